Source: an optimization exercise on an open RTL-to-GDS flow (aim: a short achievable clock period and few clock cycles). Production flows keep margins and buffers that such runs may drop. RTL that was checked went through simulation tests only; none was proved equivalent to the original. The runs stand in the order in which they began. Some may have run side by side, so a run need not build on the results above it, and the first need not be the original design. The series may have gaps, and a smaller design here may also do less where the tests do not look. Only the layout flow was run in runs 2, 4 to 12 and 14 to 19; the RTL was not checked for function there. Power figures rest on the tool's default switching activity, not on a simulated workload.

==> flow/design.v <==
package definesPkg;
   parameter IF_ID_WIDTH = 1 + 16 * 2;
   parameter ID_EX_WIDTH = (16 * 6) + (2 * 3) + (2 * 1) + 16 + 16;
   parameter EX_WB_WIDTH = (16 * 5);
	parameter BTB_num_rows = 1 << 5;
endpackage
module ALU(
	clk,
	reset,
   ALUop,
   ALUop1,
   ALUop2,
   o_N,
   o_Z,
	N,
	Z,
	update_flags,
   ALUout
);
	input clk, reset;
   input [2:0] ALUop;
   input [15:0] ALUop1;
   input [15:0] ALUop2;
   output logic o_N;
   output logic o_Z;
	output logic N;
	output logic Z;
	input update_flags;
   output logic [15:0] ALUout;
   assign o_Z = ~|{ALUout};
   assign o_N = ALUout[15];
	always_ff @(posedge clk or posedge reset) begin
		if(reset) begin
			N <= '0;
			Z <= '0;
		end else begin
			if(update_flags) begin
				N <= o_N;
				Z <= o_Z;
			end
		end
	end
   always_comb begin
      case(ALUop)
         'b000: ALUout = ALUop1 + ALUop2;
         'b001: ALUout = ALUop1 - ALUop2;
         'b010: ALUout = ALUop1 + (ALUop2 << 1);                
         'b011: ALUout = ALUop1;                                
         'b100: ALUout = (ALUop2 << 8) | {8'b0, ALUop1[7:0]};  
         default: ALUout = '0;
      endcase
   end
endmodule
import definesPkg::*;
module BTB
(
	clk,
	reset,
	i_wr,
	w_PC,
	r_PC,
	i_valid,  
	i_BT,
	o_valid,
	o_BT,
	BTBtable
);
	input clk;
	input reset;
	input i_wr, i_valid;
	input [15:0] i_BT;
	input [15:0] r_PC;
	input [15:0] w_PC;
	wire [4:0] rindex = r_PC[5:1];
	wire [4:0] windex = w_PC[5:1];
	output logic o_valid;
	output logic [15:0] o_BT;
	output logic [BTB_num_rows - 1:0][17:0] BTBtable;
	always_comb begin
		o_BT = BTBtable[rindex][15:0];
		o_valid = BTBtable[rindex][16];
	end
	always_ff @(posedge clk or posedge reset) begin
		if(reset) begin
			BTBtable <= '0;
		end else begin
			if(i_wr) begin
				BTBtable[windex] <= {1'b1, i_valid, i_BT};
			end
		end
	end
endmodule
module RF
(
   clk, 
   reset,
   reg1,
   reg2,
   regw,
   dataw,
   data2,
   data1,
   RFWrite,
	regs
);
   input clk;
   input reset;
   output logic [7:0][15:0] regs;
   input [2:0] reg1;  
   input [2:0] reg2;  
   input [2:0] regw;  
   input RFWrite;
   input [15:0] dataw;
   output [15:0] data1;
   output [15:0] data2;
   assign data1 = regs[reg1];
   assign data2 = regs[reg2];
   always_ff @(posedge clk) begin
      if(reset) begin
         regs <= {16'hBADD, 16'hCAFE, 16'hBADD, 16'hCAFE, 16'hBADD, 16'hCAFE, 16'hBADD, 16'hCAFE};
      end else begin
         if(RFWrite) begin
            regs[regw] <= dataw;
         end
      end
   end
endmodule
import definesPkg::*;
module datapath_fetch
(
   clk,
   reset,
   BT,
   i_pc_rddata,
   IF_ID,
   PC,
	taken,
	f_valid,
	o_valid,
	o_BT
);
   input clk;
   input reset;
   input [15:0] BT;
	input taken;
   input [15:0] i_pc_rddata;
	output logic f_valid;
	assign f_valid = 1'b1;
	input o_valid;
	input [15:0] o_BT;
   output logic [15:0] PC;
   output logic [IF_ID_WIDTH-1:0] IF_ID;
	logic [15:0] PC_input;
	always_comb begin
		if(taken == 1'b1) begin
			PC_input = BT;
		end else begin
			if(o_valid) begin
				PC_input = o_BT;  
			end else begin
				PC_input = PC + 16'd2;
			end
		end
	end
   always_ff @(posedge clk or posedge reset) begin
      if(reset) begin
         PC <= '0;
         IF_ID <= '0;
      end else begin
         PC <= PC_input;
         IF_ID[32] <= o_valid;
         IF_ID[31:16] <= PC_input;
         IF_ID[15:0] <= PC;
      end
   end
endmodule
import definesPkg::*;
module datapath_RF_Read
(
   clk,
   reset,
	i_pc_rddata,
   Rx,
   Ry,
   data1,
   data2,
   IF_ID,
   ID_EX,
	dataw,
	regw,
	taken,
	f_valid,
	d_valid,
	RFWrite
);
	input clk;
	input reset;
	input taken;
	input f_valid;
	output d_valid;
	input [15:0] i_pc_rddata;
	input          [IF_ID_WIDTH-1:0] IF_ID;
	output logic   [ID_EX_WIDTH-1:0] ID_EX;   
	wire [15:0] PC = IF_ID[31:16];
	wire [15:0] instr = i_pc_rddata[15:0];
	output logic [2:0] Rx;
	output logic [2:0] Ry;
	logic Rx_valid, Ry_valid;
	input [15:0] data1;  
	input [15:0] data2;  
	logic [15:0] s_ext_imm8;
	logic [15:0] s_ext_imm11;
	logic d_valid;
	always_ff @(posedge clk or posedge reset) begin
		if(reset) begin
			d_valid <= '0;
		end else begin
			d_valid <= (taken) ? '0 : f_valid;
		end
	end
	wire [4:0] opcode = instr[4:0];
	input [15:0] dataw;
	input [2:0] regw;
	input RFWrite;
	logic [15:0] operand1;
	logic [15:0] operand2;
   always_comb begin
      Ry = instr[10:8];		
      Rx = instr[7:5];
		casex(opcode) 
			5'bx00xx, 5'b0010x, 5'b10110, 5'b0100x, 5'b01010, 5'b01100: Rx_valid = '1;
			default: Rx_valid = '0;
		endcase
		casex(opcode) 
			5'b000xx, 5'b0010x: Ry_valid = '1;
			default: Ry_valid = '0;
		endcase
   end
	always_comb begin
		operand1 = data1;
		operand2 = data2;
		if((regw == Rx) & RFWrite) begin
			operand1 = dataw;
		end
		if((regw == Ry) & RFWrite) begin
			operand2 = dataw;
		end
	end
   always_comb begin
      s_ext_imm8 = {{8{instr[15]}}, instr[15:8]};
   end
   always_comb begin
      s_ext_imm11 = {{5{instr[15]}}, instr[15:5]};
   end
   always_ff @(posedge clk or posedge reset) begin
      if(reset) begin
         ID_EX <= '0;   
      end else begin
         ID_EX <= {IF_ID[32], IF_ID[15:0], Rx_valid, Ry_valid, Rx, Ry, s_ext_imm8, s_ext_imm11, operand1, operand2, PC, instr};  
      end
   end
endmodule
import definesPkg::*;
module datapath_execute
(
   clk,
   reset,
   ID_EX,
   EX_WB,
	ALUop,
	ALUop1,
	ALUop2,
	ALUout,
	Z,
	N,
	update_flags,
   o_ldst_addr,
   o_ldst_rd,
   o_ldst_wr,
   o_ldst_wrdata,
	dataw,
	regw,
	BT,
	taken,
	d_valid,
	ex_valid,
	i_wr,
	i_valid,
	already_valid,
	w_PC,
	BTBtable,
	RFWrite
);
   input clk;
   input reset;   
   input d_valid;
	input already_valid;  
	output logic i_wr;
	output logic i_valid;
	output logic [15:0] w_PC;
	output logic [15:0] BT;
	output logic taken;
	input [BTB_num_rows - 1:0][17:0] BTBtable;
   input [ID_EX_WIDTH-1:0] ID_EX;
   output logic [EX_WB_WIDTH-1:0] EX_WB;
   wire [15:0] PC;
   wire [15:0] instr;
   wire [15:0] data1;  
   wire [15:0] data2;  
   wire [15:0] s_ext_imm8;
   wire [15:0] s_ext_imm11;
	output logic ex_valid;
	wire [2:0] Rx;
	wire [2:0] Ry;
	wire Rx_valid, Ry_valid;
	wire [15:0] instr_PC;
	wire predicted;  
   assign {predicted, instr_PC, Rx_valid, Ry_valid, Rx, Ry, s_ext_imm8, s_ext_imm11, data1, data2, PC, instr} = ID_EX;
	always_ff @(posedge clk or posedge reset) begin
		if(reset) begin
			ex_valid <= '0;
		end else begin
			ex_valid <= (taken) ? '0 : d_valid;
		end
	end
   output logic [2:0] ALUop;	
   output logic [15:0] ALUop1;
   output logic [15:0] ALUop2;
	input [15:0] ALUout;
	input Z, N;
	output logic update_flags;
	output logic [15:0] o_ldst_addr;
   output logic o_ldst_rd;
   output logic o_ldst_wr;
   output logic [15:0] o_ldst_wrdata;
	wire [4:0] opcode = instr[4:0];
	input [15:0] dataw;
	input [2:0] regw;
	input RFWrite;
	logic [15:0] operand1;
	logic [15:0] operand2;
	always_comb begin
		operand1 = data1;
		operand2 = data2;
		if((regw == Rx) & Rx_valid & RFWrite) begin
			operand1 = dataw;
		end
		if((regw == Ry) & Ry_valid & RFWrite) begin
			operand2 = dataw;
		end
	end
	wire [15:0] next_PC = instr_PC + 16'd2;
	wire is_jcall = (opcode[4:3] == 2'b11) & (opcode[1:0] == 2'b00);
	logic cond;
	always_comb begin
		casex(opcode)
			5'bx1x00: cond = '1;
			5'bx1001: cond = Z;
			5'bx1010: cond = N;
			default: cond = '0;
		endcase
	end
	always_comb begin
		BT = cond ? ALUout : next_PC;
		taken = ex_valid & (BT != PC);
	end
	always_comb begin
		i_wr = taken & (cond | predicted);
		i_valid = cond;
		w_PC = instr_PC;
	end
	always_comb begin
		update_flags = '0;
		ALUop1 = '0;
		ALUop2 = '0;
		casex(opcode)
			5'b00000: begin
				ALUop1 = '0;
				ALUop2 = operand2;
			end
			5'b00001: begin
				ALUop1 = operand1;
				ALUop2 = operand2;
				update_flags = '1;
			end
			5'b0001x: begin
				ALUop1 = operand1;
				ALUop2 = operand2;
				update_flags = '1;
			end
			5'b10000: begin
				ALUop1 = '0;
				ALUop2 = s_ext_imm8;
			end
			5'b10001: begin
				ALUop1 = operand1;
				ALUop2 = s_ext_imm8;
				update_flags = '1;
			end
			5'b1001x: begin
				ALUop1 = operand1;
				ALUop2 = s_ext_imm8;
				update_flags = '1;
			end
			5'b10110: begin
				ALUop1 = operand1;
				ALUop2 = {8'b0, instr[15:8]};  
			end
			5'b11100, 5'b11000, 5'b11001, 5'b11010: begin
				ALUop1 = next_PC;
				ALUop2 = s_ext_imm11;
			end
			5'b01100, 5'b01000, 5'b01001, 5'b01010: begin
				ALUop1 = operand1;
				ALUop2 = '0;
			end
			default: begin
				ALUop1 = '0;
				ALUop2 = '0;
			end
		endcase
		update_flags = update_flags & ex_valid;
	end
   always_comb begin
      casex(opcode) 
         5'bx000x: ALUop = 3'b000; 
         5'bx001x: ALUop = 3'b001;
			5'b10110: ALUop = 3'b100;
			5'b1100x, 5'b11010, 5'b11100: ALUop = 3'b010;
			5'b0100x, 5'b01010, 5'b01100: ALUop = 3'b011;
         default: ALUop = '0;
      endcase
   end
	always_comb begin
		if(ex_valid) begin
			case(opcode)
				5'b00100: begin
					o_ldst_addr = operand2;
					o_ldst_rd = 1'b1;
					o_ldst_wr = 1'b0;
					o_ldst_wrdata = '0;
				end
				5'b00101: begin
					o_ldst_addr = operand2;
					o_ldst_rd = 1'b0;
					o_ldst_wr = 1'b1;
					o_ldst_wrdata = operand1;
				end
				default: begin
					o_ldst_addr = '0;
					o_ldst_wrdata = '0;
					o_ldst_wr = '0;
					o_ldst_rd = '0;
				end
			endcase
		end else begin
			o_ldst_addr = '0;
			o_ldst_wrdata = '0;
			o_ldst_wr = '0;
			o_ldst_rd = '0;
		end
	end
	always_ff @(posedge clk or posedge reset) begin
		if(reset) begin
			EX_WB <= '0;
		end else begin
			EX_WB <= {instr_PC + 16'd2, data1, data2, ALUout, instr};
		end
	end
endmodule
import definesPkg::*;
module datapath_writeback
(
   clk,
   reset,
   EX_WB,
	i_ldst_rddata,
	RFWrite,
	dataw,
	regw,
	ex_valid,
	wb_valid
);
   input clk;
   input reset;
	input ex_valid;
   input [EX_WB_WIDTH-1:0] EX_WB;
   input [15:0] i_ldst_rddata;
	wire [15:0] instr;
	wire [15:0] ALUout;
   wire [15:0] data1;  
   wire [15:0] data2;  
	output logic wb_valid;
	output logic RFWrite;
	output logic [15:0] dataw;
	output logic [2:0] regw;
	logic[15:0] PC;
	assign {PC, data1, data2, ALUout, instr} = EX_WB;
	wire [4:0] opcode = instr[4:0];
	always_ff @(posedge clk or posedge reset) begin
		if(reset) begin
			wb_valid <= '0;
		end else begin
			wb_valid <= ex_valid;
		end
	end
	always_comb begin
		RFWrite = 1'b0;
		dataw = '0;
		regw = '0;
		if(wb_valid) begin
			casex(opcode)
				5'b0000x, 5'b00010, 5'b1000x, 5'b10010, 5'b10110: begin
					RFWrite = 1'b1;
					dataw = ALUout;
					regw = instr[7:5];
				end
				5'b11100, 5'b01100: begin
					RFWrite = 1'b1;
					dataw = PC;
					regw = 3'd7;
				end
				5'b00100: begin
					RFWrite = 1'b1;
					dataw = i_ldst_rddata;  
					regw = instr[7:5];  
				end
				default: begin
					RFWrite = 1'b0;
					dataw = '0;
					regw = '0;
				end
			endcase
		end else begin
			RFWrite = 1'b0;
			dataw = '0;
			regw = '0;
		end
	end
endmodule
import definesPkg::*;
module cpu
(
   input clk,
   input reset,
   output [15:0] o_pc_addr,
   output o_pc_rd,
   input [15:0] i_pc_rddata,
   output [15:0] o_ldst_addr,
   output o_ldst_rd,
   output o_ldst_wr,
   input [15:0] i_ldst_rddata,
   output [15:0] o_ldst_wrdata,
   output [127:0] o_tb_regs
);
	wire [15:0] BT;
   wire [15:0] PC;	
	wire i_wr;
	wire [15:0] r_PC = PC;
	wire [15:0] w_PC;
	wire i_valid;  
	wire [15:0] i_BT = BT;
	wire o_valid;
	wire already_valid = 1'b0;
	wire [15:0] o_BT;
	wire [BTB_num_rows - 1:0][17:0] BTBtable;
	BTB btb0(.*);
   wire [IF_ID_WIDTH-1:0] IF_ID;
	wire taken;
   datapath_fetch f0(.*);
   assign o_pc_rd = '1;
   assign o_pc_addr = PC;
	wire f_valid;
   wire [15:0] data1;
   wire [15:0] data2;
   wire [15:0] dataw;
   wire [2:0] reg1; 
   wire [2:0] reg2; 
   wire [2:0] regw; 
	wire [7:0][15:0] regs;
   wire RFWrite;
   RF rf0(.*);
   assign o_tb_regs = regs;
	wire d_valid;
   wire [ID_EX_WIDTH-1:0] ID_EX;
   wire [2:0] Rx;
   wire [2:0] Ry;
   assign reg1 = Rx;
   assign reg2 = Ry;
   datapath_RF_Read r0(.*);
	wire ex_valid;
   wire [EX_WB_WIDTH-1:0] EX_WB;
   datapath_execute ex0(.*);
   wire [2:0] ALUop;
   wire [15:0] ALUop1;
   wire [15:0] ALUop2;
   wire o_N;
   wire o_Z;
	wire N, Z, update_flags;
   wire [15:0] ALUout;  
   ALU a0(.*);
   wire wb_valid;
   datapath_writeback wb0(.*);
endmodule
==> flow/run.sh <==
#!/bin/bash
# synth_recipe.tcl (not shown) runs the flow's synth.tcl, then flattens the netlist and writes it again
# the make line also repeats each setting of config.mk as NAME=value (left out here)
make -C /OpenROAD-flow-scripts/flow DESIGN_CONFIG=/design/flow/config.mk WORK_HOME=/design/flow/orfs CLKGATE_MAP_FILE= SYNTH_SCRIPT=/design/flow/synth_recipe.tcl finish
==> flow/config.mk <==
export PLATFORM = sky130hd
export DESIGN_NAME = cpu
export DESIGN_NICKNAME = cpu
export VERILOG_FILES = /design/flow/design.v
export SDC_FILE = /design/flow/constraint.sdc
export NUM_CORES = 4
export LEC_CHECK = 0
export CAP_MARGIN = 20
export CORE_MARGIN = 2
export CORE_UTILIZATION = 40
export SLEW_MARGIN = 20
==> flow/constraint.sdc <==
create_clock -name core_clock -period 10.0 [get_ports {clk}]
set_input_delay 2.0000 -clock core_clock [delete_from_list [all_inputs] [get_ports {clk}]]
set_output_delay 2.0000 -clock core_clock [all_outputs]
set_load 0.01 [all_outputs]
==> results.py, run 1 <==
metrics = {
    "global_route": {
        "met2_usage": 0.724,
        "grt_max_degree": 150,
        "use_met3": 0.201,
        "antenna_found_initial": 44,
        "grt_pass1_wl_um": 439000,
        "grtUsageMet1": 0.606,
        "grt.busiest_layer": "met2",
        "gr-total-overflow": 0,
        "grt_pass1_vias": 48100,
        "grt_usage": 0.512,
    },
    "logic_synthesis": {
        "synthesis.nets": 4981,
        "synth.distinct_cells": 114,
        "syn_area_um2": 49100,
        "ys.flop_type": "dfrtp_1",
        "synth_area_per_cell_um2": 10.0,
        "synth-edff-count": 0,
        "async_flop_share": 0.843,
        "yosysWarnings": 7,
        "ys_seq_area_frac": 0.403,
        "synth_seq_cells": 817,
        "syn-instance-count": 4895,
    },
    "route": {
        "wire_per_inst_um": 47.5,
        "drt_first_pass_iters": 8,
        "viasPerCell": 7.48,
        "num_vias": 51700,
        "totalWireLength_um": 328000,
        "ant_nets": 0,
        "drcViolationCount": 0,
        "drtIter0Drc": 8979,
    },
    "clock_network": {
        "clock_sinks": 817,
        "clk_pin_slew_ps": 60,
        "cts_tree": "yes",
        "cts_root_buf": "clkbuf_16",
        "clockBufferDepth": 3,
        "insertion_delay_ps": 760,
        "cts-resized-gates": 0,
        "numCtsBuffers": 97,
        "postCtsHoldBufs": 0,
        "postCtsSetupBuffers": 0,
        "htreeDepth": 3,
    },
    "timing": {
        "clock_skew_ps": 55.3,
        "fmax_ghz": 0.110,
        "period_minus_slack_ps": 9070,
        "hold_viol": 0,
        "maxSlewHeadroom": 0.0923,
        "setup_violations": 0,
        "final.setup.tns_ps": 0,
        "rsz0062_at_grt": "no",
        "slew_viol_final": 0,
        "max_slew.worst_pin.slew_ps": 1360,
        "min_period_over_period": 0.907,
        "setup_slack_ps": 929,
    },
    "worst_setup_path": {
        "critPathKind": "in2reg",
        "startpoint_type": "primary input",
        "cp-end-kind": "register",
        "crit_arrival_ps": 9730,
        "required_ps": 10660,
        "crit_fanout": 8,
    },
    "final_layout": {
        "final_cell_mix": "dfrtp_1 (684), o21ai_0 (458), nand2_1 (380)",
        "drive_above_1_share": 0.187,
        "fillerInstances": 11500,
        "finalNetCount": 5251,
        "mostFrequentLayoutCell": "dfrtp_1",
        "area.growth.synth_to_final_pct": 19.2,
    },
    "die": {
        "dieHeight_um": 354,
        "core_area_um2": 122000,
        "ioPinCount": 213,
        "rows": 128,
        "start_util": 0.403,
        "die_w_um": 354,
        "dieArea_um2": 126000,
    },
    "placed_design": {
        "pre_cts_slack_ps": 542,
        "port_buffers": 211,
        "globalplace.congestion": 1.09,
        "hpwl_um": 242000,
    },
    "worst_hold_path": {
        "worstHoldPathType": "reg2reg",
    },
    "job": {
        "max_cap_viol_count": 0,
    },
    "run_status": {
        "status": "finished clean",
    },
}
-- through the flow --
step                      area (µm²)  cells   util  hold slack (ps)
final                          58500   6902  0.480              355
after global routing           58500   6877  0.480              364
after CTS                      58500   6872  0.480              359
after detailed placement       55000   6691  0.452              343
after global placement         55000   6690  0.451              345
after floorplan                49200   4895      -              331
-- worst paths after layout --
kind                                   startpoint                             end  slack [ps]  cells after the start
hold / removal             f0.IF_ID[32]$_DFF_PP0_         r0.ID_EX[120]$_DFF_PP0_         350                      0
hold reg to reg            f0.IF_ID[32]$_DFF_PP0_         r0.ID_EX[120]$_DFF_PP0_         350                      0
setup reg to reg           ex0.EX_WB[3]$_DFF_PP0_  btb0.BTBtable[121]$_DFFE_PP0P_        1100                     25
setup / recovery                 i_ldst_rddata[2]  btb0.BTBtable[229]$_DFFE_PP0P_         930                     21
max in group asynchronous                   reset  btb0.BTBtable[139]$_DFFE_PP0P_        6330                      4
min in group asynchronous                   reset          r0.ID_EX[32]$_DFF_PP0_        1560                      2
-- worst max-delay path: stages --
cell	delay, ps
clkdlybuf4s50_1	450
or3b_2	440
a21boi_1	310
o221a_2	370
nand4_2	280
a311oi_1	780
nor2_1	130
ha_1	350
or3_1	420
a221o_1	270
a2111oi_0	550
a311oi_1	250
a2111o_1	500
nand3_1	300
o21bai_1	240
a31oi_1	420
a211o_1	320
a32oi_1	130
buf_4	270
nor2_1	640
a22o_1	260
-- registers in the layout, summed over array words and instances, names as in the netlist --
name	cells
ex0.ex_valid	1
r0.d_valid	1
rf0.regs	128
f0.PC	15
a0.N	1
a0.Z	1
r0.ID_EX	67
wb0.wb_valid	1
btb0.BTBtable	544
f0.IF_ID	18
ex0.EX_WB	40
-- routing by layer --
layer  vias up  wire, µm
li1      19600         -
met1     25900    113000
met2      4732    133000
met3      1348     44800
met4        33     36500
met5         -       251
-- synthesized netlist by cell type, drive strengths merged (11+ instances only) --
library cell	n	area share
nand3	190	0.020
or3	51	0.0065
mux2i	133	0.027
a32o	22	0.0045
buf	156	0.017
o21ai	484	0.049
a21oi	215	0.022
a21o	24	0.0037
o21a	17	0.0026
a31oi	27	0.0034
nor2	382	0.029
and3	36	0.0046
o221ai	38	0.0074
o41ai	28	0.0050
ha	49	0.012
nor3	80	0.0084
xnor2	50	0.0089
inv	67	0.0051
dfxtp	128	0.052
o211ai	27	0.0042
a22oi	71	0.011
a211oi	26	0.0045
o2bb2ai	106	0.019
xor2	37	0.0066
nand2	394	0.031
nor4	21	0.0031
and2	30	0.0038
a32oi	18	0.0032
o31ai	214	0.033
clkbuf	253	0.019
mux2	37	0.0086
o22ai	65	0.0083
o32ai	20	0.0036
a22o	142	0.025
a221o	60	0.012
dfrtp	689	0.35
nand4	31	0.0041
nand2b	22	0.0028
a221oi	11	0.0022
mux4	265	0.12
-- area by class of cell --
type,count,area [µm²],share of cell area
timing repair buffer,580,5320,0.0908
multi-input combinational,3599,27600,0.472
antenna,30,75.1,0.00128
sequential,817,19800,0.338
inverter,70,267,0.00455
clock buffer,147,2930,0.0500
tap,1625,2030,0.0347
clock inverter,34,485,0.00829
-- kinds of logic after synthesis --
| logic type | share of synthesized area |
|---|---|
| compound gates | 0.247 |
| xor+xnor | 0.0155 |
| fa+ha+maj | 0.0139 |
| buf+inv | 0.0412 |
| flops | 0.403 |
| mux | 0.157 |
| other cells | 0.0000763 |
| simple gates | 0.122 |
Testbench counts, summed over its fixed seeds: cycles 96,456.
Power of run 1 is not shown: the default activity estimate is doubtful for this run.
==> run 2, diff against run 1 <==
==> flow/design.v (replaced) <==
package definesPkg;
   parameter BTB_BITS = 5;
endpackage
import definesPkg::*;
module cpu
(
   input clk,
   input reset,
   output [15:0] o_pc_addr,
   output o_pc_rd,
   input [15:0] i_pc_rddata,
   output [15:0] o_ldst_addr,
   output o_ldst_rd,
   output o_ldst_wr,
   input [15:0] i_ldst_rddata,
   output [15:0] o_ldst_wrdata,
   output [127:0] o_tb_regs
);
   localparam NB = 1 << BTB_BITS;
   localparam TW = 15 - BTB_BITS;    
   logic [15:0] pc;
   logic [15:0] rf [0:7];
   logic        N, Z;
   logic        d_valid;
   logic [15:0] d_pc;
   logic        d_hold;
   logic [15:0] d_ir;
   logic        x_valid;
   logic [15:0] x_in1, x_in2;
   logic        x_sub, x_setf, x_wr, x_ld;
   logic [2:0]  x_rd;
   logic        x_br, x_breg, x_call, x_ret;
   logic [1:0]  x_cond;           
   logic [15:0] x_tgt, x_jreg, x_pc, x_pc2, x_pred;
   logic [15:0] m_addr, m_wdata;
   logic        m_rd, m_wr;
   logic        w_ld;
   logic [2:0]  w_rd;
   logic [NB-1:0] bt_v, bt_ret, bt_call;
   logic [TW-1:0] bt_tag [0:NB-1];
   logic [15:0]   bt_tgt [0:NB-1];
   logic [15:0]   rar;
   assign o_pc_addr = pc;
   assign o_pc_rd = 1'b1;
   assign o_ldst_addr = m_addr;
   assign o_ldst_wrdata = m_wdata;
   assign o_ldst_rd = m_rd;
   assign o_ldst_wr = m_wr;
   assign o_tb_regs = {rf[7], rf[6], rf[5], rf[4], rf[3], rf[2], rf[1], rf[0]};
   wire [15:0] sum = x_in1 + (x_in2 ^ {16{x_sub}}) + {15'b0, x_sub};
   logic taken;
   always_comb begin
      case (x_cond)
         2'd0: taken = x_br;
         2'd1: taken = x_br & Z;
         2'd2: taken = x_br & N;
         default: taken = 1'b0;
      endcase
   end
   wire [15:0] actual = taken ? (x_breg ? x_jreg : x_tgt) : x_pc2;
   wire        mp = x_valid & (actual != x_pred);
   wire [BTB_BITS-1:0] ridx = pc[BTB_BITS:1];
   wire        hit = bt_v[ridx] & (bt_tag[ridx] == pc[15:BTB_BITS+1]);
   wire [15:0] pc2 = pc + 16'd2;
   wire [15:0] pred_next = hit ? (bt_ret[ridx] ? rar : bt_tgt[ridx]) : pc2;
   wire [15:0] instr = d_hold ? d_ir : i_pc_rddata;
   wire [4:0]  op = instr[4:0];
   wire [2:0]  rx = instr[7:5];
   wire [2:0]  ry = instr[10:8];
   wire [15:0] s8 = {{8{instr[15]}}, instr[15:8]};
   wire [15:0] off = {{4{instr[15]}}, instr[15:5], 1'b0};
   wire [15:0] d_pc2 = d_pc + 16'd2;
   logic use_x, use_y;
   always_comb begin
      case (op)
         5'b00001, 5'b00010, 5'b00011, 5'b00101,
         5'b10001, 5'b10010, 5'b10011, 5'b10110,
         5'b01000, 5'b01001, 5'b01010, 5'b01100: use_x = 1'b1;
         default: use_x = 1'b0;
      endcase
      case (op)
         5'b00000, 5'b00001, 5'b00010, 5'b00011, 5'b00100, 5'b00101: use_y = 1'b1;
         default: use_y = 1'b0;
      endcase
   end
   logic [15:0] va, vb;
   always_comb begin
      if (x_valid & x_wr & (x_rd == rx)) va = sum;
      else if (w_ld & (w_rd == rx)) va = i_ldst_rddata;
      else va = rf[rx];
      if (x_valid & x_wr & (x_rd == ry)) vb = sum;
      else if (w_ld & (w_rd == ry)) vb = i_ldst_rddata;
      else vb = rf[ry];
   end
   wire stall = d_valid & x_valid & x_ld &
                ((use_x & (x_rd == rx)) | (use_y & (x_rd == ry)));
   wire go = d_valid & ~stall & ~mp;
   logic [15:0] n_in1, n_in2;
   logic n_sub, n_setf, n_wr, n_ld, n_st, n_br, n_breg, n_call, n_ret;
   logic [1:0] n_cond;
   logic [2:0] n_rd;
   always_comb begin
      n_in1 = 16'd0; n_in2 = 16'd0;
      n_sub = 1'b0; n_setf = 1'b0; n_wr = 1'b0; n_ld = 1'b0; n_st = 1'b0;
      n_br = 1'b0; n_breg = 1'b0; n_call = 1'b0; n_ret = 1'b0; n_cond = 2'd3;
      n_rd = rx;
      case (op)
         5'b00000: begin n_in2 = vb; n_wr = 1'b1; end                                   
         5'b00001: begin n_in1 = va; n_in2 = vb; n_wr = 1'b1; n_setf = 1'b1; end       
         5'b00010: begin n_in1 = va; n_in2 = vb; n_wr = 1'b1; n_setf = 1'b1; n_sub = 1'b1; end  
         5'b00011: begin n_in1 = va; n_in2 = vb; n_setf = 1'b1; n_sub = 1'b1; end      
         5'b00100: begin n_ld = 1'b1; end                                               
         5'b00101: begin n_st = 1'b1; end                                               
         5'b10000: begin n_in2 = s8; n_wr = 1'b1; end                                   
         5'b10001: begin n_in1 = va; n_in2 = s8; n_wr = 1'b1; n_setf = 1'b1; end       
         5'b10010: begin n_in1 = va; n_in2 = s8; n_wr = 1'b1; n_setf = 1'b1; n_sub = 1'b1; end  
         5'b10011: begin n_in1 = va; n_in2 = s8; n_setf = 1'b1; n_sub = 1'b1; end      
         5'b10110: begin n_in1 = {8'd0, va[7:0]}; n_in2 = {instr[15:8], 8'd0}; n_wr = 1'b1; end  
         5'b01000: begin n_br = 1'b1; n_breg = 1'b1; n_cond = 2'd0; n_ret = (rx == 3'd7); end  
         5'b01001: begin n_br = 1'b1; n_breg = 1'b1; n_cond = 2'd1; n_ret = (rx == 3'd7); end  
         5'b01010: begin n_br = 1'b1; n_breg = 1'b1; n_cond = 2'd2; n_ret = (rx == 3'd7); end  
         5'b01100: begin n_br = 1'b1; n_breg = 1'b1; n_cond = 2'd0; n_call = 1'b1;             
                         n_in1 = d_pc2; n_wr = 1'b1; n_rd = 3'd7; end
         5'b11000: begin n_br = 1'b1; n_cond = 2'd0; end                                
         5'b11001: begin n_br = 1'b1; n_cond = 2'd1; end                                
         5'b11010: begin n_br = 1'b1; n_cond = 2'd2; end                                
         5'b11100: begin n_br = 1'b1; n_cond = 2'd0; n_call = 1'b1;                      
                         n_in1 = d_pc2; n_wr = 1'b1; n_rd = 3'd7; end
         default: ;
      endcase
   end
   always_ff @(posedge clk or posedge reset) begin
      if (reset) begin
         pc <= 16'd0;
         d_valid <= 1'b0;
         d_hold <= 1'b0;
         x_valid <= 1'b0;
         m_rd <= 1'b0;
         m_wr <= 1'b0;
         w_ld <= 1'b0;
         N <= 1'b0;
         Z <= 1'b0;
         bt_v <= '0;
         rar <= 16'd0;
      end else begin
         if (mp) pc <= actual;
         else if (!stall) pc <= pred_next;
         if (mp & x_call) rar <= x_pc2;
         else if (!mp & hit & bt_call[ridx]) rar <= pc2;
         if (mp) begin
            d_valid <= 1'b0;
            d_hold <= 1'b0;
         end else if (stall) begin
            d_hold <= 1'b1;
         end else begin
            d_valid <= 1'b1;
            d_hold <= 1'b0;
         end
         x_valid <= go;
         m_rd <= go & n_ld;
         m_wr <= go & n_st;
         w_ld <= x_valid & x_ld;
         if (x_valid & x_setf) begin
            N <= sum[15];
            Z <= (sum == 16'd0);
         end
         if (x_valid & mp) begin
            if (taken) bt_v[x_pc[BTB_BITS:1]] <= 1'b1;
            else bt_v[x_pc[BTB_BITS:1]] <= 1'b0;
         end
      end
   end
   always_ff @(posedge clk) begin
      if (!mp & !stall) d_pc <= pc;
      if (stall) d_ir <= instr;
      x_in1 <= n_in1;
      x_in2 <= n_in2;
      x_sub <= n_sub;
      x_setf <= n_setf;
      x_wr <= n_wr;
      x_ld <= n_ld;
      x_rd <= n_rd;
      x_br <= n_br;
      x_breg <= n_breg;
      x_call <= n_call;
      x_ret <= n_ret;
      x_cond <= n_cond;
      x_tgt <= d_pc2 + off;
      x_jreg <= va;
      x_pc <= d_pc;
      x_pc2 <= d_pc2;
      x_pred <= pc;
      m_addr <= vb;
      m_wdata <= va;
      w_rd <= x_rd;
      if (x_valid & mp & taken) begin
         bt_tag[x_pc[BTB_BITS:1]] <= x_pc[15:BTB_BITS+1];
         bt_tgt[x_pc[BTB_BITS:1]] <= actual;
         bt_ret[x_pc[BTB_BITS:1]] <= x_ret;
         bt_call[x_pc[BTB_BITS:1]] <= x_call;
      end
   end
   always_ff @(posedge clk) begin
      if (reset) begin
         rf[0] <= 16'hCAFE; rf[1] <= 16'hBADD; rf[2] <= 16'hCAFE; rf[3] <= 16'hBADD;
         rf[4] <= 16'hCAFE; rf[5] <= 16'hBADD; rf[6] <= 16'hCAFE; rf[7] <= 16'hBADD;
      end else begin
         if (w_ld) rf[w_rd] <= i_ldst_rddata;
         if (x_valid & x_wr) rf[x_rd] <= sum;
      end
   end
endmodule
==> run 2 against run 1 <==
Synthesized area is 12% higher. Utilization is 1.4 points lower. Critical path type is now reg2reg. Final cell count is 14% lower. Register-to-register slack better by 2900 ps. Via count is 31% lower. Highest routed layer unchanged. Global-route usage is 27 points lower. Wire length is 47% lower. Die area is 12% higher. Largest cell class is now sequential cells.
==> results.py, run 2 <==
metrics = {
    "run_status": {
        "status": "finished clean",
    },
    "route": {
        "totalWireLength_um": 173000,
        "viasPerCell": 6.01,
        "drt_first_pass_iters": 8,
        "drtIter0Drc": 4510,
        "ant_nets": 0,
        "drcViolationCount": 0,
        "wire_per_inst_um": 29.3,
        "num_vias": 35600,
    },
    "worst_setup_path": {
        "cp_top_family": "simple AND/OR/NAND/NOR gates",
        "cp_cell_sequence": "inv_1 > ha_1 > mux2_2 > a21o_1 > nand2_2 > buf_4 > a21oi_1 > o221a_2 > a41oi_4 > buf_4 > nand2_1 > inv_2 > buf_4 > nand2_1 > nor2_4",
        "path_buf_inv": 5,
        "startpoint_type": "register",
        "cpMostUsedCell": "buf_4",
        "slowest_stage": "nor2_4",
        "rr_worst_depth": 15,
        "critPathKind": "reg2reg",
        "max_stage_delay_ps": 870,
        "r2r-start": "x_cond[0]$_DFF_P_",
        "crit_arrival_ps": 6430,
        "crit_fanout": 65,
        "timing.rr.end": "bt_tag[14][3]$_DFFE_PP_",
        "required_ps": 10390,
        "rrSetupSlack_ps": 3960,
        "crit_cells": 15,
        "cp-end-kind": "register",
    },
    "global_route": {
        "grt_pass1_wl_um": 248000,
        "grt_pass1_vias": 34200,
        "grt_max_degree": 99,
        "antenna_found_initial": 4,
        "gr-total-overflow": 0,
        "grt_usage": 0.243,
    },
    "die": {
        "core_area_um2": 137000,
        "dieHeight_um": 376,
        "start_util": 0.403,
        "ioPinCount": 213,
        "dieArea_um2": 141000,
        "rows": 136,
        "die_w_um": 376,
    },
    "final_layout": {
        "largest_reg_flops": 512,
        "fillerInstances": 11900,
        "drive_above_1_share": 0.169,
        "mostFrequentLayoutCell": "edfxtp_1",
        "area.growth.synth_to_final_pct": 16.0,
        "final_cell_mix": "edfxtp_1 (1056), nand2_1 (473), mux4_2 (256)",
        "finalNetCount": 4100,
    },
    "power_and_ir_drop": {
        "p_comb_frac": 0.297,
        "intPower_mw": 11.3,
        "seq_power_share": 0.417,
        "switchingPower_mw": 5.85,
        "p_clk_frac": 0.286,
        "switching_share": 0.342,
        "powerDensity_nw_per_um2": 268,
        "leakage_nw": 21.7,
        "ir_worst_vdd_v": 0.000259,
    },
    "clock_network": {
        "htreeDepth": 4,
        "clockBufferDepth": 3,
        "insertion_delay_ps": 780,
        "cts-resized-gates": 0,
        "clock_sinks": 1270,
        "postCtsHoldBufs": 0,
        "cts_tree": "yes",
        "clk_pin_slew_ps": 60,
        "numCtsBuffers": 134,
        "postCtsSetupBuffers": 0,
        "cts_root_buf": "clkbuf_16",
    },
    "placed_design": {
        "hpwl_um": 117000,
        "globalplace.congestion": 0.987,
        "port_buffers": 211,
        "pre_cts_slack_ps": 3960,
    },
    "timing": {
        "slew_viol_final": 0,
        "hold_viol": 0,
        "holdWs_ps": 434,
        "setup_slack_ps": 3960,
        "final.setup.tns_ps": 0,
        "clock_skew_ps": 32.8,
        "setup_violations": 0,
        "max_slew.worst_pin.slew_ps": 1210,
        "min_period_over_period": 0.604,
        "rsz0062_at_grt": "no",
        "fmax_ghz": 0.166,
        "maxSlewHeadroom": 0.193,
        "period_minus_slack_ps": 6040,
    },
    "logic_synthesis": {
        "synth_top_area_share": 0.574,
        "ys.flop_type": "edfxtp_1",
        "synthesis.nets": 3902,
        "synth_area_leaders": "edfxtp_1 (57%), mux4_2 (10%), dfxtp_1 (5.1%), dfrtp_1 (3.3%), nand2_1 (3.2%)",
        "ys_top_cells_by_count": "edfxtp_1 (1056), nand2_1 (474), mux4_2 (256)",
        "synth_most_common_cell": "edfxtp_1",
        "syn-instance-count": 3829,
        "synth_area_per_cell_um2": 14.4,
        "async_flop_share": 0.0567,
        "ys_seq_area_frac": 0.659,
        "yosysWarnings": 1,
        "synth_seq_cells": 1270,
        "synth-edff-count": 1056,
        "synth_top_cell_by_area": "edfxtp_1",
        "synth.distinct_cells": 78,
        "syn_area_um2": 55200,
    },
    "worst_hold_path": {
        "min_to": "x_pc[2]$_DFF_P_",
        "whs_path_depth": 0,
        "min_from": "d_pc[2]$_DFFE_PP_",
        "worstHoldPathType": "reg2reg",
    },
    "job": {
        "max_cap_viol_count": 0,
    },
}
-- run 2: changes by cell type in the layout (fill, tap and decap cells not counted), moves of 52 or more --
cell and delta:
buf_4 -234, a22o_1 -117, a21oi_1 -76, o21ai_0 -281
nand2_1 +93, o2bb2ai_1 -105, edfxtp_1 +1056, a22oi_1 -64
a221o_1 -58, nor2_1 -256, mux2i_1 -52, o31ai_1 -189
nor3_1 +71, dfrtp_1 -617
-- run 2: cell families (layout without fill, tap and decap cells) --
family,Yosys count,in the layout,share of synthesized area
and+or+nand+nor,1083,1083,0.0893
AOI/OAI and AO/OA,613,613,0.0694
buffers and inverters,319,622,0.0242
DFF,1270,1270,0.659
other,1,2,0.0000679
xor gates and xnor gates,100,100,0.0159
adders and majority gates,39,39,0.00911
muxes,404,404,0.133
-- run 2: area by class of cell --
cell class | instances | area (µm²) | share of cell area
repair buffers | 312 | 2910 | 0.0454
multi-input cells | 2240 | 17900 | 0.280
flip-flops and latches | 1270 | 36400 | 0.568
inverters | 69 | 264 | 0.00412
diodes | 1 | 2.50 | 0.0000391
well taps | 1794 | 2240 | 0.0351
clock buffers | 168 | 3560 | 0.0555
clock inverters | 73 | 739 | 0.0116
-- run 2: worst register-to-register path: stages, from the launching register on --
cell,delay [ps]
dfxtp_1,320
inv_1,80
ha_1,150
mux2_2,350
a21o_1,240
nand2_2,70
buf_4,520
a21oi_1,270
o221a_2,320
a41oi_4,200
buf_4,400
nand2_1,380
inv_2,140
buf_4,670
nand2_1,680
nor2_4,880
-- run 2: layer usage --
| layer | vias up | wire, µm | global-route usage |
|---|---|---|---|
| li1 | 15200 | - | - |
| met1 | 18300 | 70200 | 0.328 |
| met2 | 1738 | 83700 | 0.399 |
| met3 | 332 | 13300 | 0.0406 |
| met4 | 4 | 6240 | 0.0846 |
| met5 | - | 27 | 0 |
-- run 2: through the flow --
step	utilization	std cells	instance area [µm²]	power, mW
after floorplan	-	3829	55200	10.2
after global placement	0.435	5684	59700	12.3
after detailed placement	0.435	5685	59700	12.3
after CTS	0.467	5926	64000	17.2
after global routing	0.467	5926	64000	17.8
final	0.467	5927	64000	17.1
-- run 2: power by group through the flow --
stage                     clock (mW)  sequential (mW)  combinational (mW)
after global placement             0             7.24                5.04
after detailed placement           0             7.24                5.08
after floorplan                    0             6.92                3.33
after global routing            5.17             7.18                5.40
after CTS                       4.96             7.14                5.10
final                           4.89             7.14                5.09
-- run 2: how the worst max path moves through the flow --
stage,startpoint,endpoint,slack [ps]
global route,x_cond[0]$_DFF_P_,bt_tag[15][3]$_DFFE_PP_,3580
global placement,x_cond[0]$_DFF_P_,bt_tag[13][2]$_DFFE_PP_,4000
CTS,x_cond[0]$_DFF_P_,bt_tag[15][3]$_DFFE_PP_,3950
finish,x_cond[0]$_DFF_P_,bt_tag[14][3]$_DFFE_PP_,3960
floorplan,reset,rf[0][0]$_DFFE_PP_,3760
detailed placement,x_cond[0]$_DFF_P_,bt_tag[15][2]$_DFFE_PP_,3960
==> run 3, diff against run 2 <==
--- a/flow/design.v
+++ b/flow/design.v
@@ -33,4 +33,5 @@
    logic [1:0]  x_cond;           
    logic [15:0] x_tgt, x_jreg, x_pc, x_pc2, x_pred;
+   logic        x_eqf;            
    logic [15:0] m_addr, m_wdata;
    logic        m_rd, m_wr;
@@ -41,4 +42,8 @@
    logic [15:0]   bt_tgt [0:NB-1];
    logic [15:0]   rar;
+   logic          u_we, u_set, u_ret, u_call;
+   logic [BTB_BITS-1:0] u_idx;
+   logic [TW-1:0] u_tag;
+   logic [15:0]   u_tgt;
    assign o_pc_addr = pc;
    assign o_pc_rd = 1'b1;
@@ -59,5 +64,7 @@
    end
    wire [15:0] actual = taken ? (x_breg ? x_jreg : x_tgt) : x_pc2;
-   wire        mp = x_valid & (actual != x_pred);
+   wire        eq_t = (x_tgt == x_pred);
+   wire        eq_r = (x_jreg == x_pred);
+   wire        mp = x_valid & (taken ? ~(x_breg ? eq_r : eq_t) : ~x_eqf);
    wire [BTB_BITS-1:0] ridx = pc[BTB_BITS:1];
    wire        hit = bt_v[ridx] & (bt_tag[ridx] == pc[15:BTB_BITS+1]);
@@ -142,4 +149,5 @@
          Z <= 1'b0;
          bt_v <= '0;
+         u_we <= 1'b0;
          rar <= 16'd0;
       end else begin
@@ -165,8 +173,6 @@
             Z <= (sum == 16'd0);
          end
-         if (x_valid & mp) begin
-            if (taken) bt_v[x_pc[BTB_BITS:1]] <= 1'b1;
-            else bt_v[x_pc[BTB_BITS:1]] <= 1'b0;
-         end
+         u_we <= mp;
+         if (u_we) bt_v[u_idx] <= u_set;
       end
    end
@@ -194,9 +200,16 @@
       m_wdata <= va;
       w_rd <= x_rd;
-      if (x_valid & mp & taken) begin
-         bt_tag[x_pc[BTB_BITS:1]] <= x_pc[15:BTB_BITS+1];
-         bt_tgt[x_pc[BTB_BITS:1]] <= actual;
-         bt_ret[x_pc[BTB_BITS:1]] <= x_ret;
-         bt_call[x_pc[BTB_BITS:1]] <= x_call;
+      x_eqf <= (d_pc2 == pc);
+      u_set <= taken;
+      u_idx <= x_pc[BTB_BITS:1];
+      u_tag <= x_pc[15:BTB_BITS+1];
+      u_tgt <= actual;
+      u_ret <= x_ret;
+      u_call <= x_call;
+      if (u_we & u_set) begin
+         bt_tag[u_idx] <= u_tag;
+         bt_tgt[u_idx] <= u_tgt;
+         bt_ret[u_idx] <= u_ret;
+         bt_call[u_idx] <= u_call;
       end
    end
==> flow/flow/run.sh (new file) <==
#!/bin/bash
# Standard ORFS layout, with repair_timing aiming for a larger setup margin.
set -euo pipefail
bash standard.sh SETUP_SLACK_MARGIN=6.8 finish > standard_flow.log 2>&1
==> flow/standard.sh (new file) <==
#!/bin/bash
# synth_recipe.tcl (not shown) runs the flow's synth.tcl, then flattens the netlist and writes it again
# the make line also repeats each setting of config.mk as NAME=value (left out here)
make -C /OpenROAD-flow-scripts/flow DESIGN_CONFIG=/design/flow/config.mk WORK_HOME=/design/flow/orfs CLKGATE_MAP_FILE= SYNTH_SCRIPT=/design/flow/synth_recipe.tcl "${@:-finish}"
--- a/flow/config.mk
+++ b/flow/config.mk
@@ -6,6 +6,8 @@
 export NUM_CORES = 4
 export LEC_CHECK = 0
+export ABC_CLOCK_PERIOD_IN_PS = 3000
 export CAP_MARGIN = 20
 export CORE_MARGIN = 2
 export CORE_UTILIZATION = 40
+export SETUP_SLACK_MARGIN = 5
 export SLEW_MARGIN = 20
removed: flow/run.sh
==> run 3 against run 2 <==
Fmax rose by 63%. Sequential power rose by 5.0%. Die area rose by 1.4%. Clock skew rose by 24 ps. Cell area rose by 15%. Utilization rose by 6.1 points. Largest cell class unchanged. Final cell count rose by 9.7%. Critical path type is now reg2out. Worst setup slack improved by 2300 ps.
==> results.py, run 3 <==
metrics = {
    "run_status": {
        "status": "finished clean",
    },
    "die": {
        "ioPinCount": 213,
        "die_w_um": 378,
        "rows": 137,
        "start_util": 0.402,
        "dieArea_um2": 143000,
        "dieHeight_um": 378,
        "core_area_um2": 139000,
    },
    "worst_setup_path": {
        "cp_cell_sequence": "buf_12 > buf_16 > buf_6",
        "max_stage_delay_ps": 540,
        "startpoint_type": "register",
        "slowest_stage": "dfrtp_4",
        "required_ps": 8000,
        "cp-end-kind": "output pin",
        "crit_arrival_ps": 1720,
        "cp_top_family": "flip-flops",
        "crit_fanout": 4,
        "rrSetupSlack_ps": 6390,
        "critPathKind": "reg2out",
        "path_buf_inv": 3,
    },
    "logic_synthesis": {
        "synth_top_area_share": 0.567,
        "ys_seq_area_frac": 0.662,
        "ys_top_cells_by_count": "edfxtp_1 (1056), nand2_1 (414), mux4_2 (245)",
        "synth_area_per_cell_um2": 14.7,
        "yosysWarnings": 1,
        "synth_seq_cells": 1306,
        "synth-edff-count": 1056,
        "synthesis.nets": 3888,
        "syn_area_um2": 56000,
        "synth_top_cell_by_area": "edfxtp_1",
        "ys.flop_type": "edfxtp_1",
        "syn-instance-count": 3813,
        "async_flop_share": 0.0559,
        "synth.distinct_cells": 85,
        "synth_area_leaders": "edfxtp_1 (57%), mux4_2 (9.9%), dfxtp_1 (6.3%), dfrtp_1 (3.3%), nand2_1 (2.8%)",
        "synth_most_common_cell": "edfxtp_1",
    },
    "clock_network": {
        "cts_tree": "yes",
        "clock_sinks": 1306,
        "clockBufferDepth": 3,
        "insertion_delay_ps": 790,
        "cts_root_buf": "clkbuf_16",
        "htreeDepth": 4,
        "numCtsBuffers": 139,
        "clk_pin_slew_ps": 60,
    },
    "global_route": {
        "antenna_found_initial": 5,
        "grt_pass1_vias": 37400,
        "grt_usage": 0.265,
        "grt_pass1_wl_um": 271000,
        "gr-total-overflow": 0,
        "grt_max_degree": 66,
    },
    "timing": {
        "clock_skew_ps": 57.1,
        "setup_violations": 0,
        "final.setup.tns_ps": 0,
        "min_period_over_period": 0.372,
        "period_minus_slack_ps": 3720,
        "slew_viol_final": 0,
        "fmax_ghz": 0.269,
        "hold_viol": 0,
        "max_slew.worst_pin.slew_ps": 1110,
        "setup_slack_ps": 6280,
        "maxSlewHeadroom": 0.259,
        "rsz0062_at_grt": "yes",
    },
    "final_layout": {
        "drive_above_1_share": 0.389,
        "final_cell_mix": "edfxtp_1 (1056), buf_4 (393), nand2_1 (373)",
        "finalNetCount": 4585,
        "multiInputGateArea_um2": 20400,
        "area.growth.synth_to_final_pct": 31.2,
        "finalNonFillerCells": 6503,
        "seqCellArea_um2": 37200,
        "mostFrequentLayoutCell": "edfxtp_1",
        "fillerInstances": 11200,
        "largest_reg_flops": 512,
    },
    "placed_design": {
        "pre_cts_slack_ps": 4130,
        "globalplace.congestion": 0.954,
        "placedCellCount": 5739,
        "hpwl_um": 106000,
        "port_buffers": 211,
    },
    "power_and_ir_drop": {
        "ir_worst_vdd_v": 0.000222,
        "powerDensity_nw_per_um2": 258,
        "leakage_nw": 25.8,
        "power_mw": 18.9,
    },
    "route": {
        "viasPerCell": 6.05,
        "drtIter0Drc": 5865,
        "drt_first_pass_iters": 9,
        "drcViolationCount": 0,
        "ant_nets": 0,
        "totalWireLength_um": 196000,
        "wire_per_inst_um": 30.2,
        "num_vias": 39300,
    },
    "job": {
        "max_cap_viol_count": 0,
    },
    "worst_hold_path": {
        "worstHoldPathType": "reg2reg",
    },
}
run 3: logic make-up (layout without fill, tap and decap cells):
logic type | count (synthesis) | after routing | share of synthesized area
xor gates and xnor gates | 131 | 131 | 0.0205
AOI/OAI and AO/OA | 572 | 572 | 0.0673
buffers and inverters | 347 | 1153 | 0.0272
DFF | 1306 | 1306 | 0.662
adders and majority gates | 41 | 41 | 0.00943
muxes | 411 | 411 | 0.131
and+or+nand+nor | 1004 | 1008 | 0.0815
other | 1 | 5 | 0.0000670
run 3: cell type report:
type                    instances  share of cell area
flip-flops and latches       1306               0.507
well taps                    1876              0.0320
inverters                      92             0.00644
diodes                          4            0.000136
repair inverters                2            0.000341
clock buffers                 201              0.0536
repair buffers                805               0.116
multi-input cells            2164               0.278
clock inverters                53             0.00692
run 3: final timing paths:
kind | from | endpoint | cells past startpoint
max in group asynchronous | reset | pc[2]$_DFFE_PP0N_ | 3
max reg2reg | pc[1]$_DFFE_PP0N_ | pc[6]$_DFFE_PP0N_ | 15
min reg2reg | x_pc[8]$_DFF_P_ | u_tag[2]$_DFF_P_ | 0
min | x_pc[8]$_DFF_P_ | u_tag[2]$_DFF_P_ | 0
min in group asynchronous | reset | d_hold$_DFF_PP0_ | 2
max | pc[1]$_DFFE_PP0N_ | o_pc_addr[1] | 3
run 3: metal layers:
metal  vias to the layer above  track usage  routed length (µm)
met3                       666       0.0615               20400
met4                         8        0.131               12100
met1                     19900        0.342               73100
met5                         -            0                  46
met2                      2631        0.421               90900
li1                      16200            -                   -
run 3: stage by stage:
step	utilization	hold slack, ps	cell area, µm²
global placement	0.437	313	60800
CTS	0.510	322	71000
detailed placement	0.437	312	60800
finish	0.528	321	73500
global route	0.528	331	73400
floorplan	-	310	56800
run 3: worst reg2reg max path: stages (launching register included):
cell and delay, ps:
dfrtp_4 490, buf_6 120, buf_12 140, buf_16 160, mux4_2 520, a22o_1 250, a211o_1 320, a21oi_2 210
o22ai_4 110, nor4_4 240, buf_6 200, buf_6 130, and2_4 200, buf_4 150, o311ai_4 100, a21o_1 170
run 3: where the power goes:
group / internal [mW] / switching, mW / total (mW)
combinational: 2.96 / 3.40 / 6.37
clock: 2.88 / 2.18 / 5.06
sequential: 6.74 / 0.752 / 7.50
total: 12.6 / 6.34 / 18.9
run 3: repair_timing:
action,in CTS,in global routing
endpoints found under the setup margin,1408,524
resized for setup,1384,249
pin swaps,126,112
setup buffers,336,121
gates cloned,39,10
hold buffers,0,0
Testbench counts for the RTL of run 3, summed over its fixed seeds: cycles 85,049.
==> run 4, diff against run 3 <==
--- a/flow/design.v
+++ b/flow/design.v
@@ -26,4 +26,5 @@
    logic        d_hold;
    logic [15:0] d_ir;
+   logic        d_pt;             
    logic        x_valid;
    logic [15:0] x_in1, x_in2;
@@ -34,4 +35,5 @@
    logic [15:0] x_tgt, x_jreg, x_pc, x_pc2, x_pred;
    logic        x_eqf;            
+   logic        x_dres;           
    logic [15:0] m_addr, m_wdata;
    logic        m_rd, m_wr;
@@ -66,5 +68,5 @@
    wire        eq_t = (x_tgt == x_pred);
    wire        eq_r = (x_jreg == x_pred);
-   wire        mp = x_valid & (taken ? ~(x_breg ? eq_r : eq_t) : ~x_eqf);
+   wire        mp = x_valid & ~x_dres & (taken ? ~(x_breg ? eq_r : eq_t) : ~x_eqf);
    wire [BTB_BITS-1:0] ridx = pc[BTB_BITS:1];
    wire        hit = bt_v[ridx] & (bt_tag[ridx] == pc[15:BTB_BITS+1]);
@@ -103,4 +105,12 @@
                 ((use_x & (x_rd == rx)) | (use_y & (x_rd == ry)));
    wire go = d_valid & ~stall & ~mp;
+   wire fz = (x_valid & x_setf) ? (sum == 16'd0) : Z;
+   wire fn = (x_valid & x_setf) ? sum[15] : N;
+   wire is_jc = (op == 5'b11000) | (op == 5'b11100);
+   wire is_cz = (op == 5'b11001);
+   wire is_cn = (op == 5'b11010);
+   wire dtaken = is_jc | (is_cz & fz) | (is_cn & fn);
+   wire dmis = go & (is_jc | is_cz | is_cn) & (dtaken != d_pt);
+   wire [15:0] tgt = d_pc2 + off;
    logic [15:0] n_in1, n_in2;
    logic n_sub, n_setf, n_wr, n_ld, n_st, n_br, n_breg, n_call, n_ret;
@@ -153,8 +163,10 @@
       end else begin
          if (mp) pc <= actual;
+         else if (dmis) pc <= dtaken ? tgt : d_pc2;
          else if (!stall) pc <= pred_next;
          if (mp & x_call) rar <= x_pc2;
+         else if (dmis & is_jc & op[2]) rar <= d_pc2;
          else if (!mp & hit & bt_call[ridx]) rar <= pc2;
-         if (mp) begin
+         if (mp | dmis) begin
             d_valid <= 1'b0;
             d_hold <= 1'b0;
@@ -173,10 +185,14 @@
             Z <= (sum == 16'd0);
          end
-         u_we <= mp;
+         u_we <= mp | (x_valid & x_dres);
          if (u_we) bt_v[u_idx] <= u_set;
       end
    end
    always_ff @(posedge clk) begin
-      if (!mp & !stall) d_pc <= pc;
+      if (!mp & !stall) begin
+         d_pc <= pc;
+         d_pt <= hit;
+      end
+      x_dres <= dmis;
       if (stall) d_ir <= instr;
       x_in1 <= n_in1;
@@ -192,5 +208,5 @@
       x_ret <= n_ret;
       x_cond <= n_cond;
-      x_tgt <= d_pc2 + off;
+      x_tgt <= tgt;
       x_jreg <= va;
       x_pc <= d_pc;
==> flow/flow/run.sh (replaced) <==
#!/bin/bash
# Standard ORFS layout, with repair_timing aiming for a larger setup margin.
set -euo pipefail
bash standard.sh SETUP_SLACK_MARGIN=7.0 finish > standard_flow.log 2>&1
==> run 4 against run 3 <==
Still clean. Clock-buffer cell count fell by 8. Synthesized area grew 0.94%. Die area up 0.93%. Critical endpoint is now pc[13]$_DFFE_PP0P_. Largest cell class unchanged.
==> results.py, run 4 <==
metrics = {
    "timing": {
        "period_minus_slack_ps": 4510,
        "holdWs_ps": 310,
        "setup_violations": 0,
        "min_period_over_period": 0.451,
        "clock_skew_ps": 45.0,
        "maxSlewHeadroom": 0.237,
        "slew_viol_final": 0,
        "final.setup.tns_ps": 0,
        "hold_viol": 0,
        "rsz0062_at_grt": "yes",
        "fmax_ghz": 0.222,
        "max_slew.worst_pin.slew_ps": 1140,
    },
    "route": {
        "drt_first_pass_iters": 8,
        "totalWireLength_um": 193000,
        "drtIter0Drc": 5109,
        "drcViolationCount": 0,
        "wire_per_inst_um": 29.3,
        "num_vias": 39300,
        "ant_nets": 0,
        "viasPerCell": 5.97,
    },
    "final_layout": {
        "antenna_cells": 0,
        "mostFrequentLayoutCell": "edfxtp_1",
        "fillerInstances": 11300,
        "finalNetCount": 4666,
        "final_cell_mix": "edfxtp_1 (1057), nand2_1 (424), buf_4 (349)",
        "drive_above_1_share": 0.387,
        "seqCellArea_um2": 37300,
        "area.growth.synth_to_final_pct": 31.1,
        "largest_reg_flops": 512,
        "multiInputGateArea_um2": 21300,
        "final_util": 0.530,
    },
    "placed_design": {
        "port_buffers": 211,
        "globalplace.congestion": 0.895,
        "hpwl_um": 108000,
    },
    "worst_setup_path": {
        "startpoint_type": "primary input",
        "cp_top_family": "compound AO/OA/AOI/OAI gates",
        "critPathKind": "in2reg",
        "cp_cell_sequence": "buf_6 > mux2i_4 > buf_12 > clkinv_16 > ha_4 > fa_2 > a211oi_4 > o21ai_2 > a31oi_2 > nor2b_1 > o21a_1 > or4_4 > buf_4 > buf_6 > nand2_4 > xnor2_2 > o21ai_1 > mux2i_1 > a21o_1",
        "cp-end-kind": "register",
        "path_buf_inv": 5,
        "rrSetupSlack_ps": 5590,
        "required_ps": 10670,
        "timing.rr.end": "rar[11]$_DFFE_PP0P_",
        "rr_worst_depth": 17,
        "crit_fanout": 2,
        "r2r-start": "x_sub$_DFF_P_",
        "cpMostUsedCell": "buf_6",
        "max_stage_delay_ps": 430,
        "slowest_stage": "or4_4",
        "crit_arrival_ps": 5180,
    },
    "worst_hold_path": {
        "worstHoldPathType": "reg2reg",
        "min_to": "u_idx[3]$_DFF_P_",
        "whs_path_depth": 0,
        "min_from": "x_pc[4]$_DFF_P_",
    },
    "logic_synthesis": {
        "synth_top_cell_by_area": "edfxtp_1",
        "synth_area_per_cell_um2": 14.3,
        "synth_area_leaders": "edfxtp_1 (56%), mux4_2 (9.9%), dfxtp_1 (6.3%), dfrtp_1 (3.2%), nand2_1 (3.0%)",
        "synth_seq_cells": 1308,
        "async_flop_share": 0.0558,
        "synth_most_common_cell": "edfxtp_1",
        "ys_seq_area_frac": 0.657,
        "synth.distinct_cells": 76,
        "ys.flop_type": "edfxtp_1",
        "syn-instance-count": 3944,
        "synth-edff-count": 1057,
        "yosysWarnings": 1,
        "syn_area_um2": 56500,
        "synth_top_area_share": 0.562,
        "synthesis.nets": 4017,
        "ys_top_cells_by_count": "edfxtp_1 (1057), nand2_1 (450), mux4_2 (249)",
    },
    "die": {
        "start_util": 0.404,
        "core_area_um2": 140000,
        "dieHeight_um": 380,
        "dieArea_um2": 144000,
        "ioPinCount": 213,
        "rows": 137,
        "die_w_um": 380,
    },
    "global_route": {
        "grt_pass1_vias": 38200,
        "grt_pass1_wl_um": 273000,
        "grt_usage": 0.258,
        "antenna_found_initial": 0,
        "gr-total-overflow": 0,
        "grt_max_degree": 75,
    },
    "clock_network": {
        "clockBufferDepth": 3,
        "clock_sinks": 1308,
        "cts_root_buf": "clkbuf_16",
        "clk_pin_slew_ps": 60,
        "insertion_delay_ps": 800,
        "cts_tree": "yes",
        "numCtsBuffers": 140,
        "htreeDepth": 4,
    },
    "job": {
        "max_cap_viol_count": 0,
    },
    "power_and_ir_drop": {
        "powerDensity_nw_per_um2": 257,
        "ir_worst_vdd_v": 0.000175,
        "power_mw": 19.0,
        "leakage_nw": 26.4,
    },
    "run_status": {
        "status": "finished clean",
    },
}
-- run 4: cell types whose count changed in the layout (fill, tap and decap cells not counted), sizes merged, moves of 9 or more --
cell    change
nand3       +9
o221ai     -13
mux2       -14
mux2i      +26
nand2      +33
a21o       +10
buf        -41
clkbuf     -11
o21ai      +40
-- run 4: logic make-up after synthesis --
kind of cell             count (synthesis)  synth area share
AND/OR/NAND/NOR                       1088            0.0884
flip-flops                            1308             0.657
adder cells (fa/ha/maj)                 40           0.00908
buffers and inverters                  343            0.0248
AO/OA/AOI/OAI                          603            0.0675
multiplexers                           423             0.131
XOR/XNOR                               138            0.0217
other                                    1         0.0000664
-- run 4: worst max path at each step --
stage | depth (start not counted) | startpoint | slack (ps) | end
after global placement | 17 | i_pc_rddata[5] | 3050 | pc[15]$_DFFE_PP0P_
after CTS | 17 | i_pc_rddata[5] | 5510 | pc[15]$_DFFE_PP0P_
final | 19 | i_pc_rddata[5] | 5490 | pc[13]$_DFFE_PP0P_
after global routing | 17 | i_pc_rddata[5] | 5390 | pc[15]$_DFFE_PP0P_
after detailed placement | 17 | i_pc_rddata[5] | 3080 | pc[15]$_DFFE_PP0P_
after floorplan | 16 | i_pc_rddata[5] | 4780 | pc[15]$_DFFE_PP0P_
-- run 4: where the power goes --
group	internal (mW)	switching [mW]
clock network	2.96	2.25
logic	2.77	3.47
registers	6.80	0.810
-- run 4: metrics by stage --
step	cells	area [µm²]	setup slack [ps]
global placement	5854	61600	3050
floorplan	3944	58000	4780
detailed placement	5861	61800	3080
CTS	6480	72200	5510
global route	6582	74100	5390
finish	6582	74100	5490
-- run 4: area by class of cell --
type / instances / share of cell area
flip-flops and latches: 1308 / 0.503
multi-input cells: 2297 / 0.287
repair buffers: 760 / 0.110
clock buffers: 193 / 0.0527
well taps: 1876 / 0.0317
clock inverters: 62 / 0.00949
inverters: 82 / 0.00574
repair inverters: 4 / 0.000675
-- run 4: timing repair --
action	4_1_cts	5_1_grt
endpoints found under the setup margin	1440	500
resized for setup	1388	196
gates cloned	43	8
buffers inserted	321	94
pin swaps	131	90
hold buffers	0	0
-- run 4: per-layer routing --
layer  wire length (µm)  GRT usage
met3              18300     0.0602
met2              89800      0.411
met4              10200      0.108
met1              74400      0.339
met5                  0          0
==> run 5, diff against run 4 <==
--- a/flow/design.v
+++ b/flow/design.v
@@ -19,4 +19,5 @@
    localparam NB = 1 << BTB_BITS;
    localparam TW = 15 - BTB_BITS;    
+   localparam PT = 4;                
    logic [15:0] pc;
    logic [15:0] rf [0:7];
@@ -26,5 +27,5 @@
    logic        d_hold;
    logic [15:0] d_ir;
-   logic        d_pt;             
+   logic        d_ptok;           
    logic        x_valid;
    logic [15:0] x_in1, x_in2;
@@ -33,7 +34,9 @@
    logic        x_br, x_breg, x_call, x_ret;
    logic [1:0]  x_cond;           
-   logic [15:0] x_tgt, x_jreg, x_pc, x_pc2, x_pred;
+   wire  [15:0] x_tgt;
+   logic [15:0] x_jreg, x_pc, x_pc2, x_pred;
    logic        x_eqf;            
-   logic        x_dres;           
+   logic        x_ptok;           
+   logic [15:0] x_off;
    logic [15:0] m_addr, m_wdata;
    logic        m_rd, m_wr;
@@ -66,9 +69,10 @@
    end
    wire [15:0] actual = taken ? (x_breg ? x_jreg : x_tgt) : x_pc2;
-   wire        eq_t = (x_tgt == x_pred);
    wire        eq_r = (x_jreg == x_pred);
-   wire        mp = x_valid & ~x_dres & (taken ? ~(x_breg ? eq_r : eq_t) : ~x_eqf);
+   wire        mp = x_valid & (taken ? ~(x_breg ? eq_r : x_ptok) : ~x_eqf);
+   assign      x_tgt = x_pc2 + x_off;
    wire [BTB_BITS-1:0] ridx = pc[BTB_BITS:1];
-   wire        hit = bt_v[ridx] & (bt_tag[ridx] == pc[15:BTB_BITS+1]);
+   wire        hit = bt_v[ridx] & (bt_tag[ridx][PT-1:0] == pc[BTB_BITS+PT:BTB_BITS+1]);
+   wire        hitf = bt_v[ridx] & (bt_tag[ridx] == pc[15:BTB_BITS+1]);
    wire [15:0] pc2 = pc + 16'd2;
    wire [15:0] pred_next = hit ? (bt_ret[ridx] ? rar : bt_tgt[ridx]) : pc2;
@@ -105,12 +109,4 @@
                 ((use_x & (x_rd == rx)) | (use_y & (x_rd == ry)));
    wire go = d_valid & ~stall & ~mp;
-   wire fz = (x_valid & x_setf) ? (sum == 16'd0) : Z;
-   wire fn = (x_valid & x_setf) ? sum[15] : N;
-   wire is_jc = (op == 5'b11000) | (op == 5'b11100);
-   wire is_cz = (op == 5'b11001);
-   wire is_cn = (op == 5'b11010);
-   wire dtaken = is_jc | (is_cz & fz) | (is_cn & fn);
-   wire dmis = go & (is_jc | is_cz | is_cn) & (dtaken != d_pt);
-   wire [15:0] tgt = d_pc2 + off;
    logic [15:0] n_in1, n_in2;
    logic n_sub, n_setf, n_wr, n_ld, n_st, n_br, n_breg, n_call, n_ret;
@@ -149,9 +145,7 @@
    always_ff @(posedge clk or posedge reset) begin
       if (reset) begin
-         pc <= 16'd0;
          d_valid <= 1'b0;
          d_hold <= 1'b0;
          x_valid <= 1'b0;
-         m_rd <= 1'b0;
          m_wr <= 1'b0;
          w_ld <= 1'b0;
@@ -162,11 +156,7 @@
          rar <= 16'd0;
       end else begin
-         if (mp) pc <= actual;
-         else if (dmis) pc <= dtaken ? tgt : d_pc2;
-         else if (!stall) pc <= pred_next;
          if (mp & x_call) rar <= x_pc2;
-         else if (dmis & is_jc & op[2]) rar <= d_pc2;
          else if (!mp & hit & bt_call[ridx]) rar <= pc2;
-         if (mp | dmis) begin
+         if (mp) begin
             d_valid <= 1'b0;
             d_hold <= 1'b0;
@@ -178,5 +168,4 @@
          end
          x_valid <= go;
-         m_rd <= go & n_ld;
          m_wr <= go & n_st;
          w_ld <= x_valid & x_ld;
@@ -185,6 +174,16 @@
             Z <= (sum == 16'd0);
          end
-         u_we <= mp | (x_valid & x_dres);
+         u_we <= mp;
          if (u_we) bt_v[u_idx] <= u_set;
+      end
+   end
+   always_ff @(posedge clk) begin
+      if (reset) begin
+         pc <= 16'd0;
+         m_rd <= 1'b0;
+      end else begin
+         if (mp) pc <= actual;
+         else if (!stall) pc <= pred_next;
+         m_rd <= go & n_ld;
       end
    end
@@ -192,7 +191,8 @@
       if (!mp & !stall) begin
          d_pc <= pc;
-         d_pt <= hit;
-      end
-      x_dres <= dmis;
+         d_ptok <= hitf & ~bt_ret[ridx];
+      end
+      x_ptok <= d_ptok;
+      x_off <= off;
       if (stall) d_ir <= instr;
       x_in1 <= n_in1;
@@ -208,5 +208,4 @@
       x_ret <= n_ret;
       x_cond <= n_cond;
-      x_tgt <= tgt;
       x_jreg <= va;
       x_pc <= d_pc;
==> run 5 against run 4 <==
Still clean on timing, DRC and antenna. Final cell count increased by 0.32%. Wire length increased by 11%. Synthesized area decreased by 0.52%. Clock skew increased by 6.0 ps. Die area decreased by 0.52%. Power decreased by 7.6%. First-iteration DRC count increased by 24%. Utilization increased by 0.78 points. Sequential cell count increased by 1. Worst setup slack improved by 770 ps.
==> results.py, run 5 <==
metrics = {
    "run_status": {
        "status": "finished clean",
    },
    "clock_network": {
        "numCtsBuffers": 141,
        "htreeDepth": 4,
        "insertion_delay_ps": 810,
        "cts_root_buf": "clkbuf_16",
        "clock_sinks": 1309,
        "postCtsHoldBufs": 0,
        "clockBufferDepth": 3,
        "cts_tree": "yes",
        "clk_pin_slew_ps": 60,
    },
    "worst_setup_path": {
        "rrSetupSlack_ps": 6630,
        "crit_cells": 1,
        "rr_worst_depth": 14,
        "required_ps": 8000,
        "max_stage_delay_ps": 700,
        "critPathKind": "reg2out",
        "cp_top_family": "flip-flops",
        "slowest_stage": "edfxtp_1",
        "path_buf_inv": 1,
        "startpoint_type": "register",
        "crit_fanout": 2,
        "crit_arrival_ps": 1740,
        "cp_cell_sequence": "buf_2",
        "cp-end-kind": "output pin",
    },
    "timing": {
        "min_period_over_period": 0.374,
        "slew_viol_final": 0,
        "period_minus_slack_ps": 3740,
        "clock_skew_ps": 51.0,
        "setup_violations": 0,
        "final.setup.tns_ps": 0,
        "maxSlewHeadroom": 0.232,
        "fmax_ghz": 0.268,
        "rsz0062_at_grt": "yes",
        "hold_viol": 0,
        "max_slew.worst_pin.slew_ps": 1150,
        "setup_slack_ps": 6260,
    },
    "route": {
        "drcViolationCount": 0,
        "drt_first_pass_iters": 17,
        "totalWireLength_um": 213000,
        "viasPerCell": 6.23,
        "drtIter0Drc": 6312,
        "num_vias": 41100,
        "ant_nets": 0,
        "wire_per_inst_um": 32.3,
    },
    "logic_synthesis": {
        "synth_top_area_share": 0.565,
        "syn-instance-count": 3932,
        "synthesis.nets": 4008,
        "synth_top_cell_by_area": "edfxtp_1",
        "yosysWarnings": 1,
        "synth.distinct_cells": 81,
        "ys_seq_area_frac": 0.659,
        "synth_area_per_cell_um2": 14.3,
        "async_flop_share": 0.0428,
        "ys.flop_type": "edfxtp_1",
        "synth_most_common_cell": "edfxtp_1",
        "synth_area_leaders": "edfxtp_1 (56%), mux4_2 (8.8%), dfxtp_1 (7.0%), nand2_1 (2.9%), dfrtp_1 (2.5%)",
        "synth-edff-count": 1057,
        "synth_seq_cells": 1309,
        "ys_top_cells_by_count": "edfxtp_1 (1057), nand2_1 (439), mux4_2 (220)",
        "syn_area_um2": 56200,
    },
    "global_route": {
        "antenna_found_initial": 21,
        "grt_usage": 0.287,
        "grt_max_degree": 73,
        "grt_pass1_vias": 38700,
        "grt_pass1_wl_um": 290000,
        "gr-total-overflow": 0,
    },
    "die": {
        "die_w_um": 379,
        "ioPinCount": 213,
        "core_area_um2": 140000,
        "rows": 137,
        "dieArea_um2": 144000,
        "start_util": 0.403,
        "dieHeight_um": 379,
    },
    "worst_hold_path": {
        "whs_path_depth": 0,
        "worstHoldPathType": "reg2reg",
    },
    "final_layout": {
        "area.growth.synth_to_final_pct": 33.4,
        "mostFrequentLayoutCell": "edfxtp_1",
        "finalNetCount": 4681,
        "final_cell_mix": "edfxtp_1 (1057), nand2_1 (388), buf_4 (343)",
        "largest_reg_flops": 512,
        "drive_above_1_share": 0.407,
    },
    "placed_design": {
        "port_buffers": 211,
        "globalplace.congestion": 0.892,
        "pre_cts_slack_ps": 4290,
        "hpwl_um": 109000,
    },
    "power_and_ir_drop": {
        "powerDensity_nw_per_um2": 235,
        "leakage_nw": 26.2,
        "ir_worst_vdd_v": 0.000216,
    },
    "job": {
        "max_cap_viol_count": 0,
    },
}
run 5: cell types whose count changed after synthesis, moves of 17 or more:
cell / before / now
buf_4: 8 / 28
clkbuf_1: 181 / 148
dfrtp_1: 73 / 56
dfxtp_1: 178 / 196
mux2_2: 57 / 78
mux4_2: 249 / 220
o21ai_0: 176 / 153
run 5: kinds of logic after synthesis:
group,count (synthesis),synth area share
compound gates,613,0.0697
xor+xnor,131,0.0204
fa+ha+maj,42,0.00962
buf+inv,332,0.0260
flops,1309,0.659
mux,420,0.126
other cells,1,0.0000667
simple gates,1084,0.0890
run 5: per-layer routing:
metal  part of all wire  track usage
met5             0.0017            0
met4              0.065        0.148
met2               0.44        0.430
met3               0.12       0.0927
met1               0.37        0.372
run 5: power by group:
group	switching, mW	total (mW)	leakage [nW]	internal, mW
logic	2.77	4.81	12.0	2.04
clock network	2.27	5.32	2.29	3.05
registers	0.748	7.46	11.9	6.72
total	5.79	17.6	26.2	11.8
run 5: per-stage QoR:
| step | area (µm²) | hold slack, ps | cells | utilization | total power, mW |
|---|---|---|---|---|---|
| floorplan | 58100 | 310 | 3932 | - | 9.71 |
| global placement | 61600 | 312 | 5849 | 0.442 | 11.2 |
| detailed placement | 61700 | 312 | 5849 | 0.442 | 11.2 |
| CTS | 72300 | 328 | 6456 | 0.518 | 17.3 |
| global route | 75000 | 340 | 6597 | 0.537 | 18.1 |
| finish | 75000 | 329 | 6603 | 0.537 | 17.6 |
run 5: final timing paths:
| kind | startpoint | to |
|---|---|---|
| setup reg to reg | register | d_ptok$_DFFE_PP_ |
| min in group asynchronous | reset | u_we$_DFF_PP0_ |
| setup / recovery | rf[4][5]$_DFFE_PP_ | o_tb_regs[69] |
| hold / removal | x_pc[14]$_DFF_P_ | u_tag[8]$_DFF_P_ |
| max in group asynchronous | reset | d_valid$_DFFE_PP0N_ |
| hold reg to reg | x_pc[14]$_DFF_P_ | u_tag[8]$_DFF_P_ |
run 5: area by class of cell:
type                       count  area, µm²
antenna                        9       22.5
clock buffer                 193       3940
clock inverter                63        768
fill                       11000      64500
inverter                      72        408
multi-input combinational   2299      21700
sequential                  1309      37200
tap                         1876       2350
timing repair buffer         775       8530
timing repair inverter         7       90.1
run 5: what timing repair did:
| item | CTS | global route |
|---|---|---|
| setup buffers | 295 | 130 |
| pin swaps | 130 | 124 |
| setup endpoints to repair | 1037 | 896 |
| gates resized for setup | 1423 | 288 |
| cloned | 56 | 8 |
==> run 6, diff against run 5 <==
--- a/flow/design.v
+++ b/flow/design.v
@@ -25,9 +25,9 @@
    logic        d_valid;
    logic [15:0] d_pc;
-   logic        d_hold;
-   logic [15:0] d_ir;
    logic        d_ptok;           
    logic        x_valid;
-   logic [15:0] x_in1, x_in2;
+   logic [15:0] x_a, x_b;           
+   logic [10:0] x_hi;               
+   logic [1:0]  x_sel1, x_sel2;
    logic        x_sub, x_setf, x_wr, x_ld;
    logic [2:0]  x_rd;
@@ -38,5 +38,4 @@
    logic        x_eqf;            
    logic        x_ptok;           
-   logic [15:0] x_off;
    logic [15:0] m_addr, m_wdata;
    logic        m_rd, m_wr;
@@ -57,6 +56,22 @@
    assign o_ldst_rd = m_rd;
    assign o_ldst_wr = m_wr;
-   assign o_tb_regs = {rf[7], rf[6], rf[5], rf[4], rf[3], rf[2], rf[1], rf[0]};
-   wire [15:0] sum = x_in1 + (x_in2 ^ {16{x_sub}}) + {15'b0, x_sub};
+   logic [127:0] tb_regs;
+   assign o_tb_regs = tb_regs;
+   logic [15:0] in1, in2;
+   always_comb begin
+      case (x_sel1)
+         2'd0: in1 = x_a;
+         2'd1: in1 = {8'd0, x_a[7:0]};
+         2'd2: in1 = x_pc2;
+         default: in1 = 16'd0;
+      endcase
+      case (x_sel2)
+         2'd0: in2 = x_b;
+         2'd1: in2 = {{8{x_hi[10]}}, x_hi[10:3]};
+         2'd2: in2 = {x_hi[10:3], 8'd0};
+         default: in2 = 16'd0;
+      endcase
+   end
+   wire [15:0] sum = in1 + (in2 ^ {16{x_sub}}) + {15'b0, x_sub};
    logic taken;
    always_comb begin
@@ -71,5 +86,5 @@
    wire        eq_r = (x_jreg == x_pred);
    wire        mp = x_valid & (taken ? ~(x_breg ? eq_r : x_ptok) : ~x_eqf);
-   assign      x_tgt = x_pc2 + x_off;
+   assign      x_tgt = x_pc2 + {{4{x_hi[10]}}, x_hi, 1'b0};
    wire [BTB_BITS-1:0] ridx = pc[BTB_BITS:1];
    wire        hit = bt_v[ridx] & (bt_tag[ridx][PT-1:0] == pc[BTB_BITS+PT:BTB_BITS+1]);
@@ -77,10 +92,8 @@
    wire [15:0] pc2 = pc + 16'd2;
    wire [15:0] pred_next = hit ? (bt_ret[ridx] ? rar : bt_tgt[ridx]) : pc2;
-   wire [15:0] instr = d_hold ? d_ir : i_pc_rddata;
+   wire [15:0] instr = i_pc_rddata;
    wire [4:0]  op = instr[4:0];
    wire [2:0]  rx = instr[7:5];
    wire [2:0]  ry = instr[10:8];
-   wire [15:0] s8 = {{8{instr[15]}}, instr[15:8]};
-   wire [15:0] off = {{4{instr[15]}}, instr[15:5], 1'b0};
    wire [15:0] d_pc2 = d_pc + 16'd2;
    logic use_x, use_y;
@@ -109,35 +122,35 @@
                 ((use_x & (x_rd == rx)) | (use_y & (x_rd == ry)));
    wire go = d_valid & ~stall & ~mp;
-   logic [15:0] n_in1, n_in2;
+   logic [1:0] n_sel1, n_sel2;
    logic n_sub, n_setf, n_wr, n_ld, n_st, n_br, n_breg, n_call, n_ret;
    logic [1:0] n_cond;
    logic [2:0] n_rd;
    always_comb begin
-      n_in1 = 16'd0; n_in2 = 16'd0;
+      n_sel1 = 2'd3; n_sel2 = 2'd3;
       n_sub = 1'b0; n_setf = 1'b0; n_wr = 1'b0; n_ld = 1'b0; n_st = 1'b0;
       n_br = 1'b0; n_breg = 1'b0; n_call = 1'b0; n_ret = 1'b0; n_cond = 2'd3;
       n_rd = rx;
       case (op)
-         5'b00000: begin n_in2 = vb; n_wr = 1'b1; end                                   
-         5'b00001: begin n_in1 = va; n_in2 = vb; n_wr = 1'b1; n_setf = 1'b1; end       
-         5'b00010: begin n_in1 = va; n_in2 = vb; n_wr = 1'b1; n_setf = 1'b1; n_sub = 1'b1; end  
-         5'b00011: begin n_in1 = va; n_in2 = vb; n_setf = 1'b1; n_sub = 1'b1; end      
+         5'b00000: begin n_sel2 = 2'd0; n_wr = 1'b1; end                                   
+         5'b00001: begin n_sel1 = 2'd0; n_sel2 = 2'd0; n_wr = 1'b1; n_setf = 1'b1; end       
+         5'b00010: begin n_sel1 = 2'd0; n_sel2 = 2'd0; n_wr = 1'b1; n_setf = 1'b1; n_sub = 1'b1; end  
+         5'b00011: begin n_sel1 = 2'd0; n_sel2 = 2'd0; n_setf = 1'b1; n_sub = 1'b1; end      
          5'b00100: begin n_ld = 1'b1; end                                               
          5'b00101: begin n_st = 1'b1; end                                               
-         5'b10000: begin n_in2 = s8; n_wr = 1'b1; end                                   
-         5'b10001: begin n_in1 = va; n_in2 = s8; n_wr = 1'b1; n_setf = 1'b1; end       
-         5'b10010: begin n_in1 = va; n_in2 = s8; n_wr = 1'b1; n_setf = 1'b1; n_sub = 1'b1; end  
-         5'b10011: begin n_in1 = va; n_in2 = s8; n_setf = 1'b1; n_sub = 1'b1; end      
-         5'b10110: begin n_in1 = {8'd0, va[7:0]}; n_in2 = {instr[15:8], 8'd0}; n_wr = 1'b1; end  
+         5'b10000: begin n_sel2 = 2'd1; n_wr = 1'b1; end                                   
+         5'b10001: begin n_sel1 = 2'd0; n_sel2 = 2'd1; n_wr = 1'b1; n_setf = 1'b1; end       
+         5'b10010: begin n_sel1 = 2'd0; n_sel2 = 2'd1; n_wr = 1'b1; n_setf = 1'b1; n_sub = 1'b1; end  
+         5'b10011: begin n_sel1 = 2'd0; n_sel2 = 2'd1; n_setf = 1'b1; n_sub = 1'b1; end      
+         5'b10110: begin n_sel1 = 2'd1; n_sel2 = 2'd2; n_wr = 1'b1; end  
          5'b01000: begin n_br = 1'b1; n_breg = 1'b1; n_cond = 2'd0; n_ret = (rx == 3'd7); end  
          5'b01001: begin n_br = 1'b1; n_breg = 1'b1; n_cond = 2'd1; n_ret = (rx == 3'd7); end  
          5'b01010: begin n_br = 1'b1; n_breg = 1'b1; n_cond = 2'd2; n_ret = (rx == 3'd7); end  
          5'b01100: begin n_br = 1'b1; n_breg = 1'b1; n_cond = 2'd0; n_call = 1'b1;             
-                         n_in1 = d_pc2; n_wr = 1'b1; n_rd = 3'd7; end
+                         n_sel1 = 2'd2; n_wr = 1'b1; n_rd = 3'd7; end
          5'b11000: begin n_br = 1'b1; n_cond = 2'd0; end                                
          5'b11001: begin n_br = 1'b1; n_cond = 2'd1; end                                
          5'b11010: begin n_br = 1'b1; n_cond = 2'd2; end                                
          5'b11100: begin n_br = 1'b1; n_cond = 2'd0; n_call = 1'b1;                      
-                         n_in1 = d_pc2; n_wr = 1'b1; n_rd = 3'd7; end
+                         n_sel1 = 2'd2; n_wr = 1'b1; n_rd = 3'd7; end
          default: ;
       endcase
@@ -146,5 +159,4 @@
       if (reset) begin
          d_valid <= 1'b0;
-         d_hold <= 1'b0;
          x_valid <= 1'b0;
          m_wr <= 1'b0;
@@ -158,13 +170,5 @@
          if (mp & x_call) rar <= x_pc2;
          else if (!mp & hit & bt_call[ridx]) rar <= pc2;
-         if (mp) begin
-            d_valid <= 1'b0;
-            d_hold <= 1'b0;
-         end else if (stall) begin
-            d_hold <= 1'b1;
-         end else begin
-            d_valid <= 1'b1;
-            d_hold <= 1'b0;
-         end
+         d_valid <= ~mp & ~stall;
          x_valid <= go;
          m_wr <= go & n_st;
@@ -184,5 +188,6 @@
       end else begin
          if (mp) pc <= actual;
-         else if (!stall) pc <= pred_next;
+         else if (stall) pc <= d_pc;
+         else pc <= pred_next;
          m_rd <= go & n_ld;
       end
@@ -194,8 +199,9 @@
       end
       x_ptok <= d_ptok;
-      x_off <= off;
-      if (stall) d_ir <= instr;
-      x_in1 <= n_in1;
-      x_in2 <= n_in2;
+      x_a <= va;
+      x_b <= vb;
+      x_hi <= instr[15:5];
+      x_sel1 <= n_sel1;
+      x_sel2 <= n_sel2;
       x_sub <= n_sub;
       x_setf <= n_setf;
@@ -229,4 +235,6 @@
       end
    end
+   always_ff @(posedge clk)
+      tb_regs <= {rf[7], rf[6], rf[5], rf[4], rf[3], rf[2], rf[1], rf[0]};
    always_ff @(posedge clk) begin
       if (reset) begin
==> run 6 against run 5 <==
Highest routed layer unchanged. Utilization down 3.8 points. Still clean. Worst setup slack better by 140 ps. Critical endpoint is now o_pc_addr[1]. Largest power group unchanged. Synthesized area up 0.83%. Fmax up 3.9%. Final cell count down 9.5%. Clock skew up 5.8 ps.
==> results.py, run 6 <==
metrics = {
    "run_status": {
        "status": "finished clean",
    },
    "logic_synthesis": {
        "syn_area_um2": 56700,
        "synth_area_per_cell_um2": 16.1,
        "async_flop_share": 0.0397,
        "synth_seq_cells": 1387,
        "yosysWarnings": 1,
        "ys.flop_type": "edfxtp_1",
        "synth_top_cell_by_area": "edfxtp_1",
        "synth_compound_area_frac": 0.0516,
        "synth_top_family_by_area": "multiplexers",
        "synth_area_leaders": "edfxtp_1 (55%), mux4_2 (12%), dfxtp_1 (10%), mux2i_1 (2.8%), dfrtp_1 (2.4%)",
        "synth.distinct_cells": 73,
        "ys_top_cells_by_count": "edfxtp_1 (1041), mux4_2 (312), dfxtp_1 (291)",
        "synth-simple-area-share": 0.0561,
        "synthesis.nets": 3594,
        "synth-edff-count": 1041,
        "ys_seq_area_frac": 0.679,
        "syn-instance-count": 3521,
        "synth_xor_area_frac": 0.0190,
        "muxShareOfSynthArea": 0.164,
        "synth_adder_area_share": 0.00888,
        "synth_most_common_cell": "edfxtp_1",
        "synth_top_area_share": 0.552,
    },
    "worst_setup_path": {
        "cp-startpoint": "pc[1]$_SDFF_PP0_",
        "startpoint_type": "register",
        "r2r-start": "x_sel2[0]$_DFF_P_",
        "cp-end-kind": "output pin",
        "critPathKind": "reg2out",
        "timing.rr.end": "Z$_DFFE_PP0P_",
        "rrSetupSlack_ps": 6450,
        "crit_end": "o_pc_addr[1]",
        "required_ps": 8000,
        "crit_fanout": 4,
        "rr_worst_depth": 16,
        "crit_arrival_ps": 1590,
    },
    "timing": {
        "period_minus_slack_ps": 3590,
        "rsz0062_at_grt": "yes",
        "max_slew.worst_pin.slew_ps": 1180,
        "holdWs_ps": 322,
        "min_period_over_period": 0.359,
        "setup_slack_ps": 6410,
        "slew_viol_final": 0,
        "setup_violations": 0,
        "clock_skew_ps": 56.7,
        "final.setup.tns_ps": 0,
        "hold_viol": 0,
        "maxSlewHeadroom": 0.203,
        "fmax_ghz": 0.278,
    },
    "clock_network": {
        "clock_sinks": 1387,
        "clk_pin_slew_ps": 60,
        "cts_tree": "yes",
        "clockBufferDepth": 3,
        "postCtsHoldBufs": 0,
        "cts_root_buf": "clkbuf_16",
        "htreeDepth": 4,
        "numCtsBuffers": 145,
        "insertion_delay_ps": 810,
    },
    "route": {
        "ant_nets": 0,
        "wire_per_inst_um": 30.3,
        "drcViolationCount": 0,
        "viasPerCell": 5.89,
        "totalWireLength_um": 181000,
        "drtIter0Drc": 4303,
        "drt_first_pass_iters": 6,
        "num_vias": 35200,
    },
    "global_route": {
        "grt_pass1_vias": 34500,
        "grt_usage": 0.244,
        "grt_max_degree": 62,
        "grt_pass1_wl_um": 254000,
        "gr-total-overflow": 0,
        "antenna_found_initial": 10,
    },
    "final_layout": {
        "finalNonFillerCells": 5976,
        "design_area_um2": 70400,
        "drive_above_1_share": 0.370,
        "mostFrequentLayoutCell": "edfxtp_1",
        "largest_reg_flops": 512,
        "area.growth.synth_to_final_pct": 24.3,
        "final_util": 0.499,
        "final_cell_mix": "edfxtp_1 (1041), mux4_2 (312), buf_4 (189)",
        "finalNetCount": 4039,
    },
    "die": {
        "start_util": 0.402,
        "core_area_um2": 141000,
        "die_w_um": 380,
        "dieArea_um2": 145000,
        "ioPinCount": 213,
        "rows": 138,
        "dieHeight_um": 380,
    },
    "placed_design": {
        "port_buffers": 211,
        "placedCellCount": 5467,
        "hpwl_um": 103000,
        "globalplace.congestion": 0.873,
        "dpl_cell_area_um2": 61400,
        "pre_cts_slack_ps": 4420,
    },
    "worst_hold_path": {
        "worstHoldPathType": "reg2reg",
    },
    "power_and_ir_drop": {
        "leakage_nw": 24.0,
        "powerDensity_nw_per_um2": 255,
        "power_mw": 17.9,
        "ir_worst_vdd_v": 0.000205,
    },
    "job": {
        "max_cap_viol_count": 0,
    },
}
-- run 6: changes by cell type after synthesis, moves of 28 or more --
cell / previous run / this run
a21oi_1: 155 / 127
a311oi_1: 34 / 2
a31oi_1: 44 / 12
and3_1: 52 / 15
dfxtp_1: 196 / 291
inv_1: 65 / 30
mux2i_1: 120 / 156
mux4_2: 220 / 312
nand2_1: 439 / 174
nand3_1: 168 / 102
nor2_1: 164 / 133
o21ai_0: 153 / 228
-- run 6: layout make-up --
class                           count  area, µm²
Multi-Input combinational cell   1877      18800
Clock inverter                     62        597
Sequential cell                  1387      38800
Timing Repair Buffer              521       5670
Inverter                           32        138
Antenna cell                        1       2.50
Clock buffer                      204       4070
Fill cell                       11700      70600
Tap cell                         1890       2360
Timing Repair inverter              2       17.5
-- run 6: worst min path at each step --
stage | from | endpoint | depth (start not counted)
detailed placement | x_pc[4]$_DFF_P_ | u_idx[3]$_DFF_P_ | 0
global route | x_pc[2]$_DFF_P_ | u_idx[1]$_DFF_P_ | 0
finish | x_pc[2]$_DFF_P_ | u_idx[1]$_DFF_P_ | 0
floorplan | x_pc[1]$_DFF_P_ | u_idx[0]$_DFF_P_ | 0
global placement | x_pc[4]$_DFF_P_ | u_idx[3]$_DFF_P_ | 0
CTS | x_pc[2]$_DFF_P_ | u_idx[1]$_DFF_P_ | 0
-- run 6: power by group --
part           switching (mW)  internal, mW  total, mW
Combinational            2.69          2.11       4.80
Clock                    2.33          3.00       5.33
Sequential              0.781          7.02       7.80
Total                    5.80          12.1       17.9
-- run 6: metal layers --
layer | vias to the layer above | GRT usage | part of all wire
met5 | - | 0 | 0.00029
met4 | 10 | 0.0988 | 0.040
met3 | 393 | 0.0510 | 0.091
met2 | 1905 | 0.379 | 0.47
met1 | 18200 | 0.336 | 0.40
li1 | 14700 | - | -
-- run 6: timing repair --
item	CTS	global route
endpoints found under the setup margin	601	510
pin swaps	64	52
buffers inserted	143	65
cloned	26	8
resized for setup	1278	216
hold endpoints to repair	0	0
-- run 6: cell families (layout without fill, tap and decap cells) --
logic type / count (synthesis) / after routing
adder cells (fa/ha/maj): 39 / 39
multiplexers: 531 / 531
buffers and inverters: 268 / 821
XOR/XNOR: 123 / 123
AND/OR/NAND/NOR: 664 / 675
other: 1 / 2
flip-flops: 1387 / 1387
AO/OA/AOI/OAI: 508 / 508
-- run 6: critical path, cell delays in order (launching register included) --
cell and delay [ps]:
dfxtp_4 360, buf_16 150, buf_16 140, buf_6 110
==> run 7, diff against run 6 <==
--- a/flow/config.mk
+++ b/flow/config.mk
@@ -9,5 +9,5 @@
 export CAP_MARGIN = 20
 export CORE_MARGIN = 2
-export CORE_UTILIZATION = 40
+export CORE_UTILIZATION = 55
 export SETUP_SLACK_MARGIN = 5
 export SLEW_MARGIN = 20
==> run 7 against run 6 <==
Still clean. Synthesized area unchanged. Via count rose by 2.1%. Sequential share of layout area up 0.21 points. Die area shrank 27%. Utilization increased by 19 points. Register-to-register slack hardly changed. First-iteration DRC count up 11%. Final cell count down 9.4%. Combinational power grew 3%. Critical path depth did not move. Synthesized cell count unchanged.
==> results.py, run 7 <==
metrics = {
    "worst_setup_path": {
        "r2r-start": "pc[1]$_SDFF_PP0_",
        "crit_fanout": 3,
        "crit_arrival_ps": 1550,
        "timing.rr.end": "rar[12]$_DFFE_PP0P_",
        "cp-end-kind": "output pin",
        "path_buf_inv": 3,
        "critPathKind": "reg2out",
        "cp_top_family": "flip-flops",
        "cp_cell_sequence": "buf_12 > buf_12 > buf_6",
        "rrSetupSlack_ps": 6460,
        "slowest_stage": "dfxtp_4",
        "startpoint_type": "register",
        "rr_worst_depth": 12,
        "required_ps": 8000,
        "cpMostUsedCell": "buf_12",
        "max_stage_delay_ps": 390,
    },
    "timing": {
        "min_period_over_period": 0.355,
        "period_minus_slack_ps": 3550,
        "hold_viol": 0,
        "maxSlewHeadroom": 0.191,
        "setup_violations": 0,
        "setup_slack_ps": 6450,
        "final.setup.tns_ps": 0,
        "clock_skew_ps": 24.8,
        "slew_viol_final": 0,
        "rsz0062_at_grt": "yes",
        "max_slew.worst_pin.slew_ps": 1200,
        "holdWs_ps": 327,
        "fmax_ghz": 0.282,
    },
    "run_status": {
        "status": "finished clean",
    },
    "global_route": {
        "grt_pass1_wl_um": 258000,
        "gr-total-overflow": 0,
        "grt_usage": 0.343,
        "grt_pass1_vias": 35300,
        "antenna_found_initial": 4,
        "grt_max_degree": 70,
    },
    "clock_network": {
        "htreeDepth": 4,
        "postCtsHoldBufs": 0,
        "clockBufferDepth": 3,
        "clk_pin_slew_ps": 70,
        "clock_sinks": 1387,
        "cts_root_buf": "clkbuf_16",
        "numCtsBuffers": 144,
        "cts_tree": "yes",
        "insertion_delay_ps": 780,
    },
    "placed_design": {
        "hpwl_um": 102000,
        "port_buffers": 211,
        "globalplace.congestion": 0.936,
        "pre_cts_slack_ps": 4440,
    },
    "die": {
        "core_area_um2": 102000,
        "start_util": 0.555,
        "dieArea_um2": 106000,
        "dieHeight_um": 325,
        "ioPinCount": 213,
        "rows": 117,
        "die_w_um": 325,
    },
    "logic_synthesis": {
        "synth_area_per_cell_um2": 16.1,
        "synth-simple-area-share": 0.0561,
        "yosysWarnings": 1,
        "synth.distinct_cells": 73,
        "synthesis.nets": 3594,
        "syn_area_um2": 56700,
        "syn-instance-count": 3521,
        "synth_adder_area_share": 0.00888,
        "async_flop_share": 0.0397,
        "synth_xor_area_frac": 0.0190,
        "synth_top_cell_by_area": "edfxtp_1",
        "synth_top_area_share": 0.552,
        "synth_compound_area_frac": 0.0516,
        "synth_most_common_cell": "edfxtp_1",
        "ys_top_cells_by_count": "edfxtp_1 (1041), mux4_2 (312), dfxtp_1 (291)",
        "synth_top_family_by_area": "multiplexers",
        "muxShareOfSynthArea": 0.164,
        "synth_area_leaders": "edfxtp_1 (55%), mux4_2 (12%), dfxtp_1 (10%), mux2i_1 (2.8%), dfrtp_1 (2.4%)",
        "ys.flop_type": "edfxtp_1",
        "ys_seq_area_frac": 0.679,
        "synth-edff-count": 1041,
        "synth_seq_cells": 1387,
    },
    "power_and_ir_drop": {
        "p_clk_frac": 0.301,
        "switchingPower_mw": 5.82,
        "powerDensity_nw_per_um2": 260,
        "intPower_mw": 12.4,
        "leakage_nw": 24.0,
        "p_comb_frac": 0.270,
        "ir_worst_vdd_v": 0.000204,
        "seq_power_share": 0.429,
        "power_mw": 18.3,
        "switching_share": 0.319,
    },
    "worst_hold_path": {
        "whs_path_depth": 0,
        "worstHoldPathType": "reg2reg",
        "min_to": "u_idx[4]$_DFF_P_",
        "min_from": "x_pc[5]$_DFF_P_",
    },
    "final_layout": {
        "final_util": 0.687,
        "fillerInstances": 6750,
        "area.growth.synth_to_final_pct": 23.7,
        "drive_above_1_share": 0.368,
        "final_cell_mix": "edfxtp_1 (1041), mux4_2 (312), o21ai_0 (183)",
        "largest_reg_flops": 512,
        "mostFrequentLayoutCell": "edfxtp_1",
        "finalNetCount": 4004,
    },
    "route": {
        "drtIter0Drc": 4758,
        "drt_first_pass_iters": 8,
        "drcViolationCount": 0,
        "ant_nets": 0,
        "viasPerCell": 6.64,
        "totalWireLength_um": 181000,
        "wire_per_inst_um": 33.4,
        "num_vias": 35900,
    },
    "job": {
        "max_cap_viol_count": 0,
    },
}
## run 7: cell counts after synthesis
No cell type changed its count.
## run 7: worst reg2reg max path, cell delays in order, from the launching register on
cell,delay [ps]
dfxtp_4,420
buf_12,130
buf_12,150
buf_16,150
mux4_2,500
nor2b_4,140
a211oi_2,180
nor4_2,100
xor2_1,150
or4_4,640
or3_4,540
mux2i_2,230
o21ai_1,80
## run 7: power groups by stage
stage	combinational (mW)	sequential, mW	clock [mW]
3_3_place_gp	3.47	7.99	0
5_1_grt	5.14	7.87	5.79
2_1_floorplan	2.60	7.51	0
6_report	4.94	7.83	5.50
4_1_cts	4.76	7.79	5.54
3_5_place_dp	3.49	8.04	0
## run 7: cells by family after synthesis
| logic type | Yosys count |
|---|---|
| AOI/OAI and AO/OA | 508 |
| xor gates and xnor gates | 123 |
| adders and majority gates | 39 |
| buffers and inverters | 268 |
| DFF | 1387 |
| muxes | 531 |
| other | 1 |
| and+or+nand+nor | 664 |
## run 7: worst max path at each step
stage                                 start  slack (ps)                to  cells after the start
final                      pc[1]$_SDFF_PP0_        6450      o_pc_addr[1]                      3
after CTS                  pc[5]$_SDFF_PP0_        6530      o_pc_addr[5]                      2
after global routing      x_sel2[0]$_DFF_P_        6360     Z$_DFFE_PP0P_                     15
after floorplan              i_pc_rddata[8]        6220  pc[9]$_SDFF_PP0_                     11
after global placement      i_pc_rddata[10]        4530  pc[3]$_SDFF_PP0_                     11
after detailed placement    i_pc_rddata[10]        4440  pc[5]$_SDFF_PP0_                     11
## run 7: layout make-up
cell class,count,area [µm²],share of cell area
repair buffers,484,5620,0.0801
multi-input cells,1880,19000,0.271
clock inverters,80,856,0.0122
well taps,1368,1710,0.0244
clock buffers,181,4010,0.0572
diodes,1,2.50,0.0000357
repair inverters,2,17.5,0.000250
inverters,32,141,0.00202
flip-flops and latches,1387,38700,0.552
## run 7: what timing repair did
item | CTS | global route
gates cloned | 41 | 4
gates resized for setup | 1344 | 127
pin swaps | 77 | 35
setup endpoints to repair | 1388 | 506
buffers inserted | 142 | 24
## run 7: metrics by stage
stage,cells,cell area (µm²)
after detailed placement,4942,60700
after global routing,5415,70100
after global placement,4942,60700
after floorplan,3521,57700
after CTS,5386,69300
final,5415,70100
## run 7: routing by layer
layer,track usage,part of all wire,vias up
met3,0.0707,0.10,492
met1,0.476,0.39,18500
met5,0,0.00022,-
li1,-,-,14600
met2,0.533,0.46,2316
met4,0.144,0.048,6
==> run 8, diff against run 7 <==
--- a/flow/design.v
+++ b/flow/design.v
@@ -2,4 +2,31 @@
    parameter BTB_BITS = 5;
 endpackage
+module add16
+(
+   input  [15:0] a,
+   input  [15:0] b,
+   input         cin,
+   output [15:0] s
+);
+   wire [15:0] g0 = a & b;
+   wire [15:0] p0 = a ^ b;
+   logic [15:0] g [0:4];
+   logic [15:0] p [0:4];
+   always_comb begin
+      g[0] = g0;
+      p[0] = p0;
+      g[0][0] = g0[0] | (p0[0] & cin);
+      p[0][0] = 1'b0;
+      for (int k = 0; k < 4; k++) begin
+         g[k+1] = g[k];
+         p[k+1] = p[k];
+         for (int i = (1 << k); i < 16; i++) begin
+            g[k+1][i] = g[k][i] | (p[k][i] & g[k][i-(1<<k)]);
+            p[k+1][i] = p[k][i] & p[k][i-(1<<k)];
+         end
+      end
+   end
+   assign s = p0 ^ {g[4][14:0], cin};
+endmodule
 import definesPkg::*;
 module cpu
@@ -21,21 +48,27 @@
    localparam PT = 4;                
    logic [15:0] pc;
+   logic [15:0] pcb;              
    logic [15:0] rf [0:7];
    logic        N, Z;
    logic        d_valid;
    logic [15:0] d_pc;
-   logic        d_ptok;           
+   logic        d_bok;            
+   logic [TW-1:0] d_btag;         
+   logic        d_fall;           
    logic        x_valid;
-   logic [15:0] x_a, x_b;           
-   logic [10:0] x_hi;               
-   logic [1:0]  x_sel1, x_sel2;
+   logic [15:0] x_a, x_b;         
+   logic [10:0] x_hi;             
+   logic        x_ah, x_al;       
+   logic        x_lk;             
+   logic        x_bm;             
+   logic [15:0] x_imm;            
    logic        x_sub, x_setf, x_wr, x_ld;
    logic [2:0]  x_rd;
    logic        x_br, x_breg, x_call, x_ret;
    logic [1:0]  x_cond;           
-   wire  [15:0] x_tgt;
    logic [15:0] x_jreg, x_pc, x_pc2, x_pred;
    logic        x_eqf;            
    logic        x_ptok;           
+   logic        x_z0, x_o1;       
    logic [15:0] m_addr, m_wdata;
    logic        m_rd, m_wr;
@@ -58,20 +91,8 @@
    logic [127:0] tb_regs;
    assign o_tb_regs = tb_regs;
-   logic [15:0] in1, in2;
-   always_comb begin
-      case (x_sel1)
-         2'd0: in1 = x_a;
-         2'd1: in1 = {8'd0, x_a[7:0]};
-         2'd2: in1 = x_pc2;
-         default: in1 = 16'd0;
-      endcase
-      case (x_sel2)
-         2'd0: in2 = x_b;
-         2'd1: in2 = {{8{x_hi[10]}}, x_hi[10:3]};
-         2'd2: in2 = {x_hi[10:3], 8'd0};
-         default: in2 = 16'd0;
-      endcase
-   end
-   wire [15:0] sum = in1 + (in2 ^ {16{x_sub}}) + {15'b0, x_sub};
+   wire [15:0] in1 = (x_a & {{8{x_ah}}, {8{x_al}}}) | (x_pc2 & {16{x_lk}});
+   wire [15:0] in2 = ((x_b ^ {16{x_sub}}) & {16{x_bm}}) | x_imm;
+   wire [15:0] sum;
+   add16 alu (.a(in1), .b(in2), .cin(x_sub), .s(sum));
    logic taken;
    always_comb begin
@@ -83,12 +104,15 @@
       endcase
    end
+   wire [15:0] x_tgt;
+   add16 tgt_add (.a(x_pc2), .b({{4{x_hi[10]}}, x_hi, 1'b0}), .cin(1'b0), .s(x_tgt));
    wire [15:0] actual = taken ? (x_breg ? x_jreg : x_tgt) : x_pc2;
    wire        eq_r = (x_jreg == x_pred);
-   wire        mp = x_valid & (taken ? ~(x_breg ? eq_r : x_ptok) : ~x_eqf);
-   assign      x_tgt = x_pc2 + {{4{x_hi[10]}}, x_hi, 1'b0};
-   wire [BTB_BITS-1:0] ridx = pc[BTB_BITS:1];
-   wire        hit = bt_v[ridx] & (bt_tag[ridx][PT-1:0] == pc[BTB_BITS+PT:BTB_BITS+1]);
-   wire        hitf = bt_v[ridx] & (bt_tag[ridx] == pc[15:BTB_BITS+1]);
-   wire [15:0] pc2 = pc + 16'd2;
+   wire        skip = x_valid & taken & ~x_breg & x_o1 & x_eqf & d_valid & d_fall;
+   wire        mp = x_valid & ~skip &
+                    (taken ? ~(x_breg ? eq_r : (x_ptok | (x_z0 & x_eqf))) : ~x_eqf);
+   wire [BTB_BITS-1:0] ridx = pcb[BTB_BITS:1];
+   wire        hit = bt_v[ridx] & (bt_tag[ridx][PT-1:0] == pcb[BTB_BITS+PT:BTB_BITS+1]);
+   wire [15:0] pc2;
+   add16 pc_inc (.a(pc), .b(16'd2), .cin(1'b0), .s(pc2));
    wire [15:0] pred_next = hit ? (bt_ret[ridx] ? rar : bt_tgt[ridx]) : pc2;
    wire [15:0] instr = i_pc_rddata;
@@ -96,5 +120,6 @@
    wire [2:0]  rx = instr[7:5];
    wire [2:0]  ry = instr[10:8];
-   wire [15:0] d_pc2 = d_pc + 16'd2;
+   wire [15:0] d_pc2;
+   add16 dpc_inc (.a(d_pc), .b(16'd2), .cin(1'b0), .s(d_pc2));
    logic use_x, use_y;
    always_comb begin
@@ -119,38 +144,40 @@
       else vb = rf[ry];
    end
-   wire stall = d_valid & x_valid & x_ld &
+   wire stall = d_valid & x_valid & x_ld & ~skip &
                 ((use_x & (x_rd == rx)) | (use_y & (x_rd == ry)));
-   wire go = d_valid & ~stall & ~mp;
-   logic [1:0] n_sel1, n_sel2;
+   wire go = d_valid & ~stall & ~mp & ~skip;
+   wire [15:0] s8 = {{8{instr[15]}}, instr[15:8]};
+   logic n_ah, n_al, n_lk, n_bm;
+   logic [15:0] n_imm;
    logic n_sub, n_setf, n_wr, n_ld, n_st, n_br, n_breg, n_call, n_ret;
    logic [1:0] n_cond;
    logic [2:0] n_rd;
    always_comb begin
-      n_sel1 = 2'd3; n_sel2 = 2'd3;
+      n_ah = 1'b0; n_al = 1'b0; n_lk = 1'b0; n_bm = 1'b0; n_imm = 16'd0;
       n_sub = 1'b0; n_setf = 1'b0; n_wr = 1'b0; n_ld = 1'b0; n_st = 1'b0;
       n_br = 1'b0; n_breg = 1'b0; n_call = 1'b0; n_ret = 1'b0; n_cond = 2'd3;
       n_rd = rx;
       case (op)
-         5'b00000: begin n_sel2 = 2'd0; n_wr = 1'b1; end                                   
-         5'b00001: begin n_sel1 = 2'd0; n_sel2 = 2'd0; n_wr = 1'b1; n_setf = 1'b1; end       
-         5'b00010: begin n_sel1 = 2'd0; n_sel2 = 2'd0; n_wr = 1'b1; n_setf = 1'b1; n_sub = 1'b1; end  
-         5'b00011: begin n_sel1 = 2'd0; n_sel2 = 2'd0; n_setf = 1'b1; n_sub = 1'b1; end      
-         5'b00100: begin n_ld = 1'b1; end                                               
-         5'b00101: begin n_st = 1'b1; end                                               
-         5'b10000: begin n_sel2 = 2'd1; n_wr = 1'b1; end                                   
-         5'b10001: begin n_sel1 = 2'd0; n_sel2 = 2'd1; n_wr = 1'b1; n_setf = 1'b1; end       
-         5'b10010: begin n_sel1 = 2'd0; n_sel2 = 2'd1; n_wr = 1'b1; n_setf = 1'b1; n_sub = 1'b1; end  
-         5'b10011: begin n_sel1 = 2'd0; n_sel2 = 2'd1; n_setf = 1'b1; n_sub = 1'b1; end      
-         5'b10110: begin n_sel1 = 2'd1; n_sel2 = 2'd2; n_wr = 1'b1; end  
+         5'b00000: begin n_bm = 1'b1; n_wr = 1'b1; end                                  
+         5'b00001: begin n_ah = 1'b1; n_al = 1'b1; n_bm = 1'b1; n_wr = 1'b1; n_setf = 1'b1; end  
+         5'b00010: begin n_ah = 1'b1; n_al = 1'b1; n_bm = 1'b1; n_wr = 1'b1; n_setf = 1'b1; n_sub = 1'b1; end  
+         5'b00011: begin n_ah = 1'b1; n_al = 1'b1; n_bm = 1'b1; n_setf = 1'b1; n_sub = 1'b1; end  
+         5'b00100: begin n_ld = 1'b1; end                                              
+         5'b00101: begin n_st = 1'b1; end                                              
+         5'b10000: begin n_imm = s8; n_wr = 1'b1; end                                  
+         5'b10001: begin n_ah = 1'b1; n_al = 1'b1; n_imm = s8; n_wr = 1'b1; n_setf = 1'b1; end  
+         5'b10010: begin n_ah = 1'b1; n_al = 1'b1; n_imm = ~s8; n_wr = 1'b1; n_setf = 1'b1; n_sub = 1'b1; end  
+         5'b10011: begin n_ah = 1'b1; n_al = 1'b1; n_imm = ~s8; n_setf = 1'b1; n_sub = 1'b1; end  
+         5'b10110: begin n_al = 1'b1; n_imm = {instr[15:8], 8'd0}; n_wr = 1'b1; end    
          5'b01000: begin n_br = 1'b1; n_breg = 1'b1; n_cond = 2'd0; n_ret = (rx == 3'd7); end  
          5'b01001: begin n_br = 1'b1; n_breg = 1'b1; n_cond = 2'd1; n_ret = (rx == 3'd7); end  
          5'b01010: begin n_br = 1'b1; n_breg = 1'b1; n_cond = 2'd2; n_ret = (rx == 3'd7); end  
          5'b01100: begin n_br = 1'b1; n_breg = 1'b1; n_cond = 2'd0; n_call = 1'b1;             
-                         n_sel1 = 2'd2; n_wr = 1'b1; n_rd = 3'd7; end
-         5'b11000: begin n_br = 1'b1; n_cond = 2'd0; end                                
-         5'b11001: begin n_br = 1'b1; n_cond = 2'd1; end                                
-         5'b11010: begin n_br = 1'b1; n_cond = 2'd2; end                                
-         5'b11100: begin n_br = 1'b1; n_cond = 2'd0; n_call = 1'b1;                      
-                         n_sel1 = 2'd2; n_wr = 1'b1; n_rd = 3'd7; end
+                         n_lk = 1'b1; n_wr = 1'b1; n_rd = 3'd7; end
+         5'b11000: begin n_br = 1'b1; n_cond = 2'd0; end                               
+         5'b11001: begin n_br = 1'b1; n_cond = 2'd1; end                               
+         5'b11010: begin n_br = 1'b1; n_cond = 2'd2; end                               
+         5'b11100: begin n_br = 1'b1; n_cond = 2'd0; n_call = 1'b1;                     
+                         n_lk = 1'b1; n_wr = 1'b1; n_rd = 3'd7; end
          default: ;
       endcase
@@ -178,8 +205,9 @@
             Z <= (sum == 16'd0);
          end
-         u_we <= mp;
+         u_we <= mp | skip;
          if (u_we) bt_v[u_idx] <= u_set;
       end
    end
+   wire [15:0] pc_next = mp ? actual : (stall ? d_pc : pred_next);
    always_ff @(posedge clk) begin
       if (reset) begin
@@ -187,21 +215,29 @@
          m_rd <= 1'b0;
       end else begin
-         if (mp) pc <= actual;
-         else if (stall) pc <= d_pc;
-         else pc <= pred_next;
+         pc <= pc_next;
          m_rd <= go & n_ld;
       end
    end
+   always_ff @(posedge clk or posedge reset)
+      if (reset) pcb <= 16'd0;
+      else pcb <= pc_next;
    always_ff @(posedge clk) begin
       if (!mp & !stall) begin
          d_pc <= pc;
-         d_ptok <= hitf & ~bt_ret[ridx];
-      end
-      x_ptok <= d_ptok;
+         d_bok <= hit & ~bt_ret[ridx];
+         d_btag <= bt_tag[ridx];
+         d_fall <= ~hit;
+      end
+      x_ptok <= d_bok & (d_btag == d_pc[15:BTB_BITS+1]);
+      x_z0 <= (instr[15:5] == 11'd0);
+      x_o1 <= (instr[15:5] == 11'd1);
       x_a <= va;
       x_b <= vb;
       x_hi <= instr[15:5];
-      x_sel1 <= n_sel1;
-      x_sel2 <= n_sel2;
+      x_ah <= n_ah;
+      x_al <= n_al;
+      x_lk <= n_lk;
+      x_bm <= n_bm;
+      x_imm <= n_imm;
       x_sub <= n_sub;
       x_setf <= n_setf;
--- a/flow/config.mk
+++ b/flow/config.mk
@@ -9,5 +9,5 @@
 export CAP_MARGIN = 20
 export CORE_MARGIN = 2
-export CORE_UTILIZATION = 55
+export CORE_UTILIZATION = 40
 export SETUP_SLACK_MARGIN = 5
 export SLEW_MARGIN = 20
==> run 8 against run 7 <==
Wire length rose by 0.36%. Still clean on timing, DRC and antenna. Via count up 0.51%. Largest power group unchanged. Largest cell class unchanged. Synthesized cell count up 3.9%. Non-clock buffer count increased by 29. Global-route usage shrank 10 points. Critical path type is now reg2reg.
==> results.py, run 8 <==
metrics = {
    "logic_synthesis": {
        "synth_most_common_cell": "edfxtp_1",
        "synth_seq_cells": 1423,
        "syn-instance-count": 3658,
        "synth_area_leaders": "edfxtp_1 (55%), mux4_2 (11%), dfxtp_1 (11%), mux2i_1 (2.9%), dfrtp_1 (2.8%)",
        "synth.distinct_cells": 76,
        "async_flop_share": 0.0450,
        "syn_area_um2": 57800,
        "ys_seq_area_frac": 0.681,
        "synth_top_area_share": 0.547,
        "ys.flop_type": "edfxtp_1",
        "synth-edff-count": 1052,
        "yosysWarnings": 4,
        "synthesis.nets": 3733,
        "synth_top_cell_by_area": "edfxtp_1",
        "synth_area_per_cell_um2": 15.8,
        "ys_top_cells_by_count": "edfxtp_1 (1052), dfxtp_1 (307), mux4_2 (286)",
    },
    "die": {
        "rows": 139,
        "dieHeight_um": 384,
        "dieArea_um2": 148000,
        "start_util": 0.403,
        "core_area_um2": 143000,
        "die_w_um": 384,
        "ioPinCount": 213,
    },
    "clock_network": {
        "insertion_delay_ps": 810,
        "cts_root_buf": "clkbuf_16",
        "clk_pin_slew_ps": 60,
        "cts_tree": "yes",
        "clockBufferDepth": 3,
        "postCtsHoldBufs": 0,
        "clock_sinks": 1423,
        "numCtsBuffers": 148,
        "htreeDepth": 4,
    },
    "global_route": {
        "antenna_found_initial": 8,
        "grt_max_degree": 67,
        "grt_usage": 0.241,
        "grt_pass1_vias": 34700,
        "gr-total-overflow": 0,
        "grt_pass1_wl_um": 255000,
    },
    "route": {
        "drcViolationCount": 0,
        "num_vias": 36100,
        "drt_first_pass_iters": 6,
        "wire_per_inst_um": 29.7,
        "drtIter0Drc": 4449,
        "ant_nets": 0,
        "viasPerCell": 5.91,
        "totalWireLength_um": 182000,
    },
    "final_layout": {
        "finalNetCount": 4159,
        "largest_reg_flops": 512,
        "drive_above_1_share": 0.366,
        "fillerInstances": 11800,
        "mostFrequentLayoutCell": "edfxtp_1",
        "area.growth.synth_to_final_pct": 24.6,
        "final_cell_mix": "edfxtp_1 (1052), mux4_2 (289), o21ai_0 (192)",
    },
    "worst_setup_path": {
        "cp_cell_sequence": "buf_12 > buf_16 > mux4_2 > mux2_4 > o22ai_4 > nor3_2 > or3b_4 > or4_4 > mux2_4 > mux2_4 > mux2_4 > and2_4",
        "timing.rr.end": "pc[9]$_SDFF_PP0_",
        "cpMostUsedCell": "mux2_4",
        "r2r-start": "pcb[1]$_DFF_PP0_",
        "rrSetupSlack_ps": 6060,
        "slowest_stage": "or4_4",
        "startpoint_type": "register",
        "required_ps": 10700,
        "crit_arrival_ps": 4640,
        "path_buf_inv": 2,
        "max_stage_delay_ps": 570,
        "cp-end-kind": "register",
        "rr_worst_depth": 12,
        "critPathKind": "reg2reg",
        "crit_fanout": 6,
        "cp_top_family": "multiplexers",
    },
    "placed_design": {
        "globalplace.congestion": 0.859,
        "hpwl_um": 102000,
        "port_buffers": 211,
    },
    "power_and_ir_drop": {
        "ir_worst_vdd_v": 0.000187,
        "powerDensity_nw_per_um2": 260,
        "leakage_nw": 24.7,
    },
    "timing": {
        "min_period_over_period": 0.394,
        "period_minus_slack_ps": 3940,
        "slew_viol_final": 0,
        "clock_skew_ps": 49.8,
        "hold_viol": 0,
        "fmax_ghz": 0.254,
        "max_slew.worst_pin.slew_ps": 1100,
        "final.setup.tns_ps": 0,
        "setup_violations": 0,
        "holdWs_ps": 300,
        "rsz0062_at_grt": "yes",
        "maxSlewHeadroom": 0.258,
    },
    "run_status": {
        "status": "finished clean",
    },
    "job": {
        "max_cap_viol_count": 0,
    },
    "worst_hold_path": {
        "min_to": "u_idx[0]$_DFF_P_",
        "worstHoldPathType": "reg2reg",
        "min_from": "x_pc[1]$_DFF_P_",
        "whs_path_depth": 0,
    },
}
==> run 8: power breakdown <==
group	switching (mW)	internal [mW]	total, mW
clock	2.36	3.15	5.51
sequential	0.820	7.23	8.05
combinational	2.87	2.31	5.18
total	6.05	12.7	18.7
==> run 8: cell families after synthesis <==
| family | synth area share |
|---|---|
| compound gates | 0.0596 |
| simple gates | 0.0563 |
| mux | 0.153 |
| flops | 0.681 |
| other cells | 0.0000649 |
| fa+ha+maj | 0.00927 |
| buf+inv | 0.0207 |
| xor+xnor | 0.0199 |
==> run 8: how the worst max path moves through the flow <==
stage,cells after the start,startpoint,slack [ps],endpoint
after detailed placement,11,i_pc_rddata[2],3630,pc[2]$_SDFF_PP0_
after global routing,12,pcb[1]$_DFF_PP0_,6000,pc[9]$_SDFF_PP0_
after CTS,12,pcb[1]$_DFF_PP0_,6070,pc[9]$_SDFF_PP0_
final,12,pcb[1]$_DFF_PP0_,6060,pc[9]$_SDFF_PP0_
after global placement,12,i_pc_rddata[2],3710,pc[7]$_SDFF_PP0_
after floorplan,10,i_pc_rddata[3],5880,pc[2]$_SDFF_PP0_
==> run 8: metrics by stage <==
stage / cell area [µm²] / std cells / power, mW / util / setup WS, ps
final: 72000 / 6112 / 18.7 / 0.502 / 6060
after global routing: 72000 / 6110 / 19.4 / 0.502 / 6000
after CTS: 70600 / 6054 / 18.5 / 0.492 / 6070
after detailed placement: 62900 / 5611 / 12.3 / 0.439 / 3630
after global placement: 62900 / 5611 / 12.3 / 0.439 / 3710
after floorplan: 59500 / 3658 / 10.9 / - / 5880
==> run 8: worst register-to-register path, cell delays in order (launching register included) <==
cell and delay (ps):
dfrtp_4 480, buf_12 160, buf_16 160, mux4_2 440, mux2_4 300, o22ai_4 260
nor3_2 70, or3b_4 380, or4_4 570, mux2_4 320, mux2_4 260, mux2_4 280
and2_4 150
==> run 8: layout make-up <==
cell class              count  area [µm²]  area share
inverters                  41         178     0.00247
clock inverters            60         598     0.00831
well taps                1903        2380      0.0331
flip-flops and latches   1423       39600       0.550
clock buffers             209        4260      0.0591
diodes                      6        15.0    0.000209
repair buffers            513        5590      0.0776
repair inverters            2        15.0    0.000209
multi-input cells        1955       19300       0.269
==> run 8: layer usage <==
layer,part of all wire,global-route usage
met4,0.034,0.0820
met1,0.41,0.338
met2,0.47,0.382
met5,0.00015,0
met3,0.084,0.0377
==> run 8: timing repair <==
action,in CTS,in global routing
resized for setup,1228,200
cloned,23,10
setup buffers,151,41
pin swaps,58,59
hold endpoints to repair,0,0
setup endpoints to repair,902,635
==> run 9, diff against run 8 <==
--- a/flow/design.v
+++ b/flow/design.v
@@ -49,4 +49,5 @@
    logic [15:0] pc;
    logic [15:0] pcb;              
+   logic [15:0] pco;              
    logic [15:0] rf [0:7];
    logic        N, Z;
@@ -56,4 +57,6 @@
    logic [TW-1:0] d_btag;         
    logic        d_fall;           
+   logic        d_hold;           
+   logic [15:0] d_ir;
    logic        x_valid;
    logic [15:0] x_a, x_b;         
@@ -83,5 +86,5 @@
    logic [TW-1:0] u_tag;
    logic [15:0]   u_tgt;
-   assign o_pc_addr = pc;
+   assign o_pc_addr = pco;
    assign o_pc_rd = 1'b1;
    assign o_ldst_addr = m_addr;
@@ -116,5 +119,5 @@
    add16 pc_inc (.a(pc), .b(16'd2), .cin(1'b0), .s(pc2));
    wire [15:0] pred_next = hit ? (bt_ret[ridx] ? rar : bt_tgt[ridx]) : pc2;
-   wire [15:0] instr = i_pc_rddata;
+   wire [15:0] instr = d_hold ? d_ir : i_pc_rddata;
    wire [4:0]  op = instr[4:0];
    wire [2:0]  rx = instr[7:5];
@@ -186,4 +189,5 @@
       if (reset) begin
          d_valid <= 1'b0;
+         d_hold <= 1'b0;
          x_valid <= 1'b0;
          m_wr <= 1'b0;
@@ -197,5 +201,13 @@
          if (mp & x_call) rar <= x_pc2;
          else if (!mp & hit & bt_call[ridx]) rar <= pc2;
-         d_valid <= ~mp & ~stall;
+         if (mp | skip) begin
+            d_valid <= ~mp;
+            d_hold <= 1'b0;
+         end else if (stall) begin
+            d_hold <= 1'b1;
+         end else begin
+            d_valid <= 1'b1;
+            d_hold <= 1'b0;
+         end
          x_valid <= go;
          m_wr <= go & n_st;
@@ -209,5 +221,5 @@
       end
    end
-   wire [15:0] pc_next = mp ? actual : (stall ? d_pc : pred_next);
+   wire [15:0] pc_next = mp ? actual : (stall ? pc : pred_next);
    always_ff @(posedge clk) begin
       if (reset) begin
@@ -220,7 +232,13 @@
    end
    always_ff @(posedge clk or posedge reset)
-      if (reset) pcb <= 16'd0;
-      else pcb <= pc_next;
+      if (reset) begin
+         pcb <= 16'hFFFE;
+         pco <= 16'd0;
+      end else begin
+         pcb <= pc_next;
+         pco <= pc_next;
+      end
    always_ff @(posedge clk) begin
+      if (stall) d_ir <= instr;
       if (!mp & !stall) begin
          d_pc <= pc;
--- a/flow/config.mk
+++ b/flow/config.mk
@@ -6,5 +6,5 @@
 export NUM_CORES = 4
 export LEC_CHECK = 0
-export ABC_CLOCK_PERIOD_IN_PS = 3000
+export ABC_CLOCK_PERIOD_IN_PS = 1000
 export CAP_MARGIN = 20
 export CORE_MARGIN = 2
==> run 9 against run 8 <==
Still clean on timing, DRC and antenna. Wire length is 8.3% higher. Sequential power grew 3.9%. Synthesized area increased by 2.5%. Worst setup slack better by 270 ps. Clock skew grew 28 ps. Critical path type is now in2reg. Highest routed layer is now met4.
==> results.py, run 9 <==
metrics = {
    "logic_synthesis": {
        "synth-edff-count": 1068,
        "synth_top_cell_by_area": "edfxtp_1",
        "syn-instance-count": 3789,
        "ys.flop_type": "edfxtp_1",
        "syn_area_um2": 59200,
        "yosysWarnings": 4,
        "synthesis.nets": 3863,
        "synth_top_area_share": 0.541,
        "synth_most_common_cell": "edfxtp_1",
        "synth_area_leaders": "edfxtp_1 (54%), mux4_2 (11%), dfxtp_1 (10%), dfrtp_1 (3.0%), mux2i_1 (1.8%)",
        "async_flop_share": 0.0556,
        "synth_seq_cells": 1456,
        "synth_area_per_cell_um2": 15.6,
        "ys_seq_area_frac": 0.680,
        "ys_top_cells_by_count": "edfxtp_1 (1068), dfxtp_1 (307), mux4_2 (289)",
        "synth.distinct_cells": 89,
    },
    "timing": {
        "rsz0062_at_grt": "yes",
        "slew_viol_final": 0,
        "setup_slack_ps": 6330,
        "final.setup.tns_ps": 0,
        "maxSlewHeadroom": 0.159,
        "clock_skew_ps": 77.7,
        "setup_violations": 0,
        "hold_viol": 0,
        "fmax_ghz": 0.272,
        "max_slew.worst_pin.slew_ps": 1260,
        "period_minus_slack_ps": 3670,
        "min_period_over_period": 0.367,
    },
    "clock_network": {
        "clock_sinks": 1456,
        "cts_root_buf": "clkbuf_16",
        "cts_tree": "yes",
        "postCtsHoldBufs": 0,
        "clockBufferDepth": 3,
        "htreeDepth": 4,
        "numCtsBuffers": 154,
        "insertion_delay_ps": 810,
        "clk_pin_slew_ps": 60,
    },
    "route": {
        "viasPerCell": 6.03,
        "drcViolationCount": 0,
        "drt_first_pass_iters": 6,
        "num_vias": 38400,
        "wire_per_inst_um": 30.9,
        "totalWireLength_um": 197000,
        "drtIter0Drc": 4875,
        "ant_nets": 0,
    },
    "final_layout": {
        "drive_above_1_share": 0.395,
        "mostFrequentLayoutCell": "edfxtp_1",
        "largest_reg_flops": 512,
        "final_cell_mix": "edfxtp_1 (1068), mux4_2 (289), buf_4 (197)",
        "area.growth.synth_to_final_pct": 27.7,
        "fillerInstances": 11900,
        "finalNetCount": 4369,
        "design_area_um2": 75700,
    },
    "power_and_ir_drop": {
        "ir_worst_vdd_v": 0.000150,
        "leakage_nw": 26.3,
        "powerDensity_nw_per_um2": 264,
    },
    "worst_setup_path": {
        "crit_fanout": 6,
        "startpoint_type": "primary input",
        "slowest_stage": "or4b_4",
        "rrSetupSlack_ps": 6350,
        "max_stage_delay_ps": 610,
        "path_buf_inv": 5,
        "critPathKind": "in2reg",
        "cp_cell_sequence": "buf_6 > mux2i_4 > a21oi_2 > a221oi_2 > a21oi_2 > or4b_4 > buf_12 > nand2_8 > clkinvlp_4 > buf_6 > buf_16",
        "cp-end-kind": "register",
        "crit_arrival_ps": 4220,
        "required_ps": 10550,
        "rr_worst_depth": 11,
        "r2r-start": "pcb[2]$_DFF_PP1_",
        "timing.rr.end": "pc[5]$_SDFF_PP0_",
        "cp_top_family": "buffers and inverters",
        "crit_cells": 11,
    },
    "placed_design": {
        "globalplace.congestion": 0.910,
        "port_buffers": 211,
        "dpl_cell_area_um2": 64400,
        "hpwl_um": 109000,
        "pre_cts_slack_ps": 4070,
    },
    "die": {
        "core_area_um2": 147000,
        "dieHeight_um": 389,
        "start_util": 0.402,
        "rows": 141,
        "die_w_um": 389,
        "ioPinCount": 213,
        "dieArea_um2": 151000,
    },
    "global_route": {
        "gr-total-overflow": 0,
        "grt_pass1_vias": 36900,
        "antenna_found_initial": 8,
        "grt_usage": 0.254,
        "grt_max_degree": 72,
        "grt_pass1_wl_um": 275000,
    },
    "job": {
        "max_cap_viol_count": 0,
    },
    "worst_hold_path": {
        "min_to": "u_idx[0]$_DFF_P_",
        "whs_path_depth": 0,
        "min_from": "x_pc[1]$_DFF_P_",
        "worstHoldPathType": "reg2reg",
    },
    "run_status": {
        "status": "finished clean",
    },
}
[run 9: cell types whose count changed after synthesis, sizes merged, moves of 11 or more]
cell	delta
a32o	+11
edfxtp	+16
mux2i	-57
nand2	+41
o21ai	-74
inv	+21
mux2	+17
xor2	+20
xnor2	-15
nand4	+22
o211ai	+40
nand3	+34
[run 9: cell families after synthesis]
kind of cell | after synthesis | share of synthesized area
buffers and inverters | 313 | 0.0233
xor gates and xnor gates | 136 | 0.0201
other | 1 | 0.0000633
muxes | 466 | 0.142
AOI/OAI and AO/OA | 573 | 0.0613
DFF | 1456 | 0.680
adders and majority gates | 40 | 0.00883
and+or+nand+nor | 804 | 0.0651
[run 9: routing by layer]
| layer | share of wire | vias up | global-route usage |
|---|---|---|---|
| met5 | 0 | - | 0 |
| met4 | 0.048 | 0 | 0.106 |
| met3 | 0.098 | 465 | 0.0494 |
| met2 | 0.46 | 2224 | 0.395 |
| met1 | 0.39 | 19800 | 0.350 |
| li1 | - | 15900 | - |
[run 9: cell type report]
type	instances	area, µm²	area share
Inverter	66	317	0.00418
Tap cell	1930	2410	0.0319
Antenna cell	5	12.5	0.000165
Multi-Input combinational cell	2030	20300	0.269
Clock buffer	224	4490	0.0593
Sequential cell	1456	40500	0.535
Clock inverter	65	797	0.0105
Timing Repair Buffer	580	6720	0.0888
Timing Repair inverter	7	72.6	0.000959
[run 9: through the flow]
step | hold WS, ps | utilization | std cells | power [mW]
6_report | 291 | 0.514 | 6363 | 20.0
5_1_grt | 313 | 0.514 | 6363 | 20.7
4_1_cts | 280 | 0.503 | 6297 | 19.7
3_5_place_dp | 312 | 0.437 | 5763 | 12.9
3_3_place_gp | 312 | 0.437 | 5763 | 12.9
2_1_floorplan | 310 | - | 3789 | 11.3
[run 9: worst max path at each step]
stage / start / end / slack (ps)
after global placement: i_pc_rddata[9] / pco[3]$_DFF_PP0_ / 4040
after global routing: pcb[2]$_DFF_PP1_ / rar[4]$_DFFE_PP0P_ / 6260
final: i_pc_rddata[4] / d_pc[1]$_DFFE_PP_ / 6330
after detailed placement: i_pc_rddata[6] / pco[3]$_DFF_PP0_ / 4070
after floorplan: i_pc_rddata[2] / pc[10]$_SDFF_PP0_ / 5690
after CTS: pcb[2]$_DFF_PP1_ / rar[4]$_DFFE_PP0P_ / 6330
[run 9: worst reg2reg max path: cells and delay by family, from the launching register on]
family | cells | cell delay, ps
and+or+nand+nor | 3 | 400
DFF | 1 | 680
AOI/OAI and AO/OA | 2 | 540
buffers and inverters | 3 | 910
muxes | 3 | 1040
[run 9: repair_timing]
| item | 4_1_cts | 5_1_grt |
|---|---|---|
| hold endpoints to repair | 0 | 0 |
| setup buffers | 198 | 55 |
| gates cloned | 47 | 6 |
| gates resized for setup | 1392 | 260 |
| pin swaps | 105 | 96 |
| endpoints found under the setup margin | 908 | 635 |
[run 9: where the power goes]
| part | leakage (nW) | total, mW | internal [mW] | switching (mW) |
|---|---|---|---|---|
| clock network | 2.57 | 5.88 | 3.39 | 2.48 |
| logic | 10.6 | 5.76 | 2.54 | 3.22 |
| registers | 13.1 | 8.36 | 7.43 | 0.935 |
| total | 26.3 | 20.0 | 13.4 | 6.63 |
==> run 10, diff against run 9 <==
--- a/flow/design.v
+++ b/flow/design.v
@@ -1,4 +1,4 @@
 package definesPkg;
-   parameter BTB_BITS = 5;
+   parameter BTB_BITS = 4;
 endpackage
 module add16
==> run 10 against run 9 <==
Non-clock buffer count fell by 45. Die area fell by 30%. Power fell by 34%. Combinational power fell by 37%. Register-to-register slack improved by 110 ps. Wire length fell by 27%. Critical path depth rose by 1. Clock skew fell by 58 ps. Utilization rose by 1.6 points. Largest cell class unchanged.
==> results.py, run 10 <==
metrics = {
    "clock_network": {
        "clock_sinks": 1008,
        "cts_root_buf": "clkbuf_16",
        "numCtsBuffers": 103,
        "insertion_delay_ps": 700,
        "cts_tree": "yes",
        "postCtsHoldBufs": 0,
        "htreeDepth": 3,
        "clockBufferDepth": 3,
        "clk_pin_slew_ps": 60,
    },
    "route": {
        "totalWireLength_um": 143000,
        "wire_per_inst_um": 29.5,
        "drtIter0Drc": 3878,
        "ant_nets": 0,
        "drt_first_pass_iters": 7,
        "drcViolationCount": 0,
        "num_vias": 29100,
        "viasPerCell": 6.00,
    },
    "timing": {
        "hold_viol": 0,
        "maxSlewHeadroom": 0.247,
        "final.setup.tns_ps": 0,
        "slew_viol_final": 0,
        "max_slew.worst_pin.slew_ps": 1130,
        "clock_skew_ps": 19.5,
        "rsz0062_at_grt": "yes",
        "fmax_ghz": 0.267,
        "setup_violations": 0,
        "period_minus_slack_ps": 3740,
        "min_period_over_period": 0.374,
    },
    "worst_setup_path": {
        "cp-end-kind": "register",
        "crit_arrival_ps": 4330,
        "startpoint_type": "primary input",
        "rr_worst_depth": 9,
        "required_ps": 10590,
        "timing.rr.end": "pco[15]$_DFF_PP0_",
        "crit_fanout": 5,
        "critPathKind": "in2reg",
        "rrSetupSlack_ps": 6460,
        "r2r-start": "pcb[1]$_DFF_PP1_",
    },
    "die": {
        "start_util": 0.405,
        "rows": 117,
        "dieArea_um2": 106000,
        "dieHeight_um": 325,
        "ioPinCount": 213,
        "core_area_um2": 102000,
        "die_w_um": 325,
    },
    "final_layout": {
        "largest_reg_flops": 256,
        "final_util": 0.529,
        "seqCellArea_um2": 27100,
        "finalNetCount": 3471,
        "mostFrequentLayoutCell": "edfxtp_1",
        "drive_above_1_share": 0.387,
        "final_cell_mix": "edfxtp_1 (637), buf_6 (201), nand2_1 (191)",
        "fillerInstances": 8322,
        "multiInputGateArea_um2": 15400,
        "area.growth.synth_to_final_pct": 30.8,
        "design_area_um2": 54000,
    },
    "logic_synthesis": {
        "yosysWarnings": 4,
        "ys_top_cells_by_count": "edfxtp_1 (637), dfxtp_1 (307), nand2_1 (235)",
        "async_flop_share": 0.0635,
        "syn-instance-count": 2937,
        "synth_top_cell_by_area": "edfxtp_1",
        "synthesis.nets": 3012,
        "synth_most_common_cell": "edfxtp_1",
        "synth_area_per_cell_um2": 14.1,
        "synth_area_leaders": "edfxtp_1 (46%), dfxtp_1 (15%), mux4_2 (9.3%), dfrtp_1 (3.4%), o21ai_0 (2.2%)",
        "ys_seq_area_frac": 0.651,
        "synth_top_area_share": 0.463,
        "syn_area_um2": 41300,
        "synth_seq_cells": 1008,
        "synth.distinct_cells": 85,
        "ys.flop_type": "edfxtp_1",
        "synth-edff-count": 637,
    },
    "placed_design": {
        "hpwl_um": 84900,
        "port_buffers": 211,
        "dpl_cell_area_um2": 45300,
        "globalplace.congestion": 0.939,
    },
    "power_and_ir_drop": {
        "powerDensity_nw_per_um2": 245,
        "power_mw": 13.2,
        "p_clk_frac": 0.294,
        "p_comb_frac": 0.273,
        "switchingPower_mw": 4.34,
        "ir_worst_vdd_v": 0.000157,
        "switching_share": 0.328,
        "intPower_mw": 8.90,
        "seq_power_share": 0.433,
        "leakage_nw": 19.5,
    },
    "global_route": {
        "gr-total-overflow": 0,
        "antenna_found_initial": 5,
        "grt_usage": 0.263,
        "grt_pass1_wl_um": 202000,
        "grt_pass1_vias": 28100,
        "grt_max_degree": 66,
    },
    "worst_hold_path": {
        "min_to": "u_idx[1]$_DFF_P_",
        "worstHoldPathType": "reg2reg",
        "whs_path_depth": 0,
        "min_from": "x_pc[2]$_DFF_P_",
    },
    "job": {
        "max_cap_viol_count": 0,
    },
    "run_status": {
        "status": "finished clean",
    },
}
run 10: cell count changes after synthesis, sizes merged, moves of 16 or more:
cell,change
mux2i,-44
mux4,-108
dfrtp,-16
mux2,-47
nand4,-19
edfxtp,-431
nor2,-32
buf,-40
run 10: per-stage QoR:
stage	setup WS (ps)	hold WS, ps	std cells
final	6260	329	4854
after global routing	6220	330	4854
after CTS	6340	327	4793
after detailed placement	4060	312	4374
after global placement	4080	316	4372
after floorplan	5770	310	2937
run 10: final cells by class:
cell class,count,share of cell area
inverter,54,0.00514
sequential,1008,0.503
clock inverter,42,0.00790
tap,1368,0.0317
clock buffer,152,0.0558
antenna,1,0.0000463
timing repair inverter,4,0.00104
timing repair buffer,535,0.110
multi-input combinational,1690,0.285
run 10: timing repair:
item / 4_1_cts / 5_1_grt
pin swaps: 102 / 71
gates cloned: 40 / 3
resized for setup: 1399 / 249
setup endpoints to repair: 594 / 549
setup buffers: 185 / 57
run 10: power groups by stage:
stage | clock network (mW) | registers [mW] | logic, mW
6_report | 3.89 | 5.73 | 3.62
5_1_grt | 4.11 | 5.78 | 3.81
4_1_cts | 3.92 | 5.72 | 3.38
3_5_place_dp | 0 | 5.84 | 2.77
3_3_place_gp | 0 | 5.82 | 2.75
2_1_floorplan | 0 | 5.47 | 2.00
run 10: how the worst max path moves through the flow:
stage,startpoint,end,depth (start not counted)
3_5_place_dp,i_pc_rddata[5],pc[6]$_SDFF_PP0_,13
3_3_place_gp,i_pc_rddata[5],pc[6]$_SDFF_PP0_,13
4_1_cts,i_pc_rddata[9],pc[1]$_SDFF_PP0_,11
6_report,i_pc_rddata[4],pc[15]$_SDFF_PP0_,12
5_1_grt,i_pc_rddata[3],pc[15]$_SDFF_PP0_,13
2_1_floorplan,i_pc_rddata[5],pc[10]$_SDFF_PP0_,13
run 10: cell families (layout without fill, tap and decap cells):
kind of cell    count (synthesis)  after routing  synth area share
compound gates                534            535            0.0805
xor+xnor                      129            129            0.0276
fa+ha+maj                      41             41            0.0130
buf+inv                       250            787            0.0253
flops                        1008           1008             0.651
mux                           267            267             0.122
other cells                     1              2         0.0000908
simple gates                  707            717            0.0806
run 10: worst max-delay path, cell delays in order:
cell and delay [ps]:
buf_6 90, mux2_4 290, o211ai_1 210, o2111ai_1 140, a211o_1 250, a221o_2 410, buf_12 170, buf_8 120
buf_8 120, o211ai_1 190, a211oi_1 80, a31o_2 240
run 10: per-layer routing:
layer  vias to the layer above  GRT usage  share of wire
li1                      12100          -              -
met1                     14800      0.361           0.39
met2                      1888      0.400           0.45
met3                       309     0.0788           0.12
met4                         0     0.0834          0.035
met5                         -          0              0
==> run 11, diff against run 10 <==
--- a/flow/design.v
+++ b/flow/design.v
@@ -1,4 +1,4 @@
 package definesPkg;
-   parameter BTB_BITS = 4;
+   parameter BTB_BITS = 5;
 endpackage
 module add16
@@ -48,5 +48,5 @@
    localparam PT = 4;                
    logic [15:0] pc;
-   logic [15:0] pcb;              
+   logic [NB-1:0] oh;             
    logic [15:0] pco;              
    logic [15:0] rf [0:7];
@@ -114,9 +114,27 @@
    wire        mp = x_valid & ~skip &
                     (taken ? ~(x_breg ? eq_r : (x_ptok | (x_z0 & x_eqf))) : ~x_eqf);
-   wire [BTB_BITS-1:0] ridx = pcb[BTB_BITS:1];
-   wire        hit = bt_v[ridx] & (bt_tag[ridx][PT-1:0] == pcb[BTB_BITS+PT:BTB_BITS+1]);
+   logic [15:0]   s_tgt;
+   logic [TW-1:0] s_tag;
+   logic          s_v, s_ret, s_call;
+   always_comb begin
+      s_tgt = '0; s_tag = '0; s_v = 1'b0; s_ret = 1'b0; s_call = 1'b0;
+      for (int i = 0; i < NB; i++) begin
+         s_tgt = s_tgt | (bt_tgt[i] & {16{oh[i]}});
+         s_tag = s_tag | (bt_tag[i] & {TW{oh[i]}});
+         s_v = s_v | (bt_v[i] & oh[i]);
+         s_ret = s_ret | (bt_ret[i] & oh[i]);
+         s_call = s_call | (bt_call[i] & oh[i]);
+      end
+   end
+   wire        hit = s_v & (s_tag[PT-1:0] == pc[BTB_BITS+PT:BTB_BITS+1]);
    wire [15:0] pc2;
    add16 pc_inc (.a(pc), .b(16'd2), .cin(1'b0), .s(pc2));
-   wire [15:0] pred_next = hit ? (bt_ret[ridx] ? rar : bt_tgt[ridx]) : pc2;
+   wire [15:0] pred_next = hit ? (s_ret ? rar : s_tgt) : pc2;
+   function automatic [NB-1:0] onehot(input [BTB_BITS-1:0] i);
+      onehot = '0;
+      onehot[i] = 1'b1;
+   endfunction
+   wire [NB-1:0] oh_pred = hit ? (s_ret ? onehot(rar[BTB_BITS:1]) : onehot(s_tgt[BTB_BITS:1]))
+                               : {oh[NB-2:0], oh[NB-1]};
    wire [15:0] instr = d_hold ? d_ir : i_pc_rddata;
    wire [4:0]  op = instr[4:0];
@@ -200,5 +218,5 @@
       end else begin
          if (mp & x_call) rar <= x_pc2;
-         else if (!mp & hit & bt_call[ridx]) rar <= pc2;
+         else if (!mp & hit & s_call) rar <= pc2;
          if (mp | skip) begin
             d_valid <= ~mp;
@@ -232,17 +250,17 @@
    end
    always_ff @(posedge clk or posedge reset)
-      if (reset) begin
-         pcb <= 16'hFFFE;
-         pco <= 16'd0;
-      end else begin
-         pcb <= pc_next;
-         pco <= pc_next;
-      end
+      if (reset) pco <= 16'd0;
+      else pco <= pc_next;
+   always_ff @(posedge clk) begin
+      if (reset) oh <= onehot('0);
+      else if (mp) oh <= onehot(actual[BTB_BITS:1]);
+      else if (!stall) oh <= oh_pred;
+   end
    always_ff @(posedge clk) begin
       if (stall) d_ir <= instr;
       if (!mp & !stall) begin
          d_pc <= pc;
-         d_bok <= hit & ~bt_ret[ridx];
-         d_btag <= bt_tag[ridx];
+         d_bok <= hit & ~s_ret;
+         d_btag <= s_tag;
          d_fall <= ~hit;
       end
==> run 11 against run 10 <==
Fmax rose by 5.9%. Combinational power rose by 22%. Worst hold slack got worse by 3.8 ps. Critical path type is now reg2out. Sequential cell count rose by 471. Critical path depth fell by 11. Final cell count rose by 45%. Power rose by 43%. Die area rose by 41%.
==> results.py, run 11 <==
metrics = {
    "worst_setup_path": {
        "required_ps": 8000,
        "crit_fanout": 1,
        "max_stage_delay_ps": 520,
        "slowest_stage": "dfrtp_2",
        "crit_arrival_ps": 1530,
        "critPathKind": "reg2out",
        "cp_top_family": "flip-flops",
        "cp_cell_sequence": "buf_6",
        "path_buf_inv": 1,
        "startpoint_type": "register",
        "cp-end-kind": "output pin",
    },
    "logic_synthesis": {
        "yosysWarnings": 4,
        "synth.distinct_cells": 92,
        "ys_seq_area_frac": 0.694,
        "async_flop_share": 0.0487,
        "synth-edff-count": 1068,
        "synth_most_common_cell": "edfxtp_1",
        "synth_area_per_cell_um2": 13.2,
        "synth_top_area_share": 0.548,
        "synth_seq_cells": 1479,
        "synth_area_leaders": "edfxtp_1 (55%), dfxtp_1 (12%), a22oi_1 (4.5%), nand2_1 (3.1%), dfrtp_1 (3.1%)",
        "syn-instance-count": 4438,
        "synth_top_cell_by_area": "edfxtp_1",
        "synthesis.nets": 4517,
        "ys_top_cells_by_count": "edfxtp_1 (1068), nand2_1 (481), a22oi_1 (353)",
        "ys.flop_type": "edfxtp_1",
        "syn_area_um2": 58600,
    },
    "power_and_ir_drop": {
        "leakage_nw": 26.6,
        "p_clk_frac": 0.318,
        "switching_share": 0.333,
        "p_comb_frac": 0.234,
        "switchingPower_mw": 6.30,
        "seq_power_share": 0.448,
        "power_mw": 18.9,
        "powerDensity_nw_per_um2": 249,
        "ir_worst_vdd_v": 0.000176,
        "intPower_mw": 12.6,
    },
    "timing": {
        "period_minus_slack_ps": 3530,
        "fmax_ghz": 0.283,
        "rsz0062_at_grt": "yes",
        "clock_skew_ps": 95.8,
        "setup_violations": 0,
        "max_slew.worst_pin.slew_ps": 1140,
        "maxSlewHeadroom": 0.237,
        "min_period_over_period": 0.353,
        "slew_viol_final": 0,
        "hold_viol": 0,
        "setup_slack_ps": 6470,
        "final.setup.tns_ps": 0,
    },
    "route": {
        "totalWireLength_um": 245000,
        "drcViolationCount": 0,
        "wire_per_inst_um": 34.9,
        "drtIter0Drc": 7734,
        "drt_first_pass_iters": 9,
        "viasPerCell": 6.49,
        "ant_nets": 0,
        "num_vias": 45500,
    },
    "die": {
        "dieArea_um2": 150000,
        "core_area_um2": 146000,
        "start_util": 0.402,
        "die_w_um": 387,
        "dieHeight_um": 387,
        "ioPinCount": 213,
        "rows": 140,
    },
    "clock_network": {
        "clock_sinks": 1479,
        "cts_tree": "yes",
        "insertion_delay_ps": 840,
        "clockBufferDepth": 3,
        "htreeDepth": 4,
        "numCtsBuffers": 156,
        "clk_pin_slew_ps": 60,
        "cts_root_buf": "clkbuf_16",
    },
    "global_route": {
        "grt_pass1_vias": 42000,
        "antenna_found_initial": 12,
        "grt_max_degree": 71,
        "gr-total-overflow": 0,
        "grt_pass1_wl_um": 332000,
        "grt_usage": 0.314,
    },
    "final_layout": {
        "area.growth.synth_to_final_pct": 29.5,
        "finalNetCount": 5037,
        "drive_above_1_share": 0.296,
        "largest_reg_flops": 512,
        "fillerInstances": 12000,
        "final_util": 0.521,
        "final_cell_mix": "edfxtp_1 (1068), nand2_1 (439), a22oi_1 (334)",
        "mostFrequentLayoutCell": "edfxtp_1",
    },
    "job": {
        "max_cap_viol_count": 0,
    },
    "placed_design": {
        "hpwl_um": 134000,
        "port_buffers": 211,
        "globalplace.congestion": 0.942,
        "pre_cts_slack_ps": 4080,
    },
    "run_status": {
        "status": "finished clean",
    },
    "worst_hold_path": {
        "worstHoldPathType": "reg2reg",
    },
}
-- run 11: cell types whose count changed after synthesis, moves of 31 or more --
cell / delta
a221oi_1: +49
a22o_1: +71
a22oi_1: +335
a311oi_1: +31
a31oi_1: +46
buf_1: +40
clkbuf_1: +69
dfxtp_1: +32
edfxtp_1: +431
mux4_2: -171
nand2_1: +246
nand3_1: +58
nand4_1: +95
nor2_1: +31
-- run 11: power groups by stage --
stage          Clock (mW)  Combinational (mW)  Sequential, mW
3_5_place_dp            0                3.11            8.52
3_3_place_gp            0                3.09            8.51
4_1_cts              6.03                3.96            8.40
5_1_grt              6.28                4.58            8.50
2_1_floorplan           0                1.95            8.02
6_report             6.02                4.43            8.47
-- run 11: area by class of cell --
type | instances | area [µm²] | share of cell area
repair inverters | 5 | 81.3 | 0.00107
repair buffers | 653 | 7360 | 0.0970
clock buffers | 217 | 4510 | 0.0594
well taps | 1917 | 2400 | 0.0316
diodes | 7 | 17.5 | 0.000231
flip-flops and latches | 1479 | 41000 | 0.540
multi-input cells | 2600 | 19300 | 0.254
inverters | 63 | 338 | 0.00446
clock inverters | 74 | 893 | 0.0118
-- run 11: final timing paths --
check	startpoint	to	slack [ps]	cells after the start
worst max-delay path	pco[1]$_DFF_PP0_	o_pc_addr[1]	6470	1
worst min-delay path	x_pc[5]$_DFF_P_	u_idx[4]$_DFF_P_	320	0
worst max register to register	x_sub$_DFF_P_	Z$_DFFE_PP0P_	6520	14
worst min register to register	x_pc[5]$_DFF_P_	u_idx[4]$_DFF_P_	320	0
max in group asynchronous	reset	bt_v[25]$_DFFE_PP0P_	8230	3
min in group asynchronous	reset	pco[3]$_DFF_PP0_	1420	3
-- run 11: logic make-up after synthesis --
family	synth area share
flops	0.694
simple gates	0.101
compound gates	0.129
buf+inv	0.0249
xor+xnor	0.0215
mux	0.0188
fa+ha+maj	0.0100
other cells	0.0000640
-- run 11: repair_timing --
| item | CTS | global route |
|---|---|---|
| resized for setup | 1449 | 280 |
| buffers inserted | 228 | 59 |
| cloned | 34 | 16 |
| hold buffers | 0 | 0 |
| pin swaps | 146 | 99 |
| setup endpoints to repair | 1043 | 621 |
-- run 11: per-stage QoR --
stage | cells | hold WS (ps) | instance area [µm²]
6_report | 7015 | 325 | 75800
5_1_grt | 7008 | 327 | 75800
4_1_cts | 6932 | 324 | 73800
3_5_place_dp | 6379 | 312 | 63600
3_3_place_gp | 6379 | 316 | 63600
2_1_floorplan | 4438 | 310 | 59600
-- run 11: layer usage --
metal | GRT usage | vias to the layer above | share of wire
met5 | 0 | - | 0.00028
met4 | 0.171 | 10 | 0.068
met3 | 0.0806 | 844 | 0.13
met2 | 0.479 | 3686 | 0.44
met1 | 0.409 | 22800 | 0.36
li1 | - | 18200 | -
==> run 12, diff against run 11 <==
--- a/flow/design.v
+++ b/flow/design.v
@@ -57,6 +57,4 @@
    logic [TW-1:0] d_btag;         
    logic        d_fall;           
-   logic        d_hold;           
-   logic [15:0] d_ir;
    logic        x_valid;
    logic [15:0] x_a, x_b;         
@@ -137,5 +135,5 @@
    wire [NB-1:0] oh_pred = hit ? (s_ret ? onehot(rar[BTB_BITS:1]) : onehot(s_tgt[BTB_BITS:1]))
                                : {oh[NB-2:0], oh[NB-1]};
-   wire [15:0] instr = d_hold ? d_ir : i_pc_rddata;
+   wire [15:0] instr = i_pc_rddata;
    wire [4:0]  op = instr[4:0];
    wire [2:0]  rx = instr[7:5];
@@ -207,5 +205,4 @@
       if (reset) begin
          d_valid <= 1'b0;
-         d_hold <= 1'b0;
          x_valid <= 1'b0;
          m_wr <= 1'b0;
@@ -219,13 +216,5 @@
          if (mp & x_call) rar <= x_pc2;
          else if (!mp & hit & s_call) rar <= pc2;
-         if (mp | skip) begin
-            d_valid <= ~mp;
-            d_hold <= 1'b0;
-         end else if (stall) begin
-            d_hold <= 1'b1;
-         end else begin
-            d_valid <= 1'b1;
-            d_hold <= 1'b0;
-         end
+         d_valid <= ~mp & ~stall;
          x_valid <= go;
          m_wr <= go & n_st;
@@ -239,5 +228,5 @@
       end
    end
-   wire [15:0] pc_next = mp ? actual : (stall ? pc : pred_next);
+   wire [15:0] pc_next = mp ? actual : (stall ? d_pc : pred_next);
    always_ff @(posedge clk) begin
       if (reset) begin
@@ -255,14 +244,12 @@
       if (reset) oh <= onehot('0);
       else if (mp) oh <= onehot(actual[BTB_BITS:1]);
-      else if (!stall) oh <= oh_pred;
+      else if (stall) oh <= onehot(d_pc[BTB_BITS:1]);
+      else oh <= oh_pred;
    end
    always_ff @(posedge clk) begin
-      if (stall) d_ir <= instr;
-      if (!mp & !stall) begin
-         d_pc <= pc;
-         d_bok <= hit & ~s_ret;
-         d_btag <= s_tag;
-         d_fall <= ~hit;
-      end
+      d_pc <= pc;
+      d_bok <= hit & ~s_ret;
+      d_btag <= s_tag;
+      d_fall <= ~hit;
       x_ptok <= d_bok & (d_btag == d_pc[15:BTB_BITS+1]);
       x_z0 <= (instr[15:5] == 11'd0);
==> run 12 against run 11 <==
Clock power down 5.8%. Worst hold slack worse by 36 ps. Clock skew fell by 40 ps. Critical path type is now in2reg. Largest power group unchanged. Highest routed layer unchanged.
==> results.py, run 12 <==
metrics = {
    "die": {
        "rows": 138,
        "die_w_um": 382,
        "dieHeight_um": 382,
        "dieArea_um2": 146000,
        "ioPinCount": 213,
        "start_util": 0.404,
        "core_area_um2": 142000,
    },
    "global_route": {
        "gr-total-overflow": 0,
        "antenna_found_initial": 8,
        "grt_pass1_wl_um": 304000,
        "grt_max_degree": 75,
        "grt_usage": 0.294,
        "grt_pass1_vias": 38700,
    },
    "timing": {
        "slew_viol_final": 0,
        "clock_skew_ps": 55.4,
        "setup_violations": 0,
        "min_period_over_period": 0.384,
        "final.setup.tns_ps": 0,
        "fmax_ghz": 0.260,
        "period_minus_slack_ps": 3840,
        "hold_viol": 0,
        "rsz0062_at_grt": "yes",
        "max_slew.worst_pin.slew_ps": 1220,
        "maxSlewHeadroom": 0.176,
    },
    "power_and_ir_drop": {
        "leakage_nw": 24.3,
        "powerDensity_nw_per_um2": 217,
        "ir_worst_vdd_v": 0.000213,
    },
    "logic_synthesis": {
        "ys_seq_area_frac": 0.691,
        "synth_seq_cells": 1446,
        "async_flop_share": 0.0491,
        "yosysWarnings": 4,
        "synth_area_leaders": "edfxtp_1 (54%), dfxtp_1 (12%), a22oi_1 (4.5%), dfrtp_1 (3.1%), mux4_2 (2.5%)",
        "synth_most_common_cell": "edfxtp_1",
        "ys_top_cells_by_count": "edfxtp_1 (1024), dfxtp_1 (351), a22oi_1 (340)",
        "syn_area_um2": 57300,
        "syn-instance-count": 4073,
        "synthesis.nets": 4156,
        "ys.flop_type": "edfxtp_1",
        "synth-edff-count": 1024,
        "synth_area_per_cell_um2": 14.1,
        "synth_top_cell_by_area": "edfxtp_1",
        "synth_top_area_share": 0.537,
        "synth.distinct_cells": 93,
    },
    "worst_setup_path": {
        "r2r-start": "oh[28]$_SDFF_PP0_",
        "rr_worst_depth": 10,
        "max_stage_delay_ps": 520,
        "cp_cell_sequence": "buf_12 > buf_12 > xnor2_4 > nand3_4 > or4b_1 > o31a_1 > nor3_4 > buf_12 > nand2b_4 > inv_12 > buf_12 > a221o_1 > and2_1",
        "slowest_stage": "or4b_1",
        "cpMostUsedCell": "buf_12",
        "cp-end-kind": "register",
        "startpoint_type": "primary input",
        "timing.rr.end": "oh[3]$_SDFF_PP0_",
        "crit_arrival_ps": 4520,
        "crit_fanout": 10,
        "required_ps": 10680,
        "critPathKind": "in2reg",
        "rrSetupSlack_ps": 6360,
    },
    "final_layout": {
        "mostFrequentLayoutCell": "edfxtp_1",
        "drive_above_1_share": 0.297,
        "area.growth.synth_to_final_pct": 25.7,
        "final_cell_mix": "edfxtp_1 (1024), a22oi_1 (333), buf_6 (200)",
        "finalNetCount": 4549,
        "largest_reg_flops": 512,
        "finalNonFillerCells": 6485,
        "final_util": 0.508,
    },
    "job": {
        "max_cap_viol_count": 0,
    },
    "route": {
        "drtIter0Drc": 7359,
        "drt_first_pass_iters": 6,
        "drcViolationCount": 0,
        "wire_per_inst_um": 34.0,
        "ant_nets": 0,
        "num_vias": 41600,
        "totalWireLength_um": 220000,
        "viasPerCell": 6.42,
    },
    "clock_network": {
        "htreeDepth": 4,
        "clockBufferDepth": 3,
        "clk_pin_slew_ps": 60,
        "cts_tree": "yes",
        "cts_root_buf": "clkbuf_16",
        "insertion_delay_ps": 810,
        "postCtsHoldBufs": 0,
        "numCtsBuffers": 148,
        "clock_sinks": 1446,
    },
    "placed_design": {
        "globalplace.congestion": 0.912,
        "port_buffers": 211,
        "placedCellCount": 5991,
        "hpwl_um": 121000,
    },
    "worst_hold_path": {
        "min_from": "x_pc[4]$_DFF_P_",
        "whs_path_depth": 0,
        "min_to": "u_idx[3]$_DFF_P_",
        "worstHoldPathType": "reg2reg",
    },
    "run_status": {
        "status": "finished clean",
    },
}
## run 12: kinds of logic (layout without fill, tap and decap cells)
| family | after synthesis | after routing | synth area share |
|---|---|---|---|
| compound gates | 1051 | 1051 | 0.126 |
| xor+xnor | 147 | 147 | 0.0229 |
| fa+ha+maj | 49 | 49 | 0.0111 |
| buf+inv | 339 | 850 | 0.0230 |
| flops | 1446 | 1446 | 0.691 |
| mux | 207 | 207 | 0.0512 |
| other cells | 1 | 4 | 0.0000655 |
| simple gates | 833 | 841 | 0.0748 |
## run 12: through the flow
| step | cell area [µm²] | setup slack (ps) | total power, mW | hold WS (ps) |
|---|---|---|---|---|
| 6_report | 72000 | 6160 | 15.6 | 289 |
| 5_1_grt | 72000 | 6100 | 16.0 | 293 |
| 4_1_cts | 70800 | 6190 | 15.4 | 290 |
| 3_5_place_dp | 62500 | 3780 | 9.41 | 312 |
| 3_3_place_gp | 62400 | 3840 | 9.40 | 310 |
| 2_1_floorplan | 58600 | 5800 | 8.43 | 310 |
## run 12: timing repair
action / in CTS / in global routing
pin swaps: 94 / 54
resized for setup: 1338 / 188
cloned: 23 / 3
endpoints found under the setup margin: 1391 / 926
setup buffers: 158 / 31
## run 12: worst max path at each step
stage	slack, ps	start	endpoint
2_1_floorplan	5800	i_pc_rddata[9]	oh[0]$_SDFF_PP1_
3_3_place_gp	3840	i_pc_rddata[10]	oh[13]$_SDFF_PP0_
3_5_place_dp	3780	i_pc_rddata[1]	oh[13]$_SDFF_PP0_
4_1_cts	6190	i_pc_rddata[10]	oh[0]$_SDFF_PP1_
5_1_grt	6100	i_pc_rddata[10]	oh[13]$_SDFF_PP0_
6_report	6160	i_pc_rddata[10]	pc[13]$_SDFF_PP0_
## run 12: layout make-up
type | instances | area [µm²]
tap | 1890 | 2360
antenna | 3 | 7.51
fill | 11800 | 69800
clock buffer | 233 | 4410
timing repair buffer | 525 | 5880
clock inverter | 43 | 578
timing repair inverter | 3 | 28.8
sequential | 1446 | 39900
multi-input combinational | 2296 | 18600
inverter | 46 | 214
## run 12: worst max-delay path: cells and delay by family
kind                   cells  cell delay [ps]
buffers and inverters      5              550
AND/OR/NAND/NOR            5             1270
AO/OA/AOI/OAI              2              520
XOR/XNOR                   1              150
## run 12: per-layer routing
metal,routed length [µm],vias to the layer above,share of wire,global-route usage
met5,12,-,0.000054,0
met4,9660,2,0.044,0.113
met3,26700,507,0.12,0.0661
met2,98800,3045,0.45,0.449
met1,85200,21300,0.39,0.408
li1,-,16700,-,-
## run 12: power by group
group	total, mW	internal (mW)	switching, mW
clock network	5.67	3.23	2.45
logic	2.99	1.08	1.91
registers	6.98	6.63	0.348
total	15.6	10.9	4.71
==> run 13, diff against run 12 <==
==> flow/design.v (replaced) <==
package definesPkg;
   parameter BTB_BITS = 5;
endpackage
import definesPkg::*;
module cpu
(
   input clk,
   input reset,
   output [15:0] o_pc_addr,
   output o_pc_rd,
   input [15:0] i_pc_rddata,
   output [15:0] o_ldst_addr,
   output o_ldst_rd,
   output o_ldst_wr,
   input [15:0] i_ldst_rddata,
   output [15:0] o_ldst_wrdata,
   output [127:0] o_tb_regs
);
   localparam NB = 1 << BTB_BITS;
   localparam TW = 15 - BTB_BITS;    
   localparam PT = 4;                
   logic [15:0] pc;
   logic [15:0] rf [0:7];
   logic        N, Z;
   logic        d_valid;
   logic [15:0] d_pc;
   logic        d_bok;            
   logic [TW-1:0] d_btag;         
   logic        d_fall;           
   logic        x_valid;
   logic [15:0] x_a, x_b;           
   logic [10:0] x_hi;               
   logic [1:0]  x_sel1, x_sel2;
   logic        x_sub, x_setf, x_wr, x_ld;
   logic [2:0]  x_rd;
   logic        x_br, x_breg, x_call, x_ret;
   logic [1:0]  x_cond;           
   wire  [15:0] x_tgt;
   logic [15:0] x_jreg, x_pc, x_pc2, x_pred;
   logic        x_eqf;            
   logic        x_ptok;           
   logic        x_z0, x_o1;       
   logic [15:0] m_addr, m_wdata;
   logic        m_rd, m_wr;
   logic        w_ld;
   logic [2:0]  w_rd;
   logic [NB-1:0] bt_v, bt_ret, bt_call;
   logic [TW-1:0] bt_tag [0:NB-1];
   logic [15:0]   bt_tgt [0:NB-1];
   logic [15:0]   rar;
   logic          u_we, u_set, u_ret, u_call;
   logic [BTB_BITS-1:0] u_idx;
   logic [TW-1:0] u_tag;
   logic [15:0]   u_tgt;
   assign o_pc_addr = pc;
   assign o_pc_rd = 1'b1;
   assign o_ldst_addr = m_addr;
   assign o_ldst_wrdata = m_wdata;
   assign o_ldst_rd = m_rd;
   assign o_ldst_wr = m_wr;
   logic [127:0] tb_regs;
   assign o_tb_regs = tb_regs;
   logic [15:0] in1, in2;
   always_comb begin
      case (x_sel1)
         2'd0: in1 = x_a;
         2'd1: in1 = {8'd0, x_a[7:0]};
         2'd2: in1 = x_pc2;
         default: in1 = 16'd0;
      endcase
      case (x_sel2)
         2'd0: in2 = x_b;
         2'd1: in2 = {{8{x_hi[10]}}, x_hi[10:3]};
         2'd2: in2 = {x_hi[10:3], 8'd0};
         default: in2 = 16'd0;
      endcase
   end
   wire [15:0] sum = in1 + (in2 ^ {16{x_sub}}) + {15'b0, x_sub};
   logic taken;
   always_comb begin
      case (x_cond)
         2'd0: taken = x_br;
         2'd1: taken = x_br & Z;
         2'd2: taken = x_br & N;
         default: taken = 1'b0;
      endcase
   end
   wire [15:0] actual = taken ? (x_breg ? x_jreg : x_tgt) : x_pc2;
   wire        eq_r = (x_jreg == x_pred);
   wire        skip = x_valid & taken & ~x_breg & x_o1 & x_eqf & d_valid & d_fall;
   wire        mp = x_valid & ~skip &
                    (taken ? ~(x_breg ? eq_r : (x_ptok | (x_z0 & x_eqf))) : ~x_eqf);
   assign      x_tgt = x_pc2 + {{4{x_hi[10]}}, x_hi, 1'b0};
   wire [BTB_BITS-1:0] ridx = pc[BTB_BITS:1];
   wire        hit = bt_v[ridx] & (bt_tag[ridx][PT-1:0] == pc[BTB_BITS+PT:BTB_BITS+1]);
   wire [15:0] pc2 = pc + 16'd2;
   wire [15:0] pred_next = hit ? (bt_ret[ridx] ? rar : bt_tgt[ridx]) : pc2;
   wire [15:0] instr = i_pc_rddata;
   wire [4:0]  op = instr[4:0];
   wire [2:0]  rx = instr[7:5];
   wire [2:0]  ry = instr[10:8];
   wire [15:0] d_pc2 = d_pc + 16'd2;
   logic use_x, use_y;
   always_comb begin
      case (op)
         5'b00001, 5'b00010, 5'b00011, 5'b00101,
         5'b10001, 5'b10010, 5'b10011, 5'b10110,
         5'b01000, 5'b01001, 5'b01010, 5'b01100: use_x = 1'b1;
         default: use_x = 1'b0;
      endcase
      case (op)
         5'b00000, 5'b00001, 5'b00010, 5'b00011, 5'b00100, 5'b00101: use_y = 1'b1;
         default: use_y = 1'b0;
      endcase
   end
   logic [15:0] va, vb;
   always_comb begin
      if (x_valid & x_wr & (x_rd == rx)) va = sum;
      else if (w_ld & (w_rd == rx)) va = i_ldst_rddata;
      else va = rf[rx];
      if (x_valid & x_wr & (x_rd == ry)) vb = sum;
      else if (w_ld & (w_rd == ry)) vb = i_ldst_rddata;
      else vb = rf[ry];
   end
   wire stall = d_valid & x_valid & x_ld & ~skip &
                ((use_x & (x_rd == rx)) | (use_y & (x_rd == ry)));
   wire go = d_valid & ~stall & ~mp & ~skip;
   logic [1:0] n_sel1, n_sel2;
   logic n_sub, n_setf, n_wr, n_ld, n_st, n_br, n_breg, n_call, n_ret;
   logic [1:0] n_cond;
   logic [2:0] n_rd;
   always_comb begin
      n_sel1 = 2'd3; n_sel2 = 2'd3;
      n_sub = 1'b0; n_setf = 1'b0; n_wr = 1'b0; n_ld = 1'b0; n_st = 1'b0;
      n_br = 1'b0; n_breg = 1'b0; n_call = 1'b0; n_ret = 1'b0; n_cond = 2'd3;
      n_rd = rx;
      case (op)
         5'b00000: begin n_sel2 = 2'd0; n_wr = 1'b1; end                                   
         5'b00001: begin n_sel1 = 2'd0; n_sel2 = 2'd0; n_wr = 1'b1; n_setf = 1'b1; end       
         5'b00010: begin n_sel1 = 2'd0; n_sel2 = 2'd0; n_wr = 1'b1; n_setf = 1'b1; n_sub = 1'b1; end  
         5'b00011: begin n_sel1 = 2'd0; n_sel2 = 2'd0; n_setf = 1'b1; n_sub = 1'b1; end      
         5'b00100: begin n_ld = 1'b1; end                                               
         5'b00101: begin n_st = 1'b1; end                                               
         5'b10000: begin n_sel2 = 2'd1; n_wr = 1'b1; end                                   
         5'b10001: begin n_sel1 = 2'd0; n_sel2 = 2'd1; n_wr = 1'b1; n_setf = 1'b1; end       
         5'b10010: begin n_sel1 = 2'd0; n_sel2 = 2'd1; n_wr = 1'b1; n_setf = 1'b1; n_sub = 1'b1; end  
         5'b10011: begin n_sel1 = 2'd0; n_sel2 = 2'd1; n_setf = 1'b1; n_sub = 1'b1; end      
         5'b10110: begin n_sel1 = 2'd1; n_sel2 = 2'd2; n_wr = 1'b1; end  
         5'b01000: begin n_br = 1'b1; n_breg = 1'b1; n_cond = 2'd0; n_ret = (rx == 3'd7); end  
         5'b01001: begin n_br = 1'b1; n_breg = 1'b1; n_cond = 2'd1; n_ret = (rx == 3'd7); end  
         5'b01010: begin n_br = 1'b1; n_breg = 1'b1; n_cond = 2'd2; n_ret = (rx == 3'd7); end  
         5'b01100: begin n_br = 1'b1; n_breg = 1'b1; n_cond = 2'd0; n_call = 1'b1;             
                         n_sel1 = 2'd2; n_wr = 1'b1; n_rd = 3'd7; end
         5'b11000: begin n_br = 1'b1; n_cond = 2'd0; end                                
         5'b11001: begin n_br = 1'b1; n_cond = 2'd1; end                                
         5'b11010: begin n_br = 1'b1; n_cond = 2'd2; end                                
         5'b11100: begin n_br = 1'b1; n_cond = 2'd0; n_call = 1'b1;                      
                         n_sel1 = 2'd2; n_wr = 1'b1; n_rd = 3'd7; end
         default: ;
      endcase
   end
   always_ff @(posedge clk or posedge reset) begin
      if (reset) begin
         d_valid <= 1'b0;
         x_valid <= 1'b0;
         m_wr <= 1'b0;
         w_ld <= 1'b0;
         N <= 1'b0;
         Z <= 1'b0;
         bt_v <= '0;
         u_we <= 1'b0;
         rar <= 16'd0;
      end else begin
         if (mp & x_call) rar <= x_pc2;
         else if (!mp & hit & bt_call[ridx]) rar <= pc2;
         d_valid <= ~mp & ~stall;
         x_valid <= go;
         m_wr <= go & n_st;
         w_ld <= x_valid & x_ld;
         if (x_valid & x_setf) begin
            N <= sum[15];
            Z <= (sum == 16'd0);
         end
         u_we <= mp | skip;
         if (u_we) bt_v[u_idx] <= u_set;
      end
   end
   always_ff @(posedge clk) begin
      if (reset) begin
         pc <= 16'd0;
         m_rd <= 1'b0;
      end else begin
         if (mp) pc <= actual;
         else if (stall) pc <= d_pc;
         else pc <= pred_next;
         m_rd <= go & n_ld;
      end
   end
   always_ff @(posedge clk) begin
      if (!mp & !stall) begin
         d_pc <= pc;
         d_bok <= hit & ~bt_ret[ridx];
         d_btag <= bt_tag[ridx];
         d_fall <= ~hit;
      end
      x_ptok <= d_bok & (d_btag == d_pc[15:BTB_BITS+1]);
      x_z0 <= (instr[15:5] == 11'd0);
      x_o1 <= (instr[15:5] == 11'd1);
      x_a <= va;
      x_b <= vb;
      x_hi <= instr[15:5];
      x_sel1 <= n_sel1;
      x_sel2 <= n_sel2;
      x_sub <= n_sub;
      x_setf <= n_setf;
      x_wr <= n_wr;
      x_ld <= n_ld;
      x_rd <= n_rd;
      x_br <= n_br;
      x_breg <= n_breg;
      x_call <= n_call;
      x_ret <= n_ret;
      x_cond <= n_cond;
      x_jreg <= va;
      x_pc <= d_pc;
      x_pc2 <= d_pc2;
      x_pred <= pc;
      m_addr <= vb;
      m_wdata <= va;
      w_rd <= x_rd;
      x_eqf <= (d_pc2 == pc);
      u_set <= taken;
      u_idx <= x_pc[BTB_BITS:1];
      u_tag <= x_pc[15:BTB_BITS+1];
      u_tgt <= actual;
      u_ret <= x_ret;
      u_call <= x_call;
      if (u_we & u_set) begin
         bt_tag[u_idx] <= u_tag;
         bt_tgt[u_idx] <= u_tgt;
         bt_ret[u_idx] <= u_ret;
         bt_call[u_idx] <= u_call;
      end
   end
   always_ff @(posedge clk)
      tb_regs <= {rf[7], rf[6], rf[5], rf[4], rf[3], rf[2], rf[1], rf[0]};
   always_ff @(posedge clk) begin
      if (reset) begin
         rf[0] <= 16'hCAFE; rf[1] <= 16'hBADD; rf[2] <= 16'hCAFE; rf[3] <= 16'hBADD;
         rf[4] <= 16'hCAFE; rf[5] <= 16'hBADD; rf[6] <= 16'hCAFE; rf[7] <= 16'hBADD;
      end else begin
         if (w_ld) rf[w_rd] <= i_ldst_rddata;
         if (x_valid & x_wr) rf[x_rd] <= sum;
      end
   end
endmodule
==> run 13 against run 12 <==
Still clean on timing, DRC and antenna. Die area is 0.12% lower. Sequential share of layout area decreased by 2.0 points. Sequential power is 13% higher. Non-clock buffer count increased by 96. Sequential cell count down 46. Utilization up 0.87 points. Combinational power grew 54%. Fmax grew 10%. Via count decreased by 12%. Largest power group unchanged.
==> results.py, run 13 <==
metrics = {
    "run_status": {
        "status": "finished clean",
    },
    "final_layout": {
        "largest_reg_flops": 512,
        "finalNetCount": 4251,
        "drive_above_1_share": 0.397,
        "final_util": 0.516,
        "area.growth.synth_to_final_pct": 28.0,
        "mostFrequentLayoutCell": "edfxtp_1",
        "seqCellArea_um2": 39100,
        "finalNonFillerCells": 6192,
        "final_cell_mix": "edfxtp_1 (1052), mux4_2 (274), buf_4 (244)",
        "fillerInstances": 11400,
        "multiInputGateArea_um2": 19500,
    },
    "route": {
        "ant_nets": 0,
        "num_vias": 36800,
        "drt_first_pass_iters": 6,
        "viasPerCell": 5.94,
        "drcViolationCount": 0,
        "wire_per_inst_um": 30.9,
        "totalWireLength_um": 191000,
        "drtIter0Drc": 4534,
    },
    "logic_synthesis": {
        "synth_top_family_by_area": "multiplexers",
        "synth_top_cell_by_area": "edfxtp_1",
        "ys_seq_area_frac": 0.679,
        "synth-edff-count": 1052,
        "ys.flop_type": "edfxtp_1",
        "syn-instance-count": 3636,
        "synth_adder_area_share": 0.00879,
        "synth_area_leaders": "edfxtp_1 (55%), mux4_2 (11%), dfxtp_1 (10%), mux2i_1 (3.1%), dfrtp_1 (2.4%)",
        "synth-simple-area-share": 0.0586,
        "synth_seq_cells": 1400,
        "muxShareOfSynthArea": 0.153,
        "synth_xor_area_frac": 0.0193,
        "synthesis.nets": 3709,
        "synth_compound_area_frac": 0.0585,
        "synth_top_area_share": 0.552,
        "async_flop_share": 0.0393,
        "syn_area_um2": 57200,
        "ys_top_cells_by_count": "edfxtp_1 (1052), dfxtp_1 (293), mux4_2 (274)",
        "synth_most_common_cell": "edfxtp_1",
        "synth_area_per_cell_um2": 15.7,
        "yosysWarnings": 1,
        "synth.distinct_cells": 76,
    },
    "clock_network": {
        "clock_sinks": 1400,
        "insertion_delay_ps": 820,
        "cts_root_buf": "clkbuf_16",
        "numCtsBuffers": 146,
        "clockBufferDepth": 3,
        "cts_tree": "yes",
        "postCtsHoldBufs": 0,
        "htreeDepth": 4,
        "clk_pin_slew_ps": 60,
    },
    "worst_setup_path": {
        "crit_arrival_ps": 4130,
        "max_stage_delay_ps": 500,
        "startpoint_type": "register",
        "cp-end-kind": "register",
        "slowest_stage": "mux4_2",
        "cp_cell_sequence": "buf_12 > buf_16 > buf_12 > mux4_2 > mux2_4 > o22ai_4 > a221oi_4 > xor2_1 > and4b_4 > nand3b_4 > buf_16 > mux2i_1 > o21ai_1",
        "crit_fanout": 7,
        "crit_cells": 13,
        "rr_worst_depth": 13,
        "path_buf_inv": 4,
        "critPathKind": "reg2reg",
        "r2r-start": "pc[1]$_SDFF_PP0_",
        "required_ps": 10650,
        "cp-startpoint": "pc[1]$_SDFF_PP0_",
        "cp_top_family": "multiplexers",
    },
    "global_route": {
        "grt_usage": 0.255,
        "grt_pass1_wl_um": 265000,
        "antenna_found_initial": 14,
        "gr-total-overflow": 0,
        "grt_pass1_vias": 35300,
        "grt_max_degree": 54,
    },
    "power_and_ir_drop": {
        "ir_worst_vdd_v": 0.000165,
        "power_mw": 18.0,
        "powerDensity_nw_per_um2": 246,
        "leakage_nw": 25.2,
    },
    "die": {
        "core_area_um2": 142000,
        "dieHeight_um": 382,
        "die_w_um": 382,
        "start_util": 0.404,
        "ioPinCount": 213,
        "rows": 138,
        "dieArea_um2": 146000,
    },
    "placed_design": {
        "globalplace.congestion": 0.881,
        "placedCellCount": 5582,
        "port_buffers": 211,
        "hpwl_um": 105000,
    },
    "worst_hold_path": {
        "whs_path_depth": 0,
        "worstHoldPathType": "reg2reg",
        "min_from": "x_pc[4]$_DFF_P_",
    },
    "timing": {
        "rsz0062_at_grt": "yes",
        "max_slew.worst_pin.slew_ps": 1110,
        "clock_skew_ps": 58.8,
        "setup_violations": 0,
        "maxSlewHeadroom": 0.258,
        "slew_viol_final": 0,
        "fmax_ghz": 0.287,
        "hold_viol": 0,
        "final.setup.tns_ps": 0,
        "min_period_over_period": 0.348,
        "period_minus_slack_ps": 3480,
    },
    "job": {
        "max_cap_viol_count": 0,
    },
}
-- run 13: cell types whose count changed in the layout (fill, tap and decap cells not counted), sizes merged, moves of 67 or more --
cell / change
a221oi: -72
a22o: -79
a22oi: -301
buf: +85
mux2i: +79
mux4: +210
nand4: -67
-- run 13: area by class of cell --
class	count	area share
inverter	43	0.00258
antenna	2	0.0000684
timing repair buffer	621	0.0964
timing repair inverter	2	0.000239
multi-input combinational	1964	0.267
tap	1890	0.0323
clock buffer	210	0.0564
sequential	1400	0.534
clock inverter	60	0.0106
-- run 13: kinds of logic after synthesis --
logic type               after synthesis
AO/OA/AOI/OAI                        548
XOR/XNOR                             126
adder cells (fa/ha/maj)               39
buffers and inverters                281
flip-flops                          1400
multiplexers                         523
other                                  1
AND/OR/NAND/NOR                      718
-- run 13: layer usage --
| metal | track usage | vias up | share of wire |
|---|---|---|---|
| met2 | 0.411 | 2049 | 0.47 |
| met5 | 0 | - | 0.00062 |
| met1 | 0.335 | 18900 | 0.39 |
| li1 | - | 15300 | - |
| met4 | 0.0916 | 18 | 0.044 |
| met3 | 0.0614 | 467 | 0.095 |
-- run 13: final timing paths --
check,to,slack (ps)
max,rar[8]$_DFFE_PP0P_,6520
min in group asynchronous,bt_v[22]$_DFFE_PP0P_,1790
max in group asynchronous,rar[11]$_DFFE_PP0P_,7870
min reg2reg,u_idx[3]$_DFF_P_,320
min,u_idx[3]$_DFF_P_,320
max reg2reg,rar[8]$_DFFE_PP0P_,6520
-- run 13: report_power, final --
group,internal [mW],total [mW],switching [mW]
sequential,7.11,7.91,0.800
clock,3.15,5.52,2.36
combinational,2.05,4.59,2.55
total,12.3,18.0,5.71
-- run 13: per-stage QoR --
step           worst slack [ps]  area (µm²)  hold WS, ps
2_1_floorplan              6290       58600          310
4_1_cts                    6510       71300          323
3_3_place_gp               4640       62100          312
6_report                   6520       73200          322
3_5_place_dp               4550       62100          312
5_1_grt                    6460       73200          331
-- run 13: what timing repair did --
item / CTS / global route
setup buffers: 213 / 77
pin swaps: 108 / 82
setup endpoints to repair: 893 / 454
resized for setup: 1342 / 255
cloned: 39 / 9
Testbench counts for the RTL of run 13, summed over its fixed seeds: cycles 85,432.
==> run 14, diff against run 13 <==
==> flow/design.v (replaced) <==
package definesPkg;
   parameter BTB_BITS = 5;
endpackage
module add16
(
   input  [15:0] a,
   input  [15:0] b,
   input         cin,
   output [15:0] s
);
   wire [15:0] g0 = a & b;
   wire [15:0] p0 = a ^ b;
   logic [15:0] g [0:4];
   logic [15:0] p [0:4];
   always_comb begin
      g[0] = g0;
      p[0] = p0;
      g[0][0] = g0[0] | (p0[0] & cin);
      p[0][0] = 1'b0;
      for (int k = 0; k < 4; k++) begin
         g[k+1] = g[k];
         p[k+1] = p[k];
         for (int i = (1 << k); i < 16; i++) begin
            g[k+1][i] = g[k][i] | (p[k][i] & g[k][i-(1<<k)]);
            p[k+1][i] = p[k][i] & p[k][i-(1<<k)];
         end
      end
   end
   assign s = p0 ^ {g[4][14:0], cin};
endmodule
import definesPkg::*;
module cpu
(
   input clk,
   input reset,
   output [15:0] o_pc_addr,
   output o_pc_rd,
   input [15:0] i_pc_rddata,
   output [15:0] o_ldst_addr,
   output o_ldst_rd,
   output o_ldst_wr,
   input [15:0] i_ldst_rddata,
   output [15:0] o_ldst_wrdata,
   output [127:0] o_tb_regs
);
   localparam NB = 1 << BTB_BITS;
   localparam TW = 15 - BTB_BITS;    
   localparam PT = 4;                
   logic [15:0] pc;
   logic [NB-1:0] oh;             
   logic [15:0] pco;              
   logic [15:0] rf [0:7];
   logic        N, Z;
   logic        d_valid;
   logic [15:0] d_pc;
   logic        d_bok;            
   logic [TW-1:0] d_btag;         
   logic        d_fall;           
   logic        d_hold;           
   logic [15:0] d_ir;
   logic        x_valid;
   logic [15:0] x_a, x_b;         
   logic [10:0] x_hi;             
   logic        x_ah, x_al;       
   logic        x_lk;             
   logic        x_bm;             
   logic [15:0] x_imm;            
   logic        x_sub, x_setf, x_wr, x_ld;
   logic [7:0]  x_ldoh;           
   logic [2:0]  x_rd;
   logic        x_br, x_breg, x_call, x_ret;
   logic [1:0]  x_cond;           
   logic [15:0] x_jreg, x_pc, x_pc2, x_pred;
   logic        x_eqf;            
   logic        x_ptok;           
   logic        x_z0, x_o1;       
   logic [15:0] m_addr, m_wdata;
   logic        m_rd, m_wr;
   logic        w_ld;
   logic [2:0]  w_rd;
   logic [NB-1:0] bt_v, bt_ret, bt_call;
   logic [TW-1:0] bt_tag [0:NB-1];
   logic [15:0]   bt_tgt [0:NB-1];
   logic [15:0]   rar;
   logic          u_we, u_set, u_ret, u_call;
   logic [BTB_BITS-1:0] u_idx;
   logic [TW-1:0] u_tag;
   logic [15:0]   u_tgt;
   assign o_pc_addr = pco;
   assign o_pc_rd = 1'b1;
   assign o_ldst_addr = m_addr;
   assign o_ldst_wrdata = m_wdata;
   assign o_ldst_rd = m_rd;
   assign o_ldst_wr = m_wr;
   logic [127:0] tb_regs;
   assign o_tb_regs = tb_regs;
   wire [15:0] in1 = (x_a & {{8{x_ah}}, {8{x_al}}}) | (x_pc2 & {16{x_lk}});
   wire [15:0] in2 = ((x_b ^ {16{x_sub}}) & {16{x_bm}}) | x_imm;
   wire [15:0] sum;
   add16 alu (.a(in1), .b(in2), .cin(x_sub), .s(sum));
   logic taken;
   always_comb begin
      case (x_cond)
         2'd0: taken = x_br;
         2'd1: taken = x_br & Z;
         2'd2: taken = x_br & N;
         default: taken = 1'b0;
      endcase
   end
   wire [15:0] x_tgt;
   add16 tgt_add (.a(x_pc2), .b({{4{x_hi[10]}}, x_hi, 1'b0}), .cin(1'b0), .s(x_tgt));
   wire [15:0] actual = taken ? (x_breg ? x_jreg : x_tgt) : x_pc2;
   wire        eq_r = (x_jreg == x_pred);
   wire        skip = x_valid & taken & ~x_breg & x_o1 & x_eqf & d_valid & d_fall;
   wire        mp = x_valid & ~skip &
                    (taken ? ~(x_breg ? eq_r : (x_ptok | (x_z0 & x_eqf))) : ~x_eqf);
   logic [15:0]   s_tgt;
   logic [TW-1:0] s_tag;
   logic          s_v, s_ret, s_call;
   always_comb begin
      s_tgt = '0; s_tag = '0; s_v = 1'b0; s_ret = 1'b0; s_call = 1'b0;
      for (int i = 0; i < NB; i++) begin
         s_tgt = s_tgt | (bt_tgt[i] & {16{oh[i]}});
         s_tag = s_tag | (bt_tag[i] & {TW{oh[i]}});
         s_v = s_v | (bt_v[i] & oh[i]);
         s_ret = s_ret | (bt_ret[i] & oh[i]);
         s_call = s_call | (bt_call[i] & oh[i]);
      end
   end
   wire        hit = s_v & (s_tag[PT-1:0] == pc[BTB_BITS+PT:BTB_BITS+1]);
   wire [15:0] pc2;
   add16 pc_inc (.a(pc), .b(16'd2), .cin(1'b0), .s(pc2));
   wire [15:0] pred_next = hit ? (s_ret ? rar : s_tgt) : pc2;
   function automatic [NB-1:0] onehot(input [BTB_BITS-1:0] i);
      onehot = '0;
      onehot[i] = 1'b1;
   endfunction
   wire [NB-1:0] oh_pred = hit ? (s_ret ? onehot(rar[BTB_BITS:1]) : onehot(s_tgt[BTB_BITS:1]))
                               : {oh[NB-2:0], oh[NB-1]};
   wire [15:0] instr = d_hold ? d_ir : i_pc_rddata;
   wire [4:0]  op = instr[4:0];
   wire [2:0]  rx = instr[7:5];
   wire [2:0]  ry = instr[10:8];
   wire [15:0] d_pc2;
   add16 dpc_inc (.a(d_pc), .b(16'd2), .cin(1'b0), .s(d_pc2));
   logic use_x, use_y;
   always_comb begin
      case (op)
         5'b00001, 5'b00010, 5'b00011, 5'b00101,
         5'b10001, 5'b10010, 5'b10011, 5'b10110,
         5'b01000, 5'b01001, 5'b01010, 5'b01100: use_x = 1'b1;
         default: use_x = 1'b0;
      endcase
      case (op)
         5'b00000, 5'b00001, 5'b00010, 5'b00011, 5'b00100, 5'b00101: use_y = 1'b1;
         default: use_y = 1'b0;
      endcase
   end
   logic [15:0] va, vb;
   always_comb begin
      if (x_valid & x_wr & (x_rd == rx)) va = sum;
      else if (w_ld & (w_rd == rx)) va = i_ldst_rddata;
      else va = rf[rx];
      if (x_valid & x_wr & (x_rd == ry)) vb = sum;
      else if (w_ld & (w_rd == ry)) vb = i_ldst_rddata;
      else vb = rf[ry];
   end
   wire stall = d_valid & ~skip & ((use_x & x_ldoh[rx]) | (use_y & x_ldoh[ry]));
   wire go = d_valid & ~stall & ~mp & ~skip;
   wire [15:0] s8 = {{8{instr[15]}}, instr[15:8]};
   logic n_ah, n_al, n_lk, n_bm;
   logic [15:0] n_imm;
   logic n_sub, n_setf, n_wr, n_ld, n_st, n_br, n_breg, n_call, n_ret;
   logic [1:0] n_cond;
   logic [2:0] n_rd;
   always_comb begin
      n_ah = 1'b0; n_al = 1'b0; n_lk = 1'b0; n_bm = 1'b0; n_imm = 16'd0;
      n_sub = 1'b0; n_setf = 1'b0; n_wr = 1'b0; n_ld = 1'b0; n_st = 1'b0;
      n_br = 1'b0; n_breg = 1'b0; n_call = 1'b0; n_ret = 1'b0; n_cond = 2'd3;
      n_rd = rx;
      case (op)
         5'b00000: begin n_bm = 1'b1; n_wr = 1'b1; end                                  
         5'b00001: begin n_ah = 1'b1; n_al = 1'b1; n_bm = 1'b1; n_wr = 1'b1; n_setf = 1'b1; end  
         5'b00010: begin n_ah = 1'b1; n_al = 1'b1; n_bm = 1'b1; n_wr = 1'b1; n_setf = 1'b1; n_sub = 1'b1; end  
         5'b00011: begin n_ah = 1'b1; n_al = 1'b1; n_bm = 1'b1; n_setf = 1'b1; n_sub = 1'b1; end  
         5'b00100: begin n_ld = 1'b1; end                                              
         5'b00101: begin n_st = 1'b1; end                                              
         5'b10000: begin n_imm = s8; n_wr = 1'b1; end                                  
         5'b10001: begin n_ah = 1'b1; n_al = 1'b1; n_imm = s8; n_wr = 1'b1; n_setf = 1'b1; end  
         5'b10010: begin n_ah = 1'b1; n_al = 1'b1; n_imm = ~s8; n_wr = 1'b1; n_setf = 1'b1; n_sub = 1'b1; end  
         5'b10011: begin n_ah = 1'b1; n_al = 1'b1; n_imm = ~s8; n_setf = 1'b1; n_sub = 1'b1; end  
         5'b10110: begin n_al = 1'b1; n_imm = {instr[15:8], 8'd0}; n_wr = 1'b1; end    
         5'b01000: begin n_br = 1'b1; n_breg = 1'b1; n_cond = 2'd0; n_ret = (rx == 3'd7); end  
         5'b01001: begin n_br = 1'b1; n_breg = 1'b1; n_cond = 2'd1; n_ret = (rx == 3'd7); end  
         5'b01010: begin n_br = 1'b1; n_breg = 1'b1; n_cond = 2'd2; n_ret = (rx == 3'd7); end  
         5'b01100: begin n_br = 1'b1; n_breg = 1'b1; n_cond = 2'd0; n_call = 1'b1;             
                         n_lk = 1'b1; n_wr = 1'b1; n_rd = 3'd7; end
         5'b11000: begin n_br = 1'b1; n_cond = 2'd0; end                               
         5'b11001: begin n_br = 1'b1; n_cond = 2'd1; end                               
         5'b11010: begin n_br = 1'b1; n_cond = 2'd2; end                               
         5'b11100: begin n_br = 1'b1; n_cond = 2'd0; n_call = 1'b1;                     
                         n_lk = 1'b1; n_wr = 1'b1; n_rd = 3'd7; end
         default: ;
      endcase
   end
   always_ff @(posedge clk or posedge reset) begin
      if (reset) begin
         d_valid <= 1'b0;
         d_hold <= 1'b0;
         x_valid <= 1'b0;
         m_wr <= 1'b0;
         w_ld <= 1'b0;
         N <= 1'b0;
         Z <= 1'b0;
         bt_v <= '0;
         u_we <= 1'b0;
         rar <= 16'd0;
      end else begin
         if (mp & x_call) rar <= x_pc2;
         else if (!mp & hit & s_call) rar <= pc2;
         if (mp | skip) begin
            d_valid <= ~mp;
            d_hold <= 1'b0;
         end else if (stall) begin
            d_hold <= 1'b1;
         end else begin
            d_valid <= 1'b1;
            d_hold <= 1'b0;
         end
         x_valid <= go;
         m_wr <= go & n_st;
         w_ld <= x_valid & x_ld;
         if (x_valid & x_setf) begin
            N <= sum[15];
            Z <= (sum == 16'd0);
         end
         u_we <= mp | skip;
         if (u_we) bt_v[u_idx] <= u_set;
      end
   end
   wire [15:0] pc_next = mp ? actual : (stall ? pc : pred_next);
   always_ff @(posedge clk) begin
      if (reset) begin
         pc <= 16'd0;
         m_rd <= 1'b0;
      end else begin
         pc <= pc_next;
         m_rd <= go & n_ld;
      end
   end
   always_ff @(posedge clk or posedge reset)
      if (reset) pco <= 16'd0;
      else pco <= pc_next;
   always_ff @(posedge clk) begin
      if (reset) oh <= onehot('0);
      else if (mp) oh <= onehot(actual[BTB_BITS:1]);
      else if (!stall) oh <= oh_pred;
   end
   always_ff @(posedge clk) begin
      if (!d_hold) d_ir <= i_pc_rddata;
      if (!stall) begin
         d_pc <= pc;
         d_bok <= hit & ~s_ret;
         d_btag <= s_tag;
         d_fall <= ~hit;
      end
      x_ptok <= d_bok & (d_btag == d_pc[15:BTB_BITS+1]);
      x_z0 <= (instr[15:5] == 11'd0);
      x_o1 <= (instr[15:5] == 11'd1);
      x_a <= va;
      x_b <= vb;
      x_hi <= instr[15:5];
      x_ah <= n_ah;
      x_al <= n_al;
      x_lk <= n_lk;
      x_bm <= n_bm;
      x_imm <= n_imm;
      x_sub <= n_sub;
      x_setf <= n_setf;
      x_wr <= n_wr;
      x_ld <= n_ld;
      x_ldoh <= (go & n_ld) ? (8'd1 << rx) : 8'd0;
      x_rd <= n_rd;
      x_br <= n_br;
      x_breg <= n_breg;
      x_call <= n_call;
      x_ret <= n_ret;
      x_cond <= n_cond;
      x_jreg <= va;
      x_pc <= d_pc;
      x_pc2 <= d_pc2;
      x_pred <= pc;
      m_addr <= vb;
      m_wdata <= va;
      w_rd <= x_rd;
      x_eqf <= (d_pc2 == pc);
      u_set <= taken;
      u_idx <= x_pc[BTB_BITS:1];
      u_tag <= x_pc[15:BTB_BITS+1];
      u_tgt <= actual;
      u_ret <= x_ret;
      u_call <= x_call;
      if (u_we & u_set) begin
         bt_tag[u_idx] <= u_tag;
         bt_tgt[u_idx] <= u_tgt;
         bt_ret[u_idx] <= u_ret;
         bt_call[u_idx] <= u_call;
      end
   end
   always_ff @(posedge clk)
      tb_regs <= {rf[7], rf[6], rf[5], rf[4], rf[3], rf[2], rf[1], rf[0]};
   always_ff @(posedge clk) begin
      if (reset) begin
         rf[0] <= 16'hCAFE; rf[1] <= 16'hBADD; rf[2] <= 16'hCAFE; rf[3] <= 16'hBADD;
         rf[4] <= 16'hCAFE; rf[5] <= 16'hBADD; rf[6] <= 16'hCAFE; rf[7] <= 16'hBADD;
      end else begin
         if (w_ld) rf[w_rd] <= i_ldst_rddata;
         if (x_valid & x_wr) rf[x_rd] <= sum;
      end
   end
endmodule
--- a/flow/config.mk
+++ b/flow/config.mk
@@ -10,4 +10,6 @@
 export CORE_MARGIN = 2
 export CORE_UTILIZATION = 40
+export CTS_CLUSTER_DIAMETER = 100
+export CTS_CLUSTER_SIZE = 24
 export SETUP_SLACK_MARGIN = 5
 export SLEW_MARGIN = 20
==> run 14 against run 13 <==
Still clean. Wire length increased by 29%. Critical path depth increased by 1. Sequential power increased by 8.0%. First-iteration DRC count increased by 64%. Global-route usage increased by 6.1 points. Sequential cell count increased by 76. Sequential share of layout area increased by 1.7 points. Clock skew increased by 7.3 ps. Worst setup slack got worse by 260 ps. Synthesized area increased by 2.9%. Utilization decreased by 1.0 points. Largest cell class unchanged.
==> results.py, run 14 <==
metrics = {
    "clock_network": {
        "clockBufferDepth": 3,
        "cts_tree": "yes",
        "numCtsBuffers": 73,
        "cts_root_buf": "clkbuf_16",
        "clock_sinks": 1476,
        "insertion_delay_ps": 750,
        "clk_pin_slew_ps": 100,
        "htreeDepth": 3,
    },
    "final_layout": {
        "mostFrequentLayoutCell": "edfxtp_1",
        "design_area_um2": 73900,
        "largest_reg_flops": 512,
        "finalNonFillerCells": 6929,
        "area.growth.synth_to_final_pct": 25.6,
        "final_util": 0.507,
        "finalNetCount": 5029,
        "fillerInstances": 12200,
        "final_cell_mix": "edfxtp_1 (1052), nand2_1 (389), a22oi_1 (342)",
        "drive_above_1_share": 0.304,
    },
    "logic_synthesis": {
        "synth_most_common_cell": "edfxtp_1",
        "syn_area_um2": 58800,
        "synth-simple-area-share": 0.105,
        "ys.flop_type": "edfxtp_1",
        "syn-instance-count": 4507,
        "synth_top_family_by_area": "compound AO/OA/AOI/OAI gates",
        "synth-edff-count": 1052,
        "synth.distinct_cells": 88,
        "synth_top_area_share": 0.537,
        "ys_top_cells_by_count": "edfxtp_1 (1052), nand2_1 (439), dfxtp_1 (352)",
        "synthesis.nets": 4586,
        "synth_area_leaders": "edfxtp_1 (54%), dfxtp_1 (12%), a22oi_1 (4.5%), dfrtp_1 (3.1%), nand2_1 (2.8%)",
        "ys_seq_area_frac": 0.687,
        "synth_area_per_cell_um2": 13.1,
        "synth_xor_area_frac": 0.0205,
        "async_flop_share": 0.0488,
        "muxShareOfSynthArea": 0.0235,
        "yosysWarnings": 4,
        "synth_seq_cells": 1476,
        "synth_top_cell_by_area": "edfxtp_1",
        "synth_adder_area_share": 0.00995,
        "synth_compound_area_frac": 0.129,
    },
    "timing": {
        "maxSlewHeadroom": 0.114,
        "slew_viol_final": 0,
        "setup_violations": 0,
        "final.setup.tns_ps": 0,
        "fmax_ghz": 0.267,
        "rsz0062_at_grt": "yes",
        "min_period_over_period": 0.374,
        "clock_skew_ps": 66.1,
        "period_minus_slack_ps": 3740,
        "hold_viol": 0,
        "max_slew.worst_pin.slew_ps": 1330,
    },
    "die": {
        "ioPinCount": 213,
        "dieArea_um2": 150000,
        "dieHeight_um": 388,
        "die_w_um": 388,
        "start_util": 0.403,
        "rows": 140,
        "core_area_um2": 146000,
    },
    "global_route": {
        "grt_pass1_vias": 42000,
        "antenna_found_initial": 9,
        "grt_usage": 0.316,
        "grt_max_degree": 67,
        "grt_pass1_wl_um": 335000,
        "gr-total-overflow": 0,
    },
    "job": {
        "max_cap_viol_count": 0,
    },
    "placed_design": {
        "placedCellCount": 6443,
        "port_buffers": 211,
        "dpl_cell_area_um2": 64200,
        "globalplace.congestion": 0.957,
        "hpwl_um": 139000,
    },
    "power_and_ir_drop": {
        "ir_worst_vdd_v": 0.000196,
        "powerDensity_nw_per_um2": 266,
        "leakage_nw": 25.6,
        "power_mw": 19.7,
    },
    "worst_setup_path": {
        "critPathKind": "in2reg",
        "crit_arrival_ps": 4370,
        "slowest_stage": "o32ai_2",
        "rrSetupSlack_ps": 6360,
        "max_stage_delay_ps": 330,
        "crit_fanout": 10,
        "cp_cell_sequence": "buf_8 > mux2i_4 > buf_12 > buf_8 > nor3_4 > a21oi_2 > a32oi_2 > o32ai_2 > and2_4 > buf_12 > inv_16 > or3_1 > o221a_4 > and2_1",
        "startpoint_type": "primary input",
        "cp-end-kind": "register",
        "required_ps": 10620,
    },
    "route": {
        "drcViolationCount": 0,
        "totalWireLength_um": 247000,
        "drtIter0Drc": 7444,
        "wire_per_inst_um": 35.6,
        "viasPerCell": 6.55,
        "ant_nets": 0,
        "drt_first_pass_iters": 9,
        "num_vias": 45400,
    },
    "run_status": {
        "status": "finished clean",
    },
    "worst_hold_path": {
        "worstHoldPathType": "reg2reg",
    },
}
==> run 14: cell types whose count changed in the layout (fill, tap and decap cells not counted), sizes merged, moves of 85 or more <==
| cell | previous run | this run |
|---|---|---|
| mux2i | 178 | 73 |
| nand2 | 234 | 440 |
| clkbuf | 219 | 128 |
| a22oi | 39 | 351 |
| nand4 | 35 | 130 |
| nand3 | 107 | 192 |
| mux4 | 274 | 0 |
==> run 14: cell type report <==
class | instances | area, µm² | share of cell area
diodes | 3 | 7.51 | 0.000102
inverters | 56 | 342 | 0.00462
repair buffers | 662 | 7490 | 0.101
well taps | 1917 | 2400 | 0.0325
repair inverters | 12 | 156 | 0.00212
clock buffers | 121 | 2020 | 0.0273
clock inverters | 13 | 203 | 0.00274
multi-input cells | 2669 | 20500 | 0.278
flip-flops and latches | 1476 | 40800 | 0.552
==> run 14: metrics by stage <==
stage,hold WS (ps),worst slack (ps)
2_1_floorplan,310,6080
3_3_place_gp,313,3620
3_5_place_dp,312,3580
4_1_cts,332,6410
5_1_grt,345,6250
6_report,333,6260
==> run 14: worst paths after layout <==
path	from	endpoint	cells past startpoint
max in group asynchronous	reset	bt_v[12]$_DFFE_PP0P_	3
min reg2reg	x_ret$_SDFF_PN0_	u_ret$_DFF_P_	0
min in group asynchronous	reset	d_hold$_DFF_PP0_	3
min	x_ret$_SDFF_PN0_	u_ret$_DFF_P_	0
max	i_pc_rddata[8]	pc[9]$_SDFF_PP0_	14
max reg2reg	oh[4]$_SDFFE_PP0P_	oh[7]$_SDFFE_PP0P_	12
==> run 14: critical path: cells and delay by family <==
family | cells | cell delay [ps]
buffers and inverters | 5 | 560
muxes | 1 | 180
and+or+nand+nor | 4 | 830
AOI/OAI and AO/OA | 4 | 790
==> run 14: kinds of logic after synthesis <==
kind of cell / after synthesis
AO/OA/AOI/OAI: 1077
buffers and inverters: 371
adder cells (fa/ha/maj): 45
XOR/XNOR: 138
other: 1
flip-flops: 1476
AND/OR/NAND/NOR: 1268
multiplexers: 131
==> run 14: power breakdown <==
group          switching (mW)  total [mW]  internal [mW]
sequential               1.09        8.54           7.46
clock                    2.05        3.48           1.44
combinational            4.80        7.66           2.87
total                    7.93        19.7           11.8
==> run 14: repair_timing <==
item	in CTS	in global routing
hold buffers	0	0
buffers inserted	221	63
setup endpoints to repair	1073	620
resized for setup	1539	321
pin swaps	149	81
gates cloned	53	11
==> run 14: per-layer routing <==
metal  GRT usage  vias up  share of wire
met5           0        -        0.00017
met4       0.146        6          0.059
met3      0.0911      797           0.14
met2       0.476     3589           0.44
met1       0.421    22800           0.36
li1            -    18200              -
==> run 15, diff against run 14 <==
--- a/flow/config.mk
+++ b/flow/config.mk
@@ -10,6 +10,4 @@
 export CORE_MARGIN = 2
 export CORE_UTILIZATION = 40
-export CTS_CLUSTER_DIAMETER = 100
-export CTS_CLUSTER_SIZE = 24
 export SETUP_SLACK_MARGIN = 5
 export SLEW_MARGIN = 20
==> run 15 against run 14 <==
Critical path depth is 1 higher. Die area unchanged. Wire length is 0.19% higher. Clock-buffer cell count up 100. Power grew 13%. Sequential power about the same. Cell area increased by 3.7%. Non-clock buffer count down 17. First-iteration DRC count up 1.8%. Final cell count rose by 1.9%.
==> results.py, run 15 <==
metrics = {
    "run_status": {
        "status": "finished clean",
    },
    "timing": {
        "maxSlewHeadroom": 0.185,
        "fmax_ghz": 0.275,
        "final.setup.tns_ps": 0,
        "max_slew.worst_pin.slew_ps": 1210,
        "rsz0062_at_grt": "yes",
        "clock_skew_ps": 75.5,
        "setup_violations": 0,
        "hold_viol": 0,
        "min_period_over_period": 0.364,
        "holdWs_ps": 306,
        "period_minus_slack_ps": 3640,
        "slew_viol_final": 0,
        "setup_slack_ps": 6360,
    },
    "logic_synthesis": {
        "synth_area_per_cell_um2": 13.1,
        "synth-edff-count": 1052,
        "ys.flop_type": "edfxtp_1",
        "synth.distinct_cells": 88,
        "synth_top_cell_by_area": "edfxtp_1",
        "syn_area_um2": 58800,
        "synthesis.nets": 4586,
        "async_flop_share": 0.0488,
        "syn-instance-count": 4507,
        "synth_most_common_cell": "edfxtp_1",
        "synth_area_leaders": "edfxtp_1 (54%), dfxtp_1 (12%), a22oi_1 (4.5%), dfrtp_1 (3.1%), nand2_1 (2.8%)",
        "yosysWarnings": 4,
        "synth_top_area_share": 0.537,
        "synth_seq_cells": 1476,
        "ys_seq_area_frac": 0.687,
        "ys_top_cells_by_count": "edfxtp_1 (1052), nand2_1 (439), dfxtp_1 (352)",
    },
    "route": {
        "num_vias": 45900,
        "drcViolationCount": 0,
        "totalWireLength_um": 247000,
        "drtIter0Drc": 7578,
        "ant_nets": 0,
        "drt_first_pass_iters": 7,
        "viasPerCell": 6.50,
        "wire_per_inst_um": 35.0,
    },
    "clock_network": {
        "clk_pin_slew_ps": 60,
        "insertion_delay_ps": 810,
        "clockBufferDepth": 3,
        "cts_tree": "yes",
        "htreeDepth": 4,
        "postCtsHoldBufs": 0,
        "cts_root_buf": "clkbuf_16",
        "numCtsBuffers": 154,
        "clock_sinks": 1476,
    },
    "final_layout": {
        "mostFrequentLayoutCell": "edfxtp_1",
        "finalNonFillerCells": 7063,
        "drive_above_1_share": 0.316,
        "fillerInstances": 11900,
        "area.growth.synth_to_final_pct": 30.2,
        "finalNetCount": 5090,
        "final_cell_mix": "edfxtp_1 (1052), nand2_1 (409), a22oi_1 (343)",
        "final_util": 0.525,
        "largest_reg_flops": 512,
    },
    "placed_design": {
        "pre_cts_slack_ps": 3580,
        "hpwl_um": 139000,
        "globalplace.congestion": 0.957,
        "port_buffers": 211,
        "placedCellCount": 6443,
    },
    "worst_setup_path": {
        "crit_arrival_ps": 4310,
        "slowest_stage": "a32oi_2",
        "cp-end-kind": "register",
        "crit_fanout": 8,
        "max_stage_delay_ps": 280,
        "required_ps": 10670,
        "critPathKind": "in2reg",
        "startpoint_type": "primary input",
        "cpMostUsedCell": "buf_12",
        "cp_cell_sequence": "buf_8 > mux2i_4 > buf_12 > clkinvlp_4 > buf_12 > nor2_4 > a21oi_2 > a32oi_2 > o32ai_2 > and2_4 > nand2_4 > buf_12 > clkinv_8 > a221oi_2 > a211oi_1",
    },
    "global_route": {
        "grt_pass1_vias": 42700,
        "grt_max_degree": 68,
        "grt_usage": 0.316,
        "grt_pass1_wl_um": 336000,
        "antenna_found_initial": 11,
        "gr-total-overflow": 0,
    },
    "die": {
        "dieArea_um2": 150000,
        "start_util": 0.403,
        "dieHeight_um": 388,
        "rows": 140,
        "die_w_um": 388,
        "core_area_um2": 146000,
        "ioPinCount": 213,
    },
    "power_and_ir_drop": {
        "leakage_nw": 27.0,
        "ir_worst_vdd_v": 0.000174,
        "powerDensity_nw_per_um2": 291,
    },
    "worst_hold_path": {
        "worstHoldPathType": "reg2reg",
    },
    "job": {
        "max_cap_viol_count": 0,
    },
}
==> run 15: cells by family (layout without fill, tap and decap cells) <==
logic type	count (synthesis)	count (layout)	synth area share
buffers and inverters	371	998	0.0251
AND/OR/NAND/NOR	1268	1276	0.105
flip-flops	1476	1476	0.687
other	1	5	0.0000637
AO/OA/AOI/OAI	1077	1077	0.129
adder cells (fa/ha/maj)	45	45	0.00995
multiplexers	131	131	0.0235
XOR/XNOR	138	138	0.0205
==> run 15: power by group <==
group	internal, mW	total (mW)	switching (mW)	leakage, nW
logic	2.89	7.71	4.82	11.1
clock network	3.46	6.00	2.54	2.62
registers	7.47	8.55	1.08	13.4
total	13.8	22.3	8.44	27.0
==> run 15: through the flow <==
step	area, µm²	total power, mW
2_1_floorplan	60400	11.2
3_3_place_gp	64200	13.9
3_5_place_dp	64200	13.9
4_1_cts	74400	21.4
5_1_grt	76600	22.7
6_report	76600	22.3
==> run 15: area by class of cell <==
class,count,area [µm²],share of cell area
flip-flops and latches,1476,40800,0.532
multi-input cells,2668,20300,0.265
repair buffers,645,7260,0.0947
clock buffers,221,4490,0.0586
well taps,1917,2400,0.0313
clock inverters,66,888,0.0116
inverters,56,345,0.00451
repair inverters,10,134,0.00175
diodes,4,10.0,0.000131
==> run 15: layer usage <==
metal | global-route usage | wire length (µm) | vias up | part of all wire
met5 | 0 | 106 | - | 0.00043
met4 | 0.154 | 15200 | 12 | 0.061
met3 | 0.0908 | 33800 | 841 | 0.14
met2 | 0.477 | 108000 | 3714 | 0.44
met1 | 0.418 | 90200 | 23000 | 0.36
li1 | - | - | 18400 | -
==> run 15: what timing repair did <==
item,in CTS,in global routing
setup endpoints to repair,1051,570
gates cloned,42,17
buffers inserted,220,50
pin swaps,114,98
gates resized for setup,1448,306
==> run 15: worst max-delay path, delay by kind of cell <==
kind / cells / cell delay, ps
buf+inv: 6 / 840
compound gates: 5 / 810
simple gates: 3 / 440
mux: 1 / 180
==> run 15: worst paths after layout <==
| kind | start | to | slack [ps] | cells past startpoint |
|---|---|---|---|---|
| setup / recovery | i_pc_rddata[8] | oh[16]$_SDFFE_PP0P_ | 6360 | 15 |
| hold / removal | x_ret$_SDFF_PN0_ | u_ret$_DFF_P_ | 310 | 0 |
| setup reg to reg | oh[13]$_SDFFE_PP0P_ | oh[16]$_SDFFE_PP0P_ | 6510 | 12 |
| hold reg to reg | x_ret$_SDFF_PN0_ | u_ret$_DFF_P_ | 310 | 0 |
| max in group asynchronous | reset | u_we$_DFF_PP0_ | 7920 | 3 |
| min in group asynchronous | reset | d_hold$_DFF_PP0_ | 1510 | 3 |
==> run 16, diff against run 15 <==
--- a/flow/design.v
+++ b/flow/design.v
@@ -73,6 +73,6 @@
    logic [15:0] x_jreg, x_pc, x_pc2, x_pred;
    logic        x_eqf;            
-   logic        x_ptok;           
-   logic        x_z0, x_o1;       
+   logic        x_dres;           
+   logic        x_dupd;           
    logic [15:0] m_addr, m_wdata;
    logic        m_rd, m_wr;
@@ -112,7 +112,8 @@
    wire [15:0] actual = taken ? (x_breg ? x_jreg : x_tgt) : x_pc2;
    wire        eq_r = (x_jreg == x_pred);
-   wire        skip = x_valid & taken & ~x_breg & x_o1 & x_eqf & d_valid & d_fall;
-   wire        mp = x_valid & ~skip &
-                    (taken ? ~(x_breg ? eq_r : (x_ptok | (x_z0 & x_eqf))) : ~x_eqf);
+   wire        mp = x_valid & ~x_dres & (taken ? ~eq_r : ~x_eqf);
+   wire [15:0] zt = in1 ^ in2;
+   wire [15:0] zo = in1 | in2;
+   wire        fast_z = &(zt ~^ {zo[14:0], x_sub});
    logic [15:0]   s_tgt;
    logic [TW-1:0] s_tag;
@@ -166,6 +167,18 @@
       else vb = rf[ry];
    end
-   wire stall = d_valid & ~skip & ((use_x & x_ldoh[rx]) | (use_y & x_ldoh[ry]));
-   wire go = d_valid & ~stall & ~mp & ~skip;
+   wire stall = d_valid & ((use_x & x_ldoh[rx]) | (use_y & x_ldoh[ry]));
+   wire [15:0] d_tgt;
+   add16 dtgt_add (.a(d_pc2), .b({{4{instr[15]}}, instr[15:5], 1'b0}), .cin(1'b0), .s(d_tgt));
+   wire fz = (x_valid & x_setf) ? fast_z : Z;
+   wire fn = (x_valid & x_setf) ? sum[15] : N;
+   wire is_jc = (op == 5'b11000) | (op == 5'b11100);
+   wire is_dir = is_jc | (op == 5'b11001) | (op == 5'b11010);
+   wire dtaken = is_jc | ((op == 5'b11001) & fz) | ((op == 5'b11010) & fn);
+   wire d_ptok = d_bok & (d_btag == d_pc[15:BTB_BITS+1]);
+   wire d_z0 = (instr[15:5] == 11'd0);
+   wire d_ok = dtaken ? (d_ptok | (d_z0 & d_fall)) : d_fall;
+   wire dmis = d_valid & ~mp & is_dir & ~d_ok;
+   wire [15:0] d_next = dtaken ? d_tgt : d_pc2;
+   wire go = d_valid & ~stall & ~mp;
    wire [15:0] s8 = {{8{instr[15]}}, instr[15:8]};
    logic n_ah, n_al, n_lk, n_bm;
@@ -218,7 +231,8 @@
       end else begin
          if (mp & x_call) rar <= x_pc2;
+         else if (dmis & (op == 5'b11100)) rar <= d_pc2;
          else if (!mp & hit & s_call) rar <= pc2;
-         if (mp | skip) begin
-            d_valid <= ~mp;
+         if (mp | dmis) begin
+            d_valid <= 1'b0;
             d_hold <= 1'b0;
          end else if (stall) begin
@@ -235,9 +249,9 @@
             Z <= (sum == 16'd0);
          end
-         u_we <= mp | skip;
+         u_we <= mp | (x_valid & x_dupd);
          if (u_we) bt_v[u_idx] <= u_set;
       end
    end
-   wire [15:0] pc_next = mp ? actual : (stall ? pc : pred_next);
+   wire [15:0] pc_next = mp ? actual : dmis ? d_next : (stall ? pc : pred_next);
    always_ff @(posedge clk) begin
       if (reset) begin
@@ -255,4 +269,5 @@
       if (reset) oh <= onehot('0);
       else if (mp) oh <= onehot(actual[BTB_BITS:1]);
+      else if (dmis) oh <= onehot(d_next[BTB_BITS:1]);
       else if (!stall) oh <= oh_pred;
    end
@@ -265,7 +280,6 @@
          d_fall <= ~hit;
       end
-      x_ptok <= d_bok & (d_btag == d_pc[15:BTB_BITS+1]);
-      x_z0 <= (instr[15:5] == 11'd0);
-      x_o1 <= (instr[15:5] == 11'd1);
+      x_dres <= is_dir;
+      x_dupd <= dmis;
       x_a <= va;
       x_b <= vb;
==> run 16 against run 15 <==
Critical path depth grew 14. Die area is 3.3% higher. Synthesized area is 3.4% higher. Via count up 3.5%. Worst setup slack worse by 1100 ps. Highest routed layer unchanged.
==> results.py, run 16 <==
metrics = {
    "clock_network": {
        "cts_tree": "yes",
        "clock_sinks": 1475,
        "clk_pin_slew_ps": 70,
        "numCtsBuffers": 155,
        "cts_root_buf": "clkbuf_16",
        "postCtsHoldBufs": 0,
        "insertion_delay_ps": 820,
        "htreeDepth": 4,
        "clockBufferDepth": 3,
    },
    "die": {
        "dieHeight_um": 394,
        "start_util": 0.401,
        "rows": 143,
        "die_w_um": 394,
        "core_area_um2": 152000,
        "dieArea_um2": 155000,
        "ioPinCount": 213,
    },
    "logic_synthesis": {
        "async_flop_share": 0.0488,
        "synth_seq_cells": 1475,
        "synth.distinct_cells": 96,
        "synth_top_area_share": 0.519,
        "synth_area_per_cell_um2": 12.7,
        "synth_top_cell_by_area": "edfxtp_1",
        "ys_top_cells_by_count": "edfxtp_1 (1052), nand2_1 (486), a22oi_1 (359)",
        "ys.flop_type": "edfxtp_1",
        "yosysWarnings": 4,
        "synth_area_leaders": "edfxtp_1 (52%), dfxtp_1 (12%), a22oi_1 (4.4%), nand2_1 (3.0%), dfrtp_1 (3.0%)",
        "synth_most_common_cell": "edfxtp_1",
        "synth-edff-count": 1052,
        "synthesis.nets": 4912,
        "ys_seq_area_frac": 0.664,
        "syn-instance-count": 4800,
        "syn_area_um2": 60800,
    },
    "route": {
        "drtIter0Drc": 7270,
        "totalWireLength_um": 251000,
        "num_vias": 47500,
        "drcViolationCount": 0,
        "drt_first_pass_iters": 8,
        "ant_nets": 0,
        "viasPerCell": 6.39,
        "wire_per_inst_um": 33.7,
    },
    "final_layout": {
        "largest_reg_flops": 512,
        "multiInputGateArea_um2": 22400,
        "area.growth.synth_to_final_pct": 28.5,
        "mostFrequentLayoutCell": "edfxtp_1",
        "seqCellArea_um2": 40700,
        "finalNetCount": 5390,
        "final_cell_mix": "edfxtp_1 (1052), nand2_1 (451), a22oi_1 (355)",
        "fillerInstances": 12800,
        "drive_above_1_share": 0.297,
    },
    "run_status": {
        "status": "finished clean",
    },
    "timing": {
        "fmax_ghz": 0.210,
        "max_slew.worst_pin.slew_ps": 1180,
        "clock_skew_ps": 81.4,
        "period_minus_slack_ps": 4760,
        "min_period_over_period": 0.476,
        "setup_violations": 0,
        "slew_viol_final": 0,
        "final.setup.tns_ps": 0,
        "rsz0062_at_grt": "yes",
        "maxSlewHeadroom": 0.208,
        "hold_viol": 0,
    },
    "worst_setup_path": {
        "critPathKind": "reg2reg",
        "cp-end-kind": "register",
        "crit_arrival_ps": 5310,
        "max_stage_delay_ps": 440,
        "cp-startpoint": "x_sub$_DFF_P_",
        "slowest_stage": "dfxtp_4",
        "r2r-start": "x_sub$_DFF_P_",
        "cpMostUsedCell": "buf_6",
        "startpoint_type": "register",
        "required_ps": 10550,
        "crit_fanout": 8,
    },
    "power_and_ir_drop": {
        "leakage_nw": 27.7,
        "power_mw": 16.5,
        "ir_worst_vdd_v": 0.000169,
        "powerDensity_nw_per_um2": 211,
    },
    "global_route": {
        "antenna_found_initial": 11,
        "grt_pass1_wl_um": 345000,
        "gr-total-overflow": 0,
        "grt_pass1_vias": 44200,
        "grt_max_degree": 71,
        "grt_usage": 0.312,
    },
    "job": {
        "max_cap_viol_count": 0,
    },
    "placed_design": {
        "hpwl_um": 141000,
        "globalplace.congestion": 0.929,
        "port_buffers": 211,
    },
    "worst_hold_path": {
        "worstHoldPathType": "reg2reg",
        "min_from": "x_pc[1]$_DFF_P_",
    },
}
-- run 16: logic make-up (layout without fill, tap and decap cells) --
family          count (synthesis)  in the layout  share of synthesized area
compound gates               1141           1141                      0.134
xor+xnor                      172            172                     0.0249
fa+ha+maj                      78             78                     0.0165
buf+inv                       434           1042                     0.0279
flops                        1475           1475                      0.665
mux                           145            145                     0.0263
other cells                     1              4                  0.0000617
simple gates                 1354           1356                      0.106
-- run 16: layer usage --
| metal | part of all wire | wire length [µm] | GRT usage | up-vias |
|---|---|---|---|---|
| met5 | 0.00011 | 27 | 0 | - |
| met4 | 0.059 | 14800 | 0.151 | 4 |
| met3 | 0.13 | 31900 | 0.0860 | 808 |
| met2 | 0.45 | 112000 | 0.479 | 3627 |
| met1 | 0.37 | 92200 | 0.408 | 23700 |
| li1 | - | - | - | 19400 |
-- run 16: final timing paths --
path	endpoint	slack [ps]	cells past startpoint
max reg2reg	rf[2][14]$_DFFE_PP_	5240	29
min reg2reg	u_idx[0]$_DFF_P_	320	0
min in group asynchronous	m_wr$_DFF_PP0_	1280	2
max	rf[2][14]$_DFFE_PP_	5240	29
min	u_idx[0]$_DFF_P_	320	0
max in group asynchronous	u_we$_DFF_PP0_	7320	3
-- run 16: worst max-delay path, delay by kind of cell (launching register included) --
| family | cells | cell delay [ps] |
|---|---|---|
| buffers and inverters | 15 | 1690 |
| AO/OA/AOI/OAI | 8 | 970 |
| adder cells (fa/ha/maj) | 2 | 780 |
| flip-flops | 1 | 440 |
| XOR/XNOR | 2 | 330 |
| AND/OR/NAND/NOR | 2 | 270 |
-- run 16: cell type report --
class / instances / share of cell area
clock buffers: 217 / 0.0554
repair buffers: 634 / 0.0860
multi-input cells: 2893 / 0.286
diodes: 3 / 0.0000960
clock inverters: 72 / 0.0108
repair inverters: 8 / 0.00141
inverters: 111 / 0.00698
well taps: 2030 / 0.0325
flip-flops and latches: 1475 / 0.520
-- run 16: power by group --
group / switching (mW) / internal, mW / leakage [nW]
clock: 2.55 / 3.28 / 2.49
combinational: 2.17 / 1.29 / 11.8
sequential: 0.367 / 6.79 / 13.4
-- run 16: stage by stage --
step | hold slack (ps) | utilization | std cells | worst slack (ps) | cell area [µm²]
2_1_floorplan | 310 | - | 4800 | 4890 | 62800
4_1_cts | 315 | 0.506 | 7381 | 5370 | 76600
3_5_place_dp | 312 | 0.440 | 6835 | 3160 | 66600
5_1_grt | 323 | 0.516 | 7441 | 5100 | 78200
3_3_place_gp | 312 | 0.440 | 6835 | 3130 | 66600
6_report | 321 | 0.516 | 7443 | 5240 | 78200
-- run 16: repair_timing --
item                       4_1_cts  5_1_grt
setup buffers                  224       57
setup endpoints to repair      902      600
gates resized for setup       1419      235
pin swaps                      119       79
cloned                          33        2
==> run 17, diff against run 16 <==
--- a/flow/design.v
+++ b/flow/design.v
@@ -58,5 +58,7 @@
    logic        d_fall;           
    logic        d_hold;           
-   logic [15:0] d_ir;
+   logic [15:0] r_ir, r_pc;
+   logic        r_bok, r_fall;
+   logic [TW-1:0] r_btag;
    logic        x_valid;
    logic [15:0] x_a, x_b;         
@@ -139,10 +141,16 @@
    wire [NB-1:0] oh_pred = hit ? (s_ret ? onehot(rar[BTB_BITS:1]) : onehot(s_tgt[BTB_BITS:1]))
                                : {oh[NB-2:0], oh[NB-1]};
-   wire [15:0] instr = d_hold ? d_ir : i_pc_rddata;
+   wire [15:0] instr = d_hold ? r_ir : i_pc_rddata;
+   wire [15:0] D_pc = d_hold ? r_pc : d_pc;
+   wire        D_bok = d_hold ? r_bok : d_bok;
+   wire [TW-1:0] D_btag = d_hold ? r_btag : d_btag;
+   wire        D_fall = d_hold ? r_fall : d_fall;
+   wire        D_valid = d_hold | d_valid;
+   wire [15:0] D_after = (d_hold & d_valid) ? d_pc : pc;     
    wire [4:0]  op = instr[4:0];
    wire [2:0]  rx = instr[7:5];
    wire [2:0]  ry = instr[10:8];
    wire [15:0] d_pc2;
-   add16 dpc_inc (.a(d_pc), .b(16'd2), .cin(1'b0), .s(d_pc2));
+   add16 dpc_inc (.a(D_pc), .b(16'd2), .cin(1'b0), .s(d_pc2));
    logic use_x, use_y;
    always_comb begin
@@ -167,5 +175,19 @@
       else vb = rf[ry];
    end
-   wire stall = d_valid & ((use_x & x_ldoh[rx]) | (use_y & x_ldoh[ry]));
+   wire stall = D_valid & ((use_x & x_ldoh[rx]) | (use_y & x_ldoh[ry]));
+   logic use_xb, use_yb;
+   always_comb begin
+      case (r_ir[4:0])
+         5'b00001, 5'b00010, 5'b00011, 5'b00101,
+         5'b10001, 5'b10010, 5'b10011, 5'b10110,
+         5'b01000, 5'b01001, 5'b01010, 5'b01100: use_xb = 1'b1;
+         default: use_xb = 1'b0;
+      endcase
+      case (r_ir[4:0])
+         5'b00000, 5'b00001, 5'b00010, 5'b00011, 5'b00100, 5'b00101: use_yb = 1'b1;
+         default: use_yb = 1'b0;
+      endcase
+   end
+   wire refetch = d_hold & ((use_xb & x_ldoh[r_ir[7:5]]) | (use_yb & x_ldoh[r_ir[10:8]]));
    wire [15:0] d_tgt;
    add16 dtgt_add (.a(d_pc2), .b({{4{instr[15]}}, instr[15:5], 1'b0}), .cin(1'b0), .s(d_tgt));
@@ -175,10 +197,10 @@
    wire is_dir = is_jc | (op == 5'b11001) | (op == 5'b11010);
    wire dtaken = is_jc | ((op == 5'b11001) & fz) | ((op == 5'b11010) & fn);
-   wire d_ptok = d_bok & (d_btag == d_pc[15:BTB_BITS+1]);
+   wire d_ptok = D_bok & (D_btag == D_pc[15:BTB_BITS+1]);
    wire d_z0 = (instr[15:5] == 11'd0);
-   wire d_ok = dtaken ? (d_ptok | (d_z0 & d_fall)) : d_fall;
-   wire dmis = d_valid & ~mp & is_dir & ~d_ok;
+   wire d_ok = dtaken ? (d_ptok | (d_z0 & D_fall)) : D_fall;
+   wire dmis = D_valid & ~mp & is_dir & ~d_ok;
    wire [15:0] d_next = dtaken ? d_tgt : d_pc2;
-   wire go = d_valid & ~stall & ~mp;
+   wire go = D_valid & ~stall & ~mp;
    wire [15:0] s8 = {{8{instr[15]}}, instr[15:8]};
    logic n_ah, n_al, n_lk, n_bm;
@@ -233,13 +255,8 @@
          else if (dmis & (op == 5'b11100)) rar <= d_pc2;
          else if (!mp & hit & s_call) rar <= pc2;
-         if (mp | dmis) begin
-            d_valid <= 1'b0;
-            d_hold <= 1'b0;
-         end else if (stall) begin
-            d_hold <= 1'b1;
-         end else begin
-            d_valid <= 1'b1;
-            d_hold <= 1'b0;
-         end
+         d_valid <= ~(mp | dmis | refetch);
+         if (mp | dmis) d_hold <= 1'b0;
+         else if (d_hold) d_hold <= refetch | d_valid;
+         else d_hold <= stall;
          x_valid <= go;
          m_wr <= go & n_st;
@@ -253,5 +270,5 @@
       end
    end
-   wire [15:0] pc_next = mp ? actual : dmis ? d_next : (stall ? pc : pred_next);
+   wire [15:0] pc_next = mp ? actual : dmis ? d_next : (refetch ? d_pc : pred_next);
    always_ff @(posedge clk) begin
       if (reset) begin
@@ -270,14 +287,19 @@
       else if (mp) oh <= onehot(actual[BTB_BITS:1]);
       else if (dmis) oh <= onehot(d_next[BTB_BITS:1]);
-      else if (!stall) oh <= oh_pred;
+      else if (refetch) oh <= onehot(d_pc[BTB_BITS:1]);
+      else oh <= oh_pred;
    end
    always_ff @(posedge clk) begin
-      if (!d_hold) d_ir <= i_pc_rddata;
-      if (!stall) begin
-         d_pc <= pc;
-         d_bok <= hit & ~s_ret;
-         d_btag <= s_tag;
-         d_fall <= ~hit;
+      if (!refetch) begin
+         r_ir <= i_pc_rddata;
+         r_pc <= d_pc;
+         r_bok <= d_bok;
+         r_btag <= d_btag;
+         r_fall <= d_fall;
       end
+      d_pc <= pc;
+      d_bok <= hit & ~s_ret;
+      d_btag <= s_tag;
+      d_fall <= ~hit;
       x_dres <= is_dir;
       x_dupd <= dmis;
@@ -302,11 +324,11 @@
       x_cond <= n_cond;
       x_jreg <= va;
-      x_pc <= d_pc;
+      x_pc <= D_pc;
       x_pc2 <= d_pc2;
-      x_pred <= pc;
+      x_pred <= D_after;
       m_addr <= vb;
       m_wdata <= va;
       w_rd <= x_rd;
-      x_eqf <= (d_pc2 == pc);
+      x_eqf <= (d_pc2 == D_after);
       u_set <= taken;
       u_idx <= x_pc[BTB_BITS:1];
==> run 17 against run 16 <==
Still clean on timing, DRC and antenna. Clock power grew 5.8%. Clock-buffer cell count grew 6. Worst hold slack gained 8.6 ps. Critical path type unchanged.
==> results.py, run 17 <==
metrics = {
    "route": {
        "num_vias": 49500,
        "drcViolationCount": 0,
        "viasPerCell": 6.45,
        "totalWireLength_um": 266000,
        "ant_nets": 0,
        "drt_first_pass_iters": 8,
        "drtIter0Drc": 7201,
        "wire_per_inst_um": 34.7,
    },
    "worst_setup_path": {
        "path_buf_inv": 2,
        "cp_top_family": "compound AO/OA/AOI/OAI gates",
        "cp-end-kind": "register",
        "crit_arrival_ps": 5080,
        "cp_cell_sequence": "buf_4 > a22oi_1 > nand4_1 > or4_1 > buf_4 > a311oi_1 > a221o_1 > nor3_1 > a21o_1 > a32oi_1 > o211ai_1",
        "required_ps": 10720,
        "startpoint_type": "register",
        "cpMostUsedCell": "buf_4",
        "slowest_stage": "or4_1",
        "critPathKind": "reg2reg",
        "max_stage_delay_ps": 600,
        "crit_fanout": 34,
    },
    "global_route": {
        "grt_usage": 0.318,
        "antenna_found_initial": 14,
        "gr-total-overflow": 0,
        "grt_max_degree": 60,
        "grt_pass1_wl_um": 365000,
        "grt_pass1_vias": 46400,
    },
    "final_layout": {
        "mostFrequentLayoutCell": "edfxtp_1",
        "finalNonFillerCells": 7670,
        "final_cell_mix": "edfxtp_1 (1068), nand2_1 (444), a22oi_1 (361)",
        "area.growth.synth_to_final_pct": 27.7,
        "multiInputGateArea_um2": 24100,
        "finalNetCount": 5573,
        "fillerInstances": 13400,
        "drive_above_1_share": 0.294,
        "seqCellArea_um2": 41600,
        "largest_reg_flops": 512,
    },
    "timing": {
        "setup_violations": 0,
        "hold_viol": 0,
        "maxSlewHeadroom": 0.252,
        "max_slew.worst_pin.slew_ps": 1120,
        "holdWs_ps": 330,
        "min_period_over_period": 0.437,
        "rsz0062_at_grt": "yes",
        "slew_viol_final": 0,
        "setup_slack_ps": 5630,
        "period_minus_slack_ps": 4370,
        "clock_skew_ps": 104,
        "fmax_ghz": 0.229,
        "final.setup.tns_ps": 0,
    },
    "power_and_ir_drop": {
        "switchingPower_mw": 7.34,
        "seq_power_share": 0.386,
        "intPower_mw": 13.3,
        "p_clk_frac": 0.300,
        "powerDensity_nw_per_um2": 254,
        "switching_share": 0.356,
        "p_comb_frac": 0.315,
        "ir_worst_vdd_v": 0.000182,
        "leakage_nw": 28.1,
    },
    "logic_synthesis": {
        "synth_area_leaders": "edfxtp_1 (51%), dfxtp_1 (12%), a22oi_1 (4.3%), nand2_1 (2.9%), dfrtp_1 (2.8%)",
        "yosysWarnings": 4,
        "synth_top_cell_by_area": "edfxtp_1",
        "synth-edff-count": 1068,
        "syn_area_um2": 63500,
        "synth_area_per_cell_um2": 12.7,
        "ys_top_cells_by_count": "edfxtp_1 (1068), nand2_1 (485), dfxtp_1 (375)",
        "ys.flop_type": "edfxtp_1",
        "synth_seq_cells": 1515,
        "synth_most_common_cell": "edfxtp_1",
        "synth.distinct_cells": 114,
        "ys_seq_area_frac": 0.652,
        "synthesis.nets": 5124,
        "synth_top_area_share": 0.505,
        "async_flop_share": 0.0475,
        "syn-instance-count": 5008,
    },
    "clock_network": {
        "insertion_delay_ps": 860,
        "htreeDepth": 4,
        "cts_root_buf": "clkbuf_16",
        "cts_tree": "yes",
        "clock_sinks": 1515,
        "clk_pin_slew_ps": 60,
        "numCtsBuffers": 159,
        "clockBufferDepth": 3,
        "postCtsHoldBufs": 0,
    },
    "die": {
        "ioPinCount": 213,
        "dieArea_um2": 162000,
        "core_area_um2": 158000,
        "start_util": 0.402,
        "die_w_um": 402,
        "dieHeight_um": 402,
        "rows": 146,
    },
    "run_status": {
        "status": "finished clean",
    },
    "job": {
        "max_cap_viol_count": 0,
    },
    "placed_design": {
        "placedCellCount": 7083,
        "port_buffers": 211,
        "pre_cts_slack_ps": 3370,
        "hpwl_um": 152000,
        "globalplace.congestion": 0.960,
    },
    "worst_hold_path": {
        "worstHoldPathType": "reg2reg",
    },
}
[run 17: cell count changes after synthesis, sizes merged, moves of 13 or more]
cell | before | now
o21a | 8 | 21
nand4 | 115 | 151
buf | 89 | 136
mux2 | 56 | 80
o21ai | 190 | 221
dfxtp | 351 | 375
edfxtp | 1052 | 1068
clkbuf | 234 | 200
nor2 | 216 | 184
a32oi | 1 | 19
o211ai | 12 | 47
a211oi | 48 | 17
[run 17: cell type report]
class / instances / area share
Tap cell: 2072 / 0.0320
Sequential cell: 1515 / 0.514
Inverter: 98 / 0.00531
Clock buffer: 223 / 0.0552
Antenna cell: 5 / 0.000154
Clock inverter: 74 / 0.0127
Timing Repair inverter: 2 / 0.000216
Timing Repair Buffer: 616 / 0.0828
Multi-Input combinational cell: 3065 / 0.298
[run 17: cell families (layout without fill, tap and decap cells)]
kind of cell,count (synthesis),after routing,share of synthesized area
flops,1515,1515,0.652
fa+ha+maj,82,82,0.0166
simple gates,1396,1403,0.108
other cells,1,6,0.0000591
mux,178,178,0.0311
compound gates,1230,1230,0.139
buf+inv,435,1013,0.0295
xor+xnor,171,171,0.0241
[run 17: layer usage]
metal / track usage / vias to the layer above / wire length, µm
met2: 0.499 / 3509 / 120000
met1: 0.411 / 24900 / 96800
met3: 0.0633 / 789 / 29700
met5: 0 / - / 55
li1: - / 20200 / -
met4: 0.183 / 8 / 19200
[run 17: power by group through the flow]
| stage | clock network [mW] | logic [mW] | registers (mW) |
|---|---|---|---|
| 4_1_cts | 6.22 | 5.92 | 7.90 |
| 3_5_place_dp | 0 | 4.65 | 8.03 |
| 6_report | 6.18 | 6.49 | 7.95 |
| 3_3_place_gp | 0 | 4.64 | 8.03 |
| 5_1_grt | 6.47 | 6.70 | 7.97 |
| 2_1_floorplan | 0 | 2.96 | 7.67 |
[run 17: timing repair]
item / CTS / global route
pin swaps: 170 / 118
resized for setup: 1459 / 296
gates cloned: 37 / 8
setup endpoints to repair: 1521 / 556
buffers inserted: 197 / 43
[run 17: path summary, 6_finish.rpt]
path / startpoint / end / slack (ps) / depth (start not counted)
min in group asynchronous: reset / pco[8]$_DFF_PP0_ / 1490 / 3
max in group asynchronous: reset / x_valid$_DFF_PP0_ / 7840 / 3
worst max register to register: oh[15]$_SDFF_PP0_ / oh[15]$_SDFF_PP0_ / 5630 / 11
worst min-delay path: x_pc[3]$_DFF_P_ / u_idx[2]$_DFF_P_ / 330 / 0
worst max-delay path: oh[15]$_SDFF_PP0_ / oh[15]$_SDFF_PP0_ / 5630 / 11
worst min register to register: x_pc[3]$_DFF_P_ / u_idx[2]$_DFF_P_ / 330 / 0
[run 17: stage by stage]
stage | instance area (µm²) | util | power, mW
finish | 81100 | 0.513 | 20.6
global placement | 68800 | 0.436 | 12.7
detailed placement | 68900 | 0.436 | 12.7
floorplan | 64900 | - | 10.6
CTS | 79300 | 0.502 | 20.0
global route | 81100 | 0.513 | 21.1
==> run 18, diff against run 17 <==
--- a/flow/design.v
+++ b/flow/design.v
@@ -76,4 +76,6 @@
    logic        x_eqf;            
    logic        x_dres;           
+   logic        x_ptok;           
+   logic        x_z0;             
    logic        x_dupd;           
    logic [15:0] m_addr, m_wdata;
@@ -98,5 +100,5 @@
    assign o_tb_regs = tb_regs;
    wire [15:0] in1 = (x_a & {{8{x_ah}}, {8{x_al}}}) | (x_pc2 & {16{x_lk}});
-   wire [15:0] in2 = ((x_b ^ {16{x_sub}}) & {16{x_bm}}) | x_imm;
+   wire [15:0] in2 = (x_b & {16{x_bm}}) | x_imm;
    wire [15:0] sum;
    add16 alu (.a(in1), .b(in2), .cin(x_sub), .s(sum));
@@ -114,5 +116,6 @@
    wire [15:0] actual = taken ? (x_breg ? x_jreg : x_tgt) : x_pc2;
    wire        eq_r = (x_jreg == x_pred);
-   wire        mp = x_valid & ~x_dres & (taken ? ~eq_r : ~x_eqf);
+   wire        mp = x_valid & ~x_dres &
+                    (taken ? ~(x_breg ? eq_r : (x_ptok | (x_z0 & x_eqf))) : ~x_eqf);
    wire [15:0] zt = in1 ^ in2;
    wire [15:0] zo = in1 | in2;
@@ -192,9 +195,7 @@
    wire [15:0] d_tgt;
    add16 dtgt_add (.a(d_pc2), .b({{4{instr[15]}}, instr[15:5], 1'b0}), .cin(1'b0), .s(d_tgt));
-   wire fz = (x_valid & x_setf) ? fast_z : Z;
-   wire fn = (x_valid & x_setf) ? sum[15] : N;
    wire is_jc = (op == 5'b11000) | (op == 5'b11100);
-   wire is_dir = is_jc | (op == 5'b11001) | (op == 5'b11010);
-   wire dtaken = is_jc | ((op == 5'b11001) & fz) | ((op == 5'b11010) & fn);
+   wire is_dir = is_jc | (((op == 5'b11001) | (op == 5'b11010)) & ~(x_valid & x_setf));
+   wire dtaken = is_jc | ((op == 5'b11001) & Z) | ((op == 5'b11010) & N);
    wire d_ptok = D_bok & (D_btag == D_pc[15:BTB_BITS+1]);
    wire d_z0 = (instr[15:5] == 11'd0);
@@ -264,5 +265,5 @@
          if (x_valid & x_setf) begin
             N <= sum[15];
-            Z <= (sum == 16'd0);
+            Z <= fast_z;
          end
          u_we <= mp | (x_valid & x_dupd);
@@ -303,7 +304,9 @@
       d_fall <= ~hit;
       x_dres <= is_dir;
+      x_ptok <= d_ptok;
+      x_z0 <= d_z0;
       x_dupd <= dmis;
       x_a <= va;
-      x_b <= vb;
+      x_b <= vb ^ {16{n_sub}};
       x_hi <= instr[15:5];
       x_ah <= n_ah;
==> run 18 against run 17 <==
Final cell count increased by 0.77%. Largest power group unchanged. Fmax increased by 5.3%. Register-to-register slack improved by 310 ps. Clock power increased by 2%. Cell area increased by 1.4%. Utilization increased by 0.80 points. First-iteration DRC count increased by 8.2%. Synthesized cell count decreased by 0.58%. Highest routed layer unchanged. Clock skew decreased by 22 ps. Largest cell class unchanged.
==> results.py, run 18 <==
metrics = {
    "global_route": {
        "antenna_found_initial": 15,
        "gr-total-overflow": 0,
        "grt_pass1_wl_um": 357000,
        "grt_max_degree": 77,
        "grt_pass1_vias": 46400,
        "grt_usage": 0.311,
    },
    "timing": {
        "hold_viol": 0,
        "max_slew.worst_pin.slew_ps": 1240,
        "holdWs_ps": 330,
        "setup_slack_ps": 5850,
        "clock_skew_ps": 82.3,
        "period_minus_slack_ps": 4150,
        "min_period_over_period": 0.415,
        "fmax_ghz": 0.241,
        "final.setup.tns_ps": 0,
        "setup_violations": 0,
        "slew_viol_final": 0,
        "rsz0062_at_grt": "yes",
        "maxSlewHeadroom": 0.166,
    },
    "route": {
        "wire_per_inst_um": 33.8,
        "drcViolationCount": 0,
        "viasPerCell": 6.43,
        "ant_nets": 0,
        "drtIter0Drc": 7794,
        "num_vias": 49700,
        "totalWireLength_um": 261000,
        "drt_first_pass_iters": 8,
    },
    "final_layout": {
        "finalNetCount": 5626,
        "final_cell_mix": "edfxtp_1 (1068), nand2_1 (409), a22oi_1 (340)",
        "final_util": 0.521,
        "largest_reg_flops": 512,
        "area.growth.synth_to_final_pct": 29.9,
        "design_area_um2": 82200,
        "finalNonFillerCells": 7729,
        "drive_above_1_share": 0.321,
        "mostFrequentLayoutCell": "edfxtp_1",
    },
    "power_and_ir_drop": {
        "ir_worst_vdd_v": 0.000209,
        "leakage_nw": 29.0,
        "power_mw": 20.2,
        "powerDensity_nw_per_um2": 245,
    },
    "die": {
        "rows": 146,
        "ioPinCount": 213,
        "die_w_um": 402,
        "dieArea_um2": 161000,
        "core_area_um2": 158000,
        "dieHeight_um": 402,
        "start_util": 0.401,
    },
    "worst_setup_path": {
        "rr_worst_depth": 19,
        "rrSetupSlack_ps": 5940,
        "crit_arrival_ps": 4810,
        "startpoint_type": "primary input",
        "cp_top_family": "adder cells",
        "critPathKind": "in2reg",
        "slowest_stage": "fa_2",
        "max_stage_delay_ps": 460,
        "cp_cell_sequence": "buf_8 > mux2i_4 > clkinv_4 > ha_4 > inv_2 > fa_2 > o21ai_4 > inv_2 > ha_4 > nand2_4 > nor2_4 > xor2_4 > mux2i_4 > buf_6 > nor3_4 > buf_12 > a222oi_1 > o21ai_1",
        "cp-end-kind": "register",
        "required_ps": 10660,
        "timing.rr.end": "oh[20]$_SDFF_PP0_",
        "crit_fanout": 6,
        "path_buf_inv": 6,
        "r2r-start": "d_hold$_DFF_PP0_",
    },
    "logic_synthesis": {
        "synth_most_common_cell": "edfxtp_1",
        "syn_area_um2": 63300,
        "synth_top_area_share": 0.507,
        "synth.distinct_cells": 96,
        "ys_seq_area_frac": 0.659,
        "synth_seq_cells": 1533,
        "syn-instance-count": 4979,
        "synth_top_cell_by_area": "edfxtp_1",
        "ys.flop_type": "edfxtp_1",
        "yosysWarnings": 4,
        "synth_area_leaders": "edfxtp_1 (51%), dfxtp_1 (12%), a22oi_1 (4.2%), dfrtp_1 (2.8%), nand2_1 (2.6%)",
        "async_flop_share": 0.0470,
        "ys_top_cells_by_count": "edfxtp_1 (1068), nand2_1 (441), dfxtp_1 (393)",
        "synthesis.nets": 5095,
        "synth-edff-count": 1068,
        "synth_area_per_cell_um2": 12.7,
    },
    "clock_network": {
        "clockBufferDepth": 3,
        "numCtsBuffers": 160,
        "htreeDepth": 4,
        "postCtsHoldBufs": 0,
        "cts_tree": "yes",
        "insertion_delay_ps": 850,
        "cts_root_buf": "clkbuf_16",
        "clock_sinks": 1533,
        "clk_pin_slew_ps": 60,
    },
    "worst_hold_path": {
        "min_to": "u_tag[3]$_DFF_P_",
        "whs_path_depth": 0,
        "worstHoldPathType": "reg2reg",
        "min_from": "x_pc[9]$_DFF_P_",
    },
    "run_status": {
        "status": "finished clean",
    },
    "placed_design": {
        "port_buffers": 211,
        "dpl_cell_area_um2": 69400,
        "hpwl_um": 152000,
        "placedCellCount": 7074,
        "pre_cts_slack_ps": 3390,
        "globalplace.congestion": 0.938,
    },
    "job": {
        "max_cap_viol_count": 0,
    },
}
==> run 18: changes by cell type in the layout (fill, tap and decap cells not counted), sizes merged, moves of 20 or more <==
cell    before  now
nand4      151  119
a211oi      17   44
a21oi      140  195
nand2      487  442
mux2        80  102
a221oi      65   92
xnor2       91  111
inv        105  126
o211ai      47   12
xor2        80   60
buf        574  629
==> run 18: worst max path at each step <==
stage | to | start | cells past startpoint
global route | oh[20]$_SDFF_PP0_ | i_pc_rddata[5] | 18
global placement | oh[27]$_SDFF_PP0_ | i_pc_rddata[6] | 14
floorplan | oh[31]$_SDFF_PP0_ | i_pc_rddata[5] | 17
finish | oh[20]$_SDFF_PP0_ | i_pc_rddata[5] | 18
CTS | oh[31]$_SDFF_PP0_ | i_pc_rddata[5] | 17
detailed placement | oh[27]$_SDFF_PP0_ | i_pc_rddata[6] | 14
==> run 18: where the power goes <==
group / internal [mW] / switching (mW) / total (mW)
clock network: 3.61 / 2.71 / 6.32
registers: 7.27 / 0.591 / 7.86
logic: 2.25 / 3.75 / 6.00
==> run 18: per-layer routing <==
layer	track usage	vias up	share of wire
met2	0.469	3555	0.43
met1	0.423	25100	0.39
li1	-	20200	-
met4	0.138	8	0.055
met3	0.0819	746	0.12
met5	0	-	0.00017
==> run 18: final cells by class <==
cell class	count	area, µm²
fillers	13200	75600
flip-flops and latches	1533	42000
multi-input cells	3022	24200
repair buffers	666	7120
clock buffers	211	4440
well taps	2072	2590
clock inverters	90	1200
inverters	125	614
repair inverters	2	25.0
diodes	8	20.0
==> run 18: what timing repair did <==
item                                    in CTS  in global routing
buffers inserted                           213                 88
hold endpoints to repair                     0                  0
pin swaps                                  168                124
gates resized for setup                   1572                254
gates cloned                                34                 11
endpoints found under the setup margin     839                622
==> run 18: worst register-to-register path, delay by kind of cell, from the launching register on <==
kind	cells	cell delay (ps)
xor+xnor	1	170
compound gates	3	520
simple gates	3	180
flops	1	430
buf+inv	7	1090
mux	2	690
fa+ha+maj	3	810
==> run 18: logic make-up (layout without fill, tap and decap cells) <==
logic type,after synthesis,after routing,share of synthesized area
buffers and inverters,436,1094,0.0270
AO/OA/AOI/OAI,1238,1238,0.137
flip-flops,1533,1533,0.659
AND/OR/NAND/NOR,1315,1327,0.101
multiplexers,203,203,0.0352
XOR/XNOR,171,171,0.0238
adder cells (fa/ha/maj),82,82,0.0167
other,1,9,0.0000592
==> run 19, diff against run 18 <==
==> flow/design.v: back to that of run 14 <==
==> flow/flow/run.sh (replaced) <==
#!/bin/bash
# Standard ORFS layout, with repair_timing aiming for a larger setup margin.
set -euo pipefail
bash standard.sh SETUP_SLACK_MARGIN=6.5 finish > standard_flow.log 2>&1
==> run 19 against run 18 <==
Still clean on timing, DRC and antenna. Combinational power up 8.7%. Sequential power up 8.5%. Wire length is 13% lower. Clock skew grew 7.2 ps. Clock power down 7.0%. Synthesized area is 7.1% lower. Fmax up 15%. Critical endpoint is now rf[7][14]$_DFFE_PP_.
==> results.py, run 19 <==
metrics = {
    "run_status": {
        "status": "finished clean",
    },
    "final_layout": {
        "area.growth.synth_to_final_pct": 23.3,
        "mostFrequentLayoutCell": "edfxtp_1",
        "drive_above_1_share": 0.204,
        "finalNetCount": 4949,
        "design_area_um2": 72500,
        "final_cell_mix": "edfxtp_1 (1052), nand2_1 (428), a22oi_1 (347)",
        "finalNonFillerCells": 6919,
        "final_util": 0.497,
        "largest_reg_flops": 512,
    },
    "timing": {
        "rsz0062_at_grt": "yes",
        "period_minus_slack_ps": 3610,
        "fmax_ghz": 0.277,
        "clock_skew_ps": 89.5,
        "min_period_over_period": 0.361,
        "setup_slack_ps": 6390,
        "final.setup.tns_ps": 0,
        "max_slew.worst_pin.slew_ps": 1180,
        "slew_viol_final": 0,
        "maxSlewHeadroom": 0.209,
        "holdWs_ps": 335,
        "hold_viol": 0,
        "setup_violations": 0,
    },
    "logic_synthesis": {
        "synth.distinct_cells": 88,
        "synth_area_per_cell_um2": 13.1,
        "ys_seq_area_frac": 0.687,
        "synth_top_cell_by_area": "edfxtp_1",
        "syn_area_um2": 58800,
        "synthesis.nets": 4586,
        "synth-edff-count": 1052,
        "synth_seq_cells": 1476,
        "yosysWarnings": 4,
        "async_flop_share": 0.0488,
        "synth_area_leaders": "edfxtp_1 (54%), dfxtp_1 (12%), a22oi_1 (4.5%), dfrtp_1 (3.1%), nand2_1 (2.8%)",
        "synth_top_area_share": 0.537,
        "syn-instance-count": 4507,
        "ys.flop_type": "edfxtp_1",
        "synth_most_common_cell": "edfxtp_1",
        "ys_top_cells_by_count": "edfxtp_1 (1052), nand2_1 (439), dfxtp_1 (352)",
    },
    "job": {
        "max_cap_viol_count": 0,
    },
    "placed_design": {
        "dpl_cell_area_um2": 63600,
        "hpwl_um": 129000,
        "pre_cts_slack_ps": 3590,
        "globalplace.congestion": 0.911,
        "placedCellCount": 6446,
        "port_buffers": 211,
    },
    "worst_hold_path": {
        "worstHoldPathType": "reg2reg",
    },
    "global_route": {
        "grt_pass1_vias": 41000,
        "grt_usage": 0.289,
        "grt_max_degree": 75,
        "grt_pass1_wl_um": 310000,
        "gr-total-overflow": 0,
        "antenna_found_initial": 10,
    },
    "die": {
        "core_area_um2": 146000,
        "dieHeight_um": 388,
        "start_util": 0.403,
        "ioPinCount": 213,
        "dieArea_um2": 150000,
        "rows": 140,
        "die_w_um": 388,
    },
    "power_and_ir_drop": {
        "leakage_nw": 25.2,
        "powerDensity_nw_per_um2": 289,
        "ir_worst_vdd_v": 0.000193,
        "power_mw": 20.9,
    },
    "route": {
        "totalWireLength_um": 227000,
        "drtIter0Drc": 7225,
        "viasPerCell": 6.38,
        "drt_first_pass_iters": 8,
        "num_vias": 44100,
        "drcViolationCount": 0,
        "wire_per_inst_um": 32.8,
        "ant_nets": 0,
    },
    "worst_setup_path": {
        "required_ps": 10550,
        "crit_arrival_ps": 4170,
        "cp-end-kind": "register",
        "critPathKind": "reg2reg",
        "startpoint_type": "register",
        "crit_fanout": 8,
    },
    "clock_network": {
        "postCtsHoldBufs": 0,
        "cts_root_buf": "clkbuf_16",
        "cts_tree": "yes",
        "htreeDepth": 4,
        "insertion_delay_ps": 820,
        "clock_sinks": 1476,
        "numCtsBuffers": 153,
        "clk_pin_slew_ps": 60,
        "clockBufferDepth": 3,
    },
}
## run 19: changes by cell type after synthesis, sizes merged, moves of 24 or more
cell	before	now
a21oi	195	153
inv	121	54
mux2	102	58
xnor2	111	63
dfxtp	393	352
ha	78	42
mux2i	97	73
## run 19: kinds of logic (layout without fill, tap and decap cells)
kind of cell               after synthesis  count (layout)  share of synthesized area
AOI/OAI and AO/OA                     1077            1077                      0.129
xor gates and xnor gates               138             138                     0.0205
adders and majority gates               45              45                    0.00995
and+or+nand+nor                       1268            1269                      0.105
other                                    1               5                  0.0000637
buffers and inverters                  371             861                     0.0251
muxes                                  131             131                     0.0235
DFF                                   1476            1476                      0.687
## run 19: worst paths after layout
path / from / endpoint / slack (ps) / cells past startpoint
worst max-delay path: x_sub$_DFF_P_ / rf[7][14]$_DFFE_PP_ / 6390 / 17
worst min-delay path: x_pc[1]$_DFF_P_ / u_idx[0]$_DFF_P_ / 340 / 0
worst max register to register: x_sub$_DFF_P_ / rf[7][14]$_DFFE_PP_ / 6390 / 17
worst min register to register: x_pc[1]$_DFF_P_ / u_idx[0]$_DFF_P_ / 340 / 0
max in group asynchronous: reset / pco[1]$_DFF_PP0_ / 7110 / 5
min in group asynchronous: reset / bt_v[17]$_DFFE_PP0P_ / 1990 / 4
## run 19: layout make-up
| class | instances | area, µm² |
|---|---|---|
| diodes | 4 | 10.0 |
| clock buffers | 199 | 4140 |
| clock inverters | 84 | 1090 |
| fillers | 12400 | 73400 |
| inverters | 56 | 303 |
| multi-input cells | 2661 | 18700 |
| flip-flops and latches | 1476 | 40600 |
| well taps | 1917 | 2400 |
| repair buffers | 515 | 5120 |
| repair inverters | 7 | 98.8 |
## run 19: layer usage
| layer | wire length (µm) | track usage |
|---|---|---|
| met1 | 85200 | 0.384 |
| met2 | 101000 | 0.445 |
| met3 | 28100 | 0.0700 |
| met4 | 12800 | 0.135 |
| met5 | 33 | 0 |
## run 19: timing repair
action	4_1_cts	5_1_grt
endpoints found under the setup margin	1309	259
gates cloned	12	16
resized for setup	528	287
setup buffers	79	79
pin swaps	27	77
hold endpoints to repair	0	0
## run 19: power by group
part	internal [mW]	switching (mW)	total (mW)
registers	7.46	1.07	8.53
clock network	3.32	2.55	5.88
logic	2.32	4.21	6.52
## run 19: worst max-delay path, stage by stage (launching register included)
cell and delay, ps:
dfxtp_4 350, buf_12 140, buf_6 110, xor2_2 120, a21oi_2 90, fa_2 420, fa_2 370, nor2b_2 150
o31a_1 230, o41ai_4 110, o31ai_2 300, nor3_2 80, o21bai_1 170, a21oi_2 100, xor2_2 160, buf_6 160
buf_12 150, o21ai_0 90
==> run 20, diff against run 19 <==
--- a/flow/design.v
+++ b/flow/design.v
@@ -58,5 +58,7 @@
    logic        d_fall;           
    logic        d_hold;           
-   logic [15:0] d_ir;
+   logic [15:0] r_ir, r_pc;
+   logic        r_bok, r_fall;
+   logic [TW-1:0] r_btag;
    logic        x_valid;
    logic [15:0] x_a, x_b;         
@@ -74,5 +76,5 @@
    logic        x_eqf;            
    logic        x_ptok;           
-   logic        x_z0, x_o1;       
+   logic        x_z0;             
    logic [15:0] m_addr, m_wdata;
    logic        m_rd, m_wr;
@@ -96,5 +98,5 @@
    assign o_tb_regs = tb_regs;
    wire [15:0] in1 = (x_a & {{8{x_ah}}, {8{x_al}}}) | (x_pc2 & {16{x_lk}});
-   wire [15:0] in2 = ((x_b ^ {16{x_sub}}) & {16{x_bm}}) | x_imm;
+   wire [15:0] in2 = (x_b & {16{x_bm}}) | x_imm;
    wire [15:0] sum;
    add16 alu (.a(in1), .b(in2), .cin(x_sub), .s(sum));
@@ -112,7 +114,9 @@
    wire [15:0] actual = taken ? (x_breg ? x_jreg : x_tgt) : x_pc2;
    wire        eq_r = (x_jreg == x_pred);
-   wire        skip = x_valid & taken & ~x_breg & x_o1 & x_eqf & d_valid & d_fall;
-   wire        mp = x_valid & ~skip &
+   wire        mp = x_valid &
                     (taken ? ~(x_breg ? eq_r : (x_ptok | (x_z0 & x_eqf))) : ~x_eqf);
+   wire [15:0] zt = in1 ^ in2;
+   wire [15:0] zo = in1 | in2;
+   wire        fast_z = &(zt ~^ {zo[14:0], x_sub});
    logic [15:0]   s_tgt;
    logic [TW-1:0] s_tag;
@@ -138,10 +142,16 @@
    wire [NB-1:0] oh_pred = hit ? (s_ret ? onehot(rar[BTB_BITS:1]) : onehot(s_tgt[BTB_BITS:1]))
                                : {oh[NB-2:0], oh[NB-1]};
-   wire [15:0] instr = d_hold ? d_ir : i_pc_rddata;
+   wire [15:0] instr = d_hold ? r_ir : i_pc_rddata;
+   wire [15:0] D_pc = d_hold ? r_pc : d_pc;
+   wire        D_bok = d_hold ? r_bok : d_bok;
+   wire [TW-1:0] D_btag = d_hold ? r_btag : d_btag;
+   wire        D_fall = d_hold ? r_fall : d_fall;
+   wire        D_valid = d_hold | d_valid;
+   wire [15:0] D_after = (d_hold & d_valid) ? d_pc : pc;     
    wire [4:0]  op = instr[4:0];
    wire [2:0]  rx = instr[7:5];
    wire [2:0]  ry = instr[10:8];
    wire [15:0] d_pc2;
-   add16 dpc_inc (.a(d_pc), .b(16'd2), .cin(1'b0), .s(d_pc2));
+   add16 dpc_inc (.a(D_pc), .b(16'd2), .cin(1'b0), .s(d_pc2));
    logic use_x, use_y;
    always_comb begin
@@ -166,6 +176,22 @@
       else vb = rf[ry];
    end
-   wire stall = d_valid & ~skip & ((use_x & x_ldoh[rx]) | (use_y & x_ldoh[ry]));
-   wire go = d_valid & ~stall & ~mp & ~skip;
+   wire stall = D_valid & ((use_x & x_ldoh[rx]) | (use_y & x_ldoh[ry]));
+   logic use_xb, use_yb;
+   always_comb begin
+      case (r_ir[4:0])
+         5'b00001, 5'b00010, 5'b00011, 5'b00101,
+         5'b10001, 5'b10010, 5'b10011, 5'b10110,
+         5'b01000, 5'b01001, 5'b01010, 5'b01100: use_xb = 1'b1;
+         default: use_xb = 1'b0;
+      endcase
+      case (r_ir[4:0])
+         5'b00000, 5'b00001, 5'b00010, 5'b00011, 5'b00100, 5'b00101: use_yb = 1'b1;
+         default: use_yb = 1'b0;
+      endcase
+   end
+   wire refetch = d_hold & ((use_xb & x_ldoh[r_ir[7:5]]) | (use_yb & x_ldoh[r_ir[10:8]]));
+   wire d_ptok = D_bok & (D_btag == D_pc[15:BTB_BITS+1]);
+   wire d_z0 = (instr[15:5] == 11'd0);
+   wire go = D_valid & ~stall & ~mp;
    wire [15:0] s8 = {{8{instr[15]}}, instr[15:8]};
    logic n_ah, n_al, n_lk, n_bm;
@@ -219,13 +245,8 @@
          if (mp & x_call) rar <= x_pc2;
          else if (!mp & hit & s_call) rar <= pc2;
-         if (mp | skip) begin
-            d_valid <= ~mp;
-            d_hold <= 1'b0;
-         end else if (stall) begin
-            d_hold <= 1'b1;
-         end else begin
-            d_valid <= 1'b1;
-            d_hold <= 1'b0;
-         end
+         d_valid <= ~(mp | refetch);
+         if (mp) d_hold <= 1'b0;
+         else if (d_hold) d_hold <= refetch | d_valid;
+         else d_hold <= stall;
          x_valid <= go;
          m_wr <= go & n_st;
@@ -233,11 +254,11 @@
          if (x_valid & x_setf) begin
             N <= sum[15];
-            Z <= (sum == 16'd0);
+            Z <= fast_z;
          end
-         u_we <= mp | skip;
+         u_we <= mp;
          if (u_we) bt_v[u_idx] <= u_set;
       end
    end
-   wire [15:0] pc_next = mp ? actual : (stall ? pc : pred_next);
+   wire [15:0] pc_next = mp ? actual : (refetch ? d_pc : pred_next);
    always_ff @(posedge clk) begin
       if (reset) begin
@@ -255,19 +276,23 @@
       if (reset) oh <= onehot('0);
       else if (mp) oh <= onehot(actual[BTB_BITS:1]);
-      else if (!stall) oh <= oh_pred;
+      else if (refetch) oh <= onehot(d_pc[BTB_BITS:1]);
+      else oh <= oh_pred;
    end
    always_ff @(posedge clk) begin
-      if (!d_hold) d_ir <= i_pc_rddata;
-      if (!stall) begin
-         d_pc <= pc;
-         d_bok <= hit & ~s_ret;
-         d_btag <= s_tag;
-         d_fall <= ~hit;
+      if (!refetch) begin
+         r_ir <= i_pc_rddata;
+         r_pc <= d_pc;
+         r_bok <= d_bok;
+         r_btag <= d_btag;
+         r_fall <= d_fall;
       end
-      x_ptok <= d_bok & (d_btag == d_pc[15:BTB_BITS+1]);
-      x_z0 <= (instr[15:5] == 11'd0);
-      x_o1 <= (instr[15:5] == 11'd1);
+      d_pc <= pc;
+      d_bok <= hit & ~s_ret;
+      d_btag <= s_tag;
+      d_fall <= ~hit;
+      x_ptok <= d_ptok;
+      x_z0 <= d_z0;
       x_a <= va;
-      x_b <= vb;
+      x_b <= vb ^ {16{n_sub}};
       x_hi <= instr[15:5];
       x_ah <= n_ah;
@@ -288,11 +313,11 @@
       x_cond <= n_cond;
       x_jreg <= va;
-      x_pc <= d_pc;
+      x_pc <= D_pc;
       x_pc2 <= d_pc2;
-      x_pred <= pc;
+      x_pred <= D_after;
       m_addr <= vb;
       m_wdata <= va;
       w_rd <= x_rd;
-      x_eqf <= (d_pc2 == pc);
+      x_eqf <= (d_pc2 == D_after);
       u_set <= taken;
       u_idx <= x_pc[BTB_BITS:1];
==> flow/flow/run.sh (replaced) <==
#!/bin/bash
# Standard ORFS layout, with repair_timing aiming for a larger setup margin.
set -euo pipefail
bash standard.sh SETUP_SLACK_MARGIN=7.0 finish > standard_flow.log 2>&1
==> run 20 against run 19 <==
Via count is 11% higher. Utilization grew 4.3 points. Final cell count is 10% higher. Critical path type is now reg2out. Highest routed layer unchanged.
==> results.py, run 20 <==
metrics = {
    "run_status": {
        "status": "finished clean",
    },
    "logic_synthesis": {
        "synth_area_per_cell_um2": 13.0,
        "ys.flop_type": "edfxtp_1",
        "ys_seq_area_frac": 0.677,
        "synth-edff-count": 1067,
        "synthesis.nets": 4834,
        "synth_top_area_share": 0.521,
        "synth.distinct_cells": 99,
        "synth_most_common_cell": "edfxtp_1",
        "syn_area_um2": 61500,
        "async_flop_share": 0.0471,
        "ys_top_cells_by_count": "edfxtp_1 (1067), nand2_1 (478), dfxtp_1 (390)",
        "synth_seq_cells": 1529,
        "yosysWarnings": 4,
        "synth_top_cell_by_area": "edfxtp_1",
        "syn-instance-count": 4735,
        "synth_area_leaders": "edfxtp_1 (52%), dfxtp_1 (13%), a22oi_1 (4.0%), dfrtp_1 (2.9%), nand2_1 (2.9%)",
    },
    "timing": {
        "fmax_ghz": 0.292,
        "rsz0062_at_grt": "yes",
        "setup_violations": 0,
        "min_period_over_period": 0.342,
        "clock_skew_ps": 75.2,
        "hold_viol": 0,
        "max_slew.worst_pin.slew_ps": 1110,
        "setup_slack_ps": 6580,
        "period_minus_slack_ps": 3420,
        "slew_viol_final": 0,
        "final.setup.tns_ps": 0,
        "maxSlewHeadroom": 0.258,
        "holdWs_ps": 324,
    },
    "die": {
        "core_area_um2": 152000,
        "start_util": 0.404,
        "ioPinCount": 213,
        "rows": 143,
        "dieArea_um2": 157000,
        "die_w_um": 396,
        "dieHeight_um": 396,
    },
    "clock_network": {
        "cts_tree": "yes",
        "postCtsHoldBufs": 0,
        "numCtsBuffers": 157,
        "cts_root_buf": "clkbuf_16",
        "clock_sinks": 1529,
        "clk_pin_slew_ps": 60,
        "insertion_delay_ps": 840,
        "clockBufferDepth": 3,
        "htreeDepth": 4,
    },
    "route": {
        "drt_first_pass_iters": 13,
        "drtIter0Drc": 8842,
        "totalWireLength_um": 265000,
        "num_vias": 49200,
        "wire_per_inst_um": 34.8,
        "viasPerCell": 6.46,
        "drcViolationCount": 0,
        "ant_nets": 0,
    },
    "final_layout": {
        "drive_above_1_share": 0.342,
        "finalNonFillerCells": 7608,
        "largest_reg_flops": 512,
        "finalNetCount": 5537,
        "area.growth.synth_to_final_pct": 33.6,
        "final_cell_mix": "edfxtp_1 (1067), nand2_1 (419), buf_4 (369)",
        "mostFrequentLayoutCell": "edfxtp_1",
        "design_area_um2": 82200,
        "final_util": 0.540,
    },
    "placed_design": {
        "dpl_cell_area_um2": 67300,
        "hpwl_um": 146000,
        "port_buffers": 211,
        "globalplace.congestion": 0.963,
        "placedCellCount": 6812,
        "pre_cts_slack_ps": 4610,
    },
    "worst_hold_path": {
        "worstHoldPathType": "reg2reg",
    },
    "global_route": {
        "gr-total-overflow": 0,
        "antenna_found_initial": 18,
        "grt_pass1_wl_um": 359000,
        "grt_pass1_vias": 45400,
        "grt_max_degree": 76,
        "grt_usage": 0.326,
    },
    "worst_setup_path": {
        "slowest_stage": "dfrtp_1",
        "cp_top_family": "flip-flops",
        "critPathKind": "reg2out",
        "rrSetupSlack_ps": 6710,
        "max_stage_delay_ps": 460,
        "cp_cell_sequence": "buf_6",
        "path_buf_inv": 1,
        "cp-end-kind": "output pin",
        "required_ps": 8000,
        "crit_fanout": 1,
        "crit_arrival_ps": 1420,
        "startpoint_type": "register",
    },
    "power_and_ir_drop": {
        "ir_worst_vdd_v": 0.000201,
        "leakage_nw": 29.6,
        "powerDensity_nw_per_um2": 239,
        "power_mw": 19.6,
    },
    "job": {
        "max_cap_viol_count": 0,
    },
}
[run 20: logic make-up after synthesis]
logic type | count (synthesis) | share of synthesized area
other | 1 | 0.0000609
adder cells (fa/ha/maj) | 65 | 0.0136
AND/OR/NAND/NOR | 1325 | 0.105
flip-flops | 1529 | 0.677
XOR/XNOR | 154 | 0.0223
buffers and inverters | 384 | 0.0252
AO/OA/AOI/OAI | 1119 | 0.129
multiplexers | 158 | 0.0289
[run 20: layout make-up]
cell class	instances	area (µm²)
Timing Repair inverter	4	37.5
Clock buffer	223	4420
Multi-Input combinational cell	2825	22600
Tap cell	2030	2540
Inverter	86	447
Fill cell	12200	70100
Antenna cell	7	17.5
Clock inverter	69	704
Timing Repair Buffer	835	9500
Sequential cell	1529	42000
[run 20: per-layer routing]
| metal | GRT usage | vias up | share of wire |
|---|---|---|---|
| met5 | 0.00246 | - | 0.00091 |
| met4 | 0.147 | 18 | 0.060 |
| met3 | 0.102 | 895 | 0.15 |
| met2 | 0.484 | 4104 | 0.43 |
| met1 | 0.436 | 24500 | 0.36 |
| li1 | - | 19700 | - |
[run 20: timing repair]
item / 4_1_cts / 5_1_grt
cloned: 50 / 7
pin swaps: 201 / 129
hold endpoints to repair: 0 / 0
setup endpoints to repair: 1494 / 1061
buffers inserted: 352 / 87
resized for setup: 1675 / 318
[run 20: path summary, 6_finish.rpt]
| kind | start | to | depth (start not counted) |
|---|---|---|---|
| worst max-delay path | m_wr$_DFF_PP0_ | o_ldst_wr | 1 |
| worst min-delay path | x_pc[2]$_DFF_P_ | u_idx[1]$_DFF_P_ | 0 |
| worst max register to register | m_wdata[0]$_DFF_P_ | rf[2][12]$_DFFE_PP_ | 14 |
| worst min register to register | x_pc[2]$_DFF_P_ | u_idx[1]$_DFF_P_ | 0 |
| max in group asynchronous | reset | bt_v[14]$_DFFE_PP0P_ | 3 |
| min in group asynchronous | reset | d_hold$_DFF_PP0_ | 3 |
[run 20: where the power goes]
part	switching (mW)	total, mW	leakage, nW	internal (mW)
Clock	2.63	5.84	2.48	3.21
Sequential	0.788	8.32	13.9	7.53
Combinational	3.32	5.48	13.2	2.16
Total	6.73	19.6	29.6	12.9
Testbench counts for the RTL of run 20, summed over its fixed seeds: cycles 85,053.
==> run 21, diff against run 20 <==
--- a/flow/config.mk
+++ b/flow/config.mk
@@ -9,5 +9,5 @@
 export CAP_MARGIN = 20
 export CORE_MARGIN = 2
-export CORE_UTILIZATION = 40
+export CORE_UTILIZATION = 60
 export SETUP_SLACK_MARGIN = 5
 export SLEW_MARGIN = 20
==> run 21 against run 20 <==
First-iteration DRC count grew 1.8%. Synthesized area did not move. Combinational power rose by 2%. Still clean. Critical path type is now reg2reg. Final cell count fell by 9.0%. Global-route usage rose by 16 points. Critical endpoint is now x_b[15]$_DFF_P_. Synthesized cell count stayed put. Power is 0.63% higher.
==> results.py, run 21 <==
metrics = {
    "die": {
        "core_area_um2": 102000,
        "dieArea_um2": 105000,
        "dieHeight_um": 324,
        "start_util": 0.605,
        "die_w_um": 324,
        "rows": 117,
        "ioPinCount": 213,
    },
    "final_layout": {
        "largest_reg_flops": 512,
        "finalNetCount": 5513,
        "drive_above_1_share": 0.341,
        "final_util": 0.800,
        "mostFrequentLayoutCell": "edfxtp_1",
        "area.growth.synth_to_final_pct": 32.3,
        "final_cell_mix": "edfxtp_1 (1067), nand2_1 (421), buf_4 (329)",
    },
    "route": {
        "drcViolationCount": 0,
        "viasPerCell": 7.31,
        "drtIter0Drc": 8999,
        "wire_per_inst_um": 38.3,
        "num_vias": 50700,
        "totalWireLength_um": 265000,
        "drt_first_pass_iters": 11,
        "ant_nets": 0,
    },
    "clock_network": {
        "insertion_delay_ps": 800,
        "cts_root_buf": "clkbuf_16",
        "cts_tree": "yes",
        "postCtsHoldBufs": 0,
        "numCtsBuffers": 152,
        "htreeDepth": 4,
        "clockBufferDepth": 3,
        "clk_pin_slew_ps": 60,
        "clock_sinks": 1529,
    },
    "placed_design": {
        "globalplace.congestion": 0.958,
        "port_buffers": 211,
        "hpwl_um": 139000,
    },
    "worst_setup_path": {
        "crit_fanout": 6,
        "critPathKind": "reg2reg",
        "cp-startpoint": "x_pc2[8]$_DFF_P_",
        "rrSetupSlack_ps": 6510,
        "required_ps": 10710,
        "startpoint_type": "register",
        "crit_arrival_ps": 4190,
        "cp-end-kind": "register",
        "timing.rr.end": "x_b[15]$_DFF_P_",
        "r2r-start": "x_pc2[8]$_DFF_P_",
        "rr_worst_depth": 13,
    },
    "logic_synthesis": {
        "synth_seq_cells": 1529,
        "synthesis.nets": 4834,
        "synth_top_cell_by_area": "edfxtp_1",
        "ys_seq_area_frac": 0.677,
        "synth_most_common_cell": "edfxtp_1",
        "syn_area_um2": 61500,
        "yosysWarnings": 4,
        "synth_area_per_cell_um2": 13.0,
        "ys_top_cells_by_count": "edfxtp_1 (1067), nand2_1 (478), dfxtp_1 (390)",
        "ys.flop_type": "edfxtp_1",
        "async_flop_share": 0.0471,
        "synth_top_area_share": 0.521,
        "synth_area_leaders": "edfxtp_1 (52%), dfxtp_1 (13%), a22oi_1 (4.0%), dfrtp_1 (2.9%), nand2_1 (2.9%)",
        "synth.distinct_cells": 99,
        "synth-edff-count": 1067,
        "syn-instance-count": 4735,
    },
    "timing": {
        "maxSlewHeadroom": 0.258,
        "setup_violations": 0,
        "rsz0062_at_grt": "yes",
        "period_minus_slack_ps": 3490,
        "hold_viol": 0,
        "fmax_ghz": 0.287,
        "final.setup.tns_ps": 0,
        "min_period_over_period": 0.349,
        "clock_skew_ps": 32.9,
        "slew_viol_final": 0,
        "max_slew.worst_pin.slew_ps": 1110,
    },
    "global_route": {
        "grt_pass1_wl_um": 356000,
        "grt_usage": 0.490,
        "met2_usage": 0.728,
        "grtUsageMet1": 0.567,
        "gr-total-overflow": 0,
        "grt_pass1_vias": 46900,
        "grt.busiest_layer": "met2",
        "antenna_found_initial": 20,
        "use_met3": 0.164,
        "grt_max_degree": 76,
    },
    "worst_hold_path": {
        "min_to": "u_tag[2]$_DFF_P_",
        "whs_path_depth": 0,
        "worstHoldPathType": "reg2reg",
        "min_from": "x_pc[8]$_DFF_P_",
    },
    "run_status": {
        "status": "finished clean",
    },
    "power_and_ir_drop": {
        "powerDensity_nw_per_um2": 243,
        "leakage_nw": 29.5,
        "ir_worst_vdd_v": 0.000219,
    },
    "job": {
        "max_cap_viol_count": 0,
    },
}
-- run 21: cell count changes in the layout (fill, tap and decap cells not counted), moves of 9 or more --
cell	previous run	this run
inv_6	3	12
o21ai_0	127	115
o21ai_2	12	29
buf_4	369	329
a21oi_2	62	52
nor2_4	53	64
clkinv_1	23	14
-- run 21: power by group --
group / leakage [nW] / internal [mW] / switching [mW] / total [mW]
sequential: 13.9 / 7.53 / 0.877 / 8.41
combinational: 13.2 / 2.24 / 3.36 / 5.60
clock: 2.44 / 3.23 / 2.52 / 5.75
-- run 21: cell type report --
class                      instances  area (µm²)
antenna                           13        32.5
clock buffer                     218        4340
clock inverter                    66         661
fill                            5552       20300
inverter                          86         445
multi-input combinational       2829       22600
sequential                      1529       42000
tap                             1368        1710
timing repair buffer             809        9540
timing repair inverter             7        61.3
-- run 21: critical path, cell delays in order, from the launching register on --
cell       delay [ps]
dfxtp_1           620
a22o_1            250
ha_2              360
a21oi_1           320
o22ai_1           210
a2111oi_4         390
buf_4             180
o21ai_4            60
a31oi_4           210
xnor2_2           140
buf_6             190
buf_8             160
o21bai_4           90
xnor2_1           210
-- run 21: kinds of logic after synthesis --
group,Yosys count,share of synthesized area
AOI/OAI and AO/OA,1119,0.129
buffers and inverters,384,0.0252
muxes,158,0.0289
and+or+nand+nor,1325,0.105
other,1,0.0000609
adders and majority gates,65,0.0136
xor gates and xnor gates,154,0.0223
DFF,1529,0.677
-- run 21: how the worst max path moves through the flow --
stage          slack [ps]              endpoint  cells past startpoint
2_1_floorplan        6390        x_b[9]$_DFF_P_                      7
3_3_place_gp         4770  x_ldoh[2]$_SDFF_PP0_                     11
3_5_place_dp         4710  x_ldoh[1]$_SDFF_PP0_                     11
4_1_cts              6600      o_ldst_wrdata[9]                      1
5_1_grt              6540       x_b[15]$_DFF_P_                     13
6_report             6510       x_b[15]$_DFF_P_                     13
-- run 21: through the flow --
step           hold slack (ps)  instance area, µm²  cells  power [mW]  worst slack, ps
5_1_grt                    338               81400   6913        20.1             6540
6_report                   326               81400   6925        19.8             6510
4_1_cts                    329               78600   6794        18.6             6600
3_3_place_gp               318               66400   6135        11.7             4770
3_5_place_dp               314               66400   6136        11.7             4710
2_1_floorplan              310               63100   4735        10.1             6390
-- run 21: what timing repair did --
item | CTS | global route
pin swaps | 219 | 185
gates resized for setup | 1634 | 363
gates cloned | 60 | 12
endpoints found under the setup margin | 1463 | 582
setup buffers | 314 | 106
-- run 21: routing by layer --
layer | wire, µm | part of all wire | vias up
li1 | - | - | 19600
met1 | 80400 | 0.30 | 24300
met2 | 114000 | 0.43 | 5031
met3 | 39800 | 0.15 | 1698
met4 | 31500 | 0.12 | 6
met5 | 33 | 0.00012 | -
==> run 22, diff against run 21 <==
--- a/flow/config.mk
+++ b/flow/config.mk
@@ -9,5 +9,7 @@
 export CAP_MARGIN = 20
 export CORE_MARGIN = 2
-export CORE_UTILIZATION = 60
+export CORE_UTILIZATION = 40
+export CTS_CLUSTER_DIAMETER = 100
+export CTS_CLUSTER_SIZE = 24
 export SETUP_SLACK_MARGIN = 5
 export SLEW_MARGIN = 20
==> run 22 against run 21 <==
Worst setup slack better by 130 ps. Synthesized cell count unchanged. Global-route usage fell by 17 points. Largest power group unchanged. Highest routed layer unchanged.
==> results.py, run 22 <==
metrics = {
    "run_status": {
        "status": "finished clean",
    },
    "worst_hold_path": {
        "min_to": "u_tag[3]$_DFF_P_",
        "whs_path_depth": 0,
        "worstHoldPathType": "reg2reg",
        "min_from": "x_pc[9]$_DFF_P_",
    },
    "route": {
        "ant_nets": 0,
        "drtIter0Drc": 8894,
        "wire_per_inst_um": 35.1,
        "num_vias": 48500,
        "drt_first_pass_iters": 10,
        "drcViolationCount": 0,
        "viasPerCell": 6.52,
        "totalWireLength_um": 261000,
    },
    "power_and_ir_drop": {
        "powerDensity_nw_per_um2": 220,
        "ir_worst_vdd_v": 0.000219,
        "leakage_nw": 28.0,
    },
    "logic_synthesis": {
        "synth_area_leaders": "edfxtp_1 (52%), dfxtp_1 (13%), a22oi_1 (4.0%), dfrtp_1 (2.9%), nand2_1 (2.9%)",
        "synth.distinct_cells": 99,
        "synth_top_cell_by_area": "edfxtp_1",
        "synth_seq_cells": 1529,
        "synth_most_common_cell": "edfxtp_1",
        "syn_area_um2": 61500,
        "ys.flop_type": "edfxtp_1",
        "async_flop_share": 0.0471,
        "ys_top_cells_by_count": "edfxtp_1 (1067), nand2_1 (478), dfxtp_1 (390)",
        "synth_top_area_share": 0.521,
        "synthesis.nets": 4834,
        "synth_area_per_cell_um2": 13.0,
        "ys_seq_area_frac": 0.677,
        "syn-instance-count": 4735,
        "yosysWarnings": 4,
        "synth-edff-count": 1067,
    },
    "final_layout": {
        "final_cell_mix": "edfxtp_1 (1067), nand2_1 (422), buf_4 (337)",
        "mostFrequentLayoutCell": "edfxtp_1",
        "drive_above_1_share": 0.323,
        "finalNetCount": 5438,
        "largest_reg_flops": 512,
        "area.growth.synth_to_final_pct": 28.9,
        "design_area_um2": 79300,
    },
    "worst_setup_path": {
        "cp_top_family": "flip-flops",
        "crit_fanout": 1,
        "cp_cell_sequence": "buf_6",
        "max_stage_delay_ps": 470,
        "required_ps": 8000,
        "crit_arrival_ps": 1360,
        "r2r-start": "oh[13]$_SDFF_PP0_",
        "timing.rr.end": "oh[2]$_SDFF_PP0_",
        "rrSetupSlack_ps": 6660,
        "critPathKind": "reg2out",
        "cp-end-kind": "output pin",
        "startpoint_type": "register",
        "path_buf_inv": 1,
        "slowest_stage": "dfrtp_1",
        "rr_worst_depth": 15,
    },
    "global_route": {
        "antenna_found_initial": 19,
        "grt_max_degree": 76,
        "grt_pass1_wl_um": 354000,
        "grt_pass1_vias": 44400,
        "grt_usage": 0.320,
        "gr-total-overflow": 0,
    },
    "timing": {
        "maxSlewHeadroom": 0.177,
        "final.setup.tns_ps": 0,
        "clock_skew_ps": 93.6,
        "period_minus_slack_ps": 3360,
        "slew_viol_final": 0,
        "fmax_ghz": 0.297,
        "setup_violations": 0,
        "hold_viol": 0,
        "min_period_over_period": 0.336,
        "rsz0062_at_grt": "yes",
        "max_slew.worst_pin.slew_ps": 1230,
    },
    "clock_network": {
        "postCtsHoldBufs": 0,
        "clock_sinks": 1529,
        "clockBufferDepth": 3,
        "clk_pin_slew_ps": 100,
        "cts_tree": "yes",
        "numCtsBuffers": 75,
        "cts_root_buf": "clkbuf_16",
        "htreeDepth": 3,
        "insertion_delay_ps": 790,
    },
    "die": {
        "core_area_um2": 152000,
        "rows": 143,
        "die_w_um": 396,
        "start_util": 0.404,
        "dieHeight_um": 396,
        "dieArea_um2": 157000,
        "ioPinCount": 213,
    },
    "placed_design": {
        "port_buffers": 211,
        "globalplace.congestion": 0.963,
        "dpl_cell_area_um2": 67300,
        "hpwl_um": 146000,
    },
    "job": {
        "max_cap_viol_count": 0,
    },
}
run 22: cell counts after synthesis:
Identical to the previous run, type by type.
run 22: worst max-delay path by stage:
stage / startpoint / end / slack, ps / cells past startpoint
finish: m_wr$_DFF_PP0_ / o_ldst_wr / 6640 / 1
global route: x_cond[1]$_SDFF_PN1_ / oh[20]$_SDFF_PP0_ / 6620 / 16
CTS: m_wr$_DFF_PP0_ / o_ldst_wr / 6640 / 1
detailed placement: i_pc_rddata[9] / x_b[4]$_DFF_P_ / 4610 / 12
global placement: i_pc_rddata[9] / x_b[1]$_DFF_P_ / 4690 / 12
floorplan: i_pc_rddata[10] / x_b[9]$_DFF_P_ / 6390 / 7
run 22: cells by family (layout without fill, tap and decap cells):
| kind of cell | after synthesis | after routing | share of synthesized area |
|---|---|---|---|
| XOR/XNOR | 154 | 154 | 0.0223 |
| other | 1 | 6 | 0.0000609 |
| flip-flops | 1529 | 1529 | 0.677 |
| adder cells (fa/ha/maj) | 65 | 65 | 0.0136 |
| AND/OR/NAND/NOR | 1325 | 1329 | 0.105 |
| multiplexers | 158 | 158 | 0.0289 |
| buffers and inverters | 384 | 1046 | 0.0252 |
| AO/OA/AOI/OAI | 1119 | 1119 | 0.129 |
run 22: metal layers:
| layer | share of wire | up-vias | track usage |
|---|---|---|---|
| li1 | - | 19400 | - |
| met1 | 0.37 | 24200 | 0.427 |
| met2 | 0.43 | 3933 | 0.481 |
| met3 | 0.14 | 917 | 0.102 |
| met4 | 0.057 | 22 | 0.135 |
| met5 | 0.00054 | - | 0 |
run 22: timing repair:
action,in CTS,in global routing
endpoints found under the hold margin,0,0
resized for setup,1702,302
setup buffers,352,70
pin swaps,209,147
endpoints found under the setup margin,1496,1043
gates cloned,49,9
run 22: cell type report:
cell class / instances / area [µm²]
Clock inverter: 13 / 248
Timing Repair Buffer: 816 / 9360
Sequential cell: 1529 / 42000
Inverter: 86 / 457
Tap cell: 2030 / 2540
Timing Repair inverter: 5 / 43.8
Clock buffer: 126 / 2080
Antenna cell: 5 / 12.5
Fill cell: 12500 / 72900
Multi-Input combinational cell: 2826 / 22600
run 22: stage by stage:
| step | util | instances | hold WS [ps] | total power, mW | setup slack, ps |
|---|---|---|---|---|---|
| after floorplan | - | 4735 | 310 | 10.1 | 6390 |
| after global placement | 0.442 | 6812 | 314 | 11.8 | 4690 |
| after detailed placement | 0.442 | 6812 | 314 | 11.8 | 4610 |
| after CTS | 0.507 | 7352 | 298 | 16.7 | 6640 |
| after global routing | 0.521 | 7431 | 312 | 17.8 | 6620 |
| final | 0.521 | 7436 | 296 | 17.4 | 6640 |
run 22: power by group:
part / switching, mW / internal [mW]
Clock: 2.15 / 1.48
Sequential: 0.796 / 7.52
Combinational: 3.32 / 2.17
Total: 6.27 / 11.2
==> run 23, diff against run 22 <==
--- a/flow/config.mk
+++ b/flow/config.mk
@@ -10,6 +10,6 @@
 export CORE_MARGIN = 2
 export CORE_UTILIZATION = 40
-export CTS_CLUSTER_DIAMETER = 100
-export CTS_CLUSTER_SIZE = 24
+export CTS_CLUSTER_DIAMETER = 60
+export CTS_CLUSTER_SIZE = 30
 export SETUP_SLACK_MARGIN = 5
 export SLEW_MARGIN = 20
==> run 23 against run 22 <==
Sequential share of layout area is 1.3 points lower. Register-to-register slack got worse by 30 ps. Largest power group unchanged. Power rose by 7.5%. Final cell count grew 1.3%. Critical path type is now in2reg. Utilization grew 1.4 points. Cell area is 2.6% higher. Synthesized cell count unchanged. Combinational power down 2%. Fmax down 6.2%. Clock power up 39%. First-iteration DRC count down 2.1%. Global-route usage fell by 0.14 points.
==> results.py, run 23 <==
metrics = {
    "run_status": {
        "status": "finished clean",
    },
    "power_and_ir_drop": {
        "seq_power_share": 0.444,
        "switching_share": 0.358,
        "powerDensity_nw_per_um2": 230,
        "switchingPower_mw": 6.71,
        "leakage_nw": 29.1,
        "ir_worst_vdd_v": 0.000200,
        "p_comb_frac": 0.286,
        "p_clk_frac": 0.270,
        "intPower_mw": 12.0,
        "power_mw": 18.7,
    },
    "worst_setup_path": {
        "crit_fanout": 7,
        "crit_arrival_ps": 4230,
        "critPathKind": "in2reg",
        "startpoint_type": "primary input",
        "max_stage_delay_ps": 590,
        "cp_cell_sequence": "buf_6 > mux2i_4 > buf_12 > buf_12 > clkinv_16 > buf_6 > nand2_1 > and3_1 > a311oi_1 > a31oi_1 > a211oi_2 > a21o_1 > xnor2_2",
        "required_ps": 10650,
        "cp-end-kind": "register",
        "slowest_stage": "a31oi_1",
    },
    "die": {
        "start_util": 0.404,
        "core_area_um2": 152000,
        "die_w_um": 396,
        "dieHeight_um": 396,
        "ioPinCount": 213,
        "rows": 143,
        "dieArea_um2": 157000,
    },
    "job": {
        "max_cap_viol_count": 0,
    },
    "route": {
        "drt_first_pass_iters": 12,
        "drtIter0Drc": 8705,
        "wire_per_inst_um": 35.1,
        "viasPerCell": 6.51,
        "ant_nets": 0,
        "drcViolationCount": 0,
        "num_vias": 49000,
        "totalWireLength_um": 264000,
    },
    "timing": {
        "clock_skew_ps": 92.9,
        "period_minus_slack_ps": 3580,
        "maxSlewHeadroom": 0.156,
        "rsz0062_at_grt": "yes",
        "slew_viol_final": 0,
        "min_period_over_period": 0.358,
        "hold_viol": 0,
        "max_slew.worst_pin.slew_ps": 1260,
        "setup_violations": 0,
        "final.setup.tns_ps": 0,
        "fmax_ghz": 0.279,
    },
    "final_layout": {
        "finalNetCount": 5487,
        "design_area_um2": 81400,
        "area.growth.synth_to_final_pct": 32.3,
        "final_cell_mix": "edfxtp_1 (1067), nand2_1 (417), buf_4 (352)",
        "final_util": 0.535,
        "mostFrequentLayoutCell": "edfxtp_1",
        "largest_reg_flops": 512,
        "drive_above_1_share": 0.343,
    },
    "logic_synthesis": {
        "synth-edff-count": 1067,
        "synth_area_per_cell_um2": 13.0,
        "synth_top_area_share": 0.521,
        "synth.distinct_cells": 99,
        "async_flop_share": 0.0471,
        "synthesis.nets": 4834,
        "synth_seq_cells": 1529,
        "synth_area_leaders": "edfxtp_1 (52%), dfxtp_1 (13%), a22oi_1 (4.0%), dfrtp_1 (2.9%), nand2_1 (2.9%)",
        "synth_top_cell_by_area": "edfxtp_1",
        "ys_top_cells_by_count": "edfxtp_1 (1067), nand2_1 (478), dfxtp_1 (390)",
        "syn-instance-count": 4735,
        "syn_area_um2": 61500,
        "yosysWarnings": 4,
        "ys_seq_area_frac": 0.677,
        "ys.flop_type": "edfxtp_1",
        "synth_most_common_cell": "edfxtp_1",
    },
    "placed_design": {
        "port_buffers": 211,
        "dpl_cell_area_um2": 67300,
        "globalplace.congestion": 0.963,
        "hpwl_um": 146000,
    },
    "clock_network": {
        "numCtsBuffers": 107,
        "cts_tree": "yes",
        "clk_pin_slew_ps": 90,
        "cts_root_buf": "clkbuf_16",
        "htreeDepth": 3,
        "clockBufferDepth": 3,
        "clock_sinks": 1529,
        "insertion_delay_ps": 800,
    },
    "global_route": {
        "grt_max_degree": 76,
        "grt_pass1_wl_um": 353000,
        "gr-total-overflow": 0,
        "grt_usage": 0.319,
        "antenna_found_initial": 20,
        "grt_pass1_vias": 44800,
    },
    "worst_hold_path": {
        "worstHoldPathType": "reg2reg",
    },
}
run 23: per-stage QoR:
| stage | std cells | setup slack (ps) | hold slack [ps] |
|---|---|---|---|
| 2_1_floorplan | 4735 | 6390 | 310 |
| 3_3_place_gp | 6812 | 4690 | 314 |
| 3_5_place_dp | 6812 | 4610 | 314 |
| 4_1_cts | 7411 | 6630 | 334 |
| 5_1_grt | 7515 | 6440 | 343 |
| 6_report | 7529 | 6420 | 339 |
run 23: cell type report:
type                    instances  area (µm²)
clock buffers                 116        2740
multi-input cells            2829       22600
clock inverters                88        1330
diodes                         16        40.0
fillers                     12300       70900
inverters                      86         475
repair buffers                829        9600
flip-flops and latches       1529       42000
repair inverters                6        55.1
well taps                    2030        2540
run 23: cells by family (layout without fill, tap and decap cells):
group	Yosys count	in the layout	synth area share
buffers and inverters	384	1125	0.0252
muxes	158	158	0.0289
DFF	1529	1529	0.677
xor gates and xnor gates	154	154	0.0223
and+or+nand+nor	1325	1332	0.105
other	1	17	0.0000609
AOI/OAI and AO/OA	1119	1119	0.129
adders and majority gates	65	65	0.0136
run 23: worst paths after layout:
kind                       depth (start not counted)              start  slack, ps              endpoint
min in group asynchronous                          3              reset       1610        u_we$_DFF_PP0_
setup / recovery                                  13     i_pc_rddata[9]       6420        x_b[0]$_DFF_P_
max in group asynchronous                          3              reset       7750  bt_v[15]$_DFFE_PP0P_
hold / removal                                     0   x_pc[13]$_DFF_P_        340      u_tag[7]$_DFF_P_
setup reg to reg                                  14  oh[13]$_SDFF_PP0_       6630      pc[0]$_SDFF_PP0_
hold reg to reg                                    0   x_pc[13]$_DFF_P_        340      u_tag[7]$_DFF_P_
run 23: worst max-delay path: cells and delay by family:
| family | cells | cell delay [ps] |
|---|---|---|
| simple gates | 2 | 210 |
| mux | 1 | 170 |
| buf+inv | 5 | 640 |
| xor+xnor | 1 | 150 |
| compound gates | 4 | 1040 |
run 23: timing repair:
| item | 4_1_cts | 5_1_grt |
|---|---|---|
| hold buffers | 0 | 0 |
| gates cloned | 49 | 17 |
| endpoints found under the setup margin | 1496 | 1112 |
| gates resized for setup | 1699 | 323 |
| pin swaps | 205 | 151 |
| buffers inserted | 346 | 84 |
run 23: per-layer routing:
layer / up-vias / share of wire / GRT usage
li1: 19600 / - / -
met1: 24300 / 0.36 / 0.429
met2: 4145 / 0.43 / 0.478
met3: 898 / 0.15 / 0.0914
met4: 26 / 0.059 / 0.143
met5: - / 0.00071 / 0.000308
run 23: power by group through the flow:
stage | Sequential (mW) | Combinational, mW | Clock, mW
6_report | 8.32 | 5.36 | 5.06
5_1_grt | 8.36 | 5.51 | 5.29
4_1_cts | 8.26 | 4.80 | 5.05
3_5_place_dp | 8.42 | 3.40 | 0
3_3_place_gp | 8.40 | 3.41 | 0
2_1_floorplan | 8.01 | 2.09 | 0
==> run 24, diff against run 23 <==
--- a/flow/config.mk
+++ b/flow/config.mk
@@ -6,10 +6,8 @@
 export NUM_CORES = 4
 export LEC_CHECK = 0
-export ABC_CLOCK_PERIOD_IN_PS = 1000
+export ABC_CLOCK_PERIOD_IN_PS = 500
 export CAP_MARGIN = 20
 export CORE_MARGIN = 2
 export CORE_UTILIZATION = 40
-export CTS_CLUSTER_DIAMETER = 60
-export CTS_CLUSTER_SIZE = 30
 export SETUP_SLACK_MARGIN = 5
 export SLEW_MARGIN = 20
==> run 24 against run 23 <==
Still clean. Wire length up 0.35%. Non-clock buffer count grew 6. Cell area up 1.0%. Final cell count increased by 1.0%. Critical path depth decreased by 12. Fmax grew 4.7%. Die area did not move. Worst setup slack improved by 160 ps. Critical path type is now reg2out.
==> results.py, run 24 <==
metrics = {
    "clock_network": {
        "numCtsBuffers": 157,
        "cts_tree": "yes",
        "postCtsHoldBufs": 0,
        "cts_root_buf": "clkbuf_16",
        "clockBufferDepth": 3,
        "clk_pin_slew_ps": 60,
        "insertion_delay_ps": 840,
        "htreeDepth": 4,
        "clock_sinks": 1529,
    },
    "logic_synthesis": {
        "synth_top_area_share": 0.521,
        "yosysWarnings": 4,
        "syn-instance-count": 4735,
        "synth_area_leaders": "edfxtp_1 (52%), dfxtp_1 (13%), a22oi_1 (4.0%), dfrtp_1 (2.9%), nand2_1 (2.9%)",
        "synth_top_cell_by_area": "edfxtp_1",
        "syn_area_um2": 61500,
        "ys_top_cells_by_count": "edfxtp_1 (1067), nand2_1 (478), dfxtp_1 (390)",
        "ys.flop_type": "edfxtp_1",
        "synth_seq_cells": 1529,
        "synthesis.nets": 4834,
        "async_flop_share": 0.0471,
        "ys_seq_area_frac": 0.677,
        "synth_area_per_cell_um2": 13.0,
        "synth-edff-count": 1067,
        "synth_most_common_cell": "edfxtp_1",
        "synth.distinct_cells": 99,
    },
    "final_layout": {
        "final_util": 0.540,
        "drive_above_1_share": 0.342,
        "final_cell_mix": "edfxtp_1 (1067), nand2_1 (419), buf_4 (369)",
        "finalNetCount": 5537,
        "seqCellArea_um2": 42000,
        "design_area_um2": 82200,
        "largest_reg_flops": 512,
        "finalNonFillerCells": 7608,
        "mostFrequentLayoutCell": "edfxtp_1",
        "fillerInstances": 12200,
        "multiInputGateArea_um2": 22600,
        "area.growth.synth_to_final_pct": 33.6,
    },
    "placed_design": {
        "placedCellCount": 6812,
        "globalplace.congestion": 0.963,
        "hpwl_um": 146000,
        "pre_cts_slack_ps": 4610,
        "port_buffers": 211,
        "dpl_cell_area_um2": 67300,
    },
    "die": {
        "start_util": 0.404,
        "core_area_um2": 152000,
        "die_w_um": 396,
        "dieHeight_um": 396,
        "dieArea_um2": 157000,
        "ioPinCount": 213,
        "rows": 143,
    },
    "worst_hold_path": {
        "min_from": "x_pc[2]$_DFF_P_",
        "worstHoldPathType": "reg2reg",
        "whs_path_depth": 0,
        "min_to": "u_idx[1]$_DFF_P_",
    },
    "worst_setup_path": {
        "path_buf_inv": 1,
        "required_ps": 8000,
        "crit_arrival_ps": 1420,
        "cp-end-kind": "output pin",
        "crit_fanout": 1,
        "critPathKind": "reg2out",
        "slowest_stage": "dfrtp_1",
        "timing.rr.end": "rf[2][12]$_DFFE_PP_",
        "r2r-start": "m_wdata[0]$_DFF_P_",
        "startpoint_type": "register",
        "rr_worst_depth": 14,
        "rrSetupSlack_ps": 6710,
        "cp_cell_sequence": "buf_6",
        "max_stage_delay_ps": 460,
        "cp_top_family": "flip-flops",
    },
    "timing": {
        "period_minus_slack_ps": 3420,
        "slew_viol_final": 0,
        "setup_violations": 0,
        "clock_skew_ps": 75.2,
        "max_slew.worst_pin.slew_ps": 1110,
        "min_period_over_period": 0.342,
        "maxSlewHeadroom": 0.258,
        "setup_slack_ps": 6580,
        "rsz0062_at_grt": "yes",
        "final.setup.tns_ps": 0,
        "fmax_ghz": 0.292,
        "hold_viol": 0,
    },
    "global_route": {
        "grt_max_degree": 76,
        "gr-total-overflow": 0,
        "grt_pass1_vias": 45400,
        "grt_usage": 0.326,
        "grt_pass1_wl_um": 359000,
        "antenna_found_initial": 18,
    },
    "power_and_ir_drop": {
        "ir_worst_vdd_v": 0.000201,
        "leakage_nw": 29.6,
        "powerDensity_nw_per_um2": 239,
    },
    "route": {
        "num_vias": 49200,
        "ant_nets": 0,
        "viasPerCell": 6.46,
        "drt_first_pass_iters": 13,
        "drtIter0Drc": 8842,
        "wire_per_inst_um": 34.8,
        "totalWireLength_um": 265000,
        "drcViolationCount": 0,
    },
    "run_status": {
        "status": "finished clean",
    },
    "job": {
        "max_cap_viol_count": 0,
    },
}
## run 24: cells by family after synthesis
kind of cell / Yosys count / share of synthesized area
flip-flops: 1529 / 0.677
AND/OR/NAND/NOR: 1325 / 0.105
AO/OA/AOI/OAI: 1119 / 0.129
buffers and inverters: 384 / 0.0252
multiplexers: 158 / 0.0289
XOR/XNOR: 154 / 0.0223
adder cells (fa/ha/maj): 65 / 0.0136
other: 1 / 0.0000609
## run 24: worst max-delay path by stage
stage	slack, ps	end	cells past startpoint	from
6_report	6580	o_ldst_wr	1	m_wr$_DFF_PP0_
5_1_grt	6590	o_ldst_wr	1	m_wr$_DFF_PP0_
4_1_cts	6580	o_ldst_wr	1	m_wr$_DFF_PP0_
3_5_place_dp	4610	x_b[4]$_DFF_P_	12	i_pc_rddata[9]
3_3_place_gp	4690	x_b[1]$_DFF_P_	12	i_pc_rddata[9]
2_1_floorplan	6390	x_b[9]$_DFF_P_	7	i_pc_rddata[10]
## run 24: where the power goes
part	switching, mW	leakage (nW)	internal, mW
clock	2.63	2.48	3.21
combinational	3.32	13.2	2.16
sequential	0.788	13.9	7.53
## run 24: area by class of cell
class	count	share of cell area
inverters	86	0.00543
diodes	7	0.000213
clock inverters	69	0.00857
clock buffers	223	0.0538
repair buffers	835	0.116
well taps	2030	0.0309
repair inverters	4	0.000457
multi-input cells	2825	0.275
flip-flops and latches	1529	0.511
## run 24: per-layer routing
metal	GRT usage	share of wire	wire length, µm	vias to the layer above
met1	0.436	0.36	96300	24500
met2	0.484	0.43	114000	4104
met5	0.00246	0.00091	242	-
li1	-	-	-	19700
met3	0.102	0.15	38800	895
met4	0.147	0.060	15900	18
## run 24: through the flow
| step | hold WS [ps] | total power [mW] |
|---|---|---|
| 6_report | 324 | 19.6 |
| 5_1_grt | 335 | 20.1 |
| 4_1_cts | 322 | 18.9 |
| 3_5_place_dp | 314 | 11.8 |
| 3_3_place_gp | 314 | 11.8 |
| 2_1_floorplan | 310 | 10.1 |
## run 24: timing repair
item | CTS | global route
gates cloned | 50 | 7
resized for setup | 1675 | 318
pin swaps | 201 | 129
hold endpoints to repair | 0 | 0
endpoints found under the setup margin | 1494 | 1061
setup buffers | 352 | 87
==> run 25, diff against run 24 <==
--- a/flow/config.mk
+++ b/flow/config.mk
@@ -6,8 +6,9 @@
 export NUM_CORES = 4
 export LEC_CHECK = 0
-export ABC_CLOCK_PERIOD_IN_PS = 500
+export ABC_CLOCK_PERIOD_IN_PS = 1000
 export CAP_MARGIN = 20
 export CORE_MARGIN = 2
 export CORE_UTILIZATION = 40
+export PLACE_DENSITY_LB_ADDON = 0.2
 export SETUP_SLACK_MARGIN = 5
 export SLEW_MARGIN = 20
==> run 25 against run 24 <==
Power rose by 2.7%. Via count fell by 1.1%. Critical endpoint unchanged. Sequential share of layout area rose by 0.15 points. Highest routed layer unchanged. Sequential power rose by 0.7%. Clock power rose by 8.4%.
==> results.py, run 25 <==
metrics = {
    "worst_hold_path": {
        "worstHoldPathType": "reg2reg",
        "whs_path_depth": 0,
    },
    "global_route": {
        "grt_pass1_vias": 44700,
        "antenna_found_initial": 19,
        "grt_pass1_wl_um": 362000,
        "gr-total-overflow": 0,
        "grt_max_degree": 72,
        "grt_usage": 0.329,
    },
    "power_and_ir_drop": {
        "ir_worst_vdd_v": 0.000164,
        "leakage_nw": 29.5,
        "powerDensity_nw_per_um2": 246,
    },
    "timing": {
        "clock_skew_ps": 66.7,
        "fmax_ghz": 0.291,
        "setup_slack_ps": 6570,
        "hold_viol": 0,
        "max_slew.worst_pin.slew_ps": 1150,
        "rsz0062_at_grt": "yes",
        "maxSlewHeadroom": 0.215,
        "final.setup.tns_ps": 0,
        "period_minus_slack_ps": 3430,
        "min_period_over_period": 0.343,
        "holdWs_ps": 331,
        "setup_violations": 0,
        "slew_viol_final": 0,
    },
    "die": {
        "dieArea_um2": 157000,
        "die_w_um": 396,
        "core_area_um2": 152000,
        "ioPinCount": 213,
        "rows": 143,
        "dieHeight_um": 396,
        "start_util": 0.404,
    },
    "logic_synthesis": {
        "syn-instance-count": 4735,
        "synth-edff-count": 1067,
        "synth_area_per_cell_um2": 13.0,
        "synth_area_leaders": "edfxtp_1 (52%), dfxtp_1 (13%), a22oi_1 (4.0%), dfrtp_1 (2.9%), nand2_1 (2.9%)",
        "ys_top_cells_by_count": "edfxtp_1 (1067), nand2_1 (478), dfxtp_1 (390)",
        "async_flop_share": 0.0471,
        "syn_area_um2": 61500,
        "synth.distinct_cells": 99,
        "ys.flop_type": "edfxtp_1",
        "synth_top_cell_by_area": "edfxtp_1",
        "synth_most_common_cell": "edfxtp_1",
        "synth_seq_cells": 1529,
        "synthesis.nets": 4834,
        "ys_seq_area_frac": 0.677,
        "synth_top_area_share": 0.521,
        "yosysWarnings": 4,
    },
    "worst_setup_path": {
        "rr_worst_depth": 14,
        "crit_cells": 1,
        "max_stage_delay_ps": 450,
        "crit_arrival_ps": 1430,
        "crit_fanout": 1,
        "path_buf_inv": 1,
        "rrSetupSlack_ps": 6620,
        "cp_cell_sequence": "buf_2",
        "critPathKind": "reg2out",
        "cp-end-kind": "output pin",
        "cp_top_family": "flip-flops",
        "startpoint_type": "register",
        "slowest_stage": "dfrtp_1",
        "required_ps": 8000,
    },
    "final_layout": {
        "mostFrequentLayoutCell": "edfxtp_1",
        "final_cell_mix": "edfxtp_1 (1067), nand2_1 (432), buf_4 (360)",
        "finalNonFillerCells": 7590,
        "final_util": 0.538,
        "largest_reg_flops": 512,
        "fillerInstances": 12500,
        "finalNetCount": 5514,
        "area.growth.synth_to_final_pct": 33.2,
        "drive_above_1_share": 0.338,
    },
    "run_status": {
        "status": "finished clean",
    },
    "placed_design": {
        "placedCellCount": 6816,
        "hpwl_um": 155000,
        "pre_cts_slack_ps": 4840,
        "port_buffers": 211,
        "globalplace.congestion": 0.957,
    },
    "route": {
        "ant_nets": 0,
        "num_vias": 48600,
        "wire_per_inst_um": 35.3,
        "drt_first_pass_iters": 7,
        "viasPerCell": 6.41,
        "drtIter0Drc": 7296,
        "totalWireLength_um": 268000,
        "drcViolationCount": 0,
    },
    "clock_network": {
        "numCtsBuffers": 162,
        "clockBufferDepth": 3,
        "clock_sinks": 1529,
        "cts_tree": "yes",
        "cts_root_buf": "clkbuf_16",
        "clk_pin_slew_ps": 60,
        "htreeDepth": 4,
        "insertion_delay_ps": 830,
    },
    "job": {
        "max_cap_viol_count": 0,
    },
}
## run 25: metrics by stage
step	cell area [µm²]	power, mW
final	82000	20.2
after global routing	81900	20.6
after CTS	79700	19.5
after detailed placement	67300	11.9
after global placement	67300	11.9
after floorplan	63100	10.1
## run 25: power by group
part,switching [mW],internal (mW),total (mW)
clock,2.72,3.61,6.33
combinational,3.29,2.17,5.46
sequential,0.840,7.54,8.38
## run 25: area by class of cell
cell class              instances  area, µm²  area share
clock inverters                87       1160      0.0142
repair buffers                807       9000       0.110
diodes                          8       20.0    0.000244
clock buffers                 214       4530      0.0552
inverters                      86        469     0.00572
well taps                    2030       2540      0.0310
repair inverters                4       35.0    0.000427
multi-input cells            2825      22200       0.271
flip-flops and latches       1529      42000       0.512
## run 25: worst paths after layout
check / start / to
max: m_wr$_DFF_PP0_ / o_ldst_wr
min: x_pc[15]$_DFF_P_ / u_tag[9]$_DFF_P_
max reg2reg: m_wdata[0]$_DFF_P_ / rf[1][12]$_DFFE_PP_
min reg2reg: x_pc[15]$_DFF_P_ / u_tag[9]$_DFF_P_
max in group asynchronous: reset / pco[13]$_DFF_PP0_
min in group asynchronous: reset / d_hold$_DFF_PP0_
## run 25: metal layers
metal / share of wire / vias up / global-route usage
met2: 0.44 / 3608 / 0.497
met3: 0.13 / 726 / 0.0840
met1: 0.38 / 24700 / 0.453
li1: - / 19600 / -
met5: 0.00060 / - / 0
met4: 0.051 / 14 / 0.133
## run 25: cells by family (layout without fill, tap and decap cells)
logic type / Yosys count / count (layout) / synth area share
buffers and inverters: 384 / 1198 / 0.0252
multiplexers: 158 / 158 / 0.0289
flip-flops: 1529 / 1529 / 0.677
adder cells (fa/ha/maj): 65 / 65 / 0.0136
other: 1 / 9 / 0.0000609
XOR/XNOR: 154 / 154 / 0.0223
AO/OA/AOI/OAI: 1119 / 1120 / 0.129
AND/OR/NAND/NOR: 1325 / 1327 / 0.105
## run 25: repair_timing
item / 4_1_cts / 5_1_grt
setup endpoints to repair: 817 / 499
hold buffers: 0 / 0
buffers inserted: 331 / 87
resized for setup: 1631 / 299
pin swaps: 193 / 128
cloned: 37 / 10

==> separate check: timing with driven ports <==
No port has a modelled driver above. Below, the same layouts with a new extraction and two added sets of constraints. Step 1 (the two cells are an assumption about what drives the block):
set clk [get_ports {clk}]
set_driving_cell -lib_cell sky130_fd_sc_hd__clkbuf_16 $clk
set_driving_cell -lib_cell sky130_fd_sc_hd__buf_2 [delete_from_list [all_inputs] $clk]
Step 2 moves the port delays by t, midway between the first and last clock arrival at a register: inputs arrive t later, outputs are due t later. That takes back most of the time a late clock gives input paths. Slacks: no drivers / after step 1 / after step 2; pairs: no drivers / after step 1.
run	t, ns	slack for setup (ns)	hold slack, ns	pins driven straight from the clock port
run 1	0.815	0.929 / 0.983 / 0.168	0.355 / 0.355 / 0.355	1
run 2	0.839	3.959 / 3.959 / 3.908	0.434 / 0.434 / 0.434	1
run 3	0.830	6.284 / 6.213 / 5.517	0.321 / 0.321 / 0.321	1
run 4	0.849	5.491 / 5.522 / 4.673	0.310 / 0.310 / 0.310	1
run 5	0.867	6.264 / 6.185 / 5.536	0.329 / 0.329 / 0.329	1
run 6	0.863	6.406 / 6.327 / 5.879	0.322 / 0.322 / 0.322	1
run 7	0.837	6.449 / 6.378 / 6.001	0.327 / 0.327 / 0.327	1
run 8	0.857	6.061 / 6.061 / 5.784	0.300 / 0.300 / 0.300	1
run 9	0.843	6.328 / 6.353 / 5.517	0.291 / 0.291 / 0.291	1
run 10	0.752	6.260 / 6.276 / 5.524	0.329 / 0.329 / 0.329	1
run 11	0.875	6.469 / 6.384 / 5.663	0.325 / 0.325 / 0.325	1
run 12	0.853	6.159 / 6.185 / 5.332	0.289 / 0.289 / 0.289	1
run 13	0.858	6.516 / 6.473 / 5.927	0.322 / 0.322 / 0.322	1
run 14	0.795	6.256 / 6.289 / 5.494	0.333 / 0.333 / 0.333	1
run 15	0.868	6.357 / 6.398 / 5.530	0.306 / 0.306 / 0.306	1
run 16	0.861	5.240 / 5.240 / 4.501	0.321 / 0.321 / 0.321	1
run 17	0.900	5.633 / 5.633 / 4.808	0.330 / 0.330 / 0.330	1
run 18	0.897	5.852 / 5.895 / 4.997	0.330 / 0.330 / 0.330	1
run 19	0.875	6.386 / 6.386 / 5.576	0.335 / 0.335 / 0.335	1
run 20	0.891	6.576 / 6.492 / 5.930	0.324 / 0.324 / 0.324	1
run 21	0.861	6.513 / 6.463 / 5.858	0.326 / 0.326 / 0.326	1
run 22	0.817	6.638 / 6.562 / 5.958	0.296 / 0.296 / 0.296	1
run 23	0.845	6.417 / 6.444 / 5.599	0.339 / 0.339 / 0.339	1
run 24	0.891	6.576 / 6.492 / 5.930	0.324 / 0.324 / 0.324	1
run 25	0.879	6.566 / 6.486 / 6.012	0.331 / 0.331 / 0.331	1
After both steps setup and hold are still met in every run listed. For run 18, which loses most, drivers alone change the setup slack by +0.043 ns; drivers and shift together by -0.855 ns.
